What follows belongs to an exercise in optimizing a design on an open flow for small area, a short achievable clock period and few clock cycles; a production flow would make more cautious choices.
At most, simulation tests tie the RTL to the original design; equivalence was not proved.
The runs stand in the order in which they began. Some may have run side by side, so a run need not build on the results above it, and the first need not be the original design.
Not every run is shown, and edits may drop behaviour that the tests do not exercise.
No functional check of the RTL was part of runs 3 to 13, 16 to 18, 20 to 23, 28, 29 and 31.
Power and IR drop assume default switching activity.

$ cat flow/constraint.sdc
create_clock -name core_clock -period 6.5 [get_ports {clk}]
set_input_delay 1.3000 -clock core_clock [delete_from_list [all_inputs] [get_ports {clk}]]
set_output_delay 1.3000 -clock core_clock [all_outputs]
set_load 0.01 [all_outputs]
$ cat flow/design.v
module clz_unit
    #(
        parameter WIDTH = 32
    )
    (
        input logic[WIDTH-1:0] clz_input,
        output logic[$clog2(WIDTH)-1:0] clz,
        output logic zero
    );
    localparam TREE_WIDTH = 2**$clog2(WIDTH);
    localparam TREE_CLZ_WIDTH = $clog2(WIDTH)-1;
    localparam HALF_TREE_WIDTH = TREE_WIDTH/2;
    localparam WIDTH_DIFFERENCE = TREE_WIDTH - WIDTH;
    generate if (WIDTH == 2) begin : gen_base_case
            assign zero = ~(clz_input[1] | clz_input[0]);
            assign clz[0] = ~clz_input[1] & clz_input[0];
        end
        else begin : gen_recursive
            logic[TREE_WIDTH-1:0] padded_input;
            if (WIDTH_DIFFERENCE != 0)  
                assign padded_input = {clz_input, {WIDTH_DIFFERENCE{1'b0}}};
            else
                assign padded_input = clz_input;
            logic[TREE_CLZ_WIDTH-1:0] upper_clz;
            logic[TREE_CLZ_WIDTH-1:0] lower_clz;
            logic upper_zero;
            logic lower_zero;
            assign zero = upper_zero & lower_zero;
            assign clz[$clog2(WIDTH)-1] = upper_zero;
            clz_unit #(.WIDTH(HALF_TREE_WIDTH)) upper_tree (
                .clz_input(padded_input[TREE_WIDTH-1:HALF_TREE_WIDTH]),
                .clz(upper_clz),
                .zero(upper_zero)
            );
            clz_unit #(.WIDTH(HALF_TREE_WIDTH)) lower_tree (
                .clz_input(padded_input[HALF_TREE_WIDTH-1:0]),
                .clz(lower_clz),
                .zero(lower_zero)
            );
            for (genvar i = 0; i < TREE_CLZ_WIDTH; i++)  
                assign clz[i] = (~upper_zero & upper_clz[i]) | (upper_zero & lower_clz[i]);
        end
    endgenerate
endmodule
module div_core
    #(
        parameter DIV_WIDTH = 32
    )
    (
        input logic clk,
        input logic rst,
        input logic div_start,
        input logic [DIV_WIDTH-1:0] div_dividend,
        input logic [$clog2(DIV_WIDTH)-1:0] div_dividend_CLZ,
        input logic [DIV_WIDTH-1:0] div_divisor,
        input logic [$clog2(DIV_WIDTH)-1:0] div_divisor_CLZ,
        input logic div_divisor_is_zero,
        output logic [DIV_WIDTH-1:0] div_remainder,
        output logic [DIV_WIDTH-1:0] div_quotient,
        output logic div_done
    );
    localparam CLZ_W = $clog2(DIV_WIDTH);
    logic [CLZ_W-1:0] CLZ_delta;
    logic divisor_greater_than_dividend;
    logic [DIV_WIDTH-1:0] shifted_divisor;
    logic [1:0] new_quotient_bits;
    logic [DIV_WIDTH-1:0] sub_1x;
    logic [DIV_WIDTH-1:0] sub_2x;
    logic sub_1x_overflow;
    logic sub_2x_overflow;
    logic [CLZ_W-2:0] cycles_remaining;
    logic [CLZ_W-2:0] cycles_remaining_next;
    logic running;
    logic terminate;
    assign {divisor_greater_than_dividend, CLZ_delta} = div_divisor_CLZ - div_dividend_CLZ;
    always_ff @ (posedge clk) begin
        if (running)
            shifted_divisor <= {2'b0, shifted_divisor[DIV_WIDTH-1:2]};
        else
            shifted_divisor <= div_divisor << {CLZ_delta[CLZ_W-1:1], 1'b0}; 
    end
    logic sub2x_toss;
    assign {sub_2x_overflow, sub2x_toss, sub_2x} = {1'b0, div_remainder} - {shifted_divisor, 1'b0};
    assign {sub_1x_overflow, sub_1x} = sub_2x_overflow ? {sub2x_toss, sub_2x} + {1'b0, shifted_divisor} : {sub2x_toss, sub_2x} - {1'b0, shifted_divisor};
    assign new_quotient_bits[1] = ~sub_2x_overflow;
    assign new_quotient_bits[0] = ~sub_1x_overflow;
    always_ff @ (posedge clk) begin
        if (div_start)
            div_quotient <= '0;
        else if (running) 
            div_quotient <= {div_quotient[(DIV_WIDTH-3):0], new_quotient_bits};
    end
    always_ff @ (posedge clk) begin
        if (div_start | (running & |new_quotient_bits)) begin   
            case ({~running, sub_1x_overflow})
                0 : div_remainder <= sub_1x;
                1 : div_remainder <= sub_2x;
                default : div_remainder <= div_dividend; 
            endcase
        end
    end
    assign {terminate, cycles_remaining_next} = cycles_remaining - 1;
    always_ff @ (posedge clk) begin
        cycles_remaining <= running ? cycles_remaining_next : CLZ_delta[CLZ_W-1:1];
    end
    always_ff @ (posedge clk) begin
        if (rst)
            running <= 0;
        else
            running <= (running & ~terminate) | (div_start & ~divisor_greater_than_dividend);
    end
    assign div_done = (running & terminate) | (div_start & divisor_greater_than_dividend);
endmodule
module div_unit
    (
        input logic clk,
        input logic rst,
        input logic init_clear,
        input logic instruction_issued_with_rd,
        input logic [4:0] issue_rd_addr,
        input logic [1:0] issue_fn3,
        input logic [4:0] issue_rs1_addr,
        input logic [4:0] issue_rs2_addr,
        input logic [31:0] rs1,
        input logic [31:0] rs2,
        input logic issue_new_request,
        input logic [3:0] issue_id,
        output logic issue_ready,
        input logic wb_ack,
        output logic wb_done,
        output logic [3:0] wb_id,
        output logic [31:0] wb_rd
    );
    logic signed_divop;
    logic negate_quotient;
    logic negate_remainder;
    logic negate_dividend;
    logic negate_divisor;
    logic [31:0] unsigned_dividend;
    logic [31:0] unsigned_divisor;
    logic [4:0] dividend_CLZ;
    logic [4:0] divisor_CLZ;
    logic divisor_is_zero;
    logic fifo_valid;
    logic [31:0] fifo_unsigned_dividend;
    logic [31:0] fifo_unsigned_divisor;
    logic [4:0] fifo_dividend_CLZ;
    logic [4:0] fifo_divisor_CLZ;
    logic fifo_divisor_is_zero;
    logic fifo_reuse_result;
    logic fifo_remainder_op;
    logic fifo_negate_result;
    logic [3:0] fifo_id;
    logic fifo_pop;
    logic wb_remainder_op;
    logic wb_negate_result;
    logic core_start;
    logic core_done;
    logic [31:0] core_quotient;
    logic [31:0] core_remainder;
    logic in_progress;
    logic div_done;
    function logic [31:0] negate_if  (input logic [31:0] a, input logic b);
        negate_if = ({32{b}} ^ a) + {31'b0, b};
    endfunction
    logic [4:0] prev_div_rs1_addr;
    logic [4:0] prev_div_rs2_addr;
    logic prev_div_signed;
    logic [1:0] div_rd_match;
    logic prev_div_result_valid;
    logic div_rs_overwrite;
    logic div_op_reuse;
    assign signed_divop = ~issue_fn3[0];
    always_ff @(posedge clk) begin
        if (issue_new_request) begin
            prev_div_rs1_addr <= issue_rs1_addr;
            prev_div_rs2_addr <= issue_rs2_addr;
            prev_div_signed <= signed_divop;
        end
    end
    assign div_op_reuse = {prev_div_result_valid, prev_div_signed, prev_div_rs1_addr, prev_div_rs2_addr} == {1'b1, signed_divop, issue_rs1_addr, issue_rs2_addr};
    assign div_rd_match[0] = (issue_rd_addr == prev_div_rs1_addr);
    assign div_rd_match[1] = (issue_rd_addr == prev_div_rs2_addr);
    assign div_rs_overwrite = |div_rd_match;
    always_ff @ (posedge clk) begin
        if (rst)
            prev_div_result_valid <= 0;
        else if (issue_new_request)
            prev_div_result_valid <= ~((issue_rd_addr == issue_rs1_addr) | (issue_rd_addr == issue_rs2_addr));
        else if ((instruction_issued_with_rd & div_rs_overwrite) | init_clear)
            prev_div_result_valid <= 0;
    end
    assign negate_dividend = signed_divop & rs1[31];
    assign negate_divisor = signed_divop & rs2[31];
    assign negate_quotient = signed_divop & (rs1[31] ^ rs2[31]);
    assign negate_remainder = signed_divop & (rs1[31]);
    assign unsigned_dividend = negate_if (rs1, negate_dividend);
    assign unsigned_divisor = negate_if (rs2, negate_divisor);
    clz_unit #(.WIDTH(32)) dividend_clz_block (
        .clz_input(unsigned_dividend),
        .clz(dividend_CLZ),
        .zero()
    );
    clz_unit #(.WIDTH(32)) divisor_clz_block (
        .clz_input(unsigned_divisor),
        .clz(divisor_CLZ),
        .zero(divisor_is_zero)
    );
    logic div_ready;
    assign div_ready = (~in_progress) | wb_ack;
    always_ff @ (posedge clk) begin
        if (rst)
            fifo_valid <= 0;
        else if (issue_new_request & ~fifo_pop)
            fifo_valid <= 1;
        else if (fifo_pop & ~issue_new_request)
            fifo_valid <= 0;
    end
    always_ff @ (posedge clk) begin
        if (issue_new_request) begin
            fifo_unsigned_dividend <= unsigned_dividend;
            fifo_unsigned_divisor <= unsigned_divisor;
            fifo_dividend_CLZ <= divisor_is_zero ? '0 : dividend_CLZ;
            fifo_divisor_CLZ <= divisor_CLZ;
            fifo_divisor_is_zero <= divisor_is_zero;
            fifo_reuse_result <= div_op_reuse;
            fifo_remainder_op <= issue_fn3[1];
            fifo_negate_result <= (issue_fn3[1] ? negate_remainder : (negate_quotient & ~divisor_is_zero));
            fifo_id <= issue_id;
        end
    end
    assign issue_ready = ~fifo_valid | (~in_progress);
    assign fifo_pop = fifo_valid & div_ready;
    assign core_start = fifo_pop & ~fifo_reuse_result;
    assign div_done = core_done | (fifo_pop & fifo_reuse_result);
    always_ff @ (posedge clk) begin
        if (rst)
            in_progress <= 0;
        else
            in_progress <= fifo_pop | (in_progress & ~wb_ack);
    end
    always_ff @ (posedge clk) begin
        if (fifo_pop) begin
            wb_remainder_op <= fifo_remainder_op;
            wb_negate_result <= fifo_negate_result;
            wb_id <= fifo_id;
        end
    end
    div_core #(.DIV_WIDTH(32))
    divider_block (
        .clk(clk),
        .rst(rst),
        .div_start(core_start),
        .div_dividend(fifo_unsigned_dividend),
        .div_dividend_CLZ(fifo_dividend_CLZ),
        .div_divisor(fifo_unsigned_divisor),
        .div_divisor_CLZ(fifo_divisor_CLZ),
        .div_divisor_is_zero(fifo_divisor_is_zero),
        .div_remainder(core_remainder),
        .div_quotient(core_quotient),
        .div_done(core_done)
    );
    assign wb_rd = negate_if (wb_remainder_op ? core_remainder : core_quotient, wb_negate_result);
    always_ff @ (posedge clk) begin
        if (rst)
            wb_done <= 0;
        else
            wb_done <= (wb_done & ~wb_ack) | div_done;
    end
endmodule
$ cat flow/run.sh
#!/bin/bash
# synth_recipe.tcl (not shown) runs the flow's synth.tcl, then flattens the netlist and writes it again
# the make line also repeats each setting of config.mk as NAME=value (left out here)
make -C /OpenROAD-flow-scripts/flow DESIGN_CONFIG=/design/flow/config.mk WORK_HOME=/design/flow/orfs CLKGATE_MAP_FILE= SYNTH_SCRIPT=/design/flow/synth_recipe.tcl finish
$ cat flow/config.mk
export PLATFORM = sky130hd
export DESIGN_NAME = div_unit
export DESIGN_NICKNAME = div_unit
export VERILOG_FILES = /design/flow/design.v
export SDC_FILE = /design/flow/constraint.sdc
export NUM_CORES = 4
export LEC_CHECK = 0
export CAP_MARGIN = 20
export CORE_MARGIN = 2
export CORE_UTILIZATION = 40
export SLEW_MARGIN = 20
==> metrics.md, run 1 <==
| Metric | Value |
|---|---|
| Initial antenna violation count | `0` |
| Die height | `217.7 microns` |
| RePlAce Congestion | `0.9473` |
| Port bufs | `128` |
| DR pass1 iterations | `5` |
| Outcome | `timing/DRC/antenna clean` |
| Worst Skew | `25.87 ps` |
| Final net count | `2365` |
| Setup TNS | `0 ps` |
| Critical path required time | `6750 ps` |
| Post-Route Utilization | `46.55%` |
| Final WL | `50570 microns` |
| Clock latency on the worst-skew pair | `550 ps` |
| Yosys cell types | `103` |
| Setup Slack @ Placement | `-58.63 ps` |
| Io pins | `129` |
| Relative slew slack | `33.49%` |
| Setup CP Type | `reg2reg` |
| Synth Net Count | `2260` |
| Post-synth EDFFs | `130` |
| Tot Pwr | `10.22 mW` |
| Top cell type's share of synthesized area | `21.37%` |
| Avg WL per Cell | `17.98 microns` |
| Cell count of the worst reg-to-reg path | `25` |
| Vias | `16000` |
| Area added between synthesis and finish | `15.14%` |
| Unrepaired setup endpoints after global routing | `no` |
| Post-route minimum period | `6075 ps` |
| Final setup violation count | `0` |
| Core Box Area | `0.04519 sq mm` |
| CP Capture Type | `flip-flop` |
| Setup WS post-layout | `424.7 ps` |
| Grt total ovfl | `0` |
| F_max | `0.1646 GHz` |
| Post-route DRC violation count | `0` |
| Crit Reg-Reg Endpoint | `divider_block.div_remainder[15]` |
| Initial Util | `40.43%` |
| Layout cells sized above 1 | `7.685%` |
| Ant diodes | `0` |
| End point of the critical path | `divider_block.div_remainder[15]` |
| Least-Margin Pin Slew | `997.6 ps` |
| Chip width | `217.7 microns` |
| Fin. max-slew vios | `0` |
| CTS tree | `yes` |
| Clock-pin transition on the worst setup and hold timing paths | `60 ps` |
| Synth warnings | `2` |
| Max-Cap Viols | `0` |
| DP HPWL | `40490 microns` |
| Sequential share of the synthesized area | `29.37%` |
| Critical Path Source Type | `flip-flop` |
| Clk buf depth | `3` |
| First-pass GRT wire length | `80620 microns` |
| Largest cells by area after synthesis | `edfxtp_1 21%, xnor2_1 8.7%, mux2i_1 8.1%` |
| Mean number of vias per cell | `5.689` |
| Part of the cycle the worst path needs | `93.47%` |
| Std-Cell Rows | `78` |
| Die footprint | `0.04739 sq mm` |
| Worst VDD drop | `0.2918 mV` |
| Clock Sinks | `203` |
| Number of global-route vias before repair | `14980` |
| Root Buffer Master | `clkbuf_16` |
| Final Hold Viols | `0` |
| CTS Buf Count | `23` |
| RR Startpoint | `divider_block.div_remainder[1]` |
| HP Class | `reg2reg` |
| Yosys reg bits | `203` |
| Ys flop type | `edfxtp_1` |
| CTS Hold Buffers Added | `0` |
| CP max FO | `11` |
| Cell accounting for the most synthesized area | `edfxtp_1` |
| Flop2flop setup slack | `420 ps` |
| Antenna viol nets, final | `0` |
| GRT Total Usage | `20.96%` |
| Synth Instances | `2090` |
| Mean Syn Cell Area | `8.740 sq um` |
| PD cells | `486.0 mW/mm^2` |
| H-tree levels | `1` |
| Ys async rst share | `0%` |
| CP arrival | `6320 ps` |
| CP startpoint | `divider_block.div_remainder[1]` |
| DR iter-0 viols | `1137` |
| Synth Cell Area | `0.01827 sq mm` |
| Leakage | `8.096 nW` |
| Largest net degree at the start of global routing | `95` |
## power breakdown
part | switching (mW) | internal, mW | total (mW)
sequential | 0.188 | 1.61 | 1.79
combinational | 3.97 | 3.22 | 7.19
clock | 0.532 | 0.708 | 1.24
## Yosys cell counts, types with 11 or more instances
| library cell | number |
|---|---|
| nand2b_1 | 32 |
| clkbuf_1 | 60 |
| o31ai_1 | 13 |
| nand3_1 | 57 |
| buf_6 | 13 |
| inv_1 | 102 |
| and2_1 | 18 |
| nor2b_1 | 38 |
| or3_1 | 27 |
| dfxtp_1 | 73 |
| ha_1 | 76 |
| nand2_1 | 127 |
| nand4_1 | 39 |
| a31oi_1 | 19 |
| nor3_1 | 34 |
| a211oi_1 | 36 |
| a21o_1 | 44 |
| buf_1 | 22 |
| xor2_1 | 53 |
| and3_1 | 30 |
| mux2i_1 | 147 |
| a221oi_1 | 14 |
| or2_2 | 11 |
| xnor2_1 | 182 |
| nor2_1 | 176 |
| edfxtp_1 | 130 |
| o21ai_0 | 72 |
| o21bai_1 | 15 |
| a21oi_1 | 167 |
## layer usage
metal  track usage, %  vias up  wire length [microns]  share of wire [%]
li1                 -     7937                      -                  -
met1            29.99     7625                  24350                 48
met2            34.25      372                  23110                 46
met3            1.283       63                   1980                3.9
met4            5.594        0                   1128                2.2
met5                0        -                      0                  0
## final cells by class
type                            count  area, sq um
Inverter                          107        401.6
Clock inverter                     13        106.4
Multi-Input combinational cell   1675        12080
Clock buffer                       29        608.1
Timing Repair Buffer              185         1719
Sequential cell                   203         5369
Tap cell                          600        750.7
Fill cell                        4412        24150
## kinds of logic (layout without fill, tap and decap cells)
family / after synthesis / count (layout) / synth area share [%]
muxes: 158 / 158 / 8.979
DFF: 203 / 203 / 29.37
and+or+nand+nor: 666 / 666 / 19.05
buffers and inverters: 212 / 334 / 4.986
xor gates and xnor gates: 243 / 243 / 12.18
adders and majority gates: 79 / 79 / 5.534
AOI/OAI and AO/OA: 529 / 529 / 19.89
## sequential cells by signal, indices dropped and copies added (netlist names), 4 cells and up
signal	cells
fifo_id	4
divider_block.shifted_divisor	32
divider_block.div_remainder	32
prev_div_rs1_addr	5
fifo_unsigned_dividend	32
divider_block.div_quotient	32
prev_div_rs2_addr	5
wb_id	4
fifo_unsigned_divisor	32
fifo_dividend_CLZ	5
fifo_divisor_CLZ	5
divider_block.cycles_remaining	4
## critical path, cell delays in order (launching register included)
cell and delay [ps]:
edfxtp_1 390, inv_1 70, ha_1 160, inv_1 50, fa_1 400, a21o_1 190, a221oi_2 290, nor2_1 140
o2111ai_1 320, a211oi_2 180, a21oi_2 250, o2bb2ai_4 170, nand2_1 120, o21ai_0 150, fa_1 460, a21o_1 210
a221oi_1 370, o21ai_0 280, nor4_2 270, nor3_1 160, nor2_1 100, o21ai_0 100, xnor3_2 370, buf_4 230
mux2i_1 200, a21oi_1 90
## timing repair
action / 4_1_cts / 5_1_grt
setup endpoints to repair: 56 / 67
pin swaps: 0 / 2
hold endpoints to repair: 0 / 0
gates resized for setup: 1 / 4
buffers inserted: 0 / 3
cloned: 0 / 0
## worst min-delay path by stage
| stage | depth (start not counted) | to | start |
|---|---|---|---|
| detailed placement | 0 | wb_id[1] | fifo_id[1] |
| CTS | 0 | wb_remainder_op | fifo_remainder_op |
| finish | 0 | wb_remainder_op | fifo_remainder_op |
| floorplan | 0 | wb_id[0] | fifo_id[0] |
| global route | 0 | wb_id[3] | fifo_id[3] |
| global placement | 0 | wb_id[3] | fifo_id[3] |
## cell usage in the layout, fill, tap and decap left out, types with 38 or more instances in the layout
| master | instances |
|---|---|
| a21o_1 | 44 |
| a21oi_1 | 166 |
| buf_4 | 57 |
| clkdlybuf4s50_1 | 127 |
| dfxtp_1 | 72 |
| edfxtp_1 | 130 |
| ha_1 | 76 |
| inv_1 | 102 |
| mux2i_1 | 147 |
| nand2_1 | 127 |
| nand3_1 | 57 |
| nand4_1 | 39 |
| nor2_1 | 175 |
| nor2b_1 | 38 |
| o21ai_0 | 71 |
| xnor2_1 | 180 |
| xor2_1 | 52 |
## through the flow
stage | instances | hold slack (ps) | area, sq um
after global placement | 2767 | 401.2 | 20260
final | 2812 | 412.9 | 21030
after global routing | 2812 | 422.7 | 21030
after detailed placement | 2767 | 404.5 | 20260
after floorplan | 2090 | 400.3 | 18270
after CTS | 2809 | 415.5 | 20990
Testbench counts, summed over its fixed seeds: cycles 39,989.
==> inputs of run 2 (changes only) <==
==> flow/design.v (replaced) <==
module clz_unit
    #(
        parameter WIDTH = 32
    )
    (
        input logic[WIDTH-1:0] clz_input,
        output logic[$clog2(WIDTH)-1:0] clz,
        output logic zero
    );
    localparam TREE_WIDTH = 2**$clog2(WIDTH);
    localparam TREE_CLZ_WIDTH = $clog2(WIDTH)-1;
    localparam HALF_TREE_WIDTH = TREE_WIDTH/2;
    localparam WIDTH_DIFFERENCE = TREE_WIDTH - WIDTH;
    generate if (WIDTH == 2) begin : gen_base_case
            assign zero = ~(clz_input[1] | clz_input[0]);
            assign clz[0] = ~clz_input[1] & clz_input[0];
        end
        else begin : gen_recursive
            logic[TREE_WIDTH-1:0] padded_input;
            if (WIDTH_DIFFERENCE != 0)  
                assign padded_input = {clz_input, {WIDTH_DIFFERENCE{1'b0}}};
            else
                assign padded_input = clz_input;
            logic[TREE_CLZ_WIDTH-1:0] upper_clz;
            logic[TREE_CLZ_WIDTH-1:0] lower_clz;
            logic upper_zero;
            logic lower_zero;
            assign zero = upper_zero & lower_zero;
            assign clz[$clog2(WIDTH)-1] = upper_zero;
            clz_unit #(.WIDTH(HALF_TREE_WIDTH)) upper_tree (
                .clz_input(padded_input[TREE_WIDTH-1:HALF_TREE_WIDTH]),
                .clz(upper_clz),
                .zero(upper_zero)
            );
            clz_unit #(.WIDTH(HALF_TREE_WIDTH)) lower_tree (
                .clz_input(padded_input[HALF_TREE_WIDTH-1:0]),
                .clz(lower_clz),
                .zero(lower_zero)
            );
            for (genvar i = 0; i < TREE_CLZ_WIDTH; i++)  
                assign clz[i] = (~upper_zero & upper_clz[i]) | (upper_zero & lower_clz[i]);
        end
    endgenerate
endmodule
module div_core
    (
        input logic [31:0] remainder,
        input logic [31:0] divisor,
        output logic [31:0] remainder_next,
        output logic quotient_bit
    );
    logic [32:0] diff;
    assign diff = {1'b0, remainder} - {1'b0, divisor};
    assign quotient_bit = ~diff[32];
    assign remainder_next = quotient_bit ? diff[31:0] : remainder;
endmodule
module div_unit
    (
        input logic clk,
        input logic rst,
        input logic init_clear,
        input logic instruction_issued_with_rd,
        input logic [4:0] issue_rd_addr,
        input logic [1:0] issue_fn3,
        input logic [4:0] issue_rs1_addr,
        input logic [4:0] issue_rs2_addr,
        input logic [31:0] rs1,
        input logic [31:0] rs2,
        input logic issue_new_request,
        input logic [3:0] issue_id,
        output logic issue_ready,
        input logic wb_ack,
        output logic wb_done,
        output logic [3:0] wb_id,
        output logic [31:0] wb_rd
    );
    localparam logic [2:0] IDLE = 3'd0;
    localparam logic [2:0] NEG = 3'd1;
    localparam logic [2:0] ALIGN = 3'd2;
    localparam logic [2:0] RUN = 3'd3;
    localparam logic [2:0] POST = 3'd4;
    localparam logic [2:0] DONE = 3'd5;
    logic [2:0] state;
    logic [31:0] rem_r;      
    logic [31:0] div_r;      
    logic [31:0] quo_r;      
    logic [4:0] count;
    logic negate_dividend;
    logic negate_divisor;
    logic negate_remainder;
    logic negate_quotient;
    logic remainder_op;
    logic [4:0] prev_div_rs1_addr;
    logic [4:0] prev_div_rs2_addr;
    logic prev_div_signed;
    logic prev_div_result_valid;
    logic signed_divop;
    logic div_op_reuse;
    assign signed_divop = ~issue_fn3[0];
    always_ff @(posedge clk) begin
        if (issue_new_request) begin
            prev_div_rs1_addr <= issue_rs1_addr;
            prev_div_rs2_addr <= issue_rs2_addr;
            prev_div_signed <= signed_divop;
        end
    end
    assign div_op_reuse = {prev_div_result_valid, prev_div_signed, prev_div_rs1_addr, prev_div_rs2_addr} == {1'b1, signed_divop, issue_rs1_addr, issue_rs2_addr};
    always_ff @ (posedge clk) begin
        if (rst)
            prev_div_result_valid <= 0;
        else if (issue_new_request)
            prev_div_result_valid <= ~((issue_rd_addr == issue_rs1_addr) | (issue_rd_addr == issue_rs2_addr));
        else if ((instruction_issued_with_rd & ((issue_rd_addr == prev_div_rs1_addr) | (issue_rd_addr == prev_div_rs2_addr))) | init_clear)
            prev_div_result_valid <= 0;
    end
    logic [4:0] rem_clz;
    logic [4:0] div_clz;
    logic rem_zero;
    logic div_zero;
    logic [5:0] clz_delta;
    clz_unit #(.WIDTH(32)) rem_clz_block (
        .clz_input(rem_r),
        .clz(rem_clz),
        .zero(rem_zero)
    );
    clz_unit #(.WIDTH(32)) div_clz_block (
        .clz_input(div_r),
        .clz(div_clz),
        .zero(div_zero)
    );
    assign clz_delta = {1'b0, div_clz} - {1'b0, rem_clz};
    logic [31:0] rem_next;
    logic quotient_bit;
    div_core divider_block (
        .remainder(rem_r),
        .divisor(div_r),
        .remainder_next(rem_next),
        .quotient_bit(quotient_bit)
    );
    logic start;
    assign issue_ready = (state == IDLE) | wb_ack;
    assign start = issue_new_request & ~div_op_reuse;
    logic post_needed;
    assign post_needed = negate_remainder | negate_quotient;
    always_ff @ (posedge clk) begin
        if (rst) begin
            state <= IDLE;
            wb_done <= 0;
        end
        else if (issue_new_request) begin
            state <= div_op_reuse ? DONE : ((signed_divop & (rs1[31] | rs2[31])) ? NEG : ALIGN);
            wb_done <= div_op_reuse;
        end
        else begin
            case (state)
                NEG : state <= ALIGN;
                ALIGN : begin
                    if (div_zero | rem_zero | clz_delta[5]) begin
                        state <= negate_remainder ? POST : DONE;
                        wb_done <= ~negate_remainder;
                    end
                    else
                        state <= RUN;
                end
                RUN : begin
                    if (count == 0) begin
                        state <= post_needed ? POST : DONE;
                        wb_done <= ~post_needed;
                    end
                end
                POST : begin
                    state <= DONE;
                    wb_done <= 1;
                end
                DONE : begin
                    if (wb_ack) begin
                        state <= IDLE;
                        wb_done <= 0;
                    end
                end
                default : state <= IDLE;
            endcase
        end
    end
    always_ff @ (posedge clk) begin
        if (issue_new_request) begin
            wb_id <= issue_id;
            remainder_op <= issue_fn3[1];
        end
        if (start) begin
            negate_dividend <= signed_divop & rs1[31];
            negate_divisor <= signed_divop & rs2[31];
            negate_remainder <= signed_divop & rs1[31];
            negate_quotient <= signed_divop & (rs1[31] ^ rs2[31]);
        end
        else if (state == ALIGN & div_zero)
            negate_quotient <= 0;
    end
    always_ff @ (posedge clk) begin
        if (start)
            rem_r <= rs1;
        else if (state == NEG & negate_dividend)
            rem_r <= -rem_r;
        else if (state == RUN)
            rem_r <= rem_next;
        else if (state == POST & negate_remainder)
            rem_r <= -rem_r;
    end
    always_ff @ (posedge clk) begin
        if (start)
            div_r <= rs2;
        else if (state == NEG & negate_divisor)
            div_r <= -div_r;
        else if (state == ALIGN)
            div_r <= div_r << clz_delta[4:0];
        else if (state == RUN)
            div_r <= {1'b0, div_r[31:1]};
    end
    always_ff @ (posedge clk) begin
        if (start)
            quo_r <= '0;
        else if (state == ALIGN & div_zero)
            quo_r <= '1;
        else if (state == RUN)
            quo_r <= {quo_r[30:0], quotient_bit};
        else if (state == POST & negate_quotient)
            quo_r <= -quo_r;
    end
    always_ff @ (posedge clk) begin
        if (state == ALIGN)
            count <= clz_delta[4:0];
        else if (state == RUN)
            count <= count - 1;
    end
    assign wb_rd = remainder_op ? rem_r : quo_r;
endmodule
==> run 2 against run 1 <==
Highest routed layer unchanged. Still clean on timing, DRC and antenna. Total power is 57% lower. Utilization grew 0.65 points. Critical path depth is 11 lower.
==> metrics.md, run 2 <==
| Metric | Value |
|---|---|
| Outcome | `timing/DRC/antenna clean` |
| Final setup violation count | `0 (unchanged)` |
| Relative slew slack | `22.98% (-11 points)` |
| Initial antenna violation count | `0 (unchanged)` |
| Final WL | `44790 microns (-11%)` |
| Clock Sinks | `125 (-38%)` |
| NetSw | `1.970 mW (-58%)` |
| GRT Total Usage | `26.87% (+5.9 points)` |
| Multi-input logic area | `0.008289 sq mm (-31%)` |
| Area added between synthesis and finish | `16.41%` |
| Cell accounting for the most synthesized area | `edfxtp_1` |
| Commonest non-fill, non-tap cell in the layout | `nor2_1` |
| CTS Hold Buffers Added | `0 (unchanged)` |
| Final net count | `1735 (-27%)` |
| CP startpoint | `div_r[25]` |
| PD cells | `306.5 mW/mm^2 (-37%)` |
| Synth Net Count | `1689 (-25%)` |
| Io pins | `129 (unchanged)` |
| Largest regs | `div_r x32, quo_r x32, rem_r x32` |
| Mean Syn Cell Area | `7.976 sq um (-8.7%)` |
| CP cell instances | `or4_4, or3_1, nor4_4, a21oi_1, ha_1, nor2b_1, o21ai_0, nand2b_1, xnor2_1, nor2_1, a221oi_1, a21oi_1, a21oi_1, a21oi_1` |
| CTS tree | `yes` |
| Largest cells by area after synthesis | `edfxtp_1 21%, xnor2_1 6.1%, dfxtp_1 6.0%` |
| Largest net degree at the start of global routing | `74 (-22%)` |
| Post-synth top cells | `170 x nor2_1, 156 x nand2_1, 132 x a21oi_1` |
| Number of global-route vias before repair | `11820 (-21%)` |
| CP top delay family | `simple AND/OR/NAND/NOR gates` |
| Crit Reg-Reg Endpoint | `div_r[30]` |
| Initial Util | `40.55% (+0.12 points)` |
| CP max FO | `10 (-1)` |
| Avg WL per Cell | `22.33 microns (+24%)` |
| Core Box Area | `0.03051 sq mm (-32%)` |
| Part of the cycle the worst path needs | `80.42% (-13 points)` |
| Register area | `0.003383 sq mm (-37%)` |
| Crit-path max cell delay | `730 ps (+270 ps)` |
| Switching Share | `44.64% (-1.2 points)` |
| End point of the critical path | `div_r[30]` |
| Yosys cell types | `81 (-21%)` |
| CTS resizes | `0 (-1)` |
| Port bufs | `128 (unchanged)` |
| Fin. max-slew vios | `0 (unchanged)` |
| Worst Skew | `13.54 ps (-12.33 ps)` |
| Most frequent cells in the layout | `170 x nor2_1, 154 x nand2_1, 132 x a21oi_1` |
| Setup CP Type | `reg2reg` |
| Ys async rst share | `0% (unchanged)` |
| Leakage | `5.349 nW (-34%)` |
| Root Buffer Master | `clkbuf_16` |
| Die height | `179.9 microns (-17%)` |
| Die footprint | `0.03235 sq mm (-32%)` |
| Post-synth EDFFs | `88 (-32%)` |
| Clock latency on the worst-skew pair | `450 ps (-100 ps)` |
| Vias | `12490 (-22%)` |
| Ys flop type | `edfxtp_1` |
| Top cell type's share of synthesized area | `21.36% (about the same)` |
| Cell with the most instances after synthesis | `nor2_1` |
| CP Capture Type | `flip-flop` |
| WP buf/inv | `0 (-3)` |
| Clk buf depth | `2 (-1)` |
| Chip width | `179.9 microns (-17%)` |
| Antenna viol nets, final | `0 (unchanged)` |
| DR pass1 iterations | `6 (+1)` |
| Power share of the sequential group | `27.3% (+9.7 points)` |
| Final Hold Slack | `523.5 ps (+110.6 ps)` |
| Final-layout fill cell count | `3007 (-32%)` |
| Unrepaired setup endpoints after global routing | `no` |
| RePlAce Congestion | `0.9453 (-0.21%)` |
| RR Startpoint | `div_r[25]` |
| Synth warnings | `1 (-1)` |
| Critical Path Source Type | `flip-flop` |
| Post-route minimum period | `5227 ps (-847.8 ps)` |
| Sequential share of the synthesized area | `27.35% (-2.0 points)` |
| Clock power frac | `21.8% (+9.7 points)` |
| Comb power frac | `50.9% (-19 points)` |
| Flop2flop setup slack | `1270 ps (+850 ps)` |
| CP Depth | `14 (-44%)` |
| Std-Cell Rows | `64 (-18%)` |
| Cell internal pwr | `2.444 mW (-56%)` |
| Max-Cap Viols | `0 (unchanged)` |
| Least-Margin Pin Slew | `1155 ps (+157.7 ps)` |
| Synth Instances | `1551 (-26%)` |
| Final Hold Viols | `0 (unchanged)` |
| First-pass GRT wire length | `69070 microns (-14%)` |
| Post-route DRC violation count | `0 (unchanged)` |
| CTS Buf Count | `17 (-26%)` |
| Critical path required time | `6670 ps (-80 ps)` |
| CP arrival | `5400 ps (-920 ps)` |
| Grt total ovfl | `0 (unchanged)` |
| Setup TNS | `0 ps (unchanged)` |
| Cell count of the worst reg-to-reg path | `14 (-44%)` |
| F_max | `0.1913 GHz (+16%)` |
| DR iter-0 viols | `1456 (+28%)` |
| Ant diodes | `0 (unchanged)` |
| DP HPWL | `32210 microns (-20%)` |
| Post-CTS setup buffers | `0 (unchanged)` |
| HP Class | `reg2reg` |
| Clock-pin transition on the worst setup and hold timing paths | `70 ps (about the same)` |
| H-tree levels | `4 (+3)` |
| Yosys reg bits | `125 (-38%)` |
| Mean number of vias per cell | `6.227 (+9.5%)` |
| Synth Cell Area | `0.01237 sq mm (-32%)` |
| Layout cells sized above 1 | `8.634% (+0.95 points)` |
| Worst VDD drop | `0.2093 mV (-28%)` |
| Crit path top cell by count | `a21oi_1` |
| Crit-path slowest cell | `xnor2_1` |
## run 2: changes by cell type after synthesis, sizes merged, moves of 34 or more
| cell | delta |
|---|---|
| mux2i | -119 |
| dfxtp | -36 |
| xnor2 | -98 |
| edfxtp | -42 |
| inv | -43 |
| o21ai | +41 |
| a21oi | -36 |
| clkbuf | +34 |
## run 2: final cells by class
class,count,area share (%)
Multi-Input combinational cell,1243,57.56
Sequential cell,125,23.49
Timing Repair Buffer,149,9.992
Tap cell,396,3.441
Clock buffer,21,3.380
Inverter,61,1.590
Clock inverter,11,0.5387
## run 2: power by group through the flow
stage / combinational, mW / clock (mW) / sequential [mW]
after detailed placement: 2.19 / 0 / 1.21
after CTS: 2.21 / 0.972 / 1.19
after global routing: 2.43 / 1.00 / 1.21
after floorplan: 1.64 / 0 / 1.06
final: 2.25 / 0.964 / 1.20
after global placement: 2.20 / 0 / 1.21
## run 2: kinds of logic after synthesis
family,share of synthesized area (%)
xor gates and xnor gates,9.275
DFF,27.35
buffers and inverters,5.897
muxes,8.364
and+or+nand+nor,20.63
AOI/OAI and AO/OA,23.61
adders and majority gates,4.875
## run 2: worst min-delay path, delay by kind of cell (launching register included)
kind             cells  cell delay (ps)
muxes                1               70
and+or+nand+nor      1               80
DFF                  1              340
## run 2: worst min path at each step
stage	startpoint	end	cells after the start
floorplan	quo_r[26]	quo_r[26]	1
detailed placement	wb_done	wb_done	2
finish	wb_done	wb_done	2
global route	wb_done	wb_done	2
CTS	wb_done	wb_done	2
global placement	wb_done	wb_done	2
## run 2: metrics by stage
stage / power [mW] / instances / setup WS, ps / util (%) / instance area, sq um
global route: 4.641 / 2006 / 862.1 / 47.20 / 14400
floorplan: 2.706 / 1551 / 1489 / - / 12370
global placement: 3.405 / 1974 / 1357 / 45.35 / 13840
CTS: 4.371 / 2006 / 1359 / 47.20 / 14400
finish: 4.414 / 2006 / 1273 / 47.20 / 14400
detailed placement: 3.399 / 1974 / 1363 / 45.35 / 13840
## run 2: per-layer routing
| layer | global-route usage [%] | routed length [microns] | part of all wire (%) | vias to the layer above |
|---|---|---|---|---|
| met5 | 0 | 0 | 0 | - |
| met4 | 10.57 | 1603 | 3.6 | 0 |
| met3 | 5.612 | 3811 | 8.5 | 114 |
| met2 | 41.36 | 20080 | 45 | 635 |
| met1 | 36.86 | 19300 | 43 | 5941 |
| li1 | - | - | - | 5802 |
Testbench counts for the RTL of run 2, summed over its fixed seeds: cycles 71,538.
==> inputs of run 3 (changes only) <==
--- a/flow/design.v
+++ b/flow/design.v
@@ -46,11 +46,12 @@
     (
         input logic [31:0] remainder,
         input logic [31:0] divisor,
+        input logic divisor_negative,
         output logic [31:0] remainder_next,
         output logic quotient_bit
     );
     logic [32:0] diff;
-    assign diff = {1'b0, remainder} - {1'b0, divisor};
+    assign diff = {1'b0, remainder} + ({divisor_negative, divisor} ^ {33{~divisor_negative}}) + {32'b0, ~divisor_negative};
     assign quotient_bit = ~diff[32];
     assign remainder_next = quotient_bit ? diff[31:0] : remainder;
 endmodule
@@ -75,7 +76,6 @@
         output logic [31:0] wb_rd
     );
     localparam logic [2:0] IDLE = 3'd0;
-    localparam logic [2:0] NEG = 3'd1;
     localparam logic [2:0] ALIGN = 3'd2;
     localparam logic [2:0] RUN = 3'd3;
     localparam logic [2:0] POST = 3'd4;
@@ -87,9 +87,13 @@
     logic [4:0] count;
     logic negate_dividend;
     logic negate_divisor;
-    logic negate_remainder;
     logic negate_quotient;
     logic remainder_op;
+    logic [5:0] dividend_clz;
+    logic [5:0] divisor_clz;
+    logic dividend_pow2;
+    logic divisor_pow2;
+    logic divisor_zero;
     logic [4:0] prev_div_rs1_addr;
     logic [4:0] prev_div_rs2_addr;
     logic prev_div_signed;
@@ -113,51 +117,57 @@
         else if ((instruction_issued_with_rd & ((issue_rd_addr == prev_div_rs1_addr) | (issue_rd_addr == prev_div_rs2_addr))) | init_clear)
             prev_div_result_valid <= 0;
     end
-    logic [4:0] rem_clz;
-    logic [4:0] div_clz;
-    logic rem_zero;
-    logic div_zero;
-    logic [5:0] clz_delta;
-    clz_unit #(.WIDTH(32)) rem_clz_block (
-        .clz_input(rem_r),
-        .clz(rem_clz),
-        .zero(rem_zero)
-    );
-    clz_unit #(.WIDTH(32)) div_clz_block (
-        .clz_input(div_r),
-        .clz(div_clz),
-        .zero(div_zero)
-    );
-    assign clz_delta = {1'b0, div_clz} - {1'b0, rem_clz};
+    logic neg_rs1;
+    logic neg_rs2;
+    logic [4:0] rs1_clz;
+    logic [4:0] rs2_clz;
+    logic rs1_clz_zero;
+    logic rs2_clz_zero;
+    assign neg_rs1 = signed_divop & rs1[31];
+    assign neg_rs2 = signed_divop & rs2[31];
+    clz_unit #(.WIDTH(32)) rs1_clz_block (
+        .clz_input(rs1 ^ {32{neg_rs1}}),
+        .clz(rs1_clz),
+        .zero(rs1_clz_zero)
+    );
+    clz_unit #(.WIDTH(32)) rs2_clz_block (
+        .clz_input(rs2 ^ {32{neg_rs2}}),
+        .clz(rs2_clz),
+        .zero(rs2_clz_zero)
+    );
+    logic [6:0] clz_delta;
+    assign clz_delta = {1'b0, divisor_clz} - {1'b0, dividend_clz} + {6'b0, dividend_pow2} - {6'b0, divisor_pow2};
     logic [31:0] rem_next;
     logic quotient_bit;
     div_core divider_block (
         .remainder(rem_r),
         .divisor(div_r),
+        .divisor_negative(negate_divisor),
         .remainder_next(rem_next),
         .quotient_bit(quotient_bit)
     );
     logic start;
+    logic quotient_zero;
+    logic post_needed;
     assign issue_ready = (state == IDLE) | wb_ack;
     assign start = issue_new_request & ~div_op_reuse;
-    logic post_needed;
-    assign post_needed = negate_remainder | negate_quotient;
+    assign quotient_zero = divisor_zero | clz_delta[6];
+    assign post_needed = negate_dividend | negate_quotient;
     always_ff @ (posedge clk) begin
         if (rst) begin
             state <= IDLE;
             wb_done <= 0;
         end
         else if (issue_new_request) begin
-            state <= div_op_reuse ? DONE : ((signed_divop & (rs1[31] | rs2[31])) ? NEG : ALIGN);
+            state <= div_op_reuse ? DONE : ALIGN;
             wb_done <= div_op_reuse;
         end
         else begin
             case (state)
-                NEG : state <= ALIGN;
                 ALIGN : begin
-                    if (div_zero | rem_zero | clz_delta[5]) begin
-                        state <= negate_remainder ? POST : DONE;
-                        wb_done <= ~negate_remainder;
+                    if (quotient_zero) begin
+                        state <= DONE;
+                        wb_done <= 1;
                     end
                     else
                         state <= RUN;
@@ -188,38 +198,38 @@
             remainder_op <= issue_fn3[1];
         end
         if (start) begin
-            negate_dividend <= signed_divop & rs1[31];
-            negate_divisor <= signed_divop & rs2[31];
-            negate_remainder <= signed_divop & rs1[31];
-            negate_quotient <= signed_divop & (rs1[31] ^ rs2[31]);
-        end
-        else if (state == ALIGN & div_zero)
-            negate_quotient <= 0;
+            negate_dividend <= neg_rs1;
+            negate_divisor <= neg_rs2;
+            negate_quotient <= neg_rs1 ^ neg_rs2;
+            dividend_clz <= {rs1_clz_zero, rs1_clz & {5{~rs1_clz_zero}}};
+            divisor_clz <= {rs2_clz_zero, rs2_clz & {5{~rs2_clz_zero}}};
+            dividend_pow2 <= neg_rs1 & ~|(~rs1[31:1] & rs1[30:0]);
+            divisor_pow2 <= neg_rs2 & ~|(~rs2[31:1] & rs2[30:0]);
+            divisor_zero <= rs2_clz_zero & ~neg_rs2;
+        end
     end
     always_ff @ (posedge clk) begin
         if (start)
             rem_r <= rs1;
-        else if (state == NEG & negate_dividend)
+        else if (state == ALIGN & ~quotient_zero & negate_dividend)
             rem_r <= -rem_r;
         else if (state == RUN)
             rem_r <= rem_next;
-        else if (state == POST & negate_remainder)
+        else if (state == POST & negate_dividend)
             rem_r <= -rem_r;
     end
     always_ff @ (posedge clk) begin
         if (start)
             div_r <= rs2;
-        else if (state == NEG & negate_divisor)
-            div_r <= -div_r;
         else if (state == ALIGN)
             div_r <= div_r << clz_delta[4:0];
         else if (state == RUN)
-            div_r <= {1'b0, div_r[31:1]};
+            div_r <= {negate_divisor, div_r[31:1]};
     end
     always_ff @ (posedge clk) begin
         if (start)
             quo_r <= '0;
-        else if (state == ALIGN & div_zero)
+        else if (state == ALIGN & divisor_zero)
             quo_r <= '1;
         else if (state == RUN)
             quo_r <= {quo_r[30:0], quotient_bit};
--- a/flow/config.mk
+++ b/flow/config.mk
@@ -5,6 +5,7 @@
 export SDC_FILE = /design/flow/constraint.sdc
 export NUM_CORES = 4
 export LEC_CHECK = 0
+export ABC_AREA = 1
 export CAP_MARGIN = 20
 export CORE_MARGIN = 2
 export CORE_UTILIZATION = 40
==> run 3 against run 2 <==
Still clean. Combinational power is 5% higher. Synthesized cell count up 50%. Total power is 4.3% higher. Cell count increased by 44%. Register-to-register slack better by 900 ps. Area after synthesis increased by 19%. Global-route usage rose by 2.5 points. Worst hold slack got worse by 46 ps.
==> metrics.md, run 3 <==
| Metric | Value |
|---|---|
| Port bufs | `128 (unchanged)` |
| Post-route cell area | `0.01690 sq mm (+17%)` |
| Yosys reg bits | `140 (+12%)` |
| Largest regs | `div_r x32, quo_r x32, rem_r x32` |
| Max-Cap Viols | `0 (unchanged)` |
| Clock Sinks | `140 (+12%)` |
| Critical Path Source Type | `flip-flop` |
| H-tree levels | `4 (unchanged)` |
| Avg WL per Cell | `19.44 microns (-13%)` |
| CP top delay family | `adder cells` |
| Post-synth EDFFs | `103 (+17%)` |
| Initial Util | `40.36% (-0.19 points)` |
| Final net count | `2552 (+47%)` |
| Post-synth top cells | `622 x nand2_1, 291 x inv_1, 235 x nand3_1` |
| Initial antenna violation count | `0 (unchanged)` |
| Finished Layout Cells | `2890 (+44%)` |
| Final WL | `56190 microns (+25%)` |
| PD cells | `272.3 mW/mm^2 (-11%)` |
| Mean Syn Cell Area | `6.312 sq um (-21%)` |
| Final setup violation count | `0 (unchanged)` |
| Ys flop type | `edfxtp_1` |
| CP Capture Type | `flip-flop` |
| Part of the cycle the worst path needs | `66.59% (-14 points)` |
| Least-Margin Pin Slew | `934.1 ps (-221.2 ps)` |
| Mean number of vias per cell | `5.574 (-10%)` |
| DR iter-0 viols | `1579 (+8.4%)` |
| Outcome | `timing/DRC/antenna clean` |
| Placed Area | `0.01632 sq mm (+18%)` |
| Largest cells by area after synthesis | `edfxtp_1 21%, nand2_1 16%, nand3_1 8.0%` |
| GRT Total Usage | `29.39% (+2.5 points)` |
| Post-route DRC violation count | `0 (unchanged)` |
| Crit-path slowest cell | `inv_1` |
| RePlAce Congestion | `0.9527 (+0.78%)` |
| Unrepaired setup endpoints after global routing | `no` |
| WP buf/inv | `5 (+5)` |
| Top cell type's share of synthesized area | `21.08% (-0.28 points)` |
| Setup TNS | `0 ps (unchanged)` |
| Commonest non-fill, non-tap cell in the layout | `nand2_1` |
| Final-layout fill cell count | `3820 (+27%)` |
| Fin. max-slew vios | `0 (unchanged)` |
| CP max FO | `37 (+27)` |
| CP cell instances | `fa_1, inv_1, fa_1, inv_1, ha_1, inv_1, fa_1, buf_4, inv_1, a31oi_1, o21ai_0, nand2_1, a21oi_1, o21ai_0, nand2_1, nor2_1, nor2_1` |
| Critical path required time | `6710 ps (+40 ps)` |
| Grt total ovfl | `0 (unchanged)` |
| Post-CTS setup buffers | `0 (unchanged)` |
| Final Hold Slack | `477.6 ps (-45.84 ps)` |
| Vias | `16110 (+29%)` |
| DR pass1 iterations | `8 (+2)` |
| Crit-path max cell delay | `530 ps (-200 ps)` |
| CTS Buf Count | `17 (unchanged)` |
| Crit path top cell by count | `inv_1` |
| Cell accounting for the most synthesized area | `edfxtp_1` |
| Setup CP Type | `reg2reg` |
| Clock latency on the worst-skew pair | `460 ps (about the same)` |
| CP Depth | `17 (+3)` |
| Largest net degree at the start of global routing | `65 (-12%)` |
| Post-Route Utilization | `46.50% (-0.70 points)` |
| CTS resizes | `0 (unchanged)` |
| Chip width | `195.5 microns (+8.7%)` |
| Hold Crit Depth | `2 (unchanged)` |
| DP HPWL | `44020 microns (+37%)` |
| First-pass GRT wire length | `86980 microns (+26%)` |
| Synth Net Count | `2467 (+46%)` |
| Ys async rst share | `0% (unchanged)` |
| Area added between synthesis and finish | `15.23%` |
| Worst VDD drop | `0.1969 mV (-5.9%)` |
| Root Buffer Master | `clkbuf_16` |
| Antenna viol nets, final | `0 (unchanged)` |
| Number of global-route vias before repair | `15230 (+29%)` |
| Core Box Area | `0.03635 sq mm (+19%)` |
| F_max | `0.2310 GHz (+21%)` |
| Clock-pin transition on the worst setup and hold timing paths | `70 ps (about the same)` |
| Synth Instances | `2324 (+50%)` |
| Die footprint | `0.03822 sq mm (+18%)` |
| Synth warnings | `1 (unchanged)` |
| Worst Skew | `10.78 ps (-2.756 ps)` |
| CP arrival | `4540 ps (-860 ps)` |
| Most frequent cells in the layout | `620 x nand2_1, 291 x inv_1, 235 x nand3_1` |
| Ant diodes | `0 (unchanged)` |
| Die height | `195.5 microns (+8.7%)` |
| Leakage | `7.673 nW (+43%)` |
| Layout cells sized above 1 | `3.675% (-5.0 points)` |
| HP Class | `reg2reg` |
| Number of instances in the placed design | `2858 (+45%)` |
| Cell with the most instances after synthesis | `nand2_1` |
| Multi-input logic area | `0.009354 sq mm (+13%)` |
| Yosys cell types | `52 (-36%)` |
| Final Hold Viols | `0 (unchanged)` |
| Post-route minimum period | `4328 ps (-899.2 ps)` |
| Std-Cell Rows | `70 (+9.4%)` |
| Cell count of the worst reg-to-reg path | `17 (+3)` |
| CTS Hold Buffers Added | `0 (unchanged)` |
| Sequential share of the synthesized area | `26.13% (-1.2 points)` |
| Synth Cell Area | `0.01467 sq mm (+19%)` |
| CTS tree | `yes` |
| Clk buf depth | `2 (unchanged)` |
| Io pins | `129 (unchanged)` |
| Register area | `0.003834 sq mm (+13%)` |
| Relative slew slack | `37.66% (+15 points)` |
==> run 3: layer usage <==
metal	GRT usage, %	up-vias	share of wire (%)
li1	-	7832	-
met1	37.51	7490	42
met2	50.00	656	47
met3	4.301	130	6.9
met4	11.59	0	3.6
met5	0	-	0
==> run 3: where the power goes <==
part	total (mW)	internal (mW)	switching, mW
clock	1.04	0.600	0.436
combinational	2.36	0.787	1.57
sequential	1.21	1.07	0.134
total	4.60	2.46	2.14
==> run 3: final timing paths <==
| kind | start | end | slack [ps] |
|---|---|---|---|
| max | divisor_clz[0] | div_r[30] | 2170 |
| max reg2reg | divisor_clz[0] | div_r[30] | 2170 |
| min | quo_r[1] | quo_r[1] | 480 |
| min reg2reg | quo_r[1] | quo_r[1] | 480 |
==> run 3: area by class of cell <==
cell class,instances,area share [%]
Tap cell,468,3.464
Sequential cell,140,22.68
Clock inverter,12,0.8735
Inverter,298,6.618
Multi-Input combinational cell,1804,55.34
Clock buffer,20,2.583
Timing Repair Buffer,148,8.439
==> run 3: cells by family after synthesis <==
logic type	count (synthesis)	synth area share, %
xor gates and xnor gates	146	8.922
DFF	140	26.13
buffers and inverters	380	10.21
and+or+nand+nor	1186	34.35
AOI/OAI and AO/OA	420	15.75
adders and majority gates	52	4.640
==> run 3: through the flow <==
stage / power [mW] / setup WS, ps
floorplan: 2.808 / 3140
global placement: 3.520 / 2175
detailed placement: 3.524 / 2101
CTS: 4.568 / 2257
global route: 4.906 / 1949
finish: 4.602 / 2172
==> run 3: worst min-delay path, cell delays in order, from the launching register on <==
cell     delay (ps)
dfxtp_1         310
nand2_1          60
a21oi_1          60
==> inputs of run 4 (changes only) <==
--- a/flow/config.mk
+++ b/flow/config.mk
@@ -5,7 +5,6 @@
 export SDC_FILE = /design/flow/constraint.sdc
 export NUM_CORES = 4
 export LEC_CHECK = 0
-export ABC_AREA = 1
 export CAP_MARGIN = 20
 export CORE_MARGIN = 2
 export CORE_UTILIZATION = 40
==> run 4 against run 3 <==
Total power is 2.7% lower. Flip-flop and latch count stayed put. Synthesized cell count is 30% lower. Critical endpoint is now div_r[25]. First-iteration DRC count is 8.0% lower.
==> metrics.md, run 4 <==
| Metric | Value |
|---|---|
| Outcome | `timing/DRC/antenna clean` |
| Post-route minimum period | `4585 ps (+256.5 ps)` |
| Largest regs | `div_r x32, quo_r x32, rem_r x32` |
| H-tree levels | `4 (unchanged)` |
| GRT Total Usage | `25.20% (-4.2 points)` |
| Post-route DRC violation count | `0 (unchanged)` |
| Post-CTS setup buffers | `0 (unchanged)` |
| CTS resizes | `0 (unchanged)` |
| Hold Crit Depth | `2 (unchanged)` |
| Critical path required time | `6770 ps (+60 ps)` |
| Fin. max-slew vios | `0 (unchanged)` |
| PD cells | `287.9 mW/mm^2 (+5.7%)` |
| Core Box Area | `0.03270 sq mm (-10%)` |
| Cell count of the worst reg-to-reg path | `15 (-2)` |
| Antenna viol nets, final | `0 (unchanged)` |
| Final Hold Slack | `517.7 ps (+40.04 ps)` |
| F_max | `0.2181 GHz (-5.6%)` |
| Part of the cycle the worst path needs | `70.53% (+3.9 points)` |
| CTS Buf Count | `17 (unchanged)` |
| Ys flop type | `edfxtp_1` |
| Post-synth EDFFs | `103 (unchanged)` |
| DP HPWL | `32980 microns (-25%)` |
| Setup TNS | `0 ps (unchanged)` |
| Cell with the most instances after synthesis | `nor2_1` |
| Final-layout fill cell count | `3248 (-15%)` |
| First-pass GRT wire length | `69740 microns (-20%)` |
| Synth Net Count | `1781 (-28%)` |
| Die footprint | `0.03480 sq mm (-9.0%)` |
| Yosys cell types | `78 (+50%)` |
| DR pass1 iterations | `6 (-2)` |
| Hold EP | `quo_r[1]` |
| CTS Hold Buffers Added | `0 (unchanged)` |
| Post-Route Utilization | `47.56% (+1.1 points)` |
| Root Buffer Master | `clkbuf_16` |
| Post-Synth Adder-Cell Area | `5.107% (+0.47 points)` |
| Mean Syn Cell Area | `8.137 sq um (+29%)` |
| Avg WL per Cell | `20.72 microns (+6.6%)` |
| Crit Reg-Reg Endpoint | `div_r[25]` |
| Final Hold Viols | `0 (unchanged)` |
| Layout cells sized above 1 | `7.620% (+3.9 points)` |
| CP arrival | `4860 ps (+320 ps)` |
| Leakage | `5.596 nW (-27%)` |
| Clock-pin transition on the worst setup and hold timing paths | `70 ps (about the same)` |
| CTS tree | `yes` |
| CP max FO | `31 (-16%)` |
| Largest net degree at the start of global routing | `74 (+14%)` |
| Ys async rst share | `0% (unchanged)` |
| Vias | `13280 (-18%)` |
| Die height | `186.5 microns (-4.6%)` |
| Post-Synth XOR/XNOR Area | `8.872% (-0.050 points)` |
| Worst VDD drop | `0.2189 mV (+11%)` |
| Post-synth top cells | `152 x nor2_1, 147 x a21oi_1, 144 x nand2_1` |
| Critical Path Source Type | `flip-flop` |
| Worst Skew | `17.40 ps (+6.619 ps)` |
| Synth Instances | `1638 (-30%)` |
| Initial Util | `40.76% (+0.40 points)` |
| Post-synthesis compound-gate area fraction | `23.42% (+7.7 points)` |
| HP Class | `reg2reg` |
| Port bufs | `128 (unchanged)` |
| Initial antenna violation count | `0 (unchanged)` |
| Sequential share of the synthesized area | `28.76% (+2.6 points)` |
| Mean number of vias per cell | `6.181 (+11%)` |
| Cell accounting for the most synthesized area | `edfxtp_1` |
| RR Startpoint | `divisor_clz[0]` |
| Final WL | `44500 microns (-21%)` |
| Clock Sinks | `140 (unchanged)` |
| Synth warnings | `1 (unchanged)` |
| Grt total ovfl | `0 (unchanged)` |
| Std-Cell Rows | `66 (-5.7%)` |
| Final setup violation count | `0 (unchanged)` |
| Relative slew slack | `27.82% (-9.8 points)` |
| Largest family of logic cells by synthesized area | `compound AO/OA/AOI/OAI gates` |
| Setup CP Type | `reg2reg` |
| Ant diodes | `0 (unchanged)` |
| Final net count | `1836 (-28%)` |
| Largest cells by area after synthesis | `edfxtp_1 23%, xnor2_1 6.2%, dfxtp_1 5.6%` |
| Area added between synthesis and finish | `16.68%` |
| Io pins | `129 (unchanged)` |
| CP Capture Type | `flip-flop` |
| Clock latency on the worst-skew pair | `450 ps (about the same)` |
| Max-Cap Viols | `0 (unchanged)` |
| Least-Margin Pin Slew | `1079 ps (+144.9 ps)` |
| Most frequent cells in the layout | `151 x nor2_1, 147 x a21oi_1, 143 x nand2_1` |
| Commonest non-fill, non-tap cell in the layout | `nor2_1` |
| Mux share of post-synthesis cell area | `9.191% (+9.2 points)` |
| Clk buf depth | `2 (unchanged)` |
| Chip width | `186.5 microns (-4.6%)` |
| RePlAce Congestion | `0.9290 (-2.5%)` |
| Flop2flop setup slack | `1920 ps (-260 ps)` |
| Synth Cell Area | `0.01333 sq mm (-9.1%)` |
| Yosys reg bits | `140 (unchanged)` |
| DR iter-0 viols | `1452 (-8.0%)` |
| Top cell type's share of synthesized area | `23.21% (+2.1 points)` |
| Number of global-route vias before repair | `12100 (-21%)` |
| Unrepaired setup endpoints after global routing | `no` |
| Hold path startpoint | `quo_r[1]` |
| Synth Area in Simple Gates | `19.76% (-15 points)` |
run 4: cell count changes after synthesis, moves of 29 or more:
cell | before | now
clkbuf_1 | 48 | 88
mux2_2 | 0 | 39
nand2_1 | 622 | 144
nor2_1 | 214 | 152
o21ai_0 | 184 | 139
a211oi_1 | 1 | 33
inv_1 | 291 | 61
xor2_1 | 93 | 41
mux2i_1 | 0 | 29
xnor2_1 | 49 | 94
nand3_1 | 235 | 67
run 4: kinds of logic (layout without fill, tap and decap cells):
family          after synthesis  in the layout
compound gates              501            501
xor+xnor                    135            135
fa+ha+maj                    52             52
buf+inv                     172            240
flops                       140            140
mux                          90             90
simple gates                548            548
run 4: final cells by class:
cell class / instances / area (sq um) / share of cell area [%]
Clock buffer: 25 / 593.1 / 3.814
Clock inverter: 7 / 57.56 / 0.3701
Inverter: 64 / 241.5 / 1.553
Multi-Input combinational cell: 1326 / 8871 / 57.04
Sequential cell: 140 / 3834 / 24.65
Tap cell: 442 / 553.0 / 3.556
Timing Repair Buffer: 144 / 1401 / 9.011
run 4: routing by layer:
metal | global-route usage, % | up-vias | part of all wire [%] | routed length [microns]
li1 | - | 6208 | - | -
met1 | 37.02 | 6316 | 45 | 19860
met2 | 38.03 | 689 | 44 | 19460
met3 | 4.533 | 63 | 9.7 | 4305
met4 | 6.624 | 0 | 2.0 | 877
met5 | 0 | - | 0 | 0
run 4: worst max-delay path, stage by stage (launching register included):
cell and delay [ps]:
edfxtp_1 430, fa_1 400, inv_1 80, fa_1 400, inv_1 70, ha_1 170
inv_1 50, fa_1 850, buf_4 460, nor3b_1 610, nor2_1 80, a21oi_1 300
a21oi_1 120, nor2_1 150, a21oi_1 70, o21ai_0 160
run 4: where the power goes:
part | total (mW) | internal (mW) | switching (mW)
Combinational | 2.16 | 0.921 | 1.24
Sequential | 1.24 | 1.08 | 0.165
Clock | 1.07 | 0.642 | 0.428
run 4: metrics by stage:
stage / power (mW) / area, sq um / worst slack [ps] / instances
finish: 4.477 / 15550 / 1915 / 2148
global route: 4.730 / 15550 / 1695 / 2148
CTS: 4.445 / 15540 / 2002 / 2148
detailed placement: 3.366 / 14890 / 1646 / 2116
global placement: 3.360 / 14890 / 1789 / 2116
floorplan: 2.742 / 13330 / 1773 / 1638
run 4: how the worst max path moves through the flow:
| stage | startpoint | to | slack (ps) | cells after the start |
|---|---|---|---|---|
| 2_1_floorplan | negate_divisor | rem_r[10] | 1770 | 12 |
| 3_3_place_gp | issue_fn3[0] | divisor_clz[0] | 1790 | 7 |
| 3_5_place_dp | issue_fn3[0] | divisor_clz[0] | 1650 | 7 |
| 4_1_cts | divisor_clz[0] | div_r[25] | 2000 | 15 |
| 5_1_grt | divisor_clz[0] | div_r[25] | 1700 | 15 |
| 6_report | divisor_clz[0] | div_r[25] | 1920 | 15 |
==> inputs of run 5 (changes only) <==
--- a/flow/config.mk
+++ b/flow/config.mk
@@ -8,4 +8,5 @@
 export CAP_MARGIN = 20
 export CORE_MARGIN = 2
 export CORE_UTILIZATION = 40
+export SETUP_SLACK_MARGIN = 2.0
 export SLEW_MARGIN = 20
==> run 5 against run 4 <==
Largest cell class unchanged. Sequential power hardly changed. Critical path depth down 3. Utilization is 0.16 points higher. Sequential share of layout area decreased by 0.083 points. Flip-flop and latch count unchanged. Non-clock buffer count rose by 6. Still clean on timing, DRC and antenna. Synthesized cell count is the same. Global-route usage shrank 0.44 points. Critical path type unchanged. Routed wire length shrank 0.84%. Die area unchanged.
==> metrics.md, run 5 <==
| Metric | Value |
|---|---|
| Synth Net Count | `1781 (unchanged)` |
| Yosys cell types | `78 (unchanged)` |
| Ant diodes | `0 (unchanged)` |
| Post-route minimum period | `4343 ps (-242.2 ps)` |
| RR Startpoint | `dividend_clz[0]` |
| DR iter-0 viols | `1304 (-10%)` |
| Initial antenna violation count | `0 (unchanged)` |
| Largest net degree at the start of global routing | `73 (-1.4%)` |
| Comb power frac | `48.1% (-0.2 points)` |
| Synth Area in Simple Gates | `19.76% (unchanged)` |
| Final net count | `1842 (+0.33%)` |
| PD cells | `289.6 mW/mm^2 (+0.58%)` |
| Multi-input logic area | `0.008879 sq mm (about the same)` |
| Max-Cap Viols | `0 (unchanged)` |
| Std-Cell Rows | `66 (unchanged)` |
| Leakage | `5.614 nW (+0.32%)` |
| Mean number of vias per cell | `6.061 (-1.9%)` |
| Cell internal pwr | `2.696 mW (+2.1%)` |
| Commonest non-fill, non-tap cell in the layout | `nor2_1` |
| Synth Cell Area | `0.01333 sq mm (unchanged)` |
| Avg WL per Cell | `20.49 microns (-1.1%)` |
| Worst VDD drop | `0.2078 mV (-5.0%)` |
| Worst Skew | `16.85 ps (-0.5471 ps)` |
| CP Capture Type | `flip-flop` |
| Power share of the sequential group | `27.4% (-0.4 points)` |
| DP HPWL | `32900 microns (-0.23%)` |
| Register area | `0.003834 sq mm (unchanged)` |
| Critical path required time | `6570 ps (-200 ps)` |
| Final WL | `44130 microns (-0.84%)` |
| Post-synth EDFFs | `103 (unchanged)` |
| Clock-pin transition on the worst setup and hold timing paths | `70 ps (about the same)` |
| DR pass1 iterations | `5 (-1)` |
| Number of global-route vias before repair | `12000 (-0.85%)` |
| Cell with the most instances after synthesis | `nor2_1` |
| Cell count of the worst reg-to-reg path | `12 (-3)` |
| Post-Synth Adder-Cell Area | `5.107% (unchanged)` |
| Most frequent cells in the layout | `151 x nor2_1, 147 x a21oi_1, 143 x nand2_1` |
| Post-synthesis compound-gate area fraction | `23.42% (unchanged)` |
| Io pins | `129 (unchanged)` |
| Setup CP Type | `reg2reg` |
| Mux share of post-synthesis cell area | `9.191% (unchanged)` |
| Sequential share of the synthesized area | `28.76% (unchanged)` |
| Ys async rst share | `0% (unchanged)` |
| Ys flop type | `edfxtp_1` |
| F_max | `0.2303 GHz (+5.6%)` |
| Cell accounting for the most synthesized area | `edfxtp_1` |
| Finished Layout Cells | `2154 (+0.28%)` |
| Root Buffer Master | `clkbuf_16` |
| Outcome | `timing/DRC/antenna clean` |
| Tot Pwr | `4.518 mW (+0.92%)` |
| Part of the cycle the worst path needs | `66.81% (-3.7 points)` |
| Core Box Area | `0.03270 sq mm (unchanged)` |
| Vias | `13060 (-1.7%)` |
| Clk buf depth | `2 (unchanged)` |
| Clock Sinks | `140 (unchanged)` |
| CP startpoint | `dividend_clz[0]` |
| Yosys reg bits | `140 (unchanged)` |
| NetSw | `1.822 mW (-0.75%)` |
| Largest family of logic cells by synthesized area | `compound AO/OA/AOI/OAI gates` |
| Least-Margin Pin Slew | `1086 ps (+6.844 ps)` |
| Die height | `186.5 microns (unchanged)` |
| Fin. max-slew vios | `0 (unchanged)` |
| CTS Hold Buffers Added | `0 (unchanged)` |
| Switching Share | `40.33% (-0.68 points)` |
| Layout cells sized above 1 | `8.002% (+0.38 points)` |
| CP max FO | `9 (-71%)` |
| Synth Instances | `1638 (unchanged)` |
| Synth warnings | `1 (unchanged)` |
| Clock latency on the worst-skew pair | `440 ps (about the same)` |
| Clock power frac | `24.5% (+0.6 points)` |
| RePlAce Congestion | `0.9790 (+5.4%)` |
| Largest cells by area after synthesis | `edfxtp_1 23%, xnor2_1 6.2%, dfxtp_1 5.6%` |
| Chip width | `186.5 microns (unchanged)` |
| CP arrival | `4410 ps (-450 ps)` |
| End point of the critical path | `div_r[31]` |
| Antenna viol nets, final | `0 (unchanged)` |
| Setup TNS | `0 ps (unchanged)` |
| Mean Syn Cell Area | `8.137 sq um (unchanged)` |
| Final Hold Viols | `0 (unchanged)` |
| Crit Reg-Reg Endpoint | `div_r[31]` |
| Initial Util | `40.76% (unchanged)` |
| Number of instances in the placed design | `2119 (+0.14%)` |
| Largest regs | `div_r x32, quo_r x32, rem_r x32` |
| Final-layout fill cell count | `3227 (-0.65%)` |
| Top cell type's share of synthesized area | `23.21% (unchanged)` |
| CTS tree | `yes` |
| Post-Synth XOR/XNOR Area | `8.872% (unchanged)` |
| Flop2flop setup slack | `2160 ps (+240 ps)` |
| Final setup violation count | `0 (unchanged)` |
| Unrepaired setup endpoints after global routing | `yes` |
| Die footprint | `0.03480 sq mm (unchanged)` |
| GRT Total Usage | `24.77% (-0.44 points)` |
| Post-route DRC violation count | `0 (unchanged)` |
| CTS Buf Count | `17 (unchanged)` |
| Relative slew slack | `27.36% (-0.46 points)` |
| Port bufs | `128 (unchanged)` |
| Final Hold Slack | `527.6 ps (+9.942 ps)` |
| H-tree levels | `4 (unchanged)` |
| Area added between synthesis and finish | `17.08%` |
| Post-synth top cells | `152 x nor2_1, 147 x a21oi_1, 144 x nand2_1` |
| Critical Path Source Type | `flip-flop` |
| HP Class | `reg2reg` |
| Grt total ovfl | `0 (unchanged)` |
| First-pass GRT wire length | `68570 microns (-1.7%)` |
[run 5: final cells by class]
class / instances / area share, %
multi-input combinational: 1326 / 56.90
sequential: 140 / 24.57
timing repair buffer: 150 / 9.294
tap: 442 / 3.544
clock buffer: 19 / 2.774
inverter: 64 / 1.548
clock inverter: 13 / 1.371
[run 5: cell families after synthesis]
kind of cell / count (synthesis)
muxes: 90
buffers and inverters: 172
adders and majority gates: 52
DFF: 140
AOI/OAI and AO/OA: 501
and+or+nand+nor: 548
xor gates and xnor gates: 135
[run 5: worst min-delay path by stage]
stage / cells past startpoint / from / end / slack [ps]
floorplan: 2 / quo_r[1] / quo_r[1] / 480
global placement: 2 / quo_r[1] / quo_r[1] / 500
global route: 2 / quo_r[1] / quo_r[1] / 560
detailed placement: 2 / quo_r[1] / quo_r[1] / 510
finish: 2 / quo_r[1] / quo_r[1] / 530
CTS: 2 / quo_r[1] / quo_r[1] / 520
[run 5: per-stage QoR]
step | util (%) | instance area, sq um | setup slack (ps)
finish | 47.72 | 15600 | 2157
global route | 47.72 | 15600 | 1951
CTS | 47.58 | 15560 | 2083
detailed placement | 45.60 | 14910 | 1703
global placement | 45.60 | 14910 | 1814
floorplan | - | 13330 | 2002
[run 5: per-layer routing]
layer / GRT usage, % / routed length [microns]
met1: 36.50 / 20590
met4: 7.570 / 999
met5: 0 / 0
met2: 37.06 / 19130
met3: 4.006 / 3409
[run 5: repair_timing]
action                     CTS  global route
buffers inserted             0             3
setup endpoints to repair    0            38
resized for setup            0             2
hold endpoints to repair     0             0
[run 5: power by group through the flow]
stage | Sequential [mW] | Clock [mW] | Combinational, mW
final | 1.24 | 1.11 | 2.17
after global routing | 1.25 | 1.15 | 2.37
after CTS | 1.23 | 1.12 | 2.13
after detailed placement | 1.25 | 0 | 2.11
after global placement | 1.25 | 0 | 2.10
after floorplan | 1.17 | 0 | 1.57
[run 5: critical path, stage by stage (launching register included)]
cell and delay [ps]:
edfxtp_1 370, inv_1 70, fa_1 430, inv_1 90, fa_1 420, inv_1 80, ha_2 180, inv_1 50
fa_1 430, xnor2_1 780, nor3_1 270, and3_1 270, o21ai_0 540
==> inputs of run 6 (changes only) <==
--- a/flow/config.mk
+++ b/flow/config.mk
@@ -8,5 +8,5 @@
 export CAP_MARGIN = 20
 export CORE_MARGIN = 2
 export CORE_UTILIZATION = 40
-export SETUP_SLACK_MARGIN = 2.0
+export SETUP_SLACK_MARGIN = 3.0
 export SLEW_MARGIN = 20
==> run 6 against run 5 <==
Still clean on timing, DRC and antenna. Flip-flop and latch count did not move. Worst setup slack better by 670 ps. Clock skew down 4.5 ps. Sequential power about the same. Maximum frequency up 18%. Synthesized cell count is the same. Routed wire length rose by 8.9%. Largest power group unchanged.
==> metrics.md, run 6 <==
| Metric | Value |
|---|---|
| Die height | `186.5 microns (unchanged)` |
| HP Class | `reg2reg` |
| Avg WL per Cell | `21.60 microns (+5.4%)` |
| CTS Buf Count | `17 (unchanged)` |
| WP buf/inv | `5 (+1)` |
| Cell count of the worst reg-to-reg path | `16 (+4)` |
| Fin. max-slew vios | `0 (unchanged)` |
| RePlAce Congestion | `0.9333 (-4.7%)` |
| Root Buffer Master | `clkbuf_16` |
| Ys flop type | `edfxtp_1` |
| Initial antenna violation count | `0 (unchanged)` |
| Final WL | `48060 microns (+8.9%)` |
| CTS Hold Buffers Added | `0 (unchanged)` |
| Final net count | `1913 (+3.9%)` |
| Largest cells by area after synthesis | `edfxtp_1 23%, xnor2_1 6.2%, dfxtp_1 5.6%` |
| Critical path required time | `6640 ps (+70 ps)` |
| NetSw | `2.189 mW (+20%)` |
| Final Hold Viols | `0 (unchanged)` |
| Yosys cell types | `78 (unchanged)` |
| Power share of the sequential group | `23.5% (-3.9 points)` |
| Grt total ovfl | `0 (unchanged)` |
| Setup TNS | `0 ps (unchanged)` |
| Die footprint | `0.03480 sq mm (unchanged)` |
| Cell internal pwr | `3.108 mW (+15%)` |
| Worst VDD drop | `0.2312 mV (+11%)` |
| DR pass1 iterations | `6 (+1)` |
| Sequential share of the synthesized area | `28.76% (unchanged)` |
| CP cell instances | `buf_6, xnor2_2, inv_1, fa_2, nor2b_4, o2111ai_4, a31oi_4, a31oi_4, o21ai_2, nand2_2, o211ai_1, a21oi_2, o211ai_1, buf_4, buf_4, buf_8` |
| GRT Total Usage | `26.84% (+2.1 points)` |
| Antenna viol nets, final | `0 (unchanged)` |
| CP top delay family | `compound AO/OA/AOI/OAI gates` |
| Chip width | `186.5 microns (unchanged)` |
| Post-synth top cells | `152 x nor2_1, 147 x a21oi_1, 144 x nand2_1` |
| Most frequent cells in the layout | `143 x nor2_1, 138 x nand2_1, 128 x a21oi_1` |
| CP arrival | `3810 ps (-600 ps)` |
| Std-Cell Rows | `66 (unchanged)` |
| Mean Syn Cell Area | `8.137 sq um (unchanged)` |
| Least-Margin Pin Slew | `957.1 ps (-128.8 ps)` |
| Clock latency on the worst-skew pair | `430 ps (about the same)` |
| CP Capture Type | `flip-flop` |
| Largest net degree at the start of global routing | `74 (+1.4%)` |
| Post-route minimum period | `3670 ps (-672.9 ps)` |
| Layout cells sized above 1 | `17.55% (+9.6 points)` |
| Outcome | `timing/DRC/antenna clean` |
| Switching Share | `41.32% (+1.0 points)` |
| Clock power frac | `20.8% (-3.7 points)` |
| Number of instances in the placed design | `2117 (-0.094%)` |
| Initial Util | `40.76% (unchanged)` |
| Mean number of vias per cell | `6.240 (+3.0%)` |
| Max-Cap Viols | `0 (unchanged)` |
| Vias | `13890 (+6.3%)` |
| DP HPWL | `33170 microns (+0.82%)` |
| Synth Cell Area | `0.01333 sq mm (unchanged)` |
| DR iter-0 viols | `1508 (+16%)` |
| Area added between synthesis and finish | `28.91%` |
| Ys async rst share | `0% (unchanged)` |
| Cell accounting for the most synthesized area | `edfxtp_1` |
| Synth Instances | `1638 (unchanged)` |
| Synth warnings | `1 (unchanged)` |
| PD cells | `308.3 mW/mm^2 (+6.5%)` |
| Io pins | `129 (unchanged)` |
| Unrepaired setup endpoints after global routing | `yes` |
| Leakage | `6.223 nW (+11%)` |
| Crit-path max cell delay | `470 ps (-310 ps)` |
| Setup CP Type | `reg2reg` |
| H-tree levels | `4 (unchanged)` |
| Hold Crit Depth | `2 (unchanged)` |
| Post-synth EDFFs | `103 (unchanged)` |
| Post-route DRC violation count | `0 (unchanged)` |
| Critical Path Source Type | `flip-flop` |
| Relative slew slack | `36.19% (+8.8 points)` |
| Worst Skew | `12.35 ps (-4.501 ps)` |
| Commonest non-fill, non-tap cell in the layout | `nor2_1` |
| Ant diodes | `0 (unchanged)` |
| Comb power frac | `55.7% (+7.6 points)` |
| Port bufs | `128 (unchanged)` |
| Number of global-route vias before repair | `13030 (+8.6%)` |
| F_max | `0.2725 GHz (+18%)` |
| Crit-path slowest cell | `edfxtp_1` |
| Part of the cycle the worst path needs | `56.46% (-10 points)` |
| Synth Net Count | `1781 (unchanged)` |
| Yosys reg bits | `140 (unchanged)` |
| Clock Sinks | `140 (unchanged)` |
| Finished Layout Cells | `2225 (+3.3%)` |
| CP max FO | `8 (-1)` |
| Core Box Area | `0.03270 sq mm (unchanged)` |
| Final setup violation count | `0 (unchanged)` |
| Cell with the most instances after synthesis | `nor2_1` |
| First-pass GRT wire length | `74280 microns (+8.3%)` |
| CP Depth | `16 (+4)` |
| Top cell type's share of synthesized area | `23.21% (unchanged)` |
| CTS tree | `yes` |
| Clock-pin transition on the worst setup and hold timing paths | `60 ps (about the same)` |
| Clk buf depth | `2 (unchanged)` |
| Largest regs | `div_r x32, quo_r x32, rem_r x32` |
run 6: power by group through the flow:
| stage | combinational, mW | clock, mW | sequential, mW |
|---|---|---|---|
| after CTS | 2.66 | 1.10 | 1.23 |
| final | 2.95 | 1.10 | 1.25 |
| after floorplan | 1.59 | 0 | 1.17 |
| after detailed placement | 2.11 | 0 | 1.25 |
| after global routing | 3.14 | 1.14 | 1.26 |
| after global placement | 2.11 | 0 | 1.25 |
run 6: what timing repair did:
action / in CTS / in global routing
buffers inserted: 48 / 17
setup endpoints to repair: 176 / 139
gates resized for setup: 143 / 72
gates cloned: 10 / 1
pin swaps: 35 / 27
endpoints found under the hold margin: 0 / 0
run 6: logic make-up after synthesis:
family / Yosys count / synth area share [%]
adders and majority gates: 52 / 5.107
buffers and inverters: 172 / 4.882
xor gates and xnor gates: 135 / 8.872
DFF: 140 / 28.76
and+or+nand+nor: 548 / 19.76
muxes: 90 / 9.191
AOI/OAI and AO/OA: 501 / 23.42
run 6: cell type report:
type	count	area, sq um
inverter	64	245.2
clock inverter	14	207.7
tap	442	553.0
timing repair buffer	218	2282
fill	2988	15520
multi-input combinational	1327	9618
timing repair inverter	2	12.51
clock buffer	18	429.2
sequential	140	3834
run 6: stage by stage:
step / total power [mW] / cell area, sq um / hold WS [ps] / utilization, % / setup slack [ps]
final: 5.297 / 17180 / 523.1 / 52.54 / 2830
after global routing: 5.534 / 17180 / 552.0 / 52.54 / 2669
after CTS: 4.993 / 16720 / 516.6 / 51.13 / 2809
after detailed placement: 3.367 / 14930 / 507.0 / 45.66 / 1586
after global placement: 3.359 / 14930 / 507.6 / 45.66 / 1687
after floorplan: 2.764 / 13410 / 479.7 / - / 2178
run 6: worst paths after layout:
check / from / slack (ps) / end
max: negate_divisor / 2830 / rem_r[2]
min: quo_r[1] / 520 / quo_r[1]
max reg2reg: negate_divisor / 2830 / rem_r[2]
min reg2reg: quo_r[1] / 520 / quo_r[1]
run 6: tightest hold or removal path: stages, from the launching register on:
cell and delay, ps:
dfxtp_1 360, nand2_1 70, a21oi_1 50
run 6: per-layer routing:
metal,track usage (%),up-vias,share of wire [%]
met2,41.62,791,44
met5,0,-,0
li1,-,6388,-
met4,8.333,0,3.0
met3,4.307,127,8.8
met1,38.34,6579,44
==> inputs of run 7 (changes only) <==
--- a/flow/design.v
+++ b/flow/design.v
@@ -48,12 +48,44 @@
         input logic [31:0] divisor,
         input logic divisor_negative,
         output logic [31:0] remainder_next,
-        output logic quotient_bit
-    );
-    logic [32:0] diff;
-    assign diff = {1'b0, remainder} + ({divisor_negative, divisor} ^ {33{~divisor_negative}}) + {32'b0, ~divisor_negative};
-    assign quotient_bit = ~diff[32];
-    assign remainder_next = quotient_bit ? diff[31:0] : remainder;
+        output logic [1:0] quotient_bits
+    );
+    logic [34:0] r;
+    logic [34:0] e;
+    logic [34:0] e2;
+    logic c;
+    logic [34:0] t1;
+    logic [34:0] t2;
+    logic [34:0] t3;
+    logic [34:0] s3;
+    logic [34:0] c3;
+    assign c = ~divisor_negative;
+    assign r = {3'b0, remainder};
+    assign e = {{3{divisor_negative}}, divisor} ^ {35{c}};
+    assign e2 = {e[33:0], c};
+    assign t1 = r + e + {34'b0, c};
+    assign t2 = r + e2 + {34'b0, c};
+    assign s3 = r ^ e ^ e2;
+    assign c3 = {(r[33:0] & e[33:0]) | (r[33:0] & e2[33:0]) | (e[33:0] & e2[33:0]), c};
+    assign t3 = s3 + c3 + {34'b0, c};
+    always_comb begin
+        if (~t3[34]) begin
+            quotient_bits = 2'b11;
+            remainder_next = t3[31:0];
+        end
+        else if (~t2[34]) begin
+            quotient_bits = 2'b10;
+            remainder_next = t2[31:0];
+        end
+        else if (~t1[34]) begin
+            quotient_bits = 2'b01;
+            remainder_next = t1[31:0];
+        end
+        else begin
+            quotient_bits = 2'b00;
+            remainder_next = remainder;
+        end
+    end
 endmodule
 module div_unit
     (
@@ -84,7 +116,7 @@
     logic [31:0] rem_r;      
     logic [31:0] div_r;      
     logic [31:0] quo_r;      
-    logic [4:0] count;
+    logic [3:0] count;
     logic negate_dividend;
     logic negate_divisor;
     logic negate_quotient;
@@ -138,13 +170,13 @@
     logic [6:0] clz_delta;
     assign clz_delta = {1'b0, divisor_clz} - {1'b0, dividend_clz} + {6'b0, dividend_pow2} - {6'b0, divisor_pow2};
     logic [31:0] rem_next;
-    logic quotient_bit;
+    logic [1:0] quotient_bits;
     div_core divider_block (
         .remainder(rem_r),
         .divisor(div_r),
         .divisor_negative(negate_divisor),
         .remainder_next(rem_next),
-        .quotient_bit(quotient_bit)
+        .quotient_bits(quotient_bits)
     );
     logic start;
     logic quotient_zero;
@@ -222,9 +254,9 @@
         if (start)
             div_r <= rs2;
         else if (state == ALIGN)
-            div_r <= div_r << clz_delta[4:0];
-        else if (state == RUN)
-            div_r <= {negate_divisor, div_r[31:1]};
+            div_r <= div_r << {clz_delta[4:1], 1'b0}; 
+        else if (state == RUN)
+            div_r <= {{2{negate_divisor}}, div_r[31:2]};
     end
     always_ff @ (posedge clk) begin
         if (start)
@@ -232,13 +264,13 @@
         else if (state == ALIGN & divisor_zero)
             quo_r <= '1;
         else if (state == RUN)
-            quo_r <= {quo_r[30:0], quotient_bit};
+            quo_r <= {quo_r[29:0], quotient_bits};
         else if (state == POST & negate_quotient)
             quo_r <= -quo_r;
     end
     always_ff @ (posedge clk) begin
         if (state == ALIGN)
-            count <= clz_delta[4:0];
+            count <= clz_delta[4:1];
         else if (state == RUN)
             count <= count - 1;
     end
==> run 7 against run 6 <==
Synthesized cell count up 36%. Clock power up 5%. Final area up 34%. Critical path type unchanged.
==> metrics.md, run 7 <==
| Metric | Value |
|---|---|
| Outcome | `timing/DRC/antenna clean` |
| Met1 wire length | `29190 microns (+38%)` |
| Ys flop type | `edfxtp_1` |
| CP Capture Type | `flip-flop` |
| Relative slew slack | `42.55% (+6.4 points)` |
| F_max | `0.2382 GHz (-13%)` |
| Chip width | `211.5 microns (+13%)` |
| Layout cells sized above 1 | `20.22% (+2.7 points)` |
| Vias | `19100 (+38%)` |
| Unrepaired setup endpoints after global routing | `yes` |
| Core Box Area | `0.04279 sq mm (+31%)` |
| Synth Net Count | `2463 (+38%)` |
| Mean Syn Cell Area | `7.730 sq um (-5.0%)` |
| Leakage | `8.509 nW (+37%)` |
| Top cell type's share of synthesized area | `17.79% (-5.4 points)` |
| RePlAce Congestion | `1.007 (+7.9%)` |
| HP Class | `reg2reg` |
| CTS tree | `yes` |
| Cell with the most instances after synthesis | `a21oi_1` |
| Mean number of vias per cell | `6.400 (+2.6%)` |
| Critical Path Source Type | `flip-flop` |
| Largest cells by area after synthesis | `edfxtp_1 18%, ha_1 8.1%, xnor2_1 6.7%` |
| Largest regs | `div_r x32, quo_r x32, rem_r x32` |
| Final WL | `72330 microns (+50%)` |
| Final setup violation count | `0 (unchanged)` |
| CP arrival | `4410 ps (+600 ps)` |
| Largest net degree at the start of global routing | `68 (-8.1%)` |
| Worst VDD drop | `0.2305 mV (-0.31%)` |
| Number of global-route vias before repair | `17810 (+37%)` |
| Detail Route met2 WL | `33510 microns (+58%)` |
| Initial Util | `40.23% (-0.53 points)` |
| Setup CP Type | `reg2reg` |
| Clock latency on the worst-skew pair | `470 ps (+40 ps)` |
| Post-route minimum period | `4197 ps (+527.7 ps)` |
| Synth Instances | `2227 (+36%)` |
| Setup TNS | `0 ps (unchanged)` |
| Finished Layout Cells | `2984 (+34%)` |
| Synth warnings | `2 (+1)` |
| CTS Hold Buffers Added | `0 (unchanged)` |
| Ys async rst share | `0% (unchanged)` |
| Io pins | `129 (unchanged)` |
| Port bufs | `128 (unchanged)` |
| Commonest non-fill, non-tap cell in the layout | `nand2_1` |
| CP max FO | `19 (+11)` |
| Part of the cycle the worst path needs | `64.57% (+8.1 points)` |
| WL met3 | `5392 microns (+27%)` |
| GRT Total Usage | `31.42% (+4.6 points)` |
| Uppermost routed layer | `met4` |
| Antenna viol nets, final | `0 (unchanged)` |
| Yosys reg bits | `139 (-0.71%)` |
| Root Buffer Master | `clkbuf_16` |
| Die height | `211.5 microns (+13%)` |
| Max-Cap Viols | `0 (unchanged)` |
| Post-synth EDFFs | `102 (-0.97%)` |
| Grt total ovfl | `0 (unchanged)` |
| Fin. max-slew vios | `0 (unchanged)` |
| Post-route DRC violation count | `0 (unchanged)` |
| Area added between synthesis and finish | `34.09%` |
| Initial antenna violation count | `0 (unchanged)` |
| DP HPWL | `51910 microns (+56%)` |
| DR iter-0 viols | `2123 (+41%)` |
| DR pass1 iterations | `5 (-1)` |
| Die footprint | `0.04471 sq mm (+29%)` |
| Clock Sinks | `139 (-0.71%)` |
| Critical path required time | `6710 ps (+70 ps)` |
| Sequential share of the synthesized area | `22.09% (-6.7 points)` |
| Post-synth top cells | `230 x a21oi_1, 227 x nand2_1, 194 x o21ai_0` |
| Final net count | `2661 (+39%)` |
| Register area | `0.003804 sq mm (-0.78%)` |
| Avg WL per Cell | `24.24 microns (+12%)` |
| First-pass GRT wire length | `106500 microns (+43%)` |
| Clk buf depth | `2 (unchanged)` |
| Std-Cell Rows | `76 (+15%)` |
| Least-Margin Pin Slew | `856.1 ps (-101.1 ps)` |
| Final Hold Viols | `0 (unchanged)` |
| Yosys cell types | `92 (+18%)` |
| Cell accounting for the most synthesized area | `edfxtp_1` |
| Worst Skew | `18.97 ps (+6.612 ps)` |
| Clock-pin transition on the worst setup and hold timing paths | `70 ps (about the same)` |
| H-tree levels | `4 (unchanged)` |
| Multi-input logic area | `0.01471 sq mm (+53%)` |
| Number of instances in the placed design | `2814 (+33%)` |
| PD cells | `425.3 mW/mm^2 (+38%)` |
| Most frequent cells in the layout | `219 x nand2_1, 196 x a21oi_1, 176 x nor2_1` |
| Synth Cell Area | `0.01722 sq mm (+29%)` |
| Final-layout fill cell count | `3975 (+33%)` |
| Ant diodes | `0 (unchanged)` |
| CTS Buf Count | `17 (unchanged)` |
==> run 7: cell types whose count changed after synthesis, sizes merged, moves of 29 or more <==
cell / change
a21oi: +84
nand2: +84
ha: +64
o21ai: +51
xnor2: +38
nor2: +34
fa: +29
==> run 7: critical path, stage by stage (launching register included) <==
cell and delay, ps:
edfxtp_1 450, buf_12 190, buf_12 150, xnor2_4 280
fa_1 510, ha_4 310, o211ai_1 80, a21o_1 210
a31oi_4 260, o211ai_1 140, buf_4 190, a31oi_4 310
a2bb2oi_4 160, buf_12 220, a21oi_2 200, a311oi_2 60
o22a_1 200
==> run 7: repair_timing <==
item | 4_1_cts | 5_1_grt
setup buffers | 92 | 31
pin swaps | 99 | 55
endpoints found under the setup margin | 116 | 115
resized for setup | 256 | 112
cloned | 13 | 2
==> run 7: per-layer routing <==
metal  track usage (%)  vias up
met1             39.98     9145
met2             51.49     1009
met3             4.347      222
met4             17.29        0
li1                  -     8721
met5                 0        -
==> run 7: area by class of cell <==
type                            instances  area share [%]
Multi-Input combinational cell       1892           63.71
Sequential cell                       139           16.48
Timing Repair Buffer                  284           12.56
Tap cell                              546           2.960
Clock buffer                           18           1.859
Inverter                               91           1.501
Clock inverter                         14          0.9323
==> run 7: through the flow <==
stage	power [mW]	setup WS, ps	util [%]	hold WS [ps]	area, sq um
floorplan	5.164	2606	-	442.3	17820
global placement	6.743	1658	45.55	462.4	19490
detailed placement	6.755	1578	45.55	476.2	19490
CTS	9.139	2377	52.30	484.3	22380
global route	10.28	2181	53.94	507.4	23080
finish	9.818	2303	53.94	484.2	23080
==> run 7: worst paths after layout <==
path,startpoint,to,slack [ps],depth (start not counted)
max,negate_divisor,rem_r[2],2300,16
min,quo_r[31],quo_r[31],480,1
max reg2reg,negate_divisor,rem_r[2],2300,16
min reg2reg,quo_r[31],quo_r[31],480,1
==> run 7: where the power goes <==
group	switching [mW]	internal, mW
Sequential	0.309	1.10
Combinational	4.08	3.18
Clock	0.462	0.683
==> run 7: cells by family after synthesis <==
logic type | after synthesis | synth area share (%)
simple gates | 728 | 20.15
buf+inv | 203 | 4.470
xor+xnor | 187 | 9.514
fa+ha+maj | 145 | 11.98
mux | 57 | 3.838
flops | 139 | 22.09
compound gates | 768 | 27.96
==> inputs of run 8 (changes only) <==
--- a/flow/design.v
+++ b/flow/design.v
@@ -121,10 +121,7 @@
     logic negate_divisor;
     logic negate_quotient;
     logic remainder_op;
-    logic [5:0] dividend_clz;
-    logic [5:0] divisor_clz;
-    logic dividend_pow2;
-    logic divisor_pow2;
+    logic [6:0] clz_delta;
     logic divisor_zero;
     logic [4:0] prev_div_rs1_addr;
     logic [4:0] prev_div_rs2_addr;
@@ -167,8 +164,14 @@
         .clz(rs2_clz),
         .zero(rs2_clz_zero)
     );
-    logic [6:0] clz_delta;
-    assign clz_delta = {1'b0, divisor_clz} - {1'b0, dividend_clz} + {6'b0, dividend_pow2} - {6'b0, divisor_pow2};
+    logic [5:0] dividend_clz;
+    logic [5:0] divisor_clz;
+    logic dividend_pow2;
+    logic divisor_pow2;
+    assign dividend_clz = {rs1_clz_zero, rs1_clz & {5{~rs1_clz_zero}}};
+    assign divisor_clz = {rs2_clz_zero, rs2_clz & {5{~rs2_clz_zero}}};
+    assign dividend_pow2 = neg_rs1 & ~|(~rs1[31:1] & rs1[30:0]);
+    assign divisor_pow2 = neg_rs2 & ~|(~rs2[31:1] & rs2[30:0]);
     logic [31:0] rem_next;
     logic [1:0] quotient_bits;
     div_core divider_block (
@@ -181,25 +184,27 @@
     logic start;
     logic quotient_zero;
     logic post_needed;
+    logic wb_done_r;
     assign issue_ready = (state == IDLE) | wb_ack;
     assign start = issue_new_request & ~div_op_reuse;
     assign quotient_zero = divisor_zero | clz_delta[6];
+    assign wb_done = wb_done_r | (state == ALIGN & quotient_zero);
     assign post_needed = negate_dividend | negate_quotient;
     always_ff @ (posedge clk) begin
         if (rst) begin
             state <= IDLE;
-            wb_done <= 0;
+            wb_done_r <= 0;
         end
         else if (issue_new_request) begin
             state <= div_op_reuse ? DONE : ALIGN;
-            wb_done <= div_op_reuse;
+            wb_done_r <= div_op_reuse;
         end
         else begin
             case (state)
                 ALIGN : begin
                     if (quotient_zero) begin
-                        state <= DONE;
-                        wb_done <= 1;
+                        state <= wb_ack ? IDLE : DONE;
+                        wb_done_r <= ~wb_ack;
                     end
                     else
                         state <= RUN;
@@ -207,17 +212,17 @@
                 RUN : begin
                     if (count == 0) begin
                         state <= post_needed ? POST : DONE;
-                        wb_done <= ~post_needed;
+                        wb_done_r <= ~post_needed;
                     end
                 end
                 POST : begin
                     state <= DONE;
-                    wb_done <= 1;
+                    wb_done_r <= 1;
                 end
                 DONE : begin
                     if (wb_ack) begin
                         state <= IDLE;
-                        wb_done <= 0;
+                        wb_done_r <= 0;
                     end
                 end
                 default : state <= IDLE;
@@ -233,11 +238,8 @@
             negate_dividend <= neg_rs1;
             negate_divisor <= neg_rs2;
             negate_quotient <= neg_rs1 ^ neg_rs2;
-            dividend_clz <= {rs1_clz_zero, rs1_clz & {5{~rs1_clz_zero}}};
-            divisor_clz <= {rs2_clz_zero, rs2_clz & {5{~rs2_clz_zero}}};
-            dividend_pow2 <= neg_rs1 & ~|(~rs1[31:1] & rs1[30:0]);
-            divisor_pow2 <= neg_rs2 & ~|(~rs2[31:1] & rs2[30:0]);
-            divisor_zero <= rs2_clz_zero & ~neg_rs2;
+            clz_delta <= {1'b0, divisor_clz} - {1'b0, dividend_clz} + {6'b0, dividend_pow2} - {6'b0, divisor_pow2};
+            divisor_zero <= ~|rs2;
         end
     end
     always_ff @ (posedge clk) begin
@@ -260,9 +262,7 @@
     end
     always_ff @ (posedge clk) begin
         if (start)
-            quo_r <= '0;
-        else if (state == ALIGN & divisor_zero)
-            quo_r <= '1;
+            quo_r <= {32{~|rs2}};
         else if (state == RUN)
             quo_r <= {quo_r[29:0], quotient_bits};
         else if (state == POST & negate_quotient)
==> run 8 against run 7 <==
Global-route usage is 0.19 points higher. Largest power group unchanged. Final area is 6.7% higher. First-iteration DRC count is 11% lower. Critical endpoint is now clz_delta[3]. Largest cell class unchanged.
==> metrics.md, run 8 <==
| Metric | Value |
|---|---|
| Number of instances in the placed design | `2734 (-2.8%)` |
| Synth Instances | `2154 (-3.3%)` |
| Setup Slack @ Placement | `761.8 ps (-816.1 ps)` |
| Largest net degree at the start of global routing | `74 (+8.8%)` |
| Final WL | `72480 microns (+0.20%)` |
| PD cells | `307.2 mW/mm^2 (-28%)` |
| Crit Reg-Reg Endpoint | `rem_r[24]` |
| Most frequent cells in the layout | `189 x nand2_1, 165 x buf_4, 164 x nor2_1` |
| GRT met1 Usage | `40.24% (+0.25 points)` |
| RePlAce Congestion | `0.9667 (-4.0%)` |
| Setup WS post-layout | `2097 ps (-205.6 ps)` |
| Leakage | `9.369 nW (+10%)` |
| DR iter-0 viols | `1884 (-11%)` |
| Unrepaired setup endpoints after global routing | `yes` |
| Hold path startpoint | `wb_done_r` |
| Flop2flop setup slack | `2220 ps (-80 ps)` |
| Clock latency on the worst-skew pair | `470 ps (about the same)` |
| Synth Net Count | `2390 (-3.0%)` |
| Ys flop type | `edfxtp_1` |
| H-tree levels | `4 (unchanged)` |
| Outcome | `timing/DRC/antenna clean` |
| Commonest non-fill, non-tap cell in the layout | `nand2_1` |
| Fin. max-slew vios | `0 (unchanged)` |
| Final Hold Viols | `0 (unchanged)` |
| Mean number of vias per cell | `6.351 (-0.76%)` |
| Clk buf depth | `2 (unchanged)` |
| GRT busiest layer | `met2` |
| Grt total ovfl | `0 (unchanged)` |
| Cell with the most instances after synthesis | `nand2_1` |
| Hold EP | `wb_done_r` |
| Io pins | `129 (unchanged)` |
| Part of the cycle the worst path needs | `67.74% (+3.2 points)` |
| GRT Total Usage | `31.61% (+0.19 points)` |
| Hold Crit Depth | `2 (+1)` |
| Post-route DRC violation count | `0 (unchanged)` |
| Ys async rst share | `0% (unchanged)` |
| Area added between synthesis and finish | `44.97%` |
| Cell accounting for the most synthesized area | `edfxtp_1` |
| Synth Cell Area | `0.01699 sq mm (-1.3%)` |
| Chip width | `210.1 microns (-0.64%)` |
| Met2 Usage GRT | `50.98% (-0.50 points)` |
| DR pass1 iterations | `6 (+1)` |
| Post-route minimum period | `4403 ps (+205.6 ps)` |
| HP Class | `reg2reg` |
| Top cell type's share of synthesized area | `22.09% (+4.3 points)` |
| Mean Syn Cell Area | `7.888 sq um (+2.0%)` |
| Critical path required time | `6710 ps (about the same)` |
| Post-synth EDFFs | `125 (+23%)` |
| Clock Sinks | `130 (-6.5%)` |
| Initial Util | `40.51% (+0.28 points)` |
| Clock power frac | `12.8% (+1.1 points)` |
| Finished Layout Cells | `3016 (+1.1%)` |
| First-pass GRT wire length | `107200 microns (+0.67%)` |
| Vias | `19160 (+0.31%)` |
| Cell internal pwr | `3.968 mW (-20%)` |
| Post-Route Utilization | `58.72% (+4.8 points)` |
| Final setup violation count | `0 (unchanged)` |
| Worst Skew | `13.62 ps (-5.344 ps)` |
| Critical Path Source Type | `primary input` |
| CP Capture Type | `flip-flop` |
| Std-Cell Rows | `75 (-1.3%)` |
| Root Buffer Master | `clkbuf_16` |
| Largest regs | `div_r x32, quo_r x32, rem_r x32` |
| Switching Share | `47.57% (-1.9 points)` |
| Sequential share of the synthesized area | `22.68% (+0.59 points)` |
| CP max FO | `6 (-13)` |
| Relative slew slack | `25.72% (-17 points)` |
| Max-Cap Viols | `0 (unchanged)` |
| Layout cells sized above 1 | `30.10% (+9.9 points)` |
| Met3 Use GR | `4.514% (+0.17 points)` |
| Setup TNS | `0 ps (unchanged)` |
| Die height | `210.1 microns (-0.64%)` |
| Die footprint | `0.04414 sq mm (-1.3%)` |
| Yosys reg bits | `130 (-6.5%)` |
| Least-Margin Pin Slew | `1110 ps (+254.0 ps)` |
| Synth warnings | `2 (unchanged)` |
| NetSw | `3.600 mW (-26%)` |
| F_max | `0.2271 GHz (-4.7%)` |
| Initial antenna violation count | `6 (+6)` |
| Core Box Area | `0.04195 sq mm (-2.0%)` |
| Yosys cell types | `78 (-15%)` |
| Final-layout fill cell count | `3646 (-8.3%)` |
| Clock-pin transition on the worst setup and hold timing paths | `60 ps (about the same)` |
| CTS Buf Count | `17 (unchanged)` |
| Comb power frac | `70.9% (-3.0 points)` |
| Final net count | `2698 (+1.4%)` |
| Port bufs | `128 (unchanged)` |
| CTS tree | `yes` |
| Avg WL per Cell | `24.03 microns (-0.86%)` |
| Antenna viol nets, final | `0 (unchanged)` |
| CP arrival | `4610 ps (+200 ps)` |
| Post-synth top cells | `219 x nand2_1, 200 x a21oi_1, 188 x nor2_1` |
| Worst VDD drop | `0.2076 mV (-9.9%)` |
| RR Startpoint | `negate_divisor` |
| Power share of the sequential group | `16.3% (+1.9 points)` |
| Setup CP Type | `in2reg` |
| Largest cells by area after synthesis | `edfxtp_1 22%, ha_1 8.2%, xnor2_1 6.5%` |
| DP HPWL | `51430 microns (-0.91%)` |
| Number of global-route vias before repair | `18000 (+1.0%)` |
| Cell count of the worst reg-to-reg path | `18 (+2)` |
==> run 8: how the worst max path moves through the flow <==
stage,start,endpoint,slack [ps]
after floorplan,rs2[31],clz_delta[6],1960
after global placement,issue_fn3[0],clz_delta[6],930
after detailed placement,rs2[31],clz_delta[6],760
after CTS,issue_fn3[0],clz_delta[6],2040
after global routing,rs2[10],clz_delta[6],1870
final,rs2[10],clz_delta[3],2100
==> run 8: kinds of logic (layout without fill, tap and decap cells) <==
group           Yosys count  in the layout  share of synthesized area, %
xor+xnor                193            193                         9.948
fa+ha+maj               145            145                         12.14
compound gates          706            706                         26.08
mux                      79             79                         5.184
buf+inv                 195            514                         4.337
other cells               0              2                             0
simple gates            706            708                         19.64
flops                   130            130                         22.68
==> run 8: critical path, cell delays in order <==
cell	delay (ps)
clkdlybuf4s15_1	310
a21oi_1	90
nor3_1	220
a31oi_1	100
nand2_1	100
nand2_1	70
a21oi_2	140
nand2_1	70
a311oi_2	330
a31oi_4	70
fa_1	440
inv_1	80
fa_1	420
ha_2	200
buf_6	110
fa_1	400
xor2_1	160
==> run 8: metrics by stage <==
step	hold WS [ps]	instance area (sq um)	power, mW
global placement	480.8	19540	4.984
floorplan	459.0	17960	3.924
CTS	512.6	23020	6.879
finish	512.5	24630	7.568
detailed placement	498.8	19550	4.999
global route	531.8	24630	7.929
==> run 8: layout make-up <==
| class | count | area (sq um) | share of cell area [%] |
|---|---|---|---|
| multi-input combinational | 1831 | 15250 | 61.91 |
| timing repair buffer | 399 | 3961 | 16.08 |
| sequential | 130 | 3854 | 15.64 |
| tap | 539 | 674.4 | 2.738 |
| clock buffer | 20 | 436.7 | 1.773 |
| inverter | 82 | 325.3 | 1.321 |
| clock inverter | 12 | 116.4 | 0.4724 |
| timing repair inverter | 1 | 8.758 | 0.03556 |
| antenna | 2 | 5.005 | 0.02032 |
==> run 8: timing repair <==
item | 4_1_cts | 5_1_grt
gates resized for setup | 440 | 269
setup buffers | 171 | 64
cloned | 10 | 3
pin swaps | 115 | 125
endpoints found under the setup margin | 202 | 184
hold buffers | 0 | 0
==> run 8: routing by layer <==
metal,share of wire (%),vias up
met2,46,964
met1,40,9200
met4,6.7,8
met5,0.073,-
li1,-,8729
met3,7.0,255
==> run 8: power groups by stage <==
stage / clock [mW] / sequential [mW] / combinational (mW)
2_1_floorplan: 0 / 1.15 / 2.77
3_3_place_gp: 0 / 1.25 / 3.74
3_5_place_dp: 0 / 1.25 / 3.75
4_1_cts: 0.971 / 1.23 / 4.68
5_1_grt: 1.00 / 1.24 / 5.68
6_report: 0.967 / 1.24 / 5.37
==> inputs of run 9 (changes only) <==
--- a/flow/config.mk
+++ b/flow/config.mk
@@ -8,5 +8,4 @@
 export CAP_MARGIN = 20
 export CORE_MARGIN = 2
 export CORE_UTILIZATION = 40
-export SETUP_SLACK_MARGIN = 3.0
 export SLEW_MARGIN = 20
==> run 9 against run 8 <==
Sequential power barely moved. Critical path type unchanged. Highest routed layer is now met4. Largest cell class unchanged. Final area fell by 20%. Synthesized cell count did not move. Clock power barely moved.
==> metrics.md, run 9 <==
| Metric | Value |
|---|---|
| Most frequent cells in the layout | `218 x nand2_1, 199 x a21oi_1, 188 x nor2_1` |
| WP buf/inv | `3 (unchanged)` |
| Final setup violation count | `0 (unchanged)` |
| Core Box Area | `0.04195 sq mm (unchanged)` |
| Antenna viol nets, final | `0 (unchanged)` |
| Clock latency on the worst-skew pair | `450 ps (-20 ps)` |
| Number of global-route vias before repair | `16950 (-5.8%)` |
| Least-Margin Pin Slew | `1041 ps (-69.00 ps)` |
| Final net count | `2489 (-7.7%)` |
| Commonest non-fill, non-tap cell in the layout | `nand2_1` |
| Leakage | `7.392 nW (-21%)` |
| DR pass1 iterations | `6 (unchanged)` |
| Clock-pin transition on the worst setup and hold timing paths | `60 ps (about the same)` |
| Yosys reg bits | `130 (unchanged)` |
| CTS resizes | `0 (-100%)` |
| Fin. max-slew vios | `0 (unchanged)` |
| HP Class | `reg2reg` |
| Initial antenna violation count | `0 (-6)` |
| Setup Slack @ Placement | `323.0 ps (-438.7 ps)` |
| First-pass GRT wire length | `100500 microns (-6.2%)` |
| Ys flop type | `edfxtp_1` |
| Part of the cycle the worst path needs | `89.19% (+21 points)` |
| Mean Syn Cell Area | `7.888 sq um (unchanged)` |
| Clk buf depth | `2 (unchanged)` |
| WL met3 | `4006 microns (-21%)` |
| Synth Area in Simple Gates | `19.64% (unchanged)` |
| Grt total ovfl | `0 (unchanged)` |
| Cell accounting for the most synthesized area | `edfxtp_1` |
| Crit path top cell by count | `a21oi_1` |
| DP HPWL | `51540 microns (+0.21%)` |
| Post-CTS setup buffers | `0 (-100%)` |
| CP cell instances | `clkdlybuf4s50_1, nand2b_1, inv_1, buf_4, nor3_1, a31oi_1, a21oi_1, o21ai_0, nor2_1, a211o_1, a31oi_1, fa_1, a2111oi_0, nand4_1, nor3_1, ha_1, a21o_1, a21oi_1, o21bai_1, a21oi_1, xnor2_1` |
| Area added between synthesis and finish | `15.72%` |
| Outcome | `timing/DRC/antenna clean` |
| Die height | `210.1 microns (unchanged)` |
| Mux share of post-synthesis cell area | `5.184% (unchanged)` |
| Io pins | `129 (unchanged)` |
| CTS Hold Buffers Added | `0 (unchanged)` |
| Post-route DRC violation count | `0 (unchanged)` |
| Setup TNS | `0 ps (unchanged)` |
| Post-route cell area | `0.01966 sq mm (-20%)` |
| Synth Cell Area | `0.01699 sq mm (unchanged)` |
| CTS tree | `yes` |
| Post-synthesis compound-gate area fraction | `26.08% (unchanged)` |
| Relative slew slack | `29.95% (+4.2 points)` |
| Worst VDD drop | `0.1921 mV (-7.5%)` |
| Critical path required time | `6690 ps (-20 ps)` |
| Largest net degree at the start of global routing | `68 (-8.1%)` |
| Mean number of vias per cell | `6.281 (-1.1%)` |
| Cell with the most instances after synthesis | `nand2_1` |
| CTS Buf Count | `17 (unchanged)` |
| CP max FO | `13 (+7)` |
| H-tree levels | `4 (unchanged)` |
| Critical Path Source Type | `primary input` |
| Clock Sinks | `130 (unchanged)` |
| Number of instances in the placed design | `2773 (+1.4%)` |
| Met1 wire length | `27860 microns (-4.0%)` |
| Uppermost routed layer | `met4` |
| Largest regs | `div_r x32, quo_r x32, rem_r x32` |
| Chip width | `210.1 microns (unchanged)` |
| CP top delay family | `compound AO/OA/AOI/OAI gates` |
| Die footprint | `0.04414 sq mm (unchanged)` |
| Yosys cell types | `78 (unchanged)` |
| Post-Route Utilization | `46.88% (-12 points)` |
| Tot Pwr | `5.865 mW (-23%)` |
| Post-Synth XOR/XNOR Area | `9.948% (unchanged)` |
| Synth Net Count | `2390 (unchanged)` |
| Post-Synth Adder-Cell Area | `12.14% (unchanged)` |
| Avg WL per Cell | `23.34 microns (-2.9%)` |
| Finished Layout Cells | `2805 (-7.0%)` |
| Worst Skew | `13.19 ps (-0.4327 ps)` |
| Root Buffer Master | `clkbuf_16` |
| Synth warnings | `2 (unchanged)` |
| RePlAce Congestion | `0.9572 (-0.98%)` |
| Std-Cell Rows | `75 (unchanged)` |
| Crit-path slowest cell | `clkdlybuf4s50_1` |
| Placed Area | `0.01907 sq mm (-2.5%)` |
| Crit-path max cell delay | `530 ps (+90 ps)` |
| DR iter-0 viols | `1874 (-0.53%)` |
| PD cells | `298.3 mW/mm^2 (-2.9%)` |
| Sequential share of the synthesized area | `22.68% (unchanged)` |
| Largest family of logic cells by synthesized area | `compound AO/OA/AOI/OAI gates` |
| Vias | `17620 (-8.0%)` |
| CP Capture Type | `flip-flop` |
| Synth Instances | `2154 (unchanged)` |
| Post-synth EDFFs | `125 (unchanged)` |
| Detail Route met2 WL | `30430 microns (-9.2%)` |
| Largest cells by area after synthesis | `edfxtp_1 22%, ha_1 8.2%, xnor2_1 6.5%` |
| Layout cells sized above 1 | `7.241% (-23 points)` |
| Port bufs | `128 (unchanged)` |
| CP arrival | `5980 ps (+1370 ps)` |
| Setup CP Type | `in2reg` |
| Max-Cap Viols | `0 (unchanged)` |
| GRT Total Usage | `29.47% (-2.1 points)` |
| Initial Util | `40.51% (unchanged)` |
| Top cell type's share of synthesized area | `22.09% (unchanged)` |
| Ys async rst share | `0% (unchanged)` |
| Post-synth top cells | `219 x nand2_1, 200 x a21oi_1, 188 x nor2_1` |
| Final Hold Viols | `0 (unchanged)` |
| Setup WS post-layout | `702.8 ps (-1394 ps)` |
| Post-route minimum period | `5797 ps (+1394 ps)` |
| Final WL | `65470 microns (-9.7%)` |
| F_max | `0.1725 GHz (-24%)` |
| Unrepaired setup endpoints after global routing | `no` |
| Final Hold Slack | `508.0 ps (-4.523 ps)` |
## run 9: cell counts after synthesis
Identical to the previous run, type by type.
## run 9: area by class of cell
class / count / area [sq um]
fill: 4132 / 22280
multi-input combinational: 1829 / 12430
sequential: 130 / 3854
timing repair buffer: 193 / 1807
tap: 539 / 674.4
clock buffer: 18 / 429.2
inverter: 82 / 307.8
clock inverter: 13 / 162.7
antenna: 1 / 2.502
## run 9: kinds of logic (layout without fill, tap and decap cells)
| kind of cell | Yosys count | count (layout) |
|---|---|---|
| other | 0 | 1 |
| muxes | 79 | 79 |
| AOI/OAI and AO/OA | 706 | 706 |
| DFF | 130 | 130 |
| adders and majority gates | 145 | 145 |
| and+or+nand+nor | 706 | 706 |
| buffers and inverters | 195 | 306 |
| xor gates and xnor gates | 193 | 193 |
## run 9: power breakdown
part	switching, mW	leakage (nW)	internal, mW	total, mW
clock	0.404	0.282	0.601	1.00
combinational	2.18	5.83	1.47	3.65
sequential	0.176	1.28	1.03	1.21
total	2.76	7.39	3.10	5.86
## run 9: worst paths after layout
kind	to	start	slack [ps]	cells after the start
max	clz_delta[6]	issue_fn3[0]	700	21
min reg2reg	wb_done_r	wb_done_r	510	2
min	wb_done_r	wb_done_r	510	2
max reg2reg	rem_r[17]	negate_divisor	860	15
## run 9: worst register-to-register path, stage by stage, from the launching register on
cell and delay (ps):
edfxtp_1 820, buf_4 450, xnor2_1 130, buf_4 190, fa_1 500, ha_1 410
a21o_1 190, a21o_1 170, a21oi_1 210, o21ai_0 220, o21ai_0 630, a21oi_2 220
buf_12 230, buf_4 180, o311ai_1 580, o221ai_1 240
## run 9: per-layer routing
metal	vias to the layer above	GRT usage [%]
met4	0	14.26
met1	8439	38.37
met3	169	3.620
met5	-	0
met2	733	48.53
li1	8278	-
==> inputs of run 10 (changes only) <==
--- a/flow/design.v
+++ b/flow/design.v
@@ -5,7 +5,8 @@
     (
         input logic[WIDTH-1:0] clz_input,
         output logic[$clog2(WIDTH)-1:0] clz,
-        output logic zero
+        output logic zero,
+        output logic one_hot  
     );
     localparam TREE_WIDTH = 2**$clog2(WIDTH);
     localparam TREE_CLZ_WIDTH = $clog2(WIDTH)-1;
@@ -14,6 +15,7 @@
     generate if (WIDTH == 2) begin : gen_base_case
             assign zero = ~(clz_input[1] | clz_input[0]);
             assign clz[0] = ~clz_input[1] & clz_input[0];
+            assign one_hot = clz_input[1] ^ clz_input[0];
         end
         else begin : gen_recursive
             logic[TREE_WIDTH-1:0] padded_input;
@@ -25,17 +27,22 @@
             logic[TREE_CLZ_WIDTH-1:0] lower_clz;
             logic upper_zero;
             logic lower_zero;
+            logic upper_one_hot;
+            logic lower_one_hot;
             assign zero = upper_zero & lower_zero;
+            assign one_hot = (upper_one_hot & lower_zero) | (upper_zero & lower_one_hot);
             assign clz[$clog2(WIDTH)-1] = upper_zero;
             clz_unit #(.WIDTH(HALF_TREE_WIDTH)) upper_tree (
                 .clz_input(padded_input[TREE_WIDTH-1:HALF_TREE_WIDTH]),
                 .clz(upper_clz),
-                .zero(upper_zero)
+                .zero(upper_zero),
+                .one_hot(upper_one_hot)
             );
             clz_unit #(.WIDTH(HALF_TREE_WIDTH)) lower_tree (
                 .clz_input(padded_input[HALF_TREE_WIDTH-1:0]),
                 .clz(lower_clz),
-                .zero(lower_zero)
+                .zero(lower_zero),
+                .one_hot(lower_one_hot)
             );
             for (genvar i = 0; i < TREE_CLZ_WIDTH; i++)  
                 assign clz[i] = (~upper_zero & upper_clz[i]) | (upper_zero & lower_clz[i]);
@@ -45,23 +52,21 @@
 module div_core
     (
         input logic [31:0] remainder,
-        input logic [31:0] divisor,
-        input logic divisor_negative,
+        input logic [31:0] divisor_e,
+        input logic c,
         output logic [31:0] remainder_next,
         output logic [1:0] quotient_bits
     );
     logic [34:0] r;
     logic [34:0] e;
     logic [34:0] e2;
-    logic c;
     logic [34:0] t1;
     logic [34:0] t2;
     logic [34:0] t3;
     logic [34:0] s3;
     logic [34:0] c3;
-    assign c = ~divisor_negative;
     assign r = {3'b0, remainder};
-    assign e = {{3{divisor_negative}}, divisor} ^ {35{c}};
+    assign e = {3'b111, divisor_e};
     assign e2 = {e[33:0], c};
     assign t1 = r + e + {34'b0, c};
     assign t2 = r + e2 + {34'b0, c};
@@ -108,9 +113,9 @@
         output logic [31:0] wb_rd
     );
     localparam logic [2:0] IDLE = 3'd0;
-    localparam logic [2:0] ALIGN = 3'd2;
-    localparam logic [2:0] RUN = 3'd3;
-    localparam logic [2:0] POST = 3'd4;
+    localparam logic [2:0] ALIGN = 3'd1;
+    localparam logic [2:0] RUN = 3'd2;
+    localparam logic [2:0] POW2 = 3'd3;
     localparam logic [2:0] DONE = 3'd5;
     logic [2:0] state;
     logic [31:0] rem_r;      
@@ -121,8 +126,11 @@
     logic negate_divisor;
     logic negate_quotient;
     logic remainder_op;
-    logic [6:0] clz_delta;
-    logic divisor_zero;
+    logic [5:0] dividend_clz_r;
+    logic [5:0] divisor_clz_r;
+    logic dividend_neg_pow2;
+    logic divisor_neg_pow2;
+    logic divisor_pow2;
     logic [4:0] prev_div_rs1_addr;
     logic [4:0] prev_div_rs2_addr;
     logic prev_div_signed;
@@ -152,44 +160,71 @@
     logic [4:0] rs2_clz;
     logic rs1_clz_zero;
     logic rs2_clz_zero;
+    logic rs2_one_hot;
+    logic [5:0] dividend_clz;
+    logic [5:0] divisor_clz;
+    logic rs1_neg_pow2;
+    logic rs2_neg_pow2;
+    logic rs2_pos_pow2;
     assign neg_rs1 = signed_divop & rs1[31];
     assign neg_rs2 = signed_divop & rs2[31];
     clz_unit #(.WIDTH(32)) rs1_clz_block (
         .clz_input(rs1 ^ {32{neg_rs1}}),
         .clz(rs1_clz),
-        .zero(rs1_clz_zero)
+        .zero(rs1_clz_zero),
+        .one_hot()
     );
     clz_unit #(.WIDTH(32)) rs2_clz_block (
         .clz_input(rs2 ^ {32{neg_rs2}}),
         .clz(rs2_clz),
-        .zero(rs2_clz_zero)
+        .zero(rs2_clz_zero),
+        .one_hot(rs2_one_hot)
     );
-    logic [5:0] dividend_clz;
-    logic [5:0] divisor_clz;
-    logic dividend_pow2;
-    logic divisor_pow2;
     assign dividend_clz = {rs1_clz_zero, rs1_clz & {5{~rs1_clz_zero}}};
     assign divisor_clz = {rs2_clz_zero, rs2_clz & {5{~rs2_clz_zero}}};
-    assign dividend_pow2 = neg_rs1 & ~|(~rs1[31:1] & rs1[30:0]);
-    assign divisor_pow2 = neg_rs2 & ~|(~rs2[31:1] & rs2[30:0]);
+    assign rs1_neg_pow2 = neg_rs1 & ~|(~rs1[31:1] & rs1[30:0]);
+    assign rs2_neg_pow2 = neg_rs2 & ~|(~rs2[31:1] & rs2[30:0]);
+    assign rs2_pos_pow2 = ~neg_rs2 & rs2_one_hot;
+    logic [6:0] clz_delta;
+    logic divisor_zero;
+    logic [4:0] divisor_log2;
+    assign clz_delta = {1'b0, divisor_clz_r} - {1'b0, dividend_clz_r} + {6'b0, dividend_neg_pow2} - {6'b0, divisor_neg_pow2};
+    assign divisor_zero = divisor_clz_r[5] & ~negate_divisor;
+    assign divisor_log2 = ~divisor_clz_r[4:0] + {4'b0, divisor_neg_pow2};
     logic [31:0] rem_next;
     logic [1:0] quotient_bits;
     div_core divider_block (
         .remainder(rem_r),
-        .divisor(div_r),
-        .divisor_negative(negate_divisor),
+        .divisor_e(div_r),
+        .c(~negate_divisor),
         .remainder_next(rem_next),
         .quotient_bits(quotient_bits)
     );
+    logic [31:0] rem_reversed;
+    logic [31:0] shift_in;
+    logic [31:0] shift_out;
+    logic [31:0] shift_out_reversed;
+    logic [4:0] shift_amount;
+    logic [31:0] low_mask;
+    always_comb begin
+        for (int i = 0; i < 32; i++) begin
+            rem_reversed[i] = rem_r[31-i];
+            shift_out_reversed[i] = shift_out[31-i];
+        end
+    end
+    assign shift_in = divisor_pow2 ? rem_reversed : div_r;
+    assign shift_amount = divisor_pow2 ? divisor_log2 : {clz_delta[4:1], 1'b0}; 
+    assign shift_out = shift_in << shift_amount;
+    assign low_mask = ~(32'hffffffff << divisor_log2);
     logic start;
     logic quotient_zero;
-    logic post_needed;
     logic wb_done_r;
+    logic pow2_now;
     assign issue_ready = (state == IDLE) | wb_ack;
     assign start = issue_new_request & ~div_op_reuse;
     assign quotient_zero = divisor_zero | clz_delta[6];
     assign wb_done = wb_done_r | (state == ALIGN & quotient_zero);
-    assign post_needed = negate_dividend | negate_quotient;
+    assign pow2_now = (state == ALIGN & divisor_pow2 & ~negate_dividend & ~quotient_zero) | (state == POW2);
     always_ff @ (posedge clk) begin
         if (rst) begin
             state <= IDLE;
@@ -206,16 +241,20 @@
                         state <= wb_ack ? IDLE : DONE;
                         wb_done_r <= ~wb_ack;
                     end
+                    else if (divisor_pow2 & ~negate_dividend) begin
+                        state <= DONE;
+                        wb_done_r <= 1;
+                    end
                     else
-                        state <= RUN;
+                        state <= divisor_pow2 ? POW2 : RUN;
                 end
                 RUN : begin
                     if (count == 0) begin
-                        state <= post_needed ? POST : DONE;
-                        wb_done_r <= ~post_needed;
+                        state <= DONE;
+                        wb_done_r <= 1;
                     end
                 end
-                POST : begin
+                POW2 : begin
                     state <= DONE;
                     wb_done_r <= 1;
                 end
@@ -238,35 +277,42 @@
             negate_dividend <= neg_rs1;
             negate_divisor <= neg_rs2;
             negate_quotient <= neg_rs1 ^ neg_rs2;
-            clz_delta <= {1'b0, divisor_clz} - {1'b0, dividend_clz} + {6'b0, dividend_pow2} - {6'b0, divisor_pow2};
-            divisor_zero <= ~|rs2;
+            dividend_clz_r <= dividend_clz;
+            divisor_clz_r <= divisor_clz;
+            dividend_neg_pow2 <= rs1_neg_pow2;
+            divisor_neg_pow2 <= rs2_neg_pow2;
+            divisor_pow2 <= rs2_neg_pow2 | rs2_pos_pow2;
+        end
+        else if (state == ALIGN & quotient_zero) begin
+            negate_dividend <= 0;
+            negate_quotient <= 0;
         end
     end
     always_ff @ (posedge clk) begin
         if (start)
             rem_r <= rs1;
+        else if (pow2_now)
+            rem_r <= rem_r & low_mask;
         else if (state == ALIGN & ~quotient_zero & negate_dividend)
             rem_r <= -rem_r;
         else if (state == RUN)
             rem_r <= rem_next;
-        else if (state == POST & negate_dividend)
-            rem_r <= -rem_r;
     end
     always_ff @ (posedge clk) begin
         if (start)
             div_r <= rs2;
         else if (state == ALIGN)
-            div_r <= div_r << {clz_delta[4:1], 1'b0}; 
+            div_r <= shift_out ^ {32{~negate_divisor}};
         else if (state == RUN)
-            div_r <= {{2{negate_divisor}}, div_r[31:2]};
+            div_r <= {2'b11, div_r[31:2]};
     end
     always_ff @ (posedge clk) begin
         if (start)
             quo_r <= {32{~|rs2}};
+        else if (pow2_now)
+            quo_r <= shift_out_reversed;
         else if (state == RUN)
             quo_r <= {quo_r[29:0], quotient_bits};
-        else if (state == POST & negate_quotient)
-            quo_r <= -quo_r;
     end
     always_ff @ (posedge clk) begin
         if (state == ALIGN)
@@ -274,5 +320,9 @@
         else if (state == RUN)
             count <= count - 1;
     end
-    assign wb_rd = remainder_op ? rem_r : quo_r;
+    logic [31:0] result_magnitude;
+    logic result_negate;
+    assign result_magnitude = remainder_op ? rem_r : quo_r;
+    assign result_negate = (remainder_op ? negate_dividend : negate_quotient) & (state != ALIGN);
+    assign wb_rd = (result_magnitude ^ {32{result_negate}}) + {31'b0, result_negate};
 endmodule
--- a/flow/config.mk
+++ b/flow/config.mk
@@ -8,4 +8,5 @@
 export CAP_MARGIN = 20
 export CORE_MARGIN = 2
 export CORE_UTILIZATION = 40
+export SETUP_SLACK_MARGIN = 2.0
 export SLEW_MARGIN = 20
==> run 10 against run 9 <==
Global-route usage up 2.7 points. Non-clock buffer count grew 126. Sequential power grew 31%. Combinational power grew to 2.7 times the previous value. Flip-flop and latch count increased by 9. Clock power barely moved. First-iteration DRC count grew 30%. Maximum frequency rose by 19%. Clock skew decreased by 1.0 ps. Critical endpoint is now wb_rd[28]. Still clean. Routed wire length is 36% higher. Utilization grew 2.8 points. Cell count increased by 28%.
==> metrics.md, run 10 <==
| Metric | Value |
|---|---|
| Setup CP Type | `reg2out` |
| Setup TNS | `0 ps (unchanged)` |
| CTS Hold Buffers Added | `0 (unchanged)` |
| Part of the cycle the worst path needs | `74.80% (-14 points)` |
| Synth Instances | `2715 (+26%)` |
| Antenna viol nets, final | `0 (unchanged)` |
| CP max FO | `8 (-5)` |
| DP HPWL | `67570 microns (+31%)` |
| Mux share of post-synthesis cell area | `5.957% (+0.77 points)` |
| Ys async rst share | `0% (unchanged)` |
| CTS Buf Count | `17 (unchanged)` |
| Critical Path Source Type | `flip-flop` |
| Clock latency on the worst-skew pair | `460 ps (about the same)` |
| Initial antenna violation count | `1 (+1)` |
| Port bufs | `128 (unchanged)` |
| Commonest non-fill, non-tap cell in the layout | `nor2_1` |
| Cell internal pwr | `5.635 mW (+82%)` |
| Clk buf depth | `2 (unchanged)` |
| Post-synth top cells | `288 x nor2_1, 274 x nand2_1, 244 x a21oi_1` |
| Final WL | `88970 microns (+36%)` |
| Post-Synth XOR/XNOR Area | `10.29% (+0.34 points)` |
| Die footprint | `0.05334 sq mm (+21%)` |
| Area added between synthesis and finish | `23.26%` |
| Post-synth EDFFs | `134 (+7.2%)` |
| Root Buffer Master | `clkbuf_16` |
| Tot Pwr | `12.33 mW (+110%)` |
| Vias | `22720 (+29%)` |
| Unrepaired setup endpoints after global routing | `yes` |
| Ys flop type | `edfxtp_1` |
| DR pass1 iterations | `6 (unchanged)` |
| NetSw | `6.698 mW (+140%)` |
| Std-Cell Rows | `83 (+11%)` |
| DR iter-0 viols | `2432 (+30%)` |
| Least-Margin Pin Slew | `1050 ps (+8.855 ps)` |
| Synth Net Count | `2977 (+25%)` |
| Io pins | `129 (unchanged)` |
| HP Class | `reg2reg` |
| Mean Syn Cell Area | `7.589 sq um (-3.8%)` |
| Synth Cell Area | `0.02060 sq mm (+21%)` |
| Chip width | `231.0 microns (+9.9%)` |
| Cell with the most instances after synthesis | `nor2_1` |
| Final Hold Viols | `0 (unchanged)` |
| Power share of the sequential group | `12.8% (-7.8 points)` |
| Initial Util | `40.33% (-0.18 points)` |
| Grt total ovfl | `0 (unchanged)` |
| Clock power frac | `8.1% (-9.0 points)` |
| Clock-pin transition on the worst setup and hold timing paths | `70 ps (about the same)` |
| RePlAce Congestion | `1.043 (+9.0%)` |
| Post-route minimum period | `4862 ps (-935.3 ps)` |
| Worst VDD drop | `0.2016 mV (+4.9%)` |
| Ant diodes | `0 (-1)` |
| Largest net degree at the start of global routing | `71 (+4.4%)` |
| Mean number of vias per cell | `6.328 (+0.74%)` |
| Register area | `0.004129 sq mm (+7.1%)` |
| Post-Synth Adder-Cell Area | `11.77% (-0.37 points)` |
| Largest regs | `div_r x32, quo_r x32, rem_r x32` |
| GRT Total Usage | `32.14% (+2.7 points)` |
| Largest family of logic cells by synthesized area | `compound AO/OA/AOI/OAI gates` |
| CP Capture Type | `primary output` |
| Yosys cell types | `89 (+14%)` |
| Post-synthesis compound-gate area fraction | `25.67% (-0.41 points)` |
| Final setup violation count | `0 (unchanged)` |
| Core Box Area | `0.05109 sq mm (+22%)` |
| F_max | `0.2057 GHz (+19%)` |
| Clock Sinks | `139 (+6.9%)` |
| Largest cells by area after synthesis | `edfxtp_1 20%, ha_1 8.1%, xnor2_1 7.4%` |
| Relative slew slack | `30.00% (+0.050 points)` |
| Multi-input logic area | `0.01652 sq mm (+33%)` |
| Leakage | `9.915 nW (+34%)` |
| Post-route DRC violation count | `0 (unchanged)` |
| Top cell type's share of synthesized area | `19.53% (-2.6 points)` |
| Avg WL per Cell | `24.78 microns (+6.2%)` |
| Number of global-route vias before repair | `21230 (+25%)` |
| CTS tree | `yes` |
| CP arrival | `3560 ps (-2420 ps)` |
| Critical path required time | `5200 ps (-1490 ps)` |
| Max-Cap Viols | `0 (unchanged)` |
| Layout cells sized above 1 | `15.39% (+8.1 points)` |
| Die height | `231.0 microns (+9.9%)` |
| Sequential share of the synthesized area | `20.01% (-2.7 points)` |
| Yosys reg bits | `139 (+6.9%)` |
| PD cells | `485.6 mW/mm^2 (+63%)` |
| Final net count | `3160 (+27%)` |
| Setup Slack @ Placement | `1072 ps (+749.4 ps)` |
| Worst Skew | `12.19 ps (-0.9954 ps)` |
| Synth warnings | `2 (unchanged)` |
| Final Hold Slack | `481.0 ps (-26.97 ps)` |
| Synth Area in Simple Gates | `21.56% (+1.9 points)` |
| Comb power frac | `79.0% (+17 points)` |
| Switching Share | `54.31% (+7.2 points)` |
| Final-layout fill cell count | `4922 (+19%)` |
| Cell accounting for the most synthesized area | `edfxtp_1` |
| Setup WS post-layout | `1638 ps (+935.3 ps)` |
| Most frequent cells in the layout | `275 x nor2_1, 267 x nand2_1, 237 x a21oi_1` |
| H-tree levels | `4 (unchanged)` |
| Fin. max-slew vios | `0 (unchanged)` |
| First-pass GRT wire length | `130300 microns (+30%)` |
| Outcome | `timing/DRC/antenna clean` |
-- run 10: changes by cell type in the layout (fill, tap and decap cells not counted), moves of 15 or more --
cell             delta
a31oi_1            +28
nor2_1             +87
mux2i_1            +58
mux2_2             -22
nand2_1            +49
xnor2_1            +35
buf_2              +15
buf_6              +17
nand3_1            +15
a211oi_1           +25
clkdlybuf4s50_1    -25
a21o_1             +25
buf_4              +95
a21oi_1            +38
-- run 10: repair_timing --
| action | CTS | global route |
|---|---|---|
| setup buffers | 65 | 63 |
| setup endpoints to repair | 139 | 110 |
| pin swaps | 43 | 55 |
| gates cloned | 7 | 2 |
| resized for setup | 173 | 123 |
-- run 10: critical path, stage by stage, from the launching register on --
cell	delay, ps
edfxtp_1	510
buf_4	300
mux2i_4	130
or4_4	550
o22ai_4	180
nand2b_4	90
a2111oi_4	230
and2_4	230
nand2b_4	60
or3_4	430
nor2_4	130
xnor2_2	110
buf_2	140
-- run 10: logic make-up (layout without fill, tap and decap cells) --
family	after synthesis	in the layout
simple gates	943	945
compound gates	845	846
buf+inv	255	448
xor+xnor	242	242
fa+ha+maj	171	171
flops	139	139
mux	120	120
-- run 10: per-stage QoR --
step,instances,utilization (%),instance area [sq um]
floorplan,2715,-,20810
detailed placement,3422,44.49,22730
CTS,3526,47.66,24350
global route,3591,49.71,25400
finish,3591,49.71,25400
global placement,3422,44.49,22730
-- run 10: area by class of cell --
type / instances / area share, %
multi-input cells: 2324 / 65.05
inverters: 97 / 1.453
clock inverters: 14 / 0.6010
flip-flops and latches: 139 / 16.26
repair buffers: 319 / 11.60
well taps: 680 / 3.350
clock buffers: 18 / 1.690
-- run 10: power by group through the flow --
| stage | sequential, mW | combinational (mW) | clock, mW |
|---|---|---|---|
| 2_1_floorplan | 1.46 | 5.90 | 0 |
| 3_3_place_gp | 1.70 | 8.27 | 0 |
| 3_5_place_dp | 1.70 | 8.31 | 0 |
| 4_1_cts | 1.63 | 8.81 | 1.01 |
| 5_1_grt | 1.59 | 10.4 | 1.04 |
| 6_report | 1.58 | 9.75 | 1.00 |
-- run 10: path summary, 6_finish.rpt --
kind | from | end | slack (ps) | cells after the start
worst min register to register | wb_done_r | wb_done_r | 480 | 2
worst max register to register | rem_r[22] | rem_r[14] | 1730 | 14
worst min-delay path | wb_done_r | wb_done_r | 480 | 2
worst max-delay path | rem_r[5] | wb_rd[28] | 1640 | 12
-- run 10: metal layers --
layer / wire length (microns) / track usage, %
met1: 34770 / 40.80
met2: 40280 / 51.82
met3: 8418 / 5.509
met4: 5500 / 17.62
met5: 0 / 0
==> inputs of run 11 (changes only) <==
--- a/flow/config.mk
+++ b/flow/config.mk
@@ -8,5 +8,5 @@
 export CAP_MARGIN = 20
 export CORE_MARGIN = 2
 export CORE_UTILIZATION = 40
-export SETUP_SLACK_MARGIN = 2.0
+export SETUP_SLACK_MARGIN = 1.0
 export SLEW_MARGIN = 20
==> run 11 against run 10 <==
Largest power group unchanged. Register-to-register slack got worse by 480 ps. Worst setup slack worse by 490 ps. Non-clock buffer count fell by 111. Synthesized cell count is the same. Utilization down 3.7 points. Critical path type unchanged. Maximum frequency is 9.1% lower. Clock skew is 3.4 ps higher. Final area is 7.3% lower. Still clean on timing, DRC and antenna. Combinational power fell by 12%. Die area unchanged. Highest routed layer unchanged. Flip-flop and latch count unchanged.
==> metrics.md, run 11 <==
| Metric | Value |
|---|---|
| Critical path required time | `5200 ps (about the same)` |
| Ant diodes | `0 (unchanged)` |
| Final setup violation count | `0 (unchanged)` |
| Part of the cycle the worst path needs | `82.28% (+7.5 points)` |
| Largest cells by area after synthesis | `edfxtp_1 20%, ha_1 8.1%, xnor2_1 7.4%` |
| Initial Util | `40.33% (unchanged)` |
| Setup TNS | `0 ps (unchanged)` |
| Mean number of vias per cell | `6.250 (-1.2%)` |
| Crit-path slowest cell | `clkdlybuf4s50_1` |
| Unrepaired setup endpoints after global routing | `yes` |
| Hold path startpoint | `wb_done_r` |
| CTS Buf Count | `17 (unchanged)` |
| Cell accounting for the most synthesized area | `edfxtp_1` |
| CP cell instances | `buf_4, buf_12, mux2_2, or2_2, nor2_1, and2_2, nand3_4, or3_1, nor2_4, mux2i_2, xnor2_1, clkdlybuf4s50_1` |
| Number of global-route vias before repair | `20880 (-1.6%)` |
| Worst Skew | `15.58 ps (+3.385 ps)` |
| Top cell type's share of synthesized area | `19.53% (unchanged)` |
| Largest net degree at the start of global routing | `68 (-4.2%)` |
| Die height | `231.0 microns (unchanged)` |
| PD cells | `478.7 mW/mm^2 (-1.4%)` |
| Avg WL per Cell | `24.26 microns (-2.1%)` |
| Post-route DRC violation count | `0 (unchanged)` |
| Leakage | `9.041 nW (-8.8%)` |
| Synth Cell Area | `0.02060 sq mm (unchanged)` |
| Synth warnings | `2 (unchanged)` |
| Final-layout fill cell count | `5113 (+3.9%)` |
| Flop2flop setup slack | `1250 ps (-480 ps)` |
| Std-Cell Rows | `83 (unchanged)` |
| Commonest non-fill, non-tap cell in the layout | `nor2_1` |
| Post-Synth XOR/XNOR Area | `10.29% (unchanged)` |
| CTS tree | `yes` |
| Multi-input logic area | `0.01564 sq mm (-5.3%)` |
| Yosys cell types | `89 (unchanged)` |
| HP Class | `reg2reg` |
| Grt total ovfl | `0 (unchanged)` |
| Synth Instances | `2715 (unchanged)` |
| Cell with the most instances after synthesis | `nor2_1` |
| Clk buf depth | `2 (unchanged)` |
| Fin. max-slew vios | `0 (unchanged)` |
| Mean Syn Cell Area | `7.589 sq um (unchanged)` |
| H-tree levels | `4 (unchanged)` |
| Post-synth EDFFs | `134 (unchanged)` |
| Clock latency on the worst-skew pair | `470 ps (about the same)` |
| Finished Layout Cells | `3478 (-3.1%)` |
| Hold Crit Depth | `2 (unchanged)` |
| Die footprint | `0.05334 sq mm (unchanged)` |
| Post-route minimum period | `5348 ps (+486.0 ps)` |
| Register area | `0.004129 sq mm (unchanged)` |
| RePlAce Congestion | `1.020 (-2.2%)` |
| Ys async rst share | `0% (unchanged)` |
| Yosys reg bits | `139 (unchanged)` |
| Final Hold Viols | `0 (unchanged)` |
| Clock-pin transition on the worst setup and hold timing paths | `70 ps (about the same)` |
| GRT Total Usage | `31.06% (-1.1 points)` |
| DR iter-0 viols | `2162 (-11%)` |
| Outcome | `timing/DRC/antenna clean` |
| Final net count | `3047 (-3.6%)` |
| CTS Hold Buffers Added | `0 (unchanged)` |
| Mux share of post-synthesis cell area | `5.957% (unchanged)` |
| Tot Pwr | `11.27 mW (-8.7%)` |
| RR Startpoint | `divisor_clz_r[0]` |
| DP HPWL | `67230 microns (-0.50%)` |
| WP buf/inv | `3 (+1)` |
| Largest regs | `div_r x32, quo_r x32, rem_r x32` |
| Max-Cap Viols | `0 (unchanged)` |
| Relative slew slack | `20.91% (-9.1 points)` |
| Cell count of the worst reg-to-reg path | `13 (-1)` |
| Post-synthesis compound-gate area fraction | `25.67% (unchanged)` |
| Hold EP | `wb_done_r` |
| Least-Margin Pin Slew | `1182 ps (+132.0 ps)` |
| Final WL | `84370 microns (-5.2%)` |
| Io pins | `129 (unchanged)` |
| Setup CP Type | `reg2out` |
| CP max FO | `21 (+13)` |
| CP arrival | `4050 ps (+490 ps)` |
| Antenna viol nets, final | `0 (unchanged)` |
| CP Capture Type | `primary output` |
| Initial antenna violation count | `0 (-1)` |
| Area added between synthesis and finish | `14.20%` |
| Clock Sinks | `139 (unchanged)` |
| Chip width | `231.0 microns (unchanged)` |
| Post-Synth Adder-Cell Area | `11.77% (unchanged)` |
| F_max | `0.1870 GHz (-9.1%)` |
| Most frequent cells in the layout | `286 x nor2_1, 272 x nand2_1, 244 x a21oi_1` |
| Number of instances in the placed design | `3436 (+0.41%)` |
| Core Box Area | `0.05109 sq mm (unchanged)` |
| Crit Reg-Reg Endpoint | `rem_r[6]` |
| Crit-path max cell delay | `560 ps (about the same)` |
| DR pass1 iterations | `6 (unchanged)` |
| Worst VDD drop | `0.2190 mV (+8.7%)` |
| CP top delay family | `simple AND/OR/NAND/NOR gates` |
| First-pass GRT wire length | `126500 microns (-2.9%)` |
| Critical Path Source Type | `flip-flop` |
| Sequential share of the synthesized area | `20.01% (unchanged)` |
| Layout cells sized above 1 | `7.005% (-8.4 points)` |
| Final Hold Slack | `477.3 ps (-3.755 ps)` |
| Synth Area in Simple Gates | `21.56% (unchanged)` |
| Synth Net Count | `2977 (unchanged)` |
| Root Buffer Master | `clkbuf_16` |
| Largest family of logic cells by synthesized area | `compound AO/OA/AOI/OAI gates` |
| Ys flop type | `edfxtp_1` |
| Vias | `21740 (-4.3%)` |
| Post-synth top cells | `288 x nor2_1, 274 x nand2_1, 244 x a21oi_1` |
| Port bufs | `128 (unchanged)` |
==> run 11: cell counts after synthesis <==
No cell type changed its count.
==> run 11: worst reg2reg max path, cell delays in order, from the launching register on <==
cell	delay, ps
edfxtp_1	420
fa_1	430
fa_1	400
ha_1	290
a21o_1	180
a21oi_1	220
o21bai_1	90
a21oi_1	170
xnor2_1	350
nor3_1	210
and2_1	510
nor2_1	1040
o21ai_0	470
a31oi_1	300
==> run 11: worst max path at each step <==
| stage | start | end | cells past startpoint |
|---|---|---|---|
| finish | remainder_op | wb_rd[27] | 12 |
| global route | rem_r[6] | rem_r[1] | 13 |
| CTS | div_r[0] | rem_r[8] | 14 |
| detailed placement | state[0] | wb_rd[28] | 14 |
| global placement | state[0] | wb_rd[30] | 14 |
| floorplan | div_r[0] | rem_r[10] | 14 |
==> run 11: metal layers <==
metal | track usage [%] | routed length (microns)
met5 | 0 | 0
met4 | 15.89 | 4809
met3 | 4.904 | 7087
met2 | 50.57 | 38120
met1 | 39.71 | 34350
==> run 11: through the flow <==
stage / setup slack, ps / util, % / instance area [sq um]
floorplan: 1036 / - / 20610
global placement: 945.8 / 44.49 / 22730
detailed placement: 885.5 / 44.49 / 22730
CTS: 1013 / 45.81 / 23410
global route: 956.3 / 46.06 / 23530
finish: 1152 / 46.06 / 23530
==> run 11: cell families (layout without fill, tap and decap cells) <==
group	Yosys count	in the layout
AND/OR/NAND/NOR	943	944
AO/OA/AOI/OAI	845	845
buffers and inverters	255	337
XOR/XNOR	242	242
adder cells (fa/ha/maj)	171	171
flip-flops	139	139
multiplexers	120	120
==> run 11: layout make-up <==
type                    instances  share of cell area, %
clock inverters                14                 0.5796
repair buffers                208                  8.375
clock buffers                  18                  1.866
flip-flops and latches        139                  17.55
inverters                      97                  1.547
well taps                     680                  3.616
multi-input cells            2322                  66.47
==> run 11: what timing repair did <==
| action | 4_1_cts | 5_1_grt |
|---|---|---|
| setup buffers | 4 | 4 |
| gates cloned | 1 | 1 |
| setup endpoints to repair | 14 | 40 |
| pin swaps | 2 | 1 |
| gates resized for setup | 18 | 16 |
==> run 11: report_power, final <==
group / internal (mW) / switching (mW) / total (mW)
clock network: 0.520 / 0.468 / 0.989
registers: 1.23 / 0.423 / 1.65
logic: 3.34 / 5.28 / 8.62
==> inputs of run 12 (changes only) <==
--- a/flow/design.v
+++ b/flow/design.v
@@ -116,6 +116,7 @@
     localparam logic [2:0] ALIGN = 3'd1;
     localparam logic [2:0] RUN = 3'd2;
     localparam logic [2:0] POW2 = 3'd3;
+    localparam logic [2:0] POST = 3'd4;
     localparam logic [2:0] DONE = 3'd5;
     logic [2:0] state;
     logic [31:0] rem_r;      
@@ -218,12 +219,14 @@
     assign low_mask = ~(32'hffffffff << divisor_log2);
     logic start;
     logic quotient_zero;
+    logic post_needed;
     logic wb_done_r;
     logic pow2_now;
     assign issue_ready = (state == IDLE) | wb_ack;
     assign start = issue_new_request & ~div_op_reuse;
     assign quotient_zero = divisor_zero | clz_delta[6];
     assign wb_done = wb_done_r | (state == ALIGN & quotient_zero);
+    assign post_needed = negate_dividend | negate_quotient;
     assign pow2_now = (state == ALIGN & divisor_pow2 & ~negate_dividend & ~quotient_zero) | (state == POW2);
     always_ff @ (posedge clk) begin
         if (rst) begin
@@ -242,19 +245,20 @@
                         wb_done_r <= ~wb_ack;
                     end
                     else if (divisor_pow2 & ~negate_dividend) begin
-                        state <= DONE;
-                        wb_done_r <= 1;
+                        state <= post_needed ? POST : DONE;
+                        wb_done_r <= ~post_needed;
                     end
                     else
                         state <= divisor_pow2 ? POW2 : RUN;
                 end
                 RUN : begin
                     if (count == 0) begin
-                        state <= DONE;
-                        wb_done_r <= 1;
+                        state <= post_needed ? POST : DONE;
+                        wb_done_r <= ~post_needed;
                     end
                 end
-                POW2 : begin
+                POW2 : state <= POST;
+                POST : begin
                     state <= DONE;
                     wb_done_r <= 1;
                 end
@@ -283,10 +287,6 @@
             divisor_neg_pow2 <= rs2_neg_pow2;
             divisor_pow2 <= rs2_neg_pow2 | rs2_pos_pow2;
         end
-        else if (state == ALIGN & quotient_zero) begin
-            negate_dividend <= 0;
-            negate_quotient <= 0;
-        end
     end
     always_ff @ (posedge clk) begin
         if (start)
@@ -297,6 +297,8 @@
             rem_r <= -rem_r;
         else if (state == RUN)
             rem_r <= rem_next;
+        else if (state == POST & negate_dividend)
+            rem_r <= -rem_r;
     end
     always_ff @ (posedge clk) begin
         if (start)
@@ -313,6 +315,8 @@
             quo_r <= shift_out_reversed;
         else if (state == RUN)
             quo_r <= {quo_r[29:0], quotient_bits};
+        else if (state == POST & negate_quotient)
+            quo_r <= -quo_r;
     end
     always_ff @ (posedge clk) begin
         if (state == ALIGN)
@@ -320,9 +324,5 @@
         else if (state == RUN)
             count <= count - 1;
     end
-    logic [31:0] result_magnitude;
-    logic result_negate;
-    assign result_magnitude = remainder_op ? rem_r : quo_r;
-    assign result_negate = (remainder_op ? negate_dividend : negate_quotient) & (state != ALIGN);
-    assign wb_rd = (result_magnitude ^ {32{result_negate}}) + {31'b0, result_negate};
+    assign wb_rd = remainder_op ? rem_r : quo_r;
 endmodule
--- a/flow/config.mk
+++ b/flow/config.mk
@@ -8,5 +8,5 @@
 export CAP_MARGIN = 20
 export CORE_MARGIN = 2
 export CORE_UTILIZATION = 40
-export SETUP_SLACK_MARGIN = 1.0
+export SETUP_SLACK_MARGIN = 3.0
 export SLEW_MARGIN = 20
==> run 12 against run 11 <==
Flip-flop and latch count unchanged. Critical path depth up 2. Count of clock-buffer cells in the layout down 1. Cell count up 7.1%. Global-route usage up 7.3 points. Combinational power down 17%. Worst hold slack better by 22 ps. Sequential share of layout area down 3.3 points. Area after synthesis up 1.1%. Total power down 14%. Worst setup slack better by 450 ps. Critical path type is now reg2reg. Largest power group unchanged.
==> metrics.md, run 12 <==
| Metric | Value |
|---|---|
| Outcome | `timing/DRC/antenna clean` |
| Yosys reg bits | `139 (unchanged)` |
| Top cell type's share of synthesized area | `19.31% (-0.22 points)` |
| Clock Sinks | `139 (unchanged)` |
| Largest cells by area after synthesis | `edfxtp_1 19%, ha_1 8.0%, a21oi_1 5.8%` |
| Relative slew slack | `27.50% (+6.6 points)` |
| Antenna viol nets, final | `0 (unchanged)` |
| GRT Total Usage | `38.32% (+7.3 points)` |
| Cell with the most instances after synthesis | `nand2_1` |
| Leakage | `11.13 nW (+23%)` |
| Area added between synthesis and finish | `38.51%` |
| Final setup violation count | `0 (unchanged)` |
| Setup WS post-layout | `1605 ps (+453.2 ps)` |
| Initial antenna violation count | `9 (+9)` |
| Core Box Area | `0.05141 sq mm (+0.61%)` |
| Final Hold Viols | `0 (unchanged)` |
| First-pass GRT wire length | `151300 microns (+20%)` |
| Setup TNS | `0 ps (unchanged)` |
| Avg WL per Cell | `28.41 microns (+17%)` |
| Unrepaired setup endpoints after global routing | `yes` |
| Ys flop type | `edfxtp_1` |
| Setup CP Type | `reg2reg` |
| Post-route DRC violation count | `0 (unchanged)` |
| Layout cells sized above 1 | `26.84% (+20 points)` |
| CP arrival | `5080 ps (+1030 ps)` |
| Hold EP | `wb_done_r` |
| Setup Slack @ Placement | `1055 ps (+169.5 ps)` |
| Mean Syn Cell Area | `7.713 sq um (+1.6%)` |
| Sequential share of the synthesized area | `19.79% (-0.23 points)` |
| CTS Buf Count | `17 (unchanged)` |
| Clock-pin transition on the worst setup and hold timing paths | `70 ps (about the same)` |
| CP max FO | `8 (-62%)` |
| Cell accounting for the most synthesized area | `edfxtp_1` |
| CTS Hold Buffers Added | `0 (unchanged)` |
| Clk buf depth | `2 (unchanged)` |
| CP startpoint | `rem_r[5]` |
| Flop2flop setup slack | `1610 ps (+360 ps)` |
| Final net count | `3289 (+7.9%)` |
| Clock latency on the worst-skew pair | `470 ps (about the same)` |
| Initial Util | `40.54% (+0.21 points)` |
| RR Startpoint | `rem_r[5]` |
| Worst VDD drop | `0.1943 mV (-11%)` |
| Post-route minimum period | `4895 ps (-453.2 ps)` |
| Largest regs | `div_r x32, quo_r x32, rem_r x32` |
| Number of global-route vias before repair | `22740 (+8.9%)` |
| Synth Cell Area | `0.02084 sq mm (+1.1%)` |
| DR iter-0 viols | `2683 (+24%)` |
| DR pass1 iterations | `5 (-1)` |
| Mean number of vias per cell | `6.548 (+4.8%)` |
| H-tree levels | `4 (unchanged)` |
| Grt total ovfl | `0 (unchanged)` |
| Synth warnings | `2 (unchanged)` |
| Commonest non-fill, non-tap cell in the layout | `nand2_1` |
| Cell count of the worst reg-to-reg path | `14 (+1)` |
| Tot Pwr | `9.640 mW (-14%)` |
| F_max | `0.2043 GHz (+9.3%)` |
| Max-Cap Viols | `0 (unchanged)` |
| Hold Crit Depth | `2 (unchanged)` |
| DP HPWL | `74700 microns (+11%)` |
| Yosys cell types | `91 (+2.2%)` |
| Part of the cycle the worst path needs | `75.30% (-7.0 points)` |
| Ys async rst share | `0% (unchanged)` |
| CTS tree | `yes` |
| Crit Reg-Reg Endpoint | `rem_r[1]` |
| Die footprint | `0.05394 sq mm (+1.1%)` |
| Final WL | `105800 microns (+25%)` |
| Synth Net Count | `2964 (-0.44%)` |
| Critical path required time | `6680 ps (+1480 ps)` |
| Io pins | `129 (unchanged)` |
| Crit-path max cell delay | `600 ps (+40 ps)` |
| Chip width | `232.3 microns (+0.56%)` |
| RePlAce Congestion | `1.050 (+3.0%)` |
| Final Hold Slack | `499.3 ps (+22.03 ps)` |
| Largest net degree at the start of global routing | `83 (+22%)` |
| Worst Skew | `10.15 ps (-5.432 ps)` |
| CP cell instances | `ha_2, o211ai_1, nand2_1, a311oi_4, o211ai_1, and3_1, or4b_4, or4_4, o41ai_4, a21oi_4, a21oi_4, buf_6, buf_12, buf_12` |
| HP Class | `reg2reg` |
| Root Buffer Master | `clkbuf_16` |
| Post-synth EDFFs | `134 (unchanged)` |
| Crit-path slowest cell | `or4_4` |
| Vias | `24390 (+12%)` |
| Die height | `232.3 microns (+0.56%)` |
| Most frequent cells in the layout | `234 x nand2_1, 210 x buf_4, 204 x nor2_1` |
| CP Capture Type | `flip-flop` |
| Synth Instances | `2702 (-0.48%)` |
| Std-Cell Rows | `83 (unchanged)` |
| Fin. max-slew vios | `0 (unchanged)` |
| Hold path startpoint | `wb_done_r` |
| Post-synth top cells | `255 x nand2_1, 249 x nor2_1, 240 x a21oi_1` |
| Critical Path Source Type | `flip-flop` |
| PD cells | `334.0 mW/mm^2 (-30%)` |
| Least-Margin Pin Slew | `1084 ps (-98.39 ps)` |
| Port bufs | `128 (unchanged)` |
run 12: worst max-delay path by stage:
stage                endpoint
finish               rem_r[1]
global route        rem_r[13]
CTS                 rem_r[13]
detailed placement   rem_r[6]
global placement     rem_r[1]
floorplan           rem_r[10]
run 12: timing repair:
action	CTS	global route
cloned	14	4
gates resized for setup	489	132
endpoints found under the setup margin	242	217
pin swaps	171	87
setup buffers	192	69
run 12: final cells by class:
class                      count  area (sq um)
fill                        4715         22540
clock inverter                15         192.7
inverter                     103         404.1
clock buffer                  17         425.4
sequential                   139          4124
timing repair inverter         1         7.507
multi-input combinational   2309         18180
timing repair buffer         456          4671
tap                          680         850.8
antenna                        5         12.51
run 12: cell families after synthesis:
kind of cell,share of synthesized area (%)
buffers and inverters,4.731
adder cells (fa/ha/maj),11.64
flip-flops,19.79
AND/OR/NAND/NOR,21.05
AO/OA/AOI/OAI,26.80
multiplexers,7.967
XOR/XNOR,8.027
run 12: where the power goes:
part	leakage [nW]	switching [mW]	internal, mW
sequential	1.37	0.237	1.14
combinational	9.46	4.10	3.08
clock	0.302	0.494	0.588
run 12: stage by stage:
stage	area, sq um	utilization [%]	instances
after floorplan	21280	-	2702
after global placement	23170	45.07	3409
after detailed placement	23170	45.07	3409
after CTS	27650	53.79	3647
after global routing	28850	56.13	3720
final	28870	56.15	3725
run 12: routing by layer:
| metal | track usage, % | wire (microns) | vias to the layer above |
|---|---|---|---|
| met2 | 60.09 | 46820 | 1466 |
| met5 | 0 | 65 | - |
| met3 | 8.988 | 9389 | 444 |
| met1 | 44.79 | 39020 | 11650 |
| li1 | - | - | 10820 |
| met4 | 30.63 | 10530 | 10 |
run 12: critical path: cells and delay by family, from the launching register on:
family,cells,cell delay (ps)
AND/OR/NAND/NOR,4,1590
AO/OA/AOI/OAI,6,1590
adder cells (fa/ha/maj),1,430
flip-flops,1,580
buffers and inverters,3,400
==> inputs of run 13 (changes only) <==
--- a/flow/config.mk
+++ b/flow/config.mk
@@ -8,5 +8,5 @@
 export CAP_MARGIN = 20
 export CORE_MARGIN = 2
 export CORE_UTILIZATION = 40
-export SETUP_SLACK_MARGIN = 3.0
+export SETUP_SLACK_MARGIN = 2.0
 export SLEW_MARGIN = 20
==> run 13 against run 12 <==
Still clean on timing, DRC and antenna. Via count down 3.1%. Worst setup slack gained 230 ps. Clock skew is 6.4 ps higher. Routed wire length down 5.1%. Final area fell by 13%. Critical path depth stayed put.
==> metrics.md, run 13 <==
| Metric | Value |
|---|---|
| Clock-pin transition on the worst setup and hold timing paths | `80 ps (about the same)` |
| Multi-input logic area | `0.01651 sq mm (-9.2%)` |
| Ys async rst share | `0% (unchanged)` |
| CP cell instances | `ha_2, fa_2, a21o_1, a311o_2, a311oi_4, o211ai_1, and3_1, or4b_4, or4_4, o41ai_4, a21oi_2, a21oi_4, buf_4, buf_12` |
| Hold path startpoint | `wb_done_r` |
| Std-Cell Rows | `83 (unchanged)` |
| Post-route cell area | `0.02512 sq mm (-13%)` |
| Cell with the most instances after synthesis | `nand2_1` |
| HP Class | `reg2reg` |
| DP HPWL | `74850 microns (+0.21%)` |
| Port bufs | `128 (unchanged)` |
| Final net count | `3118 (-5.2%)` |
| Synth Net Count | `2964 (unchanged)` |
| Post-route DRC violation count | `0 (unchanged)` |
| Setup TNS | `0 ps (unchanged)` |
| CP arrival | `4830 ps (-250 ps)` |
| Number of instances in the placed design | `3417 (+0.23%)` |
| Finished Layout Cells | `3550 (-4.7%)` |
| Cell count of the worst reg-to-reg path | `14 (unchanged)` |
| Yosys cell types | `91 (unchanged)` |
| Synth Instances | `2702 (unchanged)` |
| Mean Syn Cell Area | `7.713 sq um (unchanged)` |
| DR pass1 iterations | `8 (+3)` |
| Area added between synthesis and finish | `20.56%` |
| Sequential share of the synthesized area | `19.79% (unchanged)` |
| Root Buffer Master | `clkbuf_16` |
| Setup Slack @ Placement | `1059 ps (+3.700 ps)` |
| Max-Cap Viols | `0 (unchanged)` |
| H-tree levels | `4 (unchanged)` |
| CTS tree | `yes` |
| DR iter-0 viols | `2943 (+9.7%)` |
| CTS Buf Count | `17 (unchanged)` |
| Commonest non-fill, non-tap cell in the layout | `nand2_1` |
| RePlAce Congestion | `1.058 (+0.79%)` |
| F_max | `0.2145 GHz (+5.0%)` |
| Worst VDD drop | `0.2283 mV (+18%)` |
| Clk buf depth | `2 (unchanged)` |
| Most frequent cells in the layout | `249 x nand2_1, 241 x nor2_1, 228 x a21oi_1` |
| PD cells | `324.2 mW/mm^2 (-2.9%)` |
| Final-layout fill cell count | `5060 (+7.3%)` |
| Leakage | `9.527 nW (-14%)` |
| Grt total ovfl | `0 (unchanged)` |
| Placed Area | `0.02296 sq mm (-0.90%)` |
| Antenna viol nets, final | `0 (unchanged)` |
| Setup WS post-layout | `1837 ps (+231.9 ps)` |
| Ys flop type | `edfxtp_1` |
| Die footprint | `0.05394 sq mm (unchanged)` |
| Mean number of vias per cell | `6.658 (+1.7%)` |
| Tot Pwr | `8.145 mW (-16%)` |
| CP top delay family | `compound AO/OA/AOI/OAI gates` |
| Largest regs | `div_r x32, quo_r x32, rem_r x32` |
| Chip width | `232.3 microns (unchanged)` |
| First-pass GRT wire length | `144000 microns (-4.8%)` |
| Post-synth top cells | `255 x nand2_1, 249 x nor2_1, 240 x a21oi_1` |
| Unrepaired setup endpoints after global routing | `yes` |
| Hold Crit Depth | `2 (unchanged)` |
| Post-synth EDFFs | `134 (unchanged)` |
| Worst Skew | `16.52 ps (+6.372 ps)` |
| Flop2flop setup slack | `1840 ps (+230 ps)` |
| Avg WL per Cell | `28.29 microns (-0.42%)` |
| Clock latency on the worst-skew pair | `480 ps (about the same)` |
| Initial antenna violation count | `6 (-3)` |
| Crit Reg-Reg Endpoint | `rem_r[31]` |
| Io pins | `129 (unchanged)` |
| Layout cells sized above 1 | `14.57% (-12 points)` |
| Number of global-route vias before repair | `21780 (-4.2%)` |
| Fin. max-slew vios | `0 (unchanged)` |
| Clock Sinks | `139 (unchanged)` |
| Setup CP Type | `reg2reg` |
| Largest net degree at the start of global routing | `50 (-40%)` |
| Core Box Area | `0.05141 sq mm (unchanged)` |
| Post-route minimum period | `4663 ps (-231.9 ps)` |
| CP Capture Type | `flip-flop` |
| Relative slew slack | `36.15% (+8.7 points)` |
| Initial Util | `40.54% (unchanged)` |
| Hold EP | `wb_done_r` |
| Register area | `0.004124 sq mm (unchanged)` |
| Largest cells by area after synthesis | `edfxtp_1 19%, ha_1 8.0%, a21oi_1 5.8%` |
| Outcome | `timing/DRC/antenna clean` |
| Synth warnings | `2 (unchanged)` |
| Final setup violation count | `0 (unchanged)` |
| WP buf/inv | `2 (-1)` |
| Least-Margin Pin Slew | `947.7 ps (-135.9 ps)` |
| Cell accounting for the most synthesized area | `edfxtp_1` |
| Die height | `232.3 microns (unchanged)` |
| Crit-path slowest cell | `or4_4` |
| Critical path required time | `6670 ps (about the same)` |
| Critical Path Source Type | `flip-flop` |
| Part of the cycle the worst path needs | `71.74% (-3.6 points)` |
| Final WL | `100400 microns (-5.1%)` |
| Synth Cell Area | `0.02084 sq mm (unchanged)` |
| Crit-path max cell delay | `580 ps (-20 ps)` |
| CTS Hold Buffers Added | `0 (unchanged)` |
| Post-Route Utilization | `48.87% (-7.3 points)` |
| Yosys reg bits | `139 (unchanged)` |
| RR Startpoint | `div_r[0]` |
| GRT Total Usage | `36.16% (-2.2 points)` |
| Final Hold Viols | `0 (unchanged)` |
| Final Hold Slack | `539.6 ps (+40.29 ps)` |
| Vias | `23640 (-3.1%)` |
| CP max FO | `16 (+8)` |
| Top cell type's share of synthesized area | `19.31% (unchanged)` |
==> run 13: layer usage <==
metal	vias to the layer above	global-route usage, %	share of wire (%)
met5	-	0	0.036
met4	6	23.36	7.6
met3	361	6.311	8.8
met2	1421	58.31	45
met1	11370	44.41	38
li1	10480	-	-
==> run 13: final cells by class <==
class | instances | area share (%)
clock buffer | 17 | 1.693
timing repair inverter | 1 | 0.01992
sequential | 139 | 16.41
inverter | 103 | 1.584
antenna | 1 | 0.009960
clock inverter | 15 | 0.7520
tap | 680 | 3.386
timing repair buffer | 286 | 10.42
multi-input combinational | 2308 | 65.72
==> run 13: what timing repair did <==
item	4_1_cts	5_1_grt
endpoints found under the setup margin	113	82
pin swaps	19	20
cloned	6	1
setup buffers	42	51
resized for setup	86	81
==> run 13: worst max-delay path by stage <==
stage              from        end  slack [ps]  depth (start not counted)
6_report       div_r[0]  rem_r[31]        1840                         14
5_1_grt        div_r[0]  rem_r[31]        1750                         14
4_1_cts        div_r[0]  rem_r[11]        1860                         14
3_5_place_dp   rem_r[1]   rem_r[4]        1060                         12
3_3_place_gp   rem_r[1]   rem_r[0]        1070                         11
2_1_floorplan  div_r[0]  rem_r[10]        1730                         12
==> run 13: kinds of logic (layout without fill, tap and decap cells) <==
group                    Yosys count  after routing  share of synthesized area, %
AO/OA/AOI/OAI                    869            871                         26.80
XOR/XNOR                         191            191                         8.027
adder cells (fa/ha/maj)          171            171                         11.64
buffers and inverters            258            422                         4.731
flip-flops                       139            139                         19.79
multiplexers                     156            157                         7.967
other                              0              1                             0
AND/OR/NAND/NOR                  918            918                         21.05
==> run 13: tightest hold or removal path: cells and delay by family (launching register included) <==
family | cells | cell delay [ps]
and+or+nand+nor | 1 | 90
muxes | 1 | 80
DFF | 1 | 340
==> run 13: power by group <==
| group | switching (mW) | internal (mW) |
|---|---|---|
| clock | 0.495 | 0.588 |
| combinational | 3.52 | 2.18 |
| sequential | 0.223 | 1.14 |
==> inputs of run 14 (changes only) <==
--- a/flow/design.v
+++ b/flow/design.v
@@ -73,24 +73,17 @@
     assign s3 = r ^ e ^ e2;
     assign c3 = {(r[33:0] & e[33:0]) | (r[33:0] & e2[33:0]) | (e[33:0] & e2[33:0]), c};
     assign t3 = s3 + c3 + {34'b0, c};
-    always_comb begin
-        if (~t3[34]) begin
-            quotient_bits = 2'b11;
-            remainder_next = t3[31:0];
-        end
-        else if (~t2[34]) begin
-            quotient_bits = 2'b10;
-            remainder_next = t2[31:0];
-        end
-        else if (~t1[34]) begin
-            quotient_bits = 2'b01;
-            remainder_next = t1[31:0];
-        end
-        else begin
-            quotient_bits = 2'b00;
-            remainder_next = remainder;
-        end
-    end
+    logic fits1;
+    logic fits2;
+    logic fits3;
+    logic [3:0] pick;
+    assign fits1 = ~t1[34];
+    assign fits2 = ~t2[34];
+    assign fits3 = ~t3[34];
+    assign pick = {fits3, fits2 & ~fits3, fits1 & ~fits2, ~fits1};
+    assign quotient_bits = {fits2, fits3 | (fits1 & ~fits2)};
+    assign remainder_next = (t3[31:0] & {32{pick[3]}}) | (t2[31:0] & {32{pick[2]}}) |
+                            (t1[31:0] & {32{pick[1]}}) | (remainder & {32{pick[0]}});
 endmodule
 module div_unit
     (
@@ -227,7 +220,7 @@
     assign quotient_zero = divisor_zero | clz_delta[6];
     assign wb_done = wb_done_r | (state == ALIGN & quotient_zero);
     assign post_needed = negate_dividend | negate_quotient;
-    assign pow2_now = (state == ALIGN & divisor_pow2 & ~negate_dividend & ~quotient_zero) | (state == POW2);
+    assign pow2_now = (state == ALIGN & divisor_pow2 & ~negate_dividend) | (state == POW2);
     always_ff @ (posedge clk) begin
         if (rst) begin
             state <= IDLE;
@@ -288,17 +281,28 @@
             divisor_pow2 <= rs2_neg_pow2 | rs2_pos_pow2;
         end
     end
+    logic [31:0] rem_negated;
+    logic [31:0] rem_update;
+    logic rem_take_mask;
+    logic rem_take_negated;
+    logic rem_take_next;
+    logic rem_take_hold;
+    assign rem_negated = -rem_r;
+    assign rem_take_mask = pow2_now;
+    assign rem_take_negated = (state == ALIGN & ~divisor_pow2 & negate_dividend & ~quotient_zero) |
+                              (state == ALIGN & divisor_pow2 & negate_dividend & ~quotient_zero) |
+                              (state == POST & negate_dividend);
+    assign rem_take_next = (state == RUN);
+    assign rem_take_hold = ~(rem_take_mask | rem_take_negated | rem_take_next);
+    assign rem_update = (rem_r & low_mask & {32{rem_take_mask}}) |
+                        (rem_negated & {32{rem_take_negated}}) |
+                        (rem_next & {32{rem_take_next}}) |
+                        (rem_r & {32{rem_take_hold}});
     always_ff @ (posedge clk) begin
         if (start)
             rem_r <= rs1;
-        else if (pow2_now)
-            rem_r <= rem_r & low_mask;
-        else if (state == ALIGN & ~quotient_zero & negate_dividend)
-            rem_r <= -rem_r;
-        else if (state == RUN)
-            rem_r <= rem_next;
-        else if (state == POST & negate_dividend)
-            rem_r <= -rem_r;
+        else
+            rem_r <= rem_update;
     end
     always_ff @ (posedge clk) begin
         if (start)
--- a/flow/config.mk
+++ b/flow/config.mk
@@ -8,5 +8,5 @@
 export CAP_MARGIN = 20
 export CORE_MARGIN = 2
 export CORE_UTILIZATION = 40
-export SETUP_SLACK_MARGIN = 2.0
+export SETUP_SLACK_MARGIN = 2.5
 export SLEW_MARGIN = 20
==> run 14 against run 13 <==
Cell count increased by 2.4%. First-iteration DRC count decreased by 4.6%. Maximum frequency increased by 7.0%. Still clean on timing, DRC and antenna. Total power increased by 86%. Largest cell class unchanged. Register-to-register slack improved by 320 ps. Sequential power increased by 32%. Routed wire length decreased by 4.7%. Clock power about the same. Clock skew increased by 3.4 ps.
==> metrics.md, run 14 <==
| Metric | Value |
|---|---|
| Uppermost routed layer | `met5` |
| Ys async rst share | `0% (unchanged)` |
| Number of global-route vias before repair | `22360 (+2.7%)` |
| Critical path required time | `5200 ps (-1470 ps)` |
| Met1 wire length | `37220 microns (-3.5%)` |
| Most frequent cells in the layout | `260 x nand2_1, 207 x nor2_1, 206 x a21oi_1` |
| Clock Sinks | `139 (unchanged)` |
| Largest family of logic cells by synthesized area | `compound AO/OA/AOI/OAI gates` |
| Clk buf depth | `2 (unchanged)` |
| Die footprint | `0.05294 sq mm (-1.9%)` |
| Cell with the most instances after synthesis | `nand2_1` |
| CTS Buf Count | `17 (unchanged)` |
| Post-synthesis compound-gate area fraction | `29.70% (+2.9 points)` |
| Final-layout fill cell count | `4728 (-6.6%)` |
| Avg WL per Cell | `26.32 microns (-7.0%)` |
| GRT Total Usage | `34.45% (-1.7 points)` |
| Post-route minimum period | `4356 ps (-307.1 ps)` |
| RR Startpoint | `divisor_clz_r[0]` |
| Hold path startpoint | `wb_done_r` |
| HP Class | `reg2reg` |
| Post-route DRC violation count | `0 (unchanged)` |
| Final setup violation count | `0 (unchanged)` |
| Largest cells by area after synthesis | `edfxtp_1 15%, ha_1 8.1%, a21oi_1 5.9%` |
| Final net count | `3211 (+3.0%)` |
| Port bufs | `128 (unchanged)` |
| Post-route cell area | `0.02696 sq mm (+7.3%)` |
| DR pass1 iterations | `6 (-2)` |
| Critical Path Source Type | `flip-flop` |
| Post-Synth XOR/XNOR Area | `8.310% (+0.28 points)` |
| Leakage | `10.26 nW (+7.7%)` |
| Least-Margin Pin Slew | `1054 ps (+106.8 ps)` |
| Layout cells sized above 1 | `23.13% (+8.6 points)` |
| Post-Synth Adder-Cell Area | `11.86% (+0.22 points)` |
| Part of the cycle the worst path needs | `67.01% (-4.7 points)` |
| Root Buffer Master | `clkbuf_16` |
| H-tree levels | `4 (unchanged)` |
| Initial antenna violation count | `11 (+5)` |
| Final Hold Viols | `0 (unchanged)` |
| Worst VDD drop | `0.2740 mV (+20%)` |
| Die height | `230.1 microns (-0.93%)` |
| Worst Skew | `19.88 ps (+3.358 ps)` |
| Cell accounting for the most synthesized area | `edfxtp_1` |
| Post-synth EDFFs | `102 (-24%)` |
| Ys flop type | `edfxtp_1` |
| Grt total ovfl | `0 (unchanged)` |
| Synth Instances | `2714 (+0.44%)` |
| CP max FO | `3 (-13)` |
| Detail Route met2 WL | `42140 microns (-7.1%)` |
| CTS tree | `yes` |
| CP arrival | `3060 ps (-1770 ps)` |
| Std-Cell Rows | `82 (-1.2%)` |
| PD cells | `562.7 mW/mm^2 (+74%)` |
| Yosys reg bits | `139 (unchanged)` |
| DR iter-0 viols | `2808 (-4.6%)` |
| Multi-input logic area | `0.01782 sq mm (+7.9%)` |
| Setup TNS | `0 ps (unchanged)` |
| Synth Net Count | `2976 (+0.40%)` |
| Mux share of post-synthesis cell area | `6.101% (-1.9 points)` |
| DP HPWL | `67900 microns (-9.3%)` |
| Commonest non-fill, non-tap cell in the layout | `nand2_1` |
| Vias | `23790 (+0.63%)` |
| Placed Area | `0.02235 sq mm (-2.7%)` |
| Mean Syn Cell Area | `7.533 sq um (-2.3%)` |
| Synth Area in Simple Gates | `20.23% (-0.82 points)` |
| Setup WS post-layout | `2144 ps (+307.1 ps)` |
| RePlAce Congestion | `1.031 (-2.6%)` |
| First-pass GRT wire length | `138100 microns (-4.1%)` |
| Synth warnings | `1 (-1)` |
| Core Box Area | `0.05027 sq mm (-2.2%)` |
| Yosys cell types | `97 (+6.6%)` |
| Area added between synthesis and finish | `31.88%` |
| Largest net degree at the start of global routing | `69 (+38%)` |
| Max-Cap Viols | `0 (unchanged)` |
| Clock-pin transition on the worst setup and hold timing paths | `60 ps (-20 ps)` |
| Chip width | `230.1 microns (-0.93%)` |
| Largest regs | `div_r x32, quo_r x32, rem_r x32` |
| CP startpoint | `divisor_clz_r[0]` |
| Relative slew slack | `29.70% (-6.5 points)` |
| Clock latency on the worst-skew pair | `500 ps (+20 ps)` |
| Final WL | `95680 microns (-4.7%)` |
| Initial Util | `40.67% (+0.13 points)` |
| Setup CP Type | `reg2out` |
| Fin. max-slew vios | `0 (unchanged)` |
| Outcome | `timing/DRC/antenna clean` |
| Post-synth top cells | `273 x nand2_1, 243 x a21oi_1, 230 x nor2_1` |
| Unrepaired setup endpoints after global routing | `yes` |
| Mean number of vias per cell | `6.542 (-1.7%)` |
| CTS Hold Buffers Added | `0 (unchanged)` |
| Antenna viol nets, final | `0 (unchanged)` |
| Post-Route Utilization | `53.64% (+4.8 points)` |
| Io pins | `129 (unchanged)` |
| Synth Cell Area | `0.02045 sq mm (-1.9%)` |
| F_max | `0.2296 GHz (+7.0%)` |
| Setup Slack @ Placement | `1362 ps (+303.1 ps)` |
| Register area | `0.003849 sq mm (-6.7%)` |
| Top cell type's share of synthesized area | `14.98% (-4.3 points)` |
| Sequential share of the synthesized area | `18.60% (-1.2 points)` |
| CP Capture Type | `primary output` |
| WL met3 | `9492 microns (+7.0%)` |
run 14: power by group:
part	total, mW	internal (mW)	switching, mW	leakage, nW
clock	1.10	0.658	0.447	0.308
combinational	12.3	5.12	7.15	8.63
sequential	1.80	1.19	0.608	1.33
run 14: per-stage QoR:
step	total power [mW]	std cells	hold slack [ps]
finish	15.17	3636	508.5
global route	15.87	3634	544.7
CTS	13.04	3554	518.2
detailed placement	10.57	3407	503.7
global placement	10.52	3407	492.1
floorplan	7.735	2714	465.7
run 14: cells by family (layout without fill, tap and decap cells):
logic type / after synthesis / count (layout)
buffers and inverters: 267 / 509
other: 0 / 2
multiplexers: 118 / 119
AND/OR/NAND/NOR: 874 / 874
flip-flops: 139 / 139
adder cells (fa/ha/maj): 171 / 171
AO/OA/AOI/OAI: 951 / 956
XOR/XNOR: 194 / 194
run 14: final timing paths:
| path | endpoint | cells past startpoint | slack, ps |
|---|---|---|---|
| worst max-delay path | wb_done | 9 | 2140 |
| worst min-delay path | wb_done_r | 2 | 510 |
| worst max register to register | div_r[1] | 15 | 2160 |
| worst min register to register | wb_done_r | 2 | 510 |
run 14: metal layers:
layer	track usage [%]	vias to the layer above
met5	0	-
met4	21.17	10
met3	7.006	389
met2	52.95	1338
met1	44.26	11420
li1	-	10630
run 14: cell type report:
cell class,count,share of cell area (%)
inverter,111,1.578
tap,672,3.118
timing repair buffer,366,12.59
clock buffer,20,1.657
sequential,139,14.27
clock inverter,12,0.6960
antenna,2,0.01856
multi-input combinational,2314,66.07
run 14: repair_timing:
item                       CTS  global route
setup buffers              106            80
pin swaps                   61           141
gates resized for setup    218           317
gates cloned                 9             0
setup endpoints to repair  161            84
run 14: critical path: stages, from the launching register on:
cell and delay [ps]:
edfxtp_1 430, fa_2 360, fa_2 570, ha_4 140
a21o_1 130, a21oi_2 80, or3_4 350, and3_4 210
a21o_1 150, buf_2 130
Testbench counts for the RTL of run 14, summed over its fixed seeds: cycles 36,275.
==> inputs of run 15 (changes only) <==
--- a/flow/config.mk
+++ b/flow/config.mk
@@ -8,5 +8,5 @@
 export CAP_MARGIN = 20
 export CORE_MARGIN = 2
 export CORE_UTILIZATION = 40
-export SETUP_SLACK_MARGIN = 2.5
+export SETUP_SLACK_MARGIN = 2.0
 export SLEW_MARGIN = 20
==> run 15 against run 14 <==
First-iteration DRC count down 11%. Count of clock-buffer cells in the layout down 3. Register-to-register slack worse by 90 ps. Highest routed layer unchanged. Area after synthesis unchanged. Cell count down 3.2%. Sequential power down 4%. Worst setup slack worse by 77 ps. Die area unchanged. Total power down 16%.
==> metrics.md, run 15 <==
| Metric | Value |
|---|---|
| Outcome | `timing/DRC/antenna clean` |
| CTS Hold Buffers Added | `0 (unchanged)` |
| CP Capture Type | `flip-flop` |
| Ys flop type | `edfxtp_1` |
| Chip width | `230.1 microns (unchanged)` |
| Synth Net Count | `2976 (unchanged)` |
| Clock Sinks | `139 (unchanged)` |
| Yosys cell types | `97 (unchanged)` |
| CTS tree | `yes` |
| Largest regs | `div_r x32, quo_r x32, rem_r x32` |
| Final-layout fill cell count | `5049 (+6.8%)` |
| Cell with the most instances after synthesis | `nand2_1` |
| Antenna viol nets, final | `0 (unchanged)` |
| Leakage | `9.220 nW (-10%)` |
| RePlAce Congestion | `0.9980 (-3.2%)` |
| Commonest non-fill, non-tap cell in the layout | `nand2_1` |
| Clock latency on the worst-skew pair | `500 ps (about the same)` |
| Ys async rst share | `0% (unchanged)` |
| Initial antenna violation count | `4 (-7)` |
| Critical Path Source Type | `flip-flop` |
| H-tree levels | `4 (unchanged)` |
| Die height | `230.1 microns (unchanged)` |
| Synth Cell Area | `0.02045 sq mm (unchanged)` |
| Clk buf depth | `2 (unchanged)` |
| Post-route minimum period | `4433 ps (+77.45 ps)` |
| Final net count | `3097 (-3.6%)` |
| Die footprint | `0.05294 sq mm (unchanged)` |
| Largest cells by area after synthesis | `edfxtp_1 15%, ha_1 8.1%, a21oi_1 5.9%` |
| Core Box Area | `0.05027 sq mm (unchanged)` |
| Port bufs | `128 (unchanged)` |
| CP max FO | `10 (+7)` |
| CP startpoint | `divisor_neg_pow2` |
| Clock-pin transition on the worst setup and hold timing paths | `70 ps (about the same)` |
| Cell count of the worst reg-to-reg path | `14 (-1)` |
| Std-Cell Rows | `82 (unchanged)` |
| Final WL | `93550 microns (-2.2%)` |
| RR Startpoint | `divisor_neg_pow2` |
| Number of instances in the placed design | `3415 (+0.23%)` |
| Layout cells sized above 1 | `12.22% (-11 points)` |
| Critical path required time | `6730 ps (+1530 ps)` |
| F_max | `0.2256 GHz (-1.7%)` |
| Top cell type's share of synthesized area | `14.98% (unchanged)` |
| Placed Area | `0.02242 sq mm (+0.33%)` |
| Post-route cell area | `0.02410 sq mm (-11%)` |
| Synth Instances | `2714 (unchanged)` |
| Tot Pwr | `12.78 mW (-16%)` |
| Multi-input logic area | `0.01612 sq mm (-9.5%)` |
| DP HPWL | `70640 microns (+4.0%)` |
| Mean number of vias per cell | `6.556 (+0.21%)` |
| GRT Total Usage | `33.92% (-0.52 points)` |
| Avg WL per Cell | `26.57 microns (+0.96%)` |
| Part of the cycle the worst path needs | `68.20% (+1.2 points)` |
| Final Hold Viols | `0 (unchanged)` |
| Least-Margin Pin Slew | `1123 ps (+68.48 ps)` |
| Post-synth EDFFs | `102 (unchanged)` |
| End point of the critical path | `div_r[3]` |
| Root Buffer Master | `clkbuf_16` |
| Max-Cap Viols | `0 (unchanged)` |
| Largest net degree at the start of global routing | `101 (+46%)` |
| Area added between synthesis and finish | `17.86%` |
| CP arrival | `4660 ps (+1600 ps)` |
| Register area | `0.003822 sq mm (-0.68%)` |
| Finished Layout Cells | `3521 (-3.2%)` |
| Cell accounting for the most synthesized area | `edfxtp_1` |
| Most frequent cells in the layout | `273 x nand2_1, 236 x a21oi_1, 226 x nor2_1` |
| Mean Syn Cell Area | `7.533 sq um (unchanged)` |
| Final setup violation count | `0 (unchanged)` |
| Number of global-route vias before repair | `21310 (-4.7%)` |
| PD cells | `530.5 mW/mm^2 (-5.7%)` |
| Sequential share of the synthesized area | `18.60% (unchanged)` |
| HP Class | `reg2reg` |
| Grt total ovfl | `0 (unchanged)` |
| Vias | `23080 (-3.0%)` |
| Post-synth top cells | `273 x nand2_1, 243 x a21oi_1, 230 x nor2_1` |
| First-pass GRT wire length | `135000 microns (-2.3%)` |
| DR pass1 iterations | `6 (unchanged)` |
| Unrepaired setup endpoints after global routing | `yes` |
| Flop2flop setup slack | `2070 ps (-90 ps)` |
| Worst VDD drop | `0.2726 mV (-0.49%)` |
| DR iter-0 viols | `2507 (-11%)` |
| CTS Buf Count | `17 (unchanged)` |
| Setup CP Type | `reg2reg` |
| Post-route DRC violation count | `0 (unchanged)` |
| Worst Skew | `15.61 ps (-4.270 ps)` |
| Setup TNS | `0 ps (unchanged)` |
| Yosys reg bits | `139 (unchanged)` |
| Io pins | `129 (unchanged)` |
| Relative slew slack | `24.60% (-5.1 points)` |
| Synth warnings | `1 (unchanged)` |
| Fin. max-slew vios | `0 (unchanged)` |
| Initial Util | `40.67% (unchanged)` |
| Crit Reg-Reg Endpoint | `div_r[3]` |
run 15: cell counts after synthesis:
No cell type changed its count.
run 15: repair_timing:
action                                  CTS  global route
setup buffers                            15            53
resized for setup                        47            70
cloned                                    2             3
pin swaps                                 8            20
endpoints found under the setup margin   67            54
run 15: report_power, final:
group | total (mW) | switching (mW) | internal, mW
logic | 10.0 | 6.21 | 3.82
clock network | 1.03 | 0.489 | 0.545
registers | 1.72 | 0.542 | 1.18
total | 12.8 | 7.24 | 5.55
run 15: metrics by stage:
stage | util (%) | hold WS [ps] | setup WS (ps)
after global placement | 44.60 | 493.0 | 1096
after global routing | 47.93 | 548.0 | 1911
after floorplan | - | 465.7 | 2356
after CTS | 46.37 | 523.8 | 1974
after detailed placement | 44.60 | 508.4 | 1185
final | 47.93 | 522.8 | 2067
run 15: critical path: stages, from the launching register on:
cell and delay, ps:
edfxtp_1 380, inv_2 50, fa_2 380, fa_2 550, ha_4 130, inv_1 40, fa_1 400, xor2_2 470
o21a_2 360, nand2_1 190, nor3_1 670, xnor2_1 230, nor2_1 60, a211oi_1 190, a21oi_1 60
run 15: area by class of cell:
type                    count  area share, %
repair buffers            254          9.569
inverters                 111          1.729
clock buffers              17          1.765
flip-flops and latches    139          15.86
multi-input cells        2312          66.90
well taps                 672          3.489
clock inverters            15         0.6750
diodes                      1        0.01038
run 15: routing by layer:
layer	global-route usage [%]	wire (microns)
met1	43.59	37310
met2	54.96	42890
met3	5.097	8113
met4	17.74	5222
met5	0	10
run 15: how the worst min path moves through the flow:
stage / from / to / slack [ps] / cells past startpoint
6_report: wb_done_r / wb_done_r / 520 / 2
5_1_grt: wb_done_r / wb_done_r / 550 / 2
4_1_cts: wb_done_r / wb_done_r / 520 / 2
3_5_place_dp: wb_done_r / wb_done_r / 510 / 2
3_3_place_gp: wb_done_r / wb_done_r / 490 / 2
2_1_floorplan: wb_done_r / wb_done_r / 470 / 2
run 15: cell families (layout without fill, tap and decap cells):
family,Yosys count,after routing,synth area share (%)
AOI/OAI and AO/OA,951,954,29.70
DFF,139,139,18.60
xor gates and xnor gates,194,194,8.310
muxes,118,119,6.101
adders and majority gates,171,171,11.86
other,0,1,0
buffers and inverters,267,397,5.195
and+or+nand+nor,874,874,20.23
==> inputs of run 16 (changes only) <==
--- a/flow/design.v
+++ b/flow/design.v
@@ -122,7 +122,6 @@
     logic remainder_op;
     logic [5:0] dividend_clz_r;
     logic [5:0] divisor_clz_r;
-    logic dividend_neg_pow2;
     logic divisor_neg_pow2;
     logic divisor_pow2;
     logic [4:0] prev_div_rs1_addr;
@@ -157,13 +156,12 @@
     logic rs2_one_hot;
     logic [5:0] dividend_clz;
     logic [5:0] divisor_clz;
-    logic rs1_neg_pow2;
     logic rs2_neg_pow2;
     logic rs2_pos_pow2;
     assign neg_rs1 = signed_divop & rs1[31];
     assign neg_rs2 = signed_divop & rs2[31];
     clz_unit #(.WIDTH(32)) rs1_clz_block (
-        .clz_input(rs1 ^ {32{neg_rs1}}),
+        .clz_input(neg_rs1 ? {~rs1[30:0], 1'b1} : rs1),
         .clz(rs1_clz),
         .zero(rs1_clz_zero),
         .one_hot()
@@ -176,13 +174,12 @@
     );
     assign dividend_clz = {rs1_clz_zero, rs1_clz & {5{~rs1_clz_zero}}};
     assign divisor_clz = {rs2_clz_zero, rs2_clz & {5{~rs2_clz_zero}}};
-    assign rs1_neg_pow2 = neg_rs1 & ~|(~rs1[31:1] & rs1[30:0]);
     assign rs2_neg_pow2 = neg_rs2 & ~|(~rs2[31:1] & rs2[30:0]);
     assign rs2_pos_pow2 = ~neg_rs2 & rs2_one_hot;
     logic [6:0] clz_delta;
     logic divisor_zero;
     logic [4:0] divisor_log2;
-    assign clz_delta = {1'b0, divisor_clz_r} - {1'b0, dividend_clz_r} + {6'b0, dividend_neg_pow2} - {6'b0, divisor_neg_pow2};
+    assign clz_delta = {1'b0, divisor_clz_r} - {1'b0, dividend_clz_r};
     assign divisor_zero = divisor_clz_r[5] & ~negate_divisor;
     assign divisor_log2 = ~divisor_clz_r[4:0] + {4'b0, divisor_neg_pow2};
     logic [31:0] rem_next;
@@ -276,7 +273,6 @@
             negate_quotient <= neg_rs1 ^ neg_rs2;
             dividend_clz_r <= dividend_clz;
             divisor_clz_r <= divisor_clz;
-            dividend_neg_pow2 <= rs1_neg_pow2;
             divisor_neg_pow2 <= rs2_neg_pow2;
             divisor_pow2 <= rs2_neg_pow2 | rs2_pos_pow2;
         end
==> run 16 against run 15 <==
First-iteration DRC count increased by 17%. Critical path depth decreased by 1. Register-to-register slack got worse by 70 ps. Total power decreased by 26%. Worst setup slack got worse by 120 ps. Count of clock-buffer cells in the layout unchanged. Routed wire length increased by 1.3%.
==> metrics.md, run 16 <==
| Metric | Value |
|---|---|
| Ys async rst share | `0% (unchanged)` |
| Fin. max-slew vios | `0 (unchanged)` |
| Met3 Use GR | `8.000% (+2.9 points)` |
| Root Buffer Master | `clkbuf_16` |
| Clock Sinks | `138 (-0.72%)` |
| CP arrival | `4770 ps (+110 ps)` |
| Multi-input logic area | `0.01588 sq mm (-1.5%)` |
| Final Hold Slack | `524.3 ps (+1.437 ps)` |
| Vias | `22640 (-1.9%)` |
| Critical Path Source Type | `primary input` |
| Synth Net Count | `2873 (-3.5%)` |
| CTS Buf Count | `17 (unchanged)` |
| CTS tree | `yes` |
| Sequential share of the synthesized area | `18.81% (+0.21 points)` |
| Mean number of vias per cell | `6.636 (+1.2%)` |
| Flop2flop setup slack | `2000 ps (-70 ps)` |
| Synth Instances | `2620 (-3.5%)` |
| Part of the cycle the worst path needs | `70.00% (+1.8 points)` |
| Power share of the sequential group | `15.9% (+2.4 points)` |
| CP top delay family | `simple AND/OR/NAND/NOR gates` |
| Std-Cell Rows | `82 (unchanged)` |
| Clock-pin transition on the worst setup and hold timing paths | `70 ps (about the same)` |
| Final WL | `94740 microns (+1.3%)` |
| Setup TNS | `0 ps (unchanged)` |
| Final setup violation count | `0 (unchanged)` |
| Die footprint | `0.05197 sq mm (-1.8%)` |
| GRT Total Usage | `34.87% (+0.95 points)` |
| Critical path required time | `6720 ps (about the same)` |
| Post-route DRC violation count | `0 (unchanged)` |
| Post-Synth Adder-Cell Area | `11.45% (-0.41 points)` |
| Grt total ovfl | `0 (unchanged)` |
| Max-Cap Viols | `0 (unchanged)` |
| Finished Layout Cells | `3411 (-3.1%)` |
| Layout cells sized above 1 | `12.60% (+0.38 points)` |
| CP Capture Type | `flip-flop` |
| Clock latency on the worst-skew pair | `470 ps (-30 ps)` |
| Most frequent cells in the layout | `247 x nor2_1, 237 x nand2_1, 221 x a21oi_1` |
| RePlAce Congestion | `1.067 (+6.9%)` |
| Final net count | `2978 (-3.8%)` |
| Post-Route Utilization | `47.51% (-0.42 points)` |
| Number of instances in the placed design | `3312 (-3.0%)` |
| Worst VDD drop | `0.2140 mV (-22%)` |
| Cell internal pwr | `4.310 mW (-22%)` |
| Crit-path slowest cell | `clkdlybuf4s50_1` |
| GRT met1 Usage | `43.97% (+0.38 points)` |
| Relative slew slack | `25.30% (+0.70 points)` |
| Leakage | `8.920 nW (-3.3%)` |
| Clock power frac | `11.1% (+3.0 points)` |
| Port bufs | `128 (unchanged)` |
| Synth warnings | `1 (unchanged)` |
| Largest regs | `div_r x32, quo_r x32, rem_r x32` |
| Antenna viol nets, final | `0 (unchanged)` |
| Synth Cell Area | `0.02006 sq mm (-1.9%)` |
| Cell with the most instances after synthesis | `nor2_1` |
| Post-route minimum period | `4550 ps (+116.7 ps)` |
| GRT busiest layer | `met2` |
| DR pass1 iterations | `8 (+2)` |
| Crit-path max cell delay | `690 ps (+20 ps)` |
| DP HPWL | `72410 microns (+2.5%)` |
| Post-synth EDFFs | `101 (-0.98%)` |
| Post-synthesis compound-gate area fraction | `28.36% (-1.3 points)` |
| Comb power frac | `73.0% (-5.5 points)` |
| Chip width | `228.0 microns (-0.92%)` |
| Io pins | `129 (unchanged)` |
| Ys flop type | `edfxtp_1` |
| Avg WL per Cell | `27.78 microns (+4.5%)` |
| Initial antenna violation count | `5 (+1)` |
| Commonest non-fill, non-tap cell in the layout | `nor2_1` |
| Mux share of post-synthesis cell area | `6.698% (+0.60 points)` |
| NetSw | `5.117 mW (-29%)` |
| Met2 Usage GRT | `53.07% (-1.9 points)` |
| Post-Synth XOR/XNOR Area | `8.775% (+0.46 points)` |
| DR iter-0 viols | `2934 (+17%)` |
| Largest net degree at the start of global routing | `74 (-27%)` |
| Final-layout fill cell count | `5013 (-0.71%)` |
| Number of global-route vias before repair | `20950 (-1.7%)` |
| Outcome | `timing/DRC/antenna clean` |
| Setup CP Type | `in2reg` |
| First-pass GRT wire length | `136500 microns (+1.1%)` |
| WP buf/inv | `4 (+2)` |
| Synth Area in Simple Gates | `21.17% (+0.93 points)` |
| Core Box Area | `0.04986 sq mm (-0.82%)` |
| Register area | `0.003796 sq mm (-0.69%)` |
| Least-Margin Pin Slew | `1121 ps (-2.432 ps)` |
| F_max | `0.2198 GHz (-2.6%)` |
| Cell accounting for the most synthesized area | `edfxtp_1` |
| Clk buf depth | `2 (unchanged)` |
| Top cell type's share of synthesized area | `15.12% (+0.14 points)` |
| Worst Skew | `14.54 ps (-1.068 ps)` |
| Largest family of logic cells by synthesized area | `compound AO/OA/AOI/OAI gates` |
| Final Hold Viols | `0 (unchanged)` |
| CP cell instances | `clkdlybuf4s50_1, inv_1, nand2_1, clkinvlp_4, nor3_1, a21oi_1, nor4_1, inv_1, nor2_1, nor3_1, or2_2, a31oi_1, nor2_1` |
| Initial Util | `40.24% (-0.43 points)` |
| Unrepaired setup endpoints after global routing | `yes` |
| Post-synth top cells | `249 x nor2_1, 237 x nand2_1, 226 x a21oi_1` |
| Mean Syn Cell Area | `7.658 sq um (+1.6%)` |
| Yosys reg bits | `138 (-0.72%)` |
| HP Class | `reg2reg` |
| Yosys cell types | `94 (-3.1%)` |
| Switching Share | `54.28% (-2.3 points)` |
| CP max FO | `13 (+3)` |
| H-tree levels | `4 (unchanged)` |
| Largest cells by area after synthesis | `edfxtp_1 15%, ha_1 7.9%, a21oi_1 5.6%` |
| PD cells | `397.9 mW/mm^2 (-25%)` |
| Die height | `228.0 microns (-0.92%)` |
| Area added between synthesis and finish | `18.08%` |
==> run 16: cell count changes after synthesis, moves of 8 or more <==
| cell | delta |
|---|---|
| o21ai_0 | -50 |
| nand2_1 | -36 |
| inv_1 | -25 |
| nor2_1 | +19 |
| a21oi_1 | -17 |
| o22ai_1 | -16 |
| xor2_1 | +16 |
| nor3_1 | -14 |
| or3_1 | +13 |
| a22oi_1 | -9 |
| xnor2_1 | -9 |
| nand2b_1 | +8 |
==> run 16: logic make-up after synthesis <==
family / after synthesis
muxes: 127
DFF: 138
adders and majority gates: 162
xor gates and xnor gates: 201
buffers and inverters: 245
and+or+nand+nor: 879
AOI/OAI and AO/OA: 868
==> run 16: area by class of cell <==
type	count	share of cell area, %
multi-input combinational	2237	67.04
sequential	138	16.02
timing repair buffer	244	9.396
tap	672	3.549
clock buffer	17	1.796
inverter	85	1.384
clock inverter	15	0.7605
timing repair inverter	2	0.04225
antenna	1	0.01056
==> run 16: power by group through the flow <==
stage | registers, mW | clock network [mW] | logic [mW]
after global placement | 1.50 | 0 | 6.06
after floorplan | 1.28 | 0 | 4.21
final | 1.50 | 1.05 | 6.88
after global routing | 1.50 | 1.08 | 7.27
after detailed placement | 1.50 | 0 | 6.08
after CTS | 1.48 | 1.05 | 6.28
==> run 16: worst register-to-register path: stages, from the launching register on <==
cell,delay (ps)
edfxtp_1,480
ha_1,450
a21o_1,290
a21oi_2,300
a2111oi_4,140
or2_1,300
o311a_1,350
or2_2,310
a31o_2,320
a311o_2,550
a21oi_2,490
o22ai_1,200
o221ai_1,220
==> run 16: path summary, 6_finish.rpt <==
kind                 from                 to  cells after the start
max          issue_fn3[0]  dividend_clz_r[1]                     13
min             wb_done_r          wb_done_r                      2
max reg2reg      div_r[6]           rem_r[5]                     12
min reg2reg     wb_done_r          wb_done_r                      2
==> run 16: timing repair <==
item	4_1_cts	5_1_grt
buffers inserted	5	59
pin swaps	6	11
hold buffers	0	0
gates resized for setup	45	67
endpoints found under the setup margin	34	45
gates cloned	1	1
==> run 16: routing by layer <==
layer / vias up / part of all wire, %
met4: 4 / 8.2
met5: - / 0.027
met3: 391 / 9.8
li1: 10060 / -
met1: 10820 / 39
met2: 1364 / 43
==> run 16: stage by stage <==
stage / setup WS, ps / total power, mW / area (sq um)
2_1_floorplan: 2124 / 5.496 / 20060
3_3_place_gp: 1386 / 7.555 / 22000
3_5_place_dp: 1203 / 7.578 / 22000
4_1_cts: 2005 / 8.817 / 22860
5_1_grt: 1873 / 9.855 / 23690
6_report: 1950 / 9.427 / 23690
==> inputs of run 17 (changes only) <==
--- a/flow/config.mk
+++ b/flow/config.mk
@@ -10,3 +10,4 @@
 export CORE_UTILIZATION = 40
 export SETUP_SLACK_MARGIN = 2.0
 export SLEW_MARGIN = 20
+export TNS_END_PERCENT = 0
==> run 17 against run 16 <==
Register-to-register slack lost 110 ps. Worst setup slack lost 74 ps. Total power shrank 2.6%. Worst hold slack gained 1.3 ps. Utilization shrank 1.5 points. Combinational power shrank 3.8%. Critical path depth is the same. Clock power is essentially flat. Critical path type unchanged. Largest power group unchanged. Flip-flop and latch count is the same. Non-clock buffer count shrank 56. Final area shrank 3.1%. Still clean.
==> metrics.md, run 17 <==
| Metric | Value |
|---|---|
| Outcome | `timing/DRC/antenna clean` |
| Layout cells sized above 1 | `9.213% (-3.4 points)` |
| Initial Util | `40.24% (unchanged)` |
| Crit Reg-Reg Endpoint | `rem_r[7]` |
| Core Box Area | `0.04986 sq mm (unchanged)` |
| HP Class | `reg2reg` |
| DR iter-0 viols | `3179 (+8.4%)` |
| Yosys cell types | `94 (unchanged)` |
| RePlAce Congestion | `1.067 (unchanged)` |
| Avg WL per Cell | `27.86 microns (+0.31%)` |
| Clk buf depth | `2 (unchanged)` |
| Die height | `228.0 microns (unchanged)` |
| Clock latency on the worst-skew pair | `470 ps (about the same)` |
| Final net count | `2921 (-1.9%)` |
| Critical Path Source Type | `primary input` |
| PD cells | `399.6 mW/mm^2 (+0.43%)` |
| CP arrival | `4840 ps (+70 ps)` |
| Synth Net Count | `2873 (unchanged)` |
| Ys flop type | `edfxtp_1` |
| Hold Crit Depth | `2 (unchanged)` |
| Antenna viol nets, final | `0 (unchanged)` |
| Final setup violation count | `0 (unchanged)` |
| Sequential share of the synthesized area | `18.81% (unchanged)` |
| DR pass1 iterations | `6 (-2)` |
| Flop2flop setup slack | `1890 ps (-110 ps)` |
| Commonest non-fill, non-tap cell in the layout | `nor2_1` |
| Synth warnings | `1 (unchanged)` |
| Yosys reg bits | `138 (unchanged)` |
| Setup WS post-layout | `1876 ps (-74.03 ps)` |
| Post-route DRC violation count | `0 (unchanged)` |
| Setup Slack @ Placement | `1203 ps (unchanged)` |
| CP max FO | `15 (+2)` |
| Cell count of the worst reg-to-reg path | `13 (+1)` |
| Chip width | `228.0 microns (unchanged)` |
| Die footprint | `0.05197 sq mm (unchanged)` |
| Synth Cell Area | `0.02006 sq mm (unchanged)` |
| Area added between synthesis and finish | `14.46%` |
| CP top delay family | `simple AND/OR/NAND/NOR gates` |
| Max-Cap Viols | `0 (unchanged)` |
| DP HPWL | `72410 microns (unchanged)` |
| CTS Buf Count | `17 (unchanged)` |
| Largest net degree at the start of global routing | `74 (unchanged)` |
| Final-layout fill cell count | `5045 (+0.64%)` |
| Largest regs | `div_r x32, quo_r x32, rem_r x32` |
| Number of global-route vias before repair | `20850 (-0.46%)` |
| Worst Skew | `13.22 ps (-1.321 ps)` |
| Final Hold Viols | `0 (unchanged)` |
| CP Capture Type | `flip-flop` |
| Setup TNS | `0 ps (unchanged)` |
| H-tree levels | `4 (unchanged)` |
| Unrepaired setup endpoints after global routing | `yes` |
| Hold EP | `wb_done_r` |
| First-pass GRT wire length | `136100 microns (-0.34%)` |
| Post-synth EDFFs | `101 (unchanged)` |
| Most frequent cells in the layout | `247 x nor2_1, 237 x nand2_1, 225 x a21oi_1` |
| Clock Sinks | `138 (unchanged)` |
| Fin. max-slew vios | `0 (unchanged)` |
| Crit-path slowest cell | `clkdlybuf4s50_1` |
| RR Startpoint | `rem_r[1]` |
| Crit-path max cell delay | `700 ps (about the same)` |
| Largest cells by area after synthesis | `edfxtp_1 15%, ha_1 7.9%, a21oi_1 5.6%` |
| Critical path required time | `6710 ps (about the same)` |
| Ys async rst share | `0% (unchanged)` |
| Io pins | `129 (unchanged)` |
| Root Buffer Master | `clkbuf_16` |
| Grt total ovfl | `0 (unchanged)` |
| CTS tree | `yes` |
| GRT Total Usage | `34.78% (-0.087 points)` |
| Synth Instances | `2620 (unchanged)` |
| Worst VDD drop | `0.2063 mV (-3.6%)` |
| Post-route minimum period | `4624 ps (+74.03 ps)` |
| Final WL | `93450 microns (-1.4%)` |
| F_max | `0.2163 GHz (-1.6%)` |
| Mean number of vias per cell | `6.635 (about the same)` |
| Std-Cell Rows | `82 (unchanged)` |
| CP cell instances | `clkdlybuf4s50_1, inv_1, nand2_1, clkinvlp_4, nor3_1, a21oi_1, nor4_1, inv_1, nor2_1, nor3_1, or2_2, a31oi_1, nor2_1` |
| Leakage | `8.612 nW (-3.5%)` |
| Initial antenna violation count | `3 (-2)` |
| Port bufs | `128 (unchanged)` |
| Post-synth top cells | `249 x nor2_1, 237 x nand2_1, 226 x a21oi_1` |
| Vias | `22250 (-1.7%)` |
| Setup CP Type | `in2reg` |
| Cell accounting for the most synthesized area | `edfxtp_1` |
| Part of the cycle the worst path needs | `71.14% (+1.1 points)` |
| WP buf/inv | `4 (unchanged)` |
| Mean Syn Cell Area | `7.658 sq um (unchanged)` |
| Cell with the most instances after synthesis | `nor2_1` |
| Hold path startpoint | `wb_done_r` |
| Post-Route Utilization | `46.06% (-1.5 points)` |
| Clock-pin transition on the worst setup and hold timing paths | `70 ps (about the same)` |
| Least-Margin Pin Slew | `1085 ps (-35.75 ps)` |
| Relative slew slack | `27.44% (+2.1 points)` |
| Top cell type's share of synthesized area | `15.12% (unchanged)` |
## run 17: worst reg2reg max path: cells and delay by family, from the launching register on
kind            cells  cell delay, ps
fa+ha+maj           2            1030
buf+inv             2             550
compound gates      9            2270
flops               1             600
## run 17: repair_timing
action / CTS / global route
setup buffers: 3 / 5
resized for setup: 32 / 25
pin swaps: 1 / 7
endpoints found under the setup margin: 34 / 47
gates cloned: 0 / 1
hold buffers: 0 / 0
## run 17: layout make-up
cell class	instances	area, sq um	share of cell area, %
well taps	672	840.8	3.661
repair inverters	1	5.005	0.02179
inverters	85	324.1	1.411
repair buffers	188	1768	7.699
multi-input cells	2237	15640	68.12
clock inverters	15	180.2	0.7846
clock buffers	17	425.4	1.852
flip-flops and latches	138	3776	16.44
diodes	1	2.502	0.01090
## run 17: stage by stage
step / instances / power [mW] / hold slack, ps / instance area (sq um)
after floorplan: 2620 / 5.496 / 462.3 / 20060
after global placement: 3312 / 7.555 / 508.9 / 22000
after detailed placement: 3312 / 7.578 / 513.4 / 22000
after CTS: 3347 / 8.783 / 529.6 / 22780
after global routing: 3353 / 9.631 / 598.9 / 22960
final: 3354 / 9.177 / 525.6 / 22960
## run 17: power breakdown
part | switching [mW] | internal, mW | leakage (nW)
Clock | 0.461 | 0.579 | 0.299
Combinational | 4.13 | 2.50 | 7.01
Sequential | 0.418 | 1.09 | 1.31
Total | 5.01 | 4.17 | 8.61
## run 17: cell families (layout without fill, tap and decap cells)
logic type	count (synthesis)	after routing	synth area share [%]
mux	127	127	6.698
xor+xnor	201	201	8.775
simple gates	879	879	21.17
other cells	0	1	0
flops	138	138	18.81
fa+ha+maj	162	162	11.45
compound gates	868	868	28.36
buf+inv	245	306	4.746
## run 17: layer usage
layer | track usage (%) | up-vias | part of all wire (%)
met2 | 53.01 | 1358 | 43
met3 | 7.925 | 362 | 10
li1 | - | 9927 | -
met1 | 43.95 | 10610 | 39
met5 | 0 | - | 0.014
met4 | 23.22 | 2 | 8.0
## run 17: how the worst max path moves through the flow
| stage | from | endpoint | slack, ps | cells past startpoint |
|---|---|---|---|---|
| floorplan | negate_divisor | rem_r[23] | 2120 | 17 |
| global placement | div_r[0] | rem_r[26] | 1390 | 14 |
| detailed placement | div_r[0] | rem_r[26] | 1200 | 14 |
| CTS | rem_r[1] | rem_r[28] | 1890 | 14 |
| global route | rem_r[0] | rem_r[10] | 1740 | 18 |
| finish | issue_fn3[0] | dividend_clz_r[1] | 1880 | 13 |
==> inputs of run 18 (changes only) <==
--- a/flow/design.v
+++ b/flow/design.v
@@ -68,11 +68,11 @@
     assign r = {3'b0, remainder};
     assign e = {3'b111, divisor_e};
     assign e2 = {e[33:0], c};
-    assign t1 = r + e + {34'b0, c};
-    assign t2 = r + e2 + {34'b0, c};
     assign s3 = r ^ e ^ e2;
     assign c3 = {(r[33:0] & e[33:0]) | (r[33:0] & e2[33:0]) | (e[33:0] & e2[33:0]), c};
-    assign t3 = s3 + c3 + {34'b0, c};
+    div_add add1 (.a(r), .b(e), .cin(c), .sum(t1));
+    div_add add2 (.a(r), .b(e2), .cin(c), .sum(t2));
+    div_add add3 (.a(s3), .b(c3), .cin(c), .sum(t3));
     logic fits1;
     logic fits2;
     logic fits3;
@@ -85,6 +85,51 @@
     assign remainder_next = (t3[31:0] & {32{pick[3]}}) | (t2[31:0] & {32{pick[2]}}) |
                             (t1[31:0] & {32{pick[1]}}) | (remainder & {32{pick[0]}});
 endmodule
+module div_add
+    (
+        input logic [34:0] a,
+        input logic [34:0] b,
+        input logic cin,
+        output logic [34:0] sum
+    );
+    localparam N = 35;
+    logic [N-1:0] g0;
+    logic [N-1:0] p0;
+    logic [N-1:0] g;
+    logic [N-1:0] p;
+    logic [N-1:0] gn;
+    logic [N-1:0] pn;
+    logic [N-1:0] carry;
+    always_comb begin
+        g0 = a & b;
+        p0 = a ^ b;
+        g0[0] = g0[0] | (p0[0] & cin);
+        g = g0;
+        p = p0;
+        for (int i = 1; i < N; i += 2) begin
+            g[i] = g0[i] | (p0[i] & g0[i-1]);
+            p[i] = p0[i] & p0[i-1];
+        end
+        for (int d = 2; d < N; d *= 2) begin
+            gn = g;
+            pn = p;
+            for (int i = 1; i < N; i += 2) begin
+                if (i - d >= 1) begin
+                    gn[i] = g[i] | (p[i] & g[i-d]);
+                    pn[i] = p[i] & p[i-d];
+                end
+            end
+            g = gn;
+            p = pn;
+        end
+        carry = g;
+        for (int i = 2; i < N; i += 2)
+            carry[i] = g0[i] | (p0[i] & g[i-1]);
+        sum[0] = p0[0] ^ cin;
+        for (int i = 1; i < N; i++)
+            sum[i] = p0[i] ^ carry[i-1];
+    end
+endmodule
 module div_unit
     (
         input logic clk,
@@ -161,21 +206,21 @@
     assign neg_rs1 = signed_divop & rs1[31];
     assign neg_rs2 = signed_divop & rs2[31];
     clz_unit #(.WIDTH(32)) rs1_clz_block (
-        .clz_input(neg_rs1 ? {~rs1[30:0], 1'b1} : rs1),
+        .clz_input(rs1[31] ? {~rs1[30:0], 1'b1} : rs1),
         .clz(rs1_clz),
         .zero(rs1_clz_zero),
         .one_hot()
     );
     clz_unit #(.WIDTH(32)) rs2_clz_block (
-        .clz_input(rs2 ^ {32{neg_rs2}}),
+        .clz_input(rs2 ^ {32{rs2[31]}}),
         .clz(rs2_clz),
         .zero(rs2_clz_zero),
         .one_hot(rs2_one_hot)
     );
-    assign dividend_clz = {rs1_clz_zero, rs1_clz & {5{~rs1_clz_zero}}};
-    assign divisor_clz = {rs2_clz_zero, rs2_clz & {5{~rs2_clz_zero}}};
+    assign dividend_clz = (rs1[31] & ~signed_divop) ? 6'd0 : {rs1_clz_zero, rs1_clz & {5{~rs1_clz_zero}}};
+    assign divisor_clz = (rs2[31] & ~signed_divop) ? 6'd0 : {rs2_clz_zero, rs2_clz & {5{~rs2_clz_zero}}};
     assign rs2_neg_pow2 = neg_rs2 & ~|(~rs2[31:1] & rs2[30:0]);
-    assign rs2_pos_pow2 = ~neg_rs2 & rs2_one_hot;
+    assign rs2_pos_pow2 = ~neg_rs2 & (rs2[31] ? ~|rs2[30:0] : rs2_one_hot);
     logic [6:0] clz_delta;
     logic divisor_zero;
     logic [4:0] divisor_log2;
--- a/flow/config.mk
+++ b/flow/config.mk
@@ -10,4 +10,3 @@
 export CORE_UTILIZATION = 40
 export SETUP_SLACK_MARGIN = 2.0
 export SLEW_MARGIN = 20
-export TNS_END_PERCENT = 0
==> run 18 against run 17 <==
First-iteration DRC count is 29% lower. Still clean. Total power is 34% lower. Register-to-register slack better by 200 ps. Global-route usage is 3.7 points lower. Die area is 10% lower. Critical path type is now reg2reg.
==> metrics.md, run 18 <==
| Metric | Value |
|---|---|
| DP HPWL | `56210 microns (-22%)` |
| Post-synth EDFFs | `101 (unchanged)` |
| Clock latency on the worst-skew pair | `470 ps (about the same)` |
| Post-Synth XOR/XNOR Area | `6.316% (-2.5 points)` |
| Clk buf depth | `2 (unchanged)` |
| Avg WL per Cell | `25.37 microns (-8.9%)` |
| Std-Cell Rows | `77 (-6.1%)` |
| Number of global-route vias before repair | `17970 (-14%)` |
| Mean number of vias per cell | `6.378 (-3.9%)` |
| Largest net degree at the start of global routing | `91 (+23%)` |
| Chip width | `216.3 microns (-5.1%)` |
| Relative slew slack | `15.92% (-12 points)` |
| Layout cells sized above 1 | `8.992% (-0.22 points)` |
| Largest family of logic cells by synthesized area | `compound AO/OA/AOI/OAI gates` |
| Part of the cycle the worst path needs | `67.84% (-3.3 points)` |
| Multi-input logic area | `0.01338 sq mm (-14%)` |
| CP Capture Type | `flip-flop` |
| Final-layout fill cell count | `4343 (-14%)` |
| Largest cells by area after synthesis | `edfxtp_1 17%, fa_1 9.1%, ha_1 8.3%` |
| Mux share of post-synthesis cell area | `8.440% (+1.7 points)` |
| Clock Sinks | `138 (unchanged)` |
| CTS tree | `yes` |
| Setup WS post-layout | `2090 ps (+214.4 ps)` |
| Synth Net Count | `2492 (-13%)` |
| Cell accounting for the most synthesized area | `edfxtp_1` |
| Worst VDD drop | `0.2004 mV (-2.9%)` |
| Max-Cap Viols | `0 (unchanged)` |
| GRT Total Usage | `31.11% (-3.7 points)` |
| Final WL | `73430 microns (-21%)` |
| Root Buffer Master | `clkbuf_16` |
| Die footprint | `0.04678 sq mm (-10%)` |
| Ys async rst share | `0% (unchanged)` |
| PD cells | `291.3 mW/mm^2 (-27%)` |
| Clock-pin transition on the worst setup and hold timing paths | `60 ps (about the same)` |
| Ys flop type | `edfxtp_1` |
| Synth warnings | `2 (+1)` |
| Leakage | `8.203 nW (-4.7%)` |
| F_max | `0.2268 GHz (+4.9%)` |
| Fin. max-slew vios | `0 (unchanged)` |
| Area added between synthesis and finish | `15.46%` |
| Outcome | `timing/DRC/antenna clean` |
| Post-synthesis compound-gate area fraction | `23.91% (-4.4 points)` |
| H-tree levels | `4 (unchanged)` |
| Unrepaired setup endpoints after global routing | `no` |
| Grt total ovfl | `0 (unchanged)` |
| Synth Area in Simple Gates | `17.55% (-3.6 points)` |
| Top cell type's share of synthesized area | `16.83% (+1.7 points)` |
| Cell count of the worst reg-to-reg path | `14 (+1)` |
| Critical path required time | `6840 ps (+130 ps)` |
| Synth Instances | `2200 (-16%)` |
| WL met3 | `6487 microns (-31%)` |
| Largest regs | `div_r x32, quo_r x32, rem_r x32` |
| Core Box Area | `0.04432 sq mm (-11%)` |
| Die height | `216.3 microns (-5.1%)` |
| Flop2flop setup slack | `2090 ps (+200 ps)` |
| Setup TNS | `0 ps (unchanged)` |
| Io pins | `129 (unchanged)` |
| Register area | `0.003782 sq mm (+0.17%)` |
| Post-route minimum period | `4410 ps (-214.4 ps)` |
| Setup Slack @ Placement | `1610 ps (+407.1 ps)` |
| Yosys reg bits | `138 (unchanged)` |
| Ant diodes | `0 (-1)` |
| Final setup violation count | `0 (unchanged)` |
| Final Hold Slack | `518.5 ps (-7.126 ps)` |
| Post-route DRC violation count | `0 (unchanged)` |
| Post-synth top cells | `184 x nor2_1, 169 x nand2_1, 166 x a21oi_1` |
| Post-Synth Adder-Cell Area | `17.37% (+5.9 points)` |
| Critical Path Source Type | `flip-flop` |
| Commonest non-fill, non-tap cell in the layout | `nor2_1` |
| Least-Margin Pin Slew | `1251 ps (+165.7 ps)` |
| HP Class | `reg2reg` |
| Antenna viol nets, final | `0 (unchanged)` |
| Post-Route Utilization | `46.96% (+0.91 points)` |
| Most frequent cells in the layout | `183 x nor2_1, 168 x nand2_1, 164 x a21oi_1` |
| Vias | `18460 (-17%)` |
| Synth Cell Area | `0.01803 sq mm (-10%)` |
| Crit Reg-Reg Endpoint | `rem_r[8]` |
| CTS Buf Count | `17 (unchanged)` |
| RR Startpoint | `rem_r[15]` |
| Initial antenna violation count | `2 (-1)` |
| Cell with the most instances after synthesis | `nor2_1` |
| Final Hold Viols | `0 (unchanged)` |
| Mean Syn Cell Area | `8.194 sq um (+7.0%)` |
| Final net count | `2581 (-12%)` |
| RePlAce Congestion | `1.004 (-5.9%)` |
| Uppermost routed layer | `met5` |
| CP max FO | `19 (+4)` |
| Setup CP Type | `reg2reg` |
| CP startpoint | `rem_r[15]` |
| Sequential share of the synthesized area | `20.93% (+2.1 points)` |
| Port bufs | `128 (unchanged)` |
| CP arrival | `4750 ps (-90 ps)` |
| End point of the critical path | `rem_r[8]` |
| DR pass1 iterations | `8 (+2)` |
| CTS Hold Buffers Added | `0 (unchanged)` |
| Initial Util | `40.67% (+0.44 points)` |
| Yosys cell types | `77 (-18%)` |
| First-pass GRT wire length | `110300 microns (-19%)` |
| DR iter-0 viols | `2267 (-29%)` |
| Worst Skew | `11.34 ps (-1.876 ps)` |
| Detail Route met2 WL | `33380 microns (-17%)` |
| Met1 wire length | `29920 microns (-18%)` |
==> run 18: changes by cell type after synthesis, sizes merged, moves of 25 or more <==
cell	before	now
inv	85	128
nor2	249	184
a211oi	50	24
a21oi	227	166
fa	36	82
xor2	74	49
xnor2	127	81
nand3	63	88
nand2	239	169
==> run 18: where the power goes <==
part / internal (mW) / switching (mW) / total, mW / leakage, nW
Clock: 0.585 / 0.423 / 1.01 / 0.277
Combinational: 1.53 / 2.13 / 3.66 / 6.61
Sequential: 1.09 / 0.312 / 1.40 / 1.32
==> run 18: stage by stage <==
step	power, mW	cells	instance area (sq um)
global route	6.453	2894	20810
finish	6.063	2894	20810
floorplan	3.664	2200	18030
global placement	4.847	2838	19940
CTS	5.928	2874	20580
detailed placement	4.884	2838	19950
==> run 18: cells by family after synthesis <==
kind of cell / after synthesis
xor+xnor: 130
compound gates: 668
fa+ha+maj: 201
flops: 138
buf+inv: 257
mux: 144
simple gates: 662
==> run 18: worst min-delay path by stage <==
stage                     startpoint               endpoint  slack, ps  cells after the start
2_1_floorplan  prev_div_result_valid  prev_div_result_valid        460                      2
3_3_place_gp   prev_div_result_valid  prev_div_result_valid        500                      2
3_5_place_dp   prev_div_result_valid  prev_div_result_valid        510                      2
4_1_cts        prev_div_result_valid  prev_div_result_valid        520                      2
5_1_grt        prev_div_result_valid  prev_div_result_valid        540                      2
6_report       prev_div_result_valid  prev_div_result_valid        520                      2
==> run 18: per-layer routing <==
layer | global-route usage [%] | vias to the layer above
met5 | 0 | -
li1 | - | 8369
met1 | 40.73 | 8904
met4 | 15.39 | 2
met3 | 5.235 | 205
met2 | 49.70 | 978
==> run 18: cell type report <==
type                            instances  area share (%)
Tap cell                              592           3.559
Sequential cell                       138           18.17
Clock buffer                           22           2.230
Multi-Input combinational cell       1805           64.27
Clock inverter                         10          0.5711
Inverter                              130           2.375
Timing Repair Buffer                  197           8.825
==> run 18: critical path: stages (launching register included) <==
cell and delay, ps:
dfxtp_1 710, fa_1 530, ha_1 370, and4_1 220
and3_1 220, nand3_1 170, a21oi_1 370, nor3_1 120
buf_4 190, o22ai_1 150, buf_4 340, nor2_1 110
buf_4 230, a32o_1 270, o32a_1 280
==> run 18: repair_timing <==
| action | 4_1_cts | 5_1_grt |
|---|---|---|
| pin swaps | 0 | 2 |
| setup buffers | 4 | 20 |
| gates resized for setup | 7 | 21 |
| endpoints found under the hold margin | 0 | 0 |
| setup endpoints to repair | 28 | 26 |
==> inputs of run 19 (changes only) <==
--- a/flow/design.v
+++ b/flow/design.v
@@ -206,21 +206,21 @@
     assign neg_rs1 = signed_divop & rs1[31];
     assign neg_rs2 = signed_divop & rs2[31];
     clz_unit #(.WIDTH(32)) rs1_clz_block (
-        .clz_input(rs1[31] ? {~rs1[30:0], 1'b1} : rs1),
+        .clz_input(neg_rs1 ? {~rs1[30:0], 1'b1} : rs1),
         .clz(rs1_clz),
         .zero(rs1_clz_zero),
         .one_hot()
     );
     clz_unit #(.WIDTH(32)) rs2_clz_block (
-        .clz_input(rs2 ^ {32{rs2[31]}}),
+        .clz_input(rs2 ^ {32{neg_rs2}}),
         .clz(rs2_clz),
         .zero(rs2_clz_zero),
         .one_hot(rs2_one_hot)
     );
-    assign dividend_clz = (rs1[31] & ~signed_divop) ? 6'd0 : {rs1_clz_zero, rs1_clz & {5{~rs1_clz_zero}}};
-    assign divisor_clz = (rs2[31] & ~signed_divop) ? 6'd0 : {rs2_clz_zero, rs2_clz & {5{~rs2_clz_zero}}};
+    assign dividend_clz = {rs1_clz_zero, rs1_clz & {5{~rs1_clz_zero}}};
+    assign divisor_clz = {rs2_clz_zero, rs2_clz & {5{~rs2_clz_zero}}};
     assign rs2_neg_pow2 = neg_rs2 & ~|(~rs2[31:1] & rs2[30:0]);
-    assign rs2_pos_pow2 = ~neg_rs2 & (rs2[31] ? ~|rs2[30:0] : rs2_one_hot);
+    assign rs2_pos_pow2 = ~neg_rs2 & rs2_one_hot;
     logic [6:0] clz_delta;
     logic divisor_zero;
     logic [4:0] divisor_log2;
==> run 19 against run 18 <==
Critical path depth decreased by 2. Utilization fell by 0.44 points. Sequential power rose by 19%. Sequential share of layout area fell by 0.35 points. Final area is 1.9% higher. Worst hold slack gained 86 ps. Combinational power increased by 46%. Via count increased by 2.4%. Flip-flop and latch count unchanged. Register-to-register slack improved by 50 ps. Critical path type unchanged. Largest power group unchanged.
==> metrics.md, run 19 <==
| Metric | Value |
|---|---|
| Final-layout fill cell count | `4516 (+4.0%)` |
| Final Hold Viols | `0 (unchanged)` |
| Max-Cap Viols | `0 (unchanged)` |
| Number of instances in the placed design | `2886 (+1.7%)` |
| HP Class | `reg2reg` |
| RR Startpoint | `div_r[26]` |
| Clock-pin transition on the worst setup and hold timing paths | `70 ps (about the same)` |
| Synth Area in Simple Gates | `16.74% (-0.81 points)` |
| Port bufs | `128 (unchanged)` |
| Final WL | `76140 microns (+3.7%)` |
| RePlAce Congestion | `0.9976 (-0.62%)` |
| Std-Cell Rows | `78 (+1.3%)` |
| Area added between synthesis and finish | `14.53%` |
| GRT Total Usage | `31.41% (+0.30 points)` |
| Ys async rst share | `0% (unchanged)` |
| Critical Path Source Type | `flip-flop` |
| Largest cells by area after synthesis | `edfxtp_1 16%, fa_1 8.9%, ha_1 8.0%` |
| Initial Util | `40.62% (-0.058 points)` |
| Relative slew slack | `28.48% (+13 points)` |
| CP startpoint | `div_r[26]` |
| First-pass GRT wire length | `113200 microns (+2.7%)` |
| Post-Synth Adder-Cell Area | `16.91% (-0.46 points)` |
| Chip width | `219.1 microns (+1.3%)` |
| DR pass1 iterations | `6 (-2)` |
| Final net count | `2604 (+0.89%)` |
| Initial antenna violation count | `4 (+2)` |
| Ys flop type | `edfxtp_1` |
| Yosys reg bits | `138 (unchanged)` |
| Placed Area | `0.02039 sq mm (+2.2%)` |
| Avg WL per Cell | `26.02 microns (+2.6%)` |
| Most frequent cells in the layout | `193 x a21oi_1, 185 x nand2_1, 156 x o21ai_0` |
| DR iter-0 viols | `2215 (-2.3%)` |
| Vias | `18890 (+2.4%)` |
| Post-synth EDFFs | `101 (unchanged)` |
| Mux share of post-synthesis cell area | `8.908% (+0.47 points)` |
| Post-synth top cells | `197 x a21oi_1, 187 x nand2_1, 160 x o21ai_0` |
| Leakage | `8.158 nW (-0.54%)` |
| CTS tree | `yes` |
| H-tree levels | `4 (unchanged)` |
| Crit-path slowest cell | `edfxtp_1` |
| Switching Share | `50.46% (+3.2 points)` |
| Worst VDD drop | `0.2425 mV (+21%)` |
| PD cells | `380.8 mW/mm^2 (+31%)` |
| CP arrival | `4710 ps (-40 ps)` |
| Clock power frac | `13.1% (-3.5 points)` |
| Antenna viol nets, final | `0 (unchanged)` |
| F_max | `0.2294 GHz (+1.2%)` |
| CTS Buf Count | `17 (unchanged)` |
| Outcome | `timing/DRC/antenna clean` |
| Synth Cell Area | `0.01851 sq mm (+2.7%)` |
| Fin. max-slew vios | `0 (unchanged)` |
| Worst Skew | `18.17 ps (+6.832 ps)` |
| Least-Margin Pin Slew | `1070 ps (-181.0 ps)` |
| Crit path top cell by count | `buf_4` |
| Final setup violation count | `0 (unchanged)` |
| CP cell instances | `fa_1, ha_1, a21oi_1, nor2b_1, o21ai_0, nand2b_1, a32oi_1, buf_4, nand2_1, buf_4, mux2i_1, o32a_1` |
| Hold path startpoint | `count[0]` |
| Critical path required time | `6850 ps (about the same)` |
| Power share of the sequential group | `20.6% (-2.5 points)` |
| Synth Instances | `2250 (+2.3%)` |
| Setup CP Type | `reg2reg` |
| Setup WS post-layout | `2141 ps (+50.60 ps)` |
| CP Capture Type | `flip-flop` |
| DP HPWL | `58250 microns (+3.6%)` |
| Setup TNS | `0 ps (unchanged)` |
| Post-route cell area | `0.02120 sq mm (+1.9%)` |
| Post-route minimum period | `4359 ps (-50.60 ps)` |
| Largest net degree at the start of global routing | `107 (+18%)` |
| Finished Layout Cells | `2926 (+1.1%)` |
| Root Buffer Master | `clkbuf_16` |
| Die footprint | `0.04802 sq mm (+2.6%)` |
| Clk buf depth | `2 (unchanged)` |
| Unrepaired setup endpoints after global routing | `yes` |
| Sequential share of the synthesized area | `20.39% (-0.55 points)` |
| Post-synthesis compound-gate area fraction | `25.58% (+1.7 points)` |
| Clock latency on the worst-skew pair | `460 ps (about the same)` |
| Io pins | `129 (unchanged)` |
| Part of the cycle the worst path needs | `67.06% (-0.78 points)` |
| CP max FO | `12 (-7)` |
| Core Box Area | `0.04558 sq mm (+2.8%)` |
| Layout cells sized above 1 | `9.075% (+0.083 points)` |
| Comb power frac | `66.3% (+6.0 points)` |
| Commonest non-fill, non-tap cell in the layout | `a21oi_1` |
| Largest regs | `div_r x32, quo_r x32, rem_r x32` |
| Clock Sinks | `138 (unchanged)` |
| Cell with the most instances after synthesis | `a21oi_1` |
| Mean number of vias per cell | `6.457 (+1.2%)` |
| Yosys cell types | `88 (+14%)` |
| NetSw | `4.074 mW (+42%)` |
| Top cell type's share of synthesized area | `16.38% (-0.44 points)` |
| Synth Net Count | `2542 (+2.0%)` |
| Crit-path max cell delay | `770 ps (+60 ps)` |
| Grt total ovfl | `0 (unchanged)` |
| Mean Syn Cell Area | `8.227 sq um (+0.41%)` |
| Cell accounting for the most synthesized area | `edfxtp_1` |
| Die height | `219.1 microns (+1.3%)` |
| Largest family of logic cells by synthesized area | `compound AO/OA/AOI/OAI gates` |
| Number of global-route vias before repair | `18210 (+1.4%)` |
| Synth warnings | `2 (unchanged)` |
| Post-Synth XOR/XNOR Area | `6.103% (-0.21 points)` |
| Post-route DRC violation count | `0 (unchanged)` |
| Setup Slack @ Placement | `1475 ps (-134.8 ps)` |
| Cell internal pwr | `4.000 mW (+25%)` |
run 19: cell count changes after synthesis, moves of 12 or more:
cell | previous run | this run
nand2_1 | 169 | 187
mux2_2 | 64 | 78
o211ai_1 | 18 | 32
nand2b_1 | 10 | 32
o22ai_1 | 28 | 40
nand3_1 | 88 | 59
a21o_1 | 40 | 28
or3_1 | 30 | 17
nor2_1 | 184 | 155
a21oi_1 | 166 | 197
a221oi_1 | 31 | 14
o21a_1 | 9 | 21
buf_2 | 3 | 29
clkbuf_1 | 106 | 85
run 19: power by group through the flow:
stage               Clock [mW]  Combinational [mW]  Sequential [mW]
finish                    1.05                5.35             1.67
detailed placement           0                5.11             1.66
floorplan                    0                3.55             1.40
CTS                       1.06                5.19             1.64
global placement             0                5.04             1.66
global route              1.10                5.85             1.67
run 19: stage by stage:
stage,hold WS [ps],total power [mW],utilization [%]
after CTS,611.6,7.899,46.20
after floorplan,553.8,4.943,-
after detailed placement,601.2,6.772,44.73
after global placement,583.5,6.698,44.73
final,604.9,8.074,46.52
after global routing,633.1,8.613,46.51
run 19: area by class of cell:
class                           count  area, sq um  share of cell area [%]
Clock inverter                     12        162.7                  0.7672
Multi-Input combinational cell   1859        13930                   65.71
Clock buffer                       20        446.7                   2.107
Timing Repair inverter              1        5.005                 0.02361
Antenna cell                        1        2.502                 0.01180
Sequential cell                   138         3779                   17.82
Timing Repair Buffer              174         1663                   7.843
Inverter                          121        460.4                   2.172
Tap cell                          600        750.7                   3.541
run 19: critical path: cells and delay by family, from the launching register on:
family,cells,cell delay (ps)
compound gates,4,1180
fa+ha+maj,2,860
flops,1,770
buf+inv,2,720
simple gates,3,580
mux,1,140
run 19: what timing repair did:
item | CTS | global route
setup buffers | 2 | 4
pin swaps | 1 | 2
hold buffers | 0 | 0
resized for setup | 9 | 26
gates cloned | 0 | 1
setup endpoints to repair | 22 | 32
run 19: final timing paths:
path	slack, ps	cells after the start	end
setup / recovery	2140	12	rem_r[11]
hold / removal	600	1	count[0]
setup reg to reg	2140	12	rem_r[11]
hold reg to reg	600	1	count[0]
run 19: kinds of logic after synthesis:
| group | after synthesis |
|---|---|
| compound gates | 738 |
| fa+ha+maj | 201 |
| flops | 138 |
| mux | 155 |
| xor+xnor | 129 |
| simple gates | 636 |
| buf+inv | 253 |
run 19: metal layers:
| metal | vias to the layer above | global-route usage, % | wire (microns) |
|---|---|---|---|
| met5 | - | 0 | 27 |
| met3 | 212 | 5.877 | 7452 |
| met2 | 1037 | 48.09 | 33060 |
| met4 | 4 | 16.37 | 4275 |
| li1 | 8527 | - | - |
| met1 | 9114 | 42.06 | 31330 |
Testbench counts for the RTL of run 19, summed over its fixed seeds: cycles 36,528.
==> inputs of run 20 (changes only) <==
--- a/flow/design.v
+++ b/flow/design.v
@@ -169,6 +169,21 @@
     logic [5:0] divisor_clz_r;
     logic divisor_neg_pow2;
     logic divisor_pow2;
+    function automatic logic [31:0] negate(input logic [31:0] x);
+        logic [31:0] lower_or;
+        logic [31:0] next_or;
+        lower_or = x;
+        for (int l = 0; l < 5; l++) begin
+            next_or = lower_or;
+            for (int i = 0; i < 32; i++)
+                if ((i >> l) & 1)
+                    next_or[i] = lower_or[i] | lower_or[((i >> l) << l) - 1];
+            lower_or = next_or;
+        end
+        negate[0] = x[0];
+        for (int i = 1; i < 32; i++)
+            negate[i] = x[i] ^ lower_or[i-1];
+    endfunction
     logic [4:0] prev_div_rs1_addr;
     logic [4:0] prev_div_rs2_addr;
     logic prev_div_signed;
@@ -206,21 +221,21 @@
     assign neg_rs1 = signed_divop & rs1[31];
     assign neg_rs2 = signed_divop & rs2[31];
     clz_unit #(.WIDTH(32)) rs1_clz_block (
-        .clz_input(neg_rs1 ? {~rs1[30:0], 1'b1} : rs1),
+        .clz_input(rs1[31] ? {~rs1[30:0], 1'b1} : rs1),
         .clz(rs1_clz),
         .zero(rs1_clz_zero),
         .one_hot()
     );
     clz_unit #(.WIDTH(32)) rs2_clz_block (
-        .clz_input(rs2 ^ {32{neg_rs2}}),
+        .clz_input(rs2 ^ {32{rs2[31]}}),
         .clz(rs2_clz),
         .zero(rs2_clz_zero),
         .one_hot(rs2_one_hot)
     );
-    assign dividend_clz = {rs1_clz_zero, rs1_clz & {5{~rs1_clz_zero}}};
-    assign divisor_clz = {rs2_clz_zero, rs2_clz & {5{~rs2_clz_zero}}};
+    assign dividend_clz = (rs1[31] & ~signed_divop) ? 6'd0 : {rs1_clz_zero, rs1_clz & {5{~rs1_clz_zero}}};
+    assign divisor_clz = (rs2[31] & ~signed_divop) ? 6'd0 : {rs2_clz_zero, rs2_clz & {5{~rs2_clz_zero}}};
     assign rs2_neg_pow2 = neg_rs2 & ~|(~rs2[31:1] & rs2[30:0]);
-    assign rs2_pos_pow2 = ~neg_rs2 & rs2_one_hot;
+    assign rs2_pos_pow2 = ~neg_rs2 & (rs2[31] ? ~|rs2[30:0] : rs2_one_hot);
     logic [6:0] clz_delta;
     logic divisor_zero;
     logic [4:0] divisor_log2;
@@ -328,7 +343,7 @@
     logic rem_take_negated;
     logic rem_take_next;
     logic rem_take_hold;
-    assign rem_negated = -rem_r;
+    assign rem_negated = negate(rem_r);
     assign rem_take_mask = pow2_now;
     assign rem_take_negated = (state == ALIGN & ~divisor_pow2 & negate_dividend & ~quotient_zero) |
                               (state == ALIGN & divisor_pow2 & negate_dividend & ~quotient_zero) |
@@ -361,7 +376,7 @@
         else if (state == RUN)
             quo_r <= {quo_r[29:0], quotient_bits};
         else if (state == POST & negate_quotient)
-            quo_r <= -quo_r;
+            quo_r <= negate(quo_r);
     end
     always_ff @ (posedge clk) begin
         if (state == ALIGN)
==> run 20 against run 19 <==
Critical path depth is 5 higher. Worst hold slack worse by 15 ps. Total power is 27% lower. Non-clock buffer count is 30 higher. Cell count is 1.5% lower. Count of clock-buffer cells in the layout is 3 lower. Highest routed layer is now met4.
==> metrics.md, run 20 <==
| Metric | Value |
|---|---|
| CP Capture Type | `flip-flop` |
| Layout cells sized above 1 | `9.603% (+0.53 points)` |
| Initial Util | `40.40% (-0.21 points)` |
| Mean number of vias per cell | `6.458 (about the same)` |
| Setup WS post-layout | `2053 ps (-88.29 ps)` |
| Fin. max-slew vios | `0 (unchanged)` |
| Commonest non-fill, non-tap cell in the layout | `o21ai_0` |
| Largest cells by area after synthesis | `edfxtp_1 17%, fa_1 9.2%, ha_1 8.9%` |
| Clk buf depth | `2 (unchanged)` |
| Worst VDD drop | `0.1893 mV (-22%)` |
| Clock latency on the worst-skew pair | `470 ps (about the same)` |
| Post-Route Utilization | `47.46% (+0.94 points)` |
| Vias | `18620 (-1.5%)` |
| Most frequent cells in the layout | `207 x o21ai_0, 188 x nand2_1, 165 x nor2_1` |
| Cell with the most instances after synthesis | `o21ai_0` |
| Final setup violation count | `0 (unchanged)` |
| Crit-path slowest cell | `fa_1` |
| Number of instances in the placed design | `2819 (-2.3%)` |
| Setup Slack @ Placement | `1446 ps (-29.52 ps)` |
| Part of the cycle the worst path needs | `68.42% (+1.4 points)` |
| Final net count | `2578 (-1.0%)` |
| Cell accounting for the most synthesized area | `edfxtp_1` |
| DR iter-0 viols | `1941 (-12%)` |
| Avg WL per Cell | `27.47 microns (+5.6%)` |
| Chip width | `214.9 microns (-1.9%)` |
| Area added between synthesis and finish | `17.46%` |
| Critical Path Source Type | `flip-flop` |
| Least-Margin Pin Slew | `1116 ps (+46.17 ps)` |
| Setup TNS | `0 ps (unchanged)` |
| Post-synth EDFFs | `101 (unchanged)` |
| Outcome | `timing/DRC/antenna clean` |
| First-pass GRT wire length | `116400 microns (+2.8%)` |
| Port bufs | `128 (unchanged)` |
| Placed Area | `0.01976 sq mm (-3.1%)` |
| Mean Syn Cell Area | `8.190 sq um (-0.45%)` |
| DR pass1 iterations | `6 (unchanged)` |
| Number of global-route vias before repair | `18120 (-0.52%)` |
| Critical path required time | `6850 ps (about the same)` |
| Relative slew slack | `25.09% (-3.4 points)` |
| GRT Total Usage | `33.69% (+2.3 points)` |
| Post-route cell area | `0.02090 sq mm (-1.4%)` |
| Clock Sinks | `138 (unchanged)` |
| Die footprint | `0.04618 sq mm (-3.8%)` |
| Ant diodes | `0 (-1)` |
| Leakage | `8.376 nW (+2.7%)` |
| CTS tree | `yes` |
| PD cells | `281.9 mW/mm^2 (-26%)` |
| Ys async rst share | `0% (unchanged)` |
| Synth Instances | `2172 (-3.5%)` |
| Max-Cap Viols | `0 (unchanged)` |
| Antenna viol nets, final | `0 (unchanged)` |
| DP HPWL | `60820 microns (+4.4%)` |
| Root Buffer Master | `clkbuf_16` |
| CP arrival | `4800 ps (+90 ps)` |
| Die height | `214.9 microns (-1.9%)` |
| Core Box Area | `0.04403 sq mm (-3.4%)` |
| HP Class | `reg2reg` |
| Post-route DRC violation count | `0 (unchanged)` |
| Synth Net Count | `2472 (-2.8%)` |
| Io pins | `129 (unchanged)` |
| Post-synth top cells | `212 x o21ai_0, 189 x nand2_1, 167 x nor2_1` |
| Largest net degree at the start of global routing | `74 (-31%)` |
| Finished Layout Cells | `2883 (-1.5%)` |
| RePlAce Congestion | `1.022 (+2.4%)` |
| Synth Cell Area | `0.01779 sq mm (-3.9%)` |
| Final Hold Viols | `0 (unchanged)` |
| Initial antenna violation count | `1 (-3)` |
| Ys flop type | `edfxtp_1` |
| Clock-pin transition on the worst setup and hold timing paths | `70 ps (about the same)` |
| Top cell type's share of synthesized area | `17.05% (+0.66 points)` |
| Setup CP Type | `reg2reg` |
| Grt total ovfl | `0 (unchanged)` |
| CP cell instances | `buf_12, inv_8, fa_1, inv_1, fa_1, inv_1, a31oi_2, o211a_1, nor3_2, nor3_2, o21ai_1, inv_1, o21ai_0, fa_1, a22oi_1, o221ai_1, o32a_1` |
| Tot Pwr | `5.890 mW (-27%)` |
| Final Hold Slack | `589.7 ps (-15.13 ps)` |
| Unrepaired setup endpoints after global routing | `yes` |
| Yosys reg bits | `138 (unchanged)` |
| Largest regs | `div_r x32, quo_r x32, rem_r x32` |
| Final WL | `79210 microns (+4.0%)` |
| Std-Cell Rows | `77 (-1.3%)` |
| Post-route minimum period | `4447 ps (+88.29 ps)` |
| Yosys cell types | `81 (-8.0%)` |
| H-tree levels | `4 (unchanged)` |
| CTS Hold Buffers Added | `0 (unchanged)` |
| Worst Skew | `14.07 ps (-4.106 ps)` |
| CTS Buf Count | `17 (unchanged)` |
| Synth warnings | `2 (unchanged)` |
| CP max FO | `29 (+17)` |
| Crit-path max cell delay | `460 ps (-310 ps)` |
| Sequential share of the synthesized area | `21.21% (+0.83 points)` |
| F_max | `0.2249 GHz (-2.0%)` |
==> run 20: cell count changes in the layout (fill, tap and decap cells not counted), moves of 25 or more <==
| cell | change |
|---|---|
| a21oi_1 | -41 |
| a221oi_1 | +31 |
| buf_4 | +25 |
| mux2_2 | -33 |
| o21ai_0 | +51 |
| xnor2_1 | -31 |
==> run 20: where the power goes <==
group | total (mW) | internal (mW) | switching, mW
registers | 1.35 | 1.08 | 0.277
clock network | 1.12 | 0.651 | 0.471
logic | 3.42 | 1.37 | 2.04
total | 5.89 | 3.10 | 2.79
==> run 20: area by class of cell <==
class / instances / area (sq um)
Multi-Input combinational cell: 1788 / 13260
Clock buffer: 17 / 425.4
Tap cell: 592 / 740.7
Inverter: 129 / 491.7
Sequential cell: 138 / 3797
Clock inverter: 15 / 211.5
Timing Repair Buffer: 204 / 1964
Fill cell: 4407 / 23130
==> run 20: metal layers <==
| metal | GRT usage (%) | part of all wire [%] | wire length [microns] |
|---|---|---|---|
| met3 | 6.157 | 8.4 | 6686 |
| met4 | 18.70 | 5.7 | 4543 |
| met2 | 52.77 | 45 | 35450 |
| met1 | 43.88 | 41 | 32520 |
| met5 | 0 | 0 | 0 |
==> run 20: kinds of logic (layout without fill, tap and decap cells) <==
logic type	count (synthesis)	count (layout)	synth area share (%)
simple gates	639	639	17.18
flops	138	138	21.21
fa+ha+maj	209	209	18.16
buf+inv	246	365	5.254
mux	120	120	7.069
xor+xnor	121	121	5.957
compound gates	699	699	25.17
==> run 20: path summary, 6_finish.rpt <==
check / start / to / slack (ps) / cells after the start
worst max-delay path: negate_divisor / rem_r[24] / 2050 / 17
worst min-delay path: wb_done_r / wb_done_r / 590 / 2
worst max register to register: negate_divisor / rem_r[24] / 2050 / 17
worst min register to register: wb_done_r / wb_done_r / 590 / 2
==> run 20: timing repair <==
item                                    4_1_cts  5_1_grt
pin swaps                                     2        8
setup buffers                                 3       29
gates resized for setup                      23       27
endpoints found under the setup margin       34       43
endpoints found under the hold margin         0        0
==> run 20: critical path, delay by kind of cell, from the launching register on <==
family | cells | cell delay, ps
AO/OA/AOI/OAI | 7 | 1790
adder cells (fa/ha/maj) | 3 | 1060
buffers and inverters | 5 | 610
flip-flops | 1 | 420
AND/OR/NAND/NOR | 2 | 450
==> inputs of run 21 (changes only) <==
--- a/flow/design.v
+++ b/flow/design.v
@@ -76,14 +76,15 @@
     logic fits1;
     logic fits2;
     logic fits3;
-    logic [3:0] pick;
+    logic [31:0] fit_1_or_hold;
+    logic [31:0] fit_below_3;
     assign fits1 = ~t1[34];
     assign fits2 = ~t2[34];
     assign fits3 = ~t3[34];
-    assign pick = {fits3, fits2 & ~fits3, fits1 & ~fits2, ~fits1};
     assign quotient_bits = {fits2, fits3 | (fits1 & ~fits2)};
-    assign remainder_next = (t3[31:0] & {32{pick[3]}}) | (t2[31:0] & {32{pick[2]}}) |
-                            (t1[31:0] & {32{pick[1]}}) | (remainder & {32{pick[0]}});
+    assign fit_1_or_hold = (t1[31:0] & {32{fits1}}) | (remainder & {32{~fits1}});
+    assign fit_below_3 = fits2 ? t2[31:0] : fit_1_or_hold;
+    assign remainder_next = fits3 ? t3[31:0] : fit_below_3;
 endmodule
 module div_add
     (
==> run 21 against run 20 <==
Clock power shrank 5%. First-iteration DRC count grew 1.6%. Global-route usage shrank 2.7 points. Non-clock buffer count shrank 17. Worst hold slack lost 93 ps. Highest routed layer unchanged. Maximum frequency shrank 0.50%. Routed wire length shrank 6.3%. Largest cell class unchanged. Critical path type unchanged. Area after synthesis grew 2.5%. Critical path depth shrank 2. Worst setup slack lost 22 ps.
==> metrics.md, run 21 <==
| Metric | Value |
|---|---|
| Outcome | `timing/DRC/antenna clean` |
| Largest regs | `div_r x32, quo_r x32, rem_r x32` |
| Cell accounting for the most synthesized area | `edfxtp_1` |
| Cell with the most instances after synthesis | `a21oi_1` |
| Mean Syn Cell Area | `8.313 sq um (+1.5%)` |
| Relative slew slack | `20.04% (-5.0 points)` |
| Yosys cell types | `84 (+3.7%)` |
| Worst Skew | `15.84 ps (+1.771 ps)` |
| Ys flop type | `edfxtp_1` |
| Number of global-route vias before repair | `17510 (-3.4%)` |
| Worst VDD drop | `0.1796 mV (-5.2%)` |
| DP HPWL | `56510 microns (-7.1%)` |
| Std-Cell Rows | `78 (+1.3%)` |
| Antenna viol nets, final | `0 (unchanged)` |
| Commonest non-fill, non-tap cell in the layout | `a21oi_1` |
| Port bufs | `128 (unchanged)` |
| Initial Util | `40.34% (-0.060 points)` |
| Final Hold Slack | `497.0 ps (-92.74 ps)` |
| H-tree levels | `4 (unchanged)` |
| Finished Layout Cells | `2896 (+0.45%)` |
| Unrepaired setup endpoints after global routing | `yes` |
| Post-synth top cells | `178 x a21oi_1, 174 x nor2_1, 156 x nand2_1` |
| PD cells | `291.1 mW/mm^2 (+3.3%)` |
| Synth warnings | `2 (unchanged)` |
| CP Capture Type | `flip-flop` |
| Final-layout fill cell count | `4432 (+0.57%)` |
| Hold EP | `prev_div_result_valid` |
| Io pins | `129 (unchanged)` |
| Critical Path Source Type | `flip-flop` |
| Final Hold Viols | `0 (unchanged)` |
| First-pass GRT wire length | `109700 microns (-5.7%)` |
| Clock-pin transition on the worst setup and hold timing paths | `70 ps (about the same)` |
| Critical path required time | `6920 ps (+70 ps)` |
| Post-route DRC violation count | `0 (unchanged)` |
| Tot Pwr | `6.131 mW (+4.1%)` |
| Ys async rst share | `0% (unchanged)` |
| Yosys reg bits | `138 (unchanged)` |
| Avg WL per Cell | `25.63 microns (-6.7%)` |
| Grt total ovfl | `0 (unchanged)` |
| RePlAce Congestion | `0.9590 (-6.2%)` |
| Setup CP Type | `reg2reg` |
| Top cell type's share of synthesized area | `16.64% (-0.41 points)` |
| Least-Margin Pin Slew | `1184 ps (+68.60 ps)` |
| Number of instances in the placed design | `2844 (+0.89%)` |
| Sequential share of the synthesized area | `20.70% (-0.51 points)` |
| Vias | `18330 (-1.6%)` |
| Largest net degree at the start of global routing | `82 (+11%)` |
| GRT Total Usage | `30.96% (-2.7 points)` |
| Synth Net Count | `2493 (+0.85%)` |
| Post-synth EDFFs | `101 (unchanged)` |
| DR iter-0 viols | `1973 (+1.6%)` |
| RR Startpoint | `rem_r[17]` |
| Cell count of the worst reg-to-reg path | `15 (-2)` |
| Synth Instances | `2193 (+0.97%)` |
| HP Class | `reg2reg` |
| Clock latency on the worst-skew pair | `480 ps (about the same)` |
| Chip width | `217.5 microns (+1.2%)` |
| Final WL | `74230 microns (-6.3%)` |
| Die footprint | `0.04730 sq mm (+2.4%)` |
| Largest cells by area after synthesis | `edfxtp_1 17%, fa_1 9.0%, ha_1 8.7%` |
| Clk buf depth | `2 (unchanged)` |
| CP arrival | `4890 ps (+90 ps)` |
| DR pass1 iterations | `6 (unchanged)` |
| Crit Reg-Reg Endpoint | `rem_r[30]` |
| CTS tree | `yes` |
| Max-Cap Viols | `0 (unchanged)` |
| F_max | `0.2237 GHz (-0.50%)` |
| Flop2flop setup slack | `2030 ps (-20 ps)` |
| Part of the cycle the worst path needs | `68.76% (+0.34 points)` |
| Setup TNS | `0 ps (unchanged)` |
| Layout cells sized above 1 | `9.027% (-0.58 points)` |
| Initial antenna violation count | `1 (unchanged)` |
| CP max FO | `10 (-66%)` |
| Clock Sinks | `138 (unchanged)` |
| Mean number of vias per cell | `6.329 (-2.0%)` |
| Die height | `217.5 microns (+1.2%)` |
| Most frequent cells in the layout | `178 x a21oi_1, 171 x nor2_1, 154 x nand2_1` |
| Final setup violation count | `0 (unchanged)` |
| Area added between synthesis and finish | `15.54%` |
| Hold Crit Depth | `2 (unchanged)` |
| Leakage | `8.498 nW (+1.5%)` |
| Hold path startpoint | `prev_div_result_valid` |
| Post-route minimum period | `4469 ps (+22.13 ps)` |
| Fin. max-slew vios | `0 (unchanged)` |
| Synth Cell Area | `0.01823 sq mm (+2.5%)` |
| CTS Buf Count | `17 (unchanged)` |
| Root Buffer Master | `clkbuf_16` |
| Final net count | `2580 (+0.078%)` |
| Core Box Area | `0.04519 sq mm (+2.6%)` |
[run 21: report_power, final]
part	internal [mW]	switching (mW)	total (mW)
Sequential	1.08	0.326	1.41
Clock	0.604	0.459	1.06
Combinational	1.51	2.15	3.66
Total	3.20	2.94	6.13
[run 21: per-stage QoR]
step	util, %	setup WS [ps]	cell area [sq um]
finish	46.61	2031	21060
global route	46.60	1877	21060
CTS	46.18	2024	20870
detailed placement	44.70	1590	20200
global placement	44.70	1681	20200
floorplan	-	2016	18240
[run 21: cells by family (layout without fill, tap and decap cells)]
group | count (synthesis) | count (layout) | share of synthesized area, %
and+or+nand+nor | 605 | 605 | 15.79
AOI/OAI and AO/OA | 656 | 656 | 23.11
buffers and inverters | 267 | 367 | 5.539
xor gates and xnor gates | 131 | 131 | 6.294
other | 0 | 3 | 0
DFF | 138 | 138 | 20.70
muxes | 187 | 187 | 10.84
adders and majority gates | 209 | 209 | 17.72
[run 21: cell type report]
type,instances,area [sq um],area share [%]
diodes,3,7.507,0.03564
clock buffers,18,429.2,2.038
clock inverters,14,171.4,0.8138
inverters,148,563.0,2.673
multi-input cells,1788,13600,64.58
flip-flops and latches,138,3790,17.99
well taps,600,750.7,3.564
repair buffers,187,1748,8.299
[run 21: worst max-delay path, stage by stage, from the launching register on]
cell	delay (ps)
dfxtp_1	790
ha_1	400
and4_1	250
a21oi_1	240
nand4b_1	180
nor3_2	200
buf_4	180
nor4b_1	60
nand2b_1	190
a21o_1	190
a21o_1	200
a221o_1	320
fa_1	510
mux2i_1	100
a2111oi_2	440
o22a_1	160
[run 21: what timing repair did]
action	4_1_cts	5_1_grt
gates resized for setup	10	28
buffers inserted	5	12
hold buffers	0	0
setup endpoints to repair	34	30
pin swaps	1	3
[run 21: per-layer routing]
| metal | global-route usage [%] | wire length, microns | up-vias |
|---|---|---|---|
| met2 | 48.86 | 33540 | 884 |
| met4 | 14.02 | 3354 | 0 |
| li1 | - | - | 8320 |
| met5 | 0 | 0 | - |
| met1 | 41.17 | 30830 | 8976 |
| met3 | 5.690 | 6498 | 149 |
[run 21: worst max path at each step]
stage,start,to,depth (start not counted)
2_1_floorplan,negate_divisor,rem_r[30],18
3_3_place_gp,negate_divisor,rem_r[30],16
3_5_place_dp,issue_fn3[0],rem_r[12],11
4_1_cts,rem_r[1],rem_r[28],16
5_1_grt,negate_divisor,rem_r[30],17
6_report,rem_r[17],rem_r[30],15
==> inputs of run 22 (changes only) <==
--- a/flow/design.v
+++ b/flow/design.v
@@ -361,13 +361,21 @@
         else
             rem_r <= rem_update;
     end
+    logic [31:0] div_update;
+    logic div_take_aligned;
+    logic div_take_shifted;
+    logic div_take_hold;
+    assign div_take_aligned = (state == ALIGN);
+    assign div_take_shifted = (state == RUN);
+    assign div_take_hold = ~(div_take_aligned | div_take_shifted);
+    assign div_update = ((shift_out ^ {32{~negate_divisor}}) & {32{div_take_aligned}}) |
+                        ({2'b11, div_r[31:2]} & {32{div_take_shifted}}) |
+                        (div_r & {32{div_take_hold}});
     always_ff @ (posedge clk) begin
         if (start)
             div_r <= rs2;
-        else if (state == ALIGN)
-            div_r <= shift_out ^ {32{~negate_divisor}};
-        else if (state == RUN)
-            div_r <= {2'b11, div_r[31:2]};
+        else
+            div_r <= div_update;
     end
     always_ff @ (posedge clk) begin
         if (start)
--- a/flow/config.mk
+++ b/flow/config.mk
@@ -8,5 +8,5 @@
 export CAP_MARGIN = 20
 export CORE_MARGIN = 2
 export CORE_UTILIZATION = 40
-export SETUP_SLACK_MARGIN = 2.0
+export SETUP_SLACK_MARGIN = 2.4
 export SLEW_MARGIN = 20
==> run 22 against run 21 <==
Sequential share of layout area is 1.8 points lower. Sequential power shrank 4%. Routed wire length up 4.4%. First-iteration DRC count rose by 10%. Synthesized cell count grew 0.64%. Maximum frequency up 1.6%. Via count increased by 3.3%. Final area grew 2.5%. Critical path depth grew 2. Register-to-register slack improved by 70 ps. Still clean on timing, DRC and antenna. Largest power group unchanged.
==> metrics.md, run 22 <==
| Metric | Value |
|---|---|
| Yosys reg bits | `138 (unchanged)` |
| Cell accounting for the most synthesized area | `edfxtp_1` |
| Post-route minimum period | `4399 ps (-70.80 ps)` |
| Area added between synthesis and finish | `18.25%` |
| Worst Skew | `12.19 ps (-3.651 ps)` |
| Synth Cell Area | `0.01825 sq mm (+0.12%)` |
| Final Hold Viols | `0 (unchanged)` |
| CTS tree | `yes` |
| Synth warnings | `2 (unchanged)` |
| Io pins | `129 (unchanged)` |
| Register area | `0.003495 sq mm (-7.8%)` |
| CTS Buf Count | `17 (unchanged)` |
| Clock latency on the worst-skew pair | `470 ps (about the same)` |
| Largest regs | `div_r x32, quo_r x32, rem_r x32` |
| Largest net degree at the start of global routing | `69 (-16%)` |
| Ant diodes | `0 (-3)` |
| Outcome | `timing/DRC/antenna clean` |
| HP Class | `reg2reg` |
| Number of global-route vias before repair | `18030 (+3.0%)` |
| DR iter-0 viols | `2177 (+10%)` |
| Final WL | `77510 microns (+4.4%)` |
| Mean number of vias per cell | `6.495 (+2.6%)` |
| Die height | `217.6 microns (about the same)` |
| Critical Path Source Type | `flip-flop` |
| Post-Route Utilization | `47.77% (+1.2 points)` |
| RR Startpoint | `negate_divisor` |
| Ys flop type | `edfxtp_1` |
| Post-synth top cells | `175 x a21oi_1, 152 x nor2_1, 152 x o21ai_0` |
| Leakage | `8.518 nW (+0.23%)` |
| Root Buffer Master | `clkbuf_16` |
| Relative slew slack | `15.66% (-4.4 points)` |
| Final Hold Slack | `560.4 ps (+63.41 ps)` |
| Final setup violation count | `0 (unchanged)` |
| Final-layout fill cell count | `4358 (-1.7%)` |
| H-tree levels | `4 (unchanged)` |
| Commonest non-fill, non-tap cell in the layout | `a21oi_1` |
| Hold path startpoint | `wb_done_r` |
| Vias | `18930 (+3.3%)` |
| Initial Util | `40.39% (+0.050 points)` |
| PD cells | `301.4 mW/mm^2 (+3.5%)` |
| Most frequent cells in the layout | `171 x a21oi_1, 149 x nor2_1, 142 x o21ai_0` |
| CP Capture Type | `flip-flop` |
| Worst VDD drop | `0.1762 mV (-1.9%)` |
| Layout cells sized above 1 | `13.78% (+4.8 points)` |
| First-pass GRT wire length | `115000 microns (+4.8%)` |
| Part of the cycle the worst path needs | `67.67% (-1.1 points)` |
| Ys async rst share | `0% (unchanged)` |
| Core Box Area | `0.04519 sq mm (unchanged)` |
| Setup CP Type | `reg2reg` |
| Critical path required time | `6890 ps (-30 ps)` |
| CP max FO | `3 (-7)` |
| DP HPWL | `59610 microns (+5.5%)` |
| Chip width | `217.6 microns (about the same)` |
| Least-Margin Pin Slew | `1249 ps (+64.88 ps)` |
| Clk buf depth | `2 (unchanged)` |
| F_max | `0.2273 GHz (+1.6%)` |
| Avg WL per Cell | `26.59 microns (+3.7%)` |
| CTS Hold Buffers Added | `0 (unchanged)` |
| Post-route DRC violation count | `0 (unchanged)` |
| Std-Cell Rows | `78 (unchanged)` |
| Top cell type's share of synthesized area | `11.35% (-5.3 points)` |
| Mean Syn Cell Area | `8.270 sq um (-0.51%)` |
| Post-synth EDFFs | `69 (-32%)` |
| Clock-pin transition on the worst setup and hold timing paths | `70 ps (about the same)` |
| Cell with the most instances after synthesis | `a21oi_1` |
| Largest cells by area after synthesis | `edfxtp_1 11%, fa_1 9.0%, ha_1 8.7%` |
| Final net count | `2602 (+0.85%)` |
| Unrepaired setup endpoints after global routing | `yes` |
| Grt total ovfl | `0 (unchanged)` |
| Multi-input logic area | `0.01431 sq mm (+5.2%)` |
| Initial antenna violation count | `1 (unchanged)` |
| Synth Net Count | `2507 (+0.56%)` |
| Antenna viol nets, final | `0 (unchanged)` |
| Setup Slack @ Placement | `1652 ps (+62.15 ps)` |
| CP startpoint | `negate_divisor` |
| RePlAce Congestion | `1.054 (+9.9%)` |
| Synth Instances | `2207 (+0.64%)` |
| GRT Total Usage | `32.23% (+1.3 points)` |
| Die footprint | `0.04736 sq mm (+0.12%)` |
| Port bufs | `128 (unchanged)` |
| DR pass1 iterations | `8 (+2)` |
| Yosys cell types | `84 (unchanged)` |
| Max-Cap Viols | `0 (unchanged)` |
| Setup TNS | `0 ps (unchanged)` |
| Clock Sinks | `138 (unchanged)` |
| Fin. max-slew vios | `0 (unchanged)` |
| Setup WS post-layout | `2101 ps (+70.80 ps)` |
| CP arrival | `4790 ps (-100 ps)` |
| Sequential share of the synthesized area | `18.92% (-1.8 points)` |
run 22: changes by cell type after synthesis, sizes merged, moves of 11 or more:
cell	delta
and3	-12
clkbuf	+13
dfxtp	+32
edfxtp	-32
inv	-12
mux2i	-17
nand2	-19
nand3	+16
nor2	-22
o31ai	+11
xnor2	-13
xor2	+11
run 22: area by class of cell:
cell class	instances	share of cell area, %
Multi-Input combinational cell	1806	66.31
Clock inverter	13	0.6666
Clock buffer	19	2.052
Inverter	136	2.411
Timing Repair Buffer	203	8.892
Sequential cell	138	16.19
Tap cell	600	3.478
run 22: layer usage:
metal | GRT usage [%] | part of all wire (%)
met5 | 0 | 0.015
met4 | 14.68 | 4.3
met3 | 5.453 | 9.4
met2 | 49.78 | 44
met1 | 43.92 | 42
run 22: power by group:
group,internal (mW),switching [mW],total (mW)
Sequential,1.04,0.312,1.35
Clock,0.579,0.471,1.05
Combinational,1.70,2.40,4.10
run 22: metrics by stage:
stage	power, mW	std cells	instance area, sq um
4_1_cts	6.239	2906	21240
6_report	6.505	2915	21580
5_1_grt	6.827	2915	21580
3_3_place_gp	5.011	2850	20230
2_1_floorplan	3.649	2207	18300
3_5_place_dp	5.029	2850	20230
run 22: worst paths after layout:
| kind | endpoint | slack, ps | cells past startpoint |
|---|---|---|---|
| worst max register to register | rem_r[25] | 2100 | 17 |
| worst min-delay path | wb_done_r | 560 | 2 |
| worst min register to register | wb_done_r | 560 | 2 |
| worst max-delay path | rem_r[25] | 2100 | 17 |
run 22: logic make-up (layout without fill, tap and decap cells):
logic type,count (synthesis),in the layout,synth area share [%]
muxes,179,179,10.39
DFF,138,138,18.92
adders and majority gates,209,209,17.70
AOI/OAI and AO/OA,718,718,26.12
and+or+nand+nor,571,571,15.23
xor gates and xnor gates,129,129,6.190
buffers and inverters,263,371,5.443
run 22: repair_timing:
action	CTS	global route
buffers inserted	24	8
endpoints found under the hold margin	0	0
pin swaps	28	37
setup endpoints to repair	51	46
cloned	0	1
gates resized for setup	71	63
run 22: worst max-delay path: stages (launching register included):
cell and delay (ps):
edfxtp_1 450, inv_8 50, fa_2 390, fa_2 410, a211oi_2 250, o21bai_2 120, o41a_1 380, o211a_1 250
or3_4 330, a21o_1 160, a21o_1 180, a21boi_2 190, o21ai_2 80, fa_2 350, xnor2_2 160, a2111oi_4 320
o31ai_2 100, a31oi_1 150
==> inputs of run 23 (changes only) <==
--- a/flow/config.mk
+++ b/flow/config.mk
@@ -8,5 +8,5 @@
 export CAP_MARGIN = 20
 export CORE_MARGIN = 2
 export CORE_UTILIZATION = 40
-export SETUP_SLACK_MARGIN = 2.4
+export SETUP_SLACK_MARGIN = 2.8
 export SLEW_MARGIN = 20
==> run 23 against run 22 <==
Still clean on timing, DRC and antenna. Sequential share of layout area decreased by 0.68 points. Via count increased by 2.6%. Largest power group unchanged. Critical path type unchanged. Global-route usage about the same.
==> metrics.md, run 23 <==
| Metric | Value |
|---|---|
| Outcome | `timing/DRC/antenna clean` |
| Area added between synthesis and finish | `23.55%` |
| Synth warnings | `2 (unchanged)` |
| Largest net degree at the start of global routing | `62 (-10%)` |
| Unrepaired setup endpoints after global routing | `yes` |
| Part of the cycle the worst path needs | `69.25% (+1.6 points)` |
| Core Box Area | `0.04519 sq mm (unchanged)` |
| Worst VDD drop | `0.2364 mV (+34%)` |
| Commonest non-fill, non-tap cell in the layout | `a21oi_1` |
| Io pins | `129 (unchanged)` |
| Met2 Usage GRT | `49.61% (-0.17 points)` |
| Sequential share of the synthesized area | `18.92% (unchanged)` |
| Post-Synth Adder-Cell Area | `17.70% (unchanged)` |
| CP cell instances | `inv_8, fa_2, fa_2, a211oi_2, o21bai_2, o41a_1, o211a_1, or3_4, a21o_1, a21o_1, a21boi_2, inv_1, fa_2, a2111oi_2, a2111o_1, a21oi_2` |
| Setup CP Type | `reg2reg` |
| CTS tree | `yes` |
| DR pass1 iterations | `6 (-2)` |
| First-pass GRT wire length | `115000 microns (about the same)` |
| Post-route minimum period | `4501 ps (+102.3 ps)` |
| Ys async rst share | `0% (unchanged)` |
| Mux share of post-synthesis cell area | `10.39% (unchanged)` |
| Clk buf depth | `2 (unchanged)` |
| Yosys reg bits | `138 (unchanged)` |
| F_max | `0.2222 GHz (-2.3%)` |
| Tot Pwr | `6.858 mW (+5.4%)` |
| Port bufs | `128 (unchanged)` |
| Cell with the most instances after synthesis | `a21oi_1` |
| Clock latency on the worst-skew pair | `460 ps (about the same)` |
| Vias | `19430 (+2.6%)` |
| Post-synth top cells | `175 x a21oi_1, 152 x nor2_1, 152 x o21ai_0` |
| GRT busiest layer | `met2` |
| Ant diodes | `0 (unchanged)` |
| Synth Cell Area | `0.01825 sq mm (unchanged)` |
| RePlAce Congestion | `0.9858 (-6.4%)` |
| Post-synthesis compound-gate area fraction | `26.12% (unchanged)` |
| Final-layout fill cell count | `4284 (-1.7%)` |
| HP Class | `reg2reg` |
| Worst Skew | `18.87 ps (+6.686 ps)` |
| Layout cells sized above 1 | `18.27% (+4.5 points)` |
| Initial antenna violation count | `1 (unchanged)` |
| Largest family of logic cells by synthesized area | `compound AO/OA/AOI/OAI gates` |
| Clock-pin transition on the worst setup and hold timing paths | `70 ps (about the same)` |
| Cell accounting for the most synthesized area | `edfxtp_1` |
| Antenna viol nets, final | `0 (unchanged)` |
| DP HPWL | `59680 microns (+0.11%)` |
| Critical path required time | `6880 ps (about the same)` |
| Post-route DRC violation count | `0 (unchanged)` |
| Relative slew slack | `40.29% (+25 points)` |
| CP max FO | `3 (unchanged)` |
| Root Buffer Master | `clkbuf_16` |
| Crit-path slowest cell | `fa_2` |
| Ys flop type | `edfxtp_1` |
| Final Hold Slack | `556.9 ps (-3.529 ps)` |
| PD cells | `304.1 mW/mm^2 (+0.91%)` |
| Most frequent cells in the layout | `167 x a21oi_1, 138 x nor2_1, 134 x nand2_1` |
| Chip width | `217.6 microns (unchanged)` |
| Die footprint | `0.04736 sq mm (unchanged)` |
| GRT met1 Usage | `43.97% (+0.050 points)` |
| Met3 Use GR | `6.318% (+0.86 points)` |
| Final net count | `2662 (+2.3%)` |
| Mean Syn Cell Area | `8.270 sq um (unchanged)` |
| Yosys cell types | `84 (unchanged)` |
| Post-synth EDFFs | `69 (unchanged)` |
| Final Hold Viols | `0 (unchanged)` |
| Setup TNS | `0 ps (unchanged)` |
| CTS Buf Count | `17 (unchanged)` |
| Initial Util | `40.39% (unchanged)` |
| Synth Net Count | `2507 (unchanged)` |
| Leakage | `8.893 nW (+4.4%)` |
| Synth Instances | `2207 (unchanged)` |
| Final setup violation count | `0 (unchanged)` |
| DR iter-0 viols | `2464 (+13%)` |
| Top cell type's share of synthesized area | `11.35% (unchanged)` |
| GRT Total Usage | `32.27% (+0.043 points)` |
| Post-Synth XOR/XNOR Area | `6.190% (unchanged)` |
| CP Capture Type | `flip-flop` |
| Grt total ovfl | `0 (unchanged)` |
| Largest cells by area after synthesis | `edfxtp_1 11%, fa_1 9.0%, ha_1 8.7%` |
| Clock Sinks | `138 (unchanged)` |
| Largest regs | `div_r x32, quo_r x32, rem_r x32` |
| CP arrival | `4890 ps (+100 ps)` |
| Crit path top cell by count | `fa_2` |
| WP buf/inv | `2 (+1)` |
| Fin. max-slew vios | `0 (unchanged)` |
| Die height | `217.6 microns (unchanged)` |
| H-tree levels | `4 (unchanged)` |
| Final WL | `78630 microns (+1.4%)` |
| Max-Cap Viols | `0 (unchanged)` |
| CP top delay family | `compound AO/OA/AOI/OAI gates` |
| Least-Margin Pin Slew | `895.6 ps (-353.6 ps)` |
| Critical Path Source Type | `flip-flop` |
| Crit-path max cell delay | `530 ps (+80 ps)` |
| Number of global-route vias before repair | `18380 (+2.0%)` |
| Synth Area in Simple Gates | `15.23% (unchanged)` |
| Avg WL per Cell | `26.43 microns (-0.60%)` |
| Std-Cell Rows | `78 (unchanged)` |
| Mean number of vias per cell | `6.531 (+0.55%)` |
==> run 23: cell families after synthesis <==
| group | after synthesis |
|---|---|
| AOI/OAI and AO/OA | 718 |
| and+or+nand+nor | 571 |
| buffers and inverters | 263 |
| adders and majority gates | 209 |
| muxes | 179 |
| DFF | 138 |
| xor gates and xnor gates | 129 |
==> run 23: where the power goes <==
part	leakage (nW)	internal, mW	switching, mW
clock network	0.302	0.651	0.472
registers	1.27	1.04	0.294
logic	7.32	1.87	2.53
total	8.89	3.56	3.30
==> run 23: worst paths after layout <==
path,cells after the start,slack [ps],from,to
setup / recovery,16,2000,negate_divisor,rem_r[22]
hold / removal,2,560,wb_done_r,wb_done_r
setup reg to reg,16,2000,negate_divisor,rem_r[22]
hold reg to reg,2,560,wb_done_r,wb_done_r
==> run 23: final cells by class <==
class / instances / area [sq um] / area share (%)
Multi-Input combinational cell: 1810 / 14660 / 64.99
Inverter: 136 / 524.3 / 2.325
Clock inverter: 15 / 212.7 / 0.9432
Tap cell: 600 / 750.7 / 3.329
Timing Repair Buffer: 259 / 2482 / 11.01
Sequential cell: 138 / 3498 / 15.51
Clock buffer: 17 / 425.4 / 1.886
==> run 23: repair_timing <==
action	in CTS	in global routing
resized for setup	159	101
setup buffers	56	29
gates cloned	5	0
hold buffers	0	0
pin swaps	62	64
setup endpoints to repair	128	116
==> run 23: per-stage QoR <==
| stage | worst slack [ps] | area [sq um] | util [%] | cells |
|---|---|---|---|---|
| CTS | 2062 | 21940 | 48.56 | 2946 |
| floorplan | 2218 | 18330 | - | 2207 |
| finish | 1999 | 22550 | 49.91 | 2975 |
| global placement | 1728 | 20270 | 44.85 | 2853 |
| global route | 1903 | 22550 | 49.91 | 2975 |
| detailed placement | 1594 | 20270 | 44.85 | 2853 |
==> run 23: layer usage <==
metal / share of wire (%) / wire length (microns)
met5: 0.017 / 13
met4: 4.7 / 3718
met3: 10 / 8028
met2: 44 / 34340
met1: 41 / 32530
==> run 23: worst reg2reg max path, stage by stage (launching register included) <==
cell and delay [ps]:
edfxtp_1 470, inv_8 50, fa_2 370, fa_2 410, a211oi_2 260, o21bai_2 130, o41a_1 390, o211a_1 230
or3_4 330, a21o_1 160, a21o_1 190, a21boi_2 160, inv_1 70, fa_2 530, a2111oi_2 70, a2111o_1 470
a21oi_2 160
==> inputs of run 24 (changes only) <==
--- a/flow/design.v
+++ b/flow/design.v
@@ -53,7 +53,6 @@
     (
         input logic [31:0] remainder,
         input logic [31:0] divisor_e,
-        input logic c,
         output logic [31:0] remainder_next,
         output logic [1:0] quotient_bits
     );
@@ -67,12 +66,12 @@
     logic [34:0] c3;
     assign r = {3'b0, remainder};
     assign e = {3'b111, divisor_e};
-    assign e2 = {e[33:0], c};
+    assign e2 = {e[33:0], 1'b0};
     assign s3 = r ^ e ^ e2;
-    assign c3 = {(r[33:0] & e[33:0]) | (r[33:0] & e2[33:0]) | (e[33:0] & e2[33:0]), c};
-    div_add add1 (.a(r), .b(e), .cin(c), .sum(t1));
-    div_add add2 (.a(r), .b(e2), .cin(c), .sum(t2));
-    div_add add3 (.a(s3), .b(c3), .cin(c), .sum(t3));
+    assign c3 = {(r[33:0] & e[33:0]) | (r[33:0] & e2[33:0]) | (e[33:0] & e2[33:0]), 1'b0};
+    div_add add1 (.a(r), .b(e), .sum(t1));
+    div_add add2 (.a(r), .b(e2), .sum(t2));
+    div_add add3 (.a(s3), .b(c3), .sum(t3));
     logic fits1;
     logic fits2;
     logic fits3;
@@ -90,7 +89,6 @@
     (
         input logic [34:0] a,
         input logic [34:0] b,
-        input logic cin,
         output logic [34:0] sum
     );
     localparam N = 35;
@@ -104,7 +102,6 @@
     always_comb begin
         g0 = a & b;
         p0 = a ^ b;
-        g0[0] = g0[0] | (p0[0] & cin);
         g = g0;
         p = p0;
         for (int i = 1; i < N; i += 2) begin
@@ -126,7 +123,7 @@
         carry = g;
         for (int i = 2; i < N; i += 2)
             carry[i] = g0[i] | (p0[i] & g[i-1]);
-        sum[0] = p0[0] ^ cin;
+        sum[0] = p0[0];
         for (int i = 1; i < N; i++)
             sum[i] = p0[i] ^ carry[i-1];
     end
@@ -248,7 +245,6 @@
     div_core divider_block (
         .remainder(rem_r),
         .divisor_e(div_r),
-        .c(~negate_divisor),
         .remainder_next(rem_next),
         .quotient_bits(quotient_bits)
     );
@@ -368,12 +364,12 @@
     assign div_take_aligned = (state == ALIGN);
     assign div_take_shifted = (state == RUN);
     assign div_take_hold = ~(div_take_aligned | div_take_shifted);
-    assign div_update = ((shift_out ^ {32{~negate_divisor}}) & {32{div_take_aligned}}) |
+    assign div_update = (shift_out & {32{div_take_aligned}}) |
                         ({2'b11, div_r[31:2]} & {32{div_take_shifted}}) |
                         (div_r & {32{div_take_hold}});
     always_ff @ (posedge clk) begin
         if (start)
-            div_r <= rs2;
+            div_r <= neg_rs2 ? rs2 : negate(rs2);
         else
             div_r <= div_update;
     end
--- a/flow/config.mk
+++ b/flow/config.mk
@@ -8,5 +8,5 @@
 export CAP_MARGIN = 20
 export CORE_MARGIN = 2
 export CORE_UTILIZATION = 40
-export SETUP_SLACK_MARGIN = 2.8
+export SETUP_SLACK_MARGIN = 2.0
 export SLEW_MARGIN = 20
==> run 24 against run 23 <==
First-iteration DRC count fell by 6.5%. Sequential share of layout area is 1.0 points higher. Maximum frequency rose by 3.4%. Sequential power up 5%. Area after synthesis grew 0.97%.
==> metrics.md, run 24 <==
| Metric | Value |
|---|---|
| Sequential share of the synthesized area | `18.74% (-0.18 points)` |
| Die footprint | `0.04781 sq mm (+0.95%)` |
| Clock latency on the worst-skew pair | `480 ps (+20 ps)` |
| Clock-pin transition on the worst setup and hold timing paths | `70 ps (about the same)` |
| Commonest non-fill, non-tap cell in the layout | `nor2_1` |
| Std-Cell Rows | `78 (unchanged)` |
| Initial Util | `40.61% (+0.22 points)` |
| Vias | `18520 (-4.7%)` |
| Crit-path max cell delay | `830 ps (+300 ps)` |
| Largest cells by area after synthesis | `edfxtp_1 11%, ha_1 10%, fa_1 8.5%` |
| Most frequent cells in the layout | `247 x nor2_1, 195 x nand2_1, 191 x a21oi_1` |
| Top cell type's share of synthesized area | `11.24% (-0.11 points)` |
| Unrepaired setup endpoints after global routing | `no` |
| Comb power frac | `62.1% (-2.1 points)` |
| Post-route DRC violation count | `0 (unchanged)` |
| CTS Buf Count | `17 (unchanged)` |
| Worst VDD drop | `0.1693 mV (-28%)` |
| Outcome | `timing/DRC/antenna clean` |
| Port bufs | `128 (unchanged)` |
| Final setup violation count | `0 (unchanged)` |
| Setup Slack @ Placement | `1767 ps (+172.9 ps)` |
| Core Box Area | `0.04538 sq mm (+0.43%)` |
| Clk buf depth | `2 (unchanged)` |
| PD cells | `308.3 mW/mm^2 (+1.4%)` |
| Cell internal pwr | `3.254 mW (-8.6%)` |
| Root Buffer Master | `clkbuf_16` |
| Cell with the most instances after synthesis | `nor2_1` |
| Final Hold Viols | `0 (unchanged)` |
| DP HPWL | `55370 microns (-7.2%)` |
| Fin. max-slew vios | `0 (unchanged)` |
| CP max FO | `11 (+8)` |
| First-pass GRT wire length | `107400 microns (-6.6%)` |
| CP cell instances | `ha_1, a21o_1, a21oi_1, o21ai_0, and3_1, a41oi_2, and2_1, o21a_1, o21ai_0, fa_1, xor2_1, a32oi_1, a31oi_1` |
| Yosys reg bits | `138 (unchanged)` |
| Ys flop type | `edfxtp_1` |
| Largest net degree at the start of global routing | `65 (+4.8%)` |
| RePlAce Congestion | `0.9856 (about the same)` |
| Avg WL per Cell | `23.94 microns (-9.4%)` |
| Least-Margin Pin Slew | `1008 ps (+112.6 ps)` |
| DR pass1 iterations | `8 (+2)` |
| Clock power frac | `16.3% (about the same)` |
| CTS tree | `yes` |
| Number of global-route vias before repair | `17830 (-3.0%)` |
| Yosys cell types | `90 (+7.1%)` |
| Grt total ovfl | `0 (unchanged)` |
| NetSw | `3.205 mW (-2.9%)` |
| Max-Cap Viols | `0 (unchanged)` |
| Ys async rst share | `0% (unchanged)` |
| H-tree levels | `4 (unchanged)` |
| Io pins | `129 (unchanged)` |
| Area added between synthesis and finish | `13.66%` |
| WP buf/inv | `0 (-2)` |
| GRT Total Usage | `29.68% (-2.6 points)` |
| Part of the cycle the worst path needs | `66.94% (-2.3 points)` |
| CP Capture Type | `flip-flop` |
| Power share of the sequential group | `21.7% (+2.3 points)` |
| Final net count | `2672 (+0.38%)` |
| Crit-path slowest cell | `dfxtp_1` |
| Cell accounting for the most synthesized area | `edfxtp_1` |
| Final WL | `71090 microns (-9.6%)` |
| Synth Net Count | `2608 (+4.0%)` |
| CP arrival | `4750 ps (-140 ps)` |
| CP top delay family | `compound AO/OA/AOI/OAI gates` |
| Post-route minimum period | `4351 ps (-149.7 ps)` |
| Mean Syn Cell Area | `8.045 sq um (-2.7%)` |
| Synth Cell Area | `0.01843 sq mm (+0.97%)` |
| Post-synth EDFFs | `69 (unchanged)` |
| Switching Share | `49.62% (+1.5 points)` |
| Critical Path Source Type | `flip-flop` |
| Antenna viol nets, final | `0 (unchanged)` |
| Chip width | `218.7 microns (+0.48%)` |
| Setup TNS | `0 ps (unchanged)` |
| Leakage | `8.593 nW (-3.4%)` |
| HP Class | `reg2reg` |
| Worst Skew | `16.42 ps (-2.458 ps)` |
| Post-synth top cells | `249 x nor2_1, 196 x nand2_1, 193 x a21oi_1` |
| Layout cells sized above 1 | `7.221% (-11 points)` |
| Clock Sinks | `138 (unchanged)` |
| Setup WS post-layout | `2149 ps (+149.7 ps)` |
| F_max | `0.2298 GHz (+3.4%)` |
| Die height | `218.7 microns (+0.48%)` |
| DR iter-0 viols | `2303 (-6.5%)` |
| Setup CP Type | `reg2reg` |
| Relative slew slack | `32.62% (-7.7 points)` |
| Initial antenna violation count | `1 (unchanged)` |
| Critical path required time | `6890 ps (about the same)` |
| Synth Instances | `2291 (+3.8%)` |
| Mean number of vias per cell | `6.239 (-4.5%)` |
| Synth warnings | `2 (unchanged)` |
| Crit path top cell by count | `o21ai_0` |
| Largest regs | `div_r x32, quo_r x32, rem_r x32` |
-- run 24: worst paths after layout --
kind / startpoint / to / slack [ps] / depth (start not counted)
worst max-delay path: rem_r[13] / rem_r[29] / 2150 / 13
worst min-delay path: prev_div_result_valid / prev_div_result_valid / 500 / 2
worst max register to register: rem_r[13] / rem_r[29] / 2150 / 13
worst min register to register: prev_div_result_valid / prev_div_result_valid / 500 / 2
-- run 24: repair_timing --
| item | in CTS | in global routing |
|---|---|---|
| buffers inserted | 0 | 5 |
| pin swaps | 0 | 2 |
| resized for setup | 4 | 13 |
| hold buffers | 0 | 0 |
| endpoints found under the setup margin | 22 | 34 |
-- run 24: cell type report --
type,instances,area (sq um)
inverter,147,553.0
timing repair buffer,168,1605
clock inverter,15,177.7
tap,600,750.7
fill,4517,24430
antenna,1,2.502
sequential,138,3463
multi-input combinational,1883,13970
clock buffer,17,425.4
-- run 24: kinds of logic after synthesis --
logic type	Yosys count	synth area share, %
adder cells (fa/ha/maj)	226	18.52
buffers and inverters	270	5.764
flip-flops	138	18.74
multiplexers	144	8.181
AO/OA/AOI/OAI	692	24.32
AND/OR/NAND/NOR	655	16.59
XOR/XNOR	166	7.889
-- run 24: per-stage QoR --
step / hold WS (ps) / power, mW / cell area (sq um) / std cells / utilization [%]
floorplan: 459.4 / 3.954 / 18430 / 2291 / -
global route: 516.7 / 6.883 / 20950 / 2968 / 46.15
finish: 503.5 / 6.458 / 20950 / 2969 / 46.16
global placement: 474.9 / 5.226 / 20240 / 2931 / 44.60
detailed placement: 490.9 / 5.278 / 20240 / 2931 / 44.60
CTS: 499.0 / 6.357 / 20860 / 2963 / 45.97
-- run 24: power by group through the flow --
stage	clock, mW	combinational [mW]	sequential, mW
floorplan	0	2.72	1.23
finish	1.05	4.01	1.40
global placement	0	3.83	1.39
detailed placement	0	3.88	1.40
global route	1.09	4.39	1.40
CTS	1.06	3.92	1.38
-- run 24: per-layer routing --
metal  share of wire [%]  track usage [%]  vias to the layer above
met5                   0                0                        -
met3                 8.4            3.994                      177
met4                 5.5            15.68                        0
met1                  41            39.21                     8853
met2                  45            47.09                     1001
li1                    -                -                     8492
-- run 24: worst register-to-register path, stage by stage (launching register included) --
cell     delay, ps
dfxtp_1        830
ha_1           430
a21o_1         210
a21oi_1        190
o21ai_0        340
and3_1         330
a41oi_2        260
and2_1         230
o21a_1         230
o21ai_0        150
fa_1           420
xor2_1         310
a32oi_1        170
a31oi_1        180
Testbench counts for the RTL of run 24, summed over its fixed seeds: cycles 36,528.
==> inputs of run 25 (changes only) <==
--- a/flow/config.mk
+++ b/flow/config.mk
@@ -8,5 +8,5 @@
 export CAP_MARGIN = 20
 export CORE_MARGIN = 2
 export CORE_UTILIZATION = 40
-export SETUP_SLACK_MARGIN = 2.0
+export SETUP_SLACK_MARGIN = 2.4
 export SLEW_MARGIN = 20
==> run 25 against run 24 <==
Routed wire length up 1.6%. Worst hold slack hardly changed. Count of clock-buffer cells in the layout did not move. Flip-flop and latch count stayed put. Largest cell class unchanged. Critical path type unchanged.
==> metrics.md, run 25 <==
| Metric | Value |
|---|---|
| Clock latency on the worst-skew pair | `470 ps (about the same)` |
| Setup Slack @ Placement | `1767 ps (unchanged)` |
| Max-Cap Viols | `0 (unchanged)` |
| Largest net degree at the start of global routing | `65 (unchanged)` |
| Outcome | `timing/DRC/antenna clean` |
| Top cell type's share of synthesized area | `11.24% (unchanged)` |
| Sequential share of the synthesized area | `18.74% (unchanged)` |
| Crit-path slowest cell | `dfxtp_1` |
| Post-Route Utilization | `46.70% (+0.54 points)` |
| Avg WL per Cell | `24.24 microns (+1.3%)` |
| Post-synth EDFFs | `69 (unchanged)` |
| Clk buf depth | `2 (unchanged)` |
| Clock-pin transition on the worst setup and hold timing paths | `70 ps (about the same)` |
| DR pass1 iterations | `9 (+1)` |
| Worst Skew | `11.53 ps (-4.881 ps)` |
| Tot Pwr | `6.569 mW (+1.7%)` |
| Final Hold Viols | `0 (unchanged)` |
| Post-route DRC violation count | `0 (unchanged)` |
| Critical path required time | `6840 ps (-50 ps)` |
| Std-Cell Rows | `78 (unchanged)` |
| Relative slew slack | `31.71% (-0.91 points)` |
| GRT Total Usage | `29.78% (+0.095 points)` |
| Clock Sinks | `138 (unchanged)` |
| Commonest non-fill, non-tap cell in the layout | `nor2_1` |
| Largest regs | `div_r x32, quo_r x32, rem_r x32` |
| CTS Buf Count | `17 (unchanged)` |
| Setup CP Type | `reg2reg` |
| DP HPWL | `55370 microns (unchanged)` |
| Cell accounting for the most synthesized area | `edfxtp_1` |
| Core Box Area | `0.04538 sq mm (unchanged)` |
| Synth Cell Area | `0.01843 sq mm (unchanged)` |
| Synth Net Count | `2608 (unchanged)` |
| Setup TNS | `0 ps (unchanged)` |
| RePlAce Congestion | `0.9856 (unchanged)` |
| CTS tree | `yes` |
| Final Hold Slack | `503.8 ps (+0.2930 ps)` |
| Number of global-route vias before repair | `17880 (+0.31%)` |
| Leakage | `8.663 nW (+0.81%)` |
| CP max FO | `12 (+1)` |
| Worst VDD drop | `0.1855 mV (+9.6%)` |
| CP arrival | `4310 ps (-440 ps)` |
| Layout cells sized above 1 | `9.630% (+2.4 points)` |
| Cell with the most instances after synthesis | `nor2_1` |
| Least-Margin Pin Slew | `1022 ps (+13.65 ps)` |
| Die height | `218.7 microns (unchanged)` |
| Yosys reg bits | `138 (unchanged)` |
| Final net count | `2682 (+0.37%)` |
| Crit-path max cell delay | `810 ps (-20 ps)` |
| F_max | `0.2521 GHz (+9.7%)` |
| Vias | `18720 (+1.1%)` |
| Final WL | `72190 microns (+1.6%)` |
| Initial Util | `40.61% (unchanged)` |
| CP Capture Type | `flip-flop` |
| Unrepaired setup endpoints after global routing | `yes` |
| Grt total ovfl | `0 (unchanged)` |
| Ant diodes | `0 (-1)` |
| Post-synth top cells | `249 x nor2_1, 196 x nand2_1, 193 x a21oi_1` |
| Post-route minimum period | `3966 ps (-385.4 ps)` |
| Chip width | `218.7 microns (unchanged)` |
| DR iter-0 viols | `2446 (+6.2%)` |
| First-pass GRT wire length | `107600 microns (+0.20%)` |
| Synth Instances | `2291 (unchanged)` |
| CTS Hold Buffers Added | `0 (unchanged)` |
| Root Buffer Master | `clkbuf_16` |
| Antenna viol nets, final | `0 (unchanged)` |
| HP Class | `reg2reg` |
| Ys flop type | `edfxtp_1` |
| Area added between synthesis and finish | `14.99%` |
| CP cell instances | `ha_1, nand2_1, nor3_1, nand4_1, o21ai_2, a41oi_2, and2_1, o21a_1, fa_1, xor2_1, mux2i_1, a221oi_1, o21ai_0` |
| H-tree levels | `4 (unchanged)` |
| Mean number of vias per cell | `6.287 (+0.77%)` |
| PD cells | `309.9 mW/mm^2 (+0.53%)` |
| Largest cells by area after synthesis | `edfxtp_1 11%, ha_1 10%, fa_1 8.5%` |
| Part of the cycle the worst path needs | `61.01% (-5.9 points)` |
| Io pins | `129 (unchanged)` |
| Initial antenna violation count | `1 (unchanged)` |
| Critical Path Source Type | `flip-flop` |
| Yosys cell types | `90 (unchanged)` |
| Die footprint | `0.04781 sq mm (unchanged)` |
| Synth warnings | `2 (unchanged)` |
| Ys async rst share | `0% (unchanged)` |
| Mean Syn Cell Area | `8.045 sq um (unchanged)` |
| Most frequent cells in the layout | `245 x nor2_1, 193 x nand2_1, 188 x a21oi_1` |
| Port bufs | `128 (unchanged)` |
| Final setup violation count | `0 (unchanged)` |
| Fin. max-slew vios | `0 (unchanged)` |
| Setup WS post-layout | `2534 ps (+385.4 ps)` |
[run 25: cell counts after synthesis]
Identical to the previous run, type by type.
[run 25: path summary, 6_finish.rpt]
check                                      startpoint                     to  slack [ps]  cells past startpoint
worst min register to register  prev_div_result_valid  prev_div_result_valid         500                      2
worst max-delay path                        rem_r[15]              rem_r[27]        2530                     13
worst min-delay path            prev_div_result_valid  prev_div_result_valid         500                      2
worst max register to register              rem_r[15]              rem_r[27]        2530                     13
[run 25: what timing repair did]
item	CTS	global route
cloned	0	2
setup endpoints to repair	36	69
pin swaps	4	15
gates resized for setup	36	51
setup buffers	5	8
[run 25: cell type report]
type | instances | area [sq um]
Fill cell | 4495 | 24190
Multi-Input combinational cell | 1885 | 14110
Sequential cell | 138 | 3512
Timing Repair Buffer | 176 | 1663
Tap cell | 600 | 750.7
Inverter | 147 | 553.0
Clock buffer | 17 | 425.4
Clock inverter | 15 | 177.7
[run 25: metal layers]
metal / part of all wire, % / global-route usage (%) / up-vias
li1: - / - / 8522
met1: 40 / 39.21 / 8998
met2: 46 / 47.32 / 1031
met3: 8.9 / 4.008 / 171
met4: 5.3 / 15.88 / 0
met5: 0 / 0 / -
[run 25: power by group]
group	switching, mW	internal (mW)
registers	0.359	1.05
logic	2.43	1.69
clock network	0.467	0.581
[run 25: cells by family (layout without fill, tap and decap cells)]
group | Yosys count | count (layout) | synth area share (%)
AOI/OAI and AO/OA | 692 | 692 | 24.32
xor gates and xnor gates | 166 | 166 | 7.889
adders and majority gates | 226 | 226 | 18.52
buffers and inverters | 270 | 355 | 5.764
DFF | 138 | 138 | 18.74
muxes | 144 | 144 | 8.181
and+or+nand+nor | 655 | 657 | 16.59
[run 25: per-stage QoR]
stage	area, sq um	cells
final	21190	2978
after global routing	21190	2978
after CTS	20960	2968
after detailed placement	20240	2931
after global placement	20240	2931
after floorplan	18430	2291
[run 25: critical path: cells and delay by family, from the launching register on]
kind	cells	cell delay, ps
adder cells (fa/ha/maj)	2	720
multiplexers	1	120
AO/OA/AOI/OAI	5	1260
flip-flops	1	810
XOR/XNOR	1	170
AND/OR/NAND/NOR	4	750
==> inputs of run 26 (changes only) <==
--- a/flow/config.mk
+++ b/flow/config.mk
@@ -7,6 +7,6 @@
 export LEC_CHECK = 0
 export CAP_MARGIN = 20
 export CORE_MARGIN = 2
-export CORE_UTILIZATION = 40
+export CORE_UTILIZATION = 60
 export SETUP_SLACK_MARGIN = 2.4
 export SLEW_MARGIN = 20
==> run 26 against run 25 <==
Still clean on timing, DRC and antenna. Final area shrank 1.1%. Cell count fell by 6.7%. Routed wire length decreased by 0.40%. Combinational power grew 2%. Clock skew grew 3.4 ps. Maximum frequency fell by 2.7%. Synthesized cell count did not move. Register-to-register slack worse by 30 ps. Critical path depth down 2. Largest power group unchanged.
==> metrics.md, run 26 <==
| Metric | Value |
|---|---|
| Top cell type's share of synthesized area | `11.24% (unchanged)` |
| Mean Syn Cell Area | `8.045 sq um (unchanged)` |
| Final setup violation count | `0 (unchanged)` |
| Post-synth EDFFs | `69 (unchanged)` |
| Port bufs | `128 (unchanged)` |
| Largest net degree at the start of global routing | `71 (+9.2%)` |
| Post-Synth XOR/XNOR Area | `7.889% (unchanged)` |
| Number of global-route vias before repair | `17900 (+0.084%)` |
| Mean number of vias per cell | `6.989 (+11%)` |
| Setup TNS | `0 ps (unchanged)` |
| Post-synth top cells | `249 x nor2_1, 196 x nand2_1, 193 x a21oi_1` |
| Cell accounting for the most synthesized area | `edfxtp_1` |
| WP buf/inv | `2 (+2)` |
| Ys async rst share | `0% (unchanged)` |
| Core Box Area | `0.03043 sq mm (-33%)` |
| DP HPWL | `53530 microns (-3.3%)` |
| Post-route DRC violation count | `0 (unchanged)` |
| CP top delay family | `simple AND/OR/NAND/NOR gates` |
| Post-Synth Adder-Cell Area | `18.52% (unchanged)` |
| Chip width | `179.3 microns (-18%)` |
| Outcome | `timing/DRC/antenna clean` |
| Yosys reg bits | `138 (unchanged)` |
| Clock latency on the worst-skew pair | `460 ps (about the same)` |
| Root Buffer Master | `clkbuf_16` |
| Antenna viol nets, final | `0 (unchanged)` |
| Synth Net Count | `2608 (unchanged)` |
| DR pass1 iterations | `9 (unchanged)` |
| Relative slew slack | `27.01% (-4.7 points)` |
| Synth Cell Area | `0.01843 sq mm (unchanged)` |
| Worst Skew | `14.91 ps (+3.379 ps)` |
| Mux share of post-synthesis cell area | `8.181% (unchanged)` |
| Post-Route Utilization | `68.85% (+22 points)` |
| Leakage | `8.647 nW (-0.19%)` |
| PD cells | `317.6 mW/mm^2 (+2.5%)` |
| Critical path required time | `6780 ps (-60 ps)` |
| Die height | `179.3 microns (-18%)` |
| Part of the cycle the worst path needs | `62.71% (+1.7 points)` |
| Clock Sinks | `138 (unchanged)` |
| Final WL | `71910 microns (-0.40%)` |
| Setup Slack @ Placement | `1669 ps (-97.61 ps)` |
| Setup WS post-layout | `2424 ps (-110.0 ps)` |
| RePlAce Congestion | `1.035 (+5.0%)` |
| Commonest non-fill, non-tap cell in the layout | `nor2_1` |
| Largest family of logic cells by synthesized area | `compound AO/OA/AOI/OAI gates` |
| HP Class | `reg2reg` |
| Cell count of the worst reg-to-reg path | `15 (+2)` |
| Ys flop type | `edfxtp_1` |
| Least-Margin Pin Slew | `1091 ps (+69.31 ps)` |
| Max-Cap Viols | `0 (unchanged)` |
| Post-synthesis compound-gate area fraction | `24.32% (unchanged)` |
| Final-layout fill cell count | `2579 (-43%)` |
| Synth Instances | `2291 (unchanged)` |
| Initial antenna violation count | `3 (+2)` |
| Avg WL per Cell | `25.88 microns (+6.8%)` |
| Fin. max-slew vios | `0 (unchanged)` |
| Layout cells sized above 1 | `9.255% (-0.37 points)` |
| DR iter-0 viols | `2590 (+5.9%)` |
| Unrepaired setup endpoints after global routing | `yes` |
| Final net count | `2681 (-0.037%)` |
| Initial Util | `60.57% (+20 points)` |
| Clk buf depth | `2 (unchanged)` |
| Std-Cell Rows | `64 (-18%)` |
| GRT Total Usage | `43.79% (+14 points)` |
| Final Hold Viols | `0 (unchanged)` |
| Io pins | `129 (unchanged)` |
| CP Capture Type | `flip-flop` |
| Final Hold Slack | `516.6 ps (+12.77 ps)` |
| Vias | `19420 (+3.7%)` |
| Hold Crit Depth | `2 (unchanged)` |
| Cell with the most instances after synthesis | `nor2_1` |
| CP Depth | `11 (-2)` |
| Area added between synthesis and finish | `13.67%` |
| CP cell instances | `clkdlybuf4s50_1, inv_1, ha_1, nor3b_2, nand4b_1, nor4_4, nand2_1, nor2_2, nand3_2, or3_4, o21ai_0` |
| H-tree levels | `4 (unchanged)` |
| Worst VDD drop | `0.2034 mV (+9.6%)` |
| CP arrival | `4350 ps (+40 ps)` |
| Most frequent cells in the layout | `246 x nor2_1, 193 x nand2_1, 188 x a21oi_1` |
| CP max FO | `16 (+4)` |
| Clock-pin transition on the worst setup and hold timing paths | `60 ps (about the same)` |
| Largest regs | `div_r x32, quo_r x32, rem_r x32` |
| Setup CP Type | `in2reg` |
| Post-route minimum period | `4076 ps (+110.0 ps)` |
| Largest cells by area after synthesis | `edfxtp_1 11%, ha_1 10%, fa_1 8.5%` |
| F_max | `0.2453 GHz (-2.7%)` |
| Yosys cell types | `90 (unchanged)` |
| Crit-path max cell delay | `530 ps (-280 ps)` |
| Die footprint | `0.03213 sq mm (-33%)` |
| Synth warnings | `2 (unchanged)` |
| Synth Area in Simple Gates | `16.59% (unchanged)` |
| CTS Buf Count | `17 (unchanged)` |
| Sequential share of the synthesized area | `18.74% (unchanged)` |
| CTS tree | `yes` |
| Grt total ovfl | `0 (unchanged)` |
| First-pass GRT wire length | `105200 microns (-2.2%)` |
| Critical Path Source Type | `primary input` |
| Crit-path slowest cell | `or3_4` |
run 26: cell types whose count changed in the layout (fill, tap and decap cells not counted), sizes merged:
cell / delta
inv: -6
diode: +5
dlymetal6s2s: -1
clkinvlp: +4
a31o: +1
clkbuf: +2
bufinv: +1
clkinv: -1
clkdlybuf4s50: +2
or3: -1
buf: -1
dlygate4sd2: -1
run 26: layer usage:
| layer | share of wire [%] | GRT usage, % | vias to the layer above |
|---|---|---|---|
| met5 | 0.018 | 0 | - |
| met4 | 8.0 | 30.28 | 2 |
| met3 | 12 | 12.38 | 397 |
| met2 | 43 | 65.55 | 1418 |
| met1 | 37 | 54.35 | 9084 |
| li1 | - | - | 8514 |
run 26: stage by stage:
stage               std cells  cell area (sq um)  power, mW
floorplan                2291              18430      3.954
global placement         2727              19980      5.152
detailed placement       2727              19980      5.232
CTS                      2766              20730      6.348
global route             2773              20940      6.982
finish                   2778              20950      6.654
run 26: layout make-up:
cell class / count / area, sq um / share of cell area, %
clock buffer: 19 / 442.9 / 2.114
sequential: 138 / 3496 / 16.69
antenna: 5 / 12.51 / 0.05972
timing repair buffer: 175 / 1637 / 7.812
clock inverter: 13 / 166.4 / 0.7943
multi-input combinational: 1885 / 14140 / 67.49
tap: 396 / 495.5 / 2.365
inverter: 147 / 560.5 / 2.676
run 26: kinds of logic (layout without fill, tap and decap cells):
group | count (synthesis) | after routing
xor gates and xnor gates | 166 | 166
other | 0 | 5
and+or+nand+nor | 655 | 656
buffers and inverters | 270 | 354
DFF | 138 | 138
AOI/OAI and AO/OA | 692 | 693
muxes | 144 | 144
adders and majority gates | 226 | 226
run 26: report_power, final:
part / switching, mW / internal, mW
Combinational: 2.49 / 1.69
Sequential: 0.369 / 1.05
Clock: 0.444 / 0.617
run 26: worst paths after layout:
check	start	end	slack, ps
max reg2reg	rem_r[6]	rem_r[21]	2500
max	rs2[0]	quo_r[9]	2420
min reg2reg	prev_div_result_valid	prev_div_result_valid	520
min	prev_div_result_valid	prev_div_result_valid	520
run 26: what timing repair did:
action | in CTS | in global routing
gates resized for setup | 32 | 46
setup endpoints to repair | 85 | 103
hold buffers | 0 | 0
gates cloned | 0 | 2
pin swaps | 6 | 8
buffers inserted | 7 | 5
run 26: worst reg2reg max path, cell delays in order (launching register included):
cell,delay [ps]
dfxtp_1,740
fa_1,600
ha_1,340
nor3_1,50
nor2_1,140
o2111a_2,300
nor2_4,70
o31a_1,290
o21bai_1,190
a21oi_2,100
o21bai_1,120
a21oi_1,100
fa_1,380
xnor2_1,270
nand3_1,120
o211ai_1,110
==> inputs of run 27 (changes only) <==
--- a/flow/config.mk
+++ b/flow/config.mk
@@ -7,6 +7,6 @@
 export LEC_CHECK = 0
 export CAP_MARGIN = 20
 export CORE_MARGIN = 2
-export CORE_UTILIZATION = 60
-export SETUP_SLACK_MARGIN = 2.4
+export CORE_UTILIZATION = 40
+export SETUP_SLACK_MARGIN = 3.2
 export SLEW_MARGIN = 20
==> run 27 against run 26 <==
Still clean on timing, DRC and antenna. Total power is 14% higher. Worst hold slack worse by 9.5 ps. Register-to-register slack gained 100 ps. Worst setup slack better by 180 ps. Critical path depth is 5 higher. Global-route usage shrank 11 points. Count of clock-buffer cells in the layout did not move. Synthesized cell count unchanged. Largest power group unchanged.
==> metrics.md, run 27 <==
| Metric | Value |
|---|---|
| Outcome | `timing/DRC/antenna clean` |
| Unrepaired setup endpoints after global routing | `yes` |
| Setup CP Type | `reg2reg` |
| Area added between synthesis and finish | `30.18%` |
| Core Box Area | `0.04538 sq mm (+49%)` |
| CP Capture Type | `flip-flop` |
| CTS tree | `yes` |
| CP startpoint | `div_r[2]` |
| Antenna viol nets, final | `0 (unchanged)` |
| Ant diodes | `0 (-5)` |
| CTS Buf Count | `17 (unchanged)` |
| Most frequent cells in the layout | `229 x nor2_1, 184 x nand2_1, 171 x a21oi_1` |
| Critical Path Source Type | `flip-flop` |
| Worst Skew | `19.43 ps (+4.521 ps)` |
| HP Class | `reg2reg` |
| Post-route cell area | `0.02399 sq mm (+15%)` |
| Mean Syn Cell Area | `8.045 sq um (unchanged)` |
| Port bufs | `128 (unchanged)` |
| Post-synth EDFFs | `69 (unchanged)` |
| Initial Util | `40.61% (-20 points)` |
| DR pass1 iterations | `7 (-2)` |
| DR iter-0 viols | `2454 (-5.3%)` |
| Top cell type's share of synthesized area | `11.24% (unchanged)` |
| Setup TNS | `0 ps (unchanged)` |
| Setup Slack @ Placement | `1915 ps (+245.4 ps)` |
| Initial antenna violation count | `0 (-3)` |
| CP max FO | `4 (-12)` |
| Setup WS post-layout | `2602 ps (+177.9 ps)` |
| F_max | `0.2565 GHz (+4.6%)` |
| Sequential share of the synthesized area | `18.74% (unchanged)` |
| Placed Area | `0.02045 sq mm (+2.4%)` |
| Std-Cell Rows | `78 (+22%)` |
| Largest cells by area after synthesis | `edfxtp_1 11%, ha_1 10%, fa_1 8.5%` |
| CP arrival | `4310 ps (-40 ps)` |
| Final WL | `80170 microns (+11%)` |
| Clock latency on the worst-skew pair | `490 ps (+30 ps)` |
| H-tree levels | `4 (unchanged)` |
| Layout cells sized above 1 | `22.96% (+14 points)` |
| Die height | `218.7 microns (+22%)` |
| Yosys cell types | `90 (unchanged)` |
| Largest regs | `div_r x32, quo_r x32, rem_r x32` |
| Final Hold Viols | `0 (unchanged)` |
| Mean number of vias per cell | `6.331 (-9.4%)` |
| RR Startpoint | `div_r[2]` |
| GRT Total Usage | `32.56% (-11 points)` |
| Io pins | `129 (unchanged)` |
| Synth warnings | `2 (unchanged)` |
| Ys flop type | `edfxtp_1` |
| PD cells | `316.4 mW/mm^2 (-0.39%)` |
| Least-Margin Pin Slew | `1000 ps (-90.97 ps)` |
| Cell accounting for the most synthesized area | `edfxtp_1` |
| RePlAce Congestion | `0.9929 (-4.0%)` |
| Largest net degree at the start of global routing | `64 (-9.9%)` |
| Chip width | `218.7 microns (+22%)` |
| Yosys reg bits | `138 (unchanged)` |
| Relative slew slack | `32.81% (+5.8 points)` |
| Crit path top cell by count | `o211ai_1` |
| Ys async rst share | `0% (unchanged)` |
| Synth Instances | `2291 (unchanged)` |
| Leakage | `9.911 nW (+15%)` |
| Vias | `19760 (+1.8%)` |
| Number of global-route vias before repair | `18800 (+5.0%)` |
| Grt total ovfl | `0 (unchanged)` |
| Clock Sinks | `138 (unchanged)` |
| DP HPWL | `57190 microns (+6.8%)` |
| Max-Cap Viols | `0 (unchanged)` |
| Post-route DRC violation count | `0 (unchanged)` |
| Post-Route Utilization | `52.87% (-16 points)` |
| Clk buf depth | `2 (unchanged)` |
| First-pass GRT wire length | `116800 microns (+11%)` |
| CP cell instances | `inv_4, fa_1, inv_2, ha_4, a211oi_4, o21ai_4, o2111a_2, o22ai_4, o211ai_1, buf_4, buf_6, a31o_4, a21oi_4, fa_2, a2bb2oi_1, o211ai_1` |
| Final net count | `2826 (+5.4%)` |
| Avg WL per Cell | `25.68 microns (-0.80%)` |
| Synth Cell Area | `0.01843 sq mm (unchanged)` |
| Worst VDD drop | `0.1781 mV (-12%)` |
| Final setup violation count | `0 (unchanged)` |
| Root Buffer Master | `clkbuf_16` |
| Hold path startpoint | `prev_div_result_valid` |
| Crit-path slowest cell | `fa_1` |
| Part of the cycle the worst path needs | `59.97% (-2.7 points)` |
| Critical path required time | `6910 ps (+130 ps)` |
| Post-synth top cells | `249 x nor2_1, 196 x nand2_1, 193 x a21oi_1` |
| Crit-path max cell delay | `580 ps (+50 ps)` |
| Die footprint | `0.04781 sq mm (+49%)` |
| Fin. max-slew vios | `0 (unchanged)` |
| Cell with the most instances after synthesis | `nor2_1` |
| Post-route minimum period | `3898 ps (-177.9 ps)` |
| Clock-pin transition on the worst setup and hold timing paths | `80 ps (+20 ps)` |
| Tot Pwr | `7.590 mW (+14%)` |
| Final-layout fill cell count | `4199 (+63%)` |
| Commonest non-fill, non-tap cell in the layout | `nor2_1` |
| Synth Net Count | `2608 (unchanged)` |
-- run 27: logic make-up after synthesis --
group,count (synthesis),synth area share (%)
AOI/OAI and AO/OA,692,24.32
and+or+nand+nor,655,16.59
buffers and inverters,270,5.764
adders and majority gates,226,18.52
xor gates and xnor gates,166,7.889
muxes,144,8.181
DFF,138,18.74
-- run 27: through the flow --
step / hold slack, ps / std cells
global placement: 481.3 / 2942
floorplan: 459.4 / 2291
detailed placement: 498.6 / 2942
finish: 507.1 / 3122
CTS: 507.6 / 3060
global route: 524.3 / 3122
-- run 27: final timing paths --
path         cells after the start                    end  slack, ps
max                             16              rem_r[28]       2600
min                              2  prev_div_result_valid        510
max reg2reg                     16              rem_r[28]       2600
min reg2reg                      2  prev_div_result_valid        510
-- run 27: area by class of cell --
type	instances	area, sq um	share of cell area (%)
Multi-Input combinational cell	1893	15470	64.48
Sequential cell	138	3566	14.86
Timing Repair Buffer	312	3073	12.81
Tap cell	600	750.7	3.129
Inverter	147	579.3	2.415
Clock buffer	19	432.9	1.804
Clock inverter	13	120.1	0.5007
-- run 27: where the power goes --
part           internal, mW  total, mW  switching [mW]
logic                  2.27       5.22            2.96
clock network         0.528      0.980           0.452
registers              1.05       1.39           0.333
-- run 27: repair_timing --
item | 4_1_cts | 5_1_grt
setup buffers | 75 | 57
cloned | 11 | 5
resized for setup | 307 | 200
pin swaps | 79 | 75
hold buffers | 0 | 0
endpoints found under the setup margin | 168 | 123
-- run 27: per-layer routing --
metal | track usage (%) | vias to the layer above | routed length [microns]
met5 | 0 | - | 0
met4 | 21.13 | 0 | 5330
met3 | 6.291 | 278 | 7845
met2 | 51.04 | 1152 | 36280
met1 | 40.81 | 9523 | 30710
li1 | - | 8811 | -
-- run 27: critical path, delay by kind of cell, from the launching register on --
| kind | cells | cell delay [ps] |
|---|---|---|
| AOI/OAI and AO/OA | 9 | 1770 |
| adders and majority gates | 3 | 1270 |
| buffers and inverters | 4 | 390 |
| DFF | 1 | 390 |
==> inputs of run 28 (changes only) <==
--- a/flow/design.v
+++ b/flow/design.v
@@ -166,6 +166,7 @@
     logic [5:0] dividend_clz_r;
     logic [5:0] divisor_clz_r;
     logic divisor_neg_pow2;
+    logic dividend_clz_exact;
     logic divisor_pow2;
     function automatic logic [31:0] negate(input logic [31:0] x);
         logic [31:0] lower_or;
@@ -215,6 +216,7 @@
     logic [5:0] dividend_clz;
     logic [5:0] divisor_clz;
     logic rs2_neg_pow2;
+    logic rs1_neg_pow2;
     logic rs2_pos_pow2;
     assign neg_rs1 = signed_divop & rs1[31];
     assign neg_rs2 = signed_divop & rs2[31];
@@ -233,11 +235,12 @@
     assign dividend_clz = (rs1[31] & ~signed_divop) ? 6'd0 : {rs1_clz_zero, rs1_clz & {5{~rs1_clz_zero}}};
     assign divisor_clz = (rs2[31] & ~signed_divop) ? 6'd0 : {rs2_clz_zero, rs2_clz & {5{~rs2_clz_zero}}};
     assign rs2_neg_pow2 = neg_rs2 & ~|(~rs2[31:1] & rs2[30:0]);
+    assign rs1_neg_pow2 = neg_rs1 & ~|(~rs1[31:1] & rs1[30:0]);
     assign rs2_pos_pow2 = ~neg_rs2 & (rs2[31] ? ~|rs2[30:0] : rs2_one_hot);
     logic [6:0] clz_delta;
     logic divisor_zero;
     logic [4:0] divisor_log2;
-    assign clz_delta = {1'b0, divisor_clz_r} - {1'b0, dividend_clz_r};
+    assign clz_delta = {1'b0, divisor_clz_r} + {1'b1, ~dividend_clz_r} + {6'b0, dividend_clz_exact};
     assign divisor_zero = divisor_clz_r[5] & ~negate_divisor;
     assign divisor_log2 = ~divisor_clz_r[4:0] + {4'b0, divisor_neg_pow2};
     logic [31:0] rem_next;
@@ -269,12 +272,14 @@
     logic post_needed;
     logic wb_done_r;
     logic pow2_now;
+    logic align_step;
     assign issue_ready = (state == IDLE) | wb_ack;
     assign start = issue_new_request & ~div_op_reuse;
     assign quotient_zero = divisor_zero | clz_delta[6];
     assign wb_done = wb_done_r | (state == ALIGN & quotient_zero);
     assign post_needed = negate_dividend | negate_quotient;
     assign pow2_now = (state == ALIGN & divisor_pow2 & ~negate_dividend) | (state == POW2);
+    assign align_step = (state == ALIGN) & ~divisor_pow2 & ~negate_dividend & ~quotient_zero & (clz_delta[4:1] == 4'd0);
     always_ff @ (posedge clk) begin
         if (rst) begin
             state <= IDLE;
@@ -291,7 +296,7 @@
                         state <= wb_ack ? IDLE : DONE;
                         wb_done_r <= ~wb_ack;
                     end
-                    else if (divisor_pow2 & ~negate_dividend) begin
+                    else if ((divisor_pow2 & ~negate_dividend) | align_step) begin
                         state <= post_needed ? POST : DONE;
                         wb_done_r <= ~post_needed;
                     end
@@ -331,6 +336,7 @@
             dividend_clz_r <= dividend_clz;
             divisor_clz_r <= divisor_clz;
             divisor_neg_pow2 <= rs2_neg_pow2;
+            dividend_clz_exact <= ~neg_rs1 | rs1_neg_pow2;
             divisor_pow2 <= rs2_neg_pow2 | rs2_pos_pow2;
         end
     end
@@ -345,7 +351,7 @@
     assign rem_take_negated = (state == ALIGN & ~divisor_pow2 & negate_dividend & ~quotient_zero) |
                               (state == ALIGN & divisor_pow2 & negate_dividend & ~quotient_zero) |
                               (state == POST & negate_dividend);
-    assign rem_take_next = (state == RUN);
+    assign rem_take_next = (state == RUN) | align_step;
     assign rem_take_hold = ~(rem_take_mask | rem_take_negated | rem_take_next);
     assign rem_update = (rem_r & low_mask & {32{rem_take_mask}}) |
                         (rem_negated & {32{rem_take_negated}}) |
@@ -378,7 +384,7 @@
             quo_r <= {32{~|rs2}};
         else if (pow2_now)
             quo_r <= shift_out_reversed;
-        else if (state == RUN)
+        else if ((state == RUN) | align_step)
             quo_r <= {quo_r[29:0], quotient_bits};
         else if (state == POST & negate_quotient)
             quo_r <= negate(quo_r);
--- a/flow/config.mk
+++ b/flow/config.mk
@@ -8,5 +8,5 @@
 export CAP_MARGIN = 20
 export CORE_MARGIN = 2
 export CORE_UTILIZATION = 40
-export SETUP_SLACK_MARGIN = 3.2
+export SETUP_SLACK_MARGIN = 2.4
 export SLEW_MARGIN = 20
==> run 28 against run 27 <==
Die area grew 1.6%. Flip-flop and latch count increased by 1. Cell count is 4.5% lower. Global-route usage fell by 1.6 points. Total power fell by 18%. Largest power group unchanged. Non-clock buffer count down 124. Worst hold slack improved by 14 ps. Clock skew is 5.4 ps lower. Worst setup slack worse by 230 ps. Count of clock-buffer cells in the layout fell by 1.
==> metrics.md, run 28 <==
| Metric | Value |
|---|---|
| Post-synth top cells | `211 x nor2_1, 176 x a21oi_1, 168 x nand2_1` |
| Fin. max-slew vios | `0 (unchanged)` |
| Crit-path slowest cell | `edfxtp_1` |
| F_max | `0.2422 GHz (-5.6%)` |
| Post-route minimum period | `4130 ps (+231.5 ps)` |
| Power share of the sequential group | `22.3% (+4.0 points)` |
| DR pass1 iterations | `17 (+10)` |
| Port bufs | `128 (unchanged)` |
| Yosys cell types | `88 (-2.2%)` |
| Ant diodes | `0 (unchanged)` |
| Leakage | `8.742 nW (-12%)` |
| CP arrival | `4340 ps (+30 ps)` |
| Clock Sinks | `139 (+0.72%)` |
| Std-Cell Rows | `79 (+1.3%)` |
| Core Box Area | `0.04636 sq mm (+2.2%)` |
| Critical path required time | `6710 ps (-200 ps)` |
| Mean Syn Cell Area | `8.195 sq um (+1.9%)` |
| Clock latency on the worst-skew pair | `460 ps (-30 ps)` |
| Post-synth EDFFs | `70 (+1.4%)` |
| Synth Instances | `2285 (-0.26%)` |
| Worst VDD drop | `0.2087 mV (+17%)` |
| CP cell instances | `ha_1, a21o_1, fa_2, xnor2_1, mux2i_4, buf_4, mux2_2, mux2i_1, a21oi_1, a221oi_1, o21ai_0` |
| Comb power frac | `61.7% (-7.1 points)` |
| Largest regs | `div_r x32, quo_r x32, rem_r x32` |
| Final WL | `76430 microns (-4.7%)` |
| H-tree levels | `4 (unchanged)` |
| Avg WL per Cell | `25.63 microns (-0.19%)` |
| CP top delay family | `multiplexers` |
| CP Capture Type | `flip-flop` |
| Grt total ovfl | `0 (unchanged)` |
| DP HPWL | `58560 microns (+2.4%)` |
| Tot Pwr | `6.246 mW (-18%)` |
| RR Startpoint | `divisor_clz_r[0]` |
| Chip width | `220.4 microns (+0.78%)` |
| Setup WS post-layout | `2370 ps (-231.5 ps)` |
| Hold path startpoint | `wb_done_r` |
| HP Class | `reg2reg` |
| Clk buf depth | `2 (unchanged)` |
| Ys flop type | `edfxtp_1` |
| WP buf/inv | `1 (-3)` |
| Crit-path max cell delay | `480 ps (-100 ps)` |
| Least-Margin Pin Slew | `1087 ps (+86.94 ps)` |
| Relative slew slack | `27.29% (-5.5 points)` |
| Clock power frac | `16.0% (+3.1 points)` |
| Top cell type's share of synthesized area | `11.23% (-0.017 points)` |
| Final Hold Viols | `0 (unchanged)` |
| Io pins | `129 (unchanged)` |
| Setup CP Type | `reg2reg` |
| Critical Path Source Type | `flip-flop` |
| Commonest non-fill, non-tap cell in the layout | `nor2_1` |
| Synth Net Count | `2603 (-0.19%)` |
| Root Buffer Master | `clkbuf_16` |
| Die height | `220.4 microns (+0.78%)` |
| Sequential share of the synthesized area | `18.60% (-0.14 points)` |
| Max-Cap Viols | `0 (unchanged)` |
| CTS Buf Count | `17 (unchanged)` |
| Mean number of vias per cell | `6.389 (+0.92%)` |
| PD cells | `289.4 mW/mm^2 (-8.5%)` |
| CTS Hold Buffers Added | `0 (unchanged)` |
| Final Hold Slack | `520.9 ps (+13.84 ps)` |
| Setup TNS | `0 ps (unchanged)` |
| Most frequent cells in the layout | `209 x nor2_1, 174 x a21oi_1, 166 x nand2_1` |
| Switching Share | `48.81% (-0.49 points)` |
| Antenna viol nets, final | `0 (unchanged)` |
| DR iter-0 viols | `2299 (-6.3%)` |
| Cell accounting for the most synthesized area | `edfxtp_1` |
| Finished Layout Cells | `2982 (-4.5%)` |
| CP startpoint | `divisor_clz_r[0]` |
| Cell internal pwr | `3.197 mW (-17%)` |
| Vias | `19050 (-3.6%)` |
| Final net count | `2680 (-5.2%)` |
| Area added between synthesis and finish | `15.24%` |
| Part of the cycle the worst path needs | `63.53% (+3.6 points)` |
| Initial Util | `40.39% (-0.22 points)` |
| Largest cells by area after synthesis | `edfxtp_1 11%, ha_1 10%, fa_1 8.3%` |
| Hold Crit Depth | `2 (unchanged)` |
| Outcome | `timing/DRC/antenna clean` |
| GRT Total Usage | `30.93% (-1.6 points)` |
| Synth Cell Area | `0.01873 sq mm (+1.6%)` |
| Yosys reg bits | `139 (+0.72%)` |
| Clock-pin transition on the worst setup and hold timing paths | `80 ps (about the same)` |
| Synth warnings | `2 (unchanged)` |
| Number of global-route vias before repair | `18160 (-3.4%)` |
| Cell with the most instances after synthesis | `nor2_1` |
| Initial antenna violation count | `1 (+1)` |
| First-pass GRT wire length | `112500 microns (-3.6%)` |
| Largest net degree at the start of global routing | `82 (+28%)` |
| Number of instances in the placed design | `2927 (-0.51%)` |
| Die footprint | `0.04856 sq mm (+1.6%)` |
| Worst Skew | `14.07 ps (-5.360 ps)` |
| Final setup violation count | `0 (unchanged)` |
| RePlAce Congestion | `1.003 (+0.98%)` |
| Post-route DRC violation count | `0 (unchanged)` |
| Unrepaired setup endpoints after global routing | `yes` |
| NetSw | `3.048 mW (-19%)` |
| Cell count of the worst reg-to-reg path | `11 (-5)` |
| CP Depth | `11 (-5)` |
| CP max FO | `26 (+22)` |
| Ys async rst share | `0% (unchanged)` |
| CTS tree | `yes` |
| Layout cells sized above 1 | `11.75% (-11 points)` |
| Setup Slack @ Placement | `1565 ps (-349.2 ps)` |
-- run 28: cell types whose count changed after synthesis, sizes merged, moves of 16 or more --
cell / change
nor2: -40
mux2: +32
nand2: -27
nor3: +21
a21oi: -18
clkbuf: +16
-- run 28: final cells by class --
type | instances | area [sq um]
flip-flops and latches | 139 | 3547
fillers | 4547 | 24780
inverters | 155 | 583.1
repair buffers | 188 | 1750
clock inverters | 14 | 135.1
clock buffers | 18 | 429.2
well taps | 607 | 759.5
multi-input cells | 1861 | 14380
-- run 28: stage by stage --
| stage | instance area, sq um | util, % |
|---|---|---|
| global placement | 20580 | 44.39 |
| detailed placement | 20580 | 44.39 |
| global route | 21580 | 46.55 |
| floorplan | 18730 | - |
| CTS | 21310 | 45.97 |
| finish | 21580 | 46.55 |
-- run 28: cells by family after synthesis --
kind of cell | Yosys count | share of synthesized area, %
xor gates and xnor gates | 166 | 7.764
DFF | 139 | 18.60
adders and majority gates | 227 | 18.29
and+or+nand+nor | 599 | 15.26
AOI/OAI and AO/OA | 693 | 24.28
buffers and inverters | 287 | 5.947
muxes | 174 | 9.849
-- run 28: final timing paths --
kind	endpoint	slack [ps]
max	quo_r[1]	2370
min	wb_done_r	520
max reg2reg	quo_r[1]	2370
min reg2reg	wb_done_r	520
-- run 28: layer usage --
metal | vias up | GRT usage [%] | part of all wire [%]
li1 | 8559 | - | -
met2 | 1093 | 47.22 | 43
met3 | 211 | 6.708 | 10
met4 | 2 | 15.68 | 5.3
met5 | - | 0 | 0.017
met1 | 9187 | 41.13 | 41
-- run 28: power by group through the flow --
stage | Clock [mW] | Sequential, mW | Combinational (mW)
after floorplan | 0 | 1.23 | 2.56
after detailed placement | 0 | 1.39 | 3.63
after CTS | 1.00 | 1.38 | 3.70
final | 0.997 | 1.40 | 3.85
after global routing | 1.03 | 1.40 | 4.20
after global placement | 0 | 1.39 | 3.60
-- run 28: worst min-delay path, cell delays in order, from the launching register on --
cell and delay (ps):
dfxtp_1 340, mux2i_1 70, nor2_1 80
-- run 28: what timing repair did --
action | in CTS | in global routing
pin swaps | 6 | 11
buffers inserted | 7 | 14
endpoints found under the setup margin | 89 | 89
gates resized for setup | 48 | 45
cloned | 1 | 1
==> inputs of run 29 (changes only) <==
--- a/flow/config.mk
+++ b/flow/config.mk
@@ -8,5 +8,5 @@
 export CAP_MARGIN = 20
 export CORE_MARGIN = 2
 export CORE_UTILIZATION = 40
-export SETUP_SLACK_MARGIN = 2.4
+export SETUP_SLACK_MARGIN = 2.8
 export SLEW_MARGIN = 20
==> run 29 against run 28 <==
Count of clock-buffer cells in the layout increased by 7. Sequential share of layout area decreased by 1.0 points. Routed wire length increased by 4.7%. Critical endpoint is now wb_done.
==> metrics.md, run 29 <==
| Metric | Value |
|---|---|
| Grt total ovfl | `0 (unchanged)` |
| Multi-input logic area | `0.01529 sq mm (+6.4%)` |
| Antenna viol nets, final | `0 (unchanged)` |
| Crit-path max cell delay | `460 ps (-20 ps)` |
| CP max FO | `3 (-88%)` |
| CTS Buf Count | `17 (unchanged)` |
| Final Hold Viols | `0 (unchanged)` |
| Yosys cell types | `88 (unchanged)` |
| Synth warnings | `2 (unchanged)` |
| Cell accounting for the most synthesized area | `edfxtp_1` |
| Least-Margin Pin Slew | `1095 ps (+7.525 ps)` |
| Number of global-route vias before repair | `18100 (-0.30%)` |
| Initial Util | `40.39% (unchanged)` |
| HP Class | `reg2reg` |
| Final-layout fill cell count | `4353 (-4.3%)` |
| CP cell instances | `ha_1, a21o_1, fa_2, a211oi_2, o21ai_2, nand2_2, a21o_1, buf_6` |
| Cell with the most instances after synthesis | `nor2_1` |
| Synth Cell Area | `0.01873 sq mm (unchanged)` |
| Most frequent cells in the layout | `203 x nor2_1, 162 x a21oi_1, 159 x nand2_1` |
| Initial antenna violation count | `2 (+1)` |
| Clock-pin transition on the worst setup and hold timing paths | `70 ps (about the same)` |
| Final setup violation count | `0 (unchanged)` |
| Post-synth top cells | `211 x nor2_1, 176 x a21oi_1, 168 x nand2_1` |
| Chip width | `220.4 microns (unchanged)` |
| Port bufs | `128 (unchanged)` |
| Die footprint | `0.04856 sq mm (unchanged)` |
| Clock Sinks | `139 (unchanged)` |
| Ys flop type | `edfxtp_1` |
| Unrepaired setup endpoints after global routing | `yes` |
| Ys async rst share | `0% (unchanged)` |
| Part of the cycle the worst path needs | `59.72% (-3.8 points)` |
| Area added between synthesis and finish | `24.58%` |
| Die height | `220.4 microns (unchanged)` |
| RePlAce Congestion | `1.021 (+1.8%)` |
| PD cells | `302.7 mW/mm^2 (+4.6%)` |
| Setup Slack @ Placement | `1554 ps (-11.36 ps)` |
| CP arrival | `2580 ps (-1760 ps)` |
| Relative slew slack | `26.50% (-0.80 points)` |
| Mean number of vias per cell | `6.459 (+1.1%)` |
| Setup WS post-layout | `2618 ps (+247.5 ps)` |
| Synth Instances | `2285 (unchanged)` |
| DP HPWL | `58190 microns (-0.62%)` |
| Post-route cell area | `0.02333 sq mm (+8.1%)` |
| Clk buf depth | `2 (unchanged)` |
| Critical path required time | `5200 ps (-1510 ps)` |
| Max-Cap Viols | `0 (unchanged)` |
| Mean Syn Cell Area | `8.195 sq um (unchanged)` |
| Crit-path slowest cell | `edfxtp_1` |
| Crit path top cell by count | `a21o_1` |
| Post-route DRC violation count | `0 (unchanged)` |
| CP Capture Type | `primary output` |
| Io pins | `129 (unchanged)` |
| GRT Total Usage | `31.26% (+0.32 points)` |
| Commonest non-fill, non-tap cell in the layout | `nor2_1` |
| Synth Net Count | `2603 (unchanged)` |
| F_max | `0.2576 GHz (+6.4%)` |
| Core Box Area | `0.04636 sq mm (unchanged)` |
| Final net count | `2760 (+3.0%)` |
| Outcome | `timing/DRC/antenna clean` |
| Layout cells sized above 1 | `19.47% (+7.7 points)` |
| Number of instances in the placed design | `2923 (-0.14%)` |
| Clock latency on the worst-skew pair | `460 ps (about the same)` |
| Flop2flop setup slack | `2670 ps (+300 ps)` |
| Leakage | `9.391 nW (+7.4%)` |
| Final Hold Slack | `506.7 ps (-14.24 ps)` |
| Placed Area | `0.02056 sq mm (-0.10%)` |
| Finished Layout Cells | `3064 (+2.7%)` |
| Setup CP Type | `reg2out` |
| Top cell type's share of synthesized area | `11.23% (unchanged)` |
| Yosys reg bits | `139 (unchanged)` |
| First-pass GRT wire length | `113000 microns (+0.39%)` |
| Post-route minimum period | `3882 ps (-247.5 ps)` |
| Fin. max-slew vios | `0 (unchanged)` |
| Critical Path Source Type | `flip-flop` |
| Post-synth EDFFs | `70 (unchanged)` |
| Largest regs | `div_r x32, quo_r x32, rem_r x32` |
| Root Buffer Master | `clkbuf_16` |
| Std-Cell Rows | `79 (unchanged)` |
| CTS tree | `yes` |
| Vias | `19790 (+3.9%)` |
| Sequential share of the synthesized area | `18.60% (unchanged)` |
| H-tree levels | `4 (unchanged)` |
| Final WL | `79990 microns (+4.7%)` |
| Worst VDD drop | `0.2157 mV (+3.3%)` |
| Avg WL per Cell | `26.11 microns (+1.9%)` |
| DR pass1 iterations | `6 (-11)` |
| Largest net degree at the start of global routing | `80 (-2.4%)` |
| Largest cells by area after synthesis | `edfxtp_1 11%, ha_1 10%, fa_1 8.3%` |
| Register area | `0.003596 sq mm (+1.4%)` |
| DR iter-0 viols | `2679 (+17%)` |
| Worst Skew | `15.96 ps (+1.882 ps)` |
| Setup TNS | `0 ps (unchanged)` |
## run 29: cell counts after synthesis
Identical to the previous run, type by type.
## run 29: path summary, 6_finish.rpt
kind                          from         to  depth (start not counted)
setup / recovery  divisor_clz_r[0]    wb_done                          8
hold / removal           wb_done_r  wb_done_r                          2
setup reg to reg          div_r[2]  rem_r[22]                         16
hold reg to reg          wb_done_r  wb_done_r                          2
## run 29: per-stage QoR
| stage | total power, mW | util [%] |
|---|---|---|
| after CTS | 6.331 | 47.21 |
| after global placement | 5.013 | 44.34 |
| after global routing | 7.427 | 50.31 |
| after detailed placement | 5.058 | 44.34 |
| final | 7.062 | 50.32 |
| after floorplan | 3.790 | - |
## run 29: kinds of logic (layout without fill, tap and decap cells)
logic type / after synthesis / count (layout) / share of synthesized area [%]
multiplexers: 174 / 179 / 9.849
other: 0 / 2 / 0
flip-flops: 139 / 139 / 18.60
AO/OA/AOI/OAI: 693 / 694 / 24.28
buffers and inverters: 287 / 448 / 5.947
AND/OR/NAND/NOR: 599 / 602 / 15.26
adder cells (fa/ha/maj): 227 / 227 / 18.29
XOR/XNOR: 166 / 166 / 7.764
## run 29: worst max-delay path: cells and delay by family (launching register included)
family / cells / cell delay [ps]
DFF: 1 / 460
AOI/OAI and AO/OA: 4 / 710
adders and majority gates: 2 / 730
and+or+nand+nor: 1 / 100
buffers and inverters: 1 / 110
## run 29: timing repair
item / in CTS / in global routing
resized for setup: 145 / 182
cloned: 6 / 9
pin swaps: 23 / 65
setup buffers: 30 / 62
hold buffers: 0 / 0
endpoints found under the setup margin: 129 / 121
hold endpoints to repair: 0 / 0
## run 29: where the power goes
group | switching, mW | total, mW | internal [mW]
clock network | 0.446 | 1.02 | 0.569
registers | 0.346 | 1.40 | 1.06
logic | 2.59 | 4.64 | 2.05
total | 3.38 | 7.06 | 3.68
## run 29: cell type report
class,count,area share [%]
clock buffers,25,2.269
clock inverters,7,0.2199
flip-flops and latches,139,15.41
multi-input cells,1868,65.56
well taps,607,3.256
inverters,155,2.537
diodes,2,0.02145
repair buffers,261,10.73
## run 29: per-layer routing
layer | vias to the layer above | wire, microns | GRT usage, %
li1 | 8749 | - | -
met1 | 9594 | 31030 | 40.48
met2 | 1195 | 34680 | 46.95
met3 | 253 | 9602 | 9.320
met4 | 0 | 4670 | 16.15
met5 | - | 0 | 0
==> inputs of run 30 (changes only) <==
==> flow/design.v: back to that of run 24 <==
==> run 30 against run 29 <==
Combinational power decreased by 3%. Still clean on timing, DRC and antenna. Utilization decreased by 1.9 points. Worst hold slack got worse by 12 ps. Critical path depth increased by 5.
==> metrics.md, run 30 <==
| Metric | Value |
|---|---|
| DR pass1 iterations | `6 (unchanged)` |
| Antenna viol nets, final | `0 (unchanged)` |
| CP Capture Type | `flip-flop` |
| Top cell type's share of synthesized area | `11.24% (+0.017 points)` |
| Worst Skew | `18.61 ps (+2.653 ps)` |
| Switching Share | `49.30% (+1.4 points)` |
| Most frequent cells in the layout | `241 x nor2_1, 191 x nand2_1, 179 x a21oi_1` |
| F_max | `0.2664 GHz (+3.4%)` |
| Sequential share of the synthesized area | `18.74% (+0.14 points)` |
| Synth Instances | `2291 (+0.26%)` |
| Final WL | `75470 microns (-5.6%)` |
| Clock power frac | `14.9% (+0.5 points)` |
| Cell count of the worst reg-to-reg path | `13 (-3)` |
| CP max FO | `11 (+8)` |
| Final Hold Viols | `0 (unchanged)` |
| Initial Util | `40.61% (+0.22 points)` |
| Least-Margin Pin Slew | `952.9 ps (-141.8 ps)` |
| Post-route cell area | `0.02199 sq mm (-5.7%)` |
| Part of the cycle the worst path needs | `57.75% (-2.0 points)` |
| Cell with the most instances after synthesis | `nor2_1` |
| Max-Cap Viols | `0 (unchanged)` |
| Hold Crit Depth | `2 (unchanged)` |
| NetSw | `3.417 mW (+1.0%)` |
| H-tree levels | `4 (unchanged)` |
| Post-synth EDFFs | `69 (-1.4%)` |
| Outcome | `timing/DRC/antenna clean` |
| Power share of the sequential group | `20.5% (+0.6 points)` |
| Largest regs | `div_r x32, quo_r x32, rem_r x32` |
| Post-synth top cells | `249 x nor2_1, 196 x nand2_1, 193 x a21oi_1` |
| Die footprint | `0.04781 sq mm (-1.6%)` |
| Core Box Area | `0.04538 sq mm (-2.1%)` |
| Post-route DRC violation count | `0 (unchanged)` |
| Port bufs | `128 (unchanged)` |
| Clk buf depth | `2 (unchanged)` |
| Mean number of vias per cell | `6.296 (-2.5%)` |
| Relative slew slack | `36.37% (+9.9 points)` |
| Setup WS post-layout | `2746 ps (+128.2 ps)` |
| Vias | `19040 (-3.8%)` |
| Layout cells sized above 1 | `14.32% (-5.1 points)` |
| Yosys reg bits | `138 (-0.72%)` |
| Clock Sinks | `138 (-0.72%)` |
| Synth warnings | `2 (unchanged)` |
| Critical Path Source Type | `flip-flop` |
| Placed Area | `0.02024 sq mm (-1.6%)` |
| Root Buffer Master | `clkbuf_16` |
| Synth Cell Area | `0.01843 sq mm (-1.6%)` |
| PD cells | `315.1 mW/mm^2 (+4.1%)` |
| Final setup violation count | `0 (unchanged)` |
| Comb power frac | `64.6% (-1.1 points)` |
| Fin. max-slew vios | `0 (unchanged)` |
| HP Class | `reg2reg` |
| Final-layout fill cell count | `4415 (+1.4%)` |
| Setup CP Type | `reg2reg` |
| Ys flop type | `edfxtp_1` |
| Tot Pwr | `6.932 mW (-1.8%)` |
| Grt total ovfl | `0 (unchanged)` |
| CTS Buf Count | `17 (unchanged)` |
| Post-route minimum period | `3754 ps (-128.2 ps)` |
| CP arrival | `4150 ps (+1570 ps)` |
| Clock latency on the worst-skew pair | `480 ps (+20 ps)` |
| Synth Net Count | `2608 (+0.19%)` |
| Leakage | `9.004 nW (-4.1%)` |
| Commonest non-fill, non-tap cell in the layout | `nor2_1` |
| Avg WL per Cell | `24.96 microns (-4.4%)` |
| First-pass GRT wire length | `112600 microns (-0.38%)` |
| Initial antenna violation count | `1 (-1)` |
| Final net count | `2727 (-1.2%)` |
| Ys async rst share | `0% (unchanged)` |
| Yosys cell types | `90 (+2.3%)` |
| Critical path required time | `6890 ps (+1690 ps)` |
| Cell accounting for the most synthesized area | `edfxtp_1` |
| Chip width | `218.7 microns (-0.78%)` |
| Io pins | `129 (unchanged)` |
| Unrepaired setup endpoints after global routing | `yes` |
| RePlAce Congestion | `0.9660 (-5.3%)` |
| DP HPWL | `56840 microns (-2.3%)` |
| Area added between synthesis and finish | `19.34%` |
| GRT Total Usage | `31.33% (+0.071 points)` |
| Largest cells by area after synthesis | `edfxtp_1 11%, ha_1 10%, fa_1 8.5%` |
| Cell internal pwr | `3.514 mW (-4.5%)` |
| CTS tree | `yes` |
| Std-Cell Rows | `78 (-1.3%)` |
| Clock-pin transition on the worst setup and hold timing paths | `80 ps (about the same)` |
| Worst VDD drop | `0.1781 mV (-17%)` |
| DR iter-0 viols | `2170 (-19%)` |
| Die height | `218.7 microns (-0.78%)` |
| Largest net degree at the start of global routing | `49 (-39%)` |
| Setup TNS | `0 ps (unchanged)` |
| Setup Slack @ Placement | `1720 ps (+165.5 ps)` |
| Mean Syn Cell Area | `8.045 sq um (-1.8%)` |
| Number of global-route vias before repair | `18380 (+1.5%)` |
run 30: cell count changes after synthesis, moves of 8 or more:
cell,change
nand2_1,+28
o211ai_1,+10
inv_1,-8
nor3_1,-17
a31oi_1,-10
a211oi_1,-8
a21oi_1,+17
clkbuf_1,-14
nor2_1,+38
mux2_2,-33
o22ai_1,-10
nand2b_1,+11
a22oi_1,+8
run 30: power groups by stage:
stage	combinational [mW]	clock (mW)	sequential (mW)
CTS	4.23	1.03	1.40
detailed placement	3.91	0	1.41
floorplan	2.72	0	1.23
finish	4.48	1.03	1.42
global route	4.84	1.07	1.42
global placement	3.87	0	1.41
run 30: layer usage:
metal	track usage, %	wire (microns)
met2	50.37	34450
met1	39.88	30260
met3	5.804	6611
met5	0	13
met4	16.46	4143
run 30: worst paths after layout:
| check | startpoint | end | slack, ps |
|---|---|---|---|
| worst max-delay path | rem_r[23] | rem_r[28] | 2750 |
| worst min-delay path | prev_div_result_valid | prev_div_result_valid | 490 |
| worst max register to register | rem_r[23] | rem_r[28] | 2750 |
| worst min register to register | prev_div_result_valid | prev_div_result_valid | 490 |
run 30: worst max-delay path, stage by stage, from the launching register on:
cell and delay [ps]:
dfxtp_2 590, fa_1 490, ha_1 360, a21o_1 180, a21o_1 170, a21oi_1 310
o211ai_1 140, buf_4 170, buf_6 110, a31o_4 220, a21oi_4 120, fa_1 460
a2bb2oi_2 150, o211ai_1 170
run 30: timing repair:
action / in CTS / in global routing
pin swaps: 32 / 33
buffers inserted: 35 / 19
resized for setup: 156 / 78
hold buffers: 0 / 0
endpoints found under the setup margin: 80 / 111
gates cloned: 3 / 2
run 30: stage by stage:
step	utilization, %	instances	hold slack [ps]
final	48.47	3024	494.4
after global routing	48.46	3023	519.5
after CTS	47.52	3002	496.7
after detailed placement	44.59	2932	485.7
after global placement	44.59	2932	478.3
after floorplan	-	2291	459.4
run 30: final cells by class:
type	count	area (sq um)	area share [%]
multi-input cells	1888	14480	65.82
flip-flops and latches	138	3596	16.35
repair buffers	218	2026	9.210
well taps	600	750.7	3.413
inverters	147	558.0	2.537
clock buffers	19	442.9	2.014
clock inverters	13	141.4	0.6428
diodes	1	2.502	0.01138
run 30: logic make-up (layout without fill, tap and decap cells):
family / count (synthesis) / count (layout) / synth area share [%]
XOR/XNOR: 166 / 166 / 7.889
multiplexers: 144 / 145 / 8.181
AND/OR/NAND/NOR: 655 / 658 / 16.59
other: 0 / 1 / 0
flip-flops: 138 / 138 / 18.74
buffers and inverters: 270 / 397 / 5.764
AO/OA/AOI/OAI: 692 / 693 / 24.32
adder cells (fa/ha/maj): 226 / 226 / 18.52
Testbench counts for the RTL of run 30, summed over its fixed seeds: cycles 36,528.
==> inputs of run 31 (changes only) <==
==> flow/design.v: back to that of run 28 <==
--- a/flow/config.mk
+++ b/flow/config.mk
@@ -8,5 +8,5 @@
 export CAP_MARGIN = 20
 export CORE_MARGIN = 2
 export CORE_UTILIZATION = 40
-export SETUP_SLACK_MARGIN = 2.8
+export SETUP_SLACK_MARGIN = 2.6
 export SLEW_MARGIN = 20
==> run 31 against run 30 <==
Worst hold slack better by 22 ps. Non-clock buffer count down 6. Worst setup slack worse by 200 ps. Total power down 6.6%. Sequential share of layout area down 0.20 points. Final area up 0.92%. Maximum frequency down 5.0%. Clock power down 3%. Register-to-register slack worse by 200 ps.
==> metrics.md, run 31 <==
| Metric | Value |
|---|---|
| PD cells | `291.7 mW/mm^2 (-7.4%)` |
| CP startpoint | `divisor_clz_r[2]` |
| Post-synth top cells | `211 x nor2_1, 176 x a21oi_1, 168 x nand2_1` |
| F_max | `0.2530 GHz (-5.0%)` |
| Commonest non-fill, non-tap cell in the layout | `nor2_1` |
| First-pass GRT wire length | `113600 microns (+0.93%)` |
| Crit Reg-Reg Endpoint | `div_r[25]` |
| Grt total ovfl | `0 (unchanged)` |
| Crit-path max cell delay | `570 ps (-20 ps)` |
| Outcome | `timing/DRC/antenna clean` |
| Synth warnings | `2 (unchanged)` |
| Met2 Usage GRT | `47.66% (-2.7 points)` |
| Multi-input logic area | `0.01472 sq mm (+1.7%)` |
| Mean number of vias per cell | `6.462 (+2.6%)` |
| Antenna viol nets, final | `0 (unchanged)` |
| Layout cells sized above 1 | `15.05% (+0.73 points)` |
| Root Buffer Master | `clkbuf_16` |
| Unrepaired setup endpoints after global routing | `yes` |
| Final Hold Slack | `516.5 ps (+22.12 ps)` |
| Top cell type's share of synthesized area | `11.23% (-0.017 points)` |
| Final WL | `78280 microns (+3.7%)` |
| CP arrival | `4260 ps (+110 ps)` |
| Ys async rst share | `0% (unchanged)` |
| Yosys cell types | `88 (-2.2%)` |
| Avg WL per Cell | `25.99 microns (+4.1%)` |
| Ant diodes | `0 (-1)` |
| Final net count | `2710 (-0.62%)` |
| Cell accounting for the most synthesized area | `edfxtp_1` |
| Largest regs | `div_r x32, quo_r x32, rem_r x32` |
| Worst Skew | `15.99 ps (-2.615 ps)` |
| Synth Cell Area | `0.01873 sq mm (+1.6%)` |
| Final-layout fill cell count | `4494 (+1.8%)` |
| Setup CP Type | `reg2reg` |
| Final setup violation count | `0 (unchanged)` |
| Chip width | `220.4 microns (+0.78%)` |
| Final Hold Viols | `0 (unchanged)` |
| Std-Cell Rows | `79 (+1.3%)` |
| Post-route DRC violation count | `0 (unchanged)` |
| Synth Instances | `2285 (-0.26%)` |
| CTS tree | `yes` |
| DP HPWL | `58560 microns (+3.0%)` |
| Clk buf depth | `2 (unchanged)` |
| Synth Net Count | `2603 (-0.19%)` |
| Largest net degree at the start of global routing | `82 (+67%)` |
| RePlAce Congestion | `1.003 (+3.8%)` |
| CP max FO | `10 (-1)` |
| Clock-pin transition on the worst setup and hold timing paths | `70 ps (about the same)` |
| Mean Syn Cell Area | `8.195 sq um (+1.9%)` |
| Critical path required time | `6810 ps (-80 ps)` |
| GRT Total Usage | `31.27% (-0.060 points)` |
| Sequential share of the synthesized area | `18.60% (-0.14 points)` |
| Register area | `0.003583 sq mm (-0.35%)` |
| Clock Sinks | `139 (+0.72%)` |
| Leakage | `8.946 nW (-0.64%)` |
| DR pass1 iterations | `8 (+2)` |
| Fin. max-slew vios | `0 (unchanged)` |
| Core Box Area | `0.04636 sq mm (+2.2%)` |
| Cell count of the worst reg-to-reg path | `9 (-4)` |
| Area added between synthesis and finish | `18.54%` |
| CTS Buf Count | `17 (unchanged)` |
| Most frequent cells in the layout | `207 x nor2_1, 170 x a21oi_1, 163 x nand2_1` |
| Crit-path slowest cell | `edfxtp_1` |
| End point of the critical path | `div_r[25]` |
| Crit path top cell by count | `mux2i_1` |
| Worst VDD drop | `0.2128 mV (+19%)` |
| Flop2flop setup slack | `2550 ps (-200 ps)` |
| CTS Hold Buffers Added | `0 (unchanged)` |
| Met3 Use GR | `6.612% (+0.81 points)` |
| Ys flop type | `edfxtp_1` |
| Critical Path Source Type | `flip-flop` |
| Largest cells by area after synthesis | `edfxtp_1 11%, ha_1 10%, fa_1 8.3%` |
| CP Capture Type | `flip-flop` |
| Die footprint | `0.04856 sq mm (+1.6%)` |
| Port bufs | `128 (unchanged)` |
| Initial antenna violation count | `0 (-1)` |
| Vias | `19460 (+2.2%)` |
| Tot Pwr | `6.475 mW (-6.6%)` |
| RR Startpoint | `divisor_clz_r[2]` |
| DR iter-0 viols | `2530 (+17%)` |
| Post-synth EDFFs | `70 (+1.4%)` |
| Max-Cap Viols | `0 (unchanged)` |
| CP cell instances | `ha_1, and2_1, a311o_1, xor2_2, mux2_4, mux2i_1, mux2i_1, a211oi_1, a21oi_1` |
| Setup TNS | `0 ps (unchanged)` |
| Least-Margin Pin Slew | `1352 ps (+398.9 ps)` |
| H-tree levels | `4 (unchanged)` |
| Post-Route Utilization | `47.88% (-0.59 points)` |
| Number of global-route vias before repair | `18300 (-0.43%)` |
| Relative slew slack | `9.233% (-27 points)` |
| Cell with the most instances after synthesis | `nor2_1` |
| HP Class | `reg2reg` |
| Post-route minimum period | `3953 ps (+198.6 ps)` |
| Clock latency on the worst-skew pair | `460 ps (-20 ps)` |
| GRT busiest layer | `met2` |
| Io pins | `129 (unchanged)` |
| Initial Util | `40.39% (-0.22 points)` |
| Die height | `220.4 microns (+0.78%)` |
| GRT met1 Usage | `41.74% (+1.9 points)` |
| Yosys reg bits | `139 (+0.72%)` |
| Part of the cycle the worst path needs | `60.81% (+3.1 points)` |
## run 31: changes by cell type after synthesis, moves of 10 or more
cell,before,now
a21oi_1,193,176
a31oi_1,27,37
clkbuf_1,77,91
mux2_2,49,82
nand2_1,196,168
nand2b_1,21,10
nor2_1,249,211
nor3_1,47,64
o211ai_1,41,31
o22ai_1,26,36
## run 31: cell type report
class | count | share of cell area [%]
well taps | 607 | 3.422
repair buffers | 212 | 8.940
multi-input cells | 1867 | 66.31
clock buffers | 18 | 1.933
inverters | 155 | 2.638
flip-flops and latches | 139 | 16.14
clock inverters | 14 | 0.6088
## run 31: report_power, final
part	internal (mW)	switching (mW)	total (mW)
clock	0.534	0.459	0.994
combinational	1.73	2.35	4.08
sequential	1.06	0.341	1.40
total	3.32	3.15	6.47
## run 31: critical path, delay by kind of cell (launching register included)
family	cells	cell delay, ps
multiplexers	3	1100
AO/OA/AOI/OAI	3	1010
flip-flops	1	570
XOR/XNOR	1	470
adder cells (fa/ha/maj)	1	450
AND/OR/NAND/NOR	1	200
## run 31: worst min path at each step
stage          startpoint   endpoint  slack, ps  cells after the start
2_1_floorplan   wb_done_r  wb_done_r        460                      2
3_3_place_gp    wb_done_r  wb_done_r        480                      2
3_5_place_dp    wb_done_r  wb_done_r        500                      2
4_1_cts         wb_done_r  wb_done_r        510                      2
5_1_grt         wb_done_r  wb_done_r        530                      2
6_report        wb_done_r  wb_done_r        520                      2
## run 31: through the flow
step | std cells | instance area (sq um) | worst slack [ps]
after global placement | 2927 | 20580 | 1675
after detailed placement | 2927 | 20580 | 1565
after floorplan | 2285 | 18730 | 2693
after global routing | 3012 | 22200 | 2496
after CTS | 2981 | 21560 | 2542
final | 3012 | 22200 | 2547
## run 31: cells by family after synthesis
group	Yosys count	synth area share [%]
compound gates	693	24.28
xor+xnor	166	7.764
fa+ha+maj	227	18.29
buf+inv	287	5.947
flops	139	18.60
mux	174	9.849
simple gates	599	15.26
## run 31: what timing repair did
action / 4_1_cts / 5_1_grt
setup endpoints to repair: 121 / 89
gates resized for setup: 93 / 96
pin swaps: 12 / 36
setup buffers: 19 / 26
cloned: 3 / 5
## run 31: routing by layer
layer  routed length (microns)  share of wire [%]
met1                     31590                 40
met2                     33560                 43
met3                      8794                 11
met4                      4334                5.5
met5                         0                  0
==> inputs of run 32 (changes only) <==
==> flow/design.v: back to that of run 24 <==
==> flow/config.mk (replaced) <==
export PLATFORM = sky130hd
export DESIGN_NAME = div_unit
export DESIGN_NICKNAME = div_unit
export VERILOG_FILES = /design/flow/design.v
export SDC_FILE = /design/flow/constraint.sdc
export NUM_CORES = 4
export LEC_CHECK = 0
export CAP_MARGIN = 0
export CORE_MARGIN = 2
export CORE_UTILIZATION = 40
export SETUP_SLACK_MARGIN = 2.8
export SLEW_MARGIN = 0
==> run 32 against run 31 <==
First-iteration DRC count decreased by 14%. Worst setup slack improved by 200 ps. Flip-flop and latch count is 1 lower. Synthesized cell count grew 0.26%. Routed wire length is 3.6% lower. Utilization is 0.59 points higher. Clock skew grew 2.6 ps. Critical path type unchanged.
==> metrics.md, run 32 <==
| Metric | Value |
|---|---|
| Mean number of vias per cell | `6.296 (-2.6%)` |
| Setup CP Type | `reg2reg` |
| Final setup violation count | `0 (unchanged)` |
| Std-Cell Rows | `78 (-1.3%)` |
| Setup Slack @ Placement | `1720 ps (+154.1 ps)` |
| Commonest non-fill, non-tap cell in the layout | `nor2_1` |
| Cell accounting for the most synthesized area | `edfxtp_1` |
| CP max FO | `11 (+1)` |
| Placed Area | `0.02024 sq mm (-1.7%)` |
| Least-Margin Pin Slew | `952.9 ps (-398.9 ps)` |
| Hold path startpoint | `prev_div_result_valid` |
| Most frequent cells in the layout | `241 x nor2_1, 191 x nand2_1, 179 x a21oi_1` |
| Synth Instances | `2291 (+0.26%)` |
| RePlAce Congestion | `0.9660 (-3.7%)` |
| Clock Sinks | `138 (-0.72%)` |
| Finished Layout Cells | `3024 (+0.40%)` |
| Sequential share of the synthesized area | `18.74% (+0.14 points)` |
| Port bufs | `128 (unchanged)` |
| DR pass1 iterations | `6 (-2)` |
| Critical Path Source Type | `flip-flop` |
| Chip width | `218.7 microns (-0.78%)` |
| Grt total ovfl | `0 (unchanged)` |
| Core Box Area | `0.04538 sq mm (-2.1%)` |
| Avg WL per Cell | `24.96 microns (-4.0%)` |
| RR Startpoint | `rem_r[23]` |
| Vias | `19040 (-2.2%)` |
| Largest cells by area after synthesis | `edfxtp_1 11%, ha_1 10%, fa_1 8.5%` |
| HP Class | `reg2reg` |
| DP HPWL | `56840 microns (-2.9%)` |
| Clock latency on the worst-skew pair | `480 ps (+20 ps)` |
| Post-route minimum period | `3754 ps (-198.6 ps)` |
| Post-route cell area | `0.02199 sq mm (-0.91%)` |
| Relative slew slack | `36.37% (+27 points)` |
| Synth Net Count | `2608 (+0.19%)` |
| CTS Buf Count | `17 (unchanged)` |
| Largest regs | `div_r x32, quo_r x32, rem_r x32` |
| Setup TNS | `0 ps (unchanged)` |
| Final Hold Viols | `0 (unchanged)` |
| Final net count | `2727 (+0.63%)` |
| Max-Cap Viols | `0 (unchanged)` |
| Mean Syn Cell Area | `8.045 sq um (-1.8%)` |
| Synth Cell Area | `0.01843 sq mm (-1.6%)` |
| Antenna viol nets, final | `0 (unchanged)` |
| Yosys reg bits | `138 (-0.72%)` |
| Area added between synthesis and finish | `19.34%` |
| CP Capture Type | `flip-flop` |
| Unrepaired setup endpoints after global routing | `yes` |
| Synth warnings | `2 (unchanged)` |
| Cell with the most instances after synthesis | `nor2_1` |
| Die height | `218.7 microns (-0.78%)` |
| CP arrival | `4150 ps (-110 ps)` |
| Layout cells sized above 1 | `14.32% (-0.73 points)` |
| Initial antenna violation count | `1 (+1)` |
| Yosys cell types | `90 (+2.3%)` |
| Top cell type's share of synthesized area | `11.24% (+0.017 points)` |
| Final WL | `75470 microns (-3.6%)` |
| Post-synth EDFFs | `69 (-1.4%)` |
| Outcome | `timing/DRC/antenna clean` |
| Clock-pin transition on the worst setup and hold timing paths | `80 ps (about the same)` |
| CP startpoint | `rem_r[23]` |
| Leakage | `9.004 nW (+0.65%)` |
| Worst VDD drop | `0.1781 mV (-16%)` |
| Worst Skew | `18.61 ps (+2.615 ps)` |
| F_max | `0.2664 GHz (+5.3%)` |
| DR iter-0 viols | `2170 (-14%)` |
| Largest net degree at the start of global routing | `49 (-40%)` |
| GRT Total Usage | `31.33% (+0.060 points)` |
| Post-synth top cells | `249 x nor2_1, 196 x nand2_1, 193 x a21oi_1` |
| Part of the cycle the worst path needs | `57.75% (-3.1 points)` |
| Ys flop type | `edfxtp_1` |
| Critical path required time | `6890 ps (+80 ps)` |
| Number of global-route vias before repair | `18380 (+0.43%)` |
| Flop2flop setup slack | `2750 ps (+200 ps)` |
| First-pass GRT wire length | `112600 microns (-0.92%)` |
| H-tree levels | `4 (unchanged)` |
| Number of instances in the placed design | `2932 (+0.17%)` |
| Root Buffer Master | `clkbuf_16` |
| Clk buf depth | `2 (unchanged)` |
| Setup WS post-layout | `2746 ps (+198.6 ps)` |
| CTS tree | `yes` |
| Post-Route Utilization | `48.47% (+0.59 points)` |
| CTS Hold Buffers Added | `0 (unchanged)` |
| PD cells | `315.1 mW/mm^2 (+8.0%)` |
| Die footprint | `0.04781 sq mm (-1.6%)` |
| Fin. max-slew vios | `0 (unchanged)` |
| Io pins | `129 (unchanged)` |
| Post-route DRC violation count | `0 (unchanged)` |
| Initial Util | `40.61% (+0.22 points)` |
| Ys async rst share | `0% (unchanged)` |
==> run 32: cell types whose count changed in the layout (fill, tap and decap cells not counted), sizes merged, moves of 11 or more <==
cell	previous run	this run
mux2	86	51
nand2	170	197
nor2	211	251
a31oi	38	27
nand2b	10	21
a21oi	176	194
nor3	69	48
==> run 32: per-stage QoR <==
step | hold slack (ps) | power (mW)
after floorplan | 459.4 | 3.955
after global placement | 478.3 | 5.276
after detailed placement | 485.7 | 5.328
after CTS | 496.7 | 6.665
after global routing | 519.5 | 7.333
final | 494.4 | 6.932
==> run 32: critical path, stage by stage, from the launching register on <==
cell and delay [ps]:
dfxtp_2 590, fa_1 490, ha_1 360, a21o_1 180
a21o_1 170, a21oi_1 310, o211ai_1 140, buf_4 170
buf_6 110, a31o_4 220, a21oi_4 120, fa_1 460
a2bb2oi_2 150, o211ai_1 170
==> run 32: cell families (layout without fill, tap and decap cells) <==
logic type	Yosys count	in the layout	share of synthesized area, %
muxes	144	145	8.181
adders and majority gates	226	226	18.52
other	0	1	0
xor gates and xnor gates	166	166	7.889
buffers and inverters	270	397	5.764
AOI/OAI and AO/OA	692	693	24.32
and+or+nand+nor	655	658	16.59
DFF	138	138	18.74
==> run 32: power breakdown <==
group	switching [mW]	leakage, nW	internal [mW]
sequential	0.365	1.28	1.06
combinational	2.60	7.44	1.88
clock	0.454	0.284	0.577
total	3.42	9.00	3.51
==> run 32: what timing repair did <==
action / CTS / global route
endpoints found under the setup margin: 80 / 111
pin swaps: 32 / 33
gates cloned: 3 / 2
resized for setup: 156 / 78
buffers inserted: 35 / 19
==> run 32: area by class of cell <==
cell class | instances | area [sq um]
multi-input combinational | 1888 | 14480
clock inverter | 13 | 141.4
inverter | 147 | 558.0
antenna | 1 | 2.502
clock buffer | 19 | 442.9
timing repair buffer | 218 | 2026
fill | 4415 | 23390
sequential | 138 | 3596
tap | 600 | 750.7
==> run 32: final timing paths <==
kind / end / cells past startpoint
hold / removal: prev_div_result_valid / 2
setup reg to reg: rem_r[28] / 13
setup / recovery: rem_r[28] / 13
hold reg to reg: prev_div_result_valid / 2
==> run 32: per-layer routing <==
metal	GRT usage, %	routed length, microns	share of wire [%]
met5	0	13	0.017
met4	16.46	4143	5.5
met3	5.804	6611	8.8
met2	50.37	34450	46
met1	39.88	30260	40
Testbench counts for the RTL of run 32, summed over its fixed seeds: cycles 36,528.
==> inputs of run 33 (changes only) <==
==> flow/config.mk (replaced) <==
export PLATFORM = sky130hd
export DESIGN_NAME = div_unit
export DESIGN_NICKNAME = div_unit
export VERILOG_FILES = /design/flow/design.v
export SDC_FILE = /design/flow/constraint.sdc
export NUM_CORES = 4
export LEC_CHECK = 0
export CAP_MARGIN = 20
export CORE_MARGIN = 2
export CORE_UTILIZATION = 40
export SETUP_SLACK_MARGIN = 3.0
export SLEW_MARGIN = 20
==> run 33 against run 32 <==
First-iteration DRC count increased by 8.5%. Final area increased by 4.1%. Clock skew decreased by 5.7 ps. Total power increased by 5.6%. Non-clock buffer count increased by 27. Clock power about the same. Global-route usage decreased by 0.22 points. Worst hold slack improved by 2.2 ps. Flip-flop and latch count unchanged. Area after synthesis unchanged. Via count increased by 0.90%. Highest routed layer unchanged.
==> metrics.md, run 33 <==
| Metric | Value |
|---|---|
| Outcome | `timing/DRC/antenna clean` |
| Setup CP Type | `reg2reg` |
| Vias | `19210 (+0.90%)` |
| Critical Path Source Type | `flip-flop` |
| Crit-path slowest cell | `fa_2` |
| Grt total ovfl | `0 (unchanged)` |
| Die height | `218.7 microns (unchanged)` |
| Ys async rst share | `0% (unchanged)` |
| Most frequent cells in the layout | `239 x nor2_1, 187 x nand2_1, 177 x a21oi_1` |
| H-tree levels | `4 (unchanged)` |
| CTS Buf Count | `17 (unchanged)` |
| Synth Instances | `2291 (unchanged)` |
| Clock Sinks | `138 (unchanged)` |
| Root Buffer Master | `clkbuf_16` |
| Sequential share of the synthesized area | `18.74% (unchanged)` |
| Ys flop type | `edfxtp_1` |
| Post-synth top cells | `249 x nor2_1, 196 x nand2_1, 193 x a21oi_1` |
| Setup TNS | `0 ps (unchanged)` |
| Synth Cell Area | `0.01843 sq mm (unchanged)` |
| Relative slew slack | `44.39% (+8.0 points)` |
| Area added between synthesis and finish | `24.19%` |
| Worst Skew | `12.96 ps (-5.653 ps)` |
| Final setup violation count | `0 (unchanged)` |
| Critical path required time | `6840 ps (-50 ps)` |
| Final WL | `76990 microns (+2.0%)` |
| GRT Total Usage | `31.10% (-0.22 points)` |
| F_max | `0.2662 GHz (about the same)` |
| RePlAce Congestion | `0.9979 (+3.3%)` |
| Placed Area | `0.02021 sq mm (-0.11%)` |
| Post-route cell area | `0.02289 sq mm (+4.1%)` |
| Yosys reg bits | `138 (unchanged)` |
| DP HPWL | `55890 microns (-1.7%)` |
| DR iter-0 viols | `2355 (+8.5%)` |
| Final net count | `2754 (+0.99%)` |
| CP max FO | `4 (-7)` |
| Max-Cap Viols | `0 (unchanged)` |
| Avg WL per Cell | `25.24 microns (+1.1%)` |
| Post-Route Utilization | `50.44% (+2.0 points)` |
| Clock latency on the worst-skew pair | `460 ps (-20 ps)` |
| Post-route minimum period | `3757 ps (+2.910 ps)` |
| CP Capture Type | `flip-flop` |
| HP Class | `reg2reg` |
| Cell with the most instances after synthesis | `nor2_1` |
| Yosys cell types | `90 (unchanged)` |
| Clk buf depth | `2 (unchanged)` |
| Largest cells by area after synthesis | `edfxtp_1 11%, ha_1 10%, fa_1 8.5%` |
| Layout cells sized above 1 | `17.96% (+3.6 points)` |
| Synth warnings | `2 (unchanged)` |
| Largest regs | `div_r x32, quo_r x32, rem_r x32` |
| Io pins | `129 (unchanged)` |
| Fin. max-slew vios | `0 (unchanged)` |
| Chip width | `218.7 microns (unchanged)` |
| Initial Util | `40.61% (unchanged)` |
| CTS tree | `yes` |
| CTS Hold Buffers Added | `0 (unchanged)` |
| Top cell type's share of synthesized area | `11.24% (unchanged)` |
| CP cell instances | `buf_6, fa_1, ha_4, o211ai_1, o21ai_2, o2111a_2, o22ai_4, o211ai_1, buf_4, buf_6, a21boi_4, fa_2, inv_2, a221oi_2, o22ai_1` |
| CP arrival | `4090 ps (-60 ps)` |
| Initial antenna violation count | `1 (unchanged)` |
| Core Box Area | `0.04538 sq mm (unchanged)` |
| Mean number of vias per cell | `6.299 (about the same)` |
| Antenna viol nets, final | `0 (unchanged)` |
| Crit-path max cell delay | `550 ps (-40 ps)` |
| Least-Margin Pin Slew | `834.2 ps (-118.6 ps)` |
| First-pass GRT wire length | `112000 microns (-0.51%)` |
| Mean Syn Cell Area | `8.045 sq um (unchanged)` |
| Final-layout fill cell count | `4322 (-2.1%)` |
| PD cells | `319.7 mW/mm^2 (+1.4%)` |
| Final Hold Slack | `496.6 ps (+2.218 ps)` |
| Number of global-route vias before repair | `18260 (-0.61%)` |
| Post-synth EDFFs | `69 (unchanged)` |
| Die footprint | `0.04781 sq mm (unchanged)` |
| Largest net degree at the start of global routing | `91 (+86%)` |
| Port bufs | `128 (unchanged)` |
| Std-Cell Rows | `78 (unchanged)` |
| Part of the cycle the worst path needs | `57.80% (about the same)` |
| Leakage | `9.328 nW (+3.6%)` |
| Clock-pin transition on the worst setup and hold timing paths | `60 ps (-20 ps)` |
| Commonest non-fill, non-tap cell in the layout | `nor2_1` |
| Cell accounting for the most synthesized area | `edfxtp_1` |
| Ant diodes | `0 (-1)` |
| Unrepaired setup endpoints after global routing | `yes` |
| Worst VDD drop | `0.1722 mV (-3.3%)` |
| Post-route DRC violation count | `0 (unchanged)` |
| Synth Net Count | `2608 (unchanged)` |
| Final Hold Viols | `0 (unchanged)` |
| DR pass1 iterations | `10 (+4)` |
run 33: routing by layer:
metal  vias to the layer above  wire [microns]  part of all wire (%)  GRT usage, %
li1                       8657               -                     -             -
met1                      9225           29900                    39         39.91
met2                      1090           34870                    45         49.86
met3                       237            7381                   9.6         5.066
met4                         2            4828                   6.3         16.94
met5                         -              13                 0.017             0
run 33: what timing repair did:
| item | CTS | global route |
|---|---|---|
| cloned | 6 | 3 |
| endpoints found under the setup margin | 133 | 125 |
| pin swaps | 62 | 70 |
| setup buffers | 43 | 41 |
| resized for setup | 222 | 136 |
run 33: final timing paths:
check | from | end | slack [ps] | cells after the start
worst max-delay path | div_r[2] | rem_r[30] | 2740 | 15
worst min-delay path | prev_div_result_valid | prev_div_result_valid | 500 | 2
worst max register to register | div_r[2] | rem_r[30] | 2740 | 15
worst min register to register | prev_div_result_valid | prev_div_result_valid | 500 | 2
run 33: logic make-up after synthesis:
logic type / share of synthesized area, %
compound gates: 24.32
simple gates: 16.59
buf+inv: 5.764
fa+ha+maj: 18.52
xor+xnor: 7.889
mux: 8.181
flops: 18.74
run 33: critical path, delay by kind of cell (launching register included):
kind,cells,cell delay [ps]
adder cells (fa/ha/maj),3,1310
AO/OA/AOI/OAI,8,1450
flip-flops,1,380
buffers and inverters,4,490
run 33: metrics by stage:
step | total power, mW | instances | setup slack [ps]
floorplan | 3.964 | 2291 | 2963
global placement | 5.211 | 2925 | 1811
detailed placement | 5.257 | 2925 | 1798
CTS | 6.815 | 3006 | 2759
global route | 7.716 | 3050 | 2588
finish | 7.317 | 3050 | 2743
run 33: area by class of cell:
cell class	count	area (sq um)	area share (%)
clock buffers	18	429.2	1.875
clock inverters	14	147.6	0.6451
repair buffers	245	2425	10.59
well taps	600	750.7	3.280
inverters	147	561.8	2.454
multi-input cells	1888	14980	65.44
flip-flops and latches	138	3597	15.72
run 33: power by group:
part           internal, mW  total (mW)  leakage, nW  switching, mW
clock network         0.566        1.00        0.276          0.434
logic                  2.11        4.88         7.78           2.77
registers              1.06        1.44         1.28          0.381
total                  3.73        7.32         9.33           3.59

[what the ideal ports hide]
The flow's constraints put no driver on any port. The routed layouts listed below were extracted and timed again, unchanged, in two steps. Step 1 sets driving cells, clkbuf_16 on the clock port and buf_2 on the other inputs (assumed; they add their load-dependent delay and slew). Step 2 times the ports against the registers' clock, not the clock port: input delays grow and output delays shrink by t, the midpoint of the rising clock arrivals with the driver on. a / b / c = no drivers / after step 1 / after step 2; a / b = the first two.
| run | shift t [ns] | setup slack, ns | worst data-port slew with drivers (ns) |
|---|---|---|---|
| run 1 | 0.591 | 0.425 / 0.425 / 0.425 | 0.06 |
| run 2 | 0.491 | 1.273 / 1.273 / 1.273 | 0.05 |
| run 3 | 0.507 | 2.172 / 2.172 / 2.111 | 0.06 |
| run 4 | 0.492 | 1.915 / 1.915 / 1.644 | 0.05 |
| run 5 | 0.480 | 2.157 / 2.157 / 1.828 | 0.05 |
| run 6 | 0.480 | 2.830 / 2.830 / 2.663 | 0.05 |
| run 7 | 0.520 | 2.303 / 2.303 / 2.252 | 0.10 |
| run 8 | 0.518 | 2.097 / 2.132 / 1.614 | 0.10 |
| run 9 | 0.489 | 0.703 / 0.729 / 0.240 | 0.07 |
| run 10 | 0.510 | 1.638 / 1.585 / 1.733 | 0.04 |
| run 11 | 0.516 | 1.152 / 1.098 / 1.251 | 0.04 |
| run 12 | 0.524 | 1.605 / 1.605 / 1.605 | 0.05 |
| run 13 | 0.526 | 1.837 / 1.837 / 1.752 | 0.04 |
| run 14 | 0.544 | 2.144 / 2.086 / 2.152 | 0.05 |
| run 15 | 0.553 | 2.067 / 2.009 / 1.760 | 0.06 |
| run 16 | 0.518 | 1.950 / 1.975 / 1.457 | 0.06 |
| run 17 | 0.518 | 1.876 / 1.890 / 1.384 | 0.05 |
| run 18 | 0.513 | 2.090 / 2.090 / 1.856 | 0.06 |
| run 19 | 0.508 | 2.141 / 2.141 / 1.738 | 0.06 |
| run 20 | 0.519 | 2.053 / 2.053 / 1.818 | 0.06 |
| run 21 | 0.522 | 2.031 / 2.031 / 1.670 | 0.05 |
| run 22 | 0.518 | 2.101 / 2.101 / 2.099 | 0.05 |
| run 23 | 0.504 | 1.999 / 1.999 / 1.999 | 0.06 |
| run 24 | 0.522 | 2.149 / 2.149 / 1.980 | 0.05 |
| run 25 | 0.517 | 2.534 / 2.534 / 2.167 | 0.05 |
| run 26 | 0.506 | 2.424 / 2.424 / 1.953 | 0.05 |
| run 27 | 0.530 | 2.602 / 2.602 / 2.602 | 0.06 |
| run 28 | 0.513 | 2.370 / 2.370 / 2.159 | 0.06 |
| run 29 | 0.510 | 2.618 / 2.564 / 2.435 | 0.06 |
| run 30 | 0.524 | 2.746 / 2.746 / 2.485 | 0.05 |
| run 31 | 0.513 | 2.547 / 2.547 / 2.269 | 0.06 |
| run 32 | 0.524 | 2.746 / 2.746 / 2.485 | 0.05 |
| run 33 | 0.508 | 2.743 / 2.743 / 2.654 | 0.06 |
After both steps every run listed still meets setup and hold. The setup slack of run 16, which loses most, moves by +0.025 ns with the drivers and by -0.493 ns with both steps.
